This design comes from an exercise in tuning for small area, a short achievable clock period and few clock cycles on the open sky130 flow, not from production work. Function was checked by simulation only, so behaviour that the tests miss may differ from the original. Order is by start time. A run may have started before the one above it ended, and the first run may already hold edits. Some runs may be left out. An edit can pass the tests and still lose a function that they never use. Power and IR drop assume default switching activity.

**design.v**
```verilog
typedef enum logic [1:0] {
    S_IDLE,
    S_UART_RX,
    S_MILESTONE_1,
	 S_MILESTONE_2
} top_state_type;
typedef enum logic [1:0] {
    S_RXC_IDLE,
    S_RXC_SYNC,
    S_RXC_ASSEMBLE_DATA,
    S_RXC_STOP_BIT
} RX_Controller_state_type;
typedef enum logic [2:0] {
    S_US_IDLE,
    S_US_STRIP_FILE_HEADER_1,
    S_US_STRIP_FILE_HEADER_2,
    S_US_START_FIRST_BYTE_RECEIVE,
    S_US_WRITE_FIRST_BYTE,
    S_US_START_SECOND_BYTE_RECEIVE,
    S_US_WRITE_SECOND_BYTE
} UART_SRAM_state_type;
typedef enum logic [3:0] {
    S_VS_WAIT_NEW_PIXEL_ROW,
    S_VS_NEW_PIXEL_ROW_DELAY_1,
    S_VS_NEW_PIXEL_ROW_DELAY_2,
    S_VS_NEW_PIXEL_ROW_DELAY_3,
    S_VS_NEW_PIXEL_ROW_DELAY_4,
    S_VS_NEW_PIXEL_ROW_DELAY_5,
    S_VS_FETCH_PIXEL_DATA_0,
    S_VS_FETCH_PIXEL_DATA_1,
    S_VS_FETCH_PIXEL_DATA_2,
    S_VS_FETCH_PIXEL_DATA_3
} VGA_SRAM_state_type;
parameter 
   VIEW_AREA_LEFT = 160,
   VIEW_AREA_RIGHT = 480,
   VIEW_AREA_TOP = 120,
   VIEW_AREA_BOTTOM = 360;
typedef enum logic [4:0] {
    S_MS1_IDLE,
    S_MS1_LEAD_IN_0,
    S_MS1_LEAD_IN_1,
    S_MS1_LEAD_IN_2,
    S_MS1_LEAD_IN_3,
    S_MS1_LEAD_IN_4,
    S_MS1_LEAD_IN_5,
    S_MS1_LEAD_IN_6,
    S_MS1_LEAD_IN_7,
    S_MS1_COMMON_CASE_0,
    S_MS1_COMMON_CASE_1,
    S_MS1_COMMON_CASE_2,
    S_MS1_COMMON_CASE_3,
    S_MS1_COMMON_CASE_4,
    S_MS1_COMMON_CASE_5,
    S_MS1_COMMON_CASE_6,
    S_MS1_COMMON_CASE_7,
    S_MS1_COMMON_CASE_8,
    S_MS1_COMMON_CASE_9,
    S_MS1_COMMON_CASE_10,
    S_MS1_COMMON_CASE_11,
    S_MS1_COMMON_CASE_12,
    S_MS1_COMMON_CASE_13,
    S_MS1_LEAD_OUT_0,
    S_MS1_LEAD_OUT_1,
    S_MS1_LEAD_OUT_2,
    S_MS1_LEAD_OUT_3,
    S_MS1_LEAD_OUT_4,
    S_MS1_LEAD_OUT_5,
    S_MS1_LEAD_OUT_6,
    S_MS1_LEAD_OUT_7
} MS1_state_type;
typedef enum logic [4:0] {
   S_MS2_IDLE,
	S_MS2_FSP_LEAD_IN_0,
	S_MS2_FSP_LEAD_IN_1,
	S_MS2_FSP_LEAD_IN_2,
	S_MS2_FSP_LEAD_IN_3,
	S_MS2_FSP_COMMON_CASE,
	S_MS2_FSP_COMMON_CASE_1,
	S_MS2_FSP_LEAD_OUT_0,
	S_MS2_FSP_LEAD_OUT_1,
	S_MS2_FSP_LEAD_OUT_2,
	S_MS2_FSP_LEAD_OUT_3,
	S_MS2_COMPUTE_T,
	S_MS2_FSP_LEAD_IN_4,
	S_MS2_FSP_LEAD_IN_5,
	S_MS2_FSP_LEAD_IN_6,
	S_MS2_COMPUTE_T_LI_0,
	S_MS2_COMPUTE_T_LI_1,
	S_MS2_COMPUTE_T0,
	S_MS2_COMPUTE_T1,
	S_MS2_COMPUTE_T2,
	S_MS2_COMPUTE_T3,
	S_MS2_COMPUTE_S_LI0,
	S_MS2_COMPUTE_S_LI1,
	S_MS2_COMPUTE_S0,
	S_MS2_COMPUTE_S1,
	S_MS2_COMPUTE_S2,
	S_MS2_COMPUTE_S3,
	S_MS2_COMPUTE_S4,
	S_MS2_COMPUTE_S5
} MS2_state_type;
`timescale 1ns/100ps
`default_nettype none
module milestone1(
   input logic clock,
   input logic resetn,
   input logic [15:0] SRAM_read_data,
	output logic [17:0] SRAM_address,
   output logic [15:0] SRAM_write_data,
   output logic SRAM_we_n,
	input logic M1_start,
   output logic M1_end
);
logic [17:0] even_pixel_counter;
logic [17:0] red_counter;
logic [17:0] odd_pixel_counter;
MS1_state_type MS1_state;
logic [3:0] PB_pushed;
logic [7:0] VGA_red, VGA_green, VGA_blue;
logic [9:0] pixel_X_pos;
logic [9:0] pixel_Y_pos;
logic [15:0] VGA_sram_data[5:0];
logic [2:0] rect_row_count;      
logic [2:0] rect_col_count;      
logic [5:0] rect_width_count;    
logic [4:0] rect_height_count;   
logic [2:0] color;
logic [15:0] VGA_sram_data_green [5:0];
logic [15:0] VGA_sram_data_blue [5:0];
logic [15:0] VGA_sram_data_red [5:0];
logic [15:0] u_buffer, v_buffer;
parameter signed a = 32'h129FC;  
parameter signed c = 32'h19893;  
parameter signed e = 32'hFFFF9BE8;  
parameter signed f = 32'hFFFF2FDF;  
parameter signed h = 32'h2049B;  
logic [17:0] y_counter, uv_counter, rgb_counter, row_counter;
logic signed [8:0] u_plus_5, u_minus_5, u_plus_3, u_minus_3, u_plus_1, u_minus_1;
logic signed [8:0] v_plus_5, v_minus_5, v_plus_3, v_minus_3, v_plus_1, v_minus_1;
logic signed [31:0] u_even_prime, v_even_prime, u_odd_prime, v_odd_prime;
logic [17:0] y_address;
logic [17:0] u_address;
logic [17:0] v_address;
logic [17:0] rgb_address;
logic signed [31:0] r_even, r_odd, g_even, g_odd, b_even, b_odd;
logic [7:0] clipped_r_even, clipped_r_odd, clipped_g_even, clipped_g_odd, clipped_b_even, clipped_b_odd; 
logic unsigned [7:0] y_even, y_odd;
logic signed [31:0] adder1, adder2, adder3;
logic signed [63:0] long_res1, long_res2, long_res3, long_res4, long_res5;
logic [31:0] Multi_op_1, Multi_op_2, Multi_op_3, Multi_op_4, Multi_op_5, Multi_op_6, Multi_result_1, Multi_result_2, Multi_result_3;
logic [63:0] Multi_result_long_1, Multi_result_long_2, Multi_result_long_3;
assign Multi_result_long_1 = $signed(Multi_op_1) * $signed(Multi_op_2);
assign Multi_result_long_2 = $signed(Multi_op_3) * $signed(Multi_op_4);
assign Multi_result_long_3 = $signed(Multi_op_5) * $signed(Multi_op_6);
assign Multi_result_1 = Multi_result_long_1[31:0];
assign Multi_result_2 = Multi_result_long_2[31:0];
assign Multi_result_3 = Multi_result_long_3[31:0];
always_comb begin
	if (r_even[31]) begin  
		clipped_r_even = 8'd0;  
		end else if (|r_even[30:24]) begin  
			clipped_r_even = 8'd255;	
		end else begin 
			clipped_r_even = r_even[23:16]; 
		end
	if (g_even[31]) begin 
		clipped_g_even = 8'd0;
		end else if (|g_even[30:24]) begin
			clipped_g_even = 8'd255;
		end else begin
			clipped_g_even = g_even[23:16];	
	end
	if (b_even[31]) begin
		clipped_b_even = 8'd0;
	end else if (|b_even[30:24]) begin
		clipped_b_even = 8'd255;
	end else begin
		clipped_b_even = b_even[23:16];	
	end
	if (r_odd[31]) begin
		clipped_r_odd = 8'd0;
	end else if (|r_odd[30:24]) begin
		clipped_r_odd = 8'd255;
	end else begin
		clipped_r_odd = r_odd[23:16];	
	end
	if (g_odd[31]) begin 
		clipped_g_odd = 8'd0;
	end else if (|g_odd[30:24]) begin
		clipped_g_odd = 8'd255;	
	end else begin
		clipped_g_odd = g_odd[23:16];	
	end
	if (b_odd[31]) begin
		clipped_b_odd = 8'd0;
	end else if (|b_odd[30:24]) begin
		clipped_b_odd = 8'd255;
	end else begin
		clipped_b_odd = b_odd[23:16];		
	end
end
always_ff @ (posedge clock or negedge resetn) begin
	if (resetn == 1'b0) begin
		rect_row_count <= 3'd0;
		rect_col_count <= 3'd0;
		rect_width_count <= 6'd0;
		rect_height_count <= 5'd0;			
		SRAM_we_n <= 1'b1;
		SRAM_write_data <= 16'd0;
		SRAM_address <= 18'd0;
		y_counter <= 18'd0;
		uv_counter <= 18'd0;
		rgb_counter <= 18'd0;
		y_address <= 18'd0;
		u_address <= 18'd38400;
		v_address <= 18'd57600;
		rgb_address <= 18'd146944;
		row_counter <= 18'd0;
		M1_end <= 1'b0;
		MS1_state <= S_MS1_IDLE;
	end else begin
		case (MS1_state)
				S_MS1_IDLE: begin
						y_address <= y_address + y_counter;
						u_address <= u_address + uv_counter;
						v_address <= v_address + uv_counter;
						rgb_address <= rgb_address + rgb_counter;
						adder1 <= 32'd0;
						adder2 <= 32'd0;
						adder3 <= 32'd0;
						y_counter <= 18'd0;
						uv_counter <= 18'd0;
						rgb_counter <= 18'd0;
						u_plus_5 <= 9'd0;
						u_minus_5 <= 9'd0;
						u_plus_3 <= 9'd0;
						u_minus_3 <= 9'd0;
						u_plus_1 <= 9'd0;
						u_minus_1 <= 9'd0;
						v_plus_5 <= 9'd0;
						v_minus_5 <= 9'd0;
						v_plus_3 <= 9'd0;
						v_minus_3 <= 9'd0;
						v_plus_1 <= 9'd0;
						v_minus_1 <= 9'd0;
						u_even_prime <= 32'd0;
						v_even_prime <= 32'd0;
						u_odd_prime <= 32'd0;
						v_odd_prime <= 32'd0;
						y_even <= 8'd0;
						y_odd <= 8'd0;
						if (M1_start == 1'b1) begin
							if (M1_end == 1'b1) begin
								M1_end <= 1'b1;  
							end else begin
								M1_end <= 1'b0;
							end
							MS1_state <= S_MS1_LEAD_IN_0;
						end
            end
            S_MS1_LEAD_IN_0: begin
						  row_counter <= row_counter + 18'd1;
                    SRAM_we_n <= 1'b1;
                    SRAM_address <= y_address + y_counter;  
						  y_counter <= y_counter + 2'd1;
                    MS1_state <= S_MS1_LEAD_IN_1;
            end
            S_MS1_LEAD_IN_1: begin
                    SRAM_address <= u_address + uv_counter;
                    MS1_state <= S_MS1_LEAD_IN_2;
            end
            S_MS1_LEAD_IN_2: begin
                    SRAM_address <= v_address + uv_counter;
                    uv_counter <= uv_counter + 2'd1;  
						  MS1_state <= S_MS1_LEAD_IN_3;
            end
            S_MS1_LEAD_IN_3: begin
               SRAM_address <= u_address + uv_counter;  
					y_even <= SRAM_read_data[15:8];
					y_odd <= SRAM_read_data[7:0];
               MS1_state <= S_MS1_LEAD_IN_4;
            end
            S_MS1_LEAD_IN_4: begin
               SRAM_address <= v_address + uv_counter;  
					uv_counter <= uv_counter + 2'd1;
					u_even_prime <= SRAM_read_data[15:8];
					u_minus_5 <= SRAM_read_data[15:8];
					u_minus_3 <= SRAM_read_data[15:8];
					u_plus_1 <= SRAM_read_data[7:0];
					u_minus_1 <= SRAM_read_data[15:8];
               MS1_state <= S_MS1_LEAD_IN_5;
				end	
            S_MS1_LEAD_IN_5: begin
					v_even_prime <= SRAM_read_data[15:8];
					v_minus_5 <= SRAM_read_data[15:8];
					v_minus_3 <= SRAM_read_data[15:8];
					v_plus_1 <= SRAM_read_data[7:0];
					v_minus_1 <= SRAM_read_data[15:8];
               MS1_state <= S_MS1_LEAD_IN_6;
            end
            S_MS1_LEAD_IN_6: begin
					u_plus_5 <= SRAM_read_data[7:0];
					u_plus_3 <= SRAM_read_data[15:8];
               MS1_state <= S_MS1_LEAD_IN_7;
            end
            S_MS1_LEAD_IN_7: begin
					v_plus_5 <= SRAM_read_data[7:0];
					v_plus_3 <= SRAM_read_data[15:8];
					adder1 <= u_plus_5 + u_minus_5;
					adder2 <= u_plus_3 + u_minus_3;
					adder3 <= u_plus_1 + u_minus_1;
					MS1_state <= S_MS1_COMMON_CASE_0;
            end
				S_MS1_COMMON_CASE_0: begin  
					SRAM_we_n <= 1'b1;
					SRAM_address <= y_address + y_counter;  
					if (y_counter < 18'd159) begin  
						y_counter <= y_counter + 2'd1;
					end
					Multi_op_1 <= adder1;
					Multi_op_2 <= 32'd21;
					Multi_op_3 <= adder2;
					Multi_op_4 <= 32'd52;
					Multi_op_5 <= adder3;
					Multi_op_6 <= 32'd159;
					adder1 <= v_plus_5 + v_minus_5;
					adder2 <= v_plus_3 + v_minus_3;
					adder3 <= v_plus_1 + v_minus_1;
					MS1_state <= S_MS1_COMMON_CASE_1;
            end
            S_MS1_COMMON_CASE_1: begin
					SRAM_address <= u_address + uv_counter;
					u_odd_prime <= $signed(Multi_result_1 - Multi_result_2 + Multi_result_3 + 32'd128) >>> 32'd8;  
					Multi_op_1 <= adder1;
					Multi_op_2 <= 32'd21;
					Multi_op_3 <= adder2;
					Multi_op_4 <= 32'd52;
					Multi_op_5 <= adder3;
					Multi_op_6 <= 32'd159;
					adder1 <= y_even-8'd16;  
					adder2 <= v_even_prime-32'h80;  
					adder3 <= $signed(u_even_prime)-32'h80;
					MS1_state <= S_MS1_COMMON_CASE_2;
            end
            S_MS1_COMMON_CASE_2: begin
					SRAM_address <= v_address + uv_counter;
					if (y_counter < 18'd155) begin  
						uv_counter <= uv_counter + 2'd1;
					end
					v_odd_prime <= $signed(Multi_result_1 - Multi_result_2 + Multi_result_3 + 32'd128) >>> 32'd8;
					Multi_op_1 <= a;
					Multi_op_2 <= adder1;
					Multi_op_3 <= c;
					Multi_op_4 <= adder2;
					Multi_op_5 <= e;
					Multi_op_6 <= adder3;
					MS1_state <= S_MS1_COMMON_CASE_3;
            end
            S_MS1_COMMON_CASE_3: begin
					if (y_counter > 18'd3) begin 
						SRAM_we_n <= 1'b0;
						SRAM_address <= rgb_address + rgb_counter;
						rgb_counter <= rgb_counter + 1'd1;
					   SRAM_write_data <= {clipped_g_odd[7:0], clipped_b_odd[7:0]};
					end
					y_even <= SRAM_read_data[15:8];
					y_odd <= SRAM_read_data[7:0];
					r_even <= (Multi_result_1 + Multi_result_2);  
					g_even <= Multi_result_3;  
					Multi_op_3 <= f;
					Multi_op_4 <= adder2;
					Multi_op_5 <= h;
					Multi_op_6 <= adder3;
					adder1 <= y_odd-32'd16;
					adder2 <= v_odd_prime-32'd128;
					adder3 <= u_odd_prime-32'd128;
					MS1_state <= S_MS1_COMMON_CASE_4;
            end
            S_MS1_COMMON_CASE_4: begin  
					u_buffer <= SRAM_read_data;  
					SRAM_we_n <= 1'b1;
					g_even <= (Multi_result_1 + Multi_result_2 + g_even) ;  
					b_even <= (Multi_result_1 + Multi_result_3) ;
					Multi_op_1 <= a;
					Multi_op_2 <= adder1;
					Multi_op_3 <= c;
					Multi_op_4 <= adder2;
					Multi_op_5 <= e;
					Multi_op_6 <= adder3;
               MS1_state <= S_MS1_COMMON_CASE_5;
            end
            S_MS1_COMMON_CASE_5: begin
					v_buffer <= SRAM_read_data;
					SRAM_we_n <= 1'b0;
					SRAM_address <= rgb_address + rgb_counter;
					rgb_counter <= rgb_counter + 1'd1;
					SRAM_write_data <= {clipped_r_even[7:0], clipped_g_even[7:0]};
					r_odd <= (Multi_result_1 + Multi_result_2) ;
					g_odd <= Multi_result_3;  
					Multi_op_3 <= f;
					Multi_op_4 <= adder2;
					Multi_op_5 <= h;
					Multi_op_6 <= adder3;
						u_even_prime <= u_plus_1;  
						if (y_counter > 18'd157) begin
							u_plus_5 <= u_buffer[7:0];  
						end else begin
							u_plus_5 <= u_buffer[15:8];
					MS1_state <= S_MS1_COMMON_CASE_13;
						end 
						u_minus_5 <= u_minus_3;
						u_plus_3 <= u_plus_5;
						u_minus_3 <= u_minus_1;
						u_plus_1 <= u_plus_3;
						u_minus_1 <= u_plus_1;
					MS1_state <= S_MS1_COMMON_CASE_6;
            end
            S_MS1_COMMON_CASE_6: begin
						SRAM_we_n <= 1'b0;
						SRAM_address <= rgb_address + rgb_counter;
						rgb_counter <= rgb_counter + 1'd1;
						SRAM_write_data <= {clipped_b_even[7:0], clipped_r_odd[7:0]};
						g_odd <= (Multi_result_1 + Multi_result_2 + g_odd);
						b_odd <= (Multi_result_1 + Multi_result_3);
							v_even_prime <= v_plus_1;
							if (y_counter > 18'd157) begin
								v_plus_5 <= v_buffer[7:0];  
							end else begin
								v_plus_5 <= v_buffer[15:8];
							end 
							v_minus_5 <= v_minus_3;
							v_plus_3 <= v_plus_5;
							v_minus_3 <= v_minus_1;
							v_plus_1 <= v_plus_3;
							v_minus_1 <= v_plus_1;
							adder1 <= u_plus_5 + u_minus_5;
							adder2 <= u_plus_3 + u_minus_3;
							adder3 <= u_plus_1 + u_minus_1;
						MS1_state <= S_MS1_COMMON_CASE_7;
            end
            S_MS1_COMMON_CASE_7: begin
					SRAM_we_n <= 1'b1;
					SRAM_address <= y_address + y_counter;
					y_counter <= y_counter + 2'd1;
					Multi_op_1 <= adder1;
					Multi_op_2 <= 32'd21;
					Multi_op_3 <= adder2;
					Multi_op_4 <= 32'd52;
					Multi_op_5 <= adder3;
					Multi_op_6 <= 32'd159;
					adder1 <= v_plus_5 + v_minus_5;
					adder2 <= v_plus_3 + v_minus_3;
					adder3 <= v_plus_1 + v_minus_1;
					MS1_state <= S_MS1_COMMON_CASE_8;
            end
            S_MS1_COMMON_CASE_8: begin
					u_odd_prime <= $signed(Multi_result_1 - Multi_result_2 + Multi_result_3 + 32'd128) >>> 32'd8;  
					Multi_op_1 <= adder1;
					Multi_op_2 <= 32'd21;
					Multi_op_3 <= adder2;
					Multi_op_4 <= 32'd52;
					Multi_op_5 <= adder3;
					Multi_op_6 <= 32'd159;
					adder1 <= y_even-32'd16;
					adder2 <= v_even_prime-32'd128;
					adder3 <= u_even_prime-32'd128;
					MS1_state <= S_MS1_COMMON_CASE_9;
            end
            S_MS1_COMMON_CASE_9: begin
					v_odd_prime <= $signed(Multi_result_1 - Multi_result_2 + Multi_result_3 + 32'd128) >>> 32'd8;
					Multi_op_1 <= a;
					Multi_op_2 <= adder1;
					Multi_op_3 <= c;
					Multi_op_4 <= adder2;
					Multi_op_5 <= e;
					Multi_op_6 <= adder3;
					MS1_state <= S_MS1_COMMON_CASE_10;
            end
            S_MS1_COMMON_CASE_10: begin
					SRAM_we_n <= 1'b0;
					SRAM_address <= rgb_address + rgb_counter;
					rgb_counter <= rgb_counter + 1'd1;
					SRAM_write_data <= {clipped_g_odd[7:0], clipped_b_odd[7:0]};
					y_even <= SRAM_read_data[15:8];
					y_odd <= SRAM_read_data[7:0];
					r_even <= (Multi_result_1 + Multi_result_2) ;
					g_even <= Multi_result_3;  
					Multi_op_3 <= f;
					Multi_op_4 <= adder2;
					Multi_op_5 <= h;
					Multi_op_6 <= adder3;
					adder1 <= y_odd-32'd16;
					adder2 <= v_odd_prime-32'd128;  
					adder3 <= u_odd_prime-32'd128;
					MS1_state <= S_MS1_COMMON_CASE_11;
            end
            S_MS1_COMMON_CASE_11: begin
					SRAM_we_n <= 1'b1;
					g_even <= (Multi_result_1 + Multi_result_2 + g_even);
					b_even <= (Multi_result_1 + Multi_result_3);
					Multi_op_1 <= a;
					Multi_op_2 <= adder1;
					Multi_op_3 <= c;
					Multi_op_4 <= adder2;
					Multi_op_5 <= e;
					Multi_op_6 <= adder3;
               MS1_state <= S_MS1_COMMON_CASE_12;
            end
            S_MS1_COMMON_CASE_12: begin
					SRAM_we_n <= 1'b0;
					SRAM_address <= rgb_address + rgb_counter;
					rgb_counter <= rgb_counter + 1'd1;
					SRAM_write_data <= {clipped_r_even[7:0], clipped_g_even[7:0]};
					r_odd <= (Multi_result_1 + Multi_result_2) ;
					g_odd <= Multi_result_3;  
					Multi_op_3 <= f;
					Multi_op_4 <= adder2;
					Multi_op_5 <= h;
					Multi_op_6 <= adder3;
					u_even_prime <= u_plus_1;
					u_plus_5 <= u_buffer[7:0];
					u_minus_5 <= u_minus_3;
					u_plus_3 <= u_plus_5;
					u_minus_3 <= u_minus_1;
					u_plus_1 <= u_plus_3;
					u_minus_1 <= u_plus_1;
					MS1_state <= S_MS1_COMMON_CASE_13;
            end
            S_MS1_COMMON_CASE_13: begin
					SRAM_we_n <= 1'b0;
					SRAM_address <= rgb_address + rgb_counter;
					SRAM_write_data <= {clipped_b_even[7:0], clipped_r_odd[7:0]};
					g_odd <= (Multi_result_1 + Multi_result_2 + g_odd);
					b_odd <= (Multi_result_1 + Multi_result_3) ;
					v_even_prime <= v_plus_1;
					v_plus_5 <= v_buffer[7:0];
					v_minus_5 <= v_minus_3;
					v_plus_3 <= v_plus_5;
					v_minus_3 <= v_minus_1;
					v_plus_1 <= v_plus_3;
					v_minus_1 <= v_plus_1;
					adder1 <= u_plus_5 + u_minus_5;
					adder2 <= u_plus_3 + u_minus_3;
					adder3 <= u_plus_1 + u_minus_1;
				   if (rgb_counter > 18'd477) begin  
						rgb_counter <= rgb_counter + 18'd1;
						MS1_state <= S_MS1_LEAD_OUT_0;
					end else begin
						rgb_counter <= rgb_counter + 18'd1;
						MS1_state <= S_MS1_COMMON_CASE_0;
					end
            end
				S_MS1_LEAD_OUT_0: begin
					SRAM_address <= rgb_address + rgb_counter;
					SRAM_write_data <= {clipped_g_odd[7:0], clipped_b_odd[7:0]};  
					rgb_counter <= rgb_counter + 18'd1;  
					uv_counter <= uv_counter + 18'd1;
					SRAM_we_n <= 1'b0;  
					MS1_state <= S_MS1_LEAD_OUT_1;
            end
				S_MS1_LEAD_OUT_1: begin
					SRAM_we_n <= 1'b1;
					if (row_counter > 18'd239) begin  
						M1_end <= 1'b1;
						MS1_state <= S_MS1_IDLE;
					end else begin
						MS1_state <= S_MS1_IDLE;
					end
            end
				default: MS1_state <= S_MS1_IDLE;
				endcase
		end
	end
endmodule
```
**run.sh**
```bash
#!/bin/bash
# synth_recipe.tcl (not shown) runs the flow's synth.tcl, then flattens the netlist and writes it again
# the make line also repeats each setting of config.mk as NAME=value (left out here)
make -C /OpenROAD-flow-scripts/flow DESIGN_CONFIG=/design/flow/config.mk WORK_HOME=/design/flow/orfs CLKGATE_MAP_FILE= SYNTH_SCRIPT=/design/flow/synth_recipe.tcl finish
```
**config.mk**
```make
export PLATFORM = sky130hd
export DESIGN_NAME = milestone1
export DESIGN_NICKNAME = milestone1
export VERILOG_FILES = /design/flow/design.v
export SDC_FILE = /design/flow/constraint.sdc
export NUM_CORES = 4
export LEC_CHECK = 0
export CAP_MARGIN = 20
export CORE_MARGIN = 2
export CORE_UTILIZATION = 40
export SLEW_MARGIN = 20
```
**constraint.sdc**
```tcl
create_clock -name core_clock -period 11.0 [get_ports {clock}]
set_input_delay 2.2000 -clock core_clock [delete_from_list [all_inputs] [get_ports {clock}]]
set_output_delay 2.2000 -clock core_clock [all_outputs]
set_load 0.01 [all_outputs]
```
==> impl_results.md, run 1 <==
* Skew-Pair Late Insertion Delay at 0.74 ns
* Post-DR wirelength/cell at 21.19 um
* Clk sinks at 728
* Synth Area in XOR/XNOR at 5.663%
* Post-synth top area share at 26.76%
* #FFs+latches synth at 728
* Synth Area in Adders at 37.91%
* Delay-heaviest family, CP: adder cells
* Max Transition Viols Final at 0
* Setup WS pre-CTS at 0.1494 ns
* DRC Markers at 0
* RD Place Congestion at 0.9551
* Setup violations, final at 0
* Via count at 61440
* Final wirelength at 248400 um
* Slew HR at 16.55%
* Met2 WL at 119200 um
* Critical Path Source Type: flop
* Post-synthesis sequential area ratio at 24.81%
* TNS Setup at 0 ns
* Required time of the worst setup path at 11.42 ns
* Post-synthesis mux area share at 0.1881%
* Tcrit/Tclk final at 96.05%
* Slowest cell delay on critical path at 0.56 ns
* DR top layer: met5
* Worst EP arrival at 10.99 ns
* Asr flop ratio synth at 25.41%
* Max Clock Skew at 0.06064 ns
* Top post-synthesis cells by count: inv_1, fa_1, nand2_1
* Status: timing/DRC/antenna clean
* Largest net degree at the start of global routing at 75
* Clock period minus worst slack at 10.57 ns
* Nets at 10750
* Area growth, synth to finish at 11.09%
* Post-route ant nets at 0
* Layout Utilization at 44.73%
* Overall Global Routing Usage at 23.19%
* Via/cell ratio at 5.243
* Die Width at 463.5 um
* Maximum capacitance violations at 0
* Crit end category: flop
* Met3 Wirelength at 12710 um
* Port Buffers at 54
* Synth cell types at 86
* Post-Synth Simple-Gate Area at 14.62%
* Drt first pass iters at 6
* Clk slew on worst S/H paths at 0.06 ns
* Synthesized area at 84460 um2
* Worst Path Buf+Inv at 5
* Initial core utilization at 40.26%
* Num CTS Buffers at 83
* Dominant synthesized flop cell: edfxtp_1
* Final hold violation count at 0
* Worst path most repeated cell: fa_1
* Clock buffer depth at 3
* Largest family of logic cells by synthesized area: adder cells
* Vias in the first global route at 64320
* Final WS setup at 0.4349 ns
* Worst setup path category: reg -> reg
* Share of post-route cells with drive strength above 1 at 7.573%
* Number of flops mapped to enable cells by yosys at 543
* Wl on met1 at 106900 um
* R2r worst-path depth at 42
* WP depth at 42
* Compound-Gate Fraction of Synth Area at 9.035%
* Syn Nets at 10560
* Die height at 463.5 um
* First-pass GRT wire length at 385900 um
* Number of placement rows at 168
* Largest fanout on the critical path at 10
* Synth area leader: fa_1
* Hold depth at 2
* Clk root buf: clkbuf_16
* Slowest cell on crit path: fa_1
* CTS tree: done
* DR iter-0 viols at 4372
* I/O pin cnt at 55
* Ys Warns at 1
* CORE AREA at 209800 um2
* Initial antenna violation count at 3
* Post-CTS Hold Fix Bufs at 0
* Area after DPL at 89890 um2
* Area of the die at 214900 um2
* H-tree lvl count at 3
* Global route overflow at 0
* Dpl hpwl at 200200 um
* Synth area leaders: fa_1, edfxtp_1, ha_1
* Synth Instances at 8657
* Worst-margin pin slew at 1.243 ns
* Worst Hold Class: reg -> reg
* Synthesized area per cell at 9.757 um2
* Leading cell type by number of instances after synthesis: inv_1
* Fmax at 0.09465 GHz
* Final Instance Area at 93830 um2
==> final cells by class <==
| cell class | instances | area, um2 |
|---|---|---|
| flip-flops and latches | 728 | 20950 |
| fillers | 20120 | 116000 |
| multi-input cells | 6182 | 57440 |
| clock inverters | 61 | 757.0 |
| inverters | 1407 | 5285 |
| clock buffers | 93 | 2136 |
| well taps | 2805 | 3510 |
| diodes | 2 | 5.005 |
| repair buffers | 442 | 3746 |
==> path summary, 6_finish.rpt <==
kind / from / to / slack [ns]
worst min register to register: v_address[14] / v_address[14] / 0.46
worst max-delay path: Multi_op_4[2] / g_odd[31] / 0.43
max in group asynchronous: resetn / rgb_counter[11] / 7.44
min in group asynchronous: resetn / y_counter[17] / 1.43
worst max register to register: Multi_op_4[2] / g_odd[31] / 0.43
worst min-delay path: v_address[14] / v_address[14] / 0.46
==> per-stage QoR <==
stage	instances	hold WS [ns]
2_1_floorplan	8657	0.4412
3_3_place_gp	11490	0.4491
3_5_place_dp	11490	0.4521
4_1_cts	11640	0.4619
5_1_grt	11720	0.4770
6_report	11720	0.4592
==> tightest hold or removal path, stage by stage (launching register included) <==
cell	delay (ns)
dfstp_2	0.37
nand2_1	0.05
nand2_1	0.05
==> flip-flops by register name, indices dropped and copies added, names as in the netlist, 24 cells and up <==
signal       count
adder2          32
adder3          32
g_even          32
Multi_op_5      32
v_odd_prime     24
u_odd_prime     24
Multi_op_3      32
g_odd           32
Multi_op_6      32
Multi_op_4      32
==> layer usage <==
layer,GRT usage [%],up-vias
met2,38.74,1725
met5,0,-
met1,31.32,31180
li1,-,28160
met3,2.490,382
met4,7.956,4
==> cell usage in the layout, fill, tap and decap left out, types with 30 or more instances in the layout <==
master	instances
xor2_1	171
and3_1	40
nor2b_1	58
o21a_1	46
or2_2	31
nand3_1	65
nand4_1	30
a222oi_1	32
clkbuf_16	84
buf_4	361
and2_1	685
nand2b_1	70
o21bai_1	44
ha_1	746
a21o_1	129
clkdlybuf4s50_1	53
xnor2_1	351
a21oi_1	271
nor3_1	77
o21ai_0	307
nand2_1	1079
inv_1	1403
dfrtp_1	170
a22o_1	83
nor2_1	345
fa_1	1128
edfxtp_1	543
==> cells by family after synthesis <==
family          after synthesis
flops                       728
compound gates             1170
xor+xnor                    542
buf+inv                    1747
fa+ha+maj                  1882
mux                          15
other cells                   1
simple gates               2572
==> repair_timing <==
action	CTS	global route
endpoints found under the setup margin	0	16
buffers inserted	0	73
gates resized for setup	0	67
hold endpoints to repair	0	0
Testbench counts, summed over its fixed seeds: cycles 1,628,640.
Power of run 1 is not shown: default switching activity piles up to over one toggle a cycle in this logic, so the estimate is an artifact.
==> run 2, diff against run 1 <==
==> design.v (replaced) <==
`timescale 1ns/100ps
`default_nettype none
module milestone1(
   input  logic        clock,
   input  logic        resetn,
   input  logic [15:0] SRAM_read_data,
   output logic [17:0] SRAM_address,
   output logic [15:0] SRAM_write_data,
   output logic        SRAM_we_n,
   input  logic        M1_start,
   output logic        M1_end
);
logic [4:0]  t;
logic        run;         
logic [6:0]  gr;          
logic [15:0] yaddr;       
logic [14:0] caddr;       
logic [17:0] waddr;       
logic        first;       
wire last_grp  = (gr == 7'd79);
wire img_done  = yaddr[15] & yaddr[12] & yaddr[10] & yaddr[9];  
logic [7:0]  win [1:11];    
logic [7:0]  st_u, st_v;    
logic [15:0] ybuf;
logic signed [9:0] cu, cv;  
logic [7:0]  h1, h2;        
wire [8:0] s1 = win[5] + win[7];
wire [8:0] s3 = win[3] + win[9];
wire [8:0] s5 = win[1] + win[11];
wire signed [17:0] isum = $signed({9'd0, s1}) * 18'sd159 - $signed({9'd0, s3}) * 18'sd52
                        + $signed({9'd0, s5}) * 18'sd21 + 18'sd128;
wire signed [9:0] ival = isum[17:8];
wire odd_px = (t == 5'd1) || (t == 5'd4);
wire [7:0] px_y = odd_px ? ybuf[7:0] : ybuf[15:8];
wire signed [9:0] px_u = odd_px ? cu : $signed({2'b00, win[4]});
wire signed [9:0] px_v = odd_px ? cv : $signed({2'b00, win[5]});
wire signed [27:0] yy = $signed({20'd0, px_y}) * 28'sd76284;
wire signed [27:0] r_x = yy + px_v * 28'sd104595 - 28'sd14608704;
wire signed [27:0] g_x = yy - px_u * 28'sd25624 - px_v * 28'sd53281 + 28'sd8879296;
wire signed [27:0] b_x = yy + px_u * 28'sd132251 - 28'sd18148672;
function automatic [7:0] clip(input logic signed [27:0] x);
   if (x[27])            clip = 8'd0;
   else if (|x[26:24])   clip = 8'd255;
   else                  clip = x[23:16];
endfunction
wire [7:0] r8 = clip(r_x);
wire [7:0] g8 = clip(g_x);
wire [7:0] b8 = clip(b_x);
logic       sh;            
logic [1:0] shsrc;         
always_comb begin
   sh = 1'b0; shsrc = 2'd3;
   case (t)
      5'd0:  begin sh = 1'b1; shsrc = (gr >= 7'd78) ? 2'd3 : 2'd0; end
      5'd1:  begin sh = 1'b1; shsrc = (gr >= 7'd78) ? 2'd3 : 2'd0; end
      5'd9, 5'd10, 5'd17: begin sh = 1'b1; shsrc = 2'd0; end
      5'd18: begin sh = last_grp; shsrc = 2'd0; end
      5'd11, 5'd12, 5'd13, 5'd14: begin sh = 1'b1; shsrc = 2'd3; end
      5'd15: begin sh = 1'b1; shsrc = 2'd1; end
      5'd16: begin sh = 1'b1; shsrc = 2'd2; end
      5'd19: begin sh = 1'b1; shsrc = (gr == 7'd78) ? 2'd3 : 2'd1; end
      5'd20: begin sh = 1'b1; shsrc = (gr == 7'd78) ? 2'd3 : 2'd2; end
      default: ;
   endcase
end
logic [7:0] sh_in;
always_comb begin
   case (shsrc)
      2'd0: sh_in = SRAM_read_data[15:8];
      2'd1: sh_in = st_u;
      2'd2: sh_in = st_v;
      default: sh_in = win[10];
   endcase
end
always_ff @(posedge clock) begin
   if (run && sh) begin
      for (int i = 1; i < 11; i++) win[i] <= win[i+1];
      win[11] <= sh_in;
   end
   if (run && (t == 5'd0 || t == 5'd9 || t == 5'd17)) st_u <= SRAM_read_data[7:0];
   if (run && (t == 5'd1 || t == 5'd10 || (t == 5'd18 && last_grp))) st_v <= SRAM_read_data[7:0];
   if (run && (t == 5'd2 || t == 5'd21)) ybuf <= SRAM_read_data;
   if (run && (t == 5'd1 || t == 5'd20)) cu <= ival;
   if (run && (t == 5'd2 || t == 5'd21)) cv <= ival;
   case (t)
      5'd0, 5'd3: h1 <= b8;
      5'd1, 5'd4: begin h1 <= g8; h2 <= b8; end
      default: ;
   endcase
end
wire wr_slot = (t <= 5'd5);
always_ff @(posedge clock or negedge resetn) begin
   if (!resetn) begin
      t <= 5'd6;
      run <= 1'b0;
      gr <= 7'd79;
      yaddr <= 16'd0;
      caddr <= 15'd0;
      waddr <= 18'd146944;
      SRAM_address <= 18'd0;
      SRAM_we_n <= 1'b1;
      M1_end <= 1'b0;
   end else begin
      if (!run) begin
         SRAM_we_n <= 1'b1;
         if (M1_start && !M1_end) run <= 1'b1;
      end else begin
         if (t == 5'd6 && last_grp && img_done) begin
            run <= 1'b0;
            M1_end <= 1'b1;
         end
         if (t == 5'd21) begin
            t <= 5'd0;
            gr <= last_grp ? 7'd0 : gr + 7'd1;
         end else if (t == 5'd5 && !last_grp)
            t <= 5'd18;
         else
            t <= t + 5'd1;
         SRAM_we_n <= 1'b1;
         case (t)
            5'd0, 5'd1, 5'd2, 5'd3, 5'd4, 5'd5: begin
               SRAM_we_n <= 1'b0;
               SRAM_address <= waddr;
               waddr <= waddr + 18'd1;
            end
            5'd18, 5'd21: begin
               SRAM_address <= {2'b00, yaddr};
               yaddr <= yaddr + 16'd1;
            end
            5'd6, 5'd14, 5'd19: SRAM_address <= 18'd38400 + caddr;
            5'd7, 5'd15, 5'd20: SRAM_address <= 18'd57600 + caddr;
            default: ;
         endcase
         if ((t == 5'd7 || t == 5'd15) || (t == 5'd20 && gr < 7'd77) || (t == 5'd20 && gr == 7'd79))
            caddr <= caddr + 15'd1;
      end
   end
end
always_ff @(posedge clock) begin
   case (t)
      5'd0, 5'd3: SRAM_write_data <= {r8, g8};
      5'd1, 5'd4: SRAM_write_data <= {h1, r8};
      5'd2, 5'd5: SRAM_write_data <= {h1, h2};
      default: ;
   endcase
end
endmodule
==> impl_results.md, run 2 <==
* Status: timing/DRC/antenna clean
* H-tree lvl count at 1 (-2)
* Die height at 270.8 um (-42%)
* Worst setup path category: reg -> reg
* Vias in the first global route at 20190 (-69%)
* Synth area leader: ha_1
* Maximum capacitance violations at 0 (unchanged)
* Area of the die at 73340 um2 (-66%)
* Share of post-route cells with drive strength above 1 at 6.544% (-1.0 points)
* Filler cell count at 6620 (-67%)
* Commonest non-fill, non-tap cells in the layout: ha_1, inv_1, fa_1, edfxtp_1, a21oi_1
* Synthesized area at 28480 um2 (-66%)
* Required time of the worst setup path at 11.38 ns (-0.04 ns)
* Dpl hpwl at 58780 um (-71%)
* Clock period minus worst slack at 10.47 ns (-0.09290 ns)
* Overall Global Routing Usage at 19.13% (-4.1 points)
* Largest fanout on the critical path at 25 (+15)
* Regs by FF count: win: 88 flops, SRAM_address: 18 flops, waddr: 18 flops
* Slew HR at 32.03% (+15 points)
* Clock buffer depth at 3 (unchanged)
* Asr flop ratio synth at 32.28% (+6.9 points)
* Setup violations, final at 0 (unchanged)
* Critical Path Source Type: flop
* Worst path most repeated cell: ha_1
* Number of placement rows at 97 (-42%)
* Synth area leaders: ha_1, edfxtp_1, fa_1
* Fmax at 0.09549 GHz (+0.89%)
* Drt first pass iters at 7 (+1)
* RD Place Congestion at 0.9403 (-1.5%)
* Tcrit/Tclk final at 95.20% (-0.84 points)
* Post-synthesis sequential area ratio at 25.40% (+0.60 points)
* Nets at 3645 (-66%)
* Synth cell types at 86 (unchanged)
* CORE AREA at 70270 um2 (-67%)
* Initial antenna violation count at 1 (-2)
* Max Transition Viols Final at 0 (unchanged)
* Via count at 19070 (-69%)
* Leading cell type by number of instances after synthesis: ha_1
* First-pass GRT wire length at 111400 um (-71%)
* Ys Warns at 2 (+1)
* #FFs+latches synth at 254 (-65%)
* Worst Hold Class: reg -> reg
* Worst-margin pin slew at 1.016 ns (-0.2270 ns)
* Via/cell ratio at 5.063 (-3.4%)
* I/O pin cnt at 55 (unchanged)
* Global route overflow at 0 (unchanged)
* Largest net degree at the start of global routing at 83 (+11%)
* Synthesized area per cell at 10.53 um2 (+7.9%)
* TNS Setup at 0 ns (unchanged)
* Number of flops mapped to enable cells by yosys at 172 (-68%)
* CTS tree: done
* Slowest cell delay on critical path at 0.56 ns (about the same)
* DRC Markers at 0 (unchanged)
* Max Clock Skew at 0.02757 ns (-0.03307 ns)
* Synth Instances at 2704 (-69%)
* Port Buffers at 54 (unchanged)
* Clk sinks at 254 (-65%)
* Dominant synthesized flop cell: edfxtp_1
* Final wirelength at 69000 um (-72%)
* RSZ-0062 raised after global routing: false
* DR iter-0 viols at 994 (-77%)
* Die Width at 270.8 um (-42%)
* Post-DR wirelength/cell at 18.32 um (-14%)
* Max FFs per register at 88
* Clk root buf: clkbuf_16
* Final hold violation count at 0 (unchanged)
* Area growth, synth to finish at 10.65%
* Post-synth top area share at 24.91% (-1.8 points)
* Commonest non-fill, non-tap cell in the layout: ha_1
* Initial core utilization at 40.52% (+0.26 points)
* Crit end category: flop
* Syn Nets at 3543 (-66%)
* Skew-Pair Late Insertion Delay at 0.56 ns (-0.18 ns)
* Clk slew on worst S/H paths at 0.07 ns (about the same)
* Ant diodes at 0 (-2)
* Post-route ant nets at 0 (unchanged)
* Num CTS Buffers at 27 (-67%)
* Worst EP arrival at 10.86 ns (-0.13 ns)
* Slowest cell on crit path: dfstp_2
* Top post-synthesis cells by count: ha_1, inv_1, fa_1
* Largest Register: win
## run 2: cell types whose count changed after synthesis, moves of 186 or more
| cell | before | now |
|---|---|---|
| inv_1 | 1406 | 560 |
| and2_1 | 687 | 12 |
| edfxtp_1 | 543 | 172 |
| nand2_1 | 1083 | 118 |
| clkbuf_1 | 319 | 17 |
| xnor2_1 | 363 | 115 |
| fa_1 | 1129 | 253 |
| ha_1 | 753 | 567 |
| o21ai_0 | 313 | 75 |
| nor2_1 | 355 | 104 |
## run 2: worst paths after layout
check	startpoint	end	depth (start not counted)	slack [ns]
setup / recovery	t[1]	SRAM_write_data[1]	40	0.53
hold / removal	win[8][2]	win[7][2]	0	0.41
setup reg to reg	t[1]	SRAM_write_data[1]	40	0.53
hold reg to reg	win[8][2]	win[7][2]	0	0.41
max in group asynchronous	resetn	t[3]	1	8.77
min in group asynchronous	resetn	SRAM_address[2]	1	1.68
## run 2: area by class of cell
class                   instances  area, um2  share of cell area (%)
clock buffers                  32      714.4                   2.267
clock inverters                18      205.2                  0.6512
inverters                     562       2110                   6.695
multi-input cells            1859      19130                   60.70
flip-flops and latches        254       7234                   22.96
well taps                     940       1176                   3.733
repair buffers                102      943.4                   2.994
## run 2: logic make-up (layout without fill, tap and decap cells)
family                     after synthesis  after routing  share of synthesized area [%]
muxes                                   65             65                          2.373
AOI/OAI and AO/OA                      407            407                          9.763
buffers and inverters                  591            714                          7.882
DFF                                    254            254                          25.40
xor gates and xnor gates               167            167                          5.136
adders and majority gates              820            820                          42.70
and+or+nand+nor                        400            400                          6.744
## run 2: per-stage QoR
step | hold slack [ns] | util [%] | instance area [um2] | instances | setup WS [ns]
after floorplan | 0.4003 | - | 28480 | 2704 | 1.030
after global placement | 0.4021 | 43.30 | 30430 | 3710 | 0.4812
after detailed placement | 0.4045 | 43.30 | 30430 | 3710 | 0.3308
after CTS | 0.4133 | 44.61 | 31350 | 3760 | 0.3254
after global routing | 0.4249 | 44.84 | 31510 | 3767 | 0.04299
final | 0.4131 | 44.84 | 31510 | 3767 | 0.5278
## run 2: critical path, delay by kind of cell (launching register included)
family | cells | cell delay (ns)
adder cells (fa/ha/maj) | 13 | 4.98
buffers and inverters | 6 | 0.60
XOR/XNOR | 2 | 0.30
AO/OA/AOI/OAI | 12 | 2.71
flip-flops | 1 | 0.56
multiplexers | 2 | 0.60
AND/OR/NAND/NOR | 5 | 0.53
## run 2: timing repair
| action | CTS | global route |
|---|---|---|
| setup endpoints to repair | 0 | 30 |
| setup buffers | 0 | 6 |
| resized for setup | 0 | 19 |
| hold buffers | 0 | 0 |
| hold endpoints to repair | 0 | 0 |
## run 2: layer usage
metal / track usage [%] / routed length (um)
met5: 0 / 0
met4: 4.085 / 1370
met3: 1.065 / 1987
met2: 32.19 / 32540
met1: 27.20 / 33100
Testbench counts for the RTL of run 2, summed over its fixed seeds: cycles 1,169,292.
Power of run 2 is not shown: the default activity estimate is doubtful for this run.
==> run 3, diff against run 2 <==
==> design.v (replaced) <==
`timescale 1ns/100ps
`default_nettype none
module milestone1(
   input  logic        clock,
   input  logic        resetn,
   input  logic [15:0] SRAM_read_data,
   output logic [17:0] SRAM_address,
   output logic [15:0] SRAM_write_data,
   output logic        SRAM_we_n,
   input  logic        M1_start,
   output logic        M1_end
);
logic [4:0]  t;
logic        run;
logic [6:0]  gr;          
logic [15:0] yaddr;       
logic [14:0] caddr;       
logic [17:0] waddr;       
wire last_grp = (gr == 7'd79);
wire img_done = yaddr[15] & yaddr[12] & yaddr[10] & yaddr[9];  
logic [7:0]  win [1:11];   
logic [7:0]  st_u, st_v;   
logic [7:0]  yl;           
logic [8:0]  cu;           
logic [7:0]  py;           
logic [8:0]  pu, pv;
logic [7:0]  h1, h2;       
wire [7:0] tp0 = win[1], tp1 = win[3], tp2 = win[5], tp3 = win[7], tp4 = win[9], tp5 = win[11];
wire [8:0] s1 = tp2 + tp3;
wire [8:0] s3 = tp1 + tp4;
wire [8:0] s5 = tp0 + tp5;
wire [10:0] pu3 = {2'b00, pu} + {1'b0, pu, 1'b0};
wire [10:0] pv3 = {2'b00, pv} + {1'b0, pv, 1'b0};
wire ip_w1 = s1[0] ^ s1[2];
wire ip_w2 = s1[0] & s1[2];
wire ip_w3 = s1[1] ^ s1[3];
wire ip_w4 = s1[1] & s1[3];
wire ip_w5 = ~s1[4] ^ ~s3[0];
wire ip_w6 = ~s1[4] & ~s3[0];
wire ip_w7 = s1[0] ^ ~s1[5] ^ ~s3[0];
wire ip_w8 = (s1[0] & ~s1[5]) | (s1[0] & ~s3[0]) | (~s1[5] & ~s3[0]);
wire ip_w9 = ~s3[1] ^ ~s3[3] ^ s5[1];
wire ip_w10 = (~s3[1] & ~s3[3]) | (~s3[1] & s5[1]) | (~s3[3] & s5[1]);
wire ip_w11 = s1[1] ^ ~s1[6] ^ ~s3[1];
wire ip_w12 = (s1[1] & ~s1[6]) | (s1[1] & ~s3[1]) | (~s1[6] & ~s3[1]);
wire ip_w13 = ~s3[2] ^ ~s3[4] ^ s5[2];
wire ip_w14 = (~s3[2] & ~s3[4]) | (~s3[2] & s5[2]) | (~s3[4] & s5[2]);
wire ip_w15 = ~s1[7] ^ ~s3[2] ^ ~s3[3];
wire ip_w16 = (~s1[7] & ~s3[2]) | (~s1[7] & ~s3[3]) | (~s3[2] & ~s3[3]);
wire ip_w17 = ~s3[5] ^ s5[3] ^ s5[5];
wire ip_w18 = (~s3[5] & s5[3]) | (~s3[5] & s5[5]) | (s5[3] & s5[5]);
wire ip_w19 = s5[7] ^ 1'b1;
wire ip_w20 = s5[7] & 1'b1;
wire ip_w21 = ~s1[8] ^ ~s3[3] ^ ~s3[4];
wire ip_w22 = (~s1[8] & ~s3[3]) | (~s1[8] & ~s3[4]) | (~s3[3] & ~s3[4]);
wire ip_w23 = ~s3[6] ^ s5[4] ^ s5[6];
wire ip_w24 = (~s3[6] & s5[4]) | (~s3[6] & s5[6]) | (s5[4] & s5[6]);
wire ip_w25 = s5[8] ^ ip_w3 ^ ip_w2;
wire ip_w26 = (s5[8] & ip_w3) | (s5[8] & ip_w2) | (ip_w3 & ip_w2);
wire ip_w27 = s1[2] ^ s1[4] ^ ~s3[4];
wire ip_w28 = (s1[2] & s1[4]) | (s1[2] & ~s3[4]) | (s1[4] & ~s3[4]);
wire ip_w29 = ~s3[5] ^ ~s3[7] ^ s5[5];
wire ip_w30 = (~s3[5] & ~s3[7]) | (~s3[5] & s5[5]) | (~s3[7] & s5[5]);
wire ip_w31 = s5[7] ^ 1'b1 ^ ip_w4;
wire ip_w32 = (s5[7] & 1'b1) | (s5[7] & ip_w4) | (1'b1 & ip_w4);
wire ip_w33 = s1[3] ^ s1[5] ^ ~s3[5];
wire ip_w34 = (s1[3] & s1[5]) | (s1[3] & ~s3[5]) | (s1[5] & ~s3[5]);
wire ip_w35 = ~s3[6] ^ ~s3[8] ^ s5[6];
wire ip_w36 = (~s3[6] & ~s3[8]) | (~s3[6] & s5[6]) | (~s3[8] & s5[6]);
wire ip_w37 = s5[8] ^ 1'b1;
wire ip_w38 = s5[8] & 1'b1;
wire ip_w39 = s1[4] ^ s1[6] ^ ~s3[6];
wire ip_w40 = (s1[4] & s1[6]) | (s1[4] & ~s3[6]) | (s1[6] & ~s3[6]);
wire ip_w41 = s1[5] ^ s1[7];
wire ip_w42 = s1[5] & s1[7];
wire ip_w43 = ~s1[2] ^ ~s3[0];
wire ip_w44 = ~s1[2] & ~s3[0];
wire ip_w45 = ~s1[3] ^ ~s3[1];
wire ip_w46 = ~s1[3] & ~s3[1];
wire ip_w47 = ~s3[2] ^ s5[0] ^ s5[2];
wire ip_w48 = (~s3[2] & s5[0]) | (~s3[2] & s5[2]) | (s5[0] & s5[2]);
wire ip_w49 = s5[4] ^ 1'b1;
wire ip_w50 = s5[4] & 1'b1;
wire ip_w51 = s5[3] ^ s5[5] ^ 1'b1;
wire ip_w52 = (s5[3] & s5[5]) | (s5[3] & 1'b1) | (s5[5] & 1'b1);
wire ip_w53 = ip_w7 ^ ip_w9 ^ ip_w6;
wire ip_w54 = (ip_w7 & ip_w9) | (ip_w7 & ip_w6) | (ip_w9 & ip_w6);
wire ip_w55 = s5[4] ^ s5[6] ^ ip_w11;
wire ip_w56 = (s5[4] & s5[6]) | (s5[4] & ip_w11) | (s5[6] & ip_w11);
wire ip_w57 = ip_w13 ^ ip_w8 ^ ip_w10;
wire ip_w58 = (ip_w13 & ip_w8) | (ip_w13 & ip_w10) | (ip_w8 & ip_w10);
wire ip_w59 = ip_w1 ^ ip_w15 ^ ip_w17;
wire ip_w60 = (ip_w1 & ip_w15) | (ip_w1 & ip_w17) | (ip_w15 & ip_w17);
wire ip_w61 = ip_w19 ^ ip_w12 ^ ip_w14;
wire ip_w62 = (ip_w19 & ip_w12) | (ip_w19 & ip_w14) | (ip_w12 & ip_w14);
wire ip_w63 = ip_w21 ^ ip_w23 ^ ip_w25;
wire ip_w64 = (ip_w21 & ip_w23) | (ip_w21 & ip_w25) | (ip_w23 & ip_w25);
wire ip_w65 = ip_w16 ^ ip_w18 ^ ip_w20;
wire ip_w66 = (ip_w16 & ip_w18) | (ip_w16 & ip_w20) | (ip_w18 & ip_w20);
wire ip_w67 = ip_w27 ^ ip_w29 ^ ip_w31;
wire ip_w68 = (ip_w27 & ip_w29) | (ip_w27 & ip_w31) | (ip_w29 & ip_w31);
wire ip_w69 = ip_w22 ^ ip_w24 ^ ip_w26;
wire ip_w70 = (ip_w22 & ip_w24) | (ip_w22 & ip_w26) | (ip_w24 & ip_w26);
wire ip_w71 = ip_w33 ^ ip_w35 ^ ip_w37;
wire ip_w72 = (ip_w33 & ip_w35) | (ip_w33 & ip_w37) | (ip_w35 & ip_w37);
wire ip_w73 = ip_w28 ^ ip_w30 ^ ip_w32;
wire ip_w74 = (ip_w28 & ip_w30) | (ip_w28 & ip_w32) | (ip_w30 & ip_w32);
wire ip_w75 = ~s3[7] ^ s5[7] ^ ip_w39;
wire ip_w76 = (~s3[7] & s5[7]) | (~s3[7] & ip_w39) | (s5[7] & ip_w39);
wire ip_w77 = ip_w34 ^ ip_w36 ^ ip_w38;
wire ip_w78 = (ip_w34 & ip_w36) | (ip_w34 & ip_w38) | (ip_w36 & ip_w38);
wire ip_w79 = ~s3[7] ^ ~s3[8] ^ s5[8];
wire ip_w80 = (~s3[7] & ~s3[8]) | (~s3[7] & s5[8]) | (~s3[8] & s5[8]);
wire ip_w81 = 1'b1 ^ ip_w41 ^ ip_w40;
wire ip_w82 = (1'b1 & ip_w41) | (1'b1 & ip_w40) | (ip_w41 & ip_w40);
wire ip_w83 = s1[6] ^ s1[8] ^ ~s3[8];
wire ip_w84 = (s1[6] & s1[8]) | (s1[6] & ~s3[8]) | (s1[8] & ~s3[8]);
wire ip_w85 = s5[0] ^ s5[2];
wire ip_w86 = s5[0] & s5[2];
wire ip_w87 = s5[1] ^ s5[3] ^ ip_w45;
wire ip_w88 = (s5[1] & s5[3]) | (s5[1] & ip_w45) | (s5[3] & ip_w45);
wire ip_w89 = ip_w5 ^ ip_w47 ^ ip_w49;
wire ip_w90 = (ip_w5 & ip_w47) | (ip_w5 & ip_w49) | (ip_w47 & ip_w49);
wire ip_w91 = ip_w51 ^ ip_w53 ^ ip_w48;
wire ip_w92 = (ip_w51 & ip_w53) | (ip_w51 & ip_w48) | (ip_w53 & ip_w48);
wire ip_w93 = ip_w55 ^ ip_w57 ^ ip_w52;
wire ip_w94 = (ip_w55 & ip_w57) | (ip_w55 & ip_w52) | (ip_w57 & ip_w52);
wire ip_w95 = ip_w59 ^ ip_w61 ^ ip_w56;
wire ip_w96 = (ip_w59 & ip_w61) | (ip_w59 & ip_w56) | (ip_w61 & ip_w56);
wire ip_w97 = ip_w63 ^ ip_w65 ^ ip_w60;
wire ip_w98 = (ip_w63 & ip_w65) | (ip_w63 & ip_w60) | (ip_w65 & ip_w60);
wire ip_w99 = ip_w67 ^ ip_w69 ^ ip_w64;
wire ip_w100 = (ip_w67 & ip_w69) | (ip_w67 & ip_w64) | (ip_w69 & ip_w64);
wire ip_w101 = ip_w71 ^ ip_w73 ^ ip_w68;
wire ip_w102 = (ip_w71 & ip_w73) | (ip_w71 & ip_w68) | (ip_w73 & ip_w68);
wire ip_w103 = ip_w75 ^ ip_w77 ^ ip_w72;
wire ip_w104 = (ip_w75 & ip_w77) | (ip_w75 & ip_w72) | (ip_w77 & ip_w72);
wire ip_w105 = ip_w79 ^ ip_w81 ^ ip_w76;
wire ip_w106 = (ip_w79 & ip_w81) | (ip_w79 & ip_w76) | (ip_w81 & ip_w76);
wire ip_w107 = ip_w42 ^ ip_w83 ^ ip_w80;
wire ip_w108 = (ip_w42 & ip_w83) | (ip_w42 & ip_w80) | (ip_w83 & ip_w80);
wire ip_w109 = ~s1[0] ^ s5[0];
wire ip_w110 = ~s1[0] & s5[0];
wire ip_w111 = ~s1[1] ^ s5[1];
wire ip_w112 = ~s1[1] & s5[1];
wire ip_w113 = 1'b1 ^ ip_w43 ^ ip_w85;
wire ip_w114 = (1'b1 & ip_w43) | (1'b1 & ip_w85) | (ip_w43 & ip_w85);
wire ip_w115 = ip_w44 ^ ip_w87 ^ ip_w86;
wire ip_w116 = (ip_w44 & ip_w87) | (ip_w44 & ip_w86) | (ip_w87 & ip_w86);
wire ip_w117 = ip_w46 ^ ip_w89 ^ ip_w88;
wire ip_w118 = (ip_w46 & ip_w89) | (ip_w46 & ip_w88) | (ip_w89 & ip_w88);
wire ip_w119 = ip_w50 ^ ip_w91 ^ ip_w90;
wire ip_w120 = (ip_w50 & ip_w91) | (ip_w50 & ip_w90) | (ip_w91 & ip_w90);
wire ip_w121 = ip_w54 ^ ip_w93 ^ ip_w92;
wire ip_w122 = (ip_w54 & ip_w93) | (ip_w54 & ip_w92) | (ip_w93 & ip_w92);
wire ip_w123 = ip_w58 ^ ip_w95 ^ ip_w94;
wire ip_w124 = (ip_w58 & ip_w95) | (ip_w58 & ip_w94) | (ip_w95 & ip_w94);
wire ip_w125 = ip_w62 ^ ip_w97 ^ ip_w96;
wire ip_w126 = (ip_w62 & ip_w97) | (ip_w62 & ip_w96) | (ip_w97 & ip_w96);
wire ip_w127 = ip_w66 ^ ip_w99 ^ ip_w98;
wire ip_w128 = (ip_w66 & ip_w99) | (ip_w66 & ip_w98) | (ip_w99 & ip_w98);
wire ip_w129 = ip_w70 ^ ip_w101 ^ ip_w100;
wire ip_w130 = (ip_w70 & ip_w101) | (ip_w70 & ip_w100) | (ip_w101 & ip_w100);
wire ip_w131 = ip_w74 ^ ip_w103 ^ ip_w102;
wire ip_w132 = (ip_w74 & ip_w103) | (ip_w74 & ip_w102) | (ip_w103 & ip_w102);
wire ip_w133 = ip_w78 ^ ip_w105 ^ ip_w104;
wire ip_w134 = (ip_w78 & ip_w105) | (ip_w78 & ip_w104) | (ip_w105 & ip_w104);
wire ip_w135 = ip_w82 ^ ip_w107 ^ ip_w106;
wire ip_w136 = (ip_w82 & ip_w107) | (ip_w82 & ip_w106) | (ip_w107 & ip_w106);
wire ip_w137 = s1[7] ^ ip_w84 ^ ip_w108;
wire ip_w138 = (s1[7] & ip_w84) | (s1[7] & ip_w108) | (ip_w84 & ip_w108);
wire [16:0] ip_a = {1'b0, s1[8], ip_w137, ip_w135, ip_w133, ip_w131, ip_w129, ip_w127, ip_w125, ip_w123, ip_w121, ip_w119, ip_w117, ip_w115, ip_w113, ip_w111, 1'b1};
wire [16:0] ip_b = {1'b0, ip_w138, ip_w136, ip_w134, ip_w132, ip_w130, ip_w128, ip_w126, ip_w124, ip_w122, ip_w120, ip_w118, ip_w116, ip_w114, ip_w112, ip_w110, ip_w109};
wire [6:0] ip_lo = {1'b0, ip_a[5:0]} + {1'b0, ip_b[5:0]};
logic [10:0] ip_ha, ip_hb; logic ip_c;
always_ff @(posedge clock) begin ip_ha <= ip_a[16:6]; ip_hb <= ip_b[16:6]; ip_c <= ip_lo[6]; end
wire [10:0] ip_s = ip_ha + ip_hb + {10'd0, ip_c};
wire [8:0] ival = ip_s[10:2];    
wire ur_w1 = py[2] ^ py[4];
wire ur_w2 = py[2] & py[4];
wire ur_w3 = py[0] ^ py[3];
wire ur_w4 = py[0] & py[3];
wire ur_w5 = ~py[6] ^ pv[1];
wire ur_w6 = ~py[6] & pv[1];
wire ur_w7 = py[0] ^ ~py[7] ^ pv[2];
wire ur_w8 = (py[0] & ~py[7]) | (py[0] & pv[2]) | (~py[7] & pv[2]);
wire ur_w9 = py[1] ^ pv[3];
wire ur_w10 = py[1] & pv[3];
wire ur_w11 = py[0] ^ py[2] ^ pv3[0];
wire ur_w12 = (py[0] & py[2]) | (py[0] & pv3[0]) | (py[2] & pv3[0]);
wire ur_w13 = pv[4] ^ pv[7];
wire ur_w14 = pv[4] & pv[7];
wire ur_w15 = py[1] ^ py[3] ^ pv3[1];
wire ur_w16 = (py[1] & py[3]) | (py[1] & pv3[1]) | (py[3] & pv3[1]);
wire ur_w17 = pv[5] ^ pv[8];
wire ur_w18 = pv[5] & pv[8];
wire ur_w19 = py[0] ^ py[2] ^ py[4];
wire ur_w20 = (py[0] & py[2]) | (py[0] & py[4]) | (py[2] & py[4]);
wire ur_w21 = pv3[2] ^ pv[6];
wire ur_w22 = pv3[2] & pv[6];
wire ur_w23 = py[1] ^ py[3] ^ py[5];
wire ur_w24 = (py[1] & py[3]) | (py[1] & py[5]) | (py[3] & py[5]);
wire ur_w25 = pv3[3] ^ pv[7] ^ 1'b1;
wire ur_w26 = (pv3[3] & pv[7]) | (pv3[3] & 1'b1) | (pv[7] & 1'b1);
wire ur_w27 = py[6] ^ pv3[0] ^ pv3[4];
wire ur_w28 = (py[6] & pv3[0]) | (py[6] & pv3[4]) | (pv3[0] & pv3[4]);
wire ur_w29 = pv[8] ^ 1'b1 ^ ur_w1;
wire ur_w30 = (pv[8] & 1'b1) | (pv[8] & ur_w1) | (1'b1 & ur_w1);
wire ur_w31 = py[5] ^ py[7] ^ pv3[1];
wire ur_w32 = (py[5] & py[7]) | (py[5] & pv3[1]) | (py[7] & pv3[1]);
wire ur_w33 = pv3[5] ^ ur_w3 ^ ur_w2;
wire ur_w34 = (pv3[5] & ur_w3) | (pv3[5] & ur_w2) | (ur_w3 & ur_w2);
wire ur_w35 = py[1] ^ py[4] ^ py[6];
wire ur_w36 = (py[1] & py[4]) | (py[1] & py[6]) | (py[4] & py[6]);
wire ur_w37 = pv3[2] ^ pv3[6] ^ ur_w4;
wire ur_w38 = (pv3[2] & pv3[6]) | (pv3[2] & ur_w4) | (pv3[6] & ur_w4);
wire ur_w39 = py[2] ^ py[5] ^ py[7];
wire ur_w40 = (py[2] & py[5]) | (py[2] & py[7]) | (py[5] & py[7]);
wire ur_w41 = pv3[3] ^ pv3[7] ^ 1'b1;
wire ur_w42 = (pv3[3] & pv3[7]) | (pv3[3] & 1'b1) | (pv3[7] & 1'b1);
wire ur_w43 = py[3] ^ py[6] ^ pv3[4];
wire ur_w44 = (py[3] & py[6]) | (py[3] & pv3[4]) | (py[6] & pv3[4]);
wire ur_w45 = py[4] ^ py[7] ^ pv3[5];
wire ur_w46 = (py[4] & py[7]) | (py[4] & pv3[5]) | (py[7] & pv3[5]);
wire ur_w47 = ~py[4] ^ pv[2];
wire ur_w48 = ~py[4] & pv[2];
wire ur_w49 = ~py[5] ^ pv[0] ^ pv[3];
wire ur_w50 = (~py[5] & pv[0]) | (~py[5] & pv[3]) | (pv[0] & pv[3]);
wire ur_w51 = pv[4] ^ pv3[8] ^ 1'b1;
wire ur_w52 = (pv[4] & pv3[8]) | (pv[4] & 1'b1) | (pv3[8] & 1'b1);
wire ur_w53 = pv[5] ^ pv3[9] ^ ur_w7;
wire ur_w54 = (pv[5] & pv3[9]) | (pv[5] & ur_w7) | (pv3[9] & ur_w7);
wire ur_w55 = pv[6] ^ pv3[10] ^ ur_w9;
wire ur_w56 = (pv[6] & pv3[10]) | (pv[6] & ur_w9) | (pv3[10] & ur_w9);
wire ur_w57 = 1'b1 ^ ur_w11 ^ ur_w13;
wire ur_w58 = (1'b1 & ur_w11) | (1'b1 & ur_w13) | (ur_w11 & ur_w13);
wire ur_w59 = ur_w15 ^ ur_w17 ^ ur_w12;
wire ur_w60 = (ur_w15 & ur_w17) | (ur_w15 & ur_w12) | (ur_w17 & ur_w12);
wire ur_w61 = ur_w19 ^ ur_w21 ^ ur_w16;
wire ur_w62 = (ur_w19 & ur_w21) | (ur_w19 & ur_w16) | (ur_w21 & ur_w16);
wire ur_w63 = ur_w23 ^ ur_w25 ^ ur_w20;
wire ur_w64 = (ur_w23 & ur_w25) | (ur_w23 & ur_w20) | (ur_w25 & ur_w20);
wire ur_w65 = ur_w27 ^ ur_w29 ^ ur_w24;
wire ur_w66 = (ur_w27 & ur_w29) | (ur_w27 & ur_w24) | (ur_w29 & ur_w24);
wire ur_w67 = ur_w31 ^ ur_w33 ^ ur_w28;
wire ur_w68 = (ur_w31 & ur_w33) | (ur_w31 & ur_w28) | (ur_w33 & ur_w28);
wire ur_w69 = ur_w35 ^ ur_w37 ^ ur_w32;
wire ur_w70 = (ur_w35 & ur_w37) | (ur_w35 & ur_w32) | (ur_w37 & ur_w32);
wire ur_w71 = ur_w39 ^ ur_w41 ^ ur_w36;
wire ur_w72 = (ur_w39 & ur_w41) | (ur_w39 & ur_w36) | (ur_w41 & ur_w36);
wire ur_w73 = pv3[8] ^ ur_w43 ^ ur_w40;
wire ur_w74 = (pv3[8] & ur_w43) | (pv3[8] & ur_w40) | (ur_w43 & ur_w40);
wire ur_w75 = pv3[9] ^ 1'b1 ^ ur_w45;
wire ur_w76 = (pv3[9] & 1'b1) | (pv3[9] & ur_w45) | (1'b1 & ur_w45);
wire ur_w77 = py[5] ^ pv3[6] ^ pv3[10];
wire ur_w78 = (py[5] & pv3[6]) | (py[5] & pv3[10]) | (pv3[6] & pv3[10]);
wire ur_w79 = py[6] ^ pv3[7];
wire ur_w80 = py[6] & pv3[7];
wire ur_w81 = ~py[0] ^ pv3[2];
wire ur_w82 = ~py[0] & pv3[2];
wire ur_w83 = ~py[1] ^ pv3[3];
wire ur_w84 = ~py[1] & pv3[3];
wire ur_w85 = ~py[2] ^ pv[0] ^ pv3[4];
wire ur_w86 = (~py[2] & pv[0]) | (~py[2] & pv3[4]) | (pv[0] & pv3[4]);
wire ur_w87 = ~py[3] ^ pv[1] ^ pv3[5];
wire ur_w88 = (~py[3] & pv[1]) | (~py[3] & pv3[5]) | (pv[1] & pv3[5]);
wire ur_w89 = pv3[6] ^ 1'b1 ^ ur_w47;
wire ur_w90 = (pv3[6] & 1'b1) | (pv3[6] & ur_w47) | (1'b1 & ur_w47);
wire ur_w91 = pv3[7] ^ ur_w49 ^ ur_w48;
wire ur_w92 = (pv3[7] & ur_w49) | (pv3[7] & ur_w48) | (ur_w49 & ur_w48);
wire ur_w93 = ur_w5 ^ ur_w51 ^ ur_w50;
wire ur_w94 = (ur_w5 & ur_w51) | (ur_w5 & ur_w50) | (ur_w51 & ur_w50);
wire ur_w95 = ur_w6 ^ ur_w53 ^ ur_w52;
wire ur_w96 = (ur_w6 & ur_w53) | (ur_w6 & ur_w52) | (ur_w53 & ur_w52);
wire ur_w97 = ur_w8 ^ ur_w55 ^ ur_w54;
wire ur_w98 = (ur_w8 & ur_w55) | (ur_w8 & ur_w54) | (ur_w55 & ur_w54);
wire ur_w99 = ur_w10 ^ ur_w57 ^ ur_w56;
wire ur_w100 = (ur_w10 & ur_w57) | (ur_w10 & ur_w56) | (ur_w57 & ur_w56);
wire ur_w101 = ur_w14 ^ ur_w59 ^ ur_w58;
wire ur_w102 = (ur_w14 & ur_w59) | (ur_w14 & ur_w58) | (ur_w59 & ur_w58);
wire ur_w103 = ur_w18 ^ ur_w61 ^ ur_w60;
wire ur_w104 = (ur_w18 & ur_w61) | (ur_w18 & ur_w60) | (ur_w61 & ur_w60);
wire ur_w105 = ur_w22 ^ ur_w63 ^ ur_w62;
wire ur_w106 = (ur_w22 & ur_w63) | (ur_w22 & ur_w62) | (ur_w63 & ur_w62);
wire ur_w107 = ur_w26 ^ ur_w65 ^ ur_w64;
wire ur_w108 = (ur_w26 & ur_w65) | (ur_w26 & ur_w64) | (ur_w65 & ur_w64);
wire ur_w109 = ur_w30 ^ ur_w67 ^ ur_w66;
wire ur_w110 = (ur_w30 & ur_w67) | (ur_w30 & ur_w66) | (ur_w67 & ur_w66);
wire ur_w111 = ur_w34 ^ ur_w69 ^ ur_w68;
wire ur_w112 = (ur_w34 & ur_w69) | (ur_w34 & ur_w68) | (ur_w69 & ur_w68);
wire ur_w113 = ur_w38 ^ ur_w71 ^ ur_w70;
wire ur_w114 = (ur_w38 & ur_w71) | (ur_w38 & ur_w70) | (ur_w71 & ur_w70);
wire ur_w115 = ur_w42 ^ ur_w73 ^ ur_w72;
wire ur_w116 = (ur_w42 & ur_w73) | (ur_w42 & ur_w72) | (ur_w73 & ur_w72);
wire ur_w117 = ur_w44 ^ ur_w75 ^ ur_w74;
wire ur_w118 = (ur_w44 & ur_w75) | (ur_w44 & ur_w74) | (ur_w75 & ur_w74);
wire ur_w119 = ur_w46 ^ ur_w77 ^ ur_w76;
wire ur_w120 = (ur_w46 & ur_w77) | (ur_w46 & ur_w76) | (ur_w77 & ur_w76);
wire ur_w121 = 1'b1 ^ ur_w79 ^ ur_w78;
wire ur_w122 = (1'b1 & ur_w79) | (1'b1 & ur_w78) | (ur_w79 & ur_w78);
wire ur_w123 = py[7] ^ pv3[8] ^ ur_w80;
wire ur_w124 = (py[7] & pv3[8]) | (py[7] & ur_w80) | (pv3[8] & ur_w80);
wire [26:0] ur_a = {1'b1, pv3[10], pv3[9], ur_w123, ur_w121, ur_w119, ur_w117, ur_w115, ur_w113, ur_w111, ur_w109, ur_w107, ur_w105, ur_w103, ur_w101, ur_w99, ur_w97, ur_w95, ur_w93, ur_w91, ur_w89, ur_w87, ur_w85, ur_w83, 1'b1, pv3[1], pv3[0]};
wire [26:0] ur_b = {1'b0, 1'b1, ur_w124, ur_w122, ur_w120, ur_w118, ur_w116, ur_w114, ur_w112, ur_w110, ur_w108, ur_w106, ur_w104, ur_w102, ur_w100, ur_w98, ur_w96, ur_w94, ur_w92, ur_w90, ur_w88, ur_w86, ur_w84, ur_w82, ur_w81, 1'b0, 1'b0};
wire [12:0] ur_lo = {1'b0, ur_a[11:0]} + {1'b0, ur_b[11:0]};
logic [14:0] ur_ha, ur_hb; logic ur_c;
always_ff @(posedge clock) begin ur_ha <= ur_a[26:12]; ur_hb <= ur_b[26:12]; ur_c <= ur_lo[12]; end
wire [14:0] ur_s = ur_ha + ur_hb + {14'd0, ur_c};
wire [7:0] ur8 = ur_s[14] ? 8'd0 : (|ur_s[13:12]) ? 8'd255 : ur_s[11:4];
wire ug_w1 = py[0] ^ py[2] ^ py[4];
wire ug_w2 = (py[0] & py[2]) | (py[0] & py[4]) | (py[2] & py[4]);
wire ug_w3 = py[1] ^ py[3] ^ py[5];
wire ug_w4 = (py[1] & py[3]) | (py[1] & py[5]) | (py[3] & py[5]);
wire ug_w5 = py[2] ^ py[4] ^ py[6];
wire ug_w6 = (py[2] & py[4]) | (py[2] & py[6]) | (py[4] & py[6]);
wire ug_w7 = ~pu3[2] ^ ~pu[5];
wire ug_w8 = ~pu3[2] & ~pu[5];
wire ug_w9 = py[0] ^ py[3] ^ py[5];
wire ug_w10 = (py[0] & py[3]) | (py[0] & py[5]) | (py[3] & py[5]);
wire ug_w11 = py[7] ^ ~pu3[3] ^ ~pu[6];
wire ug_w12 = (py[7] & ~pu3[3]) | (py[7] & ~pu[6]) | (~pu3[3] & ~pu[6]);
wire ug_w13 = ~pv3[2] ^ ~pv[4];
wire ug_w14 = ~pv3[2] & ~pv[4];
wire ug_w15 = py[1] ^ py[4] ^ py[6];
wire ug_w16 = (py[1] & py[4]) | (py[1] & py[6]) | (py[4] & py[6]);
wire ug_w17 = ~pu3[4] ^ ~pu[7] ^ ~pv3[3];
wire ug_w18 = (~pu3[4] & ~pu[7]) | (~pu3[4] & ~pv3[3]) | (~pu[7] & ~pv3[3]);
wire ug_w19 = py[2] ^ py[5] ^ py[7];
wire ug_w20 = (py[2] & py[5]) | (py[2] & py[7]) | (py[5] & py[7]);
wire ug_w21 = ~pu3[5] ^ ~pu[8];
wire ug_w22 = ~pu3[5] & ~pu[8];
wire ug_w23 = py[3] ^ py[6] ^ ~pu3[6];
wire ug_w24 = (py[3] & py[6]) | (py[3] & ~pu3[6]) | (py[6] & ~pu3[6]);
wire ug_w25 = py[4] ^ py[7];
wire ug_w26 = py[4] & py[7];
wire ug_w27 = ~py[3] ^ ~pu3[2];
wire ug_w28 = ~py[3] & ~pu3[2];
wire ug_w29 = ~py[4] ^ ~pu3[3] ^ ~pv[1];
wire ug_w30 = (~py[4] & ~pu3[3]) | (~py[4] & ~pv[1]) | (~pu3[3] & ~pv[1]);
wire ug_w31 = ~py[5] ^ ~pu3[4];
wire ug_w32 = ~py[5] & ~pu3[4];
wire ug_w33 = ~py[6] ^ ~pu3[5] ^ ~pv[3];
wire ug_w34 = (~py[6] & ~pu3[5]) | (~py[6] & ~pv[3]) | (~pu3[5] & ~pv[3]);
wire ug_w35 = py[0] ^ ~py[7] ^ ~pu3[6];
wire ug_w36 = (py[0] & ~py[7]) | (py[0] & ~pu3[6]) | (~py[7] & ~pu3[6]);
wire ug_w37 = py[1] ^ ~pu[0] ^ ~pu3[7];
wire ug_w38 = (py[1] & ~pu[0]) | (py[1] & ~pu3[7]) | (~pu[0] & ~pu3[7]);
wire ug_w39 = py[0] ^ py[2] ^ ~pu[1];
wire ug_w40 = (py[0] & py[2]) | (py[0] & ~pu[1]) | (py[2] & ~pu[1]);
wire ug_w41 = py[1] ^ py[3] ^ ~pu[2];
wire ug_w42 = (py[1] & py[3]) | (py[1] & ~pu[2]) | (py[3] & ~pu[2]);
wire ug_w43 = ~pu3[9] ^ ~pv[0];
wire ug_w44 = ~pu3[9] & ~pv[0];
wire ug_w45 = ~pu3[0] ^ ~pu[3] ^ ~pu3[10];
wire ug_w46 = (~pu3[0] & ~pu[3]) | (~pu3[0] & ~pu3[10]) | (~pu[3] & ~pu3[10]);
wire ug_w47 = ~pv[1] ^ ~pv[8] ^ ug_w1;
wire ug_w48 = (~pv[1] & ~pv[8]) | (~pv[1] & ug_w1) | (~pv[8] & ug_w1);
wire ug_w49 = ~pu3[1] ^ ~pu[4] ^ ~pv3[0];
wire ug_w50 = (~pu3[1] & ~pu[4]) | (~pu3[1] & ~pv3[0]) | (~pu[4] & ~pv3[0]);
wire ug_w51 = ~pv[2] ^ ug_w3 ^ ug_w2;
wire ug_w52 = (~pv[2] & ug_w3) | (~pv[2] & ug_w2) | (ug_w3 & ug_w2);
wire ug_w53 = ~pv3[1] ^ ~pv[3] ^ 1'b1;
wire ug_w54 = (~pv3[1] & ~pv[3]) | (~pv3[1] & 1'b1) | (~pv[3] & 1'b1);
wire ug_w55 = ug_w5 ^ ug_w7 ^ ug_w4;
wire ug_w56 = (ug_w5 & ug_w7) | (ug_w5 & ug_w4) | (ug_w7 & ug_w4);
wire ug_w57 = 1'b1 ^ ug_w9 ^ ug_w11;
wire ug_w58 = (1'b1 & ug_w9) | (1'b1 & ug_w11) | (ug_w9 & ug_w11);
wire ug_w59 = ug_w13 ^ ug_w6 ^ ug_w8;
wire ug_w60 = (ug_w13 & ug_w6) | (ug_w13 & ug_w8) | (ug_w6 & ug_w8);
wire ug_w61 = ~pv[5] ^ ug_w15 ^ ug_w17;
wire ug_w62 = (~pv[5] & ug_w15) | (~pv[5] & ug_w17) | (ug_w15 & ug_w17);
wire ug_w63 = ug_w10 ^ ug_w12 ^ ug_w14;
wire ug_w64 = (ug_w10 & ug_w12) | (ug_w10 & ug_w14) | (ug_w12 & ug_w14);
wire ug_w65 = ~pv3[4] ^ ~pv[6] ^ ug_w19;
wire ug_w66 = (~pv3[4] & ~pv[6]) | (~pv3[4] & ug_w19) | (~pv[6] & ug_w19);
wire ug_w67 = ug_w21 ^ ug_w16 ^ ug_w18;
wire ug_w68 = (ug_w21 & ug_w16) | (ug_w21 & ug_w18) | (ug_w16 & ug_w18);
wire ug_w69 = ~pv3[5] ^ ~pv[7] ^ 1'b1;
wire ug_w70 = (~pv3[5] & ~pv[7]) | (~pv3[5] & 1'b1) | (~pv[7] & 1'b1);
wire ug_w71 = ug_w23 ^ ug_w20 ^ ug_w22;
wire ug_w72 = (ug_w23 & ug_w20) | (ug_w23 & ug_w22) | (ug_w20 & ug_w22);
wire ug_w73 = ~pu3[7] ^ ~pv3[6] ^ ~pv[8];
wire ug_w74 = (~pu3[7] & ~pv3[6]) | (~pu3[7] & ~pv[8]) | (~pv3[6] & ~pv[8]);
wire ug_w75 = 1'b1 ^ ug_w25 ^ ug_w24;
wire ug_w76 = (1'b1 & ug_w25) | (1'b1 & ug_w24) | (ug_w25 & ug_w24);
wire ug_w77 = py[5] ^ ~pu3[8] ^ ~pv3[7];
wire ug_w78 = (py[5] & ~pu3[8]) | (py[5] & ~pv3[7]) | (~pu3[8] & ~pv3[7]);
wire ug_w79 = 1'b1 ^ ug_w26;
wire ug_w80 = 1'b1 & ug_w26;
wire ug_w81 = py[6] ^ ~pu3[9] ^ ~pv3[8];
wire ug_w82 = (py[6] & ~pu3[9]) | (py[6] & ~pv3[8]) | (~pu3[9] & ~pv3[8]);
wire ug_w83 = py[7] ^ ~pu3[10];
wire ug_w84 = py[7] & ~pu3[10];
wire ug_w85 = ~py[1] ^ ~pu3[0];
wire ug_w86 = ~py[1] & ~pu3[0];
wire ug_w87 = ~py[2] ^ ~pu3[1];
wire ug_w88 = ~py[2] & ~pu3[1];
wire ug_w89 = ~pv[0] ^ ~pv[5] ^ 1'b1;
wire ug_w90 = (~pv[0] & ~pv[5]) | (~pv[0] & 1'b1) | (~pv[5] & 1'b1);
wire ug_w91 = ~pv[6] ^ 1'b1 ^ ug_w29;
wire ug_w92 = (~pv[6] & 1'b1) | (~pv[6] & ug_w29) | (1'b1 & ug_w29);
wire ug_w93 = ~pv[2] ^ ~pv[7] ^ ug_w31;
wire ug_w94 = (~pv[2] & ~pv[7]) | (~pv[2] & ug_w31) | (~pv[7] & ug_w31);
wire ug_w95 = ~pv[8] ^ 1'b1 ^ ug_w33;
wire ug_w96 = (~pv[8] & 1'b1) | (~pv[8] & ug_w33) | (1'b1 & ug_w33);
wire ug_w97 = ~pv[4] ^ 1'b1 ^ ug_w35;
wire ug_w98 = (~pv[4] & 1'b1) | (~pv[4] & ug_w35) | (1'b1 & ug_w35);
wire ug_w99 = ~pv[5] ^ 1'b1 ^ ug_w37;
wire ug_w100 = (~pv[5] & 1'b1) | (~pv[5] & ug_w37) | (1'b1 & ug_w37);
wire ug_w101 = ~pu3[8] ^ ~pv[6] ^ ug_w39;
wire ug_w102 = (~pu3[8] & ~pv[6]) | (~pu3[8] & ug_w39) | (~pv[6] & ug_w39);
wire ug_w103 = ~pv[7] ^ ug_w41 ^ ug_w43;
wire ug_w104 = (~pv[7] & ug_w41) | (~pv[7] & ug_w43) | (ug_w41 & ug_w43);
wire ug_w105 = ug_w45 ^ ug_w47 ^ ug_w42;
wire ug_w106 = (ug_w45 & ug_w47) | (ug_w45 & ug_w42) | (ug_w47 & ug_w42);
wire ug_w107 = ug_w49 ^ ug_w51 ^ ug_w46;
wire ug_w108 = (ug_w49 & ug_w51) | (ug_w49 & ug_w46) | (ug_w51 & ug_w46);
wire ug_w109 = ug_w53 ^ ug_w55 ^ ug_w50;
wire ug_w110 = (ug_w53 & ug_w55) | (ug_w53 & ug_w50) | (ug_w55 & ug_w50);
wire ug_w111 = ug_w57 ^ ug_w59 ^ ug_w54;
wire ug_w112 = (ug_w57 & ug_w59) | (ug_w57 & ug_w54) | (ug_w59 & ug_w54);
wire ug_w113 = ug_w61 ^ ug_w63 ^ ug_w58;
wire ug_w114 = (ug_w61 & ug_w63) | (ug_w61 & ug_w58) | (ug_w63 & ug_w58);
wire ug_w115 = ug_w65 ^ ug_w67 ^ ug_w62;
wire ug_w116 = (ug_w65 & ug_w67) | (ug_w65 & ug_w62) | (ug_w67 & ug_w62);
wire ug_w117 = ug_w69 ^ ug_w71 ^ ug_w66;
wire ug_w118 = (ug_w69 & ug_w71) | (ug_w69 & ug_w66) | (ug_w71 & ug_w66);
wire ug_w119 = ug_w73 ^ ug_w75 ^ ug_w70;
wire ug_w120 = (ug_w73 & ug_w75) | (ug_w73 & ug_w70) | (ug_w75 & ug_w70);
wire ug_w121 = ug_w77 ^ ug_w79 ^ ug_w74;
wire ug_w122 = (ug_w77 & ug_w79) | (ug_w77 & ug_w74) | (ug_w79 & ug_w74);
wire ug_w123 = 1'b1 ^ ug_w81 ^ ug_w78;
wire ug_w124 = (1'b1 & ug_w81) | (1'b1 & ug_w78) | (ug_w81 & ug_w78);
wire ug_w125 = ~pv3[9] ^ 1'b1 ^ ug_w83;
wire ug_w126 = (~pv3[9] & 1'b1) | (~pv3[9] & ug_w83) | (1'b1 & ug_w83);
wire ug_w127 = ~pv3[10] ^ 1'b1;
wire ug_w128 = ~pv3[10] & 1'b1;
wire ug_w129 = ~py[0] ^ ~pv[2];
wire ug_w130 = ~py[0] & ~pv[2];
wire ug_w131 = ~pv[3] ^ 1'b1 ^ ug_w85;
wire ug_w132 = (~pv[3] & 1'b1) | (~pv[3] & ug_w85) | (1'b1 & ug_w85);
wire ug_w133 = ~pv[4] ^ ug_w87 ^ ug_w86;
wire ug_w134 = (~pv[4] & ug_w87) | (~pv[4] & ug_w86) | (ug_w87 & ug_w86);
wire ug_w135 = ug_w27 ^ ug_w89 ^ ug_w88;
wire ug_w136 = (ug_w27 & ug_w89) | (ug_w27 & ug_w88) | (ug_w89 & ug_w88);
wire ug_w137 = ug_w28 ^ ug_w91 ^ ug_w90;
wire ug_w138 = (ug_w28 & ug_w91) | (ug_w28 & ug_w90) | (ug_w91 & ug_w90);
wire ug_w139 = ug_w30 ^ ug_w93 ^ ug_w92;
wire ug_w140 = (ug_w30 & ug_w93) | (ug_w30 & ug_w92) | (ug_w93 & ug_w92);
wire ug_w141 = ug_w32 ^ ug_w95 ^ ug_w94;
wire ug_w142 = (ug_w32 & ug_w95) | (ug_w32 & ug_w94) | (ug_w95 & ug_w94);
wire ug_w143 = ug_w34 ^ ug_w97 ^ ug_w96;
wire ug_w144 = (ug_w34 & ug_w97) | (ug_w34 & ug_w96) | (ug_w97 & ug_w96);
wire ug_w145 = ug_w36 ^ ug_w99 ^ ug_w98;
wire ug_w146 = (ug_w36 & ug_w99) | (ug_w36 & ug_w98) | (ug_w99 & ug_w98);
wire ug_w147 = ug_w38 ^ ug_w101 ^ ug_w100;
wire ug_w148 = (ug_w38 & ug_w101) | (ug_w38 & ug_w100) | (ug_w101 & ug_w100);
wire ug_w149 = ug_w40 ^ ug_w103 ^ ug_w102;
wire ug_w150 = (ug_w40 & ug_w103) | (ug_w40 & ug_w102) | (ug_w103 & ug_w102);
wire ug_w151 = ug_w44 ^ ug_w105 ^ ug_w104;
wire ug_w152 = (ug_w44 & ug_w105) | (ug_w44 & ug_w104) | (ug_w105 & ug_w104);
wire ug_w153 = ug_w48 ^ ug_w107 ^ ug_w106;
wire ug_w154 = (ug_w48 & ug_w107) | (ug_w48 & ug_w106) | (ug_w107 & ug_w106);
wire ug_w155 = ug_w52 ^ ug_w109 ^ ug_w108;
wire ug_w156 = (ug_w52 & ug_w109) | (ug_w52 & ug_w108) | (ug_w109 & ug_w108);
wire ug_w157 = ug_w56 ^ ug_w111 ^ ug_w110;
wire ug_w158 = (ug_w56 & ug_w111) | (ug_w56 & ug_w110) | (ug_w111 & ug_w110);
wire ug_w159 = ug_w60 ^ ug_w113 ^ ug_w112;
wire ug_w160 = (ug_w60 & ug_w113) | (ug_w60 & ug_w112) | (ug_w113 & ug_w112);
wire ug_w161 = ug_w64 ^ ug_w115 ^ ug_w114;
wire ug_w162 = (ug_w64 & ug_w115) | (ug_w64 & ug_w114) | (ug_w115 & ug_w114);
wire ug_w163 = ug_w68 ^ ug_w117 ^ ug_w116;
wire ug_w164 = (ug_w68 & ug_w117) | (ug_w68 & ug_w116) | (ug_w117 & ug_w116);
wire ug_w165 = ug_w72 ^ ug_w119 ^ ug_w118;
wire ug_w166 = (ug_w72 & ug_w119) | (ug_w72 & ug_w118) | (ug_w119 & ug_w118);
wire ug_w167 = ug_w76 ^ ug_w121 ^ ug_w120;
wire ug_w168 = (ug_w76 & ug_w121) | (ug_w76 & ug_w120) | (ug_w121 & ug_w120);
wire ug_w169 = ug_w80 ^ ug_w123 ^ ug_w122;
wire ug_w170 = (ug_w80 & ug_w123) | (ug_w80 & ug_w122) | (ug_w123 & ug_w122);
wire ug_w171 = ug_w82 ^ ug_w125 ^ ug_w124;
wire ug_w172 = (ug_w82 & ug_w125) | (ug_w82 & ug_w124) | (ug_w125 & ug_w124);
wire ug_w173 = ug_w84 ^ ug_w127 ^ ug_w126;
wire ug_w174 = (ug_w84 & ug_w127) | (ug_w84 & ug_w126) | (ug_w127 & ug_w126);
wire [26:0] ug_a = {1'b1, ug_w128, ug_w173, ug_w171, ug_w169, ug_w167, ug_w165, ug_w163, ug_w161, ug_w159, ug_w157, ug_w155, ug_w153, ug_w151, ug_w149, ug_w147, ug_w145, ug_w143, ug_w141, ug_w139, ug_w137, ug_w135, ug_w133, ug_w131, 1'b1, ~pv[1], ~pv[0]};
wire [26:0] ug_b = {1'b0, ug_w174, ug_w172, ug_w170, ug_w168, ug_w166, ug_w164, ug_w162, ug_w160, ug_w158, ug_w156, ug_w154, ug_w152, ug_w150, ug_w148, ug_w146, ug_w144, ug_w142, ug_w140, ug_w138, ug_w136, ug_w134, ug_w132, ug_w130, ug_w129, 1'b0, 1'b1};
wire [12:0] ug_lo = {1'b0, ug_a[11:0]} + {1'b0, ug_b[11:0]};
logic [14:0] ug_ha, ug_hb; logic ug_c;
always_ff @(posedge clock) begin ug_ha <= ug_a[26:12]; ug_hb <= ug_b[26:12]; ug_c <= ug_lo[12]; end
wire [14:0] ug_s = ug_ha + ug_hb + {14'd0, ug_c};
wire [7:0] ug8 = ug_s[14] ? 8'd0 : (|ug_s[13:12]) ? 8'd255 : ug_s[11:4];
wire ub_w1 = ~py[6] ^ pu[1];
wire ub_w2 = ~py[6] & pu[1];
wire ub_w3 = py[0] ^ ~py[7] ^ pu[2];
wire ub_w4 = (py[0] & ~py[7]) | (py[0] & pu[2]) | (~py[7] & pu[2]);
wire ub_w5 = py[1] ^ pu[0] ^ pu[3];
wire ub_w6 = (py[1] & pu[0]) | (py[1] & pu[3]) | (pu[0] & pu[3]);
wire ub_w7 = py[0] ^ py[2] ^ pu[1];
wire ub_w8 = (py[0] & py[2]) | (py[0] & pu[1]) | (py[2] & pu[1]);
wire ub_w9 = py[1] ^ py[3] ^ pu[2];
wire ub_w10 = (py[1] & py[3]) | (py[1] & pu[2]) | (py[3] & pu[2]);
wire ub_w11 = py[0] ^ py[2] ^ py[4];
wire ub_w12 = (py[0] & py[2]) | (py[0] & py[4]) | (py[2] & py[4]);
wire ub_w13 = pu[3] ^ pu[6];
wire ub_w14 = pu[3] & pu[6];
wire ub_w15 = py[1] ^ py[3] ^ py[5];
wire ub_w16 = (py[1] & py[3]) | (py[1] & py[5]) | (py[3] & py[5]);
wire ub_w17 = pu[4] ^ pu[7] ^ 1'b1;
wire ub_w18 = (pu[4] & pu[7]) | (pu[4] & 1'b1) | (pu[7] & 1'b1);
wire ub_w19 = py[2] ^ py[4] ^ py[6];
wire ub_w20 = (py[2] & py[4]) | (py[2] & py[6]) | (py[4] & py[6]);
wire ub_w21 = pu[5] ^ pu[8] ^ 1'b1;
wire ub_w22 = (pu[5] & pu[8]) | (pu[5] & 1'b1) | (pu[8] & 1'b1);
wire ub_w23 = py[0] ^ py[3] ^ py[5];
wire ub_w24 = (py[0] & py[3]) | (py[0] & py[5]) | (py[3] & py[5]);
wire ub_w25 = py[7] ^ pu[6];
wire ub_w26 = py[7] & pu[6];
wire ub_w27 = py[1] ^ py[4] ^ py[6];
wire ub_w28 = (py[1] & py[4]) | (py[1] & py[6]) | (py[4] & py[6]);
wire ub_w29 = pu[0] ^ pu[7];
wire ub_w30 = pu[0] & pu[7];
wire ub_w31 = py[2] ^ py[5] ^ py[7];
wire ub_w32 = (py[2] & py[5]) | (py[2] & py[7]) | (py[5] & py[7]);
wire ub_w33 = pu[1] ^ pu[8];
wire ub_w34 = pu[1] & pu[8];
wire ub_w35 = py[3] ^ py[6] ^ pu[2];
wire ub_w36 = (py[3] & py[6]) | (py[3] & pu[2]) | (py[6] & pu[2]);
wire ub_w37 = ~py[4] ^ pu3[3];
wire ub_w38 = ~py[4] & pu3[3];
wire ub_w39 = ~py[5] ^ pu[0] ^ pu3[4];
wire ub_w40 = (~py[5] & pu[0]) | (~py[5] & pu3[4]) | (pu[0] & pu3[4]);
wire ub_w41 = pu3[5] ^ pu3[8] ^ 1'b1;
wire ub_w42 = (pu3[5] & pu3[8]) | (pu3[5] & 1'b1) | (pu3[8] & 1'b1);
wire ub_w43 = pu3[6] ^ pu3[9] ^ ub_w3;
wire ub_w44 = (pu3[6] & pu3[9]) | (pu3[6] & ub_w3) | (pu3[9] & ub_w3);
wire ub_w45 = pu3[7] ^ pu3[10] ^ ub_w5;
wire ub_w46 = (pu3[7] & pu3[10]) | (pu3[7] & ub_w5) | (pu3[10] & ub_w5);
wire ub_w47 = pu[4] ^ pu3[8] ^ ub_w7;
wire ub_w48 = (pu[4] & pu3[8]) | (pu[4] & ub_w7) | (pu3[8] & ub_w7);
wire ub_w49 = pu[5] ^ pu3[9] ^ ub_w9;
wire ub_w50 = (pu[5] & pu3[9]) | (pu[5] & ub_w9) | (pu3[9] & ub_w9);
wire ub_w51 = pu3[10] ^ ub_w11 ^ ub_w13;
wire ub_w52 = (pu3[10] & ub_w11) | (pu3[10] & ub_w13) | (ub_w11 & ub_w13);
wire ub_w53 = ub_w15 ^ ub_w17 ^ ub_w12;
wire ub_w54 = (ub_w15 & ub_w17) | (ub_w15 & ub_w12) | (ub_w17 & ub_w12);
wire ub_w55 = ub_w19 ^ ub_w21 ^ ub_w16;
wire ub_w56 = (ub_w19 & ub_w21) | (ub_w19 & ub_w16) | (ub_w21 & ub_w16);
wire ub_w57 = ub_w23 ^ ub_w25 ^ ub_w20;
wire ub_w58 = (ub_w23 & ub_w25) | (ub_w23 & ub_w20) | (ub_w25 & ub_w20);
wire ub_w59 = ub_w27 ^ ub_w29 ^ ub_w24;
wire ub_w60 = (ub_w27 & ub_w29) | (ub_w27 & ub_w24) | (ub_w29 & ub_w24);
wire ub_w61 = ub_w31 ^ ub_w33 ^ ub_w28;
wire ub_w62 = (ub_w31 & ub_w33) | (ub_w31 & ub_w28) | (ub_w33 & ub_w28);
wire ub_w63 = 1'b1 ^ ub_w35 ^ ub_w32;
wire ub_w64 = (1'b1 & ub_w35) | (1'b1 & ub_w32) | (ub_w35 & ub_w32);
wire ub_w65 = py[4] ^ py[7] ^ pu[3];
wire ub_w66 = (py[4] & py[7]) | (py[4] & pu[3]) | (py[7] & pu[3]);
wire ub_w67 = py[5] ^ pu[4];
wire ub_w68 = py[5] & pu[4];
wire ub_w69 = py[6] ^ pu[5];
wire ub_w70 = py[6] & pu[5];
wire ub_w71 = py[7] ^ pu[6];
wire ub_w72 = py[7] & pu[6];
wire ub_w73 = ~py[0] ^ pu3[2];
wire ub_w74 = ~py[0] & pu3[2];
wire ub_w75 = ~py[1] ^ pu3[0] ^ pu3[3];
wire ub_w76 = (~py[1] & pu3[0]) | (~py[1] & pu3[3]) | (pu3[0] & pu3[3]);
wire ub_w77 = ~py[2] ^ pu3[1] ^ pu3[4];
wire ub_w78 = (~py[2] & pu3[1]) | (~py[2] & pu3[4]) | (pu3[1] & pu3[4]);
wire ub_w79 = ~py[3] ^ pu3[2] ^ pu3[5];
wire ub_w80 = (~py[3] & pu3[2]) | (~py[3] & pu3[5]) | (pu3[2] & pu3[5]);
wire ub_w81 = pu3[6] ^ 1'b1 ^ ub_w37;
wire ub_w82 = (pu3[6] & 1'b1) | (pu3[6] & ub_w37) | (1'b1 & ub_w37);
wire ub_w83 = pu3[7] ^ ub_w39 ^ ub_w38;
wire ub_w84 = (pu3[7] & ub_w39) | (pu3[7] & ub_w38) | (ub_w39 & ub_w38);
wire ub_w85 = ub_w1 ^ ub_w41 ^ ub_w40;
wire ub_w86 = (ub_w1 & ub_w41) | (ub_w1 & ub_w40) | (ub_w41 & ub_w40);
wire ub_w87 = ub_w2 ^ ub_w43 ^ ub_w42;
wire ub_w88 = (ub_w2 & ub_w43) | (ub_w2 & ub_w42) | (ub_w43 & ub_w42);
wire ub_w89 = ub_w4 ^ ub_w45 ^ ub_w44;
wire ub_w90 = (ub_w4 & ub_w45) | (ub_w4 & ub_w44) | (ub_w45 & ub_w44);
wire ub_w91 = ub_w6 ^ ub_w47 ^ ub_w46;
wire ub_w92 = (ub_w6 & ub_w47) | (ub_w6 & ub_w46) | (ub_w47 & ub_w46);
wire ub_w93 = ub_w8 ^ ub_w49 ^ ub_w48;
wire ub_w94 = (ub_w8 & ub_w49) | (ub_w8 & ub_w48) | (ub_w49 & ub_w48);
wire ub_w95 = ub_w10 ^ ub_w51 ^ ub_w50;
wire ub_w96 = (ub_w10 & ub_w51) | (ub_w10 & ub_w50) | (ub_w51 & ub_w50);
wire ub_w97 = ub_w14 ^ ub_w53 ^ ub_w52;
wire ub_w98 = (ub_w14 & ub_w53) | (ub_w14 & ub_w52) | (ub_w53 & ub_w52);
wire ub_w99 = ub_w18 ^ ub_w55 ^ ub_w54;
wire ub_w100 = (ub_w18 & ub_w55) | (ub_w18 & ub_w54) | (ub_w55 & ub_w54);
wire ub_w101 = ub_w22 ^ ub_w57 ^ ub_w56;
wire ub_w102 = (ub_w22 & ub_w57) | (ub_w22 & ub_w56) | (ub_w57 & ub_w56);
wire ub_w103 = ub_w26 ^ ub_w59 ^ ub_w58;
wire ub_w104 = (ub_w26 & ub_w59) | (ub_w26 & ub_w58) | (ub_w59 & ub_w58);
wire ub_w105 = ub_w30 ^ ub_w61 ^ ub_w60;
wire ub_w106 = (ub_w30 & ub_w61) | (ub_w30 & ub_w60) | (ub_w61 & ub_w60);
wire ub_w107 = ub_w34 ^ ub_w63 ^ ub_w62;
wire ub_w108 = (ub_w34 & ub_w63) | (ub_w34 & ub_w62) | (ub_w63 & ub_w62);
wire ub_w109 = ub_w36 ^ ub_w65 ^ ub_w64;
wire ub_w110 = (ub_w36 & ub_w65) | (ub_w36 & ub_w64) | (ub_w65 & ub_w64);
wire ub_w111 = 1'b1 ^ ub_w67 ^ ub_w66;
wire ub_w112 = (1'b1 & ub_w67) | (1'b1 & ub_w66) | (ub_w67 & ub_w66);
wire ub_w113 = 1'b1 ^ ub_w69 ^ ub_w68;
wire ub_w114 = (1'b1 & ub_w69) | (1'b1 & ub_w68) | (ub_w69 & ub_w68);
wire ub_w115 = 1'b1 ^ ub_w71 ^ ub_w70;
wire ub_w116 = (1'b1 & ub_w71) | (1'b1 & ub_w70) | (ub_w71 & ub_w70);
wire ub_w117 = pu[7] ^ 1'b1 ^ ub_w72;
wire ub_w118 = (pu[7] & 1'b1) | (pu[7] & ub_w72) | (1'b1 & ub_w72);
wire [26:0] ub_a = {1'b1, pu[8], ub_w117, ub_w115, ub_w113, ub_w111, ub_w109, ub_w107, ub_w105, ub_w103, ub_w101, ub_w99, ub_w97, ub_w95, ub_w93, ub_w91, ub_w89, ub_w87, ub_w85, ub_w83, ub_w81, ub_w79, ub_w77, ub_w75, 1'b1, pu3[1], pu3[0]};
wire [26:0] ub_b = {1'b0, ub_w118, ub_w116, ub_w114, ub_w112, ub_w110, ub_w108, ub_w106, ub_w104, ub_w102, ub_w100, ub_w98, ub_w96, ub_w94, ub_w92, ub_w90, ub_w88, ub_w86, ub_w84, ub_w82, ub_w80, ub_w78, ub_w76, ub_w74, ub_w73, 1'b0, 1'b0};
wire [12:0] ub_lo = {1'b0, ub_a[11:0]} + {1'b0, ub_b[11:0]};
logic [14:0] ub_ha, ub_hb; logic ub_c;
always_ff @(posedge clock) begin ub_ha <= ub_a[26:12]; ub_hb <= ub_b[26:12]; ub_c <= ub_lo[12]; end
wire [14:0] ub_s = ub_ha + ub_hb + {14'd0, ub_c};
wire [7:0] ub8 = ub_s[14] ? 8'd0 : (|ub_s[13:12]) ? 8'd255 : ub_s[11:4];
wire t_we    = (t <= 5'd4) || (t == 5'd9) || (t == 5'd10);
wire t_yrd   = (t == 5'd5) || (t == 5'd8) || (t == 5'd23) || (t == 5'd26);
wire t_urd   = (t == 5'd6) || (t == 5'd11) || (t == 5'd19) || (t == 5'd24);
wire t_vrd   = (t == 5'd7) || (t == 5'd12) || (t == 5'd20) || (t == 5'd25);
wire t_le    = (t == 5'd1) || (t == 5'd8) || (t == 5'd26);
logic sh, sh_bus, sh_stu, sh_stv;    
always_comb begin
   sh = 1'b0; sh_bus = 1'b0; sh_stu = 1'b0; sh_stv = 1'b0;
   case (t)
      5'd0:  begin sh = 1'b1; sh_bus = (gr < 7'd78); end
      5'd4:  begin sh = 1'b1; sh_stu = (gr != 7'd78); end
      5'd7:  begin sh = 1'b1; sh_stv = (gr != 7'd78); end
      5'd9:  begin sh = 1'b1; sh_bus = (gr != 7'd77) && (gr != 7'd78); end
      5'd14, 5'd15, 5'd22, 5'd23, 5'd27: begin sh = 1'b1; sh_bus = 1'b1; end
      5'd16, 5'd17, 5'd18, 5'd19: sh = 1'b1;
      5'd20, 5'd24: begin sh = 1'b1; sh_stu = 1'b1; end
      5'd21, 5'd25: begin sh = 1'b1; sh_stv = 1'b1; end
      default: ;
   endcase
end
wire [7:0] sh_in = sh_bus ? SRAM_read_data[15:8] : sh_stu ? st_u : sh_stv ? st_v : win[10];
always_ff @(posedge clock) begin
   if (sh) begin
      for (int i = 1; i < 11; i++) win[i] <= win[i+1];
      win[11] <= sh_in;
   end
   if ((t == 5'd9) || (t == 5'd14) || (t == 5'd22) || (t == 5'd27)) st_u <= SRAM_read_data[7:0];
   if ((t == 5'd0) || (t == 5'd15) || (t == 5'd23)) st_v <= SRAM_read_data[7:0];
   cu <= ival;
   yl <= SRAM_read_data[7:0];
   if (t_le) begin
      py <= SRAM_read_data[15:8];
      pu <= {win[4][7], ~win[4][7], win[4][6:0]};
      pv <= {win[5][7], ~win[5][7], win[5][6:0]};
   end else begin
      py <= yl;
      pu <= cu;
      pv <= ival;
   end
   h1 <= ((t == 5'd0) || (t == 5'd3)) ? ub8 : ug8;
   h2 <= ub8;
   case (t)
      5'd0, 5'd3: SRAM_write_data <= {ur8, ug8};
      5'd1, 5'd4: SRAM_write_data <= {h1, ur8};
      5'd2, 5'd5, 5'd10: SRAM_write_data <= {h1, h2};
      default: ;
   endcase
end
always_ff @(posedge clock or negedge resetn) begin
   if (!resetn) begin
      t <= 5'd11;
      run <= 1'b0;
      gr <= 7'd79;
      yaddr <= 16'd0;
      caddr <= 15'd0;
      waddr <= 18'd146944;
      SRAM_address <= 18'd0;
      SRAM_we_n <= 1'b1;
      M1_end <= 1'b0;
   end else if (!run) begin
      SRAM_we_n <= 1'b1;
      if (M1_start && !M1_end) run <= 1'b1;
   end else begin
      if (t == 5'd11 && last_grp && img_done) begin
         run <= 1'b0;
         M1_end <= 1'b1;
      end
      if (t == 5'd9 || t == 5'd27) begin
         t <= 5'd0;
         gr <= last_grp ? 7'd0 : gr + 7'd1;
      end else if (t == 5'd4)
         t <= last_grp ? 5'd10 : 5'd5;
      else
         t <= t + 5'd1;
      SRAM_we_n <= ~t_we;
      if (t_we) begin
         SRAM_address <= waddr;
         waddr <= waddr + 18'd1;
      end else if (t_yrd) begin
         SRAM_address <= {2'b00, yaddr};
         yaddr <= yaddr + 16'd1;
      end else if (t_urd)
         SRAM_address <= 18'd38400 + caddr;
      else if (t_vrd)
         SRAM_address <= 18'd57600 + caddr;
      if ((t == 5'd12) || (t == 5'd20) || (t == 5'd25) || (t == 5'd7 && gr != 7'd77 && gr != 7'd78))
         caddr <= caddr + 15'd1;
   end
end
endmodule
==> impl_results.md, run 3 <==
* Dominant synthesized flop cell: dfxtp_1
* P_leak at 11.46 nW
* Pwr Density at 141.9 nW/um2
* Worst R2R Start: win[5][0]
* Skew-Pair Late Insertion Delay at 0.56 ns (about the same)
* Ys Warns at 2 (unchanged)
* Critical Path Source Type: flop
* CTS resizes at 0 (unchanged)
* Area of the multi-input gates at 12320 um2 (-36%)
* Number of flops mapped to enable cells by yosys at 120 (-30%)
* Die height at 242.4 um (-10%)
* Regs by FF count: win: 88 flops, SRAM_address: 18 flops, waddr: 18 flops
* Port Buffers at 54 (unchanged)
* CP Launch Point: win[5][0]
* Commonest non-fill, non-tap cell in the layout: inv_1
* Critical-path cell list: ha_1 -> inv_1 -> fa_1 -> nor2b_1 -> o21ai_0 -> a21boi_0 -> o21ai_0 -> a21boi_0 -> o21ai_0 -> nor2b_1 -> fa_1 -> inv_1 -> fa_1 -> fa_1 -> inv_1 -> fa_1
* H-tree lvl count at 2 (+1)
* Initial core utilization at 40.40% (-0.12 points)
* Synth Instances at 2035 (-25%)
* Setup violations, final at 0 (unchanged)
* Worst Hold Class: reg -> reg
* Status: timing/DRC/antenna clean
* Via/cell ratio at 5.005 (-1.2%)
* Syn Nets at 2460 (-31%)
* Filler cell count at 5198 (-21%)
* Die Width at 242.4 um (-10%)
* Worst path most repeated cell: fa_1
* Global route overflow at 0 (unchanged)
* Worst setup path category: reg -> reg
* DRC Markers at 0 (unchanged)
* RD Place Congestion at 0.9009 (-4.2%)
* First-pass GRT wire length at 83100 um (-25%)
* Clk root buf: clkbuf_16
* Tcrit/Tclk final at 41.32% (-54 points)
* Num CTS Buffers at 42 (+56%)
* Slowest cell delay on critical path at 0.54 ns (-0.02 ns)
* Largest net degree at the start of global routing at 89 (+7.2%)
* Dpl hpwl at 39940 um (-32%)
* Worst-margin pin slew at 1.108 ns (+0.09178 ns)
* CORE AREA at 56280 um2 (-20%)
* Worst EP arrival at 4.98 ns (-5.88 ns)
* Vias in the first global route at 15180 (-25%)
* Area growth, synth to finish at 12.11%
* Asr flop ratio synth at 22.28% (-10 points)
* Max Transition Viols Final at 0 (unchanged)
* Post-route ant nets at 0 (unchanged)
* Post-DR wirelength/cell at 17.91 um (-2.2%)
* CTS tree: done
* Synth cell types at 88 (+2.3%)
* Max Clock Skew at 0.01052 ns (-0.01705 ns)
* Commonest non-fill, non-tap cells in the layout: inv_1, ha_1, fa_1, dfxtp_1, edfxtp_1
* Slowest cell on crit path: fa_1
* TNS Setup at 0 ns (unchanged)
* Slew HR at 26.04% (-6.0 points)
* Post-CTS Setup Repair Bufs at 0 (unchanged)
* Leading cell type by number of instances after synthesis: inv_1
* Largest fanout on the critical path at 3 (-88%)
* Hold WS at 0.4151 ns (+0.001986 ns)
* Synthesized area per cell at 11.17 um2 (+6.1%)
* Peak VDD IR at 121.5 uV
* Synth area leader: fa_1
* Top post-synthesis cells by count: inv_1, ha_1, fa_1
* DR iter-0 viols at 939 (-5.5%)
* #FFs+latches synth at 368 (+45%)
* Overall Global Routing Usage at 17.99% (-1.1 points)
* Nets at 2526 (-31%)
* Initial antenna violation count at 0 (-1)
* Area of the die at 58770 um2 (-20%)
* Post-synthesis sequential area ratio at 39.57% (+14 points)
* Clk sinks at 368 (+45%)
* Post-CTS Hold Fix Bufs at 0 (unchanged)
* Clock buffer depth at 3 (unchanged)
* Maximum capacitance violations at 0 (unchanged)
* Max FFs per register at 88 (unchanged)
* Hold path startpoint: win[8][2]
* Largest Register: win
* Via count at 14460 (-24%)
* Seq. cell area at 8997 um2 (+24%)
* Post-synth top area share at 16.46% (-8.4 points)
* Inst Count DP at 2813 (-24%)
* I/O pin cnt at 55 (unchanged)
* Share of post-route cells with drive strength above 1 at 7.689% (+1.1 points)
* RSZ-0062 raised after global routing: false
* Layout Utilization at 45.29% (+0.45 points)
* Ant diodes at 0 (unchanged)
* Clock period minus worst slack at 4.546 ns (-5.927 ns)
* Fmax at 0.2200 GHz (+130%)
* Drt first pass iters at 5 (-2)
* Final wirelength at 51740 um (-25%)
* Clk slew on worst S/H paths at 0.06 ns (about the same)
* Required time of the worst setup path at 11.43 ns (+0.05 ns)
* Number of placement rows at 87 (-10%)
* Final Instance Count excl. Fillers at 2889 (-23%)
* Final hold violation count at 0 (unchanged)
* Crit end category: flop
* Synth area leaders: fa_1, edfxtp_1, dfxtp_1
* Synthesized area at 22740 um2 (-20%)
-- run 3: cell count changes in the layout (fill, tap and decap cells not counted), sizes merged, moves of 21 or more --
cell	before	now
xor2	52	31
inv	563	339
edfxtp	172	120
a21oi	117	70
fa	253	187
dfxtp	0	166
clkbuf	32	53
buf	49	9
mux2i	45	14
ha	567	219
-- run 3: cell type report --
class	count	area share (%)
tap	756	3.711
timing repair buffer	62	2.361
inverter	335	4.933
multi-input combinational	1292	48.33
sequential	368	35.30
clock inverter	23	0.8001
clock buffer	53	4.565
-- run 3: layer usage --
layer | share of wire [%] | global-route usage, % | vias up
met4 | 2.7 | 5.428 | 0
met3 | 4.6 | 3.346 | 85
met2 | 47 | 29.50 | 296
li1 | - | - | 6955
met5 | 0 | 0 | -
met1 | 46 | 24.21 | 7123
-- run 3: through the flow --
stage	power, mW	area, um2	setup slack (ns)
detailed placement	2.248	24110	6.452
CTS	3.663	25480	6.437
global route	3.808	25490	6.079
global placement	2.234	24110	6.588
finish	3.616	25490	6.454
floorplan	2.057	22740	2.565
-- run 3: final timing paths --
check,cells after the start,slack [ns],end
setup / recovery,16,6.45,ip_ha[2]
hold / removal,0,0.42,win[7][2]
setup reg to reg,16,6.45,ip_ha[2]
hold reg to reg,0,0.42,win[7][2]
max in group asynchronous,1,8.81,run
min in group asynchronous,1,1.68,SRAM_address[15]
-- run 3: critical path: cells and delay by family (launching register included) --
family	cells	cell delay [ns]
adders and majority gates	6	2.60
AOI/OAI and AO/OA	5	0.93
DFF	1	0.38
buffers and inverters	3	0.17
and+or+nand+nor	2	0.33
-- run 3: cell families (layout without fill, tap and decap cells) --
family	count (synthesis)	count (layout)	share of synthesized area, %
xor+xnor	128	128	5.024
mux	42	42	2.003
fa+ha+maj	409	409	28.65
flops	368	368	39.57
buf+inv	375	473	6.372
simple gates	371	371	8.128
compound gates	342	342	10.25
-- run 3: report_power, final --
part / internal (mW) / switching [mW] / leakage, nW / total, mW
combinational: 0.289 / 0.407 / 7.12 / 0.696
sequential: 1.49 / 0.0345 / 3.67 / 1.53
clock: 0.821 / 0.573 / 0.673 / 1.39
total: 2.60 / 1.01 / 11.5 / 3.62
Testbench counts for the RTL of run 3, summed over its fixed seeds: cycles 1,170,732.
==> run 4, diff against run 3 <==
--- a/design.v
+++ b/design.v
@@ -12,12 +12,13 @@
 );
 logic [4:0]  t;
 logic        run;
+logic        st;          
 logic [6:0]  gr;          
 logic [15:0] yaddr;       
-logic [14:0] caddr;       
 logic [17:0] waddr;       
 wire last_grp = (gr == 7'd79);
-wire img_done = yaddr[15] & yaddr[12] & yaddr[10] & yaddr[9];  
+wire g78      = (gr == 7'd78);
+wire img_done = yaddr[15] & yaddr[12] & yaddr[10] & yaddr[9] & yaddr[1];  
 logic [7:0]  win [1:11];   
 logic [7:0]  st_u, st_v;   
 logic [7:0]  yl;           
@@ -25,7 +26,9 @@
 logic [7:0]  py;           
 logic [8:0]  pu, pv;
 logic [7:0]  h1, h2;       
-wire [7:0] tp0 = win[1], tp1 = win[3], tp2 = win[5], tp3 = win[7], tp4 = win[9], tp5 = win[11];
+wire clamp5 = last_grp && (t <= 5'd1);
+wire [7:0] tp0 = win[1], tp1 = win[3], tp2 = win[5], tp3 = win[7], tp4 = win[9];
+wire [7:0] tp5 = clamp5 ? win[9] : win[11];
 wire [8:0] s1 = tp2 + tp3;
 wire [8:0] s3 = tp1 + tp4;
 wire [8:0] s5 = tp0 + tp5;
@@ -613,23 +616,22 @@
 always_ff @(posedge clock) begin ub_ha <= ub_a[26:12]; ub_hb <= ub_b[26:12]; ub_c <= ub_lo[12]; end
 wire [14:0] ub_s = ub_ha + ub_hb + {14'd0, ub_c};
 wire [7:0] ub8 = ub_s[14] ? 8'd0 : (|ub_s[13:12]) ? 8'd255 : ub_s[11:4];
-wire t_we    = (t <= 5'd4) || (t == 5'd9) || (t == 5'd10);
-wire t_yrd   = (t == 5'd5) || (t == 5'd8) || (t == 5'd23) || (t == 5'd26);
-wire t_urd   = (t == 5'd6) || (t == 5'd11) || (t == 5'd19) || (t == 5'd24);
-wire t_vrd   = (t == 5'd7) || (t == 5'd12) || (t == 5'd20) || (t == 5'd25);
-wire t_le    = (t == 5'd1) || (t == 5'd8) || (t == 5'd26);
+wire t_we    = !st && ((t <= 5'd4) || (t == 5'd9));
+wire t_yrd   = (t == 5'd5) || (t == 5'd8 && !(st && g78)) || (t == 5'd14);
+wire t_crd   = (t == 5'd6) || (t == 5'd7) || (t == 5'd10) || (t == 5'd11) || (t == 5'd15);
+wire t_le    = (t == 5'd1) || (t == 5'd8);
 logic sh, sh_bus, sh_stu, sh_stv;    
 always_comb begin
    sh = 1'b0; sh_bus = 1'b0; sh_stu = 1'b0; sh_stv = 1'b0;
    case (t)
-      5'd0:  begin sh = 1'b1; sh_bus = (gr < 7'd78); end
-      5'd4:  begin sh = 1'b1; sh_stu = (gr != 7'd78); end
-      5'd7:  begin sh = 1'b1; sh_stv = (gr != 7'd78); end
-      5'd9:  begin sh = 1'b1; sh_bus = (gr != 7'd77) && (gr != 7'd78); end
-      5'd14, 5'd15, 5'd22, 5'd23, 5'd27: begin sh = 1'b1; sh_bus = 1'b1; end
-      5'd16, 5'd17, 5'd18, 5'd19: sh = 1'b1;
-      5'd20, 5'd24: begin sh = 1'b1; sh_stu = 1'b1; end
-      5'd21, 5'd25: begin sh = 1'b1; sh_stv = 1'b1; end
+      5'd0:  begin sh = 1'b1; sh_bus = !g78; end
+      5'd1, 5'd2, 5'd3: sh = last_grp;
+      5'd4:  begin sh = 1'b1; sh_stu = !g78 && !last_grp; end
+      5'd7:  begin sh = 1'b1; sh_stv = !g78; end
+      5'd9:  begin sh = 1'b1; sh_bus = (gr != 7'd77); end
+      5'd13, 5'd14: begin sh = 1'b1; sh_bus = 1'b1; end
+      5'd10, 5'd15: begin sh = 1'b1; sh_stu = 1'b1; end
+      5'd11: begin sh = 1'b1; sh_stv = 1'b1; end
       default: ;
    endcase
 end
@@ -639,8 +641,8 @@
       for (int i = 1; i < 11; i++) win[i] <= win[i+1];
       win[11] <= sh_in;
    end
-   if ((t == 5'd9) || (t == 5'd14) || (t == 5'd22) || (t == 5'd27)) st_u <= SRAM_read_data[7:0];
-   if ((t == 5'd0) || (t == 5'd15) || (t == 5'd23)) st_v <= SRAM_read_data[7:0];
+   if ((t == 5'd9) || (t == 5'd13)) st_u <= SRAM_read_data[7:0];
+   if ((t == 5'd0) || (t == 5'd14)) st_v <= SRAM_read_data[7:0];
    cu <= ival;
    yl <= SRAM_read_data[7:0];
    if (t_le) begin
@@ -661,45 +663,54 @@
       default: ;
    endcase
 end
+logic [16:0] cbase;
+always_comb begin
+   case (t)
+      5'd6:    cbase = g78 ? (st ? 17'd38400 : 17'd38401) : 17'd38402;
+      5'd7:    cbase = g78 ? (st ? 17'd57600 : 17'd57601) : 17'd57602;
+      5'd10:   cbase = 17'd38401;
+      5'd11:   cbase = 17'd57601;
+      default: cbase = 17'd38402;
+   endcase
+end
+wire [17:0] caddr = {3'b000, yaddr[15:1]} + {1'b0, cbase};
+wire fin = (t == 5'd0) && img_done;    
 always_ff @(posedge clock or negedge resetn) begin
    if (!resetn) begin
-      t <= 5'd11;
+      t <= 5'd6;
       run <= 1'b0;
-      gr <= 7'd79;
+      st <= 1'b1;
+      gr <= 7'd78;
       yaddr <= 16'd0;
-      caddr <= 15'd0;
       waddr <= 18'd146944;
-      SRAM_address <= 18'd0;
       SRAM_we_n <= 1'b1;
       M1_end <= 1'b0;
    end else if (!run) begin
       SRAM_we_n <= 1'b1;
       if (M1_start && !M1_end) run <= 1'b1;
    end else begin
-      if (t == 5'd11 && last_grp && img_done) begin
+      if (fin) begin
          run <= 1'b0;
          M1_end <= 1'b1;
       end
-      if (t == 5'd9 || t == 5'd27) begin
+      if (t == 5'd9) begin
          t <= 5'd0;
          gr <= last_grp ? 7'd0 : gr + 7'd1;
+         if (last_grp) st <= 1'b0;
       end else if (t == 5'd4)
          t <= last_grp ? 5'd10 : 5'd5;
+      else if (t == 5'd15)
+         t <= 5'd7;
       else
          t <= t + 5'd1;
-      SRAM_we_n <= ~t_we;
-      if (t_we) begin
-         SRAM_address <= waddr;
-         waddr <= waddr + 18'd1;
-      end else if (t_yrd) begin
-         SRAM_address <= {2'b00, yaddr};
-         yaddr <= yaddr + 16'd1;
-      end else if (t_urd)
-         SRAM_address <= 18'd38400 + caddr;
-      else if (t_vrd)
-         SRAM_address <= 18'd57600 + caddr;
-      if ((t == 5'd12) || (t == 5'd20) || (t == 5'd25) || (t == 5'd7 && gr != 7'd77 && gr != 7'd78))
-         caddr <= caddr + 15'd1;
+      SRAM_we_n <= ~t_we | fin;
+      if (t_we) waddr <= waddr + 18'd1;
+      if (t_yrd) yaddr <= yaddr + 16'd1;
    end
 end
+always_ff @(posedge clock) begin
+   if (t_we)       SRAM_address <= waddr;
+   else if (t_yrd) SRAM_address <= {2'b00, yaddr};
+   else            SRAM_address <= caddr;
+end
 endmodule
==> impl_results.md, run 4 <==
* Post-CTS Hold Fix Bufs at 0 (unchanged)
* CTS resizes at 0 (unchanged)
* Post-DR wirelength/cell at 17.33 um (-3.2%)
* Number of flops mapped to enable cells by yosys at 120 (unchanged)
* Clock period minus worst slack at 6.220 ns (+1.674 ns)
* H-tree lvl count at 2 (unchanged)
* Port Buffers at 54 (unchanged)
* RD Place Congestion at 0.8918 (-1.0%)
* Largest family of logic cells by synthesized area: adder cells
* Commonest non-fill, non-tap cells in the layout: inv_1, ha_1, fa_1, dfxtp_1, edfxtp_1
* Die height at 235.9 um (-2.7%)
* P_leak at 11.06 nW (-3.4%)
* Nets at 2408 (-4.7%)
* Via/cell ratio at 4.946 (-1.2%)
* Vias in the first global route at 14040 (-7.5%)
* I/O pin cnt at 55 (unchanged)
* Top post-synthesis cells by count: inv_1, ha_1, fa_1
* Max Transition Viols Final at 0 (unchanged)
* Synth area leaders: fa_1, dfxtp_1, edfxtp_1
* Worst setup path category: reg -> reg
* Final wirelength at 46660 um (-9.8%)
* Synth Instances at 1893 (-7.0%)
* CTS tree: done
* Via count at 13320 (-7.9%)
* Number of placement rows at 84 (-3.4%)
* Regs by FF count: win: 88 flops, SRAM_address: 18 flops, waddr: 18 flops
* Reg2Reg Capture Point: ip_ha[3]
* Synth Area in XOR/XNOR at 4.520% (-0.50 points)
* Largest net degree at the start of global routing at 89 (unchanged)
* Num CTS Buffers at 40 (-4.8%)
* Tcrit/Tclk final at 56.54% (+15 points)
* Slew HR at 28.08% (+2.0 points)
* Maximum capacitance violations at 0 (unchanged)
* Filler cell count at 4825 (-7.2%)
* Post-synth top area share at 17.40% (+0.94 points)
* Worst Hold Class: reg -> reg
* Synth Area in Adders at 30.77% (+2.1 points)
* Peak VDD IR at 118.1 uV (-2.8%)
* Share of post-route cells with drive strength above 1 at 7.681% (-0.0079 points)
* Asr flop ratio synth at 14.12% (-8.2 points)
* Max Clock Skew at 0.02586 ns (+0.01534 ns)
* Overall Global Routing Usage at 17.48% (-0.51 points)
* Total power at 3.424 mW (-5.3%)
* Largest Register: win
* Crit end category: flop
* Largest fanout on the critical path at 8 (+5)
* Post-CTS Setup Repair Bufs at 0 (unchanged)
* Setup WS pre-CTS at 4.804 ns (-1.648 ns)
* Global route overflow at 0 (unchanged)
* Initial core utilization at 40.69% (+0.29 points)
* Dpl hpwl at 36830 um (-7.8%)
* #FFs+latches synth at 354 (-3.8%)
* R2r worst-path depth at 19 (+3)
* Post-route ant nets at 0 (unchanged)
* First-pass GRT wire length at 76570 um (-7.9%)
* Reg-to-reg slack, setup at 4.78 ns (-1.67 ns)
* DRC Markers at 0 (unchanged)
* Clock buffer depth at 3 (unchanged)
* Clk root buf: clkbuf_16
* Die Width at 235.9 um (-2.7%)
* CP Capture Point: ip_ha[3]
* Critical Path Source Type: flop
* Fmax at 0.1608 GHz (-27%)
* Skew-Pair Late Insertion Delay at 0.56 ns (about the same)
* Synthesized area at 21510 um2 (-5.4%)
* Drt first pass iters at 5 (unchanged)
* Required time of the worst setup path at 11.44 ns (about the same)
* Ant diodes at 0 (unchanged)
* TNS Setup at 0 ns (unchanged)
* Setup violations, final at 0 (unchanged)
* Initial antenna violation count at 2 (+2)
* Worst-margin pin slew at 1.079 ns (-0.02881 ns)
* Post-synthesis sequential area ratio at 39.77% (+0.20 points)
* Status: timing/DRC/antenna clean
* Max FFs per register at 88 (unchanged)
* Final hold violation count at 0 (unchanged)
* Commonest non-fill, non-tap cell in the layout: inv_1
* Leading cell type by number of instances after synthesis: inv_1
* Compound-Gate Fraction of Synth Area at 9.545% (-0.71 points)
* Post-Synth Simple-Gate Area at 6.061% (-2.1 points)
* Ys Warns at 2 (unchanged)
* Worst R2R Start: gr[6]
* Area of the die at 55650 um2 (-5.3%)
* Pwr Density at 141.3 nW/um2 (-0.40%)
* Area growth, synth to finish at 12.66%
* Post-synthesis mux area share at 2.996% (+0.99 points)
* Syn Nets at 2328 (-5.4%)
* Worst EP arrival at 6.66 ns (+1.68 ns)
* Clk slew on worst S/H paths at 0.06 ns (about the same)
* CP Launch Point: gr[6]
* Synth cell types at 69 (-22%)
* Final WS setup at 4.780 ns (-1.674 ns)
* CORE AREA at 52870 um2 (-6.1%)
* Synthesized area per cell at 11.36 um2 (+1.7%)
* Clk sinks at 354 (-3.8%)
* Dominant synthesized flop cell: dfxtp_1
* DR iter-0 viols at 742 (-21%)
* RSZ-0062 raised after global routing: false
* Synth area leader: fa_1
run 4: metal layers:
metal	wire (um)	track usage (%)
met5	0	0
met4	945	4.767
met3	2175	2.902
met2	21520	28.22
met1	22020	24.34
run 4: power by group:
part           internal (mW)  leakage, nW  switching [mW]
clock                  0.813        0.653           0.544
combinational          0.252         7.03           0.344
sequential              1.44         3.38          0.0335
run 4: how the worst min path moves through the flow:
| stage | from | endpoint | slack [ns] | cells after the start |
|---|---|---|---|---|
| after CTS | win[6][2] | win[5][2] | 0.42 | 0 |
| final | win[6][2] | win[5][2] | 0.42 | 0 |
| after floorplan | win[2][0] | win[1][0] | 0.40 | 0 |
| after global placement | win[8][4] | win[7][4] | 0.40 | 0 |
| after global routing | win[8][5] | win[7][5] | 0.42 | 0 |
| after detailed placement | win[6][2] | win[5][2] | 0.40 | 0 |
run 4: final cells by class:
class | count | area (um2) | area share (%)
Clock buffer | 56 | 1155 | 4.765
Clock inverter | 18 | 205.2 | 0.8467
Inverter | 335 | 1257 | 5.189
Multi-Input combinational cell | 1181 | 11610 | 47.90
Sequential cell | 354 | 8556 | 35.30
Tap cell | 688 | 860.8 | 3.552
Timing Repair Buffer | 61 | 591.8 | 2.442
run 4: cell families (layout without fill, tap and decap cells):
family                     count (synthesis)  in the layout
buffers and inverters                    358            470
AOI/OAI and AO/OA                        311            311
adders and majority gates                417            417
DFF                                      354            354
and+or+nand+nor                          283            283
muxes                                     59             59
xor gates and xnor gates                 111            111
run 4: worst max-delay path, cell delays in order, from the launching register on:
cell,delay [ns]
dfstp_2,0.53
nand2b_1,0.10
nor3_2,0.35
nand2_1,0.17
nor4_1,0.33
o21ai_1,0.40
mux2_2,0.40
ha_1,0.27
a21o_1,0.17
a21o_1,0.20
a21o_1,0.19
a21oi_1,0.24
o21bai_1,0.10
a21oi_1,0.18
xor2_1,0.60
ha_1,0.36
fa_1,0.47
fa_1,0.54
inv_1,0.05
fa_1,0.43
run 4: through the flow:
stage | util (%) | cells | hold WS [ns] | instance area (um2)
after detailed placement | 43.24 | 2618 | 0.4045 | 22860
after floorplan | - | 1893 | 0.4003 | 21510
after CTS | 45.81 | 2692 | 0.4154 | 24220
after global routing | 45.84 | 2693 | 0.4240 | 24230
after global placement | 43.24 | 2618 | 0.4008 | 22860
final | 45.84 | 2693 | 0.4162 | 24230
Testbench counts for the RTL of run 4, summed over its fixed seeds: cycles 1,157,880.
==> run 5, diff against run 4 <==
==> design.v (replaced) <==
`timescale 1ns/100ps
`default_nettype none
module milestone1(
   input  logic        clock,
   input  logic        resetn,
   input  logic [15:0] SRAM_read_data,
   output logic [17:0] SRAM_address,
   output logic [15:0] SRAM_write_data,
   output logic        SRAM_we_n,
   input  logic        M1_start,
   output logic        M1_end
);
logic [4:0]  t;
logic        run;
logic        st;          
logic [6:0]  gr;          
logic [15:0] yaddr;       
logic [17:0] waddr;       
wire last_grp = (gr == 7'd79);
wire g78      = (gr == 7'd78);
wire img_done = yaddr[15] & yaddr[12] & yaddr[10] & yaddr[9] & yaddr[1];  
logic [7:0]  win [1:11];   
logic [7:0]  st_u, st_v;   
logic [7:0]  yl;           
logic [8:0]  cu;           
logic [7:0]  py;           
logic [8:0]  pu, pv;
logic [10:0] pu3, pv3;     
logic [7:0]  h1, h2;       
logic clamp5;    
always_ff @(posedge clock) clamp5 <= (t == 5'd9 && g78) || (t == 5'd0 && last_grp);
wire [7:0] tp0 = win[1], tp1 = win[3], tp2 = win[5], tp3 = win[7], tp4 = win[9];
wire [7:0] tp5 = clamp5 ? win[9] : win[11];
wire [8:0] s1 = tp2 + tp3;
wire [8:0] s3 = tp1 + tp4;
wire [8:0] s5 = tp0 + tp5;
wire ip_w1 = ~tp2[0] ^ ~tp3[0] ^ tp0[0];
wire ip_w2 = (~tp2[0] & ~tp3[0]) | (~tp2[0] & tp0[0]) | (~tp3[0] & tp0[0]);
wire ip_w3 = 1'b1 ^ ~tp2[1] ^ ~tp3[1];
wire ip_w4 = (1'b1 & ~tp2[1]) | (1'b1 & ~tp3[1]) | (~tp2[1] & ~tp3[1]);
wire ip_w5 = tp0[1] ^ ip_w2 ^ ip_w3;
wire ip_w6 = (tp0[1] & ip_w2) | (tp0[1] & ip_w3) | (ip_w2 & ip_w3);
wire ip_w7 = ~tp2[2] ^ ~tp3[2] ^ ~tp1[0];
wire ip_w8 = (~tp2[2] & ~tp3[2]) | (~tp2[2] & ~tp1[0]) | (~tp3[2] & ~tp1[0]);
wire ip_w9 = ~tp4[0] ^ tp0[0] ^ tp0[2];
wire ip_w10 = (~tp4[0] & tp0[0]) | (~tp4[0] & tp0[2]) | (tp0[0] & tp0[2]);
wire ip_w11 = ip_w4 ^ ip_w7 ^ ip_w9;
wire ip_w12 = (ip_w4 & ip_w7) | (ip_w4 & ip_w9) | (ip_w7 & ip_w9);
wire ip_w13 = tp5[0] ^ tp5[2] ^ ip_w6;
wire ip_w14 = (tp5[0] & tp5[2]) | (tp5[0] & ip_w6) | (tp5[2] & ip_w6);
wire ip_w15 = 1'b1 ^ ~tp2[3] ^ ~tp3[3];
wire ip_w16 = (1'b1 & ~tp2[3]) | (1'b1 & ~tp3[3]) | (~tp2[3] & ~tp3[3]);
wire ip_w17 = ~tp1[1] ^ ~tp4[1] ^ tp0[1];
wire ip_w18 = (~tp1[1] & ~tp4[1]) | (~tp1[1] & tp0[1]) | (~tp4[1] & tp0[1]);
wire ip_w19 = tp0[3] ^ ip_w8 ^ ip_w10;
wire ip_w20 = (tp0[3] & ip_w8) | (tp0[3] & ip_w10) | (ip_w8 & ip_w10);
wire ip_w21 = ip_w15 ^ ip_w17 ^ tp5[1];
wire ip_w22 = (ip_w15 & ip_w17) | (ip_w15 & tp5[1]) | (ip_w17 & tp5[1]);
wire ip_w23 = tp5[3] ^ ip_w12 ^ ip_w19;
wire ip_w24 = (tp5[3] & ip_w12) | (tp5[3] & ip_w19) | (ip_w12 & ip_w19);
wire ip_w25 = ip_w21 ^ ip_w14 ^ ip_w23;
wire ip_w26 = (ip_w21 & ip_w14) | (ip_w21 & ip_w23) | (ip_w14 & ip_w23);
wire ip_w27 = ~tp2[4] ^ ~tp3[4] ^ ~tp1[0];
wire ip_w28 = (~tp2[4] & ~tp3[4]) | (~tp2[4] & ~tp1[0]) | (~tp3[4] & ~tp1[0]);
wire ip_w29 = ~tp1[2] ^ ~tp4[0] ^ ~tp4[2];
wire ip_w30 = (~tp1[2] & ~tp4[0]) | (~tp1[2] & ~tp4[2]) | (~tp4[0] & ~tp4[2]);
wire ip_w31 = tp0[0] ^ tp0[2] ^ tp0[4];
wire ip_w32 = (tp0[0] & tp0[2]) | (tp0[0] & tp0[4]) | (tp0[2] & tp0[4]);
wire ip_w33 = ip_w16 ^ ip_w18 ^ ip_w27;
wire ip_w34 = (ip_w16 & ip_w18) | (ip_w16 & ip_w27) | (ip_w18 & ip_w27);
wire ip_w35 = ip_w29 ^ ip_w31 ^ tp5[0];
wire ip_w36 = (ip_w29 & ip_w31) | (ip_w29 & tp5[0]) | (ip_w31 & tp5[0]);
wire ip_w37 = tp5[2] ^ tp5[4] ^ ip_w20;
wire ip_w38 = (tp5[2] & tp5[4]) | (tp5[2] & ip_w20) | (tp5[4] & ip_w20);
wire ip_w39 = ip_w33 ^ ip_w22 ^ ip_w35;
wire ip_w40 = (ip_w33 & ip_w22) | (ip_w33 & ip_w35) | (ip_w22 & ip_w35);
wire ip_w41 = ip_w24 ^ ip_w37 ^ ip_w39;
wire ip_w42 = (ip_w24 & ip_w37) | (ip_w24 & ip_w39) | (ip_w37 & ip_w39);
wire ip_w43 = 1'b1 ^ tp2[0] ^ ~tp2[5];
wire ip_w44 = (1'b1 & tp2[0]) | (1'b1 & ~tp2[5]) | (tp2[0] & ~tp2[5]);
wire ip_w45 = tp3[0] ^ ~tp3[5] ^ ~tp1[0];
wire ip_w46 = (tp3[0] & ~tp3[5]) | (tp3[0] & ~tp1[0]) | (~tp3[5] & ~tp1[0]);
wire ip_w47 = ~tp1[1] ^ ~tp1[3] ^ ~tp4[0];
wire ip_w48 = (~tp1[1] & ~tp1[3]) | (~tp1[1] & ~tp4[0]) | (~tp1[3] & ~tp4[0]);
wire ip_w49 = ~tp4[1] ^ ~tp4[3] ^ tp0[1];
wire ip_w50 = (~tp4[1] & ~tp4[3]) | (~tp4[1] & tp0[1]) | (~tp4[3] & tp0[1]);
wire ip_w51 = tp0[3] ^ tp0[5] ^ ip_w28;
wire ip_w52 = (tp0[3] & tp0[5]) | (tp0[3] & ip_w28) | (tp0[5] & ip_w28);
wire ip_w53 = ip_w30 ^ ip_w32 ^ ip_w43;
wire ip_w54 = (ip_w30 & ip_w32) | (ip_w30 & ip_w43) | (ip_w32 & ip_w43);
wire ip_w55 = ip_w45 ^ ip_w47 ^ ip_w49;
wire ip_w56 = (ip_w45 & ip_w47) | (ip_w45 & ip_w49) | (ip_w47 & ip_w49);
wire ip_w57 = tp5[1] ^ tp5[3] ^ tp5[5];
wire ip_w58 = (tp5[1] & tp5[3]) | (tp5[1] & tp5[5]) | (tp5[3] & tp5[5]);
wire ip_w59 = ip_w34 ^ ip_w51 ^ ip_w53;
wire ip_w60 = (ip_w34 & ip_w51) | (ip_w34 & ip_w53) | (ip_w51 & ip_w53);
wire ip_w61 = ip_w55 ^ ip_w36 ^ ip_w57;
wire ip_w62 = (ip_w55 & ip_w36) | (ip_w55 & ip_w57) | (ip_w36 & ip_w57);
wire ip_w63 = ip_w38 ^ ip_w59 ^ ip_w40;
wire ip_w64 = (ip_w38 & ip_w59) | (ip_w38 & ip_w40) | (ip_w59 & ip_w40);
wire ip_w65 = ip_w61 ^ ip_w42 ^ ip_w63;
wire ip_w66 = (ip_w61 & ip_w42) | (ip_w61 & ip_w63) | (ip_w42 & ip_w63);
wire ip_w67 = 1'b1 ^ tp2[1] ^ ~tp2[6];
wire ip_w68 = (1'b1 & tp2[1]) | (1'b1 & ~tp2[6]) | (tp2[1] & ~tp2[6]);
wire ip_w69 = tp3[1] ^ ~tp3[6] ^ ~tp1[1];
wire ip_w70 = (tp3[1] & ~tp3[6]) | (tp3[1] & ~tp1[1]) | (~tp3[6] & ~tp1[1]);
wire ip_w71 = ~tp1[2] ^ ~tp1[4] ^ ~tp4[1];
wire ip_w72 = (~tp1[2] & ~tp1[4]) | (~tp1[2] & ~tp4[1]) | (~tp1[4] & ~tp4[1]);
wire ip_w73 = ~tp4[2] ^ ~tp4[4] ^ tp0[2];
wire ip_w74 = (~tp4[2] & ~tp4[4]) | (~tp4[2] & tp0[2]) | (~tp4[4] & tp0[2]);
wire ip_w75 = tp0[4] ^ tp0[6] ^ ip_w44;
wire ip_w76 = (tp0[4] & tp0[6]) | (tp0[4] & ip_w44) | (tp0[6] & ip_w44);
wire ip_w77 = ip_w46 ^ ip_w48 ^ ip_w50;
wire ip_w78 = (ip_w46 & ip_w48) | (ip_w46 & ip_w50) | (ip_w48 & ip_w50);
wire ip_w79 = ip_w67 ^ ip_w69 ^ ip_w71;
wire ip_w80 = (ip_w67 & ip_w69) | (ip_w67 & ip_w71) | (ip_w69 & ip_w71);
wire ip_w81 = ip_w73 ^ tp5[2] ^ tp5[4];
wire ip_w82 = (ip_w73 & tp5[2]) | (ip_w73 & tp5[4]) | (tp5[2] & tp5[4]);
wire ip_w83 = tp5[6] ^ ip_w52 ^ ip_w54;
wire ip_w84 = (tp5[6] & ip_w52) | (tp5[6] & ip_w54) | (ip_w52 & ip_w54);
wire ip_w85 = ip_w56 ^ ip_w75 ^ ip_w77;
wire ip_w86 = (ip_w56 & ip_w75) | (ip_w56 & ip_w77) | (ip_w75 & ip_w77);
wire ip_w87 = ip_w79 ^ ip_w58 ^ ip_w81;
wire ip_w88 = (ip_w79 & ip_w58) | (ip_w79 & ip_w81) | (ip_w58 & ip_w81);
wire ip_w89 = ip_w60 ^ ip_w83 ^ ip_w85;
wire ip_w90 = (ip_w60 & ip_w83) | (ip_w60 & ip_w85) | (ip_w83 & ip_w85);
wire ip_w91 = ip_w62 ^ ip_w87 ^ ip_w89;
wire ip_w92 = (ip_w62 & ip_w87) | (ip_w62 & ip_w89) | (ip_w87 & ip_w89);
wire ip_w93 = ip_w64 ^ ip_w91 ^ ip_w66;
wire ip_w94 = (ip_w64 & ip_w91) | (ip_w64 & ip_w66) | (ip_w91 & ip_w66);
wire ip_w95 = 1'b1 ^ tp2[0] ^ tp2[2];
wire ip_w96 = (1'b1 & tp2[0]) | (1'b1 & tp2[2]) | (tp2[0] & tp2[2]);
wire ip_w97 = ~tp2[7] ^ tp3[0] ^ tp3[2];
wire ip_w98 = (~tp2[7] & tp3[0]) | (~tp2[7] & tp3[2]) | (tp3[0] & tp3[2]);
wire ip_w99 = ~tp3[7] ^ ~tp1[2] ^ ~tp1[3];
wire ip_w100 = (~tp3[7] & ~tp1[2]) | (~tp3[7] & ~tp1[3]) | (~tp1[2] & ~tp1[3]);
wire ip_w101 = ~tp1[5] ^ ~tp4[2] ^ ~tp4[3];
wire ip_w102 = (~tp1[5] & ~tp4[2]) | (~tp1[5] & ~tp4[3]) | (~tp4[2] & ~tp4[3]);
wire ip_w103 = ~tp4[5] ^ tp0[3] ^ tp0[5];
wire ip_w104 = (~tp4[5] & tp0[3]) | (~tp4[5] & tp0[5]) | (tp0[3] & tp0[5]);
wire ip_w105 = tp0[7] ^ ip_w68 ^ ip_w70;
wire ip_w106 = (tp0[7] & ip_w68) | (tp0[7] & ip_w70) | (ip_w68 & ip_w70);
wire ip_w107 = ip_w72 ^ ip_w74 ^ ip_w95;
wire ip_w108 = (ip_w72 & ip_w74) | (ip_w72 & ip_w95) | (ip_w74 & ip_w95);
wire ip_w109 = ip_w97 ^ ip_w99 ^ ip_w101;
wire ip_w110 = (ip_w97 & ip_w99) | (ip_w97 & ip_w101) | (ip_w99 & ip_w101);
wire ip_w111 = ip_w103 ^ tp5[3] ^ tp5[5];
wire ip_w112 = (ip_w103 & tp5[3]) | (ip_w103 & tp5[5]) | (tp5[3] & tp5[5]);
wire ip_w113 = tp5[7] ^ ip_w76 ^ ip_w78;
wire ip_w114 = (tp5[7] & ip_w76) | (tp5[7] & ip_w78) | (ip_w76 & ip_w78);
wire ip_w115 = ip_w80 ^ ip_w105 ^ ip_w107;
wire ip_w116 = (ip_w80 & ip_w105) | (ip_w80 & ip_w107) | (ip_w105 & ip_w107);
wire ip_w117 = ip_w109 ^ ip_w82 ^ ip_w111;
wire ip_w118 = (ip_w109 & ip_w82) | (ip_w109 & ip_w111) | (ip_w82 & ip_w111);
wire ip_w119 = ip_w84 ^ ip_w86 ^ ip_w113;
wire ip_w120 = (ip_w84 & ip_w86) | (ip_w84 & ip_w113) | (ip_w86 & ip_w113);
wire ip_w121 = ip_w115 ^ ip_w88 ^ ip_w117;
wire ip_w122 = (ip_w115 & ip_w88) | (ip_w115 & ip_w117) | (ip_w88 & ip_w117);
wire ip_w123 = ip_w90 ^ ip_w119 ^ ip_w121;
wire ip_w124 = (ip_w90 & ip_w119) | (ip_w90 & ip_w121) | (ip_w119 & ip_w121);
wire ip_w125 = ip_w92 ^ ip_w123 ^ ip_w94;
wire ip_w126 = (ip_w92 & ip_w123) | (ip_w92 & ip_w94) | (ip_w123 & ip_w94);
wire ip_w127 = tp2[1] ^ tp2[3] ^ tp3[1];
wire ip_w128 = (tp2[1] & tp2[3]) | (tp2[1] & tp3[1]) | (tp2[3] & tp3[1]);
wire ip_w129 = tp3[3] ^ ~tp1[3] ^ ~tp1[4];
wire ip_w130 = (tp3[3] & ~tp1[3]) | (tp3[3] & ~tp1[4]) | (~tp1[3] & ~tp1[4]);
wire ip_w131 = ~tp1[6] ^ ~tp4[3] ^ ~tp4[4];
wire ip_w132 = (~tp1[6] & ~tp4[3]) | (~tp1[6] & ~tp4[4]) | (~tp4[3] & ~tp4[4]);
wire ip_w133 = ~tp4[6] ^ tp0[4] ^ tp0[6];
wire ip_w134 = (~tp4[6] & tp0[4]) | (~tp4[6] & tp0[6]) | (tp0[4] & tp0[6]);
wire ip_w135 = ip_w96 ^ ip_w98 ^ ip_w100;
wire ip_w136 = (ip_w96 & ip_w98) | (ip_w96 & ip_w100) | (ip_w98 & ip_w100);
wire ip_w137 = ip_w102 ^ ip_w104 ^ ip_w127;
wire ip_w138 = (ip_w102 & ip_w104) | (ip_w102 & ip_w127) | (ip_w104 & ip_w127);
wire ip_w139 = ip_w129 ^ ip_w131 ^ ip_w133;
wire ip_w140 = (ip_w129 & ip_w131) | (ip_w129 & ip_w133) | (ip_w131 & ip_w133);
wire ip_w141 = tp5[4] ^ tp5[6] ^ ip_w106;
wire ip_w142 = (tp5[4] & tp5[6]) | (tp5[4] & ip_w106) | (tp5[6] & ip_w106);
wire ip_w143 = ip_w108 ^ ip_w110 ^ ip_w135;
wire ip_w144 = (ip_w108 & ip_w110) | (ip_w108 & ip_w135) | (ip_w110 & ip_w135);
wire ip_w145 = ip_w137 ^ ip_w139 ^ ip_w112;
wire ip_w146 = (ip_w137 & ip_w139) | (ip_w137 & ip_w112) | (ip_w139 & ip_w112);
wire ip_w147 = ip_w114 ^ ip_w141 ^ ip_w116;
wire ip_w148 = (ip_w114 & ip_w141) | (ip_w114 & ip_w116) | (ip_w141 & ip_w116);
wire ip_w149 = ip_w143 ^ ip_w118 ^ ip_w145;
wire ip_w150 = (ip_w143 & ip_w118) | (ip_w143 & ip_w145) | (ip_w118 & ip_w145);
wire ip_w151 = ip_w120 ^ ip_w147 ^ ip_w122;
wire ip_w152 = (ip_w120 & ip_w147) | (ip_w120 & ip_w122) | (ip_w147 & ip_w122);
wire ip_w153 = ip_w149 ^ ip_w124 ^ ip_w151;
wire ip_w154 = (ip_w149 & ip_w124) | (ip_w149 & ip_w151) | (ip_w124 & ip_w151);
wire ip_w155 = 1'b1 ^ tp2[2] ^ tp2[4];
wire ip_w156 = (1'b1 & tp2[2]) | (1'b1 & tp2[4]) | (tp2[2] & tp2[4]);
wire ip_w157 = tp3[2] ^ tp3[4] ^ ~tp1[4];
wire ip_w158 = (tp3[2] & tp3[4]) | (tp3[2] & ~tp1[4]) | (tp3[4] & ~tp1[4]);
wire ip_w159 = ~tp1[5] ^ ~tp1[7] ^ ~tp4[4];
wire ip_w160 = (~tp1[5] & ~tp1[7]) | (~tp1[5] & ~tp4[4]) | (~tp1[7] & ~tp4[4]);
wire ip_w161 = ~tp4[5] ^ ~tp4[7] ^ tp0[5];
wire ip_w162 = (~tp4[5] & ~tp4[7]) | (~tp4[5] & tp0[5]) | (~tp4[7] & tp0[5]);
wire ip_w163 = tp0[7] ^ ip_w128 ^ ip_w130;
wire ip_w164 = (tp0[7] & ip_w128) | (tp0[7] & ip_w130) | (ip_w128 & ip_w130);
wire ip_w165 = ip_w132 ^ ip_w134 ^ ip_w155;
wire ip_w166 = (ip_w132 & ip_w134) | (ip_w132 & ip_w155) | (ip_w134 & ip_w155);
wire ip_w167 = ip_w157 ^ ip_w159 ^ ip_w161;
wire ip_w168 = (ip_w157 & ip_w159) | (ip_w157 & ip_w161) | (ip_w159 & ip_w161);
wire ip_w169 = tp5[5] ^ tp5[7] ^ ip_w136;
wire ip_w170 = (tp5[5] & tp5[7]) | (tp5[5] & ip_w136) | (tp5[7] & ip_w136);
wire ip_w171 = ip_w138 ^ ip_w140 ^ ip_w163;
wire ip_w172 = (ip_w138 & ip_w140) | (ip_w138 & ip_w163) | (ip_w140 & ip_w163);
wire ip_w173 = ip_w165 ^ ip_w167 ^ ip_w142;
wire ip_w174 = (ip_w165 & ip_w167) | (ip_w165 & ip_w142) | (ip_w167 & ip_w142);
wire ip_w175 = ip_w144 ^ ip_w169 ^ ip_w171;
wire ip_w176 = (ip_w144 & ip_w169) | (ip_w144 & ip_w171) | (ip_w169 & ip_w171);
wire ip_w177 = ip_w146 ^ ip_w173 ^ ip_w148;
wire ip_w178 = (ip_w146 & ip_w173) | (ip_w146 & ip_w148) | (ip_w173 & ip_w148);
wire ip_w179 = ip_w175 ^ ip_w150 ^ ip_w177;
wire ip_w180 = (ip_w175 & ip_w150) | (ip_w175 & ip_w177) | (ip_w150 & ip_w177);
wire ip_w181 = ip_w152 ^ ip_w179 ^ ip_w154;
wire ip_w182 = (ip_w152 & ip_w179) | (ip_w152 & ip_w154) | (ip_w179 & ip_w154);
wire ip_w183 = 1'b1 ^ tp2[3] ^ tp2[5];
wire ip_w184 = (1'b1 & tp2[3]) | (1'b1 & tp2[5]) | (tp2[3] & tp2[5]);
wire ip_w185 = tp3[3] ^ tp3[5] ^ ~tp1[5];
wire ip_w186 = (tp3[3] & tp3[5]) | (tp3[3] & ~tp1[5]) | (tp3[5] & ~tp1[5]);
wire ip_w187 = ~tp1[6] ^ ~tp4[5] ^ ~tp4[6];
wire ip_w188 = (~tp1[6] & ~tp4[5]) | (~tp1[6] & ~tp4[6]) | (~tp4[5] & ~tp4[6]);
wire ip_w189 = tp0[6] ^ ip_w156 ^ ip_w158;
wire ip_w190 = (tp0[6] & ip_w156) | (tp0[6] & ip_w158) | (ip_w156 & ip_w158);
wire ip_w191 = ip_w160 ^ ip_w162 ^ ip_w183;
wire ip_w192 = (ip_w160 & ip_w162) | (ip_w160 & ip_w183) | (ip_w162 & ip_w183);
wire ip_w193 = ip_w185 ^ ip_w187 ^ tp5[6];
wire ip_w194 = (ip_w185 & ip_w187) | (ip_w185 & tp5[6]) | (ip_w187 & tp5[6]);
wire ip_w195 = ip_w164 ^ ip_w166 ^ ip_w168;
wire ip_w196 = (ip_w164 & ip_w166) | (ip_w164 & ip_w168) | (ip_w166 & ip_w168);
wire ip_w197 = ip_w189 ^ ip_w191 ^ ip_w193;
wire ip_w198 = (ip_w189 & ip_w191) | (ip_w189 & ip_w193) | (ip_w191 & ip_w193);
wire ip_w199 = ip_w170 ^ ip_w172 ^ ip_w195;
wire ip_w200 = (ip_w170 & ip_w172) | (ip_w170 & ip_w195) | (ip_w172 & ip_w195);
wire ip_w201 = ip_w174 ^ ip_w197 ^ ip_w176;
wire ip_w202 = (ip_w174 & ip_w197) | (ip_w174 & ip_w176) | (ip_w197 & ip_w176);
wire ip_w203 = ip_w199 ^ ip_w178 ^ ip_w201;
wire ip_w204 = (ip_w199 & ip_w178) | (ip_w199 & ip_w201) | (ip_w178 & ip_w201);
wire ip_w205 = ip_w180 ^ ip_w203 ^ ip_w182;
wire ip_w206 = (ip_w180 & ip_w203) | (ip_w180 & ip_w182) | (ip_w203 & ip_w182);
wire ip_w207 = tp2[4] ^ tp2[6] ^ tp3[4];
wire ip_w208 = (tp2[4] & tp2[6]) | (tp2[4] & tp3[4]) | (tp2[6] & tp3[4]);
wire ip_w209 = tp3[6] ^ ~tp1[6] ^ ~tp1[7];
wire ip_w210 = (tp3[6] & ~tp1[6]) | (tp3[6] & ~tp1[7]) | (~tp1[6] & ~tp1[7]);
wire ip_w211 = ~tp4[6] ^ ~tp4[7] ^ tp0[7];
wire ip_w212 = (~tp4[6] & ~tp4[7]) | (~tp4[6] & tp0[7]) | (~tp4[7] & tp0[7]);
wire ip_w213 = ip_w184 ^ ip_w186 ^ ip_w188;
wire ip_w214 = (ip_w184 & ip_w186) | (ip_w184 & ip_w188) | (ip_w186 & ip_w188);
wire ip_w215 = ip_w207 ^ ip_w209 ^ ip_w211;
wire ip_w216 = (ip_w207 & ip_w209) | (ip_w207 & ip_w211) | (ip_w209 & ip_w211);
wire ip_w217 = tp5[7] ^ ip_w190 ^ ip_w192;
wire ip_w218 = (tp5[7] & ip_w190) | (tp5[7] & ip_w192) | (ip_w190 & ip_w192);
wire ip_w219 = ip_w213 ^ ip_w215 ^ ip_w194;
wire ip_w220 = (ip_w213 & ip_w215) | (ip_w213 & ip_w194) | (ip_w215 & ip_w194);
wire ip_w221 = ip_w196 ^ ip_w217 ^ ip_w198;
wire ip_w222 = (ip_w196 & ip_w217) | (ip_w196 & ip_w198) | (ip_w217 & ip_w198);
wire ip_w223 = ip_w219 ^ ip_w200 ^ ip_w221;
wire ip_w224 = (ip_w219 & ip_w200) | (ip_w219 & ip_w221) | (ip_w200 & ip_w221);
wire ip_w225 = ip_w202 ^ ip_w223 ^ ip_w204;
wire ip_w226 = (ip_w202 & ip_w223) | (ip_w202 & ip_w204) | (ip_w223 & ip_w204);
wire ip_w227 = 1'b1 ^ tp2[5] ^ tp2[7];
wire ip_w228 = (1'b1 & tp2[5]) | (1'b1 & tp2[7]) | (tp2[5] & tp2[7]);
wire ip_w229 = tp3[5] ^ tp3[7] ^ ~tp1[7];
wire ip_w230 = (tp3[5] & tp3[7]) | (tp3[5] & ~tp1[7]) | (tp3[7] & ~tp1[7]);
wire ip_w231 = ~tp4[7] ^ ip_w208 ^ ip_w210;
wire ip_w232 = (~tp4[7] & ip_w208) | (~tp4[7] & ip_w210) | (ip_w208 & ip_w210);
wire ip_w233 = ip_w212 ^ ip_w227 ^ ip_w229;
wire ip_w234 = (ip_w212 & ip_w227) | (ip_w212 & ip_w229) | (ip_w227 & ip_w229);
wire ip_w235 = ip_w214 ^ ip_w216 ^ ip_w231;
wire ip_w236 = (ip_w214 & ip_w216) | (ip_w214 & ip_w231) | (ip_w216 & ip_w231);
wire ip_w237 = ip_w233 ^ ip_w218 ^ ip_w235;
wire ip_w238 = (ip_w233 & ip_w218) | (ip_w233 & ip_w235) | (ip_w218 & ip_w235);
wire ip_w239 = ip_w220 ^ ip_w237 ^ ip_w222;
wire ip_w240 = (ip_w220 & ip_w237) | (ip_w220 & ip_w222) | (ip_w237 & ip_w222);
wire ip_w241 = ip_w224 ^ ip_w239 ^ ip_w226;
wire ip_w242 = (ip_w224 & ip_w239) | (ip_w224 & ip_w226) | (ip_w239 & ip_w226);
wire ip_w243 = tp2[6] ^ tp3[6] ^ ip_w228;
wire ip_w244 = (tp2[6] & tp3[6]) | (tp2[6] & ip_w228) | (tp3[6] & ip_w228);
wire ip_w245 = ip_w230 ^ ip_w232 ^ ip_w234;
wire ip_w246 = (ip_w230 & ip_w232) | (ip_w230 & ip_w234) | (ip_w232 & ip_w234);
wire ip_w247 = ip_w243 ^ ip_w236 ^ ip_w245;
wire ip_w248 = (ip_w243 & ip_w236) | (ip_w243 & ip_w245) | (ip_w236 & ip_w245);
wire ip_w249 = ip_w238 ^ ip_w247 ^ ip_w240;
wire ip_w250 = (ip_w238 & ip_w247) | (ip_w238 & ip_w240) | (ip_w247 & ip_w240);
wire ip_w251 = tp2[7] ^ tp3[7] ^ ip_w244;
wire ip_w252 = (tp2[7] & tp3[7]) | (tp2[7] & ip_w244) | (tp3[7] & ip_w244);
wire ip_w253 = ip_w246 ^ ip_w251 ^ ip_w248;
wire ip_w254 = (ip_w246 & ip_w251) | (ip_w246 & ip_w248) | (ip_w251 & ip_w248);
wire [16:0] ip_a = {1'b0, ip_w252, ip_w250, ip_w242, ip_w241, ip_w206, ip_w205, ip_w181, ip_w126, ip_w125, ip_w93, ip_w65, ip_w26, ip_w25, ip_w11, tp5[1], tp5[0]};
wire [16:0] ip_b = {1'b0, ip_w254, ip_w253, ip_w249, 1'b0, ip_w225, 1'b0, 1'b0, ip_w153, 1'b0, 1'b0, 1'b0, ip_w41, 1'b0, ip_w13, ip_w5, ip_w1};
wire [6:0] ip_lo = {1'b0, ip_a[5:0]} + {1'b0, ip_b[5:0]};
logic [10:0] ip_ha, ip_hb; logic ip_c;
always_ff @(posedge clock) begin ip_ha <= ip_a[16:6]; ip_hb <= ip_b[16:6]; ip_c <= ip_lo[6]; end
wire [10:0] ip_s = ip_ha + ip_hb + {10'd0, ip_c};
wire [8:0] ival = ip_s[10:2];    
wire ur_w1 = 1'b1 ^ ~py[0] ^ pv3[2];
wire ur_w2 = (1'b1 & ~py[0]) | (1'b1 & pv3[2]) | (~py[0] & pv3[2]);
wire ur_w3 = ~py[1] ^ pv3[3] ^ ur_w2;
wire ur_w4 = (~py[1] & pv3[3]) | (~py[1] & ur_w2) | (pv3[3] & ur_w2);
wire ur_w5 = ~py[2] ^ pv[0] ^ pv3[4];
wire ur_w6 = (~py[2] & pv[0]) | (~py[2] & pv3[4]) | (pv[0] & pv3[4]);
wire ur_w7 = ~py[3] ^ pv[1] ^ pv3[5];
wire ur_w8 = (~py[3] & pv[1]) | (~py[3] & pv3[5]) | (pv[1] & pv3[5]);
wire ur_w9 = 1'b1 ^ ~py[4] ^ pv[2];
wire ur_w10 = (1'b1 & ~py[4]) | (1'b1 & pv[2]) | (~py[4] & pv[2]);
wire ur_w11 = pv3[6] ^ ur_w8 ^ ur_w9;
wire ur_w12 = (pv3[6] & ur_w8) | (pv3[6] & ur_w9) | (ur_w8 & ur_w9);
wire ur_w13 = ~py[5] ^ pv[0] ^ pv[3];
wire ur_w14 = (~py[5] & pv[0]) | (~py[5] & pv[3]) | (pv[0] & pv[3]);
wire ur_w15 = pv3[7] ^ ur_w10 ^ ur_w13;
wire ur_w16 = (pv3[7] & ur_w10) | (pv3[7] & ur_w13) | (ur_w10 & ur_w13);
wire ur_w17 = 1'b1 ^ ~py[6] ^ pv[1];
wire ur_w18 = (1'b1 & ~py[6]) | (1'b1 & pv[1]) | (~py[6] & pv[1]);
wire ur_w19 = pv[4] ^ pv3[8] ^ ur_w14;
wire ur_w20 = (pv[4] & pv3[8]) | (pv[4] & ur_w14) | (pv3[8] & ur_w14);
wire ur_w21 = ur_w17 ^ ur_w16 ^ ur_w19;
wire ur_w22 = (ur_w17 & ur_w16) | (ur_w17 & ur_w19) | (ur_w16 & ur_w19);
wire ur_w23 = py[0] ^ ~py[7] ^ pv[2];
wire ur_w24 = (py[0] & ~py[7]) | (py[0] & pv[2]) | (~py[7] & pv[2]);
wire ur_w25 = pv[5] ^ pv3[9] ^ ur_w18;
wire ur_w26 = (pv[5] & pv3[9]) | (pv[5] & ur_w18) | (pv3[9] & ur_w18);
wire ur_w27 = ur_w23 ^ ur_w20 ^ ur_w25;
wire ur_w28 = (ur_w23 & ur_w20) | (ur_w23 & ur_w25) | (ur_w20 & ur_w25);
wire ur_w29 = py[1] ^ pv[3] ^ pv[6];
wire ur_w30 = (py[1] & pv[3]) | (py[1] & pv[6]) | (pv[3] & pv[6]);
wire ur_w31 = pv3[10] ^ ur_w24 ^ ur_w29;
wire ur_w32 = (pv3[10] & ur_w24) | (pv3[10] & ur_w29) | (ur_w24 & ur_w29);
wire ur_w33 = ur_w26 ^ ur_w31 ^ ur_w28;
wire ur_w34 = (ur_w26 & ur_w31) | (ur_w26 & ur_w28) | (ur_w31 & ur_w28);
wire ur_w35 = 1'b1 ^ py[0] ^ py[2];
wire ur_w36 = (1'b1 & py[0]) | (1'b1 & py[2]) | (py[0] & py[2]);
wire ur_w37 = pv3[0] ^ pv[4] ^ pv[7];
wire ur_w38 = (pv3[0] & pv[4]) | (pv3[0] & pv[7]) | (pv[4] & pv[7]);
wire ur_w39 = ur_w30 ^ ur_w35 ^ ur_w37;
wire ur_w40 = (ur_w30 & ur_w35) | (ur_w30 & ur_w37) | (ur_w35 & ur_w37);
wire ur_w41 = ur_w32 ^ ur_w39 ^ ur_w34;
wire ur_w42 = (ur_w32 & ur_w39) | (ur_w32 & ur_w34) | (ur_w39 & ur_w34);
wire ur_w43 = py[1] ^ py[3] ^ pv3[1];
wire ur_w44 = (py[1] & py[3]) | (py[1] & pv3[1]) | (py[3] & pv3[1]);
wire ur_w45 = pv[5] ^ pv[8] ^ ur_w36;
wire ur_w46 = (pv[5] & pv[8]) | (pv[5] & ur_w36) | (pv[8] & ur_w36);
wire ur_w47 = ur_w38 ^ ur_w43 ^ ur_w40;
wire ur_w48 = (ur_w38 & ur_w43) | (ur_w38 & ur_w40) | (ur_w43 & ur_w40);
wire ur_w49 = ur_w45 ^ ur_w47 ^ ur_w42;
wire ur_w50 = (ur_w45 & ur_w47) | (ur_w45 & ur_w42) | (ur_w47 & ur_w42);
wire ur_w51 = py[0] ^ py[2] ^ py[4];
wire ur_w52 = (py[0] & py[2]) | (py[0] & py[4]) | (py[2] & py[4]);
wire ur_w53 = pv3[2] ^ pv[6] ^ ur_w44;
wire ur_w54 = (pv3[2] & pv[6]) | (pv3[2] & ur_w44) | (pv[6] & ur_w44);
wire ur_w55 = ur_w51 ^ ur_w46 ^ ur_w53;
wire ur_w56 = (ur_w51 & ur_w46) | (ur_w51 & ur_w53) | (ur_w46 & ur_w53);
wire ur_w57 = ur_w48 ^ ur_w55 ^ ur_w50;
wire ur_w58 = (ur_w48 & ur_w55) | (ur_w48 & ur_w50) | (ur_w55 & ur_w50);
wire ur_w59 = 1'b1 ^ py[1] ^ py[3];
wire ur_w60 = (1'b1 & py[1]) | (1'b1 & py[3]) | (py[1] & py[3]);
wire ur_w61 = py[5] ^ pv3[3] ^ pv[7];
wire ur_w62 = (py[5] & pv3[3]) | (py[5] & pv[7]) | (pv3[3] & pv[7]);
wire ur_w63 = ur_w52 ^ ur_w59 ^ ur_w61;
wire ur_w64 = (ur_w52 & ur_w59) | (ur_w52 & ur_w61) | (ur_w59 & ur_w61);
wire ur_w65 = ur_w54 ^ ur_w63 ^ ur_w56;
wire ur_w66 = (ur_w54 & ur_w63) | (ur_w54 & ur_w56) | (ur_w63 & ur_w56);
wire ur_w67 = 1'b1 ^ py[2] ^ py[4];
wire ur_w68 = (1'b1 & py[2]) | (1'b1 & py[4]) | (py[2] & py[4]);
wire ur_w69 = py[6] ^ pv3[0] ^ pv3[4];
wire ur_w70 = (py[6] & pv3[0]) | (py[6] & pv3[4]) | (pv3[0] & pv3[4]);
wire ur_w71 = pv[8] ^ ur_w60 ^ ur_w62;
wire ur_w72 = (pv[8] & ur_w60) | (pv[8] & ur_w62) | (ur_w60 & ur_w62);
wire ur_w73 = ur_w67 ^ ur_w69 ^ ur_w64;
wire ur_w74 = (ur_w67 & ur_w69) | (ur_w67 & ur_w64) | (ur_w69 & ur_w64);
wire ur_w75 = ur_w71 ^ ur_w73 ^ ur_w66;
wire ur_w76 = (ur_w71 & ur_w73) | (ur_w71 & ur_w66) | (ur_w73 & ur_w66);
wire ur_w77 = py[0] ^ py[3] ^ py[5];
wire ur_w78 = (py[0] & py[3]) | (py[0] & py[5]) | (py[3] & py[5]);
wire ur_w79 = py[7] ^ pv3[1] ^ pv3[5];
wire ur_w80 = (py[7] & pv3[1]) | (py[7] & pv3[5]) | (pv3[1] & pv3[5]);
wire ur_w81 = ur_w68 ^ ur_w70 ^ ur_w77;
wire ur_w82 = (ur_w68 & ur_w70) | (ur_w68 & ur_w77) | (ur_w70 & ur_w77);
wire ur_w83 = ur_w79 ^ ur_w72 ^ ur_w81;
wire ur_w84 = (ur_w79 & ur_w72) | (ur_w79 & ur_w81) | (ur_w72 & ur_w81);
wire ur_w85 = ur_w74 ^ ur_w83 ^ ur_w76;
wire ur_w86 = (ur_w74 & ur_w83) | (ur_w74 & ur_w76) | (ur_w83 & ur_w76);
wire ur_w87 = py[1] ^ py[4] ^ py[6];
wire ur_w88 = (py[1] & py[4]) | (py[1] & py[6]) | (py[4] & py[6]);
wire ur_w89 = pv3[2] ^ pv3[6] ^ ur_w78;
wire ur_w90 = (pv3[2] & pv3[6]) | (pv3[2] & ur_w78) | (pv3[6] & ur_w78);
wire ur_w91 = ur_w80 ^ ur_w87 ^ ur_w82;
wire ur_w92 = (ur_w80 & ur_w87) | (ur_w80 & ur_w82) | (ur_w87 & ur_w82);
wire ur_w93 = ur_w89 ^ ur_w84 ^ ur_w91;
wire ur_w94 = (ur_w89 & ur_w84) | (ur_w89 & ur_w91) | (ur_w84 & ur_w91);
wire ur_w95 = 1'b1 ^ py[2] ^ py[5];
wire ur_w96 = (1'b1 & py[2]) | (1'b1 & py[5]) | (py[2] & py[5]);
wire ur_w97 = py[7] ^ pv3[3] ^ pv3[7];
wire ur_w98 = (py[7] & pv3[3]) | (py[7] & pv3[7]) | (pv3[3] & pv3[7]);
wire ur_w99 = ur_w88 ^ ur_w95 ^ ur_w97;
wire ur_w100 = (ur_w88 & ur_w95) | (ur_w88 & ur_w97) | (ur_w95 & ur_w97);
wire ur_w101 = ur_w90 ^ ur_w99 ^ ur_w92;
wire ur_w102 = (ur_w90 & ur_w99) | (ur_w90 & ur_w92) | (ur_w99 & ur_w92);
wire ur_w103 = py[3] ^ py[6] ^ pv3[4];
wire ur_w104 = (py[3] & py[6]) | (py[3] & pv3[4]) | (py[6] & pv3[4]);
wire ur_w105 = pv3[8] ^ ur_w96 ^ ur_w98;
wire ur_w106 = (pv3[8] & ur_w96) | (pv3[8] & ur_w98) | (ur_w96 & ur_w98);
wire ur_w107 = ur_w103 ^ ur_w100 ^ ur_w105;
wire ur_w108 = (ur_w103 & ur_w100) | (ur_w103 & ur_w105) | (ur_w100 & ur_w105);
wire ur_w109 = 1'b1 ^ py[4] ^ py[7];
wire ur_w110 = (1'b1 & py[4]) | (1'b1 & py[7]) | (py[4] & py[7]);
wire ur_w111 = pv3[5] ^ pv3[9] ^ ur_w104;
wire ur_w112 = (pv3[5] & pv3[9]) | (pv3[5] & ur_w104) | (pv3[9] & ur_w104);
wire ur_w113 = ur_w109 ^ ur_w106 ^ ur_w111;
wire ur_w114 = (ur_w109 & ur_w106) | (ur_w109 & ur_w111) | (ur_w106 & ur_w111);
wire ur_w115 = py[5] ^ pv3[6] ^ pv3[10];
wire ur_w116 = (py[5] & pv3[6]) | (py[5] & pv3[10]) | (pv3[6] & pv3[10]);
wire ur_w117 = ur_w110 ^ ur_w115 ^ ur_w112;
wire ur_w118 = (ur_w110 & ur_w115) | (ur_w110 & ur_w112) | (ur_w115 & ur_w112);
wire ur_w119 = 1'b1 ^ py[6] ^ pv3[7];
wire ur_w120 = (1'b1 & py[6]) | (1'b1 & pv3[7]) | (py[6] & pv3[7]);
wire ur_w121 = ur_w116 ^ ur_w119 ^ ur_w118;
wire ur_w122 = (ur_w116 & ur_w119) | (ur_w116 & ur_w118) | (ur_w119 & ur_w118);
wire ur_w123 = py[7] ^ pv3[8] ^ ur_w120;
wire ur_w124 = (py[7] & pv3[8]) | (py[7] & ur_w120) | (pv3[8] & ur_w120);
wire [26:0] ur_a = {1'b1, pv3[10], pv3[9], ur_w122, ur_w121, ur_w114, ur_w108, ur_w102, ur_w94, ur_w86, ur_w85, ur_w75, ur_w58, ur_w57, ur_w49, ur_w41, ur_w33, ur_w22, ur_w21, ur_w12, ur_w11, ur_w6, ur_w4, ur_w3, ur_w1, pv3[1], pv3[0]};
wire [26:0] ur_b = {1'b0, 1'b1, ur_w124, ur_w123, 1'b0, ur_w117, ur_w113, ur_w107, ur_w101, ur_w93, 1'b0, 1'b0, ur_w65, 1'b0, 1'b0, 1'b0, 1'b0, ur_w27, 1'b0, ur_w15, 1'b0, ur_w7, ur_w5, 1'b0, 1'b0, 1'b0, 1'b0};
wire [8:0] ur_lo = {1'b0, ur_a[7:0]} + {1'b0, ur_b[7:0]};
logic [18:0] ur_ha, ur_hb; logic ur_c;
always_ff @(posedge clock) begin ur_ha <= ur_a[26:8]; ur_hb <= ur_b[26:8]; ur_c <= ur_lo[8]; end
wire [18:0] ur_s = ur_ha + ur_hb + {18'd0, ur_c};
wire [7:0] ur8 = ur_s[18] ? 8'd0 : (|ur_s[17:16]) ? 8'd255 : ur_s[15:8];
wire ug_w1 = 1'b1 ^ ~py[0] ^ ~pv[2];
wire ug_w2 = (1'b1 & ~py[0]) | (1'b1 & ~pv[2]) | (~py[0] & ~pv[2]);
wire ug_w3 = 1'b1 ^ ~py[1] ^ ~pu3[0];
wire ug_w4 = (1'b1 & ~py[1]) | (1'b1 & ~pu3[0]) | (~py[1] & ~pu3[0]);
wire ug_w5 = ~pv[3] ^ ug_w2 ^ ug_w3;
wire ug_w6 = (~pv[3] & ug_w2) | (~pv[3] & ug_w3) | (ug_w2 & ug_w3);
wire ug_w7 = ~py[2] ^ ~pu3[1] ^ ~pv[4];
wire ug_w8 = (~py[2] & ~pu3[1]) | (~py[2] & ~pv[4]) | (~pu3[1] & ~pv[4]);
wire ug_w9 = ug_w4 ^ ug_w7 ^ ug_w6;
wire ug_w10 = (ug_w4 & ug_w7) | (ug_w4 & ug_w6) | (ug_w7 & ug_w6);
wire ug_w11 = 1'b1 ^ ~py[3] ^ ~pu3[2];
wire ug_w12 = (1'b1 & ~py[3]) | (1'b1 & ~pu3[2]) | (~py[3] & ~pu3[2]);
wire ug_w13 = ~pv[0] ^ ~pv[5] ^ ug_w8;
wire ug_w14 = (~pv[0] & ~pv[5]) | (~pv[0] & ug_w8) | (~pv[5] & ug_w8);
wire ug_w15 = ug_w11 ^ ug_w13 ^ ug_w10;
wire ug_w16 = (ug_w11 & ug_w13) | (ug_w11 & ug_w10) | (ug_w13 & ug_w10);
wire ug_w17 = 1'b1 ^ ~py[4] ^ ~pu3[3];
wire ug_w18 = (1'b1 & ~py[4]) | (1'b1 & ~pu3[3]) | (~py[4] & ~pu3[3]);
wire ug_w19 = ~pv[1] ^ ~pv[6] ^ ug_w12;
wire ug_w20 = (~pv[1] & ~pv[6]) | (~pv[1] & ug_w12) | (~pv[6] & ug_w12);
wire ug_w21 = ug_w17 ^ ug_w14 ^ ug_w19;
wire ug_w22 = (ug_w17 & ug_w14) | (ug_w17 & ug_w19) | (ug_w14 & ug_w19);
wire ug_w23 = ~py[5] ^ ~pu3[4] ^ ~pv[2];
wire ug_w24 = (~py[5] & ~pu3[4]) | (~py[5] & ~pv[2]) | (~pu3[4] & ~pv[2]);
wire ug_w25 = ~pv[7] ^ ug_w18 ^ ug_w23;
wire ug_w26 = (~pv[7] & ug_w18) | (~pv[7] & ug_w23) | (ug_w18 & ug_w23);
wire ug_w27 = ug_w20 ^ ug_w25 ^ ug_w22;
wire ug_w28 = (ug_w20 & ug_w25) | (ug_w20 & ug_w22) | (ug_w25 & ug_w22);
wire ug_w29 = 1'b1 ^ ~py[6] ^ ~pu3[5];
wire ug_w30 = (1'b1 & ~py[6]) | (1'b1 & ~pu3[5]) | (~py[6] & ~pu3[5]);
wire ug_w31 = ~pv[3] ^ ~pv[8] ^ ug_w24;
wire ug_w32 = (~pv[3] & ~pv[8]) | (~pv[3] & ug_w24) | (~pv[8] & ug_w24);
wire ug_w33 = ug_w29 ^ ug_w26 ^ ug_w31;
wire ug_w34 = (ug_w29 & ug_w26) | (ug_w29 & ug_w31) | (ug_w26 & ug_w31);
wire ug_w35 = 1'b1 ^ py[0] ^ ~py[7];
wire ug_w36 = (1'b1 & py[0]) | (1'b1 & ~py[7]) | (py[0] & ~py[7]);
wire ug_w37 = ~pu3[6] ^ ~pv[4] ^ ug_w30;
wire ug_w38 = (~pu3[6] & ~pv[4]) | (~pu3[6] & ug_w30) | (~pv[4] & ug_w30);
wire ug_w39 = ug_w35 ^ ug_w32 ^ ug_w37;
wire ug_w40 = (ug_w35 & ug_w32) | (ug_w35 & ug_w37) | (ug_w32 & ug_w37);
wire ug_w41 = 1'b1 ^ py[1] ^ ~pu[0];
wire ug_w42 = (1'b1 & py[1]) | (1'b1 & ~pu[0]) | (py[1] & ~pu[0]);
wire ug_w43 = ~pu3[7] ^ ~pv[5] ^ ug_w36;
wire ug_w44 = (~pu3[7] & ~pv[5]) | (~pu3[7] & ug_w36) | (~pv[5] & ug_w36);
wire ug_w45 = ug_w41 ^ ug_w38 ^ ug_w43;
wire ug_w46 = (ug_w41 & ug_w38) | (ug_w41 & ug_w43) | (ug_w38 & ug_w43);
wire ug_w47 = py[0] ^ py[2] ^ ~pu[1];
wire ug_w48 = (py[0] & py[2]) | (py[0] & ~pu[1]) | (py[2] & ~pu[1]);
wire ug_w49 = ~pu3[8] ^ ~pv[6] ^ ug_w42;
wire ug_w50 = (~pu3[8] & ~pv[6]) | (~pu3[8] & ug_w42) | (~pv[6] & ug_w42);
wire ug_w51 = ug_w47 ^ ug_w44 ^ ug_w49;
wire ug_w52 = (ug_w47 & ug_w44) | (ug_w47 & ug_w49) | (ug_w44 & ug_w49);
wire ug_w53 = py[1] ^ py[3] ^ ~pu[2];
wire ug_w54 = (py[1] & py[3]) | (py[1] & ~pu[2]) | (py[3] & ~pu[2]);
wire ug_w55 = ~pu3[9] ^ ~pv[0] ^ ~pv[7];
wire ug_w56 = (~pu3[9] & ~pv[0]) | (~pu3[9] & ~pv[7]) | (~pv[0] & ~pv[7]);
wire ug_w57 = ug_w48 ^ ug_w53 ^ ug_w55;
wire ug_w58 = (ug_w48 & ug_w53) | (ug_w48 & ug_w55) | (ug_w53 & ug_w55);
wire ug_w59 = ug_w50 ^ ug_w57 ^ ug_w52;
wire ug_w60 = (ug_w50 & ug_w57) | (ug_w50 & ug_w52) | (ug_w57 & ug_w52);
wire ug_w61 = py[0] ^ py[2] ^ py[4];
wire ug_w62 = (py[0] & py[2]) | (py[0] & py[4]) | (py[2] & py[4]);
wire ug_w63 = ~pu3[0] ^ ~pu[3] ^ ~pu3[10];
wire ug_w64 = (~pu3[0] & ~pu[3]) | (~pu3[0] & ~pu3[10]) | (~pu[3] & ~pu3[10]);
wire ug_w65 = ~pv[1] ^ ~pv[8] ^ ug_w54;
wire ug_w66 = (~pv[1] & ~pv[8]) | (~pv[1] & ug_w54) | (~pv[8] & ug_w54);
wire ug_w67 = ug_w56 ^ ug_w61 ^ ug_w63;
wire ug_w68 = (ug_w56 & ug_w61) | (ug_w56 & ug_w63) | (ug_w61 & ug_w63);
wire ug_w69 = ug_w58 ^ ug_w65 ^ ug_w67;
wire ug_w70 = (ug_w58 & ug_w65) | (ug_w58 & ug_w67) | (ug_w65 & ug_w67);
wire ug_w71 = py[1] ^ py[3] ^ py[5];
wire ug_w72 = (py[1] & py[3]) | (py[1] & py[5]) | (py[3] & py[5]);
wire ug_w73 = ~pu3[1] ^ ~pu[4] ^ ~pv3[0];
wire ug_w74 = (~pu3[1] & ~pu[4]) | (~pu3[1] & ~pv3[0]) | (~pu[4] & ~pv3[0]);
wire ug_w75 = ~pv[2] ^ ug_w62 ^ ug_w64;
wire ug_w76 = (~pv[2] & ug_w62) | (~pv[2] & ug_w64) | (ug_w62 & ug_w64);
wire ug_w77 = ug_w71 ^ ug_w73 ^ ug_w66;
wire ug_w78 = (ug_w71 & ug_w73) | (ug_w71 & ug_w66) | (ug_w73 & ug_w66);
wire ug_w79 = ug_w68 ^ ug_w75 ^ ug_w77;
wire ug_w80 = (ug_w68 & ug_w75) | (ug_w68 & ug_w77) | (ug_w75 & ug_w77);
wire ug_w81 = 1'b1 ^ py[2] ^ py[4];
wire ug_w82 = (1'b1 & py[2]) | (1'b1 & py[4]) | (py[2] & py[4]);
wire ug_w83 = py[6] ^ ~pu3[2] ^ ~pu[5];
wire ug_w84 = (py[6] & ~pu3[2]) | (py[6] & ~pu[5]) | (~pu3[2] & ~pu[5]);
wire ug_w85 = ~pv3[1] ^ ~pv[3] ^ ug_w72;
wire ug_w86 = (~pv3[1] & ~pv[3]) | (~pv3[1] & ug_w72) | (~pv[3] & ug_w72);
wire ug_w87 = ug_w74 ^ ug_w81 ^ ug_w83;
wire ug_w88 = (ug_w74 & ug_w81) | (ug_w74 & ug_w83) | (ug_w81 & ug_w83);
wire ug_w89 = ug_w76 ^ ug_w85 ^ ug_w87;
wire ug_w90 = (ug_w76 & ug_w85) | (ug_w76 & ug_w87) | (ug_w85 & ug_w87);
wire ug_w91 = ug_w78 ^ ug_w89 ^ ug_w80;
wire ug_w92 = (ug_w78 & ug_w89) | (ug_w78 & ug_w80) | (ug_w89 & ug_w80);
wire ug_w93 = 1'b1 ^ py[0] ^ py[3];
wire ug_w94 = (1'b1 & py[0]) | (1'b1 & py[3]) | (py[0] & py[3]);
wire ug_w95 = py[5] ^ py[7] ^ ~pu3[3];
wire ug_w96 = (py[5] & py[7]) | (py[5] & ~pu3[3]) | (py[7] & ~pu3[3]);
wire ug_w97 = ~pu[6] ^ ~pv3[2] ^ ~pv[4];
wire ug_w98 = (~pu[6] & ~pv3[2]) | (~pu[6] & ~pv[4]) | (~pv3[2] & ~pv[4]);
wire ug_w99 = ug_w82 ^ ug_w84 ^ ug_w93;
wire ug_w100 = (ug_w82 & ug_w84) | (ug_w82 & ug_w93) | (ug_w84 & ug_w93);
wire ug_w101 = ug_w95 ^ ug_w97 ^ ug_w86;
wire ug_w102 = (ug_w95 & ug_w97) | (ug_w95 & ug_w86) | (ug_w97 & ug_w86);
wire ug_w103 = ug_w88 ^ ug_w99 ^ ug_w101;
wire ug_w104 = (ug_w88 & ug_w99) | (ug_w88 & ug_w101) | (ug_w99 & ug_w101);
wire ug_w105 = ug_w90 ^ ug_w103 ^ ug_w92;
wire ug_w106 = (ug_w90 & ug_w103) | (ug_w90 & ug_w92) | (ug_w103 & ug_w92);
wire ug_w107 = py[1] ^ py[4] ^ py[6];
wire ug_w108 = (py[1] & py[4]) | (py[1] & py[6]) | (py[4] & py[6]);
wire ug_w109 = ~pu3[4] ^ ~pu[7] ^ ~pv3[3];
wire ug_w110 = (~pu3[4] & ~pu[7]) | (~pu3[4] & ~pv3[3]) | (~pu[7] & ~pv3[3]);
wire ug_w111 = ~pv[5] ^ ug_w94 ^ ug_w96;
wire ug_w112 = (~pv[5] & ug_w94) | (~pv[5] & ug_w96) | (ug_w94 & ug_w96);
wire ug_w113 = ug_w98 ^ ug_w107 ^ ug_w109;
wire ug_w114 = (ug_w98 & ug_w107) | (ug_w98 & ug_w109) | (ug_w107 & ug_w109);
wire ug_w115 = ug_w100 ^ ug_w111 ^ ug_w113;
wire ug_w116 = (ug_w100 & ug_w111) | (ug_w100 & ug_w113) | (ug_w111 & ug_w113);
wire ug_w117 = ug_w102 ^ ug_w115 ^ ug_w104;
wire ug_w118 = (ug_w102 & ug_w115) | (ug_w102 & ug_w104) | (ug_w115 & ug_w104);
wire ug_w119 = py[2] ^ py[5] ^ py[7];
wire ug_w120 = (py[2] & py[5]) | (py[2] & py[7]) | (py[5] & py[7]);
wire ug_w121 = ~pu3[5] ^ ~pu[8] ^ ~pv3[4];
wire ug_w122 = (~pu3[5] & ~pu[8]) | (~pu3[5] & ~pv3[4]) | (~pu[8] & ~pv3[4]);
wire ug_w123 = ~pv[6] ^ ug_w108 ^ ug_w110;
wire ug_w124 = (~pv[6] & ug_w108) | (~pv[6] & ug_w110) | (ug_w108 & ug_w110);
wire ug_w125 = ug_w119 ^ ug_w121 ^ ug_w112;
wire ug_w126 = (ug_w119 & ug_w121) | (ug_w119 & ug_w112) | (ug_w121 & ug_w112);
wire ug_w127 = ug_w114 ^ ug_w123 ^ ug_w125;
wire ug_w128 = (ug_w114 & ug_w123) | (ug_w114 & ug_w125) | (ug_w123 & ug_w125);
wire ug_w129 = ug_w116 ^ ug_w127 ^ ug_w118;
wire ug_w130 = (ug_w116 & ug_w127) | (ug_w116 & ug_w118) | (ug_w127 & ug_w118);
wire ug_w131 = 1'b1 ^ py[3] ^ py[6];
wire ug_w132 = (1'b1 & py[3]) | (1'b1 & py[6]) | (py[3] & py[6]);
wire ug_w133 = ~pu3[6] ^ ~pv3[5] ^ ~pv[7];
wire ug_w134 = (~pu3[6] & ~pv3[5]) | (~pu3[6] & ~pv[7]) | (~pv3[5] & ~pv[7]);
wire ug_w135 = ug_w120 ^ ug_w122 ^ ug_w131;
wire ug_w136 = (ug_w120 & ug_w122) | (ug_w120 & ug_w131) | (ug_w122 & ug_w131);
wire ug_w137 = ug_w133 ^ ug_w124 ^ ug_w135;
wire ug_w138 = (ug_w133 & ug_w124) | (ug_w133 & ug_w135) | (ug_w124 & ug_w135);
wire ug_w139 = ug_w126 ^ ug_w137 ^ ug_w128;
wire ug_w140 = (ug_w126 & ug_w137) | (ug_w126 & ug_w128) | (ug_w137 & ug_w128);
wire ug_w141 = 1'b1 ^ py[4] ^ py[7];
wire ug_w142 = (1'b1 & py[4]) | (1'b1 & py[7]) | (py[4] & py[7]);
wire ug_w143 = ~pu3[7] ^ ~pv3[6] ^ ~pv[8];
wire ug_w144 = (~pu3[7] & ~pv3[6]) | (~pu3[7] & ~pv[8]) | (~pv3[6] & ~pv[8]);
wire ug_w145 = ug_w132 ^ ug_w134 ^ ug_w141;
wire ug_w146 = (ug_w132 & ug_w134) | (ug_w132 & ug_w141) | (ug_w134 & ug_w141);
wire ug_w147 = ug_w143 ^ ug_w136 ^ ug_w145;
wire ug_w148 = (ug_w143 & ug_w136) | (ug_w143 & ug_w145) | (ug_w136 & ug_w145);
wire ug_w149 = ug_w138 ^ ug_w147 ^ ug_w140;
wire ug_w150 = (ug_w138 & ug_w147) | (ug_w138 & ug_w140) | (ug_w147 & ug_w140);
wire ug_w151 = 1'b1 ^ py[5] ^ ~pu3[8];
wire ug_w152 = (1'b1 & py[5]) | (1'b1 & ~pu3[8]) | (py[5] & ~pu3[8]);
wire ug_w153 = ~pv3[7] ^ ug_w142 ^ ug_w144;
wire ug_w154 = (~pv3[7] & ug_w142) | (~pv3[7] & ug_w144) | (ug_w142 & ug_w144);
wire ug_w155 = ug_w151 ^ ug_w146 ^ ug_w153;
wire ug_w156 = (ug_w151 & ug_w146) | (ug_w151 & ug_w153) | (ug_w146 & ug_w153);
wire ug_w157 = ug_w148 ^ ug_w155 ^ ug_w150;
wire ug_w158 = (ug_w148 & ug_w155) | (ug_w148 & ug_w150) | (ug_w155 & ug_w150);
wire ug_w159 = 1'b1 ^ py[6] ^ ~pu3[9];
wire ug_w160 = (1'b1 & py[6]) | (1'b1 & ~pu3[9]) | (py[6] & ~pu3[9]);
wire ug_w161 = ~pv3[8] ^ ug_w152 ^ ug_w159;
wire ug_w162 = (~pv3[8] & ug_w152) | (~pv3[8] & ug_w159) | (ug_w152 & ug_w159);
wire ug_w163 = ug_w154 ^ ug_w161 ^ ug_w156;
wire ug_w164 = (ug_w154 & ug_w161) | (ug_w154 & ug_w156) | (ug_w161 & ug_w156);
wire ug_w165 = 1'b1 ^ py[7] ^ ~pu3[10];
wire ug_w166 = (1'b1 & py[7]) | (1'b1 & ~pu3[10]) | (py[7] & ~pu3[10]);
wire ug_w167 = ~pv3[9] ^ ug_w160 ^ ug_w165;
wire ug_w168 = (~pv3[9] & ug_w160) | (~pv3[9] & ug_w165) | (ug_w160 & ug_w165);
wire ug_w169 = ug_w162 ^ ug_w167 ^ ug_w164;
wire ug_w170 = (ug_w162 & ug_w167) | (ug_w162 & ug_w164) | (ug_w167 & ug_w164);
wire ug_w171 = 1'b1 ^ ~pv3[10] ^ ug_w166;
wire ug_w172 = (1'b1 & ~pv3[10]) | (1'b1 & ug_w166) | (~pv3[10] & ug_w166);
wire ug_w173 = ug_w168 ^ ug_w171 ^ ug_w170;
wire ug_w174 = (ug_w168 & ug_w171) | (ug_w168 & ug_w170) | (ug_w171 & ug_w170);
wire [26:0] ug_a = {1'b1, ug_w172, ug_w173, ug_w169, ug_w158, ug_w157, ug_w149, ug_w130, ug_w129, ug_w106, ug_w105, ug_w91, ug_w70, ug_w60, ug_w59, ug_w46, ug_w40, ug_w34, ug_w28, ug_w27, ug_w16, ug_w15, ug_w9, ug_w5, ug_w1, ~pv[1], ~pv[0]};
wire [26:0] ug_b = {1'b0, ug_w174, 1'b0, 1'b0, ug_w163, 1'b0, 1'b0, ug_w139, 1'b0, ug_w117, 1'b0, 1'b0, ug_w79, ug_w69, 1'b0, ug_w51, ug_w45, ug_w39, ug_w33, 1'b0, ug_w21, 1'b0, 1'b0, 1'b0, 1'b0, 1'b0, 1'b1};
wire [8:0] ug_lo = {1'b0, ug_a[7:0]} + {1'b0, ug_b[7:0]};
logic [18:0] ug_ha, ug_hb; logic ug_c;
always_ff @(posedge clock) begin ug_ha <= ug_a[26:8]; ug_hb <= ug_b[26:8]; ug_c <= ug_lo[8]; end
wire [18:0] ug_s = ug_ha + ug_hb + {18'd0, ug_c};
wire [7:0] ug8 = ug_s[18] ? 8'd0 : (|ug_s[17:16]) ? 8'd255 : ug_s[15:8];
wire ub_w1 = 1'b1 ^ ~py[0] ^ pu3[2];
wire ub_w2 = (1'b1 & ~py[0]) | (1'b1 & pu3[2]) | (~py[0] & pu3[2]);
wire ub_w3 = ~py[1] ^ pu3[0] ^ pu3[3];
wire ub_w4 = (~py[1] & pu3[0]) | (~py[1] & pu3[3]) | (pu3[0] & pu3[3]);
wire ub_w5 = ~py[2] ^ pu3[1] ^ pu3[4];
wire ub_w6 = (~py[2] & pu3[1]) | (~py[2] & pu3[4]) | (pu3[1] & pu3[4]);
wire ub_w7 = ~py[3] ^ pu3[2] ^ pu3[5];
wire ub_w8 = (~py[3] & pu3[2]) | (~py[3] & pu3[5]) | (pu3[2] & pu3[5]);
wire ub_w9 = 1'b1 ^ ~py[4] ^ pu3[3];
wire ub_w10 = (1'b1 & ~py[4]) | (1'b1 & pu3[3]) | (~py[4] & pu3[3]);
wire ub_w11 = pu3[6] ^ ub_w8 ^ ub_w9;
wire ub_w12 = (pu3[6] & ub_w8) | (pu3[6] & ub_w9) | (ub_w8 & ub_w9);
wire ub_w13 = ~py[5] ^ pu[0] ^ pu3[4];
wire ub_w14 = (~py[5] & pu[0]) | (~py[5] & pu3[4]) | (pu[0] & pu3[4]);
wire ub_w15 = pu3[7] ^ ub_w10 ^ ub_w13;
wire ub_w16 = (pu3[7] & ub_w10) | (pu3[7] & ub_w13) | (ub_w10 & ub_w13);
wire ub_w17 = 1'b1 ^ ~py[6] ^ pu[1];
wire ub_w18 = (1'b1 & ~py[6]) | (1'b1 & pu[1]) | (~py[6] & pu[1]);
wire ub_w19 = pu3[5] ^ pu3[8] ^ ub_w14;
wire ub_w20 = (pu3[5] & pu3[8]) | (pu3[5] & ub_w14) | (pu3[8] & ub_w14);
wire ub_w21 = ub_w17 ^ ub_w16 ^ ub_w19;
wire ub_w22 = (ub_w17 & ub_w16) | (ub_w17 & ub_w19) | (ub_w16 & ub_w19);
wire ub_w23 = py[0] ^ ~py[7] ^ pu[2];
wire ub_w24 = (py[0] & ~py[7]) | (py[0] & pu[2]) | (~py[7] & pu[2]);
wire ub_w25 = pu3[6] ^ pu3[9] ^ ub_w18;
wire ub_w26 = (pu3[6] & pu3[9]) | (pu3[6] & ub_w18) | (pu3[9] & ub_w18);
wire ub_w27 = ub_w23 ^ ub_w20 ^ ub_w25;
wire ub_w28 = (ub_w23 & ub_w20) | (ub_w23 & ub_w25) | (ub_w20 & ub_w25);
wire ub_w29 = py[1] ^ pu[0] ^ pu[3];
wire ub_w30 = (py[1] & pu[0]) | (py[1] & pu[3]) | (pu[0] & pu[3]);
wire ub_w31 = pu3[7] ^ pu3[10] ^ ub_w24;
wire ub_w32 = (pu3[7] & pu3[10]) | (pu3[7] & ub_w24) | (pu3[10] & ub_w24);
wire ub_w33 = ub_w29 ^ ub_w26 ^ ub_w31;
wire ub_w34 = (ub_w29 & ub_w26) | (ub_w29 & ub_w31) | (ub_w26 & ub_w31);
wire ub_w35 = py[0] ^ py[2] ^ pu[1];
wire ub_w36 = (py[0] & py[2]) | (py[0] & pu[1]) | (py[2] & pu[1]);
wire ub_w37 = pu[4] ^ pu3[8] ^ ub_w30;
wire ub_w38 = (pu[4] & pu3[8]) | (pu[4] & ub_w30) | (pu3[8] & ub_w30);
wire ub_w39 = ub_w35 ^ ub_w32 ^ ub_w37;
wire ub_w40 = (ub_w35 & ub_w32) | (ub_w35 & ub_w37) | (ub_w32 & ub_w37);
wire ub_w41 = py[1] ^ py[3] ^ pu[2];
wire ub_w42 = (py[1] & py[3]) | (py[1] & pu[2]) | (py[3] & pu[2]);
wire ub_w43 = pu[5] ^ pu3[9] ^ ub_w36;
wire ub_w44 = (pu[5] & pu3[9]) | (pu[5] & ub_w36) | (pu3[9] & ub_w36);
wire ub_w45 = ub_w41 ^ ub_w38 ^ ub_w43;
wire ub_w46 = (ub_w41 & ub_w38) | (ub_w41 & ub_w43) | (ub_w38 & ub_w43);
wire ub_w47 = py[0] ^ py[2] ^ py[4];
wire ub_w48 = (py[0] & py[2]) | (py[0] & py[4]) | (py[2] & py[4]);
wire ub_w49 = pu[3] ^ pu[6] ^ pu3[10];
wire ub_w50 = (pu[3] & pu[6]) | (pu[3] & pu3[10]) | (pu[6] & pu3[10]);
wire ub_w51 = ub_w42 ^ ub_w47 ^ ub_w49;
wire ub_w52 = (ub_w42 & ub_w47) | (ub_w42 & ub_w49) | (ub_w47 & ub_w49);
wire ub_w53 = ub_w44 ^ ub_w51 ^ ub_w46;
wire ub_w54 = (ub_w44 & ub_w51) | (ub_w44 & ub_w46) | (ub_w51 & ub_w46);
wire ub_w55 = 1'b1 ^ py[1] ^ py[3];
wire ub_w56 = (1'b1 & py[1]) | (1'b1 & py[3]) | (py[1] & py[3]);
wire ub_w57 = py[5] ^ pu[4] ^ pu[7];
wire ub_w58 = (py[5] & pu[4]) | (py[5] & pu[7]) | (pu[4] & pu[7]);
wire ub_w59 = ub_w48 ^ ub_w50 ^ ub_w55;
wire ub_w60 = (ub_w48 & ub_w50) | (ub_w48 & ub_w55) | (ub_w50 & ub_w55);
wire ub_w61 = ub_w57 ^ ub_w52 ^ ub_w59;
wire ub_w62 = (ub_w57 & ub_w52) | (ub_w57 & ub_w59) | (ub_w52 & ub_w59);
wire ub_w63 = 1'b1 ^ py[2] ^ py[4];
wire ub_w64 = (1'b1 & py[2]) | (1'b1 & py[4]) | (py[2] & py[4]);
wire ub_w65 = py[6] ^ pu[5] ^ pu[8];
wire ub_w66 = (py[6] & pu[5]) | (py[6] & pu[8]) | (pu[5] & pu[8]);
wire ub_w67 = ub_w56 ^ ub_w58 ^ ub_w63;
wire ub_w68 = (ub_w56 & ub_w58) | (ub_w56 & ub_w63) | (ub_w58 & ub_w63);
wire ub_w69 = ub_w65 ^ ub_w60 ^ ub_w67;
wire ub_w70 = (ub_w65 & ub_w60) | (ub_w65 & ub_w67) | (ub_w60 & ub_w67);
wire ub_w71 = py[0] ^ py[3] ^ py[5];
wire ub_w72 = (py[0] & py[3]) | (py[0] & py[5]) | (py[3] & py[5]);
wire ub_w73 = py[7] ^ pu[6] ^ ub_w64;
wire ub_w74 = (py[7] & pu[6]) | (py[7] & ub_w64) | (pu[6] & ub_w64);
wire ub_w75 = ub_w66 ^ ub_w71 ^ ub_w68;
wire ub_w76 = (ub_w66 & ub_w71) | (ub_w66 & ub_w68) | (ub_w71 & ub_w68);
wire ub_w77 = ub_w73 ^ ub_w70 ^ ub_w75;
wire ub_w78 = (ub_w73 & ub_w70) | (ub_w73 & ub_w75) | (ub_w70 & ub_w75);
wire ub_w79 = py[1] ^ py[4] ^ py[6];
wire ub_w80 = (py[1] & py[4]) | (py[1] & py[6]) | (py[4] & py[6]);
wire ub_w81 = pu[0] ^ pu[7] ^ ub_w72;
wire ub_w82 = (pu[0] & pu[7]) | (pu[0] & ub_w72) | (pu[7] & ub_w72);
wire ub_w83 = ub_w79 ^ ub_w74 ^ ub_w81;
wire ub_w84 = (ub_w79 & ub_w74) | (ub_w79 & ub_w81) | (ub_w74 & ub_w81);
wire ub_w85 = ub_w76 ^ ub_w83 ^ ub_w78;
wire ub_w86 = (ub_w76 & ub_w83) | (ub_w76 & ub_w78) | (ub_w83 & ub_w78);
wire ub_w87 = py[2] ^ py[5] ^ py[7];
wire ub_w88 = (py[2] & py[5]) | (py[2] & py[7]) | (py[5] & py[7]);
wire ub_w89 = pu[1] ^ pu[8] ^ ub_w80;
wire ub_w90 = (pu[1] & pu[8]) | (pu[1] & ub_w80) | (pu[8] & ub_w80);
wire ub_w91 = ub_w87 ^ ub_w82 ^ ub_w89;
wire ub_w92 = (ub_w87 & ub_w82) | (ub_w87 & ub_w89) | (ub_w82 & ub_w89);
wire ub_w93 = ub_w84 ^ ub_w91 ^ ub_w86;
wire ub_w94 = (ub_w84 & ub_w91) | (ub_w84 & ub_w86) | (ub_w91 & ub_w86);
wire ub_w95 = 1'b1 ^ py[3] ^ py[6];
wire ub_w96 = (1'b1 & py[3]) | (1'b1 & py[6]) | (py[3] & py[6]);
wire ub_w97 = pu[2] ^ ub_w88 ^ ub_w95;
wire ub_w98 = (pu[2] & ub_w88) | (pu[2] & ub_w95) | (ub_w88 & ub_w95);
wire ub_w99 = ub_w90 ^ ub_w97 ^ ub_w92;
wire ub_w100 = (ub_w90 & ub_w97) | (ub_w90 & ub_w92) | (ub_w97 & ub_w92);
wire ub_w101 = py[4] ^ py[7] ^ pu[3];
wire ub_w102 = (py[4] & py[7]) | (py[4] & pu[3]) | (py[7] & pu[3]);
wire ub_w103 = ub_w96 ^ ub_w101 ^ ub_w98;
wire ub_w104 = (ub_w96 & ub_w101) | (ub_w96 & ub_w98) | (ub_w101 & ub_w98);
wire ub_w105 = 1'b1 ^ py[5] ^ pu[4];
wire ub_w106 = (1'b1 & py[5]) | (1'b1 & pu[4]) | (py[5] & pu[4]);
wire ub_w107 = ub_w102 ^ ub_w105 ^ ub_w104;
wire ub_w108 = (ub_w102 & ub_w105) | (ub_w102 & ub_w104) | (ub_w105 & ub_w104);
wire ub_w109 = 1'b1 ^ py[6] ^ pu[5];
wire ub_w110 = (1'b1 & py[6]) | (1'b1 & pu[5]) | (py[6] & pu[5]);
wire ub_w111 = ub_w106 ^ ub_w109 ^ ub_w108;
wire ub_w112 = (ub_w106 & ub_w109) | (ub_w106 & ub_w108) | (ub_w109 & ub_w108);
wire ub_w113 = 1'b1 ^ py[7] ^ pu[6];
wire ub_w114 = (1'b1 & py[7]) | (1'b1 & pu[6]) | (py[7] & pu[6]);
wire ub_w115 = ub_w110 ^ ub_w113 ^ ub_w112;
wire ub_w116 = (ub_w110 & ub_w113) | (ub_w110 & ub_w112) | (ub_w113 & ub_w112);
wire ub_w117 = 1'b1 ^ pu[7] ^ ub_w114;
wire ub_w118 = (1'b1 & pu[7]) | (1'b1 & ub_w114) | (pu[7] & ub_w114);
wire [26:0] ub_a = {1'b1, pu[8], ub_w116, ub_w115, ub_w111, ub_w107, ub_w100, ub_w94, ub_w93, ub_w85, ub_w77, ub_w62, ub_w54, ub_w53, ub_w40, ub_w34, ub_w28, ub_w22, ub_w21, ub_w12, ub_w11, ub_w6, ub_w4, ub_w2, ub_w1, pu3[1], pu3[0]};
wire [26:0] ub_b = {1'b0, ub_w118, ub_w117, 1'b0, 1'b0, 1'b0, ub_w103, ub_w99, 1'b0, 1'b0, 1'b0, ub_w69, ub_w61, 1'b0, ub_w45, ub_w39, ub_w33, ub_w27, 1'b0, ub_w15, 1'b0, ub_w7, ub_w5, ub_w3, 1'b0, 1'b0, 1'b0};
wire [8:0] ub_lo = {1'b0, ub_a[7:0]} + {1'b0, ub_b[7:0]};
logic [18:0] ub_ha, ub_hb; logic ub_c;
always_ff @(posedge clock) begin ub_ha <= ub_a[26:8]; ub_hb <= ub_b[26:8]; ub_c <= ub_lo[8]; end
wire [18:0] ub_s = ub_ha + ub_hb + {18'd0, ub_c};
wire [7:0] ub8 = ub_s[18] ? 8'd0 : (|ub_s[17:16]) ? 8'd255 : ub_s[15:8];
wire t_we    = !st && ((t <= 5'd4) || (t == 5'd9));
wire t_yrd   = (t == 5'd5) || (t == 5'd8 && !(st && g78)) || (t == 5'd14);
wire t_crd   = (t == 5'd6) || (t == 5'd7) || (t == 5'd10) || (t == 5'd11) || (t == 5'd15);
wire t_le    = (t == 5'd1) || (t == 5'd8);
logic sh, sh_bus, sh_stu, sh_stv;    
always_comb begin
   sh = 1'b0; sh_bus = 1'b0; sh_stu = 1'b0; sh_stv = 1'b0;
   case (t)
      5'd0:  begin sh = 1'b1; sh_bus = !g78; end
      5'd1, 5'd2, 5'd3: sh = last_grp;
      5'd4:  begin sh = 1'b1; sh_stu = !g78 && !last_grp; end
      5'd7:  begin sh = 1'b1; sh_stv = !g78; end
      5'd9:  begin sh = 1'b1; sh_bus = (gr != 7'd77); end
      5'd13, 5'd14: begin sh = 1'b1; sh_bus = 1'b1; end
      5'd10, 5'd15: begin sh = 1'b1; sh_stu = 1'b1; end
      5'd11: begin sh = 1'b1; sh_stv = 1'b1; end
      default: ;
   endcase
end
wire [7:0] sh_in = sh_bus ? SRAM_read_data[15:8] : sh_stu ? st_u : sh_stv ? st_v : win[10];
wire [8:0] nu = t_le ? {win[4][7], ~win[4][7], win[4][6:0]} : cu;
wire [8:0] nv = t_le ? {win[5][7], ~win[5][7], win[5][6:0]} : ival;
always_ff @(posedge clock) begin
   if (sh) begin
      for (int i = 1; i < 11; i++) win[i] <= win[i+1];
      win[11] <= sh_in;
   end
   if ((t == 5'd9) || (t == 5'd13)) st_u <= SRAM_read_data[7:0];
   if ((t == 5'd0) || (t == 5'd14)) st_v <= SRAM_read_data[7:0];
   cu <= ival;
   yl <= SRAM_read_data[7:0];
   py <= t_le ? SRAM_read_data[15:8] : yl;
   pu <= nu;
   pv <= nv;
   pu3 <= {2'b00, nu} + {1'b0, nu, 1'b0};
   pv3 <= {2'b00, nv} + {1'b0, nv, 1'b0};
   h1 <= ((t == 5'd0) || (t == 5'd3)) ? ub8 : ug8;
   h2 <= ub8;
   case (t)
      5'd0, 5'd3: SRAM_write_data <= {ur8, ug8};
      5'd1, 5'd4: SRAM_write_data <= {h1, ur8};
      5'd2, 5'd5, 5'd10: SRAM_write_data <= {h1, h2};
      default: ;
   endcase
end
logic [16:0] cbase;
always_comb begin
   case (t)
      5'd6:    cbase = g78 ? (st ? 17'd38400 : 17'd38401) : 17'd38402;
      5'd7:    cbase = g78 ? (st ? 17'd57600 : 17'd57601) : 17'd57602;
      5'd10:   cbase = 17'd38401;
      5'd11:   cbase = 17'd57601;
      default: cbase = 17'd38402;
   endcase
end
wire [17:0] caddr = {3'b000, yaddr[15:1]} + {1'b0, cbase};
wire fin = (t == 5'd0) && img_done;    
always_ff @(posedge clock or negedge resetn) begin
   if (!resetn) begin
      t <= 5'd6;
      run <= 1'b0;
      st <= 1'b1;
      gr <= 7'd78;
      yaddr <= 16'd0;
      waddr <= 18'd146944;
      SRAM_we_n <= 1'b1;
      M1_end <= 1'b0;
   end else if (!run) begin
      SRAM_we_n <= 1'b1;
      if (M1_start && !M1_end) run <= 1'b1;
   end else begin
      if (fin) begin
         run <= 1'b0;
         M1_end <= 1'b1;
      end
      if (t == 5'd9) begin
         t <= 5'd0;
         gr <= last_grp ? 7'd0 : gr + 7'd1;
         if (last_grp) st <= 1'b0;
      end else if (t == 5'd4)
         t <= last_grp ? 5'd10 : 5'd5;
      else if (t == 5'd15)
         t <= 5'd7;
      else
         t <= t + 5'd1;
      SRAM_we_n <= ~t_we | fin;
      if (t_we) waddr <= waddr + 18'd1;
      if (t_yrd) yaddr <= yaddr + 16'd1;
   end
end
always_ff @(posedge clock) begin
   if (t_we)       SRAM_address <= waddr;
   else if (t_yrd) SRAM_address <= {2'b00, yaddr};
   else            SRAM_address <= caddr;
end
endmodule
==> impl_results.md, run 5 <==
* Setup violations, final at 0 (unchanged)
* Area after DPL at 23470 um2 (+2.7%)
* Clk sinks at 370 (+4.5%)
* Clk slew on worst S/H paths at 0.06 ns (about the same)
* H-tree lvl count at 2 (unchanged)
* RD Place Congestion at 0.8986 (+0.76%)
* Worst Hold Class: reg -> reg
* First-pass GRT wire length at 79750 um (+4.2%)
* TNS Setup at 0 ns (unchanged)
* Leading cell type by number of instances after synthesis: inv_1
* Pwr Density at 141.0 nW/um2 (-0.23%)
* Final hold violation count at 0 (unchanged)
* Top post-synthesis cells by count: inv_1, fa_1, dfxtp_1
* Drt first pass iters at 5 (unchanged)
* Clock buffer depth at 3 (unchanged)
* Via count at 13220 (-0.73%)
* Synthesized area per cell at 11.75 um2 (+3.4%)
* Initial core utilization at 40.30% (-0.39 points)
* Maximum capacitance violations at 0 (unchanged)
* Initial antenna violation count at 0 (-2)
* Net Sw Frac at 27.09% (+0.18 points)
* Commonest non-fill, non-tap cells in the layout: inv_1, fa_1, dfxtp_1, edfxtp_1, ha_1
* Required time of the worst setup path at 11.47 ns (+0.03 ns)
* I/O pin cnt at 55 (unchanged)
* CORE AREA at 54880 um2 (+3.8%)
* Commonest non-fill, non-tap cell in the layout: inv_1
* Dpl hpwl at 40450 um (+9.8%)
* Asr flop ratio synth at 13.51% (-0.61 points)
* Post-route ant nets at 0 (unchanged)
* Crit end category: flop
* Final Instance Area at 24900 um2 (+2.8%)
* Die height at 239.1 um (+1.4%)
* Tcrit/Tclk final at 39.84% (-17 points)
* Max FFs per register at 88 (unchanged)
* Num CTS Buffers at 43 (+7.5%)
* Syn Nets at 2307 (-0.90%)
* Worst EP arrival at 4.85 ns (-1.81 ns)
* Synth cell types at 73 (+5.8%)
* Skew-Pair Late Insertion Delay at 0.60 ns (+0.04 ns)
* Largest net degree at the start of global routing at 77 (-13%)
* Post-CTS Hold Fix Bufs at 0 (unchanged)
* Nets at 2381 (-1.1%)
* Register share of total power at 44.3% (+1.3 points)
* Max Transition Viols Final at 0 (unchanged)
* Peak VDD IR at 121.8 uV (+3.2%)
* Ant diodes at 0 (unchanged)
* Combinational Power Share at 15.2% (-2.2 points)
* Psw at 0.9511 mW (+3.2%)
* CTS resizes at 0 (unchanged)
* Post-CTS Setup Repair Bufs at 0 (unchanged)
* Final wirelength at 50190 um (+7.6%)
* Clock network power share at 40.5% (+0.9 points)
* CTS tree: done
* Area of the die at 57180 um2 (+2.8%)
* Worst-margin pin slew at 1.103 ns (+0.02439 ns)
* Largest fanout on the critical path at 4 (-4)
* DR iter-0 viols at 745 (+0.40%)
* Clock period minus worst slack at 4.383 ns (-1.837 ns)
* Post-synthesis sequential area ratio at 40.14% (+0.36 points)
* Synth Instances at 1882 (-0.58%)
* Synthesized area at 22110 um2 (+2.8%)
* Hold path startpoint: pv3[9]
* Ys Warns at 2 (unchanged)
* Worst R2R Start: win[5][7]
* DRC Markers at 0 (unchanged)
* #FFs+latches synth at 370 (+4.5%)
* CP Launch Point: win[5][7]
* Hold WS at 0.3971 ns (-0.01908 ns)
* P_leak at 11.30 nW (+2.1%)
* Slew HR at 26.46% (-1.6 points)
* Vias in the first global route at 14140 (+0.69%)
* Die Width at 239.1 um (+1.4%)
* Area growth, synth to finish at 12.60% (about the same)
* Largest Register: win
* Number of flops mapped to enable cells by yosys at 120 (unchanged)
* Overall Global Routing Usage at 18.39% (+0.91 points)
* Share of post-route cells with drive strength above 1 at 7.534% (-0.15 points)
* Clk root buf: clkbuf_16
* Dominant synthesized flop cell: dfxtp_1
* Synth area leaders: fa_1, dfxtp_1, edfxtp_1
* Global route overflow at 0 (unchanged)
* Internal at 2.559 mW (+2.3%)
* Fmax at 0.2282 GHz (+42%)
* Via/cell ratio at 4.906 (-0.80%)
* RSZ-0062 raised after global routing: false
* Number of placement rows at 86 (+2.4%)
* Post-synth top area share at 26.16% (+8.8 points)
* Port Buffers at 54 (unchanged)
* Status: timing/DRC/antenna clean
* Worst setup path category: reg -> reg
* Critical Path Source Type: flop
* Synth area leader: fa_1
* Post-DR wirelength/cell at 18.62 um (+7.5%)
* Max Clock Skew at 0.02494 ns (-0.0009131 ns)
[run 5: stage by stage]
stage | std cells | setup WS, ns | utilization, % | power, mW
finish | 2695 | 6.617 | 45.38 | 3.510
global route | 2695 | 6.439 | 45.38 | 3.689
CTS | 2695 | 6.600 | 45.36 | 3.557
detailed placement | 2615 | 6.597 | 42.77 | 2.118
global placement | 2615 | 6.631 | 42.77 | 2.108
floorplan | 1882 | 2.952 | - | 1.951
[run 5: cell type report]
cell class | count | area (um2)
fill | 5025 | 29980
multi-input combinational | 1059 | 11560
sequential | 370 | 8876
inverter | 423 | 1588
clock buffer | 62 | 1209
tap | 704 | 880.8
timing repair buffer | 59 | 573.1
clock inverter | 18 | 216.5
[run 5: worst max-delay path, stage by stage, from the launching register on]
cell      delay, ns
edfxtp_1       0.43
inv_1          0.14
fa_1           0.52
fa_1           0.55
inv_1          0.06
fa_1           0.52
inv_1          0.05
fa_1           0.46
fa_1           0.40
fa_1           0.42
inv_1          0.09
fa_1           0.17
inv_1          0.05
fa_1           0.42
[run 5: layer usage]
layer	part of all wire (%)	up-vias	GRT usage, %	wire length (um)
met5	0	-	0	0
met4	2.7	0	5.928	1367
met3	4.8	88	3.360	2430
met2	48	315	30.34	23910
met1	45	6647	24.58	22480
li1	-	6173	-	-
[run 5: logic make-up after synthesis]
logic type                 synth area share [%]
xor gates and xnor gates                  3.129
muxes                                     2.665
buffers and inverters                     7.723
adders and majority gates                 32.78
AOI/OAI and AO/OA                         7.649
and+or+nand+nor                           5.918
DFF                                       40.14
[run 5: power groups by stage]
stage | logic, mW | clock network, mW | registers (mW)
2_1_floorplan | 0.384 | 0 | 1.57
3_3_place_gp | 0.526 | 0 | 1.58
3_5_place_dp | 0.533 | 0 | 1.58
4_1_cts | 0.537 | 1.46 | 1.56
5_1_grt | 0.606 | 1.52 | 1.57
6_report | 0.532 | 1.42 | 1.56
[run 5: worst paths after layout]
path,end,slack [ns],cells after the start
min in group asynchronous,yaddr[6],1.74,2
hold / removal,ur_ha[16],0.40,0
max in group asynchronous,gr[0],8.80,2
setup / recovery,ip_ha[4],6.62,13
setup reg to reg,ip_ha[4],6.62,13
hold reg to reg,ur_ha[16],0.40,0
Testbench counts for the RTL of run 5, summed over its fixed seeds: cycles 1,157,880.
==> run 6, diff against run 5 <==
==> design.v (replaced) <==
`timescale 1ns/100ps
`default_nettype none
module milestone1(
   input  logic        clock,
   input  logic        resetn,
   input  logic [15:0] SRAM_read_data,
   output logic [17:0] SRAM_address,
   output logic [15:0] SRAM_write_data,
   output logic        SRAM_we_n,
   input  logic        M1_start,
   output logic        M1_end
);
logic [4:0]  t;
logic        run;
logic        st;          
logic [6:0]  gr;          
logic [15:0] yaddr;       
logic [17:0] waddr;       
wire last_grp = (gr == 7'd79);
wire g78      = (gr == 7'd78);
wire img_done = yaddr[15] & yaddr[12] & yaddr[10] & yaddr[9] & yaddr[1];  
logic [7:0]  win [1:11];   
logic [7:0]  st_u, st_v;   
logic [7:0]  yl;           
logic [8:0]  cu;           
logic [7:0]  py;           
logic [8:0]  pu, pv;
logic [10:0] pu3, pv3;     
logic [7:0]  h1, h2;       
logic clamp5;    
always_ff @(posedge clock) clamp5 <= (t == 5'd9 && g78) || (t == 5'd0 && last_grp);
wire [7:0] tp0 = win[1], tp1 = win[3], tp2 = win[5], tp3 = win[7], tp4 = win[9];
wire [7:0] tp5 = clamp5 ? win[9] : win[11];
wire [8:0] s1 = tp2 + tp3;
wire [8:0] s3 = tp1 + tp4;
wire [8:0] s5 = tp0 + tp5;
wire ip_w1 = tp2[0] ^ tp3[0];
wire ip_w2 = tp2[0] & tp3[0];
wire ip_w4, ip_w3;
fadd u_ip_w3 (.a(tp2[1]), .b(tp3[1]), .c(tp1[3]), .s(ip_w3), .co(ip_w4));
wire ip_w6, ip_w5;
fadd u_ip_w5 (.a(tp1[4]), .b(tp4[3]), .c(tp4[4]), .s(ip_w5), .co(ip_w6));
wire ip_w8, ip_w7;
fadd u_ip_w7 (.a(tp2[0]), .b(tp2[2]), .c(tp3[0]), .s(ip_w7), .co(ip_w8));
wire ip_w10, ip_w9;
fadd u_ip_w9 (.a(tp3[2]), .b(tp1[4]), .c(tp1[5]), .s(ip_w9), .co(ip_w10));
wire ip_w12, ip_w11;
fadd u_ip_w11 (.a(tp4[4]), .b(tp4[5]), .c(tp0[3]), .s(ip_w11), .co(ip_w12));
wire ip_w13 = tp0[5] ^ tp0[7];
wire ip_w14 = tp0[5] & tp0[7];
wire ip_w15 = tp2[1] ^ tp2[3];
wire ip_w16 = tp2[1] | tp2[3];
wire ip_w18, ip_w17;
fadd u_ip_w17 (.a(tp3[1]), .b(tp3[3]), .c(tp1[5]), .s(ip_w17), .co(ip_w18));
wire ip_w20, ip_w19;
fadd u_ip_w19 (.a(tp1[6]), .b(tp4[5]), .c(tp4[6]), .s(ip_w19), .co(ip_w20));
wire ip_w21 = tp2[2] ^ tp2[4];
wire ip_w22 = tp2[2] | tp2[4];
wire ip_w24, ip_w23;
fadd u_ip_w23 (.a(tp3[2]), .b(tp3[4]), .c(tp1[6]), .s(ip_w23), .co(ip_w24));
wire ip_w25 = tp1[7] ^ tp4[6];
wire ip_w26 = tp1[7] & tp4[6];
wire ip_w27 = ~1'b0 ^ tp2[3];
wire ip_w28 = ~1'b0 & tp2[3];
wire ip_w29 = tp1[0] ^ tp1[1];
wire ip_w30 = tp1[0] & tp1[1];
wire ip_w32, ip_w31;
fadd u_ip_w31 (.a(tp1[1]), .b(tp1[2]), .c(tp4[1]), .s(ip_w31), .co(ip_w32));
wire ip_w34, ip_w33;
fadd u_ip_w33 (.a(tp4[2]), .b(tp0[0]), .c(tp0[2]), .s(ip_w33), .co(ip_w34));
wire ip_w36, ip_w35;
fadd u_ip_w35 (.a(tp1[2]), .b(tp1[3]), .c(tp4[2]), .s(ip_w35), .co(ip_w36));
wire ip_w38, ip_w37;
fadd u_ip_w37 (.a(tp4[3]), .b(tp0[1]), .c(tp0[3]), .s(ip_w37), .co(ip_w38));
wire ip_w40, ip_w39;
fadd u_ip_w39 (.a(tp2[5]), .b(tp3[5]), .c(~tp0[5]), .s(ip_w39), .co(ip_w40));
wire ip_w42, ip_w41;
fadd u_ip_w41 (.a(tp0[2]), .b(tp0[4]), .c(tp0[6]), .s(ip_w41), .co(ip_w42));
wire ip_w44, ip_w43;
fadd u_ip_w43 (.a(tp2[6]), .b(tp3[6]), .c(tp1[0]), .s(ip_w43), .co(ip_w44));
wire ip_w46, ip_w45;
fadd u_ip_w45 (.a(~tp4[0]), .b(ip_w2), .c(ip_w3), .s(ip_w45), .co(ip_w46));
wire ip_w47 = ip_w5 ^ ip_w41;
wire ip_w48 = ip_w5 & ip_w41;
wire ip_w50, ip_w49;
fadd u_ip_w49 (.a(tp2[7]), .b(tp3[7]), .c(tp1[1]), .s(ip_w49), .co(ip_w50));
wire ip_w52, ip_w51;
fadd u_ip_w51 (.a(~tp4[1]), .b(ip_w13), .c(ip_w4), .s(ip_w51), .co(ip_w52));
wire ip_w54, ip_w53;
fadd u_ip_w53 (.a(ip_w6), .b(ip_w7), .c(ip_w9), .s(ip_w53), .co(ip_w54));
wire ip_w56, ip_w55;
fadd u_ip_w55 (.a(ip_w11), .b(tp5[3]), .c(tp5[5]), .s(ip_w55), .co(ip_w56));
wire ip_w58, ip_w57;
fadd u_ip_w57 (.a(tp1[2]), .b(tp4[2]), .c(~tp0[4]), .s(ip_w57), .co(ip_w58));
wire ip_w60, ip_w59;
fadd u_ip_w59 (.a(tp0[6]), .b(~ip_w15), .c(ip_w14), .s(ip_w59), .co(ip_w60));
wire ip_w62, ip_w61;
fadd u_ip_w61 (.a(ip_w8), .b(ip_w10), .c(ip_w12), .s(ip_w61), .co(ip_w62));
wire ip_w64, ip_w63;
fadd u_ip_w63 (.a(ip_w17), .b(ip_w19), .c(tp5[4]), .s(ip_w63), .co(ip_w64));
wire ip_w66, ip_w65;
fadd u_ip_w65 (.a(tp4[7]), .b(tp0[5]), .c(tp0[7]), .s(ip_w65), .co(ip_w66));
wire ip_w68, ip_w67;
fadd u_ip_w67 (.a(tp1[3]), .b(tp4[3]), .c(ip_w21), .s(ip_w67), .co(ip_w68));
wire ip_w70, ip_w69;
fadd u_ip_w69 (.a(ip_w25), .b(ip_w16), .c(ip_w18), .s(ip_w69), .co(ip_w70));
wire ip_w72, ip_w71;
fadd u_ip_w71 (.a(ip_w20), .b(ip_w23), .c(ip_w65), .s(ip_w71), .co(ip_w72));
wire ip_w74, ip_w73;
fadd u_ip_w73 (.a(tp2[5]), .b(tp3[3]), .c(tp3[5]), .s(ip_w73), .co(ip_w74));
wire ip_w76, ip_w75;
fadd u_ip_w75 (.a(tp1[7]), .b(tp4[7]), .c(tp0[6]), .s(ip_w75), .co(ip_w76));
wire ip_w78, ip_w77;
fadd u_ip_w77 (.a(tp1[4]), .b(tp4[4]), .c(~ip_w27), .s(ip_w77), .co(ip_w78));
wire ip_w80, ip_w79;
fadd u_ip_w79 (.a(ip_w22), .b(ip_w26), .c(ip_w24), .s(ip_w79), .co(ip_w80));
wire ip_w81 = tp2[4] ^ tp2[6];
wire ip_w82 = tp2[4] | tp2[6];
wire ip_w84, ip_w83;
fadd u_ip_w83 (.a(tp3[4]), .b(tp3[6]), .c(tp0[7]), .s(ip_w83), .co(ip_w84));
wire ip_w85 = tp1[5] ^ tp4[5];
wire ip_w86 = ~(tp1[5] | tp4[5]);
wire ip_w87 = ~1'b0 ^ tp2[5];
wire ip_w88 = ~1'b0 & tp2[5];
wire ip_w90, ip_w89;
fadd u_ip_w89 (.a(tp1[0]), .b(tp4[0]), .c(tp0[0]), .s(ip_w89), .co(ip_w90));
wire ip_w92, ip_w91;
fadd u_ip_w91 (.a(tp4[0]), .b(tp4[1]), .c(tp0[1]), .s(ip_w91), .co(ip_w92));
wire ip_w94, ip_w93;
fadd u_ip_w93 (.a(tp2[3]), .b(tp3[3]), .c(~tp0[3]), .s(ip_w93), .co(ip_w94));
wire ip_w96, ip_w95;
fadd u_ip_w95 (.a(tp2[4]), .b(tp3[4]), .c(~tp0[4]), .s(ip_w95), .co(ip_w96));
wire ip_w98, ip_w97;
fadd u_ip_w97 (.a(ip_w30), .b(ip_w31), .c(ip_w33), .s(ip_w97), .co(ip_w98));
wire ip_w99 = tp5[0] ^ tp5[2];
wire ip_w100 = tp5[0] & tp5[2];
wire ip_w102, ip_w101;
fadd u_ip_w101 (.a(ip_w1), .b(ip_w32), .c(ip_w34), .s(ip_w101), .co(ip_w102));
wire ip_w104, ip_w103;
fadd u_ip_w103 (.a(ip_w35), .b(ip_w37), .c(tp5[1]), .s(ip_w103), .co(ip_w104));
wire ip_w106, ip_w105;
fadd u_ip_w105 (.a(~ip_w39), .b(tp5[3]), .c(tp5[5]), .s(ip_w105), .co(ip_w106));
wire ip_w108, ip_w107;
fadd u_ip_w107 (.a(ip_w36), .b(ip_w38), .c(~ip_w40), .s(ip_w107), .co(ip_w108));
wire ip_w110, ip_w109;
fadd u_ip_w109 (.a(tp5[2]), .b(tp5[4]), .c(tp5[6]), .s(ip_w109), .co(ip_w110));
wire ip_w112, ip_w111;
fadd u_ip_w111 (.a(~ip_w43), .b(ip_w47), .c(ip_w107), .s(ip_w111), .co(ip_w112));
wire ip_w114, ip_w113;
fadd u_ip_w113 (.a(~ip_w42), .b(ip_w44), .c(ip_w49), .s(ip_w113), .co(ip_w114));
wire ip_w116, ip_w115;
fadd u_ip_w115 (.a(tp5[7]), .b(ip_w48), .c(ip_w51), .s(ip_w115), .co(ip_w116));
wire ip_w118, ip_w117;
fadd u_ip_w117 (.a(ip_w46), .b(ip_w53), .c(~ip_w113), .s(ip_w117), .co(ip_w118));
wire ip_w120, ip_w119;
fadd u_ip_w119 (.a(ip_w50), .b(ip_w57), .c(~tp5[6]), .s(ip_w119), .co(ip_w120));
wire ip_w122, ip_w121;
fadd u_ip_w121 (.a(ip_w59), .b(ip_w52), .c(ip_w61), .s(ip_w121), .co(ip_w122));
wire ip_w124, ip_w123;
fadd u_ip_w123 (.a(ip_w54), .b(ip_w56), .c(ip_w63), .s(ip_w123), .co(ip_w124));
wire ip_w126, ip_w125;
fadd u_ip_w125 (.a(~ip_w58), .b(tp5[5]), .c(tp5[7]), .s(ip_w125), .co(ip_w126));
wire ip_w128, ip_w127;
fadd u_ip_w127 (.a(ip_w60), .b(ip_w62), .c(ip_w69), .s(ip_w127), .co(ip_w128));
wire ip_w130, ip_w129;
fadd u_ip_w129 (.a(~ip_w67), .b(ip_w71), .c(ip_w64), .s(ip_w129), .co(ip_w130));
wire ip_w132, ip_w131;
fadd u_ip_w131 (.a(ip_w66), .b(ip_w73), .c(ip_w75), .s(ip_w131), .co(ip_w132));
wire ip_w134, ip_w133;
fadd u_ip_w133 (.a(tp5[6]), .b(ip_w70), .c(ip_w79), .s(ip_w133), .co(ip_w134));
wire ip_w136, ip_w135;
fadd u_ip_w135 (.a(ip_w68), .b(ip_w77), .c(~ip_w72), .s(ip_w135), .co(ip_w136));
wire ip_w138, ip_w137;
fadd u_ip_w137 (.a(ip_w28), .b(ip_w85), .c(ip_w74), .s(ip_w137), .co(ip_w138));
wire ip_w140, ip_w139;
fadd u_ip_w139 (.a(~ip_w81), .b(ip_w76), .c(ip_w83), .s(ip_w139), .co(ip_w140));
wire ip_w142, ip_w141;
fadd u_ip_w141 (.a(tp5[7]), .b(ip_w80), .c(ip_w137), .s(ip_w141), .co(ip_w142));
wire ip_w144, ip_w143;
fadd u_ip_w143 (.a(tp2[7]), .b(tp3[5]), .c(tp3[7]), .s(ip_w143), .co(ip_w144));
wire ip_w146, ip_w145;
fadd u_ip_w145 (.a(tp1[6]), .b(tp4[6]), .c(~ip_w87), .s(ip_w145), .co(ip_w146));
wire ip_w148, ip_w147;
fadd u_ip_w147 (.a(ip_w82), .b(ip_w86), .c(ip_w84), .s(ip_w147), .co(ip_w148));
wire ip_w149 = tp2[6] ^ tp3[6];
wire ip_w150 = tp2[6] | tp3[6];
wire ip_w151 = tp1[7] ^ tp4[7];
wire ip_w152 = ~(tp1[7] | tp4[7]);
wire ip_w153 = 1'b0 ^ tp2[1];
wire ip_w154 = ~(1'b0 | tp2[1]);
wire ip_w156, ip_w155;
fadd u_ip_w155 (.a(tp2[2]), .b(tp3[2]), .c(~tp0[2]), .s(ip_w155), .co(ip_w156));
wire ip_w157 = ip_w89 ^ tp5[0];
wire ip_w158 = ip_w89 & tp5[0];
wire ip_w160, ip_w159;
fadd u_ip_w159 (.a(ip_w29), .b(ip_w90), .c(ip_w91), .s(ip_w159), .co(ip_w160));
wire ip_w162, ip_w161;
fadd u_ip_w161 (.a(~ip_w93), .b(tp5[1]), .c(tp5[3]), .s(ip_w161), .co(ip_w162));
wire ip_w164, ip_w163;
fadd u_ip_w163 (.a(~ip_w92), .b(ip_w94), .c(ip_w95), .s(ip_w163), .co(ip_w164));
wire ip_w166, ip_w165;
fadd u_ip_w165 (.a(tp5[4]), .b(ip_w97), .c(ip_w99), .s(ip_w165), .co(ip_w166));
wire ip_w168, ip_w167;
fadd u_ip_w167 (.a(~ip_w96), .b(ip_w101), .c(ip_w98), .s(ip_w167), .co(ip_w168));
wire ip_w170, ip_w169;
fadd u_ip_w169 (.a(ip_w100), .b(ip_w103), .c(ip_w105), .s(ip_w169), .co(ip_w170));
wire ip_w172, ip_w171;
fadd u_ip_w171 (.a(ip_w102), .b(ip_w45), .c(ip_w104), .s(ip_w171), .co(ip_w172));
wire ip_w174, ip_w173;
fadd u_ip_w173 (.a(ip_w106), .b(ip_w109), .c(ip_w111), .s(ip_w173), .co(ip_w174));
wire ip_w176, ip_w175;
fadd u_ip_w175 (.a(ip_w108), .b(ip_w110), .c(ip_w55), .s(ip_w175), .co(ip_w176));
wire ip_w178, ip_w177;
fadd u_ip_w177 (.a(ip_w112), .b(ip_w115), .c(ip_w117), .s(ip_w177), .co(ip_w178));
wire ip_w180, ip_w179;
fadd u_ip_w179 (.a(ip_w114), .b(ip_w119), .c(~ip_w116), .s(ip_w179), .co(ip_w180));
wire ip_w182, ip_w181;
fadd u_ip_w181 (.a(ip_w121), .b(ip_w118), .c(ip_w123), .s(ip_w181), .co(ip_w182));
wire ip_w184, ip_w183;
fadd u_ip_w183 (.a(~ip_w120), .b(ip_w125), .c(ip_w122), .s(ip_w183), .co(ip_w184));
wire ip_w186, ip_w185;
fadd u_ip_w185 (.a(ip_w127), .b(ip_w129), .c(ip_w124), .s(ip_w185), .co(ip_w186));
wire ip_w188, ip_w187;
fadd u_ip_w187 (.a(ip_w131), .b(ip_w126), .c(ip_w128), .s(ip_w187), .co(ip_w188));
wire ip_w190, ip_w189;
fadd u_ip_w189 (.a(ip_w133), .b(~ip_w135), .c(ip_w130), .s(ip_w189), .co(ip_w190));
wire ip_w192, ip_w191;
fadd u_ip_w191 (.a(~ip_w78), .b(ip_w132), .c(ip_w139), .s(ip_w191), .co(ip_w192));
wire ip_w194, ip_w193;
fadd u_ip_w193 (.a(ip_w134), .b(ip_w141), .c(ip_w191), .s(ip_w193), .co(ip_w194));
wire ip_w196, ip_w195;
fadd u_ip_w195 (.a(ip_w143), .b(~ip_w145), .c(ip_w138), .s(ip_w195), .co(ip_w196));
wire ip_w198, ip_w197;
fadd u_ip_w197 (.a(ip_w147), .b(ip_w140), .c(ip_w142), .s(ip_w197), .co(ip_w198));
wire ip_w200, ip_w199;
fadd u_ip_w199 (.a(ip_w88), .b(ip_w151), .c(ip_w144), .s(ip_w199), .co(ip_w200));
wire ip_w202, ip_w201;
fadd u_ip_w201 (.a(ip_w149), .b(ip_w146), .c(~ip_w148), .s(ip_w201), .co(ip_w202));
wire ip_w203 = tp2[7] ^ tp3[7];
wire ip_w204 = tp2[7] | tp3[7];
wire ip_w205 = ip_w150 ^ ip_w152;
wire ip_w206 = ip_w150 & ip_w152;
wire ip_w207 = tp2[0] ^ tp3[0];
wire ip_w208 = ~(tp2[0] | tp3[0]);
wire ip_w210, ip_w209;
fadd u_ip_w209 (.a(~tp3[1]), .b(tp0[1]), .c(ip_w153), .s(ip_w209), .co(ip_w210));
wire ip_w212, ip_w211;
fadd u_ip_w211 (.a(ip_w154), .b(~ip_w155), .c(tp5[2]), .s(ip_w211), .co(ip_w212));
wire ip_w214, ip_w213;
fadd u_ip_w213 (.a(~ip_w156), .b(ip_w159), .c(ip_w158), .s(ip_w213), .co(ip_w214));
wire ip_w216, ip_w215;
fadd u_ip_w215 (.a(ip_w160), .b(~ip_w163), .c(ip_w162), .s(ip_w215), .co(ip_w216));
wire ip_w218, ip_w217;
fadd u_ip_w217 (.a(~ip_w164), .b(ip_w167), .c(ip_w166), .s(ip_w217), .co(ip_w218));
wire ip_w220, ip_w219;
fadd u_ip_w219 (.a(ip_w168), .b(ip_w171), .c(ip_w170), .s(ip_w219), .co(ip_w220));
wire ip_w222, ip_w221;
fadd u_ip_w221 (.a(ip_w172), .b(ip_w175), .c(ip_w174), .s(ip_w221), .co(ip_w222));
wire ip_w224, ip_w223;
fadd u_ip_w223 (.a(ip_w176), .b(~ip_w179), .c(ip_w178), .s(ip_w223), .co(ip_w224));
wire ip_w226, ip_w225;
fadd u_ip_w225 (.a(~ip_w180), .b(ip_w183), .c(ip_w185), .s(ip_w225), .co(ip_w226));
wire ip_w228, ip_w227;
fadd u_ip_w227 (.a(ip_w184), .b(ip_w187), .c(ip_w189), .s(ip_w227), .co(ip_w228));
wire ip_w230, ip_w229;
fadd u_ip_w229 (.a(~ip_w136), .b(ip_w188), .c(ip_w190), .s(ip_w229), .co(ip_w230));
wire ip_w232, ip_w231;
fadd u_ip_w231 (.a(ip_w195), .b(ip_w192), .c(ip_w197), .s(ip_w231), .co(ip_w232));
wire ip_w234, ip_w233;
fadd u_ip_w233 (.a(ip_w199), .b(ip_w196), .c(~ip_w201), .s(ip_w233), .co(ip_w234));
wire ip_w236, ip_w235;
fadd u_ip_w235 (.a(~ip_w203), .b(ip_w205), .c(ip_w200), .s(ip_w235), .co(ip_w236));
wire ip_w237 = ~1'b0 ^ ip_w204;
wire ip_w238 = ~1'b0 & ip_w204;
wire ip_w239 = tp0[0] ^ ip_w207;
wire ip_w240 = tp0[0] & ip_w207;
wire ip_w242, ip_w241;
fadd u_ip_w241 (.a(ip_w208), .b(tp5[1]), .c(ip_w209), .s(ip_w241), .co(ip_w242));
wire ip_w244, ip_w243;
fadd u_ip_w243 (.a(ip_w210), .b(ip_w157), .c(ip_w211), .s(ip_w243), .co(ip_w244));
wire ip_w246, ip_w245;
fadd u_ip_w245 (.a(ip_w212), .b(ip_w161), .c(ip_w213), .s(ip_w245), .co(ip_w246));
wire ip_w248, ip_w247;
fadd u_ip_w247 (.a(ip_w214), .b(ip_w165), .c(ip_w215), .s(ip_w247), .co(ip_w248));
wire ip_w250, ip_w249;
fadd u_ip_w249 (.a(ip_w216), .b(ip_w169), .c(ip_w217), .s(ip_w249), .co(ip_w250));
wire ip_w252, ip_w251;
fadd u_ip_w251 (.a(ip_w218), .b(ip_w173), .c(ip_w219), .s(ip_w251), .co(ip_w252));
wire ip_w254, ip_w253;
fadd u_ip_w253 (.a(ip_w177), .b(ip_w220), .c(ip_w221), .s(ip_w253), .co(ip_w254));
wire ip_w256, ip_w255;
fadd u_ip_w255 (.a(ip_w181), .b(ip_w222), .c(ip_w223), .s(ip_w255), .co(ip_w256));
wire ip_w258, ip_w257;
fadd u_ip_w257 (.a(ip_w182), .b(ip_w224), .c(ip_w225), .s(ip_w257), .co(ip_w258));
wire ip_w260, ip_w259;
fadd u_ip_w259 (.a(ip_w186), .b(ip_w227), .c(ip_w226), .s(ip_w259), .co(ip_w260));
wire ip_w262, ip_w261;
fadd u_ip_w261 (.a(ip_w193), .b(ip_w229), .c(ip_w228), .s(ip_w261), .co(ip_w262));
wire ip_w264, ip_w263;
fadd u_ip_w263 (.a(ip_w194), .b(ip_w231), .c(ip_w230), .s(ip_w263), .co(ip_w264));
wire ip_w266, ip_w265;
fadd u_ip_w265 (.a(ip_w198), .b(ip_w233), .c(ip_w232), .s(ip_w265), .co(ip_w266));
wire ip_w268, ip_w267;
fadd u_ip_w267 (.a(~ip_w202), .b(ip_w235), .c(ip_w234), .s(ip_w267), .co(ip_w268));
wire ip_w270, ip_w269;
fadd u_ip_w269 (.a(ip_w206), .b(ip_w237), .c(ip_w236), .s(ip_w269), .co(ip_w270));
wire ip_w271 = ~1'b0 ^ ip_w238;
wire ip_w272 = ~1'b0 & ip_w238;
wire [16:0] ip_a = {ip_w271, ip_w269, ip_w267, ip_w265, ip_w263, ip_w261, ip_w259, ip_w257, ip_w255, ip_w253, ip_w251, ip_w249, ip_w247, ip_w245, ip_w243, ip_w241, tp5[0]};
wire [16:0] ip_b = {ip_w270, ip_w268, ip_w266, ip_w264, ip_w262, ip_w260, ip_w258, ip_w256, ip_w254, ip_w252, ip_w250, ip_w248, ip_w246, ip_w244, ip_w242, ip_w240, ip_w239};
wire [6:0] ip_lo = {1'b0, ip_a[5:0]} + {1'b0, ip_b[5:0]};
logic [10:0] ip_ha, ip_hb; logic ip_c;
always_ff @(posedge clock) begin ip_ha <= ip_a[16:6]; ip_hb <= ip_b[16:6]; ip_c <= ip_lo[6]; end
wire [10:0] ip_s = ip_ha + ip_hb + {10'd0, ip_c};
wire [8:0] ival = ip_s[10:2];    
wire ur_w1 = ~1'b0 ^ py[2];
wire ur_w2 = ~1'b0 & py[2];
wire ur_w3 = py[0] ^ py[3];
wire ur_w4 = py[0] & py[3];
wire ur_w5 = 1'b0 ^ py[6];
wire ur_w6 = ~(1'b0 | py[6]);
wire ur_w8, ur_w7;
fadd u_ur_w7 (.a(py[0]), .b(pv[2]), .c(pv[5]), .s(ur_w7), .co(ur_w8));
wire ur_w9 = py[1] ^ pv[3];
wire ur_w10 = py[1] & pv[3];
wire ur_w11 = py[0] ^ py[2];
wire ur_w12 = py[0] | py[2];
wire ur_w13 = pv3[0] ^ pv[4];
wire ur_w14 = pv3[0] & pv[4];
wire ur_w16, ur_w15;
fadd u_ur_w15 (.a(py[1]), .b(py[3]), .c(pv3[1]), .s(ur_w15), .co(ur_w16));
wire ur_w17 = pv[5] ^ pv[8];
wire ur_w18 = pv[5] & pv[8];
wire ur_w20, ur_w19;
fadd u_ur_w19 (.a(py[0]), .b(py[2]), .c(py[4]), .s(ur_w19), .co(ur_w20));
wire ur_w21 = pv3[2] ^ pv[6];
wire ur_w22 = pv3[2] & pv[6];
wire ur_w23 = py[1] ^ py[3];
wire ur_w24 = py[1] | py[3];
wire ur_w26, ur_w25;
fadd u_ur_w25 (.a(py[5]), .b(pv3[3]), .c(pv[7]), .s(ur_w25), .co(ur_w26));
wire ur_w28, ur_w27;
fadd u_ur_w27 (.a(py[4]), .b(py[6]), .c(pv3[0]), .s(ur_w27), .co(ur_w28));
wire ur_w30, ur_w29;
fadd u_ur_w29 (.a(pv3[4]), .b(pv[8]), .c(ur_w1), .s(ur_w29), .co(ur_w30));
wire ur_w32, ur_w31;
fadd u_ur_w31 (.a(py[5]), .b(py[7]), .c(pv3[1]), .s(ur_w31), .co(ur_w32));
wire ur_w34, ur_w33;
fadd u_ur_w33 (.a(pv3[5]), .b(ur_w3), .c(ur_w2), .s(ur_w33), .co(ur_w34));
wire ur_w36, ur_w35;
fadd u_ur_w35 (.a(py[1]), .b(py[4]), .c(py[6]), .s(ur_w35), .co(ur_w36));
wire ur_w38, ur_w37;
fadd u_ur_w37 (.a(pv3[2]), .b(pv3[6]), .c(ur_w4), .s(ur_w37), .co(ur_w38));
wire ur_w39 = py[2] ^ py[5];
wire ur_w40 = py[2] | py[5];
wire ur_w42, ur_w41;
fadd u_ur_w41 (.a(py[7]), .b(pv3[3]), .c(pv3[7]), .s(ur_w41), .co(ur_w42));
wire ur_w44, ur_w43;
fadd u_ur_w43 (.a(py[3]), .b(py[6]), .c(pv3[4]), .s(ur_w43), .co(ur_w44));
wire ur_w45 = py[4] ^ py[7];
wire ur_w46 = py[4] | py[7];
wire ur_w47 = 1'b0 ^ py[4];
wire ur_w48 = ~(1'b0 | py[4]);
wire ur_w50, ur_w49;
fadd u_ur_w49 (.a(pv[0]), .b(pv[3]), .c(pv3[7]), .s(ur_w49), .co(ur_w50));
wire ur_w52, ur_w51;
fadd u_ur_w51 (.a(pv[1]), .b(pv[4]), .c(pv3[8]), .s(ur_w51), .co(ur_w52));
wire ur_w54, ur_w53;
fadd u_ur_w53 (.a(~py[7]), .b(pv3[9]), .c(ur_w6), .s(ur_w53), .co(ur_w54));
wire ur_w56, ur_w55;
fadd u_ur_w55 (.a(pv[6]), .b(pv3[10]), .c(ur_w9), .s(ur_w55), .co(ur_w56));
wire ur_w58, ur_w57;
fadd u_ur_w57 (.a(pv[7]), .b(~ur_w11), .c(ur_w13), .s(ur_w57), .co(ur_w58));
wire ur_w60, ur_w59;
fadd u_ur_w59 (.a(ur_w17), .b(ur_w12), .c(ur_w14), .s(ur_w59), .co(ur_w60));
wire ur_w62, ur_w61;
fadd u_ur_w61 (.a(ur_w21), .b(ur_w18), .c(ur_w16), .s(ur_w61), .co(ur_w62));
wire ur_w64, ur_w63;
fadd u_ur_w63 (.a(ur_w22), .b(ur_w20), .c(ur_w25), .s(ur_w63), .co(ur_w64));
wire ur_w66, ur_w65;
fadd u_ur_w65 (.a(ur_w24), .b(ur_w26), .c(ur_w27), .s(ur_w65), .co(ur_w66));
wire ur_w68, ur_w67;
fadd u_ur_w67 (.a(ur_w28), .b(ur_w31), .c(ur_w30), .s(ur_w67), .co(ur_w68));
wire ur_w70, ur_w69;
fadd u_ur_w69 (.a(ur_w32), .b(ur_w35), .c(ur_w34), .s(ur_w69), .co(ur_w70));
wire ur_w72, ur_w71;
fadd u_ur_w71 (.a(~ur_w39), .b(ur_w36), .c(ur_w41), .s(ur_w71), .co(ur_w72));
wire ur_w74, ur_w73;
fadd u_ur_w73 (.a(pv3[8]), .b(ur_w40), .c(ur_w42), .s(ur_w73), .co(ur_w74));
wire ur_w76, ur_w75;
fadd u_ur_w75 (.a(pv3[5]), .b(pv3[9]), .c(~ur_w45), .s(ur_w75), .co(ur_w76));
wire ur_w78, ur_w77;
fadd u_ur_w77 (.a(py[5]), .b(pv3[6]), .c(pv3[10]), .s(ur_w77), .co(ur_w78));
wire ur_w79 = ~1'b0 ^ py[6];
wire ur_w80 = ~1'b0 & py[6];
wire ur_w81 = 1'b0 ^ py[0];
wire ur_w82 = ~(1'b0 | py[0]);
wire ur_w83 = ~py[1] ^ pv3[3];
wire ur_w84 = ~py[1] & pv3[3];
wire ur_w86, ur_w85;
fadd u_ur_w85 (.a(~py[2]), .b(pv[0]), .c(pv3[4]), .s(ur_w85), .co(ur_w86));
wire ur_w88, ur_w87;
fadd u_ur_w87 (.a(~py[3]), .b(pv[1]), .c(pv3[5]), .s(ur_w87), .co(ur_w88));
wire ur_w90, ur_w89;
fadd u_ur_w89 (.a(pv[2]), .b(pv3[6]), .c(ur_w47), .s(ur_w89), .co(ur_w90));
wire ur_w92, ur_w91;
fadd u_ur_w91 (.a(~py[5]), .b(ur_w48), .c(ur_w49), .s(ur_w91), .co(ur_w92));
wire ur_w94, ur_w93;
fadd u_ur_w93 (.a(ur_w5), .b(ur_w50), .c(ur_w51), .s(ur_w93), .co(ur_w94));
wire ur_w96, ur_w95;
fadd u_ur_w95 (.a(ur_w52), .b(ur_w7), .c(ur_w53), .s(ur_w95), .co(ur_w96));
wire ur_w98, ur_w97;
fadd u_ur_w97 (.a(ur_w8), .b(ur_w54), .c(ur_w55), .s(ur_w97), .co(ur_w98));
wire ur_w100, ur_w99;
fadd u_ur_w99 (.a(ur_w10), .b(ur_w56), .c(ur_w57), .s(ur_w99), .co(ur_w100));
wire ur_w102, ur_w101;
fadd u_ur_w101 (.a(ur_w15), .b(ur_w58), .c(ur_w59), .s(ur_w101), .co(ur_w102));
wire ur_w104, ur_w103;
fadd u_ur_w103 (.a(ur_w19), .b(ur_w60), .c(ur_w61), .s(ur_w103), .co(ur_w104));
wire ur_w106, ur_w105;
fadd u_ur_w105 (.a(~ur_w23), .b(ur_w62), .c(ur_w63), .s(ur_w105), .co(ur_w106));
wire ur_w108, ur_w107;
fadd u_ur_w107 (.a(ur_w29), .b(ur_w64), .c(ur_w65), .s(ur_w107), .co(ur_w108));
wire ur_w110, ur_w109;
fadd u_ur_w109 (.a(ur_w33), .b(ur_w66), .c(ur_w67), .s(ur_w109), .co(ur_w110));
wire ur_w112, ur_w111;
fadd u_ur_w111 (.a(ur_w37), .b(ur_w68), .c(ur_w69), .s(ur_w111), .co(ur_w112));
wire ur_w114, ur_w113;
fadd u_ur_w113 (.a(ur_w38), .b(ur_w71), .c(ur_w70), .s(ur_w113), .co(ur_w114));
wire ur_w116, ur_w115;
fadd u_ur_w115 (.a(ur_w43), .b(ur_w73), .c(ur_w72), .s(ur_w115), .co(ur_w116));
wire ur_w118, ur_w117;
fadd u_ur_w117 (.a(ur_w44), .b(ur_w75), .c(ur_w74), .s(ur_w117), .co(ur_w118));
wire ur_w120, ur_w119;
fadd u_ur_w119 (.a(ur_w46), .b(ur_w77), .c(ur_w76), .s(ur_w119), .co(ur_w120));
wire ur_w122, ur_w121;
fadd u_ur_w121 (.a(pv3[7]), .b(ur_w79), .c(ur_w78), .s(ur_w121), .co(ur_w122));
wire ur_w124, ur_w123;
fadd u_ur_w123 (.a(py[7]), .b(pv3[8]), .c(ur_w80), .s(ur_w123), .co(ur_w124));
wire [26:0] ur_a = {~1'b0, pv3[10], pv3[9], ur_w123, ur_w121, ur_w119, ur_w117, ur_w115, ur_w113, ur_w111, ur_w109, ur_w107, ur_w105, ur_w103, ur_w101, ur_w99, ur_w97, ur_w95, ur_w93, ur_w91, ur_w89, ur_w87, ur_w85, ur_w83, pv3[2], pv3[1], pv3[0]};
wire [26:0] ur_b = {1'b0, ~1'b0, ur_w124, ur_w122, ur_w120, ur_w118, ur_w116, ur_w114, ur_w112, ur_w110, ur_w108, ur_w106, ur_w104, ur_w102, ur_w100, ur_w98, ur_w96, ur_w94, ur_w92, ur_w90, ur_w88, ur_w86, ur_w84, ur_w82, ur_w81, 1'b0, 1'b0};
wire [14:0] ur_lo = {1'b0, ur_a[13:0]} + {1'b0, ur_b[13:0]};
logic [12:0] ur_ha, ur_hb; logic ur_c;
always_ff @(posedge clock) begin ur_ha <= ur_a[26:14]; ur_hb <= ur_b[26:14]; ur_c <= ur_lo[14]; end
wire [12:0] ur_s = (ur_ha + ur_hb + {12'd0, ur_c});
wire [7:0] ur8 = ur_s[12] ? 8'd0 : (|ur_s[11:10]) ? 8'd255 : ur_s[9:2];
wire ug_w1 = 1'b0 ^ py[1];
wire ug_w2 = ~(1'b0 | py[1]);
wire ug_w4, ug_w3;
fadd u_ug_w3 (.a(pu3[0]), .b(pu[3]), .c(pu3[10]), .s(ug_w3), .co(ug_w4));
wire ug_w5 = pv[1] ^ pv[8];
wire ug_w6 = pv[1] & pv[8];
wire ug_w8, ug_w7;
fadd u_ug_w7 (.a(pu3[1]), .b(pu[4]), .c(pv3[0]), .s(ug_w7), .co(ug_w8));
wire ug_w9 = py[1] ^ py[3];
wire ug_w10 = ~(py[1] | py[3]);
wire ug_w11 = ~py[2] ^ ~py[4];
wire ug_w12 = ~py[2] | ~py[4];
wire ug_w14, ug_w13;
fadd u_ug_w13 (.a(pu3[2]), .b(pu[5]), .c(pv3[1]), .s(ug_w13), .co(ug_w14));
wire ug_w15 = ~py[0] ^ ~py[3];
wire ug_w16 = ~py[0] | ~py[3];
wire ug_w18, ug_w17;
fadd u_ug_w17 (.a(pu3[3]), .b(pu[6]), .c(pv3[2]), .s(ug_w17), .co(ug_w18));
wire ug_w19 = py[5] ^ py[7];
wire ug_w20 = ~(py[5] | py[7]);
wire ug_w22, ug_w21;
fadd u_ug_w21 (.a(pu3[4]), .b(pu[7]), .c(pv3[3]), .s(ug_w21), .co(ug_w22));
wire ug_w24, ug_w23;
fadd u_ug_w23 (.a(py[1]), .b(py[4]), .c(py[6]), .s(ug_w23), .co(ug_w24));
wire ug_w25 = ~py[2] ^ ~py[5];
wire ug_w26 = ~py[2] | ~py[5];
wire ug_w28, ug_w27;
fadd u_ug_w27 (.a(pu3[5]), .b(pu[8]), .c(pv3[4]), .s(ug_w27), .co(ug_w28));
wire ug_w29 = pu3[6] ^ pv3[5];
wire ug_w30 = pu3[6] & pv3[5];
wire ug_w31 = 1'b0 ^ py[4];
wire ug_w32 = ~(1'b0 | py[4]);
wire ug_w33 = ~1'b0 ^ py[3];
wire ug_w34 = ~1'b0 & py[3];
wire ug_w35 = py[4] ^ pu3[3];
wire ug_w36 = py[4] & pu3[3];
wire ug_w37 = py[5] ^ pu3[4];
wire ug_w38 = py[5] | pu3[4];
wire ug_w39 = py[6] ^ pu3[5];
wire ug_w40 = py[6] & pu3[5];
wire ug_w41 = py[7] ^ pu3[6];
wire ug_w42 = py[7] & pu3[6];
wire ug_w43 = pu[0] ^ pu3[7];
wire ug_w44 = pu[0] & pu3[7];
wire ug_w46, ug_w45;
fadd u_ug_w45 (.a(pu[1]), .b(pu3[8]), .c(pv[6]), .s(ug_w45), .co(ug_w46));
wire ug_w48, ug_w47;
fadd u_ug_w47 (.a(pu[2]), .b(pu3[9]), .c(pv[0]), .s(ug_w47), .co(ug_w48));
wire ug_w49 = ~py[3] ^ pv[7];
wire ug_w50 = ~py[3] & pv[7];
wire ug_w52, ug_w51;
fadd u_ug_w51 (.a(py[0]), .b(py[2]), .c(py[4]), .s(ug_w51), .co(ug_w52));
wire ug_w54, ug_w53;
fadd u_ug_w53 (.a(ug_w5), .b(ug_w2), .c(ug_w3), .s(ug_w53), .co(ug_w54));
wire ug_w56, ug_w55;
fadd u_ug_w55 (.a(~py[5]), .b(pv[2]), .c(ug_w9), .s(ug_w55), .co(ug_w56));
wire ug_w58, ug_w57;
fadd u_ug_w57 (.a(ug_w6), .b(ug_w4), .c(ug_w7), .s(ug_w57), .co(ug_w58));
wire ug_w60, ug_w59;
fadd u_ug_w59 (.a(py[6]), .b(~pv[3]), .c(ug_w11), .s(ug_w59), .co(ug_w60));
wire ug_w62, ug_w61;
fadd u_ug_w61 (.a(ug_w10), .b(ug_w8), .c(ug_w13), .s(ug_w61), .co(ug_w62));
wire ug_w64, ug_w63;
fadd u_ug_w63 (.a(pv[4]), .b(~ug_w15), .c(ug_w19), .s(ug_w63), .co(ug_w64));
wire ug_w66, ug_w65;
fadd u_ug_w65 (.a(ug_w12), .b(ug_w14), .c(ug_w17), .s(ug_w65), .co(ug_w66));
wire ug_w68, ug_w67;
fadd u_ug_w67 (.a(pv[5]), .b(ug_w16), .c(ug_w20), .s(ug_w67), .co(ug_w68));
wire ug_w70, ug_w69;
fadd u_ug_w69 (.a(ug_w18), .b(ug_w21), .c(~ug_w23), .s(ug_w69), .co(ug_w70));
wire ug_w72, ug_w71;
fadd u_ug_w71 (.a(py[7]), .b(~pv[6]), .c(ug_w25), .s(ug_w71), .co(ug_w72));
wire ug_w74, ug_w73;
fadd u_ug_w73 (.a(ug_w22), .b(~ug_w24), .c(ug_w27), .s(ug_w73), .co(ug_w74));
wire ug_w76, ug_w75;
fadd u_ug_w75 (.a(py[3]), .b(py[6]), .c(~pv[7]), .s(ug_w75), .co(ug_w76));
wire ug_w78, ug_w77;
fadd u_ug_w77 (.a(ug_w29), .b(ug_w26), .c(ug_w28), .s(ug_w77), .co(ug_w78));
wire ug_w80, ug_w79;
fadd u_ug_w79 (.a(pu3[7]), .b(pv3[6]), .c(pv[8]), .s(ug_w79), .co(ug_w80));
wire ug_w82, ug_w81;
fadd u_ug_w81 (.a(~py[7]), .b(ug_w31), .c(ug_w30), .s(ug_w81), .co(ug_w82));
wire ug_w83 = ~py[5] ^ pu3[8];
wire ug_w84 = ~py[5] | pu3[8];
wire ug_w85 = pv3[7] ^ ug_w32;
wire ug_w86 = pv3[7] & ug_w32;
wire ug_w87 = pu3[9] ^ pv3[8];
wire ug_w88 = pu3[9] & pv3[8];
wire ug_w89 = 1'b0 ^ py[7];
wire ug_w90 = ~(1'b0 | py[7]);
wire ug_w91 = ~1'b0 ^ py[1];
wire ug_w92 = ~1'b0 & py[1];
wire ug_w93 = py[2] ^ pu3[1];
wire ug_w94 = py[2] | pu3[1];
wire ug_w96, ug_w95;
fadd u_ug_w95 (.a(pu3[2]), .b(pv[0]), .c(pv[5]), .s(ug_w95), .co(ug_w96));
wire ug_w98, ug_w97;
fadd u_ug_w97 (.a(pv[1]), .b(pv[6]), .c(ug_w35), .s(ug_w97), .co(ug_w98));
wire ug_w100, ug_w99;
fadd u_ug_w99 (.a(pv[2]), .b(pv[7]), .c(~ug_w37), .s(ug_w99), .co(ug_w100));
wire ug_w102, ug_w101;
fadd u_ug_w101 (.a(pv[3]), .b(pv[8]), .c(ug_w39), .s(ug_w101), .co(ug_w102));
wire ug_w104, ug_w103;
fadd u_ug_w103 (.a(~py[0]), .b(pv[4]), .c(ug_w41), .s(ug_w103), .co(ug_w104));
wire ug_w106, ug_w105;
fadd u_ug_w105 (.a(~py[1]), .b(pv[5]), .c(ug_w43), .s(ug_w105), .co(ug_w106));
wire ug_w108, ug_w107;
fadd u_ug_w107 (.a(py[0]), .b(py[2]), .c(~ug_w44), .s(ug_w107), .co(ug_w108));
wire ug_w110, ug_w109;
fadd u_ug_w109 (.a(ug_w1), .b(ug_w49), .c(ug_w46), .s(ug_w109), .co(ug_w110));
wire ug_w112, ug_w111;
fadd u_ug_w111 (.a(ug_w50), .b(ug_w48), .c(~ug_w51), .s(ug_w111), .co(ug_w112));
wire ug_w114, ug_w113;
fadd u_ug_w113 (.a(~ug_w52), .b(ug_w55), .c(ug_w54), .s(ug_w113), .co(ug_w114));
wire ug_w116, ug_w115;
fadd u_ug_w115 (.a(ug_w56), .b(~ug_w59), .c(ug_w58), .s(ug_w115), .co(ug_w116));
wire ug_w118, ug_w117;
fadd u_ug_w117 (.a(~ug_w60), .b(ug_w63), .c(ug_w62), .s(ug_w117), .co(ug_w118));
wire ug_w120, ug_w119;
fadd u_ug_w119 (.a(ug_w64), .b(ug_w67), .c(ug_w66), .s(ug_w119), .co(ug_w120));
wire ug_w122, ug_w121;
fadd u_ug_w121 (.a(ug_w68), .b(~ug_w71), .c(ug_w70), .s(ug_w121), .co(ug_w122));
wire ug_w124, ug_w123;
fadd u_ug_w123 (.a(ug_w75), .b(ug_w72), .c(~ug_w77), .s(ug_w123), .co(ug_w124));
wire ug_w126, ug_w125;
fadd u_ug_w125 (.a(~ug_w76), .b(ug_w79), .c(ug_w81), .s(ug_w125), .co(ug_w126));
wire ug_w128, ug_w127;
fadd u_ug_w127 (.a(~ug_w83), .b(ug_w80), .c(ug_w85), .s(ug_w127), .co(ug_w128));
wire ug_w130, ug_w129;
fadd u_ug_w129 (.a(~py[6]), .b(ug_w87), .c(ug_w84), .s(ug_w129), .co(ug_w130));
wire ug_w132, ug_w131;
fadd u_ug_w131 (.a(pu3[10]), .b(pv3[9]), .c(ug_w89), .s(ug_w131), .co(ug_w132));
wire ug_w133 = ~1'b0 ^ pv3[10];
wire ug_w134 = ~1'b0 & pv3[10];
wire ug_w135 = ~1'b0 ^ py[0];
wire ug_w136 = ~1'b0 & py[0];
wire ug_w138, ug_w137;
fadd u_ug_w137 (.a(pu3[0]), .b(pv[3]), .c(ug_w91), .s(ug_w137), .co(ug_w138));
wire ug_w140, ug_w139;
fadd u_ug_w139 (.a(pv[4]), .b(~ug_w93), .c(ug_w92), .s(ug_w139), .co(ug_w140));
wire ug_w142, ug_w141;
fadd u_ug_w141 (.a(ug_w33), .b(ug_w94), .c(ug_w95), .s(ug_w141), .co(ug_w142));
wire ug_w144, ug_w143;
fadd u_ug_w143 (.a(ug_w34), .b(ug_w96), .c(ug_w97), .s(ug_w143), .co(ug_w144));
wire ug_w146, ug_w145;
fadd u_ug_w145 (.a(ug_w36), .b(ug_w98), .c(ug_w99), .s(ug_w145), .co(ug_w146));
wire ug_w148, ug_w147;
fadd u_ug_w147 (.a(ug_w38), .b(ug_w100), .c(ug_w101), .s(ug_w147), .co(ug_w148));
wire ug_w150, ug_w149;
fadd u_ug_w149 (.a(ug_w40), .b(ug_w102), .c(ug_w103), .s(ug_w149), .co(ug_w150));
wire ug_w152, ug_w151;
fadd u_ug_w151 (.a(ug_w42), .b(ug_w104), .c(ug_w105), .s(ug_w151), .co(ug_w152));
wire ug_w154, ug_w153;
fadd u_ug_w153 (.a(ug_w45), .b(ug_w106), .c(~ug_w107), .s(ug_w153), .co(ug_w154));
wire ug_w156, ug_w155;
fadd u_ug_w155 (.a(ug_w47), .b(~ug_w108), .c(ug_w109), .s(ug_w155), .co(ug_w156));
wire ug_w158, ug_w157;
fadd u_ug_w157 (.a(ug_w110), .b(ug_w53), .c(ug_w111), .s(ug_w157), .co(ug_w158));
wire ug_w160, ug_w159;
fadd u_ug_w159 (.a(ug_w112), .b(ug_w57), .c(ug_w113), .s(ug_w159), .co(ug_w160));
wire ug_w162, ug_w161;
fadd u_ug_w161 (.a(ug_w61), .b(ug_w114), .c(ug_w115), .s(ug_w161), .co(ug_w162));
wire ug_w164, ug_w163;
fadd u_ug_w163 (.a(ug_w65), .b(ug_w116), .c(ug_w117), .s(ug_w163), .co(ug_w164));
wire ug_w166, ug_w165;
fadd u_ug_w165 (.a(ug_w69), .b(ug_w118), .c(ug_w119), .s(ug_w165), .co(ug_w166));
wire ug_w168, ug_w167;
fadd u_ug_w167 (.a(ug_w73), .b(ug_w120), .c(ug_w121), .s(ug_w167), .co(ug_w168));
wire ug_w170, ug_w169;
fadd u_ug_w169 (.a(ug_w74), .b(ug_w122), .c(~ug_w123), .s(ug_w169), .co(ug_w170));
wire ug_w172, ug_w171;
fadd u_ug_w171 (.a(ug_w78), .b(ug_w125), .c(~ug_w124), .s(ug_w171), .co(ug_w172));
wire ug_w174, ug_w173;
fadd u_ug_w173 (.a(ug_w82), .b(ug_w127), .c(ug_w126), .s(ug_w173), .co(ug_w174));
wire ug_w176, ug_w175;
fadd u_ug_w175 (.a(ug_w86), .b(ug_w129), .c(ug_w128), .s(ug_w175), .co(ug_w176));
wire ug_w178, ug_w177;
fadd u_ug_w177 (.a(ug_w88), .b(ug_w130), .c(ug_w131), .s(ug_w177), .co(ug_w178));
wire ug_w180, ug_w179;
fadd u_ug_w179 (.a(ug_w90), .b(ug_w133), .c(ug_w132), .s(ug_w179), .co(ug_w180));
wire [26:0] ug_a = {~1'b0, ug_w134, ug_w179, ug_w177, ug_w175, ug_w173, ug_w171, ug_w169, ug_w167, ug_w165, ug_w163, ug_w161, ug_w159, ug_w157, ug_w155, ug_w153, ug_w151, ug_w149, ug_w147, ug_w145, ug_w143, ug_w141, ug_w139, ug_w137, pv[2], pv[1], pv[0]};
wire [26:0] ug_b = {1'b0, ug_w180, ug_w178, ug_w176, ug_w174, ug_w172, ug_w170, ug_w168, ug_w166, ug_w164, ug_w162, ug_w160, ug_w158, ug_w156, ug_w154, ug_w152, ug_w150, ug_w148, ug_w146, ug_w144, ug_w142, ug_w140, ug_w138, ug_w136, ug_w135, ~1'b0, ~1'b0};
wire [14:0] ug_lo = {1'b0, ug_a[13:0]} + {1'b0, ug_b[13:0]};
logic [12:0] ug_ha, ug_hb; logic ug_c;
always_ff @(posedge clock) begin ug_ha <= ug_a[26:14]; ug_hb <= ug_b[26:14]; ug_c <= ug_lo[14]; end
wire [12:0] ug_s = ~(ug_ha + ug_hb + {12'd0, ug_c});
wire [7:0] ug8 = ug_s[12] ? 8'd0 : (|ug_s[11:10]) ? 8'd255 : ug_s[9:2];
wire ub_w1 = 1'b0 ^ py[6];
wire ub_w2 = ~(1'b0 | py[6]);
wire ub_w4, ub_w3;
fadd u_ub_w3 (.a(py[0]), .b(pu[2]), .c(pu3[6]), .s(ub_w3), .co(ub_w4));
wire ub_w6, ub_w5;
fadd u_ub_w5 (.a(py[1]), .b(pu[0]), .c(pu[3]), .s(ub_w5), .co(ub_w6));
wire ub_w8, ub_w7;
fadd u_ub_w7 (.a(py[0]), .b(py[2]), .c(pu[1]), .s(ub_w7), .co(ub_w8));
wire ub_w10, ub_w9;
fadd u_ub_w9 (.a(py[1]), .b(py[3]), .c(pu[2]), .s(ub_w9), .co(ub_w10));
wire ub_w12, ub_w11;
fadd u_ub_w11 (.a(py[0]), .b(py[2]), .c(py[4]), .s(ub_w11), .co(ub_w12));
wire ub_w13 = pu[3] ^ pu[6];
wire ub_w14 = pu[3] & pu[6];
wire ub_w15 = py[1] ^ py[3];
wire ub_w16 = py[1] | py[3];
wire ub_w18, ub_w17;
fadd u_ub_w17 (.a(py[5]), .b(pu[4]), .c(pu[7]), .s(ub_w17), .co(ub_w18));
wire ub_w19 = py[2] ^ py[4];
wire ub_w20 = py[2] | py[4];
wire ub_w22, ub_w21;
fadd u_ub_w21 (.a(py[6]), .b(pu[5]), .c(pu[8]), .s(ub_w21), .co(ub_w22));
wire ub_w24, ub_w23;
fadd u_ub_w23 (.a(py[0]), .b(py[3]), .c(py[5]), .s(ub_w23), .co(ub_w24));
wire ub_w25 = py[7] ^ pu[6];
wire ub_w26 = py[7] & pu[6];
wire ub_w28, ub_w27;
fadd u_ub_w27 (.a(py[1]), .b(py[4]), .c(py[6]), .s(ub_w27), .co(ub_w28));
wire ub_w29 = pu[0] ^ pu[7];
wire ub_w30 = pu[0] & pu[7];
wire ub_w32, ub_w31;
fadd u_ub_w31 (.a(py[2]), .b(py[5]), .c(py[7]), .s(ub_w31), .co(ub_w32));
wire ub_w33 = pu[1] ^ pu[8];
wire ub_w34 = pu[1] & pu[8];
wire ub_w35 = py[3] ^ py[6];
wire ub_w36 = py[3] | py[6];
wire ub_w37 = 1'b0 ^ py[4];
wire ub_w38 = ~(1'b0 | py[4]);
wire ub_w40, ub_w39;
fadd u_ub_w39 (.a(pu[0]), .b(pu3[4]), .c(pu3[7]), .s(ub_w39), .co(ub_w40));
wire ub_w42, ub_w41;
fadd u_ub_w41 (.a(pu[1]), .b(pu3[5]), .c(pu3[8]), .s(ub_w41), .co(ub_w42));
wire ub_w44, ub_w43;
fadd u_ub_w43 (.a(~py[7]), .b(pu3[9]), .c(ub_w2), .s(ub_w43), .co(ub_w44));
wire ub_w46, ub_w45;
fadd u_ub_w45 (.a(pu3[7]), .b(pu3[10]), .c(ub_w4), .s(ub_w45), .co(ub_w46));
wire ub_w48, ub_w47;
fadd u_ub_w47 (.a(pu[4]), .b(pu3[8]), .c(ub_w6), .s(ub_w47), .co(ub_w48));
wire ub_w50, ub_w49;
fadd u_ub_w49 (.a(pu[5]), .b(pu3[9]), .c(ub_w8), .s(ub_w49), .co(ub_w50));
wire ub_w52, ub_w51;
fadd u_ub_w51 (.a(pu3[10]), .b(ub_w13), .c(ub_w10), .s(ub_w51), .co(ub_w52));
wire ub_w54, ub_w53;
fadd u_ub_w53 (.a(ub_w14), .b(ub_w12), .c(ub_w17), .s(ub_w53), .co(ub_w54));
wire ub_w56, ub_w55;
fadd u_ub_w55 (.a(ub_w16), .b(ub_w18), .c(ub_w21), .s(ub_w55), .co(ub_w56));
wire ub_w58, ub_w57;
fadd u_ub_w57 (.a(ub_w25), .b(ub_w20), .c(ub_w22), .s(ub_w57), .co(ub_w58));
wire ub_w60, ub_w59;
fadd u_ub_w59 (.a(ub_w29), .b(ub_w26), .c(ub_w24), .s(ub_w59), .co(ub_w60));
wire ub_w62, ub_w61;
fadd u_ub_w61 (.a(ub_w33), .b(ub_w30), .c(ub_w28), .s(ub_w61), .co(ub_w62));
wire ub_w64, ub_w63;
fadd u_ub_w63 (.a(pu[2]), .b(~ub_w35), .c(ub_w34), .s(ub_w63), .co(ub_w64));
wire ub_w66, ub_w65;
fadd u_ub_w65 (.a(py[4]), .b(py[7]), .c(pu[3]), .s(ub_w65), .co(ub_w66));
wire ub_w67 = ~1'b0 ^ py[5];
wire ub_w68 = ~1'b0 & py[5];
wire ub_w69 = ~1'b0 ^ py[6];
wire ub_w70 = ~1'b0 & py[6];
wire ub_w71 = ~1'b0 ^ py[7];
wire ub_w72 = ~1'b0 & py[7];
wire ub_w73 = 1'b0 ^ py[0];
wire ub_w74 = ~(1'b0 | py[0]);
wire ub_w76, ub_w75;
fadd u_ub_w75 (.a(~py[1]), .b(pu3[0]), .c(pu3[3]), .s(ub_w75), .co(ub_w76));
wire ub_w78, ub_w77;
fadd u_ub_w77 (.a(~py[2]), .b(pu3[1]), .c(pu3[4]), .s(ub_w77), .co(ub_w78));
wire ub_w80, ub_w79;
fadd u_ub_w79 (.a(~py[3]), .b(pu3[2]), .c(pu3[5]), .s(ub_w79), .co(ub_w80));
wire ub_w82, ub_w81;
fadd u_ub_w81 (.a(pu3[3]), .b(pu3[6]), .c(ub_w37), .s(ub_w81), .co(ub_w82));
wire ub_w84, ub_w83;
fadd u_ub_w83 (.a(~py[5]), .b(ub_w38), .c(ub_w39), .s(ub_w83), .co(ub_w84));
wire ub_w86, ub_w85;
fadd u_ub_w85 (.a(ub_w1), .b(ub_w40), .c(ub_w41), .s(ub_w85), .co(ub_w86));
wire ub_w88, ub_w87;
fadd u_ub_w87 (.a(ub_w42), .b(ub_w3), .c(ub_w43), .s(ub_w87), .co(ub_w88));
wire ub_w90, ub_w89;
fadd u_ub_w89 (.a(ub_w5), .b(ub_w44), .c(ub_w45), .s(ub_w89), .co(ub_w90));
wire ub_w92, ub_w91;
fadd u_ub_w91 (.a(ub_w7), .b(ub_w46), .c(ub_w47), .s(ub_w91), .co(ub_w92));
wire ub_w94, ub_w93;
fadd u_ub_w93 (.a(ub_w9), .b(ub_w48), .c(ub_w49), .s(ub_w93), .co(ub_w94));
wire ub_w96, ub_w95;
fadd u_ub_w95 (.a(ub_w11), .b(ub_w50), .c(ub_w51), .s(ub_w95), .co(ub_w96));
wire ub_w98, ub_w97;
fadd u_ub_w97 (.a(~ub_w15), .b(ub_w52), .c(ub_w53), .s(ub_w97), .co(ub_w98));
wire ub_w100, ub_w99;
fadd u_ub_w99 (.a(~ub_w19), .b(ub_w54), .c(ub_w55), .s(ub_w99), .co(ub_w100));
wire ub_w102, ub_w101;
fadd u_ub_w101 (.a(ub_w23), .b(ub_w57), .c(ub_w56), .s(ub_w101), .co(ub_w102));
wire ub_w104, ub_w103;
fadd u_ub_w103 (.a(ub_w27), .b(ub_w58), .c(ub_w59), .s(ub_w103), .co(ub_w104));
wire ub_w106, ub_w105;
fadd u_ub_w105 (.a(ub_w31), .b(ub_w60), .c(ub_w61), .s(ub_w105), .co(ub_w106));
wire ub_w108, ub_w107;
fadd u_ub_w107 (.a(ub_w32), .b(ub_w63), .c(ub_w62), .s(ub_w107), .co(ub_w108));
wire ub_w110, ub_w109;
fadd u_ub_w109 (.a(ub_w36), .b(ub_w65), .c(ub_w64), .s(ub_w109), .co(ub_w110));
wire ub_w112, ub_w111;
fadd u_ub_w111 (.a(pu[4]), .b(ub_w67), .c(ub_w66), .s(ub_w111), .co(ub_w112));
wire ub_w114, ub_w113;
fadd u_ub_w113 (.a(pu[5]), .b(ub_w69), .c(ub_w68), .s(ub_w113), .co(ub_w114));
wire ub_w116, ub_w115;
fadd u_ub_w115 (.a(pu[6]), .b(ub_w71), .c(ub_w70), .s(ub_w115), .co(ub_w116));
wire ub_w117 = pu[7] ^ ub_w72;
wire ub_w118 = pu[7] | ub_w72;
wire [26:0] ub_a = {~1'b0, pu[8], ~ub_w117, ub_w115, ub_w113, ub_w111, ub_w109, ub_w107, ub_w105, ub_w103, ub_w101, ub_w99, ub_w97, ub_w95, ub_w93, ub_w91, ub_w89, ub_w87, ub_w85, ub_w83, ub_w81, ub_w79, ub_w77, ub_w75, pu3[2], pu3[1], pu3[0]};
wire [26:0] ub_b = {1'b0, ub_w118, ub_w116, ub_w114, ub_w112, ub_w110, ub_w108, ub_w106, ub_w104, ub_w102, ub_w100, ub_w98, ub_w96, ub_w94, ub_w92, ub_w90, ub_w88, ub_w86, ub_w84, ub_w82, ub_w80, ub_w78, ub_w76, ub_w74, ub_w73, 1'b0, 1'b0};
wire [14:0] ub_lo = {1'b0, ub_a[13:0]} + {1'b0, ub_b[13:0]};
logic [12:0] ub_ha, ub_hb; logic ub_c;
always_ff @(posedge clock) begin ub_ha <= ub_a[26:14]; ub_hb <= ub_b[26:14]; ub_c <= ub_lo[14]; end
wire [12:0] ub_s = (ub_ha + ub_hb + {12'd0, ub_c});
wire [7:0] ub8 = ub_s[12] ? 8'd0 : (|ub_s[11:10]) ? 8'd255 : ub_s[9:2];
wire t_we    = !st && ((t <= 5'd4) || (t == 5'd9));
wire t_yrd   = (t == 5'd5) || (t == 5'd8 && !(st && g78)) || (t == 5'd14);
wire t_crd   = (t == 5'd6) || (t == 5'd7) || (t == 5'd10) || (t == 5'd11) || (t == 5'd15);
wire t_le    = (t == 5'd1) || (t == 5'd8);
logic sh, sh_bus, sh_stu, sh_stv;    
always_comb begin
   sh = 1'b0; sh_bus = 1'b0; sh_stu = 1'b0; sh_stv = 1'b0;
   case (t)
      5'd0:  begin sh = 1'b1; sh_bus = !g78; end
      5'd1, 5'd2, 5'd3: sh = last_grp;
      5'd4:  begin sh = 1'b1; sh_stu = !g78 && !last_grp; end
      5'd7:  begin sh = 1'b1; sh_stv = !g78; end
      5'd9:  begin sh = 1'b1; sh_bus = (gr != 7'd77); end
      5'd13, 5'd14: begin sh = 1'b1; sh_bus = 1'b1; end
      5'd10, 5'd15: begin sh = 1'b1; sh_stu = 1'b1; end
      5'd11: begin sh = 1'b1; sh_stv = 1'b1; end
      default: ;
   endcase
end
wire [7:0] sh_in = sh_bus ? SRAM_read_data[15:8] : sh_stu ? st_u : sh_stv ? st_v : win[10];
wire [8:0] nu = t_le ? {win[4][7], ~win[4][7], win[4][6:0]} : cu;
wire [8:0] nv = t_le ? {win[5][7], ~win[5][7], win[5][6:0]} : ival;
always_ff @(posedge clock) begin
   if (sh) begin
      for (int i = 1; i < 11; i++) win[i] <= win[i+1];
      win[11] <= sh_in;
   end
   if ((t == 5'd9) || (t == 5'd13)) st_u <= SRAM_read_data[7:0];
   if ((t == 5'd0) || (t == 5'd14)) st_v <= SRAM_read_data[7:0];
   cu <= ival;
   yl <= SRAM_read_data[7:0];
   py <= t_le ? SRAM_read_data[15:8] : yl;
   pu <= nu;
   pv <= nv;
   pu3 <= {2'b00, nu} + {1'b0, nu, 1'b0};
   pv3 <= {2'b00, nv} + {1'b0, nv, 1'b0};
   h1 <= ((t == 5'd0) || (t == 5'd3)) ? ub8 : ug8;
   h2 <= ub8;
   case (t)
      5'd0, 5'd3: SRAM_write_data <= {ur8, ug8};
      5'd1, 5'd4: SRAM_write_data <= {h1, ur8};
      5'd2, 5'd5, 5'd10: SRAM_write_data <= {h1, h2};
      default: ;
   endcase
end
logic [16:0] cbase;
always_comb begin
   case (t)
      5'd6:    cbase = g78 ? (st ? 17'd38400 : 17'd38401) : 17'd38402;
      5'd7:    cbase = g78 ? (st ? 17'd57600 : 17'd57601) : 17'd57602;
      5'd10:   cbase = 17'd38401;
      5'd11:   cbase = 17'd57601;
      default: cbase = 17'd38402;
   endcase
end
wire [17:0] caddr = {3'b000, yaddr[15:1]} + {1'b0, cbase};
wire fin = (t == 5'd0) && img_done;    
always_ff @(posedge clock or negedge resetn) begin
   if (!resetn) begin
      t <= 5'd6;
      run <= 1'b0;
      st <= 1'b1;
      gr <= 7'd78;
      yaddr <= 16'd0;
      waddr <= 18'd146944;
      SRAM_we_n <= 1'b1;
      M1_end <= 1'b0;
   end else if (!run) begin
      SRAM_we_n <= 1'b1;
      if (M1_start && !M1_end) run <= 1'b1;
   end else begin
      if (fin) begin
         run <= 1'b0;
         M1_end <= 1'b1;
      end
      if (t == 5'd9) begin
         t <= 5'd0;
         gr <= last_grp ? 7'd0 : gr + 7'd1;
         if (last_grp) st <= 1'b0;
      end else if (t == 5'd4)
         t <= last_grp ? 5'd10 : 5'd5;
      else if (t == 5'd15)
         t <= 5'd7;
      else
         t <= t + 5'd1;
      SRAM_we_n <= ~t_we | fin;
      if (t_we) waddr <= waddr + 18'd1;
      if (t_yrd) yaddr <= yaddr + 16'd1;
   end
end
always_ff @(posedge clock) begin
   if (t_we)       SRAM_address <= waddr;
   else if (t_yrd) SRAM_address <= {2'b00, yaddr};
   else            SRAM_address <= caddr;
end
endmodule
module fadd(input logic a, input logic b, input logic c, output logic s, output logic co);
assign s = a ^ b ^ c;
assign co = (a & b) | (a & c) | (b & c);
endmodule
--- a/config.mk
+++ b/config.mk
@@ -9,3 +9,5 @@
 export CORE_MARGIN = 2
 export CORE_UTILIZATION = 40
 export SLEW_MARGIN = 20
+export SYNTH_HIERARCHICAL = 1
+export SYNTH_MINIMUM_KEEP_SIZE = 0
==> impl_results.md, run 6 <==
* Ys Warns at 8 (+6)
* Asr flop ratio synth at 13.74% (+0.22 points)
* Via count at 12510 (-5.4%)
* Port Buffers at 54 (unchanged)
* Setup violations, final at 0 (unchanged)
* Hold depth at 0 (unchanged)
* Clk root buf: clkbuf_16
* Clock period minus worst slack at 3.923 ns (-0.4600 ns)
* Global route overflow at 0 (unchanged)
* Pwr Density at 140.5 nW/um2 (-0.34%)
* Clk sinks at 364 (-1.6%)
* Via/cell ratio at 5.069 (+3.3%)
* Critical Path Source Type: flop
* Area growth, synth to finish at 12.87%
* Fmax at 0.2549 GHz (+12%)
* Area after DPL at 22930 um2 (-2.3%)
* Status: timing/DRC/antenna clean
* Regs by FF count: win: 88 flops, SRAM_address: 18 flops, waddr: 18 flops
* Synthesized area per cell at 12.95 um2 (+10%)
* I/O pin cnt at 55 (unchanged)
* Final hold violation count at 0 (unchanged)
* Post-CTS Setup Repair Bufs at 0 (unchanged)
* Register share of total power at 43.7% (-0.6 points)
* Crit end category: flop
* Area of the die at 55690 um2 (-2.6%)
* Post-CTS Hold Fix Bufs at 0 (unchanged)
* Slew HR at 38.80% (+12 points)
* Commonest non-fill, non-tap cell in the layout: fa_1
* Synth area leader: fa_1
* TNS Setup at 0 ns (unchanged)
* Ant diodes at 0 (unchanged)
* RSZ-0062 raised after global routing: false
* Reg2Reg Capture Point: pv3[9]
* Leading cell type by number of instances after synthesis: fa_1
* Top post-synthesis cells by count: fa_1, dfxtp_1, ha_1
* H-tree lvl count at 2 (unchanged)
* Worst EP arrival at 4.35 ns (-0.50 ns)
* Number of placement rows at 85 (-1.2%)
* Total power at 3.414 mW (-2.7%)
* Syn Nets at 2127 (-7.8%)
* Max FFs per register at 88 (unchanged)
* Net Sw Frac at 25.42% (-1.7 points)
* Worst Hold Class: reg -> reg
* Post-synthesis sequential area ratio at 40.67% (+0.54 points)
* Final Instance Count excl. Fillers at 2467 (-8.5%)
* Inst Count DP at 2399 (-8.3%)
* RD Place Congestion at 0.8779 (-2.3%)
* Skew-Pair Late Insertion Delay at 0.55 ns (-0.05 ns)
* Largest net degree at the start of global routing at 89 (+16%)
* Share of post-route cells with drive strength above 1 at 9.034% (+1.5 points)
* Max Clock Skew at 0.02186 ns (-0.003085 ns)
* Layout Utilization at 45.42% (+0.048 points)
* Worst setup path category: reg -> reg
* Clock network power share at 40.7% (+0.2 points)
* Final wirelength at 47980 um (-4.4%)
* Initial antenna violation count at 2 (+2)
* Peak VDD IR at 132.8 uV (+9.0%)
* Number of flops mapped to enable cells by yosys at 120 (unchanged)
* Max Transition Viols Final at 0 (unchanged)
* Commonest non-fill, non-tap cells in the layout: fa_1, dfxtp_1, ha_1, inv_1, edfxtp_1
* Maximum capacitance violations at 0 (unchanged)
* Hold path startpoint: win[6][3]
* Hold WS at 0.4174 ns (+0.02031 ns)
* R2r worst-path depth at 17 (+4)
* Hold Crit Endpoint: win[5][3]
* Required time of the worst setup path at 11.43 ns (-0.04 ns)
* Final Instance Area at 24300 um2 (-2.4%)
* Synth Instances at 1663 (-12%)
* Tcrit/Tclk final at 35.66% (-4.2 points)
* P_leak at 10.20 nW (-9.7%)
* CORE AREA at 53500 um2 (-2.5%)
* Clock buffer depth at 3 (unchanged)
* CTS resizes at 0 (unchanged)
* Worst R2R Start: t[1]
* Post-synth top area share at 25.57% (-0.59 points)
* Internal at 2.546 mW (-0.52%)
* Clk slew on worst S/H paths at 0.07 ns (about the same)
* Synth cell types at 79 (+8.2%)
* Setup WS pre-CTS at 7.067 ns (+0.4697 ns)
* Psw at 0.8680 mW (-8.7%)
* Die height at 236.0 um (-1.3%)
* Post-route ant nets at 0 (unchanged)
* Overall Global Routing Usage at 17.73% (-0.66 points)
* Num CTS Buffers at 38 (-12%)
* Dpl hpwl at 37070 um (-8.4%)
* Dominant synthesized flop cell: dfxtp_1
* Synth area leaders: fa_1, dfxtp_1, edfxtp_1
* DR iter-0 viols at 746 (+0.13%)
* Worst-margin pin slew at 0.9181 ns (-0.1851 ns)
* Final WS setup at 7.077 ns (+0.4600 ns)
* Reg-to-reg slack, setup at 7.08 ns (+0.46 ns)
* Largest Register: win
* CTS tree: done
* Synthesized area at 21530 um2 (-2.7%)
* DRC Markers at 0 (unchanged)
* Nets at 2207 (-7.3%)
* #FFs+latches synth at 364 (-1.6%)
* Post-DR wirelength/cell at 19.45 um (+4.4%)
* Drt first pass iters at 5 (unchanged)
* CP Launch Point: t[1]
* Vias in the first global route at 13320 (-5.8%)
* Largest fanout on the critical path at 35 (+31)
* Die Width at 236.0 um (-1.3%)
* Combinational Power Share at 15.6% (+0.4 points)
* Initial core utilization at 40.24% (-0.055 points)
* First-pass GRT wire length at 76270 um (-4.4%)
## run 6: cell count changes after synthesis, sizes merged, moves of 10 or more
cell   delta
o22ai    +10
fa       -14
nor2b    +10
nand4    -10
o21a     +12
inv     -281
a21oi    -11
nor2     +19
nand3    -14
o31ai    -10
ha       +53
nor3     +11
o21ai    +16
## run 6: area by class of cell
| cell class | count | area, um2 |
|---|---|---|
| inverters | 141 | 529.3 |
| multi-input cells | 1131 | 12140 |
| clock buffers | 53 | 1151 |
| fillers | 4812 | 29200 |
| clock inverters | 15 | 216.5 |
| repair buffers | 67 | 636.9 |
| well taps | 696 | 870.8 |
| flip-flops and latches | 364 | 8756 |
## run 6: critical path, cell delays in order, from the launching register on
cell and delay [ns]:
dfstp_2 0.56, inv_1 0.07, ha_1 0.22, nor2b_1 0.16, a21oi_1 0.14, or3_1 0.12
buf_4 0.40, o21ai_0 0.31, ha_1 0.32, fa_1 0.41, a21o_1 0.17, a21oi_1 0.21
o21bai_1 0.08, a21oi_1 0.23, nor2b_1 0.08, nor2_1 0.09, o21bai_1 0.08, xor2_1 0.14
## run 6: cells by family after synthesis
kind of cell	count (synthesis)	synth area share [%]
simple gates	294	6.765
xor+xnor	82	3.336
compound gates	255	7.922
buf+inv	168	3.040
mux	55	2.813
fa+ha+maj	445	35.45
flops	364	40.67
## run 6: how the worst max path moves through the flow
stage | end
after detailed placement | pv3[9]
final | pv3[9]
after floorplan | win[10][0]
after global routing | pu3[9]
after global placement | pv3[9]
after CTS | pv3[9]
## run 6: modules after synthesis (local to each module, per instance)
module | copies in the design | cell area [um2]
milestone1 | 1 | 16080
fadd | 272 | 20.02
## run 6: power groups by stage
stage | Combinational [mW] | Clock [mW] | Sequential [mW]
2_1_floorplan | 0.381 | 0 | 1.52
3_3_place_gp | 0.520 | 0 | 1.52
3_5_place_dp | 0.530 | 0 | 1.52
4_1_cts | 0.534 | 1.42 | 1.49
5_1_grt | 0.600 | 1.47 | 1.50
6_report | 0.533 | 1.39 | 1.49
## run 6: routing by layer
metal / track usage [%] / wire length [um] / part of all wire, %
met3: 3.078 / 2123 / 4.4
met5: 0 / 0 / 0
met2: 28.69 / 22460 / 47
met4: 5.462 / 1235 / 2.6
met1: 24.39 / 22170 / 46
Testbench counts for the RTL of run 6, summed over its fixed seeds: cycles 1,157,880.
==> run 7, diff against run 6 <==
--- a/design.v
+++ b/design.v
@@ -756,25 +756,58 @@
 always_ff @(posedge clock) begin ub_ha <= ub_a[26:14]; ub_hb <= ub_b[26:14]; ub_c <= ub_lo[14]; end
 wire [12:0] ub_s = (ub_ha + ub_hb + {12'd0, ub_c});
 wire [7:0] ub8 = ub_s[12] ? 8'd0 : (|ub_s[11:10]) ? 8'd255 : ub_s[9:2];
-wire t_we    = !st && ((t <= 5'd4) || (t == 5'd9));
-wire t_yrd   = (t == 5'd5) || (t == 5'd8 && !(st && g78)) || (t == 5'd14);
-wire t_crd   = (t == 5'd6) || (t == 5'd7) || (t == 5'd10) || (t == 5'd11) || (t == 5'd15);
-wire t_le    = (t == 5'd1) || (t == 5'd8);
+logic [4:0] tn;
+logic [6:0] grn;
+logic       stn;
+always_comb begin
+   tn = t; grn = gr; stn = st;
+   if (run) begin
+      if (t == 5'd9) begin
+         tn = 5'd0;
+         grn = last_grp ? 7'd0 : gr + 7'd1;
+         if (last_grp) stn = 1'b0;
+      end else if (t == 5'd4)
+         tn = last_grp ? 5'd10 : 5'd5;
+      else if (t == 5'd15)
+         tn = 5'd7;
+      else
+         tn = t + 5'd1;
+   end
+end
+wire n_g78  = (grn == 7'd78);
+wire n_last = (grn == 7'd79);
+logic t_we, t_yrd, t_le, isv;
+logic [1:0] coff;
 logic sh, sh_bus, sh_stu, sh_stv;    
+logic d_sh, d_bus, d_stu, d_stv;
 always_comb begin
-   sh = 1'b0; sh_bus = 1'b0; sh_stu = 1'b0; sh_stv = 1'b0;
-   case (t)
-      5'd0:  begin sh = 1'b1; sh_bus = !g78; end
-      5'd1, 5'd2, 5'd3: sh = last_grp;
-      5'd4:  begin sh = 1'b1; sh_stu = !g78 && !last_grp; end
-      5'd7:  begin sh = 1'b1; sh_stv = !g78; end
-      5'd9:  begin sh = 1'b1; sh_bus = (gr != 7'd77); end
-      5'd13, 5'd14: begin sh = 1'b1; sh_bus = 1'b1; end
-      5'd10, 5'd15: begin sh = 1'b1; sh_stu = 1'b1; end
-      5'd11: begin sh = 1'b1; sh_stv = 1'b1; end
+   d_sh = 1'b0; d_bus = 1'b0; d_stu = 1'b0; d_stv = 1'b0;
+   case (tn)
+      5'd0:  begin d_sh = 1'b1; d_bus = !n_g78; end
+      5'd1, 5'd2, 5'd3: d_sh = n_last;
+      5'd4:  begin d_sh = 1'b1; d_stu = !n_g78 && !n_last; end
+      5'd7:  begin d_sh = 1'b1; d_stv = !n_g78; end
+      5'd9:  begin d_sh = 1'b1; d_bus = (grn != 7'd77); end
+      5'd13, 5'd14: begin d_sh = 1'b1; d_bus = 1'b1; end
+      5'd10, 5'd15: begin d_sh = 1'b1; d_stu = 1'b1; end
+      5'd11: begin d_sh = 1'b1; d_stv = 1'b1; end
       default: ;
    endcase
 end
+always_ff @(posedge clock or negedge resetn) begin
+   if (!resetn) begin
+      t_we <= 1'b0; t_yrd <= 1'b0; t_le <= 1'b0; isv <= 1'b0; coff <= 2'd0;
+      sh <= 1'b0; sh_bus <= 1'b0; sh_stu <= 1'b0; sh_stv <= 1'b0;
+   end else begin
+      t_we  <= !stn && ((tn <= 5'd4) || (tn == 5'd9));
+      t_yrd <= (tn == 5'd5) || (tn == 5'd8 && !(stn && n_g78)) || (tn == 5'd14);
+      t_le  <= (tn == 5'd1) || (tn == 5'd8);
+      isv   <= (tn == 5'd7) || (tn == 5'd11);
+      coff  <= ((tn == 5'd6) || (tn == 5'd7)) ? (n_g78 ? (stn ? 2'd0 : 2'd1) : 2'd2)
+             : ((tn == 5'd10) || (tn == 5'd11)) ? 2'd1 : 2'd2;
+      sh <= d_sh; sh_bus <= d_bus; sh_stu <= d_stu; sh_stv <= d_stv;
+   end
+end
 wire [7:0] sh_in = sh_bus ? SRAM_read_data[15:8] : sh_stu ? st_u : sh_stv ? st_v : win[10];
 wire [8:0] nu = t_le ? {win[4][7], ~win[4][7], win[4][6:0]} : cu;
 wire [8:0] nv = t_le ? {win[5][7], ~win[5][7], win[5][6:0]} : ival;
@@ -801,16 +834,7 @@
       default: ;
    endcase
 end
-logic [16:0] cbase;
-always_comb begin
-   case (t)
-      5'd6:    cbase = g78 ? (st ? 17'd38400 : 17'd38401) : 17'd38402;
-      5'd7:    cbase = g78 ? (st ? 17'd57600 : 17'd57601) : 17'd57602;
-      5'd10:   cbase = 17'd38401;
-      5'd11:   cbase = 17'd57601;
-      default: cbase = 17'd38402;
-   endcase
-end
+wire [16:0] cbase = (isv ? 17'd57600 : 17'd38400) + {15'd0, coff};
 wire [17:0] caddr = {3'b000, yaddr[15:1]} + {1'b0, cbase};
 wire fin = (t == 5'd0) && img_done;    
 always_ff @(posedge clock or negedge resetn) begin
@@ -831,16 +855,9 @@
          run <= 1'b0;
          M1_end <= 1'b1;
       end
-      if (t == 5'd9) begin
-         t <= 5'd0;
-         gr <= last_grp ? 7'd0 : gr + 7'd1;
-         if (last_grp) st <= 1'b0;
-      end else if (t == 5'd4)
-         t <= last_grp ? 5'd10 : 5'd5;
-      else if (t == 5'd15)
-         t <= 5'd7;
-      else
-         t <= t + 5'd1;
+      t <= tn;
+      gr <= grn;
+      st <= stn;
       SRAM_we_n <= ~t_we | fin;
       if (t_we) waddr <= waddr + 18'd1;
       if (t_yrd) yaddr <= yaddr + 16'd1;
==> impl_results.md, run 7 <==
* Net Sw Frac at 26.52% (+1.1 points)
* TNS Setup at 0 ns (unchanged)
* Regs by FF count: win: 88 flops, SRAM_address: 18 flops, waddr: 18 flops
* Leading cell type by number of instances after synthesis: fa_1
* P_leak at 10.26 nW (+0.61%)
* Global route overflow at 0 (unchanged)
* Delay-heaviest family, CP: buffers and inverters
* Max FFs per register at 88 (unchanged)
* Dominant synthesized flop cell: dfxtp_1
* GRT busiest layer: met2
* Commonest non-fill, non-tap cells in the layout: fa_1, dfxtp_1, ha_1, inv_1, edfxtp_1
* Nets at 2258 (+2.3%)
* Worst-margin pin slew at 1.072 ns (+0.1543 ns)
* Tcrit/Tclk final at 34.82% (-0.84 points)
* Final Instance Count excl. Fillers at 2525 (+2.4%)
* Slowest cell on crit path: clkdlybuf4s50_1
* Status: timing/DRC/antenna clean
* Max Clock Skew at 0.05090 ns (+0.02904 ns)
* Max Transition Viols Final at 0 (unchanged)
* Fmax at 0.2610 GHz (+2.4%)
* Syn Nets at 2180 (+2.5%)
* Post-synth top area share at 25.10% (-0.48 points)
* Clock period minus worst slack at 3.831 ns (-0.09217 ns)
* Combinational Power Share at 15.9% (+0.3 points)
* Worst EP arrival at 1.63 ns (-2.72 ns)
* Largest Register: win
* Ant diodes at 0 (unchanged)
* Die height at 238.2 um (+0.93%)
* Area of the die at 56730 um2 (+1.9%)
* Largest fanout on the critical path at 1 (-97%)
* Slowest cell delay on critical path at 0.54 ns (-0.02 ns)
* Via/cell ratio at 5.136 (+1.3%)
* Via count at 12970 (+3.7%)
* Inst Count DP at 2447 (+2.0%)
* Dpl hpwl at 37900 um (+2.2%)
* H-tree lvl count at 2 (unchanged)
* Post-CTS Hold Fix Bufs at 0 (unchanged)
* Final wirelength at 48970 um (+2.1%)
* Critical-path cell list: clkdlybuf4s50_1
* Ys Warns at 8 (unchanged)
* Required time of the worst setup path at 8.80 ns (-2.63 ns)
* Asr flop ratio synth at 16.04% (+2.3 points)
* Initial antenna violation count at 3 (+1)
* Clock buffer depth at 3 (unchanged)
* Pwr Density at 140.6 nW/um2 (+0.10%)
* Clk root buf: clkbuf_16
* Post-CTS Setup Repair Bufs at 0 (unchanged)
* Commonest non-fill, non-tap cell in the layout: fa_1
* Worst setup path category: reg -> out
* Worst Path Buf+Inv at 1 (-1)
* Critical Path Source Type: flop
* Hold WS at 0.4159 ns (-0.001495 ns)
* DR iter-0 viols at 905 (+21%)
* Filler cell count at 4834 (+0.46%)
* RD Place Congestion at 0.9112 (+3.8%)
* #FFs+latches synth at 374 (+2.7%)
* Synth area leader: fa_1
* Worst Hold Class: reg -> reg
* CTS tree: done
* Vias in the first global route at 14310 (+7.4%)
* Met2 Use GR at 30.65% (+2.0 points)
* Internal at 2.553 mW (+0.29%)
* Skew-Pair Late Insertion Delay at 0.59 ns (+0.04 ns)
* Setup violations, final at 0 (unchanged)
* Clock network power share at 40.1% (-0.6 points)
* Die Width at 238.2 um (+0.93%)
* Initial core utilization at 40.60% (+0.36 points)
* First-pass GRT wire length at 78990 um (+3.6%)
* Final Instance Area at 24710 um2 (+1.7%)
* I/O pin cnt at 55 (unchanged)
* CTS resizes at 0 (unchanged)
* Crit end category: primary output
* DRC Markers at 0 (unchanged)
* Port Buffers at 54 (unchanged)
* CORE AREA at 54030 um2 (+0.99%)
* Peak VDD IR at 113.6 uV (-14%)
* Slew HR at 28.24% (-11 points)
* Clk sinks at 374 (+2.7%)
* Post-synthesis sequential area ratio at 41.05% (+0.38 points)
* Number of flops mapped to enable cells by yosys at 120 (unchanged)
* Clk slew on worst S/H paths at 0.06 ns (about the same)
* Post-route ant nets at 0 (unchanged)
* Final hold violation count at 0 (unchanged)
* Overall Global Routing Usage at 18.17% (+0.43 points)
* Largest net degree at the start of global routing at 70 (-21%)
* Post-DR wirelength/cell at 19.39 um (-0.29%)
* Met3 Resource Use GR at 2.788% (-0.29 points)
* Area growth, synth to finish at 12.63%
* Register share of total power at 44.0% (+0.3 points)
* RSZ-0062 raised after global routing: false
* Synthesized area per cell at 12.78 um2 (-1.3%)
* Synthesized area at 21940 um2 (+1.9%)
* Synth Instances at 1717 (+3.2%)
* Maximum capacitance violations at 0 (unchanged)
* Area after DPL at 23310 um2 (+1.7%)
* Synth cell types at 74 (-6.3%)
* Synth area leaders: fa_1, dfxtp_1, edfxtp_1
* Setup WS pre-CTS at 7.306 ns (+0.2388 ns)
* Number of placement rows at 85 (unchanged)
* Share of post-route cells with drive strength above 1 at 8.584% (-0.45 points)
* Top post-synthesis cells by count: fa_1, dfxtp_1, ha_1
* Num CTS Buffers at 42 (+11%)
* Final WS setup at 7.169 ns (+0.09217 ns)
* Psw at 0.9217 mW (+6.2%)
* Drt first pass iters at 7 (+2)
* M1 GR Usage at 24.00% (-0.39 points)
run 7: power groups by stage:
stage          clock, mW  sequential [mW]  combinational [mW]
3_3_place_gp           0             1.56               0.546
5_1_grt             1.49             1.54               0.632
3_5_place_dp           0             1.56               0.553
6_report            1.39             1.53               0.551
4_1_cts             1.43             1.53               0.557
2_1_floorplan          0             1.56               0.401
run 7: Yosys stat by module (local to each module, per instance):
module | cells inside | area [um2] | times used
milestone1 | 1445 | 16490 | 1
fadd | 1 | 20.02 | 272
run 7: metrics by stage:
stage          util (%)  total power, mW
2_1_floorplan         -            1.957
3_3_place_gp      43.14            2.103
3_5_place_dp      43.14            2.112
4_1_cts           45.71            3.522
5_1_grt           45.73            3.660
6_report          45.73            3.475
run 7: path summary, 6_finish.rpt:
kind / from / endpoint / slack (ns) / cells after the start
setup / recovery: SRAM_we_n / SRAM_we_n / 7.17 / 1
hold / removal: win[8][4] / win[7][4] / 0.42 / 0
setup reg to reg: ip_ha[0] / pv3[9] / 7.27 / 17
hold reg to reg: win[8][4] / win[7][4] / 0.42 / 0
max in group asynchronous: resetn / sh / 8.64 / 2
min in group asynchronous: resetn / waddr[16] / 1.79 / 2
run 7: cells by family (layout without fill, tap and decap cells):
family / after synthesis / in the layout / synth area share, %
fa+ha+maj: 444 / 444 / 34.73
flops: 374 / 374 / 41.05
simple gates: 297 / 297 / 6.616
compound gates: 279 / 279 / 8.333
buf+inv: 185 / 297 / 3.217
xor+xnor: 85 / 85 / 3.394
mux: 53 / 53 / 2.652
run 7: cell type report:
type | count | area (um2) | share of cell area (%)
clock buffers | 59 | 1186 | 4.800
well taps | 696 | 870.8 | 3.524
inverters | 153 | 574.3 | 2.324
flip-flops and latches | 374 | 9010 | 36.46
multi-input cells | 1158 | 12240 | 49.55
repair buffers | 66 | 625.6 | 2.532
clock inverters | 19 | 198.9 | 0.8051
run 7: metal layers:
| metal | vias to the layer above | wire length, um |
|---|---|---|
| li1 | 6037 | - |
| met1 | 6555 | 21840 |
| met2 | 290 | 23630 |
| met3 | 82 | 2143 |
| met4 | 4 | 1318 |
| met5 | - | 42 |
Testbench counts for the RTL of run 7, summed over its fixed seeds: cycles 1,157,880.
==> run 8, diff against run 7 <==
--- a/config.mk
+++ b/config.mk
@@ -8,6 +8,7 @@
 export CAP_MARGIN = 20
 export CORE_MARGIN = 2
 export CORE_UTILIZATION = 40
+export CTS_BUF_LIST = sky130_fd_sc_hd__clkbuf_4
 export SLEW_MARGIN = 20
 export SYNTH_HIERARCHICAL = 1
 export SYNTH_MINIMUM_KEEP_SIZE = 0
==> impl_results.md, run 8 <==
* CTS resizes at 0 (unchanged)
* Crit end category: primary output
* Largest Register: win
* Number of placement rows at 85 (unchanged)
* Largest net degree at the start of global routing at 70 (unchanged)
* DRC Markers at 0 (unchanged)
* Post-synthesis sequential area ratio at 41.05% (unchanged)
* Port Buffers at 54 (unchanged)
* RD Place Congestion at 0.9112 (unchanged)
* Slew HR at 28.87% (+0.63 points)
* Commonest non-fill, non-tap cells in the layout: fa_1, dfxtp_1, ha_1, inv_1, clkbuf_4
* Critical Path Source Type: flop
* Final hold violation count at 0 (unchanged)
* Number of flops mapped to enable cells by yosys at 120 (unchanged)
* Die Width at 238.2 um (unchanged)
* Post-CTS Setup Repair Bufs at 0 (unchanged)
* Delay-heaviest family, CP: buffers and inverters
* Final wirelength at 49880 um (+1.9%)
* Final Instance Count excl. Fillers at 2635 (+4.4%)
* Synthesized area at 21940 um2 (unchanged)
* Post-DR wirelength/cell at 18.93 um (-2.4%)
* Via count at 13370 (+3.1%)
* Syn Nets at 2180 (unchanged)
* Ys Warns at 8 (unchanged)
* Initial antenna violation count at 4 (+1)
* Max FFs per register at 88 (unchanged)
* Top post-synthesis cells by count: fa_1, dfxtp_1, ha_1
* Slowest cell on crit path: clkdlybuf4s50_1
* Global route overflow at 0 (unchanged)
* Synth cell types at 74 (unchanged)
* Regs by FF count: win: 88 flops, SRAM_address: 18 flops, waddr: 18 flops
* Critical-path cell list: clkdlybuf4s50_1
* Area growth, synth to finish at 12.32%
* Clk sinks at 374 (unchanged)
* RSZ-0062 raised after global routing: false
* Largest fanout on the critical path at 1 (unchanged)
* Vias in the first global route at 14860 (+3.9%)
* Worst-margin pin slew at 1.063 ns (-0.009415 ns)
* Post-CTS Hold Fix Bufs at 0 (unchanged)
* Initial core utilization at 40.60% (unchanged)
* Die height at 238.2 um (unchanged)
* Worst setup path category: reg -> out
* Leading cell type by number of instances after synthesis: fa_1
* Setup violations, final at 0 (unchanged)
* Internal at 2.392 mW (-6.3%)
* Num CTS Buffers at 100 (+140%)
* Pwr Density at 135.3 nW/um2 (-3.8%)
* Area of the die at 56730 um2 (unchanged)
* I/O pin cnt at 55 (unchanged)
* Synth Instances at 1717 (unchanged)
* Peak VDD IR at 91.61 uV (-19%)
* Synth area leader: fa_1
* Worst Path Buf+Inv at 1 (unchanged)
* Synth area leaders: fa_1, dfxtp_1, edfxtp_1
* Fmax at 0.2449 GHz (-6.2%)
* Nets at 2316 (+2.6%)
* Max Clock Skew at 0.06901 ns (+0.01811 ns)
* Area after DPL at 23310 um2 (unchanged)
* Status: timing/DRC/antenna clean
* Dominant synthesized flop cell: dfxtp_1
* CTS tree: done
* #FFs+latches synth at 374 (unchanged)
* Register share of total power at 45.9% (+1.9 points)
* Final Instance Area at 24640 um2 (-0.28%)
* Clock period minus worst slack at 4.083 ns (+0.2526 ns)
* Clock network power share at 37.5% (-2.6 points)
* Net Sw Frac at 28.26% (+1.7 points)
* Post-synth top area share at 25.10% (unchanged)
* Clk slew on worst S/H paths at 0.07 ns (about the same)
* Commonest non-fill, non-tap cell in the layout: fa_1
* First-pass GRT wire length at 80550 um (+2.0%)
* Clk root buf: clkbuf_4
* Combinational Power Share at 16.6% (+0.7 points)
* Overall Global Routing Usage at 18.53% (+0.36 points)
* Final WS setup at 6.917 ns (-0.2526 ns)
* Post-route ant nets at 0 (unchanged)
* CORE AREA at 54030 um2 (unchanged)
* Max Transition Viols Final at 0 (unchanged)
* Asr flop ratio synth at 16.04% (unchanged)
* Worst Hold Class: reg -> reg
* H-tree lvl count at 3 (+1)
* DR iter-0 viols at 736 (-19%)
* Worst EP arrival at 1.88 ns (+0.25 ns)
* P_leak at 10.37 nW (+1.0%)
* Psw at 0.9420 mW (+2.2%)
* Slowest cell delay on critical path at 0.54 ns (about the same)
* Required time of the worst setup path at 8.80 ns (about the same)
* Synthesized area per cell at 12.78 um2 (unchanged)
* Share of post-route cells with drive strength above 1 at 12.75% (+4.2 points)
* TNS Setup at 0 ns (unchanged)
* Tcrit/Tclk final at 37.12% (+2.3 points)
* Inst Count DP at 2447 (unchanged)
* Setup WS pre-CTS at 7.306 ns (unchanged)
* Skew-Pair Late Insertion Delay at 0.85 ns (+0.26 ns)
* Clock buffer depth at 3 (unchanged)
* Maximum capacitance violations at 0 (unchanged)
* Via/cell ratio at 5.074 (-1.2%)
* Drt first pass iters at 5 (-2)
* Dpl hpwl at 37900 um (unchanged)
run 8: cell counts after synthesis:
No cell type changed its count.
run 8: worst paths after layout:
path | start | end | slack (ns) | cells after the start
hold / removal | win[6][4] | win[5][4] | 0.41 | 0
setup / recovery | SRAM_we_n | SRAM_we_n | 6.92 | 1
max in group asynchronous | resetn | sh | 8.88 | 2
min in group asynchronous | resetn | waddr[7] | 1.54 | 2
hold reg to reg | win[6][4] | win[5][4] | 0.41 | 0
setup reg to reg | ip_ha[0] | pv3[9] | 7.25 | 17
run 8: cells by family after synthesis:
family,after synthesis,share of synthesized area (%)
simple gates,297,6.616
fa+ha+maj,444,34.73
flops,374,41.05
mux,53,2.652
xor+xnor,85,3.394
buf+inv,185,3.217
compound gates,279,8.333
run 8: worst register-to-register path: stages, from the launching register on:
cell	delay [ns]
dfxtp_1	0.30
ha_1	0.30
a211oi_1	0.27
nor2_1	0.10
or2_2	0.30
xor2_1	0.15
nand2_1	0.06
o21ai_0	0.22
ha_1	0.33
fa_1	0.41
a21o_1	0.17
a21oi_1	0.24
o21bai_1	0.10
a21oi_1	0.25
nor2b_1	0.07
nor2_1	0.10
o21bai_1	0.08
xnor2_1	0.13
run 8: final cells by class:
type,count,area (um2)
fill,4906,29390
multi-input combinational,1158,12240
sequential,374,9010
clock buffer,141,1059
tap,696,870.8
timing repair buffer,66,625.6
inverter,153,574.3
clock inverter,46,255.2
antenna,1,2.502
run 8: power by group through the flow:
stage | registers (mW) | clock network, mW | logic [mW]
finish | 1.53 | 1.25 | 0.553
global route | 1.53 | 1.38 | 0.633
floorplan | 1.56 | 0 | 0.401
CTS | 1.53 | 1.30 | 0.558
global placement | 1.56 | 0 | 0.546
detailed placement | 1.56 | 0 | 0.553
run 8: stage by stage:
stage / total power [mW] / hold WS, ns / utilization, %
6_report: 3.334 / 0.4128 / 45.61
3_5_place_dp: 2.112 / 0.4045 / 43.14
2_1_floorplan: 1.957 / 0.3950 / -
3_3_place_gp: 2.103 / 0.4016 / 43.14
4_1_cts: 3.387 / 0.4173 / 45.57
5_1_grt: 3.550 / 0.4165 / 45.61
run 8: modules after synthesis (local to each module, per instance):
module / times used / flip-flops and latches
milestone1: 1 / 374
fadd: 272 / 0
run 8: metal layers:
| layer | global-route usage (%) | vias to the layer above | wire length, um |
|---|---|---|---|
| met4 | 6.818 | 4 | 1443 |
| met2 | 30.71 | 343 | 24030 |
| met1 | 23.79 | 6707 | 21920 |
| met3 | 4.223 | 102 | 2472 |
| li1 | - | 6214 | - |
| met5 | 0 | - | 21 |
==> run 9, diff against run 8 <==
==> flow/run.sh (new file) <==
#!/bin/bash
# The standard layout; the timing repair aims at a tighter setup target
# (repair_timing setup margin). Clock and constraints are unchanged.
set -euo pipefail
bash standard.sh SETUP_SLACK_MARGIN=7.8 finish > standard.log 2>&1
==> standard.sh (new file) <==
#!/bin/bash
# synth_recipe.tcl (not shown) runs the flow's synth.tcl, then flattens the netlist and writes it again
# the make line also repeats each setting of config.mk as NAME=value (left out here)
make -C /OpenROAD-flow-scripts/flow DESIGN_CONFIG=/design/flow/config.mk WORK_HOME=/design/flow/orfs CLKGATE_MAP_FILE= SYNTH_SCRIPT=/design/flow/synth_recipe.tcl "${@:-finish}"
--- a/config.mk
+++ b/config.mk
@@ -8,7 +8,6 @@
 export CAP_MARGIN = 20
 export CORE_MARGIN = 2
 export CORE_UTILIZATION = 40
-export CTS_BUF_LIST = sky130_fd_sc_hd__clkbuf_4
 export SLEW_MARGIN = 20
 export SYNTH_HIERARCHICAL = 1
 export SYNTH_MINIMUM_KEEP_SIZE = 0
removed: run.sh
==> impl_results.md, run 9 <==
* Status: timing/DRC/antenna clean
* Synthesized area per cell at 12.78 um2 (unchanged)
* Peak VDD IR at 123.8 uV (+35%)
* Pwr Density at 138.9 nW/um2 (+2.7%)
* Asr flop ratio synth at 16.04% (unchanged)
* Ys Warns at 8 (unchanged)
* Final Instance Area at 25370 um2 (+3.0%)
* Worst Hold Class: reg -> reg
* Area of the die at 56730 um2 (unchanged)
* Critical-path cell list: fa_2 -> fa_1 -> fa_1 -> fa_1 -> fa_1 -> fa_1
* Largest Register: win
* Clk root buf: clkbuf_16
* Post-DR wirelength/cell at 19.34 um (+2.2%)
* Synthesized area at 21940 um2 (unchanged)
* Combinational Power Share at 16.2% (-0.4 points)
* Max Clock Skew at 0.01205 ns (-0.05696 ns)
* Slowest cell on crit path: fa_2
* Final wirelength at 49950 um (+0.14%)
* Synth cell types at 74 (unchanged)
* Tcrit/Tclk final at 32.06% (-5.1 points)
* Required time of the worst setup path at 11.45 ns (+2.65 ns)
* Drt first pass iters at 5 (unchanged)
* Port Buffers at 54 (unchanged)
* Max FFs per register at 88 (unchanged)
* Clk slew on worst S/H paths at 0.06 ns (about the same)
* Fmax at 0.2836 GHz (+16%)
* Global route overflow at 0 (unchanged)
* Max Transition Viols Final at 0 (unchanged)
* Slowest cell delay on critical path at 0.58 ns (+0.04 ns)
* Setup violations, final at 0 (unchanged)
* Post-synth top area share at 25.10% (unchanged)
* H-tree lvl count at 2 (-1)
* I/O pin cnt at 55 (unchanged)
* Syn Nets at 2180 (unchanged)
* Number of placement rows at 85 (unchanged)
* Post-synthesis sequential area ratio at 41.05% (unchanged)
* Synth area leaders: fa_1, dfxtp_1, edfxtp_1
* Clock buffer depth at 3 (unchanged)
* TNS Setup at 0 ns (unchanged)
* Final WS setup at 7.474 ns (+0.5570 ns)
* Commonest non-fill, non-tap cells in the layout: fa_1, dfxtp_1, ha_1, inv_1, edfxtp_1
* Final hold violation count at 0 (unchanged)
* Worst-margin pin slew at 0.9578 ns (-0.1052 ns)
* Via/cell ratio at 5.125 (+1.0%)
* Regs by FF count: win: 88 flops, SRAM_address: 18 flops, waddr: 18 flops
* CORE AREA at 54030 um2 (unchanged)
* #FFs+latches synth at 374 (unchanged)
* DR iter-0 viols at 871 (+18%)
* Synth area leader: fa_1
* Clk sinks at 374 (unchanged)
* Setup WS pre-CTS at 7.340 ns (+0.03427 ns)
* Via count at 13240 (-0.99%)
* Vias in the first global route at 14130 (-5.0%)
* Slew HR at 36.15% (+7.3 points)
* Commonest non-fill, non-tap cell in the layout: fa_1
* Nets at 2316 (unchanged)
* CTS tree: done
* Worst path most repeated cell: fa_1
* Overall Global Routing Usage at 18.09% (-0.44 points)
* RSZ-0062 raised after global routing: true
* Area growth, synth to finish at 15.64%
* Post-CTS Hold Fix Bufs at 0 (unchanged)
* Net Sw Frac at 26.43% (-1.8 points)
* Leading cell type by number of instances after synthesis: fa_1
* Dominant synthesized flop cell: dfxtp_1
* Initial core utilization at 40.60% (unchanged)
* P_leak at 10.60 nW (+2.2%)
* First-pass GRT wire length at 78440 um (-2.6%)
* Post-route ant nets at 0 (unchanged)
* Critical Path Source Type: flop
* Synth Instances at 1717 (unchanged)
* Number of flops mapped to enable cells by yosys at 120 (unchanged)
* Clock period minus worst slack at 3.526 ns (-0.5570 ns)
* Ant diodes at 0 (-1)
* Top post-synthesis cells by count: fa_1, dfxtp_1, ha_1
* Worst setup path category: reg -> reg
* Dpl hpwl at 37910 um (about the same)
* Clock network power share at 40.3% (+2.8 points)
* Register share of total power at 43.5% (-2.4 points)
* Worst Path Buf+Inv at 0 (-1)
* Num CTS Buffers at 42 (-58%)
* Initial antenna violation count at 0 (-4)
* Share of post-route cells with drive strength above 1 at 17.06% (+4.3 points)
* Largest net degree at the start of global routing at 88 (+26%)
* Psw at 0.9316 mW (-1.1%)
* Skew-Pair Late Insertion Delay at 0.58 ns (-0.27 ns)
* Crit end category: flop
* Area after DPL at 23320 um2 (about the same)
* Worst EP arrival at 3.98 ns (+2.10 ns)
* DRC Markers at 0 (unchanged)
* Die Width at 238.2 um (unchanged)
* Maximum capacitance violations at 0 (unchanged)
* Internal at 2.593 mW (+8.4%)
* Filler cell count at 4784 (-2.5%)
* Hold WS at 0.4159 ns (+0.003102 ns)
* Largest fanout on the critical path at 3 (+2)
* RD Place Congestion at 0.8849 (-2.9%)
* Die height at 238.2 um (unchanged)
* Delay-heaviest family, CP: adder cells
run 9: cell counts after synthesis:
No cell type changed its count.
run 9: final timing paths:
path,start,to,slack [ns],depth (start not counted)
max,win[3][6],ip_ha[3],7.47,6
min,win[8][3],win[7][3],0.42,0
max in group asynchronous,resetn,sh,8.61,2
max reg2reg,win[3][6],ip_ha[3],7.47,6
min reg2reg,win[8][3],win[7][3],0.42,0
min in group asynchronous,resetn,waddr[14],1.80,2
run 9: Yosys stat by module (local to each module, per instance):
module | area, um2 | flip-flops and latches | cells inside | copies in the design
milestone1 | 16490 | 374 | 1445 | 1
fadd | 20.02 | 0 | 1 | 272
run 9: layer usage:
layer / share of wire (%) / vias up / track usage, %
li1: - / 6158 / -
met3: 4.8 / 80 / 3.239
met2: 48 / 304 / 30.47
met1: 44 / 6695 / 23.69
met5: 0 / - / 0
met4: 2.7 / 0 / 5.871
run 9: timing repair:
item                                   4_1_cts  5_1_grt
resized for setup                          193       49
buffers inserted                            33       27
pin swaps                                   12       25
setup endpoints to repair                   72       79
endpoints found under the hold margin        0        0
run 9: area by class of cell:
class                   count  area [um2]  area share [%]
well taps                 696       870.8           3.433
clock buffers              55        1182           4.661
inverters                 153       591.8           2.333
repair buffers            124       985.9           3.886
clock inverters            23       224.0          0.8828
flip-flops and latches    374        9037           35.62
multi-input cells        1158       12480           49.18
run 9: logic make-up (layout without fill, tap and decap cells):
| group | Yosys count | count (layout) | synth area share (%) |
|---|---|---|---|
| buf+inv | 185 | 355 | 3.217 |
| flops | 374 | 374 | 41.05 |
| mux | 53 | 53 | 2.652 |
| simple gates | 297 | 297 | 6.616 |
| fa+ha+maj | 444 | 444 | 34.73 |
| xor+xnor | 85 | 85 | 3.394 |
| compound gates | 279 | 279 | 8.333 |
run 9: power groups by stage:
stage / registers, mW / clock network, mW / logic [mW]
2_1_floorplan: 1.56 / 0 / 0.401
3_3_place_gp: 1.56 / 0 / 0.541
3_5_place_dp: 1.56 / 0 / 0.551
4_1_cts: 1.54 / 1.46 / 0.558
5_1_grt: 1.54 / 1.51 / 0.643
6_report: 1.53 / 1.42 / 0.570
run 9: worst register-to-register path: cells and delay by family, from the launching register on:
family / cells / cell delay, ns
flops: 1 / 0.49
fa+ha+maj: 6 / 2.93
run 9: metrics by stage:
| step | utilization [%] | cells | total power [mW] |
|---|---|---|---|
| global route | 46.96 | 2583 | 3.694 |
| finish | 46.96 | 2583 | 3.525 |
| floorplan | - | 1717 | 1.957 |
| detailed placement | 43.17 | 2445 | 2.115 |
| CTS | 46.19 | 2556 | 3.555 |
| global placement | 43.15 | 2444 | 2.104 |
==> run 10, diff against run 9 <==
==> run.sh (new file) <==
#!/bin/bash
# synth_recipe.tcl (not shown) runs the flow's synth.tcl, then flattens the netlist and writes it again
# the make line also repeats each setting of config.mk as NAME=value (left out here)
make -C /OpenROAD-flow-scripts/flow DESIGN_CONFIG=/design/flow/config.mk WORK_HOME=/design/flow/orfs CLKGATE_MAP_FILE= SYNTH_SCRIPT=/design/flow/synth_recipe.tcl finish
--- a/config.mk
+++ b/config.mk
@@ -8,6 +8,8 @@
 export CAP_MARGIN = 20
 export CORE_MARGIN = 2
 export CORE_UTILIZATION = 40
+export CTS_CLUSTER_DIAMETER = 100
+export CTS_CLUSTER_SIZE = 30
 export SLEW_MARGIN = 20
 export SYNTH_HIERARCHICAL = 1
 export SYNTH_MINIMUM_KEEP_SIZE = 0
removed: flow/run.sh
removed: standard.sh
==> impl_results.md, run 10 <==
* Register share of total power at 51.4% (+7.9 points)
* Status: timing/DRC/antenna clean
* Dpl hpwl at 37900 um (about the same)
* Worst EP arrival at 1.65 ns (-2.33 ns)
* Synth Instances at 1717 (unchanged)
* Worst Path Buf+Inv at 1 (+1)
* Number of flops mapped to enable cells by yosys at 120 (unchanged)
* Dominant synthesized flop cell: dfxtp_1
* Reg-to-reg slack, setup at 7.26 ns (-0.21 ns)
* Combinational Power Share at 18.5% (+2.3 points)
* Ys Warns at 8 (unchanged)
* Top post-synthesis cells by count: fa_1, dfxtp_1, ha_1
* Hold Crit Endpoint: win[1][0]
* Net Sw Frac at 28.48% (+2.0 points)
* Post-CTS Hold Fix Bufs at 0 (unchanged)
* Largest fanout on the critical path at 1 (-2)
* Num CTS Buffers at 20 (-52%)
* Synth area leader: fa_1
* DRC Markers at 0 (unchanged)
* Fmax at 0.2599 GHz (-8.4%)
* #FFs+latches synth at 374 (unchanged)
* Largest family of logic cells by synthesized area: adder cells
* Post-synth top area share at 25.10% (unchanged)
* Clock buffer depth at 3 (unchanged)
* Area after DPL at 23310 um2 (about the same)
* Initial core utilization at 40.60% (unchanged)
* Max FFs per register at 88 (unchanged)
* RD Place Congestion at 0.9112 (+3.0%)
* DR iter-0 viols at 847 (-2.8%)
* Setup violations, final at 0 (unchanged)
* Area growth, synth to finish at 9.571%
* Synth Area in XOR/XNOR at 3.394% (unchanged)
* Slew HR at 28.85% (-7.3 points)
* Nets at 2236 (-3.5%)
* Inst Count DP at 2447 (+0.082%)
* Final WS setup at 7.152 ns (-0.3216 ns)
* Commonest non-fill, non-tap cells in the layout: fa_1, dfxtp_1, ha_1, inv_1, edfxtp_1
* Skew-Pair Late Insertion Delay at 0.57 ns (about the same)
* Worst Hold Class: reg -> reg
* Max Clock Skew at 0.05516 ns (+0.04311 ns)
* Post-Synth Simple-Gate Area at 6.616% (unchanged)
* Commonest non-fill, non-tap cell in the layout: fa_1
* R2r worst-path depth at 17 (+11)
* Leading cell type by number of instances after synthesis: fa_1
* Ant diodes at 0 (unchanged)
* Compound-Gate Fraction of Synth Area at 8.333% (unchanged)
* Filler cell count at 4887 (+2.2%)
* P_leak at 9.935 nW (-6.3%)
* Required time of the worst setup path at 8.80 ns (-2.65 ns)
* Final Instance Area at 24040 um2 (-5.3%)
* Max Transition Viols Final at 0 (unchanged)
* Clock network power share at 30.1% (-10 points)
* Critical Path Source Type: flop
* Synthesized area per cell at 12.78 um2 (unchanged)
* H-tree lvl count at 1 (-1)
* Synth cell types at 74 (unchanged)
* Crit end category: primary output
* Synth Area in Adders at 34.73% (unchanged)
* Setup WS pre-CTS at 7.306 ns (-0.03427 ns)
* Via/cell ratio at 5.172 (+0.92%)
* Number of placement rows at 85 (unchanged)
* Initial antenna violation count at 3 (+3)
* Delay-heaviest family, CP: buffers and inverters
* Overall Global Routing Usage at 17.76% (-0.33 points)
* Internal at 2.128 mW (-18%)
* Hold depth at 0 (unchanged)
* Clk sinks at 374 (unchanged)
* Syn Nets at 2180 (unchanged)
* I/O pin cnt at 55 (unchanged)
* Post-DR wirelength/cell at 19.46 um (+0.61%)
* Regs by FF count: win: 88 flops, SRAM_address: 18 flops, waddr: 18 flops
* Hold path startpoint: win[2][0]
* Die Width at 238.2 um (unchanged)
* Synth area leaders: fa_1, dfxtp_1, edfxtp_1
* Post-synthesis sequential area ratio at 41.05% (unchanged)
* Final Instance Count excl. Fillers at 2483 (-3.9%)
* Final wirelength at 48310 um (-3.3%)
* Asr flop ratio synth at 16.04% (unchanged)
* Psw at 0.8473 mW (-9.1%)
* Worst R2R Start: ip_ha[0]
* Global route overflow at 0 (unchanged)
* Maximum capacitance violations at 0 (unchanged)
* Clock period minus worst slack at 3.848 ns (+0.3216 ns)
* Port Buffers at 54 (unchanged)
* Largest Register: win
* CORE AREA at 54030 um2 (unchanged)
* Synthesized area at 21940 um2 (unchanged)
* CTS tree: done
* Drt first pass iters at 5 (unchanged)
* Slowest cell delay on critical path at 0.54 ns (-0.04 ns)
* Post-synthesis mux area share at 2.652% (unchanged)
* Area of the die at 56730 um2 (unchanged)
* Die height at 238.2 um (unchanged)
* Worst-margin pin slew at 1.063 ns (+0.1056 ns)
* Worst setup path category: reg -> out
* Reg2Reg Capture Point: pv3[9]
* Final hold violation count at 0 (unchanged)
* TNS Setup at 0 ns (unchanged)
* Largest net degree at the start of global routing at 70 (-20%)
* Pwr Density at 123.8 nW/um2 (-11%)
* Clk root buf: clkbuf_16
* Via count at 12840 (-3.0%)
* Slowest cell on crit path: clkdlybuf4s50_1
* Share of post-route cells with drive strength above 1 at 6.771% (-10 points)
* First-pass GRT wire length at 77950 um (-0.62%)
* Post-route ant nets at 0 (unchanged)
* Critical-path cell list: clkdlybuf4s50_1
* Vias in the first global route at 14020 (-0.74%)
* Tcrit/Tclk final at 34.98% (+2.9 points)
* CTS resizes at 0 (-100%)
* Post-CTS Setup Repair Bufs at 0 (-100%)
* Peak VDD IR at 100.5 uV (-19%)
* Clk slew on worst S/H paths at 0.11 ns (+0.05 ns)
* RSZ-0062 raised after global routing: false
-- run 10: how the worst max path moves through the flow --
stage / to / cells past startpoint / from
2_1_floorplan: ip_ha[3] / 6 / win[7][2]
3_3_place_gp: pv3[9] / 17 / ip_ha[0]
3_5_place_dp: pv3[9] / 17 / ip_ha[0]
4_1_cts: SRAM_we_n / 1 / SRAM_we_n
5_1_grt: pv3[9] / 17 / ip_ha[0]
6_report: SRAM_we_n / 1 / SRAM_we_n
-- run 10: cell families (layout without fill, tap and decap cells) --
kind of cell,Yosys count,after routing
simple gates,297,297
flops,374,374
fa+ha+maj,444,444
mux,53,53
buf+inv,185,255
compound gates,279,279
xor+xnor,85,85
-- run 10: final cells by class --
| type | count | area, um2 | share of cell area, % |
|---|---|---|---|
| Sequential cell | 374 | 9010 | 37.48 |
| Multi-Input combinational cell | 1158 | 12240 | 50.93 |
| Clock buffer | 26 | 523.0 | 2.176 |
| Inverter | 153 | 574.3 | 2.389 |
| Timing Repair Buffer | 66 | 625.6 | 2.603 |
| Tap cell | 696 | 870.8 | 3.623 |
| Clock inverter | 10 | 190.2 | 0.7912 |
-- run 10: routing by layer --
metal	global-route usage, %	wire length (um)	part of all wire, %
met2	30.38	23500	49
met4	4.640	1279	2.6
met5	0	21	0.043
met3	2.291	1956	4.0
met1	23.90	21550	45
-- run 10: power by group through the flow --
stage / clock, mW / sequential [mW] / combinational (mW)
after floorplan: 0 / 1.56 / 0.401
after global placement: 0 / 1.56 / 0.546
after detailed placement: 0 / 1.56 / 0.553
after CTS: 0.929 / 1.53 / 0.558
after global routing: 0.982 / 1.53 / 0.633
final: 0.896 / 1.53 / 0.551
-- run 10: modules after synthesis, one instance, submodules excluded --
| module | flip-flops and latches | copies in the design | cell area [um2] |
|---|---|---|---|
| fadd | 0 | 272 | 20.02 |
| milestone1 | 374 | 1 | 16490 |
-- run 10: per-stage QoR --
| step | util (%) | hold WS [ns] | power, mW |
|---|---|---|---|
| after floorplan | - | 0.3950 | 1.957 |
| after global placement | 43.14 | 0.4016 | 2.103 |
| after detailed placement | 43.14 | 0.4045 | 2.112 |
| after CTS | 44.46 | 0.4190 | 3.015 |
| after global routing | 44.49 | 0.4164 | 3.149 |
| final | 44.49 | 0.4259 | 2.975 |
==> run 11, diff against run 10 <==
--- a/config.mk
+++ b/config.mk
@@ -8,8 +8,8 @@
 export CAP_MARGIN = 20
 export CORE_MARGIN = 2
 export CORE_UTILIZATION = 40
-export CTS_CLUSTER_DIAMETER = 100
-export CTS_CLUSTER_SIZE = 30
+export CTS_CLUSTER_DIAMETER = 80
+export CTS_CLUSTER_SIZE = 40
 export SLEW_MARGIN = 20
 export SYNTH_HIERARCHICAL = 1
 export SYNTH_MINIMUM_KEEP_SIZE = 0
==> impl_results.md, run 11 <==
* Internal at 2.268 mW (+6.6%)
* Largest fanout on the critical path at 1 (unchanged)
* H-tree lvl count at 1 (unchanged)
* Via count at 12910 (+0.54%)
* Clk root buf: clkbuf_16
* DR iter-0 viols at 775 (-8.5%)
* Commonest non-fill, non-tap cell in the layout: fa_1
* Syn Nets at 2180 (unchanged)
* Clock period minus worst slack at 3.847 ns (-0.001050 ns)
* Clk slew on worst S/H paths at 0.10 ns (about the same)
* Ant diodes at 0 (unchanged)
* Top post-synthesis cells by count: fa_1, dfxtp_1, ha_1
* Critical-path cell list: clkdlybuf4s50_1
* Fmax at 0.2599 GHz (about the same)
* Skew-Pair Late Insertion Delay at 0.58 ns (about the same)
* Number of placement rows at 85 (unchanged)
* Tcrit/Tclk final at 34.97% (about the same)
* #FFs+latches synth at 374 (unchanged)
* Max Clock Skew at 0.02550 ns (-0.02966 ns)
* Post-route ant nets at 0 (unchanged)
* Regs by FF count: win: 88 flops, SRAM_address: 18 flops, waddr: 18 flops
* Max FFs per register at 88 (unchanged)
* Largest net degree at the start of global routing at 70 (unchanged)
* Net Sw Frac at 28.90% (+0.43 points)
* Global route overflow at 0 (unchanged)
* Worst Hold Class: reg -> reg
* Synth cell types at 74 (unchanged)
* Final hold violation count at 0 (unchanged)
* Peak VDD IR at 158.3 uV (+57%)
* P_leak at 10.07 nW (+1.4%)
* Final Instance Count excl. Fillers at 2496 (+0.52%)
* Initial antenna violation count at 3 (unchanged)
* Pwr Density at 131.3 nW/um2 (+6.1%)
* Vias in the first global route at 14120 (+0.69%)
* Synth area leaders: fa_1, dfxtp_1, edfxtp_1
* Inst Count DP at 2447 (unchanged)
* Post-CTS Setup Repair Bufs at 0 (unchanged)
* Initial core utilization at 40.60% (unchanged)
* Worst EP arrival at 1.65 ns (about the same)
* Share of post-route cells with drive strength above 1 at 7.667% (+0.90 points)
* Post-DR wirelength/cell at 19.40 um (-0.31%)
* RSZ-0062 raised after global routing: false
* Hold depth at 0 (unchanged)
* Clock network power share at 34.8% (+4.7 points)
* Slowest cell delay on critical path at 0.54 ns (about the same)
* First-pass GRT wire length at 78020 um (about the same)
* Worst Path Buf+Inv at 1 (unchanged)
* Nets at 2243 (+0.31%)
* Area of the multi-input gates at 12240 um2 (unchanged)
* Die Width at 238.2 um (unchanged)
* TNS Setup at 0 ns (unchanged)
* RD Place Congestion at 0.9112 (unchanged)
* Maximum capacitance violations at 0 (unchanged)
* Clock buffer depth at 3 (unchanged)
* Synthesized area per cell at 12.78 um2 (unchanged)
* CTS tree: done
* Die height at 238.2 um (unchanged)
* Psw at 0.9222 mW (+8.8%)
* DRC Markers at 0 (unchanged)
* Seq. cell area at 9010 um2 (unchanged)
* Ys Warns at 8 (unchanged)
* Largest Register: win
* CORE AREA at 54030 um2 (unchanged)
* Slew HR at 27.94% (-0.91 points)
* Total power at 3.190 mW (+7.2%)
* Leading cell type by number of instances after synthesis: fa_1
* Area of the die at 56730 um2 (unchanged)
* Post-CTS Hold Fix Bufs at 0 (unchanged)
* Overall Global Routing Usage at 17.78% (+0.022 points)
* Crit end category: primary output
* Asr flop ratio synth at 16.04% (unchanged)
* Synth area leader: fa_1
* Max Transition Viols Final at 0 (unchanged)
* Port Buffers at 54 (unchanged)
* Worst-margin pin slew at 1.077 ns (+0.01361 ns)
* Post-synthesis sequential area ratio at 41.05% (unchanged)
* Register share of total power at 47.9% (-3.5 points)
* WP depth at 1 (unchanged)
* Worst setup path category: reg -> out
* Post-synth top area share at 25.10% (unchanged)
* Clk sinks at 374 (unchanged)
* I/O pin cnt at 55 (unchanged)
* Synthesized area at 21940 um2 (unchanged)
* Combinational Power Share at 17.3% (-1.2 points)
* Required time of the worst setup path at 8.80 ns (about the same)
* Synth Instances at 1717 (unchanged)
* Dpl hpwl at 37900 um (unchanged)
* Setup violations, final at 0 (unchanged)
* Delay-heaviest family, CP: buffers and inverters
* CTS resizes at 0 (unchanged)
* Num CTS Buffers at 27 (+35%)
* Area growth, synth to finish at 10.79%
* Final wirelength at 48410 um (+0.21%)
* Status: timing/DRC/antenna clean
* Critical Path Source Type: flop
* Number of flops mapped to enable cells by yosys at 120 (unchanged)
* Slowest cell on crit path: clkdlybuf4s50_1
* Dominant synthesized flop cell: dfxtp_1
* Commonest non-fill, non-tap cells in the layout: fa_1, dfxtp_1, ha_1, inv_1, edfxtp_1
* Filler cell count at 4844 (-0.88%)
* Via/cell ratio at 5.172 (about the same)
* Drt first pass iters at 7 (+2)
* R2r worst-path depth at 17 (unchanged)
==> run 11: cell types whose count changed in the layout (fill, tap and decap cells not counted), sizes merged <==
| cell | delta |
|---|---|
| inv | +12 |
| clkbuf | +2 |
| clkinv | -1 |
==> run 11: cell families (layout without fill, tap and decap cells) <==
family	after synthesis	count (layout)	synth area share, %
compound gates	279	279	8.333
xor+xnor	85	85	3.394
fa+ha+maj	444	444	34.73
buf+inv	185	268	3.217
flops	374	374	41.05
mux	53	53	2.652
simple gates	297	297	6.616
==> run 11: per-layer routing <==
metal | up-vias | global-route usage (%) | share of wire [%]
met4 | 4 | 5.341 | 3.2
met1 | 6542 | 23.75 | 44
li1 | 6000 | - | -
met2 | 262 | 29.99 | 48
met5 | - | 0 | 0.043
met3 | 102 | 2.696 | 4.2
==> run 11: area by class of cell <==
type	count	share of cell area [%]
Clock buffer	28	2.796
Clock inverter	21	1.236
Inverter	153	2.363
Multi-Input combinational cell	1158	50.38
Sequential cell	374	37.07
Tap cell	696	3.583
Timing Repair Buffer	66	2.574
==> run 11: stage by stage <==
stage               worst slack [ns]  cell area (um2)  hold WS [ns]  utilization, %
floorplan                      7.528            21940        0.3950               -
global placement               7.432            23310        0.4016           43.14
detailed placement             7.306            23310        0.4045           43.14
CTS                            7.099            24290        0.4240           44.96
global route                   6.973            24300        0.4208           44.98
finish                         7.153            24300        0.4203           44.98
==> run 11: power groups by stage <==
stage	Combinational, mW	Sequential, mW	Clock (mW)
floorplan	0.401	1.56	0
global placement	0.546	1.56	0
detailed placement	0.553	1.56	0
CTS	0.558	1.53	1.15
global route	0.633	1.53	1.20
finish	0.552	1.53	1.11
==> run 11: Yosys stat by module (local to each module, per instance) <==
module	cells	flops+latches	cell area (um2)
fadd	1	0	20.02
milestone1	1445	374	16490
==> run 11: worst paths after layout <==
check | from | end | slack [ns]
setup / recovery | SRAM_we_n | SRAM_we_n | 7.15
hold / removal | win[6][4] | win[5][4] | 0.42
setup reg to reg | ip_ha[0] | pv3[9] | 7.30
hold reg to reg | win[6][4] | win[5][4] | 0.42
max in group asynchronous | resetn | sh | 8.66
min in group asynchronous | resetn | waddr[7] | 1.75
==> run 12, diff against run 11 <==
--- a/design.v
+++ b/design.v
@@ -836,6 +836,8 @@
 end
 wire [16:0] cbase = (isv ? 17'd57600 : 17'd38400) + {15'd0, coff};
 wire [17:0] caddr = {3'b000, yaddr[15:1]} + {1'b0, cbase};
+logic we;                     
+assign SRAM_we_n = ~we;
 wire fin = (t == 5'd0) && img_done;    
 always_ff @(posedge clock or negedge resetn) begin
    if (!resetn) begin
@@ -845,10 +847,10 @@
       gr <= 7'd78;
       yaddr <= 16'd0;
       waddr <= 18'd146944;
-      SRAM_we_n <= 1'b1;
+      we <= 1'b0;
       M1_end <= 1'b0;
    end else if (!run) begin
-      SRAM_we_n <= 1'b1;
+      we <= 1'b0;
       if (M1_start && !M1_end) run <= 1'b1;
    end else begin
       if (fin) begin
@@ -858,7 +860,7 @@
       t <= tn;
       gr <= grn;
       st <= stn;
-      SRAM_we_n <= ~t_we | fin;
+      we <= t_we & ~fin;
       if (t_we) waddr <= waddr + 18'd1;
       if (t_yrd) yaddr <= yaddr + 16'd1;
    end
==> flow/run.sh (new file) <==
#!/bin/bash
# The standard layout; the timing repair aims at a tighter setup target
# (repair_timing setup margin), and the clock tree is built without dummy loads.
# Clock and constraints are unchanged.
set -euo pipefail
bash standard.sh SETUP_SLACK_MARGIN=7.8 "CTS_ARGS=-sink_clustering_enable -repair_clock_nets -sink_clustering_size 30 -sink_clustering_max_diameter 100 -dont_use_dummy_load" finish > standard.log 2>&1
==> standard.sh (new file) <==
#!/bin/bash
# synth_recipe.tcl (not shown) runs the flow's synth.tcl, then flattens the netlist and writes it again
# the make line also repeats each setting of config.mk as NAME=value (left out here)
make -C /OpenROAD-flow-scripts/flow DESIGN_CONFIG=/design/flow/config.mk WORK_HOME=/design/flow/orfs CLKGATE_MAP_FILE= SYNTH_SCRIPT=/design/flow/synth_recipe.tcl "${@:-finish}"
--- a/config.mk
+++ b/config.mk
@@ -8,8 +8,8 @@
 export CAP_MARGIN = 20
 export CORE_MARGIN = 2
 export CORE_UTILIZATION = 40
-export CTS_CLUSTER_DIAMETER = 80
-export CTS_CLUSTER_SIZE = 40
+export CTS_CLUSTER_DIAMETER = 100
+export CTS_CLUSTER_SIZE = 30
 export SLEW_MARGIN = 20
 export SYNTH_HIERARCHICAL = 1
 export SYNTH_MINIMUM_KEEP_SIZE = 0
removed: run.sh
==> impl_results.md, run 12 <==
* Post-synthesis mux area share at 2.754% (+0.10 points)
* Global route overflow at 0 (unchanged)
* Compound-Gate Fraction of Synth Area at 8.325% (about the same)
* Final Instance Area at 24420 um2 (+0.48%)
* Reg2Reg Capture Point: ip_ha[3]
* Post-synthesis sequential area ratio at 40.95% (-0.10 points)
* Number of flops mapped to enable cells by yosys at 120 (unchanged)
* Nets at 2306 (+2.8%)
* Slew HR at 30.09% (+2.2 points)
* Synth Instances at 1735 (+1.0%)
* Post-CTS Hold Fix Bufs at 0 (unchanged)
* Initial antenna violation count at 0 (-3)
* Ys Warns at 8 (unchanged)
* Largest Register: win
* Max FFs per register at 88 (unchanged)
* Hold WS at 0.4030 ns (-0.01720 ns)
* Via/cell ratio at 5.174 (about the same)
* Synth area leaders: fa_1, dfxtp_1, edfxtp_1
* Worst setup path category: reg -> reg
* Port Buffers at 54 (unchanged)
* Number of placement rows at 85 (unchanged)
* First-pass GRT wire length at 78240 um (+0.28%)
* Clk sinks at 374 (unchanged)
* TNS Setup at 0 ns (unchanged)
* Worst EP arrival at 3.96 ns (+2.31 ns)
* Via count at 13130 (+1.7%)
* Area of the multi-input gates at 12470 um2 (+1.9%)
* Required time of the worst setup path at 11.44 ns (+2.64 ns)
* RSZ-0062 raised after global routing: true
* Area of the die at 56860 um2 (+0.23%)
* Max Transition Viols Final at 0 (unchanged)
* Largest family of logic cells by synthesized area: adder cells
* Synth Area in Adders at 34.65% (-0.081 points)
* Vias in the first global route at 14050 (-0.48%)
* Worst R2R Start: win[9][5]
* H-tree lvl count at 1 (unchanged)
* Largest fanout on the critical path at 4 (+3)
* Leading cell type by number of instances after synthesis: fa_1
* Initial core utilization at 40.62% (about the same)
* CP Launch Point: win[9][5]
* DR iter-0 viols at 746 (-3.7%)
* Drt first pass iters at 5 (-2)
* Dpl hpwl at 37750 um (-0.40%)
* Post-synth top area share at 25.04% (-0.059 points)
* Worst Hold Class: reg -> reg
* Commonest non-fill, non-tap cells in the layout: fa_1, dfxtp_1, ha_1, inv_1, edfxtp_1
* Synth cell types at 73 (-1.4%)
* Area after DPL at 23380 um2 (+0.33%)
* Num CTS Buffers at 19 (-30%)
* Seq. cell area at 9026 um2 (+0.18%)
* CP Capture Point: ip_ha[3]
* Skew-Pair Late Insertion Delay at 0.55 ns (-0.03 ns)
* Synthesized area at 21990 um2 (+0.23%)
* Post-route ant nets at 0 (unchanged)
* R2r worst-path depth at 6 (-11)
* Top post-synthesis cells by count: fa_1, dfxtp_1, ha_1
* Asr flop ratio synth at 16.04% (unchanged)
* Post-Synth Simple-Gate Area at 6.623% (+0.0073 points)
* #FFs+latches synth at 374 (unchanged)
* Setup violations, final at 0 (unchanged)
* Clk slew on worst S/H paths at 0.11 ns (about the same)
* Status: timing/DRC/antenna clean
* Post-DR wirelength/cell at 19.46 um (+0.32%)
* Reg-to-reg slack, setup at 7.47 ns (+0.17 ns)
* Clock period minus worst slack at 3.526 ns (-0.3213 ns)
* Share of post-route cells with drive strength above 1 at 14.07% (+6.4 points)
* Max Clock Skew at 0.07205 ns (+0.04655 ns)
* Clock buffer depth at 3 (unchanged)
* Synth Area in XOR/XNOR at 3.426% (+0.032 points)
* Largest net degree at the start of global routing at 84 (+20%)
* Fmax at 0.2836 GHz (+9.1%)
* CTS tree: done
* Regs by FF count: win: 88 flops, SRAM_address: 18 flops, waddr: 18 flops
* Final hold violation count at 0 (unchanged)
* Dominant synthesized flop cell: dfxtp_1
* Commonest non-fill, non-tap cell in the layout: fa_1
* I/O pin cnt at 55 (unchanged)
* Maximum capacitance violations at 0 (unchanged)
* Filler cell count at 4847 (+0.062%)
* Area growth, synth to finish at 11.06%
* Synth area leader: fa_1
* Die Width at 238.5 um (+0.12%)
* Die height at 238.5 um (+0.12%)
* Syn Nets at 2198 (+0.83%)
* Final wirelength at 49380 um (+2.0%)
* Crit end category: flop
* Overall Global Routing Usage at 17.77% (about the same)
* Critical Path Source Type: flop
* DRC Markers at 0 (unchanged)
* Tcrit/Tclk final at 32.05% (-2.9 points)
* Clk root buf: clkbuf_16
* Worst-margin pin slew at 1.049 ns (-0.02833 ns)
* RD Place Congestion at 0.9156 (+0.48%)
* CORE AREA at 54130 um2 (+0.20%)
* Synthesized area per cell at 12.67 um2 (-0.81%)
==> run 12: changes by cell type in the layout (fill, tap and decap cells not counted), sizes merged, moves of 9 or more <==
cell	before	now
nor3	29	17
o221ai	1	10
nor2	65	76
clkdlybuf4s50	53	17
o2bb2ai	9	0
inv	169	147
buf	13	104
clkbuf	28	19
==> run 12: metal layers <==
metal	vias to the layer above	GRT usage (%)	share of wire, %
met3	78	2.487	4.5
met4	0	4.773	2.8
met5	-	0	0
met1	6622	24.03	45
met2	284	30.06	48
li1	6147	-	-
==> run 12: how the worst min path moves through the flow <==
| stage | from | endpoint | slack (ns) | cells past startpoint |
|---|---|---|---|---|
| final | win[8][2] | win[7][2] | 0.40 | 0 |
| after global routing | win[8][2] | win[7][2] | 0.40 | 0 |
| after CTS | win[8][2] | win[7][2] | 0.40 | 0 |
| after detailed placement | win[2][2] | win[1][2] | 0.41 | 0 |
| after floorplan | pv3[10] | ur_ha[11] | 0.39 | 0 |
| after global placement | win[6][6] | win[5][6] | 0.40 | 0 |
==> run 12: kinds of logic after synthesis <==
| kind of cell | Yosys count |
|---|---|
| fa+ha+maj | 444 |
| flops | 374 |
| simple gates | 304 |
| compound gates | 284 |
| buf+inv | 188 |
| xor+xnor | 86 |
| mux | 55 |
==> run 12: per-stage QoR <==
| stage | util (%) | instances | setup WS, ns |
|---|---|---|---|
| after CTS | 44.68 | 2525 | 7.485 |
| after global routing | 45.11 | 2537 | 7.386 |
| final | 45.11 | 2538 | 7.474 |
| after floorplan | - | 1735 | 7.591 |
| after global placement | 43.20 | 2462 | 7.446 |
| after detailed placement | 43.20 | 2462 | 7.255 |
==> run 12: timing repair <==
item                                    in CTS  in global routing
gates resized for setup                    186                 47
endpoints found under the setup margin      60                 59
pin swaps                                   19                  4
buffers inserted                            44                 12
==> run 12: final cells by class <==
cell class                      count  share of cell area [%]
Sequential cell                   374                   36.96
Antenna cell                        1                 0.01025
Tap cell                          696                   3.566
Clock buffer                       19                   1.947
Multi-Input combinational cell   1173                   51.08
Inverter                          154                   2.470
Timing Repair Buffer              121                   3.961
==> run 12: critical path, cell delays in order, from the launching register on <==
cell and delay (ns):
edfxtp_1 0.52, fa_1 0.46, fa_1 0.58, fa_1 0.44, fa_1 0.49, fa_1 0.52
fa_1 0.41
==> run 12: modules after synthesis, one instance, submodules excluded <==
module | times used | cells inside | flops+latches
fadd | 272 | 1 | 0
milestone1 | 1 | 1463 | 374
Testbench counts for the RTL of run 12, summed over its fixed seeds: cycles 1,157,880.
Power of run 12 is left out: the tool's default activity adds up to more than one toggle a clock period on the data nets, which glitch-free logic cannot reach.
==> run 13, diff against run 12 <==
==> flow/run.sh (replaced) <==
#!/bin/bash
# The standard layout; the timing repair aims at a tighter setup target
# (repair_timing setup margin), and the clock tree is built without dummy loads.
# Clock and constraints are unchanged.
set -euo pipefail
bash standard.sh SETUP_SLACK_MARGIN=7.5 "CTS_ARGS=-sink_clustering_enable -repair_clock_nets -sink_clustering_size 30 -sink_clustering_max_diameter 100 -dont_use_dummy_load" finish > standard.log 2>&1
==> impl_results.md, run 13 <==
* Initial antenna violation count at 0 (unchanged)
* Filler cell count at 4893 (+0.95%)
* Largest Register: win
* Final wirelength at 49400 um (about the same)
* TNS Setup at 0 ns (unchanged)
* Max FFs per register at 88 (unchanged)
* Initial core utilization at 40.62% (unchanged)
* RD Place Congestion at 0.8784 (-4.1%)
* Worst setup path category: reg -> reg
* Drt first pass iters at 5 (unchanged)
* Num CTS Buffers at 18 (-1)
* Post-synth top area share at 25.04% (unchanged)
* Fmax at 0.2821 GHz (-0.54%)
* Via count at 13070 (-0.44%)
* Largest fanout on the critical path at 3 (-1)
* CP Launch Point: win[3][6]
* DR iter-0 viols at 764 (+2.4%)
* Clock period minus worst slack at 3.545 ns (+0.01924 ns)
* Worst Hold Class: reg -> reg
* Max Transition Viols Final at 0 (unchanged)
* RSZ-0062 raised after global routing: true
* Final hold violation count at 0 (unchanged)
* Worst-margin pin slew at 1.090 ns (+0.04122 ns)
* Port Buffers at 54 (unchanged)
* Maximum capacitance violations at 0 (unchanged)
* Tcrit/Tclk final at 32.23% (+0.17 points)
* Crit end category: flop
* Worst EP arrival at 3.99 ns (+0.03 ns)
* Hold path startpoint: win[2][2]
* Area of the multi-input gates at 12470 um2 (about the same)
* Ys Warns at 8 (unchanged)
* Skew-Pair Late Insertion Delay at 0.55 ns (about the same)
* Synth cell types at 73 (unchanged)
* Required time of the worst setup path at 11.45 ns (about the same)
* Area of the die at 56860 um2 (unchanged)
* Asr flop ratio synth at 16.04% (unchanged)
* Post-CTS Hold Fix Bufs at 0 (unchanged)
* Commonest non-fill, non-tap cells in the layout: fa_1, dfxtp_1, ha_1, inv_1, edfxtp_1
* Number of placement rows at 85 (unchanged)
* Syn Nets at 2198 (unchanged)
* Nets at 2298 (-0.35%)
* Synth area leaders: fa_1, dfxtp_1, edfxtp_1
* Ant diodes at 0 (-1)
* Overall Global Routing Usage at 17.73% (-0.039 points)
* H-tree lvl count at 1 (unchanged)
* Vias in the first global route at 13850 (-1.4%)
* Dpl hpwl at 37690 um (-0.14%)
* Synth Instances at 1735 (unchanged)
* Via/cell ratio at 5.169 (about the same)
* Worst R2R Start: win[3][6]
* Clk slew on worst S/H paths at 0.12 ns (about the same)
* Final WS setup at 7.455 ns (-0.01924 ns)
* Post-DR wirelength/cell at 19.53 um (+0.38%)
* Top post-synthesis cells by count: fa_1, dfxtp_1, ha_1
* Critical Path Source Type: flop
* Regs by FF count: win: 88 flops, SRAM_address: 18 flops, waddr: 18 flops
* Max Clock Skew at 0.08402 ns (+0.01197 ns)
* Share of post-route cells with drive strength above 1 at 10.37% (-3.7 points)
* Clock buffer depth at 3 (unchanged)
* Post-synthesis sequential area ratio at 40.95% (unchanged)
* DRC Markers at 0 (unchanged)
* Global route overflow at 0 (unchanged)
* Clk sinks at 374 (unchanged)
* CORE AREA at 54130 um2 (unchanged)
* Leading cell type by number of instances after synthesis: fa_1
* Status: timing/DRC/antenna clean
* First-pass GRT wire length at 77780 um (-0.58%)
* Synth area leader: fa_1
* Die height at 238.5 um (unchanged)
* Area growth, synth to finish at 10.67%
* Post-route ant nets at 0 (unchanged)
* Number of flops mapped to enable cells by yosys at 120 (unchanged)
* Synthesized area per cell at 12.67 um2 (unchanged)
* Dominant synthesized flop cell: dfxtp_1
* Setup violations, final at 0 (unchanged)
* Seq. cell area at 9014 um2 (-0.14%)
* #FFs+latches synth at 374 (unchanged)
* Clk root buf: clkbuf_16
* Synthesized area at 21990 um2 (unchanged)
* Commonest non-fill, non-tap cell in the layout: fa_1
* Die Width at 238.5 um (unchanged)
* Setup WS pre-CTS at 7.280 ns (+0.02482 ns)
* Slew HR at 27.34% (-2.7 points)
* I/O pin cnt at 55 (unchanged)
* Largest net degree at the start of global routing at 68 (-19%)
* CTS tree: done
[run 13: logic make-up (layout without fill, tap and decap cells)]
family / after synthesis / count (layout) / synth area share (%)
flip-flops: 374 / 374 / 40.95
buffers and inverters: 188 / 286 / 3.266
AND/OR/NAND/NOR: 304 / 304 / 6.623
AO/OA/AOI/OAI: 284 / 284 / 8.325
XOR/XNOR: 86 / 86 / 3.426
multiplexers: 55 / 55 / 2.754
adder cells (fa/ha/maj): 444 / 444 / 34.65
[run 13: cell type report]
type | count | area share [%]
clock buffer | 18 | 1.851
inverter | 154 | 2.406
multi-input combinational | 1173 | 51.24
sequential | 374 | 37.04
tap | 696 | 3.579
timing repair buffer | 114 | 3.887
[run 13: layer usage]
metal,track usage [%],share of wire (%),vias to the layer above
met5,0,0,-
met4,3.580,2.1,0
met3,2.846,4.7,53
met2,30.09,48,266
met1,24.11,45,6630
li1,-,-,6124
[run 13: final timing paths]
path	end	depth (start not counted)	slack (ns)
setup reg to reg	ip_ha[3]	6	7.46
setup / recovery	ip_ha[3]	6	7.46
hold / removal	win[1][2]	0	0.38
min in group asynchronous	we	2	1.78
hold reg to reg	win[1][2]	0	0.38
max in group asynchronous	sh	2	8.61
[run 13: per-module statistics from Yosys (local to each module, per instance)]
module | copies in the design | area [um2] | cells
milestone1 | 1 | 16540 | 1463
fadd | 272 | 20.02 | 1
[run 13: repair_timing]
item                       CTS  global route
resized for setup           47            47
setup endpoints to repair   47            15
setup buffers               26            23
pin swaps                    7            21
[run 13: critical path, cell delays in order (launching register included)]
cell and delay (ns):
edfxtp_1 0.49, fa_2 0.58, fa_1 0.43, fa_1 0.54
fa_1 0.46, fa_1 0.52, fa_2 0.43
[run 13: through the flow]
stage | area [um2] | hold slack, ns | util (%) | std cells
floorplan | 21990 | 0.3950 | - | 1735
global placement | 23340 | 0.4012 | 43.12 | 2462
detailed placement | 23340 | 0.4045 | 43.12 | 2462
CTS | 23970 | 0.3852 | 44.28 | 2506
global route | 24330 | 0.4062 | 44.95 | 2529
finish | 24330 | 0.3820 | 44.95 | 2529
Power of run 13 is left out for the same reason.
==> run 14, diff against run 13 <==
==> flow/run.sh (replaced) <==
#!/bin/bash
# The standard layout; the timing repair aims at a tighter setup target
# (repair_timing setup margin), the clock tree is built without dummy loads, and
# the port buffers are plain buffers. Clock and constraints are unchanged.
set -euo pipefail
bash standard.sh SETUP_SLACK_MARGIN=7.8 \
  "CTS_ARGS=-sink_clustering_enable -repair_clock_nets -sink_clustering_size 30 -sink_clustering_max_diameter 100 -dont_use_dummy_load" \
  "BUFFER_PORTS_ARGS=-buffer_cell sky130_fd_sc_hd__buf_2" \
  finish > standard.log 2>&1
==> impl_results.md, run 14 <==
* Clock period minus worst slack at 3.563 ns (+0.01826 ns)
* Maximum capacitance violations at 0 (unchanged)
* Synth area leader: fa_1
* Share of post-route cells with drive strength above 1 at 16.30% (+5.9 points)
* Nets at 2318 (+0.87%)
* Reg2Reg Capture Point: ip_ha[3]
* Critical-path cell list: fa_2 -> fa_2 -> fa_2 -> fa_1 -> fa_1 -> fa_1
* Clk slew on worst S/H paths at 0.11 ns (about the same)
* Final wirelength at 49450 um (+0.11%)
* Area of the die at 56860 um2 (unchanged)
* Final Instance Area at 24430 um2 (+0.38%)
* Number of flops mapped to enable cells by yosys at 120 (unchanged)
* Die Width at 238.5 um (unchanged)
* Post-DR wirelength/cell at 19.40 um (-0.68%)
* Largest Register: win
* CP Capture Point: ip_ha[3]
* Largest net degree at the start of global routing at 69 (+1.5%)
* Filler cell count at 4893 (unchanged)
* Leading cell type by number of instances after synthesis: fa_1
* Drt first pass iters at 5 (unchanged)
* Fmax at 0.2807 GHz (-0.51%)
* CP Launch Point: win[3][6]
* Post-synthesis sequential area ratio at 40.95% (unchanged)
* Max Clock Skew at 0.06273 ns (-0.02130 ns)
* Dominant synthesized flop cell: dfxtp_1
* Area growth, synth to finish at 11.09%
* First-pass GRT wire length at 78270 um (+0.62%)
* Ant diodes at 0 (unchanged)
* Synth cell types at 73 (unchanged)
* Number of placement rows at 85 (unchanged)
* Post-synth top area share at 25.04% (unchanged)
* Vias in the first global route at 14020 (+1.2%)
* Top post-synthesis cells by count: fa_1, dfxtp_1, ha_1
* Worst setup path category: reg -> reg
* Clk root buf: clkbuf_16
* Die height at 238.5 um (unchanged)
* Max FFs per register at 88 (unchanged)
* Reg-to-reg slack, setup at 7.44 ns (-0.02 ns)
* Post-route ant nets at 0 (unchanged)
* CTS tree: done
* Area after DPL at 23120 um2 (-0.95%)
* Syn Nets at 2198 (unchanged)
* Synth area leaders: fa_1, dfxtp_1, edfxtp_1
* Final hold violation count at 0 (unchanged)
* R2r worst-path depth at 6 (unchanged)
* CORE AREA at 54130 um2 (unchanged)
* Global route overflow at 0 (unchanged)
* Via count at 13110 (+0.31%)
* Port Buffers at 54 (unchanged)
* Asr flop ratio synth at 16.04% (unchanged)
* Slowest cell delay on critical path at 0.59 ns (about the same)
* Required time of the worst setup path at 11.44 ns (about the same)
* Critical Path Source Type: flop
* Skew-Pair Late Insertion Delay at 0.55 ns (about the same)
* Via/cell ratio at 5.144 (-0.48%)
* Overall Global Routing Usage at 17.86% (+0.13 points)
* Num CTS Buffers at 17 (-1)
* Initial core utilization at 40.62% (unchanged)
* Worst Hold Class: reg -> reg
* Slew HR at 31.89% (+4.5 points)
* Post-CTS Hold Fix Bufs at 0 (unchanged)
* Setup violations, final at 0 (unchanged)
* TNS Setup at 0 ns (unchanged)
* H-tree lvl count at 1 (unchanged)
* Max Transition Viols Final at 0 (unchanged)
* RSZ-0062 raised after global routing: true
* Final WS setup at 7.437 ns (-0.01826 ns)
* Initial antenna violation count at 0 (unchanged)
* Clk sinks at 374 (unchanged)
* Synthesized area per cell at 12.67 um2 (unchanged)
* Commonest non-fill, non-tap cell in the layout: fa_1
* #FFs+latches synth at 374 (unchanged)
* Crit end category: flop
* Largest fanout on the critical path at 3 (unchanged)
* Setup WS pre-CTS at 7.327 ns (+0.04747 ns)
* Ys Warns at 8 (unchanged)
* RD Place Congestion at 0.8986 (+2.3%)
* Status: timing/DRC/antenna clean
* Hold WS at 0.3801 ns (-0.001960 ns)
* Synthesized area at 21990 um2 (unchanged)
* I/O pin cnt at 55 (unchanged)
* Dpl hpwl at 37900 um (+0.54%)
* Regs by FF count: win: 88 flops, SRAM_address: 18 flops, waddr: 18 flops
* Worst R2R Start: win[3][6]
* DRC Markers at 0 (unchanged)
* Tcrit/Tclk final at 32.39% (+0.17 points)
* Slowest cell on crit path: fa_2
* Synth Instances at 1735 (unchanged)
* DR iter-0 viols at 639 (-16%)
* Worst-margin pin slew at 1.022 ns (-0.06820 ns)
* Clock buffer depth at 3 (unchanged)
* Worst EP arrival at 4.00 ns (about the same)
* Commonest non-fill, non-tap cells in the layout: fa_1, dfxtp_1, ha_1, inv_1, edfxtp_1
-- run 14: changes by cell type in the layout (fill, tap and decap cells not counted), moves of 15 or more --
cell and delta:
buf_2 +45, dlygate4sd2_1 -35, fa_1 -23, fa_2 +23
clkdlybuf4s50_1 -17, buf_6 +15
-- run 14: how the worst min path moves through the flow --
stage          slack (ns)  cells past startpoint   endpoint      start
2_1_floorplan        0.39                      0  ur_ha[11]    pv3[10]
6_report             0.38                      0  win[7][0]  win[8][0]
3_5_place_dp         0.40                      0  win[1][7]  win[2][7]
4_1_cts              0.38                      0  win[7][0]  win[8][0]
5_1_grt              0.38                      0  win[7][0]  win[8][0]
3_3_place_gp         0.40                      0  win[7][2]  win[8][2]
-- run 14: through the flow --
step / instances / util (%)
floorplan: 1735 / -
global placement: 2462 / 42.71
detailed placement: 2462 / 42.71
CTS: 2516 / 44.21
global route: 2549 / 45.12
finish: 2549 / 45.12
-- run 14: logic make-up (layout without fill, tap and decap cells) --
logic type | Yosys count | after routing | share of synthesized area [%]
flip-flops | 374 | 374 | 40.95
AO/OA/AOI/OAI | 284 | 284 | 8.325
buffers and inverters | 188 | 306 | 3.266
AND/OR/NAND/NOR | 304 | 304 | 6.623
multiplexers | 55 | 55 | 2.754
XOR/XNOR | 86 | 86 | 3.426
adder cells (fa/ha/maj) | 444 | 444 | 34.65
-- run 14: modules after synthesis, one instance, submodules excluded --
module,cells,flip-flops and latches,area [um2],times used
fadd,1,0,20.02,272
milestone1,1463,374,16540,1
-- run 14: what timing repair did --
item,CTS,global route
setup buffers,37,33
gates resized for setup,37,65
setup endpoints to repair,55,59
pin swaps,14,35
-- run 14: metal layers --
| metal | GRT usage, % | vias to the layer above | wire length, um | share of wire (%) |
|---|---|---|---|---|
| li1 | - | 6165 | - | - |
| met1 | 24.02 | 6604 | 22080 | 45 |
| met2 | 30.29 | 285 | 23780 | 48 |
| met3 | 3.112 | 59 | 2462 | 5.0 |
| met4 | 3.939 | 0 | 1124 | 2.3 |
| met5 | 0 | - | 0 | 0 |
-- run 14: area by class of cell --
class | count | area, um2 | share of cell area [%]
flip-flops and latches | 374 | 9022 | 36.94
repair buffers | 135 | 978.4 | 4.006
inverters | 154 | 600.6 | 2.459
well taps | 696 | 870.8 | 3.565
multi-input cells | 1173 | 12530 | 51.29
clock buffers | 17 | 425.4 | 1.742
-- run 14: worst max-delay path: cells and delay by family, from the launching register on --
kind,cells,cell delay [ns]
DFF,1,0.51
adders and majority gates,6,2.94
Power of run 14 is left out for the same reason.
==> run 15, diff against run 14 <==
--- a/design.v
+++ b/design.v
@@ -29,290 +29,294 @@
 logic [7:0]  h1, h2;       
 logic clamp5;    
 always_ff @(posedge clock) clamp5 <= (t == 5'd9 && g78) || (t == 5'd0 && last_grp);
-wire [7:0] tp0 = win[1], tp1 = win[3], tp2 = win[5], tp3 = win[7], tp4 = win[9];
 wire [7:0] tp5 = clamp5 ? win[9] : win[11];
-wire [8:0] s1 = tp2 + tp3;
-wire [8:0] s3 = tp1 + tp4;
-wire [8:0] s5 = tp0 + tp5;
-wire ip_w1 = tp2[0] ^ tp3[0];
-wire ip_w2 = tp2[0] & tp3[0];
-wire ip_w4, ip_w3;
-fadd u_ip_w3 (.a(tp2[1]), .b(tp3[1]), .c(tp1[3]), .s(ip_w3), .co(ip_w4));
-wire ip_w6, ip_w5;
-fadd u_ip_w5 (.a(tp1[4]), .b(tp4[3]), .c(tp4[4]), .s(ip_w5), .co(ip_w6));
+wire [7:0] w2 = win[2], w4 = win[4], w6 = win[6], w8 = win[8], w10 = win[10];
+wire ip_w2, ip_w1;
+fadd u_ip_w1 (.a(w2[3]), .b(w2[5]), .c(w2[7]), .s(ip_w1), .co(ip_w2));
+wire ip_w3 = ~1'b0 ^ w2[4];
+wire ip_w4 = ~1'b0 & w2[4];
+wire ip_w5 = ~1'b0 ^ w2[5];
+wire ip_w6 = ~1'b0 & w2[5];
 wire ip_w8, ip_w7;
-fadd u_ip_w7 (.a(tp2[0]), .b(tp2[2]), .c(tp3[0]), .s(ip_w7), .co(ip_w8));
+fadd u_ip_w7 (.a(w2[1]), .b(w2[3]), .c(w2[5]), .s(ip_w7), .co(ip_w8));
 wire ip_w10, ip_w9;
-fadd u_ip_w9 (.a(tp3[2]), .b(tp1[4]), .c(tp1[5]), .s(ip_w9), .co(ip_w10));
+fadd u_ip_w9 (.a(w2[2]), .b(w2[4]), .c(w2[6]), .s(ip_w9), .co(ip_w10));
 wire ip_w12, ip_w11;
-fadd u_ip_w11 (.a(tp4[4]), .b(tp4[5]), .c(tp0[3]), .s(ip_w11), .co(ip_w12));
-wire ip_w13 = tp0[5] ^ tp0[7];
-wire ip_w14 = tp0[5] & tp0[7];
-wire ip_w15 = tp2[1] ^ tp2[3];
-wire ip_w16 = tp2[1] | tp2[3];
+fadd u_ip_w11 (.a(w4[3]), .b(w4[4]), .c(w10[3]), .s(ip_w11), .co(ip_w12));
+wire ip_w13 = w10[4] ^ w6[1];
+wire ip_w14 = w10[4] & w6[1];
+wire ip_w16, ip_w15;
+fadd u_ip_w15 (.a(w4[4]), .b(w4[5]), .c(w10[4]), .s(ip_w15), .co(ip_w16));
 wire ip_w18, ip_w17;
-fadd u_ip_w17 (.a(tp3[1]), .b(tp3[3]), .c(tp1[5]), .s(ip_w17), .co(ip_w18));
+fadd u_ip_w17 (.a(w10[5]), .b(w6[0]), .c(w6[2]), .s(ip_w17), .co(ip_w18));
 wire ip_w20, ip_w19;
-fadd u_ip_w19 (.a(tp1[6]), .b(tp4[5]), .c(tp4[6]), .s(ip_w19), .co(ip_w20));
-wire ip_w21 = tp2[2] ^ tp2[4];
-wire ip_w22 = tp2[2] | tp2[4];
+fadd u_ip_w19 (.a(w4[1]), .b(w10[1]), .c(w6[7]), .s(ip_w19), .co(ip_w20));
+wire ip_w21 = w8[0] ^ w8[2];
+wire ip_w22 = w8[0] & w8[2];
 wire ip_w24, ip_w23;
-fadd u_ip_w23 (.a(tp3[2]), .b(tp3[4]), .c(tp1[6]), .s(ip_w23), .co(ip_w24));
-wire ip_w25 = tp1[7] ^ tp4[6];
-wire ip_w26 = tp1[7] & tp4[6];
-wire ip_w27 = ~1'b0 ^ tp2[3];
-wire ip_w28 = ~1'b0 & tp2[3];
-wire ip_w29 = tp1[0] ^ tp1[1];
-wire ip_w30 = tp1[0] & tp1[1];
+fadd u_ip_w23 (.a(w2[6]), .b(w4[5]), .c(w4[6]), .s(ip_w23), .co(ip_w24));
+wire ip_w26, ip_w25;
+fadd u_ip_w25 (.a(w10[5]), .b(w10[6]), .c(w6[1]), .s(ip_w25), .co(ip_w26));
+wire ip_w28, ip_w27;
+fadd u_ip_w27 (.a(w6[3]), .b(w8[1]), .c(w8[3]), .s(ip_w27), .co(ip_w28));
+wire ip_w30, ip_w29;
+fadd u_ip_w29 (.a(w4[2]), .b(w10[2]), .c(~ip_w3), .s(ip_w29), .co(ip_w30));
 wire ip_w32, ip_w31;
-fadd u_ip_w31 (.a(tp1[1]), .b(tp1[2]), .c(tp4[1]), .s(ip_w31), .co(ip_w32));
+fadd u_ip_w31 (.a(w2[7]), .b(w4[6]), .c(w4[7]), .s(ip_w31), .co(ip_w32));
 wire ip_w34, ip_w33;
-fadd u_ip_w33 (.a(tp4[2]), .b(tp0[0]), .c(tp0[2]), .s(ip_w33), .co(ip_w34));
+fadd u_ip_w33 (.a(w10[6]), .b(w10[7]), .c(w6[2]), .s(ip_w33), .co(ip_w34));
 wire ip_w36, ip_w35;
-fadd u_ip_w35 (.a(tp1[2]), .b(tp1[3]), .c(tp4[2]), .s(ip_w35), .co(ip_w36));
+fadd u_ip_w35 (.a(w6[4]), .b(w8[2]), .c(w8[4]), .s(ip_w35), .co(ip_w36));
 wire ip_w38, ip_w37;
-fadd u_ip_w37 (.a(tp4[3]), .b(tp0[1]), .c(tp0[3]), .s(ip_w37), .co(ip_w38));
-wire ip_w40, ip_w39;
-fadd u_ip_w39 (.a(tp2[5]), .b(tp3[5]), .c(~tp0[5]), .s(ip_w39), .co(ip_w40));
+fadd u_ip_w37 (.a(w4[3]), .b(w10[3]), .c(~ip_w5), .s(ip_w37), .co(ip_w38));
+wire ip_w39 = w2[6] ^ ~w4[4];
+wire ip_w40 = w2[6] | ~w4[4];
 wire ip_w42, ip_w41;
-fadd u_ip_w41 (.a(tp0[2]), .b(tp0[4]), .c(tp0[6]), .s(ip_w41), .co(ip_w42));
+fadd u_ip_w41 (.a(w4[7]), .b(w10[7]), .c(w6[3]), .s(ip_w41), .co(ip_w42));
 wire ip_w44, ip_w43;
-fadd u_ip_w43 (.a(tp2[6]), .b(tp3[6]), .c(tp1[0]), .s(ip_w43), .co(ip_w44));
-wire ip_w46, ip_w45;
-fadd u_ip_w45 (.a(~tp4[0]), .b(ip_w2), .c(ip_w3), .s(ip_w45), .co(ip_w46));
-wire ip_w47 = ip_w5 ^ ip_w41;
-wire ip_w48 = ip_w5 & ip_w41;
+fadd u_ip_w43 (.a(w6[5]), .b(w8[3]), .c(w8[5]), .s(ip_w43), .co(ip_w44));
+wire ip_w45 = w2[7] ^ ~w4[5];
+wire ip_w46 = w2[7] | ~w4[5];
+wire ip_w48, ip_w47;
+fadd u_ip_w47 (.a(w2[1]), .b(w2[3]), .c(w4[0]), .s(ip_w47), .co(ip_w48));
 wire ip_w50, ip_w49;
-fadd u_ip_w49 (.a(tp2[7]), .b(tp3[7]), .c(tp1[1]), .s(ip_w49), .co(ip_w50));
+fadd u_ip_w49 (.a(w2[0]), .b(w2[2]), .c(w2[4]), .s(ip_w49), .co(ip_w50));
 wire ip_w52, ip_w51;
-fadd u_ip_w51 (.a(~tp4[1]), .b(ip_w13), .c(ip_w4), .s(ip_w51), .co(ip_w52));
+fadd u_ip_w51 (.a(w4[1]), .b(w4[2]), .c(w10[1]), .s(ip_w51), .co(ip_w52));
 wire ip_w54, ip_w53;
-fadd u_ip_w53 (.a(ip_w6), .b(ip_w7), .c(ip_w9), .s(ip_w53), .co(ip_w54));
+fadd u_ip_w53 (.a(w4[2]), .b(w4[3]), .c(w10[2]), .s(ip_w53), .co(ip_w54));
 wire ip_w56, ip_w55;
-fadd u_ip_w55 (.a(ip_w11), .b(tp5[3]), .c(tp5[5]), .s(ip_w55), .co(ip_w56));
-wire ip_w58, ip_w57;
-fadd u_ip_w57 (.a(tp1[2]), .b(tp4[2]), .c(~tp0[4]), .s(ip_w57), .co(ip_w58));
+fadd u_ip_w55 (.a(w10[3]), .b(w6[0]), .c(w8[0]), .s(ip_w55), .co(ip_w56));
+wire ip_w57 = w6[5] ^ w8[5];
+wire ip_w58 = ~(w6[5] | w8[5]);
 wire ip_w60, ip_w59;
-fadd u_ip_w59 (.a(tp0[6]), .b(~ip_w15), .c(ip_w14), .s(ip_w59), .co(ip_w60));
+fadd u_ip_w59 (.a(w4[0]), .b(w10[0]), .c(w6[6]), .s(ip_w59), .co(ip_w60));
 wire ip_w62, ip_w61;
-fadd u_ip_w61 (.a(ip_w8), .b(ip_w10), .c(ip_w12), .s(ip_w61), .co(ip_w62));
+fadd u_ip_w61 (.a(w8[1]), .b(~w8[6]), .c(ip_w13), .s(ip_w61), .co(ip_w62));
 wire ip_w64, ip_w63;
-fadd u_ip_w63 (.a(ip_w17), .b(ip_w19), .c(tp5[4]), .s(ip_w63), .co(ip_w64));
+fadd u_ip_w63 (.a(ip_w8), .b(ip_w9), .c(ip_w11), .s(ip_w63), .co(ip_w64));
 wire ip_w66, ip_w65;
-fadd u_ip_w65 (.a(tp4[7]), .b(tp0[5]), .c(tp0[7]), .s(ip_w65), .co(ip_w66));
+fadd u_ip_w65 (.a(~w8[7]), .b(ip_w21), .c(ip_w14), .s(ip_w65), .co(ip_w66));
 wire ip_w68, ip_w67;
-fadd u_ip_w67 (.a(tp1[3]), .b(tp4[3]), .c(ip_w21), .s(ip_w67), .co(ip_w68));
+fadd u_ip_w67 (.a(ip_w10), .b(ip_w12), .c(ip_w1), .s(ip_w67), .co(ip_w68));
 wire ip_w70, ip_w69;
-fadd u_ip_w69 (.a(ip_w25), .b(ip_w16), .c(ip_w18), .s(ip_w69), .co(ip_w70));
+fadd u_ip_w69 (.a(ip_w15), .b(ip_w17), .c(~ip_w19), .s(ip_w69), .co(ip_w70));
 wire ip_w72, ip_w71;
-fadd u_ip_w71 (.a(ip_w20), .b(ip_w23), .c(ip_w65), .s(ip_w71), .co(ip_w72));
+fadd u_ip_w71 (.a(ip_w22), .b(ip_w2), .c(ip_w16), .s(ip_w71), .co(ip_w72));
 wire ip_w74, ip_w73;
-fadd u_ip_w73 (.a(tp2[5]), .b(tp3[3]), .c(tp3[5]), .s(ip_w73), .co(ip_w74));
+fadd u_ip_w73 (.a(ip_w18), .b(ip_w23), .c(ip_w25), .s(ip_w73), .co(ip_w74));
 wire ip_w76, ip_w75;
-fadd u_ip_w75 (.a(tp1[7]), .b(tp4[7]), .c(tp0[6]), .s(ip_w75), .co(ip_w76));
+fadd u_ip_w75 (.a(ip_w20), .b(~ip_w27), .c(ip_w29), .s(ip_w75), .co(ip_w76));
 wire ip_w78, ip_w77;
-fadd u_ip_w77 (.a(tp1[4]), .b(tp4[4]), .c(~ip_w27), .s(ip_w77), .co(ip_w78));
+fadd u_ip_w77 (.a(ip_w4), .b(ip_w24), .c(ip_w26), .s(ip_w77), .co(ip_w78));
 wire ip_w80, ip_w79;
-fadd u_ip_w79 (.a(ip_w22), .b(ip_w26), .c(ip_w24), .s(ip_w79), .co(ip_w80));
-wire ip_w81 = tp2[4] ^ tp2[6];
-wire ip_w82 = tp2[4] | tp2[6];
+fadd u_ip_w79 (.a(ip_w28), .b(ip_w31), .c(ip_w33), .s(ip_w79), .co(ip_w80));
+wire ip_w82, ip_w81;
+fadd u_ip_w81 (.a(~ip_w35), .b(ip_w30), .c(ip_w37), .s(ip_w81), .co(ip_w82));
 wire ip_w84, ip_w83;
-fadd u_ip_w83 (.a(tp3[4]), .b(tp3[6]), .c(tp0[7]), .s(ip_w83), .co(ip_w84));
-wire ip_w85 = tp1[5] ^ tp4[5];
-wire ip_w86 = ~(tp1[5] | tp4[5]);
-wire ip_w87 = ~1'b0 ^ tp2[5];
-wire ip_w88 = ~1'b0 & tp2[5];
+fadd u_ip_w83 (.a(w10[4]), .b(~ip_w6), .c(ip_w39), .s(ip_w83), .co(ip_w84));
+wire ip_w86, ip_w85;
+fadd u_ip_w85 (.a(ip_w32), .b(ip_w34), .c(ip_w36), .s(ip_w85), .co(ip_w86));
+wire ip_w88, ip_w87;
+fadd u_ip_w87 (.a(ip_w41), .b(ip_w43), .c(~ip_w38), .s(ip_w87), .co(ip_w88));
 wire ip_w90, ip_w89;
-fadd u_ip_w89 (.a(tp1[0]), .b(tp4[0]), .c(tp0[0]), .s(ip_w89), .co(ip_w90));
+fadd u_ip_w89 (.a(w6[4]), .b(w6[6]), .c(w8[4]), .s(ip_w89), .co(ip_w90));
 wire ip_w92, ip_w91;
-fadd u_ip_w91 (.a(tp4[0]), .b(tp4[1]), .c(tp0[1]), .s(ip_w91), .co(ip_w92));
+fadd u_ip_w91 (.a(w10[5]), .b(~w8[6]), .c(ip_w45), .s(ip_w91), .co(ip_w92));
 wire ip_w94, ip_w93;
-fadd u_ip_w93 (.a(tp2[3]), .b(tp3[3]), .c(~tp0[3]), .s(ip_w93), .co(ip_w94));
-wire ip_w96, ip_w95;
-fadd u_ip_w95 (.a(tp2[4]), .b(tp3[4]), .c(~tp0[4]), .s(ip_w95), .co(ip_w96));
+fadd u_ip_w93 (.a(ip_w40), .b(ip_w42), .c(ip_w44), .s(ip_w93), .co(ip_w94));
+wire ip_w95 = ~w4[6] ^ ~w10[6];
+wire ip_w96 = ~w4[6] | ~w10[6];
 wire ip_w98, ip_w97;
-fadd u_ip_w97 (.a(ip_w30), .b(ip_w31), .c(ip_w33), .s(ip_w97), .co(ip_w98));
-wire ip_w99 = tp5[0] ^ tp5[2];
-wire ip_w100 = tp5[0] & tp5[2];
-wire ip_w102, ip_w101;
-fadd u_ip_w101 (.a(ip_w1), .b(ip_w32), .c(ip_w34), .s(ip_w101), .co(ip_w102));
+fadd u_ip_w97 (.a(w6[5]), .b(w6[7]), .c(w8[5]), .s(ip_w97), .co(ip_w98));
+wire ip_w99 = w8[7] ^ ip_w46;
+wire ip_w100 = w8[7] & ip_w46;
+wire ip_w101 = ~w4[7] ^ ~w10[7];
+wire ip_w102 = ~w4[7] | ~w10[7];
 wire ip_w104, ip_w103;
-fadd u_ip_w103 (.a(ip_w35), .b(ip_w37), .c(tp5[1]), .s(ip_w103), .co(ip_w104));
+fadd u_ip_w103 (.a(w2[0]), .b(w2[2]), .c(w4[0]), .s(ip_w103), .co(ip_w104));
 wire ip_w106, ip_w105;
-fadd u_ip_w105 (.a(~ip_w39), .b(tp5[3]), .c(tp5[5]), .s(ip_w105), .co(ip_w106));
-wire ip_w108, ip_w107;
-fadd u_ip_w107 (.a(ip_w36), .b(ip_w38), .c(~ip_w40), .s(ip_w107), .co(ip_w108));
+fadd u_ip_w105 (.a(w4[1]), .b(w10[0]), .c(w10[1]), .s(ip_w105), .co(ip_w106));
+wire ip_w107 = w6[3] ^ w8[3];
+wire ip_w108 = ~(w6[3] | w8[3]);
 wire ip_w110, ip_w109;
-fadd u_ip_w109 (.a(tp5[2]), .b(tp5[4]), .c(tp5[6]), .s(ip_w109), .co(ip_w110));
+fadd u_ip_w109 (.a(~w10[2]), .b(w6[4]), .c(w8[4]), .s(ip_w109), .co(ip_w110));
 wire ip_w112, ip_w111;
-fadd u_ip_w111 (.a(~ip_w43), .b(ip_w47), .c(ip_w107), .s(ip_w111), .co(ip_w112));
+fadd u_ip_w111 (.a(ip_w48), .b(ip_w49), .c(ip_w51), .s(ip_w111), .co(ip_w112));
 wire ip_w114, ip_w113;
-fadd u_ip_w113 (.a(~ip_w42), .b(ip_w44), .c(ip_w49), .s(ip_w113), .co(ip_w114));
+fadd u_ip_w113 (.a(ip_w57), .b(ip_w50), .c(ip_w52), .s(ip_w113), .co(ip_w114));
 wire ip_w116, ip_w115;
-fadd u_ip_w115 (.a(tp5[7]), .b(ip_w48), .c(ip_w51), .s(ip_w115), .co(ip_w116));
+fadd u_ip_w115 (.a(ip_w7), .b(ip_w53), .c(ip_w55), .s(ip_w115), .co(ip_w116));
 wire ip_w118, ip_w117;
-fadd u_ip_w117 (.a(ip_w46), .b(ip_w53), .c(~ip_w113), .s(ip_w117), .co(ip_w118));
+fadd u_ip_w117 (.a(ip_w58), .b(ip_w54), .c(ip_w56), .s(ip_w117), .co(ip_w118));
 wire ip_w120, ip_w119;
-fadd u_ip_w119 (.a(ip_w50), .b(ip_w57), .c(~tp5[6]), .s(ip_w119), .co(ip_w120));
+fadd u_ip_w119 (.a(~ip_w59), .b(ip_w61), .c(ip_w117), .s(ip_w119), .co(ip_w120));
 wire ip_w122, ip_w121;
-fadd u_ip_w121 (.a(ip_w59), .b(ip_w52), .c(ip_w61), .s(ip_w121), .co(ip_w122));
+fadd u_ip_w121 (.a(~ip_w60), .b(ip_w62), .c(ip_w65), .s(ip_w121), .co(ip_w122));
 wire ip_w124, ip_w123;
-fadd u_ip_w123 (.a(ip_w54), .b(ip_w56), .c(ip_w63), .s(ip_w123), .co(ip_w124));
+fadd u_ip_w123 (.a(ip_w64), .b(ip_w67), .c(ip_w69), .s(ip_w123), .co(ip_w124));
 wire ip_w126, ip_w125;
-fadd u_ip_w125 (.a(~ip_w58), .b(tp5[5]), .c(tp5[7]), .s(ip_w125), .co(ip_w126));
+fadd u_ip_w125 (.a(ip_w66), .b(ip_w71), .c(ip_w68), .s(ip_w125), .co(ip_w126));
 wire ip_w128, ip_w127;
-fadd u_ip_w127 (.a(ip_w60), .b(ip_w62), .c(ip_w69), .s(ip_w127), .co(ip_w128));
+fadd u_ip_w127 (.a(ip_w70), .b(ip_w73), .c(~ip_w75), .s(ip_w127), .co(ip_w128));
 wire ip_w130, ip_w129;
-fadd u_ip_w129 (.a(~ip_w67), .b(ip_w71), .c(ip_w64), .s(ip_w129), .co(ip_w130));
+fadd u_ip_w129 (.a(ip_w72), .b(ip_w77), .c(ip_w74), .s(ip_w129), .co(ip_w130));
 wire ip_w132, ip_w131;
-fadd u_ip_w131 (.a(ip_w66), .b(ip_w73), .c(ip_w75), .s(ip_w131), .co(ip_w132));
+fadd u_ip_w131 (.a(~ip_w79), .b(ip_w76), .c(ip_w81), .s(ip_w131), .co(ip_w132));
 wire ip_w134, ip_w133;
-fadd u_ip_w133 (.a(tp5[6]), .b(ip_w70), .c(ip_w79), .s(ip_w133), .co(ip_w134));
+fadd u_ip_w133 (.a(ip_w78), .b(ip_w85), .c(ip_w80), .s(ip_w133), .co(ip_w134));
 wire ip_w136, ip_w135;
-fadd u_ip_w135 (.a(ip_w68), .b(ip_w77), .c(~ip_w72), .s(ip_w135), .co(ip_w136));
+fadd u_ip_w135 (.a(ip_w83), .b(~ip_w87), .c(ip_w82), .s(ip_w135), .co(ip_w136));
 wire ip_w138, ip_w137;
-fadd u_ip_w137 (.a(ip_w28), .b(ip_w85), .c(ip_w74), .s(ip_w137), .co(ip_w138));
+fadd u_ip_w137 (.a(~ip_w89), .b(ip_w84), .c(ip_w91), .s(ip_w137), .co(ip_w138));
 wire ip_w140, ip_w139;
-fadd u_ip_w139 (.a(~ip_w81), .b(ip_w76), .c(ip_w83), .s(ip_w139), .co(ip_w140));
+fadd u_ip_w139 (.a(ip_w86), .b(ip_w93), .c(ip_w88), .s(ip_w139), .co(ip_w140));
 wire ip_w142, ip_w141;
-fadd u_ip_w141 (.a(tp5[7]), .b(ip_w80), .c(ip_w137), .s(ip_w141), .co(ip_w142));
+fadd u_ip_w141 (.a(~ip_w95), .b(ip_w90), .c(ip_w97), .s(ip_w141), .co(ip_w142));
 wire ip_w144, ip_w143;
-fadd u_ip_w143 (.a(tp2[7]), .b(tp3[5]), .c(tp3[7]), .s(ip_w143), .co(ip_w144));
+fadd u_ip_w143 (.a(ip_w99), .b(~ip_w92), .c(ip_w94), .s(ip_w143), .co(ip_w144));
 wire ip_w146, ip_w145;
-fadd u_ip_w145 (.a(tp1[6]), .b(tp4[6]), .c(~ip_w87), .s(ip_w145), .co(ip_w146));
+fadd u_ip_w145 (.a(w6[6]), .b(w8[6]), .c(~ip_w101), .s(ip_w145), .co(ip_w146));
 wire ip_w148, ip_w147;
-fadd u_ip_w147 (.a(ip_w82), .b(ip_w86), .c(ip_w84), .s(ip_w147), .co(ip_w148));
-wire ip_w149 = tp2[6] ^ tp3[6];
-wire ip_w150 = tp2[6] | tp3[6];
-wire ip_w151 = tp1[7] ^ tp4[7];
-wire ip_w152 = ~(tp1[7] | tp4[7]);
-wire ip_w153 = 1'b0 ^ tp2[1];
-wire ip_w154 = ~(1'b0 | tp2[1]);
+fadd u_ip_w147 (.a(ip_w96), .b(ip_w98), .c(ip_w100), .s(ip_w147), .co(ip_w148));
+wire ip_w149 = w6[7] ^ w8[7];
+wire ip_w150 = w6[7] | w8[7];
+wire ip_w151 = ~1'b0 ^ w2[1];
+wire ip_w152 = ~1'b0 & w2[1];
+wire ip_w154, ip_w153;
+fadd u_ip_w153 (.a(~w10[0]), .b(w6[2]), .c(w8[2]), .s(ip_w153), .co(ip_w154));
 wire ip_w156, ip_w155;
-fadd u_ip_w155 (.a(tp2[2]), .b(tp3[2]), .c(~tp0[2]), .s(ip_w155), .co(ip_w156));
-wire ip_w157 = ip_w89 ^ tp5[0];
-wire ip_w158 = ip_w89 & tp5[0];
+fadd u_ip_w155 (.a(ip_w107), .b(ip_w104), .c(ip_w47), .s(ip_w155), .co(ip_w156));
+wire ip_w158, ip_w157;
+fadd u_ip_w157 (.a(ip_w108), .b(ip_w106), .c(~ip_w109), .s(ip_w157), .co(ip_w158));
 wire ip_w160, ip_w159;
-fadd u_ip_w159 (.a(ip_w29), .b(ip_w90), .c(ip_w91), .s(ip_w159), .co(ip_w160));
+fadd u_ip_w159 (.a(~ip_w110), .b(ip_w113), .c(ip_w112), .s(ip_w159), .co(ip_w160));
 wire ip_w162, ip_w161;
-fadd u_ip_w161 (.a(~ip_w93), .b(tp5[1]), .c(tp5[3]), .s(ip_w161), .co(ip_w162));
+fadd u_ip_w161 (.a(ip_w114), .b(ip_w116), .c(ip_w63), .s(ip_w161), .co(ip_w162));
 wire ip_w164, ip_w163;
-fadd u_ip_w163 (.a(~ip_w92), .b(ip_w94), .c(ip_w95), .s(ip_w163), .co(ip_w164));
+fadd u_ip_w163 (.a(ip_w118), .b(ip_w121), .c(ip_w120), .s(ip_w163), .co(ip_w164));
 wire ip_w166, ip_w165;
-fadd u_ip_w165 (.a(tp5[4]), .b(ip_w97), .c(ip_w99), .s(ip_w165), .co(ip_w166));
+fadd u_ip_w165 (.a(ip_w122), .b(ip_w125), .c(ip_w124), .s(ip_w165), .co(ip_w166));
 wire ip_w168, ip_w167;
-fadd u_ip_w167 (.a(~ip_w96), .b(ip_w101), .c(ip_w98), .s(ip_w167), .co(ip_w168));
+fadd u_ip_w167 (.a(ip_w126), .b(ip_w129), .c(ip_w128), .s(ip_w167), .co(ip_w168));
 wire ip_w170, ip_w169;
-fadd u_ip_w169 (.a(ip_w100), .b(ip_w103), .c(ip_w105), .s(ip_w169), .co(ip_w170));
+fadd u_ip_w169 (.a(ip_w130), .b(ip_w133), .c(~ip_w135), .s(ip_w169), .co(ip_w170));
 wire ip_w172, ip_w171;
-fadd u_ip_w171 (.a(ip_w102), .b(ip_w45), .c(ip_w104), .s(ip_w171), .co(ip_w172));
+fadd u_ip_w171 (.a(~ip_w137), .b(ip_w134), .c(ip_w139), .s(ip_w171), .co(ip_w172));
 wire ip_w174, ip_w173;
-fadd u_ip_w173 (.a(ip_w106), .b(ip_w109), .c(ip_w111), .s(ip_w173), .co(ip_w174));
+fadd u_ip_w173 (.a(ip_w141), .b(~ip_w138), .c(ip_w143), .s(ip_w173), .co(ip_w174));
 wire ip_w176, ip_w175;
-fadd u_ip_w175 (.a(ip_w108), .b(ip_w110), .c(ip_w55), .s(ip_w175), .co(ip_w176));
+fadd u_ip_w175 (.a(ip_w145), .b(ip_w142), .c(ip_w147), .s(ip_w175), .co(ip_w176));
 wire ip_w178, ip_w177;
-fadd u_ip_w177 (.a(ip_w112), .b(ip_w115), .c(ip_w117), .s(ip_w177), .co(ip_w178));
-wire ip_w180, ip_w179;
-fadd u_ip_w179 (.a(ip_w114), .b(ip_w119), .c(~ip_w116), .s(ip_w179), .co(ip_w180));
+fadd u_ip_w177 (.a(ip_w102), .b(~ip_w149), .c(ip_w146), .s(ip_w177), .co(ip_w178));
+wire ip_w179 = w6[0] ^ w8[0];
+wire ip_w180 = ~(w6[0] | w8[0]);
 wire ip_w182, ip_w181;
-fadd u_ip_w181 (.a(ip_w121), .b(ip_w118), .c(ip_w123), .s(ip_w181), .co(ip_w182));
+fadd u_ip_w181 (.a(w6[1]), .b(w8[1]), .c(~ip_w151), .s(ip_w181), .co(ip_w182));
 wire ip_w184, ip_w183;
-fadd u_ip_w183 (.a(~ip_w120), .b(ip_w125), .c(ip_w122), .s(ip_w183), .co(ip_w184));
+fadd u_ip_w183 (.a(ip_w152), .b(ip_w103), .c(~ip_w153), .s(ip_w183), .co(ip_w184));
 wire ip_w186, ip_w185;
-fadd u_ip_w185 (.a(ip_w127), .b(ip_w129), .c(ip_w124), .s(ip_w185), .co(ip_w186));
+fadd u_ip_w185 (.a(~ip_w154), .b(ip_w105), .c(ip_w155), .s(ip_w185), .co(ip_w186));
 wire ip_w188, ip_w187;
-fadd u_ip_w187 (.a(ip_w131), .b(ip_w126), .c(ip_w128), .s(ip_w187), .co(ip_w188));
+fadd u_ip_w187 (.a(ip_w156), .b(ip_w111), .c(ip_w157), .s(ip_w187), .co(ip_w188));
 wire ip_w190, ip_w189;
-fadd u_ip_w189 (.a(ip_w133), .b(~ip_w135), .c(ip_w130), .s(ip_w189), .co(ip_w190));
+fadd u_ip_w189 (.a(ip_w158), .b(ip_w115), .c(ip_w159), .s(ip_w189), .co(ip_w190));
 wire ip_w192, ip_w191;
-fadd u_ip_w191 (.a(~ip_w78), .b(ip_w132), .c(ip_w139), .s(ip_w191), .co(ip_w192));
+fadd u_ip_w191 (.a(ip_w160), .b(ip_w119), .c(ip_w161), .s(ip_w191), .co(ip_w192));
 wire ip_w194, ip_w193;
-fadd u_ip_w193 (.a(ip_w134), .b(ip_w141), .c(ip_w191), .s(ip_w193), .co(ip_w194));
+fadd u_ip_w193 (.a(ip_w162), .b(ip_w123), .c(ip_w163), .s(ip_w193), .co(ip_w194));
 wire ip_w196, ip_w195;
-fadd u_ip_w195 (.a(ip_w143), .b(~ip_w145), .c(ip_w138), .s(ip_w195), .co(ip_w196));
+fadd u_ip_w195 (.a(ip_w164), .b(ip_w127), .c(ip_w165), .s(ip_w195), .co(ip_w196));
 wire ip_w198, ip_w197;
-fadd u_ip_w197 (.a(ip_w147), .b(ip_w140), .c(ip_w142), .s(ip_w197), .co(ip_w198));
+fadd u_ip_w197 (.a(~ip_w131), .b(ip_w166), .c(ip_w167), .s(ip_w197), .co(ip_w198));
 wire ip_w200, ip_w199;
-fadd u_ip_w199 (.a(ip_w88), .b(ip_w151), .c(ip_w144), .s(ip_w199), .co(ip_w200));
+fadd u_ip_w199 (.a(~ip_w132), .b(ip_w168), .c(ip_w169), .s(ip_w199), .co(ip_w200));
 wire ip_w202, ip_w201;
-fadd u_ip_w201 (.a(ip_w149), .b(ip_w146), .c(~ip_w148), .s(ip_w201), .co(ip_w202));
-wire ip_w203 = tp2[7] ^ tp3[7];
-wire ip_w204 = tp2[7] | tp3[7];
-wire ip_w205 = ip_w150 ^ ip_w152;
-wire ip_w206 = ip_w150 & ip_w152;
-wire ip_w207 = tp2[0] ^ tp3[0];
-wire ip_w208 = ~(tp2[0] | tp3[0]);
-wire ip_w210, ip_w209;
-fadd u_ip_w209 (.a(~tp3[1]), .b(tp0[1]), .c(ip_w153), .s(ip_w209), .co(ip_w210));
-wire ip_w212, ip_w211;
-fadd u_ip_w211 (.a(ip_w154), .b(~ip_w155), .c(tp5[2]), .s(ip_w211), .co(ip_w212));
-wire ip_w214, ip_w213;
-fadd u_ip_w213 (.a(~ip_w156), .b(ip_w159), .c(ip_w158), .s(ip_w213), .co(ip_w214));
-wire ip_w216, ip_w215;
-fadd u_ip_w215 (.a(ip_w160), .b(~ip_w163), .c(ip_w162), .s(ip_w215), .co(ip_w216));
-wire ip_w218, ip_w217;
-fadd u_ip_w217 (.a(~ip_w164), .b(ip_w167), .c(ip_w166), .s(ip_w217), .co(ip_w218));
-wire ip_w220, ip_w219;
-fadd u_ip_w219 (.a(ip_w168), .b(ip_w171), .c(ip_w170), .s(ip_w219), .co(ip_w220));
-wire ip_w222, ip_w221;
-fadd u_ip_w221 (.a(ip_w172), .b(ip_w175), .c(ip_w174), .s(ip_w221), .co(ip_w222));
-wire ip_w224, ip_w223;
-fadd u_ip_w223 (.a(ip_w176), .b(~ip_w179), .c(ip_w178), .s(ip_w223), .co(ip_w224));
-wire ip_w226, ip_w225;
-fadd u_ip_w225 (.a(~ip_w180), .b(ip_w183), .c(ip_w185), .s(ip_w225), .co(ip_w226));
-wire ip_w228, ip_w227;
-fadd u_ip_w227 (.a(ip_w184), .b(ip_w187), .c(ip_w189), .s(ip_w227), .co(ip_w228));
-wire ip_w230, ip_w229;
-fadd u_ip_w229 (.a(~ip_w136), .b(ip_w188), .c(ip_w190), .s(ip_w229), .co(ip_w230));
-wire ip_w232, ip_w231;
-fadd u_ip_w231 (.a(ip_w195), .b(ip_w192), .c(ip_w197), .s(ip_w231), .co(ip_w232));
-wire ip_w234, ip_w233;
-fadd u_ip_w233 (.a(ip_w199), .b(ip_w196), .c(~ip_w201), .s(ip_w233), .co(ip_w234));
-wire ip_w236, ip_w235;
-fadd u_ip_w235 (.a(~ip_w203), .b(ip_w205), .c(ip_w200), .s(ip_w235), .co(ip_w236));
-wire ip_w237 = ~1'b0 ^ ip_w204;
-wire ip_w238 = ~1'b0 & ip_w204;
-wire ip_w239 = tp0[0] ^ ip_w207;
-wire ip_w240 = tp0[0] & ip_w207;
-wire ip_w242, ip_w241;
-fadd u_ip_w241 (.a(ip_w208), .b(tp5[1]), .c(ip_w209), .s(ip_w241), .co(ip_w242));
-wire ip_w244, ip_w243;
-fadd u_ip_w243 (.a(ip_w210), .b(ip_w157), .c(ip_w211), .s(ip_w243), .co(ip_w244));
-wire ip_w246, ip_w245;
-fadd u_ip_w245 (.a(ip_w212), .b(ip_w161), .c(ip_w213), .s(ip_w245), .co(ip_w246));
-wire ip_w248, ip_w247;
-fadd u_ip_w247 (.a(ip_w214), .b(ip_w165), .c(ip_w215), .s(ip_w247), .co(ip_w248));
-wire ip_w250, ip_w249;
-fadd u_ip_w249 (.a(ip_w216), .b(ip_w169), .c(ip_w217), .s(ip_w249), .co(ip_w250));
-wire ip_w252, ip_w251;
-fadd u_ip_w251 (.a(ip_w218), .b(ip_w173), .c(ip_w219), .s(ip_w251), .co(ip_w252));
-wire ip_w254, ip_w253;
-fadd u_ip_w253 (.a(ip_w177), .b(ip_w220), .c(ip_w221), .s(ip_w253), .co(ip_w254));
-wire ip_w256, ip_w255;
-fadd u_ip_w255 (.a(ip_w181), .b(ip_w222), .c(ip_w223), .s(ip_w255), .co(ip_w256));
-wire ip_w258, ip_w257;
-fadd u_ip_w257 (.a(ip_w182), .b(ip_w224), .c(ip_w225), .s(ip_w257), .co(ip_w258));
-wire ip_w260, ip_w259;
-fadd u_ip_w259 (.a(ip_w186), .b(ip_w227), .c(ip_w226), .s(ip_w259), .co(ip_w260));
-wire ip_w262, ip_w261;
-fadd u_ip_w261 (.a(ip_w193), .b(ip_w229), .c(ip_w228), .s(ip_w261), .co(ip_w262));
-wire ip_w264, ip_w263;
-fadd u_ip_w263 (.a(ip_w194), .b(ip_w231), .c(ip_w230), .s(ip_w263), .co(ip_w264));
-wire ip_w266, ip_w265;
-fadd u_ip_w265 (.a(ip_w198), .b(ip_w233), .c(ip_w232), .s(ip_w265), .co(ip_w266));
-wire ip_w268, ip_w267;
-fadd u_ip_w267 (.a(~ip_w202), .b(ip_w235), .c(ip_w234), .s(ip_w267), .co(ip_w268));
-wire ip_w270, ip_w269;
-fadd u_ip_w269 (.a(ip_w206), .b(ip_w237), .c(ip_w236), .s(ip_w269), .co(ip_w270));
-wire ip_w271 = ~1'b0 ^ ip_w238;
-wire ip_w272 = ~1'b0 & ip_w238;
-wire [16:0] ip_a = {ip_w271, ip_w269, ip_w267, ip_w265, ip_w263, ip_w261, ip_w259, ip_w257, ip_w255, ip_w253, ip_w251, ip_w249, ip_w247, ip_w245, ip_w243, ip_w241, tp5[0]};
-wire [16:0] ip_b = {ip_w270, ip_w268, ip_w266, ip_w264, ip_w262, ip_w260, ip_w258, ip_w256, ip_w254, ip_w252, ip_w250, ip_w248, ip_w246, ip_w244, ip_w242, ip_w240, ip_w239};
-wire [6:0] ip_lo = {1'b0, ip_a[5:0]} + {1'b0, ip_b[5:0]};
-logic [10:0] ip_ha, ip_hb; logic ip_c;
-always_ff @(posedge clock) begin ip_ha <= ip_a[16:6]; ip_hb <= ip_b[16:6]; ip_c <= ip_lo[6]; end
-wire [10:0] ip_s = ip_ha + ip_hb + {10'd0, ip_c};
-wire [8:0] ival = ip_s[10:2];    
+fadd u_ip_w201 (.a(~ip_w136), .b(ip_w171), .c(ip_w170), .s(ip_w201), .co(ip_w202));
+wire ip_w204, ip_w203;
+fadd u_ip_w203 (.a(ip_w140), .b(ip_w173), .c(ip_w172), .s(ip_w203), .co(ip_w204));
+wire ip_w206, ip_w205;
+fadd u_ip_w205 (.a(ip_w144), .b(ip_w175), .c(ip_w174), .s(ip_w205), .co(ip_w206));
+wire ip_w208, ip_w207;
+fadd u_ip_w207 (.a(ip_w148), .b(ip_w177), .c(ip_w176), .s(ip_w207), .co(ip_w208));
+wire ip_w209 = ip_w150 ^ ip_w178;
+wire ip_w210 = ip_w150 | ip_w178;
+wire [16:0] ip_a = {~1'b0, ~ip_w209, ip_w207, ip_w205, ip_w203, ip_w201, ip_w199, ip_w197, ip_w195, ip_w193, ip_w191, ip_w189, ip_w187, ip_w185, ip_w183, ~ip_w181, w2[0]};
+wire [16:0] ip_b = {ip_w210, ip_w208, ip_w206, ip_w204, ip_w202, ip_w200, ip_w198, ip_w196, ip_w194, ip_w192, ip_w190, ip_w188, ip_w186, ip_w184, ~ip_w182, ip_w180, ip_w179};
+logic [16:0] pa, pb;
+always_ff @(posedge clock) begin pa <= ip_a; pb <= ip_b; end
+wire iq_w1 = pa[4] ^ pb[4];
+wire iq_w2 = pa[4] & pb[4];
+wire iq_w4, iq_w3;
+fadd u_iq_w3 (.a(pa[5]), .b(pb[5]), .c(tp5[1]), .s(iq_w3), .co(iq_w4));
+wire iq_w6, iq_w5;
+fadd u_iq_w5 (.a(pa[6]), .b(pb[6]), .c(tp5[2]), .s(iq_w5), .co(iq_w6));
+wire iq_w8, iq_w7;
+fadd u_iq_w7 (.a(pa[7]), .b(pb[7]), .c(tp5[3]), .s(iq_w7), .co(iq_w8));
+wire iq_w9 = pa[8] ^ pb[8];
+wire iq_w10 = pa[8] & pb[8];
+wire iq_w11 = pa[9] ^ pb[9];
+wire iq_w12 = pa[9] & pb[9];
+wire iq_w13 = pa[2] ^ pb[2];
+wire iq_w14 = pa[2] & pb[2];
+wire iq_w16, iq_w15;
+fadd u_iq_w15 (.a(pa[3]), .b(pb[3]), .c(tp5[1]), .s(iq_w15), .co(iq_w16));
+wire iq_w18, iq_w17;
+fadd u_iq_w17 (.a(iq_w1), .b(tp5[0]), .c(tp5[2]), .s(iq_w17), .co(iq_w18));
+wire iq_w20, iq_w19;
+fadd u_iq_w19 (.a(iq_w2), .b(tp5[3]), .c(tp5[5]), .s(iq_w19), .co(iq_w20));
+wire iq_w22, iq_w21;
+fadd u_iq_w21 (.a(tp5[4]), .b(tp5[6]), .c(iq_w4), .s(iq_w21), .co(iq_w22));
+wire iq_w24, iq_w23;
+fadd u_iq_w23 (.a(tp5[5]), .b(tp5[7]), .c(iq_w6), .s(iq_w23), .co(iq_w24));
+wire iq_w26, iq_w25;
+fadd u_iq_w25 (.a(iq_w9), .b(tp5[4]), .c(tp5[6]), .s(iq_w25), .co(iq_w26));
+wire iq_w28, iq_w27;
+fadd u_iq_w27 (.a(iq_w11), .b(iq_w10), .c(tp5[5]), .s(iq_w27), .co(iq_w28));
+wire iq_w30, iq_w29;
+fadd u_iq_w29 (.a(pa[10]), .b(pb[10]), .c(iq_w12), .s(iq_w29), .co(iq_w30));
+wire iq_w31 = pa[11] ^ pb[11];
+wire iq_w32 = pa[11] & pb[11];
+wire iq_w33 = pa[0] ^ pb[0];
+wire iq_w34 = pa[0] & pb[0];
+wire iq_w36, iq_w35;
+fadd u_iq_w35 (.a(pa[1]), .b(pb[1]), .c(tp5[1]), .s(iq_w35), .co(iq_w36));
+wire iq_w38, iq_w37;
+fadd u_iq_w37 (.a(iq_w13), .b(tp5[0]), .c(tp5[2]), .s(iq_w37), .co(iq_w38));
+wire iq_w40, iq_w39;
+fadd u_iq_w39 (.a(iq_w14), .b(tp5[3]), .c(iq_w15), .s(iq_w39), .co(iq_w40));
+wire iq_w42, iq_w41;
+fadd u_iq_w41 (.a(tp5[4]), .b(iq_w16), .c(iq_w17), .s(iq_w41), .co(iq_w42));
+wire iq_w44, iq_w43;
+fadd u_iq_w43 (.a(iq_w18), .b(iq_w3), .c(iq_w19), .s(iq_w43), .co(iq_w44));
+wire iq_w46, iq_w45;
+fadd u_iq_w45 (.a(iq_w20), .b(iq_w5), .c(iq_w21), .s(iq_w45), .co(iq_w46));
+wire iq_w48, iq_w47;
+fadd u_iq_w47 (.a(iq_w7), .b(iq_w22), .c(iq_w23), .s(iq_w47), .co(iq_w48));
+wire iq_w50, iq_w49;
+fadd u_iq_w49 (.a(iq_w8), .b(iq_w25), .c(iq_w24), .s(iq_w49), .co(iq_w50));
+wire iq_w52, iq_w51;
+fadd u_iq_w51 (.a(tp5[7]), .b(iq_w26), .c(iq_w27), .s(iq_w51), .co(iq_w52));
+wire iq_w54, iq_w53;
+fadd u_iq_w53 (.a(tp5[6]), .b(iq_w29), .c(iq_w28), .s(iq_w53), .co(iq_w54));
+wire iq_w56, iq_w55;
+fadd u_iq_w55 (.a(iq_w31), .b(tp5[7]), .c(iq_w30), .s(iq_w55), .co(iq_w56));
+wire iq_w58, iq_w57;
+fadd u_iq_w57 (.a(pa[12]), .b(pb[12]), .c(iq_w32), .s(iq_w57), .co(iq_w58));
+wire iq_w59 = pa[13] ^ pb[13];
+wire iq_w60 = pa[13] & pb[13];
+wire iq_w61 = pa[14] ^ pb[14];
+wire iq_w62 = pa[14] & pb[14];
+wire iq_w63 = pa[15] ^ pb[15];
+wire iq_w64 = pa[15] & pb[15];
+wire iq_w65 = pa[16] ^ pb[16];
+wire iq_w66 = pa[16] & pb[16];
+wire [16:0] iq_a = {iq_w65, iq_w63, iq_w61, iq_w59, iq_w57, iq_w55, iq_w53, iq_w51, iq_w49, iq_w47, iq_w45, iq_w43, iq_w41, iq_w39, iq_w37, iq_w35, tp5[0]};
+wire [16:0] iq_b = {iq_w64, iq_w62, iq_w60, iq_w58, iq_w56, iq_w54, iq_w52, iq_w50, iq_w48, iq_w46, iq_w44, iq_w42, iq_w40, iq_w38, iq_w36, iq_w34, iq_w33};
+wire [8:0] iq_lo = {1'b0, iq_a[7:0]} + {1'b0, iq_b[7:0]};
+logic [8:0] iq_ha, iq_hb; logic iq_c;
+always_ff @(posedge clock) begin iq_ha <= iq_a[16:8]; iq_hb <= iq_b[16:8]; iq_c <= iq_lo[8]; end
+wire [8:0] ival = iq_ha + iq_hb + {8'd0, iq_c};    
 wire ur_w1 = ~1'b0 ^ py[2];
 wire ur_w2 = ~1'b0 & py[2];
 wire ur_w3 = py[0] ^ py[3];
@@ -785,7 +789,8 @@
    case (tn)
       5'd0:  begin d_sh = 1'b1; d_bus = !n_g78; end
       5'd1, 5'd2, 5'd3: d_sh = n_last;
-      5'd4:  begin d_sh = 1'b1; d_stu = !n_g78 && !n_last; end
+      5'd4:  d_sh = n_last;
+      5'd6:  begin d_sh = 1'b1; d_stu = !n_g78; end
       5'd7:  begin d_sh = 1'b1; d_stv = !n_g78; end
       5'd9:  begin d_sh = 1'b1; d_bus = (grn != 7'd77); end
       5'd13, 5'd14: begin d_sh = 1'b1; d_bus = 1'b1; end
==> flow/run.sh (replaced) <==
#!/bin/bash
# The standard layout; the timing repair aims at a tighter setup target
# (repair_timing setup margin), and the clock tree is built without dummy loads.
# Clock and constraints are unchanged.
set -euo pipefail
bash standard.sh SETUP_SLACK_MARGIN=7.8 "CTS_ARGS=-sink_clustering_enable -repair_clock_nets -sink_clustering_size 30 -sink_clustering_max_diameter 100 -dont_use_dummy_load" finish > standard.log 2>&1
==> impl_results.md, run 15 <==
* Status: timing/DRC/antenna clean
* Num CTS Buffers at 19 (+2)
* CTS tree: done
* Post-synthesis sequential area ratio at 41.53% (+0.58 points)
* Tcrit/Tclk final at 30.11% (-2.3 points)
* Post-Synth Simple-Gate Area at 6.756% (+0.13 points)
* WP depth at 2 (-4)
* Synth area leaders: fa_1, dfxtp_1, edfxtp_1
* Regs by FF count: win: 80 flops, SRAM_address: 18 flops, waddr: 18 flops
* Clock period minus worst slack at 3.312 ns (-0.2507 ns)
* Nets at 2313 (-0.22%)
* H-tree lvl count at 1 (unchanged)
* Critical-path cell list: inv_1 -> buf_2
* Slew HR at 30.52% (-1.4 points)
* Overall Global Routing Usage at 18.01% (+0.15 points)
* I/O pin cnt at 55 (unchanged)
* Worst EP arrival at 1.11 ns (-2.89 ns)
* Global route overflow at 0 (unchanged)
* Initial antenna violation count at 1 (+1)
* Clk root buf: clkbuf_16
* Commonest non-fill, non-tap cells in the layout: fa_1, dfxtp_1, ha_1, inv_1, edfxtp_1
* Worst-margin pin slew at 1.042 ns (+0.02049 ns)
* Commonest non-fill, non-tap cell in the layout: fa_1
* Die Width at 241.2 um (+1.1%)
* Synthesized area per cell at 12.76 um2 (+0.66%)
* TNS Setup at 0 ns (unchanged)
* Largest Register: win
* Reg2Reg Capture Point: pa[10]
* Maximum capacitance violations at 0 (unchanged)
* Slowest cell on crit path: dfrtp_1
* Post-route ant nets at 0 (unchanged)
* Post-DR wirelength/cell at 19.50 um (+0.53%)
* Top post-synthesis cells by count: fa_1, dfxtp_1, ha_1
* Slowest cell delay on critical path at 0.38 ns (-0.21 ns)
* RD Place Congestion at 0.9013 (+0.30%)
* Required time of the worst setup path at 8.80 ns (-2.64 ns)
* Synth Instances at 1764 (+1.7%)
* Dpl hpwl at 39330 um (+3.8%)
* Skew-Pair Late Insertion Delay at 0.56 ns (about the same)
* Synth area leader: fa_1
* Critical Path Source Type: flop
* Worst setup path category: reg -> out
* Synth cell types at 75 (+2.7%)
* Fmax at 0.3019 GHz (+7.6%)
* Share of post-route cells with drive strength above 1 at 11.55% (-4.7 points)
* Asr flop ratio synth at 15.19% (-0.85 points)
* Area of the die at 58170 um2 (+2.3%)
* Largest fanout on the critical path at 1 (-2)
* Clk sinks at 395 (+5.6%)
* Worst R2R Start: win[4][7]
* Post-synth top area share at 24.55% (-0.48 points)
* #FFs+latches synth at 395 (+5.6%)
* Area growth, synth to finish at 9.469%
* Number of placement rows at 86 (+1.2%)
* Largest net degree at the start of global routing at 81 (+17%)
* Drt first pass iters at 5 (unchanged)
* Max FFs per register at 80 (-9.1%)
* Largest family of logic cells by synthesized area: adder cells
* DRC Markers at 0 (unchanged)
* Setup violations, final at 0 (unchanged)
* P_leak at 10.38 nW
* Number of flops mapped to enable cells by yosys at 112 (-6.7%)
* Filler cell count at 5084 (+3.9%)
* RSZ-0062 raised after global routing: true
* CP Capture Point: SRAM_we_n
* Peak VDD IR at 98.74 uV
* DR iter-0 viols at 805 (+26%)
* Max Transition Viols Final at 0 (unchanged)
* Post-synthesis mux area share at 2.641% (-0.11 points)
* R2r worst-path depth at 6 (unchanged)
* Worst Hold Class: reg -> reg
* Compound-Gate Fraction of Synth Area at 8.696% (+0.37 points)
* Syn Nets at 2231 (+1.5%)
* CORE AREA at 55310 um2 (+2.2%)
* Initial core utilization at 40.69% (+0.067 points)
* Final wirelength at 50570 um (+2.3%)
* First-pass GRT wire length at 80420 um (+2.8%)
* Max Clock Skew at 0.08299 ns (+0.02026 ns)
* Worst Path Buf+Inv at 2 (+2)
* Die height at 241.2 um (+1.1%)
* Synthesized area at 22500 um2 (+2.3%)
* Leading cell type by number of instances after synthesis: fa_1
* Dominant synthesized flop cell: dfxtp_1
* Via count at 13290 (+1.3%)
* Clock buffer depth at 3 (unchanged)
* Reg-to-reg slack, setup at 7.78 ns (+0.34 ns)
* Post-CTS Hold Fix Bufs at 0 (unchanged)
* CP Launch Point: we
* Final hold violation count at 0 (unchanged)
* Delay-heaviest family, CP: flip-flops
* Synth Area in Adders at 34.12% (-0.54 points)
* Synth Area in XOR/XNOR at 3.269% (-0.16 points)
* Port Buffers at 54 (unchanged)
* Ys Warns at 8 (unchanged)
* Final Instance Count excl. Fillers at 2593 (+1.7%)
* Vias in the first global route at 14250 (+1.6%)
* Inst Count DP at 2541 (+3.2%)
* Via/cell ratio at 5.125 (-0.38%)
* Clk slew on worst S/H paths at 0.11 ns (about the same)
* Crit end category: primary output
* Pwr Density at 120.9 nW/um2
## run 15: changes by cell type after synthesis, moves of 8 or more
| cell | before | now |
|---|---|---|
| inv_1 | 152 | 140 |
| a211oi_1 | 19 | 11 |
| o221ai_1 | 10 | 0 |
| a21o_1 | 25 | 46 |
| nand2_1 | 99 | 86 |
| dfxtp_1 | 194 | 223 |
| buf_2 | 2 | 10 |
| a31oi_1 | 15 | 5 |
| edfxtp_1 | 120 | 112 |
| a21oi_1 | 70 | 86 |
| nand3_1 | 25 | 34 |
| o21ai_1 | 2 | 11 |
| o21ai_0 | 63 | 51 |
## run 15: worst reg2reg max path: stages (launching register included)
cell,delay [ns]
edfxtp_1,0.50
buf_4,0.19
fa_1,0.39
fa_2,0.59
fa_1,0.46
fa_1,0.55
fa_2,0.43
## run 15: logic make-up (layout without fill, tap and decap cells)
| logic type | Yosys count | count (layout) |
|---|---|---|
| simple gates | 305 | 305 |
| compound gates | 302 | 302 |
| xor+xnor | 84 | 84 |
| flops | 395 | 395 |
| other cells | 0 | 1 |
| buf+inv | 176 | 256 |
| mux | 54 | 54 |
| fa+ha+maj | 448 | 448 |
## run 15: area by class of cell
cell class | count | area (um2) | area share (%)
timing repair buffer | 94 | 718.2 | 2.915
inverter | 143 | 548.0 | 2.225
multi-input combinational | 1193 | 12580 | 51.06
sequential | 395 | 9375 | 38.06
antenna | 1 | 2.502 | 0.01016
clock buffer | 19 | 475.5 | 1.930
tap | 748 | 935.9 | 3.799
## run 15: worst min-delay path by stage
stage	from	end	slack, ns	cells past startpoint
after floorplan	pb[16]	iq_ha[8]	0.34	1
after global placement	pb[16]	iq_ha[8]	0.34	1
after detailed placement	pb[16]	iq_ha[8]	0.35	1
after CTS	pb[16]	iq_ha[8]	0.36	1
after global routing	pb[16]	iq_ha[8]	0.39	1
final	pb[16]	iq_ha[8]	0.36	1
## run 15: power breakdown
group	leakage (nW)	switching (mW)	internal, mW
logic	6.39	0.360	0.254
clock network	0.234	0.449	0.311
registers	3.76	0.0304	1.57
total	10.4	0.839	2.14
## run 15: metal layers
metal	vias to the layer above	track usage (%)	part of all wire, %
met5	-	0	0
met4	0	3.498	1.9
met3	50	1.922	3.6
met2	245	30.76	49
met1	6807	25.00	46
li1	6186	-	-
## run 15: metrics by stage
stage	hold slack (ns)	util (%)	total power [mW]	area (um2)	setup slack, ns
3_3_place_gp	0.3411	43.20	2.239	23890	7.497
4_1_cts	0.3625	44.07	3.018	24370	7.658
3_5_place_dp	0.3487	43.22	2.249	23900	7.308
5_1_grt	0.3909	44.53	3.142	24630	7.630
2_1_floorplan	0.3379	-	2.052	22500	7.835
6_report	0.3646	44.54	2.979	24630	7.688
## run 15: modules after synthesis (local to each module, per instance)
| module | area [um2] | cells | flops+latches |
|---|---|---|---|
| milestone1 | 17080 | 1493 | 395 |
| fadd | 20.02 | 1 | 0 |
## run 15: timing repair
action	CTS	global route
setup endpoints to repair	56	50
setup buffers	11	21
resized for setup	176	26
pin swaps	3	5
Testbench counts for the RTL of run 15, summed over its fixed seeds: cycles 1,157,880.
==> run 16, diff against run 15 <==
==> flow/run.sh (replaced) <==
#!/bin/bash
# The standard layout; the timing repair aims at a tighter setup target
# (repair_timing setup margin), and the clock tree is built without dummy loads.
# Clock and constraints are unchanged.
set -euo pipefail
bash standard.sh SETUP_SLACK_MARGIN=8.0 "CTS_ARGS=-sink_clustering_enable -repair_clock_nets -sink_clustering_size 30 -sink_clustering_max_diameter 100 -dont_use_dummy_load" finish > standard.log 2>&1
==> impl_results.md, run 16 <==
* Status: timing/DRC/antenna clean
* Clock buffer depth at 3 (unchanged)
* Overall Global Routing Usage at 18.42% (+0.41 points)
* Synth Instances at 1764 (unchanged)
* Layout Utilization at 45.50% (+0.96 points)
* Area of the die at 58170 um2 (unchanged)
* Syn Nets at 2231 (unchanged)
* Vias in the first global route at 14530 (+2.0%)
* Via count at 13490 (+1.5%)
* Dpl hpwl at 39880 um (+1.4%)
* P_leak at 10.57 nW (+1.8%)
* Die Width at 241.2 um (unchanged)
* Total power at 2.993 mW (+0.45%)
* Number of flops mapped to enable cells by yosys at 112 (unchanged)
* Leading cell type by number of instances after synthesis: fa_1
* Ys Warns at 8 (unchanged)
* H-tree lvl count at 1 (unchanged)
* Worst Hold Class: reg -> reg
* Post-route ant nets at 0 (unchanged)
* Hold WS at 0.3724 ns (+0.007782 ns)
* Inst Count DP at 2540 (-0.039%)
* Clk root buf: clkbuf_16
* Global route overflow at 0 (unchanged)
* Pwr Density at 118.9 nW/um2 (-1.7%)
* #FFs+latches synth at 395 (unchanged)
* Synthesized area per cell at 12.76 um2 (unchanged)
* Final WS setup at 7.688 ns (unchanged)
* First-pass GRT wire length at 82140 um (+2.1%)
* Fmax at 0.3019 GHz (unchanged)
* Largest Register: win
* Clock period minus worst slack at 3.312 ns (unchanged)
* Final Instance Area at 25170 um2 (+2.2%)
* CP Launch Point: we
* Skew-Pair Late Insertion Delay at 0.56 ns (about the same)
* Synth cell types at 75 (unchanged)
* Regs by FF count: win: 80 flops, SRAM_address: 18 flops, waddr: 18 flops
* Clk sinks at 395 (unchanged)
* Final wirelength at 51790 um (+2.4%)
* Drt first pass iters at 8 (+3)
* Share of post-route cells with drive strength above 1 at 15.68% (+4.1 points)
* CTS tree: done
* Die height at 241.2 um (unchanged)
* Clk slew on worst S/H paths at 0.11 ns (about the same)
* TNS Setup at 0 ns (unchanged)
* Final Instance Count excl. Fillers at 2630 (+1.4%)
* Peak VDD IR at 124.4 uV (+26%)
* DRC Markers at 0 (unchanged)
* CORE AREA at 55310 um2 (unchanged)
* Setup WS pre-CTS at 7.371 ns (+0.06305 ns)
* RD Place Congestion at 0.9102 (+0.99%)
* Commonest non-fill, non-tap cell in the layout: fa_1
* Slew HR at 29.71% (-0.81 points)
* Critical Path Source Type: flop
* DR iter-0 viols at 731 (-9.2%)
* Worst setup path category: reg -> out
* Via/cell ratio at 5.128 (about the same)
* RSZ-0062 raised after global routing: true
* Max Clock Skew at 0.08332 ns (+0.0003314 ns)
* Worst R2R Start: win[8][4]
* Port Buffers at 54 (unchanged)
* Nets at 2350 (+1.6%)
* Max Transition Viols Final at 0 (unchanged)
* Required time of the worst setup path at 8.80 ns (about the same)
* I/O pin cnt at 55 (unchanged)
* Crit end category: primary output
* Largest net degree at the start of global routing at 81 (unchanged)
* Largest fanout on the critical path at 1 (unchanged)
* Area after DPL at 23900 um2 (unchanged)
* Worst EP arrival at 1.11 ns (about the same)
* Filler cell count at 5062 (-0.43%)
* Initial antenna violation count at 0 (-1)
* Dominant synthesized flop cell: dfxtp_1
* Final hold violation count at 0 (unchanged)
* Max FFs per register at 80 (unchanged)
* Post-synth top area share at 24.55% (unchanged)
* Initial core utilization at 40.69% (unchanged)
* Post-DR wirelength/cell at 19.69 um (+0.98%)
* Post-synthesis sequential area ratio at 41.53% (unchanged)
* Asr flop ratio synth at 15.19% (unchanged)
* Tcrit/Tclk final at 30.11% (unchanged)
* Top post-synthesis cells by count: fa_1, dfxtp_1, ha_1
* Synth area leader: fa_1
* Area growth, synth to finish at 11.83%
* Maximum capacitance violations at 0 (unchanged)
* Worst-margin pin slew at 1.054 ns (+0.01211 ns)
* Synthesized area at 22500 um2 (unchanged)
* Setup violations, final at 0 (unchanged)
* Num CTS Buffers at 19 (unchanged)
* Hold path startpoint: pb[16]
* Synth area leaders: fa_1, dfxtp_1, edfxtp_1
* Commonest non-fill, non-tap cells in the layout: fa_1, dfxtp_1, ha_1, inv_1, edfxtp_1
* Number of placement rows at 86 (unchanged)
==> run 16: cell types whose count changed in the layout (fill, tap and decap cells not counted), sizes merged <==
cell | previous run | this run
buf | 77 | 114
clkinvlp | 3 | 7
inv | 138 | 134
==> run 16: area by class of cell <==
cell class                 instances  area (um2)  area share [%]
antenna                            1       2.502        0.009944
clock buffer                      19       475.5           1.889
inverter                         143       563.0           2.237
multi-input combinational       1193       12750           50.65
sequential                       395        9394           37.33
tap                              748       935.9           3.719
timing repair buffer             131        1049           4.166
==> run 16: where the power goes <==
group	switching [mW]	total (mW)	internal, mW
sequential	0.0297	1.60	1.57
combinational	0.368	0.629	0.261
clock	0.448	0.760	0.311
==> run 16: per-layer routing <==
layer | share of wire (%) | wire (um) | vias up | global-route usage (%)
met5 | 0 | 0 | - | 0
met4 | 2.0 | 1032 | 0 | 3.928
met3 | 3.4 | 1769 | 62 | 1.807
met2 | 49 | 25260 | 236 | 31.54
met1 | 46 | 23730 | 6917 | 25.46
li1 | - | - | 6272 | -
==> run 16: worst paths after layout <==
kind	slack, ns	to	depth (start not counted)
max reg2reg	7.84	pa[10]	7
min	0.37	iq_ha[8]	1
min reg2reg	0.37	iq_ha[8]	1
max	7.69	SRAM_we_n	2
min in group asynchronous	1.77	yaddr[11]	2
max in group asynchronous	8.60	sh	2
==> run 16: logic make-up (layout without fill, tap and decap cells) <==
| logic type | after synthesis | count (layout) | share of synthesized area, % |
|---|---|---|---|
| buf+inv | 176 | 293 | 2.991 |
| mux | 54 | 54 | 2.641 |
| compound gates | 302 | 302 | 8.696 |
| fa+ha+maj | 448 | 448 | 34.12 |
| simple gates | 305 | 305 | 6.756 |
| flops | 395 | 395 | 41.53 |
| other cells | 0 | 1 | 0 |
| xor+xnor | 84 | 84 | 3.269 |
==> run 16: modules after synthesis (local to each module, per instance) <==
module / cells / copies in the design / cell area (um2) / flops+latches
milestone1: 1493 / 1 / 17080 / 395
fadd: 1 / 271 / 20.02 / 0
==> run 16: what timing repair did <==
item,4_1_cts,5_1_grt
hold buffers,0,0
setup buffers,40,30
resized for setup,211,56
endpoints found under the setup margin,69,67
cloned,0,0
pin swaps,12,20
endpoints found under the hold margin,0,0
==> run 16: worst max-delay path, stage by stage, from the launching register on <==
cell,delay [ns]
dfrtp_1,0.38
inv_1,0.05
buf_2,0.12
==> run 17, diff against run 16 <==
==> flow/run.sh (replaced) <==
#!/bin/bash
# The standard layout; the timing repair aims at a tighter setup target
# (repair_timing setup margin), and the clock tree is built without dummy loads.
# Clock and constraints are unchanged.
set -euo pipefail
bash standard.sh SETUP_SLACK_MARGIN=7.7 "CTS_ARGS=-sink_clustering_enable -repair_clock_nets -sink_clustering_size 30 -sink_clustering_max_diameter 100 -dont_use_dummy_load" finish > standard.log 2>&1
==> impl_results.md, run 17 <==
* Post-synthesis sequential area ratio at 41.53% (unchanged)
* Dominant synthesized flop cell: dfxtp_1
* Fmax at 0.3025 GHz (+0.20%)
* Post-CTS Hold Fix Bufs at 0 (unchanged)
* Clk sinks at 395 (unchanged)
* Final hold violation count at 0 (unchanged)
* M1 GR Usage at 24.89% (-0.56 points)
* Area after DPL at 23900 um2 (unchanged)
* Initial core utilization at 40.69% (unchanged)
* Post-route ant nets at 0 (unchanged)
* Post-synth top area share at 24.55% (unchanged)
* Crit end category: primary output
* Final Instance Area at 24370 um2 (-3.1%)
* Maximum capacitance violations at 0 (unchanged)
* Nets at 2295 (-2.3%)
* Commonest non-fill, non-tap cell in the layout: fa_1
* Reg2Reg Capture Point: pa[10]
* Synth area leaders: fa_1, dfxtp_1, edfxtp_1
* Clk root buf: clkbuf_16
* Peak VDD IR at 98.61 uV (-21%)
* RD Place Congestion at 0.9013 (-0.98%)
* Skew-Pair Late Insertion Delay at 0.56 ns (about the same)
* Die height at 241.2 um (unchanged)
* Filler cell count at 5104 (+0.83%)
* Number of placement rows at 86 (unchanged)
* Ant diodes at 0 (-1)
* Final wirelength at 50250 um (-3.0%)
* Leading cell type by number of instances after synthesis: fa_1
* Regs by FF count: win: 80 flops, SRAM_address: 18 flops, waddr: 18 flops
* Synth cell types at 75 (unchanged)
* Asr flop ratio synth at 15.19% (unchanged)
* Vias in the first global route at 14210 (-2.2%)
* Reg-to-reg slack, setup at 7.79 ns (-0.05 ns)
* Overall Global Routing Usage at 17.95% (-0.46 points)
* Hold path startpoint: pb[16]
* Commonest non-fill, non-tap cells in the layout: fa_1, dfxtp_1, ha_1, inv_1, edfxtp_1
* Pwr Density at 121.8 nW/um2 (+2.4%)
* Worst EP arrival at 1.11 ns (about the same)
* Synth area leader: fa_1
* Total power at 2.969 mW (-0.78%)
* Global route overflow at 0 (unchanged)
* DR iter-0 viols at 717 (-1.9%)
* Ys Warns at 8 (unchanged)
* Required time of the worst setup path at 8.80 ns (about the same)
* Clk slew on worst S/H paths at 0.11 ns (about the same)
* Clock period minus worst slack at 3.306 ns (-0.006490 ns)
* I/O pin cnt at 55 (unchanged)
* Met3 Resource Use GR at 1.887% (+0.080 points)
* Syn Nets at 2231 (unchanged)
* Hold Crit Endpoint: iq_ha[8]
* Worst setup path category: reg -> out
* Critical Path Source Type: flop
* Final WS setup at 7.694 ns (+0.006490 ns)
* Slew HR at 29.75% (+0.035 points)
* Hold depth at 1 (unchanged)
* Area of the multi-input gates at 12530 um2 (-1.7%)
* Clock buffer depth at 3 (unchanged)
* CTS tree: done
* Num CTS Buffers at 19 (unchanged)
* Met2 Use GR at 30.60% (-0.94 points)
* Seq. cell area at 9371 um2 (-0.24%)
* Max FFs per register at 80 (unchanged)
* Port Buffers at 54 (unchanged)
* Worst-margin pin slew at 1.054 ns (-0.0005185 ns)
* R2r worst-path depth at 7 (unchanged)
* Die Width at 241.2 um (unchanged)
* Synth Instances at 1764 (unchanged)
* Post-DR wirelength/cell at 19.52 um (-0.87%)
* RSZ-0062 raised after global routing: true
* First-pass GRT wire length at 80190 um (-2.4%)
* Final Instance Count excl. Fillers at 2574 (-2.1%)
* Dpl hpwl at 39330 um (-1.4%)
* Setup WS pre-CTS at 7.308 ns (-0.06305 ns)
* CORE AREA at 55310 um2 (unchanged)
* Max Transition Viols Final at 0 (unchanged)
* H-tree lvl count at 1 (unchanged)
* Via/cell ratio at 5.128 (about the same)
* DRC Markers at 0 (unchanged)
* Number of flops mapped to enable cells by yosys at 112 (unchanged)
* Largest fanout on the critical path at 1 (unchanged)
* GRT busiest layer: met2
* Via count at 13200 (-2.1%)
* Largest net degree at the start of global routing at 81 (unchanged)
* Tcrit/Tclk final at 30.05% (-0.059 points)
* Initial antenna violation count at 1 (+1)
* Inst Count DP at 2541 (+0.039%)
* Worst R2R Start: win[6][3]
* Layout Utilization at 44.07% (-1.4 points)
* Status: timing/DRC/antenna clean
* Worst Hold Class: reg -> reg
* Area growth, synth to finish at 8.318%
* Share of post-route cells with drive strength above 1 at 9.858% (-5.8 points)
* Synthesized area at 22500 um2 (unchanged)
* Largest Register: win
* Area of the die at 58170 um2 (unchanged)
* Drt first pass iters at 5 (-3)
* Setup violations, final at 0 (unchanged)
* Max Clock Skew at 0.08092 ns (-0.002401 ns)
* P_leak at 10.28 nW (-2.7%)
* Synthesized area per cell at 12.76 um2 (unchanged)
* Top post-synthesis cells by count: fa_1, dfxtp_1, ha_1
* TNS Setup at 0 ns (unchanged)
* #FFs+latches synth at 395 (unchanged)
* Hold WS at 0.3637 ns (-0.008696 ns)
[run 17: changes by cell type in the layout (fill, tap and decap cells not counted), sizes merged]
cell	previous run	this run
buf	114	59
diode	1	0
inv	134	139
clkinvlp	7	2
[run 17: kinds of logic after synthesis]
| family | Yosys count | share of synthesized area [%] |
|---|---|---|
| muxes | 54 | 2.641 |
| DFF | 395 | 41.53 |
| adders and majority gates | 448 | 34.12 |
| and+or+nand+nor | 305 | 6.756 |
| buffers and inverters | 176 | 2.991 |
| AOI/OAI and AO/OA | 302 | 8.696 |
| xor gates and xnor gates | 84 | 3.269 |
[run 17: repair_timing]
action	CTS	global route
setup buffers	3	11
pin swaps	2	3
gates resized for setup	159	17
setup endpoints to repair	47	21
hold endpoints to repair	0	0
[run 17: how the worst max path moves through the flow]
stage | cells past startpoint | startpoint | to
after floorplan | 10 | py[1] | ub_c
final | 2 | we | SRAM_we_n
after detailed placement | 10 | py[1] | ub_c
after global routing | 2 | we | SRAM_we_n
after CTS | 2 | we | SRAM_we_n
after global placement | 10 | py[1] | ub_c
[run 17: modules after synthesis, one instance, submodules excluded]
| module | area (um2) | copies in the design |
|---|---|---|
| fadd | 20.02 | 271 |
| milestone1 | 17080 | 1 |
[run 17: worst max-delay path, cell delays in order (launching register included)]
cell and delay [ns]:
dfrtp_1 0.38, inv_1 0.05, buf_2 0.12
[run 17: where the power goes]
part | internal, mW | switching, mW | leakage (nW) | total, mW
combinational | 0.251 | 0.357 | 6.29 | 0.608
sequential | 1.57 | 0.0310 | 3.76 | 1.61
clock | 0.311 | 0.445 | 0.234 | 0.756
[run 17: per-layer routing]
layer,part of all wire [%],routed length [um],up-vias
met5,0,0,-
met4,2.2,1087,0
met3,3.4,1727,60
met2,49,24400,243
met1,46,23030,6747
li1,-,-,6149
[run 17: area by class of cell]
cell class | count | share of cell area [%]
tap | 748 | 3.840
inverter | 143 | 2.233
multi-input combinational | 1193 | 51.39
clock buffer | 19 | 1.951
timing repair buffer | 76 | 2.135
sequential | 395 | 38.45
==> run 18, diff against run 17 <==
--- a/design.v
+++ b/design.v
@@ -799,11 +799,8 @@
       default: ;
    endcase
 end
-always_ff @(posedge clock or negedge resetn) begin
-   if (!resetn) begin
-      t_we <= 1'b0; t_yrd <= 1'b0; t_le <= 1'b0; isv <= 1'b0; coff <= 2'd0;
-      sh <= 1'b0; sh_bus <= 1'b0; sh_stu <= 1'b0; sh_stv <= 1'b0;
-   end else begin
+always_ff @(posedge clock) begin
+   begin
       t_we  <= !stn && ((tn <= 5'd4) || (tn == 5'd9));
       t_yrd <= (tn == 5'd5) || (tn == 5'd8 && !(stn && n_g78)) || (tn == 5'd14);
       t_le  <= (tn == 5'd1) || (tn == 5'd8);
==> impl_results.md, run 18 <==
* Status: timing/DRC/antenna clean
* Clk sinks at 395 (unchanged)
* Synth area leader: fa_1
* TNS Setup at 0 ns (unchanged)
* Ys Warns at 8 (unchanged)
* Pwr Density at 121.8 nW/um2 (about the same)
* Global route overflow at 0 (unchanged)
* Initial antenna violation count at 2 (+1)
* Critical-path cell list: buf_2
* Area of the die at 57900 um2 (-0.47%)
* Post-route ant nets at 0 (unchanged)
* Area after DPL at 23800 um2 (-0.44%)
* Required time of the worst setup path at 8.80 ns (about the same)
* Met3 Wirelength at 2105 um (+22%)
* CORE AREA at 55200 um2 (-0.19%)
* Synthesized area per cell at 12.70 um2 (-0.48%)
* Port Buffers at 54 (unchanged)
* Clock period minus worst slack at 3.337 ns (+0.03114 ns)
* Via/cell ratio at 5.089 (-0.76%)
* Slowest cell delay on critical path at 0.43 ns (+0.05 ns)
* DRC Markers at 0 (unchanged)
* Met2 WL at 23780 um (-2.5%)
* Maximum capacitance violations at 0 (unchanged)
* Max Transition Viols Final at 0 (unchanged)
* Area growth, synth to finish at 8.375% (about the same)
* Final WS setup at 7.663 ns (-0.03114 ns)
* Post-synth top area share at 24.67% (+0.12 points)
* RD Place Congestion at 0.8723 (-3.2%)
* P_leak at 10.03 nW (-2.4%)
* Clock buffer depth at 3 (unchanged)
* Commonest non-fill, non-tap cells in the layout: fa_1, dfxtp_1, ha_1, inv_1, edfxtp_1
* Largest Register: win
* Worst-margin pin slew at 1.048 ns (-0.005407 ns)
* Hold WS at 0.3690 ns (+0.005281 ns)
* Skew-Pair Late Insertion Delay at 0.55 ns (about the same)
* Slew HR at 29.85% (+0.10 points)
* First-pass GRT wire length at 77210 um (-3.7%)
* Via count at 13070 (-0.95%)
* Delay-heaviest family, CP: flip-flops
* Top post-synthesis cells by count: fa_1, dfxtp_1, ha_1
* Wl on met1 at 22340 um (-3.0%)
* Asr flop ratio synth at 12.66% (-2.5 points)
* Setup violations, final at 0 (unchanged)
* Synthesized area at 22400 um2 (-0.48%)
* Dominant synthesized flop cell: dfxtp_1
* Largest fanout on the critical path at 1 (unchanged)
* RSZ-0062 raised after global routing: true
* Synth Instances at 1764 (unchanged)
* Clk slew on worst S/H paths at 0.10 ns (about the same)
* Worst EP arrival at 1.14 ns (+0.03 ns)
* Peak VDD IR at 115.5 uV (+17%)
* Post-CTS Hold Fix Bufs at 0 (unchanged)
* Post-DR wirelength/cell at 19.15 um (-1.9%)
* Overall Global Routing Usage at 17.50% (-0.46 points)
* Critical Path Source Type: flop
* Largest net degree at the start of global routing at 81 (unchanged)
* Num CTS Buffers at 19 (unchanged)
* Layout Utilization at 43.97% (-0.10 points)
* Drt first pass iters at 5 (unchanged)
* Setup WS pre-CTS at 7.530 ns (+0.2218 ns)
* Initial core utilization at 40.57% (-0.12 points)
* Final wirelength at 49190 um (-2.1%)
* Max Clock Skew at 0.04928 ns (-0.03164 ns)
* Final Instance Area at 24270 um2 (-0.43%)
* H-tree lvl count at 1 (unchanged)
* Worst Hold Class: reg -> reg
* Max FFs per register at 80 (unchanged)
* Dpl hpwl at 38340 um (-2.5%)
* Die height at 240.6 um (-0.24%)
* DR top layer: met5
* Syn Nets at 2231 (unchanged)
* Clk root buf: clkbuf_16
* Die Width at 240.6 um (-0.24%)
* Post-synthesis sequential area ratio at 41.51% (about the same)
* CTS tree: done
* Slowest cell on crit path: edfxtp_1
* Fmax at 0.2997 GHz (-0.93%)
* #FFs+latches synth at 395 (unchanged)
* Vias in the first global route at 13650 (-3.9%)
* Filler cell count at 5006 (-1.9%)
* I/O pin cnt at 55 (unchanged)
* Nets at 2290 (-0.22%)
* Commonest non-fill, non-tap cell in the layout: fa_1
* Crit end category: primary output
* Share of post-route cells with drive strength above 1 at 8.951% (-0.91 points)
* DR iter-0 viols at 879 (+23%)
* Worst Path Buf+Inv at 1 (-1)
* Synth area leaders: fa_1, dfxtp_1, edfxtp_1
* Synth cell types at 79 (+5.3%)
* Tcrit/Tclk final at 30.34% (+0.28 points)
* Final hold violation count at 0 (unchanged)
* Leading cell type by number of instances after synthesis: fa_1
* Number of flops mapped to enable cells by yosys at 112 (unchanged)
* Ant diodes at 0 (unchanged)
* Number of placement rows at 86 (unchanged)
* Worst setup path category: reg -> out
* Regs by FF count: win: 80 flops, SRAM_address: 18 flops, waddr: 18 flops
==> run 18: power by group <==
part	internal [mW]	total (mW)	switching, mW
combinational	0.251	0.597	0.346
sequential	1.57	1.60	0.0297
clock	0.311	0.755	0.444
total	2.14	2.96	0.820
==> run 18: stage by stage <==
stage          cells  total power, mW
2_1_floorplan   1764            2.048
3_3_place_gp    2543            2.221
3_5_place_dp    2543            2.227
4_1_cts         2563            2.989
5_1_grt         2569            3.118
6_report        2569            2.957
==> run 18: logic make-up (layout without fill, tap and decap cells) <==
logic type | Yosys count | after routing | synth area share (%)
AO/OA/AOI/OAI | 281 | 281 | 8.185
XOR/XNOR | 80 | 80 | 3.129
multiplexers | 51 | 51 | 2.486
AND/OR/NAND/NOR | 335 | 335 | 7.419
adder cells (fa/ha/maj) | 448 | 448 | 34.28
flip-flops | 395 | 395 | 41.51
buffers and inverters | 174 | 231 | 2.995
==> run 18: per-module statistics from Yosys (local to each module, per instance) <==
| module | cell area, um2 | flip-flops and latches |
|---|---|---|
| milestone1 | 16970 | 395 |
| fadd | 20.02 | 0 |
==> run 18: final timing paths <==
| path | cells past startpoint | startpoint | endpoint | slack (ns) |
|---|---|---|---|---|
| min in group asynchronous | 2 | resetn | waddr[8] | 1.75 |
| setup reg to reg | 7 | ub_ha[0] | h1[6] | 7.79 |
| hold / removal | 1 | pb[16] | iq_ha[8] | 0.37 |
| setup / recovery | 1 | SRAM_write_data[0] | SRAM_write_data[0] | 7.66 |
| hold reg to reg | 1 | pb[16] | iq_ha[8] | 0.37 |
| max in group asynchronous | 2 | resetn | t[4] | 8.80 |
==> run 18: final cells by class <==
class	instances	area, um2	area share (%)
inverter	143	536.8	2.212
tap	748	935.9	3.856
clock buffer	19	475.5	1.959
sequential	395	9313	38.37
timing repair buffer	69	506.7	2.088
multi-input combinational	1195	12500	51.52
==> run 18: metal layers <==
layer	up-vias	track usage, %
li1	6151	-
met1	6627	23.91
met2	236	29.78
met3	57	2.310
met4	2	3.896
met5	-	0
==> run 18: what timing repair did <==
item,CTS,global route
gates resized for setup,158,19
hold endpoints to repair,0,0
setup endpoints to repair,40,32
setup buffers,1,5
pin swaps,0,3
Testbench counts for the RTL of run 18, summed over its fixed seeds: cycles 1,157,880.
==> run 19, diff against run 18 <==
--- a/config.mk
+++ b/config.mk
@@ -7,7 +7,7 @@
 export LEC_CHECK = 0
 export CAP_MARGIN = 20
 export CORE_MARGIN = 2
-export CORE_UTILIZATION = 40
+export CORE_UTILIZATION = 60
 export CTS_CLUSTER_DIAMETER = 100
 export CTS_CLUSTER_SIZE = 30
 export SLEW_MARGIN = 20
==> impl_results.md, run 19 <==
* Seq. cell area at 9319 um2 (about the same)
* Asr flop ratio synth at 12.66% (unchanged)
* Nets at 2300 (+0.44%)
* R2r worst-path depth at 7 (unchanged)
* Total power at 2.915 mW (-1.4%)
* Drt first pass iters at 7 (+2)
* Initial antenna violation count at 2 (unchanged)
* Reg2Reg Capture Point: pa[9]
* Vias in the first global route at 14020 (+2.7%)
* Initial core utilization at 61.03% (+20 points)
* Post-synthesis sequential area ratio at 41.51% (unchanged)
* Port Buffers at 54 (unchanged)
* Clk slew on worst S/H paths at 0.11 ns (about the same)
* Worst EP arrival at 1.10 ns (-0.04 ns)
* Post-route ant nets at 0 (unchanged)
* Worst R2R Start: win[8][1]
* Synth area leader: fa_1
* Clock period minus worst slack at 3.300 ns (-0.03690 ns)
* Worst Hold Class: reg -> reg
* Via/cell ratio at 5.708 (+12%)
* Fmax at 0.3030 GHz (+1.1%)
* Post-synth top area share at 24.67% (unchanged)
* Final hold violation count at 0 (unchanged)
* Leading cell type by number of instances after synthesis: fa_1
* Clock buffer depth at 3 (unchanged)
* Synthesized area at 22400 um2 (unchanged)
* Number of placement rows at 70 (-19%)
* Die height at 197.2 um (-18%)
* Crit end category: primary output
* Setup violations, final at 0 (unchanged)
* Tcrit/Tclk final at 30.00% (-0.34 points)
* TNS Setup at 0 ns (unchanged)
* Required time of the worst setup path at 8.80 ns (about the same)
* Commonest non-fill, non-tap cells in the layout: fa_1, dfxtp_1, ha_1, inv_1, edfxtp_1
* Via count at 13120 (+0.38%)
* Dpl hpwl at 38090 um (-0.65%)
* Share of post-route cells with drive strength above 1 at 9.558% (+0.61 points)
* Peak VDD IR at 109.1 uV (-5.6%)
* First-pass GRT wire length at 77520 um (+0.40%)
* Overall Global Routing Usage at 26.49% (+9.0 points)
* Largest fanout on the critical path at 1 (unchanged)
* Clk root buf: clkbuf_16
* H-tree lvl count at 1 (unchanged)
* Commonest non-fill, non-tap cell in the layout: fa_1
* I/O pin cnt at 55 (unchanged)
* CORE AREA at 36700 um2 (-34%)
* Synth cell types at 79 (unchanged)
* DR iter-0 viols at 737 (-16%)
* Synth Instances at 1764 (unchanged)
* RSZ-0062 raised after global routing: true
* Critical Path Source Type: flop
* Syn Nets at 2231 (unchanged)
* CP Launch Point: we
* Maximum capacitance violations at 0 (unchanged)
* Worst setup path category: reg -> out
* Max Transition Viols Final at 0 (unchanged)
* Area growth, synth to finish at 6.799%
* Die Width at 197.2 um (-18%)
* Status: timing/DRC/antenna clean
* Ant diodes at 0 (unchanged)
* Dominant synthesized flop cell: dfxtp_1
* CP Capture Point: SRAM_we_n
* Number of flops mapped to enable cells by yosys at 112 (unchanged)
* Filler cell count at 2783 (-44%)
* Reg-to-reg slack, setup at 7.79 ns (about the same)
* Slew HR at 32.16% (+2.3 points)
* Clk sinks at 395 (unchanged)
* Max Clock Skew at 0.05582 ns (+0.006536 ns)
* Max FFs per register at 80 (unchanged)
* Largest net degree at the start of global routing at 81 (unchanged)
* #FFs+latches synth at 395 (unchanged)
* Global route overflow at 0 (unchanged)
* Post-DR wirelength/cell at 21.16 um (+11%)
* P_leak at 10.04 nW (about the same)
* CTS tree: done
* Worst-margin pin slew at 1.018 ns (-0.03081 ns)
* Layout Utilization at 65.18% (+21 points)
* Regs by FF count: win: 80 flops, SRAM_address: 18 flops, waddr: 18 flops
* Pwr Density at 121.9 nW/um2 (about the same)
* Final wirelength at 48650 um (-1.1%)
* Num CTS Buffers at 17 (-2)
* DRC Markers at 0 (unchanged)
* Ys Warns at 8 (unchanged)
* Hold WS at 0.3788 ns (+0.009784 ns)
* Skew-Pair Late Insertion Delay at 0.54 ns (about the same)
* Largest Register: win
* Area of the die at 38890 um2 (-33%)
* Synthesized area per cell at 12.70 um2 (unchanged)
* Area of the multi-input gates at 12490 um2 (-0.11%)
* Post-CTS Hold Fix Bufs at 0 (unchanged)
* Synth area leaders: fa_1, dfxtp_1, edfxtp_1
* Top post-synthesis cells by count: fa_1, dfxtp_1, ha_1
* RD Place Congestion at 0.8963 (+2.8%)
==> run 19: cell count changes in the layout (fill, tap and decap cells not counted), moves of 2 or more <==
| cell | previous run | this run |
|---|---|---|
| buf_6 | 3 | 0 |
| buf_4 | 14 | 27 |
| buf_2 | 34 | 37 |
| dfxtp_2 | 11 | 13 |
| clkbuf_16 | 19 | 17 |
| dfxtp_1 | 221 | 218 |
==> run 19: worst min path at each step <==
stage,from,endpoint,slack [ns],depth (start not counted)
2_1_floorplan,pb[16],iq_ha[8],0.34,1
3_3_place_gp,pb[16],iq_ha[8],0.34,1
3_5_place_dp,pb[16],iq_ha[8],0.35,1
4_1_cts,pb[16],iq_ha[8],0.38,1
5_1_grt,pb[16],iq_ha[8],0.38,1
6_report,pb[16],iq_ha[8],0.38,1
==> run 19: timing repair <==
action,CTS,global route
pin swaps,0,7
endpoints found under the setup margin,44,21
resized for setup,158,18
setup buffers,1,18
==> run 19: worst max-delay path, cell delays in order, from the launching register on <==
cell and delay (ns):
dfrtp_1 0.39, inv_1 0.06, buf_2 0.12
==> run 19: layout make-up <==
type | count | share of cell area [%]
tap | 468 | 2.448
timing repair buffer | 81 | 2.333
clock buffer | 17 | 1.779
sequential | 395 | 38.96
inverter | 143 | 2.260
multi-input combinational | 1195 | 52.22
==> run 19: per-module statistics from Yosys, one instance, submodules excluded <==
module | cell area [um2] | cells inside | flops+latches | times used
milestone1 | 16970 | 1493 | 395 | 1
fadd | 20.02 | 1 | 0 | 271
==> run 19: power by group <==
part           leakage (nW)  internal (mW)  switching [mW]  total (mW)
logic                  6.11          0.252           0.344       0.596
registers              3.72           1.57          0.0332        1.61
clock network         0.209          0.280           0.431       0.711
==> run 19: metrics by stage <==
step / worst slack, ns / cells / area, um2
2_1_floorplan: 7.898 / 1764 / 22400
4_1_cts: 7.665 / 2281 / 23720
5_1_grt: 7.627 / 2299 / 23920
3_3_place_gp: 7.572 / 2263 / 23450
6_report: 7.700 / 2299 / 23920
3_5_place_dp: 7.557 / 2263 / 23450
==> run 19: cells by family after synthesis <==
group	Yosys count	synth area share, %
AOI/OAI and AO/OA	281	8.185
xor gates and xnor gates	80	3.129
buffers and inverters	174	2.995
muxes	51	2.486
DFF	395	41.51
adders and majority gates	448	34.28
and+or+nand+nor	335	7.419
==> run 19: layer usage <==
metal / vias up / global-route usage (%) / routed length, um
met4: 2 / 11.22 / 2299
met2: 279 / 44.26 / 23540
met5: - / 0 / 8
met3: 110 / 3.620 / 1968
li1: 6172 / - / -
met1: 6560 / 35.08 / 20830
==> run 20, diff against run 19 <==
--- a/config.mk
+++ b/config.mk
@@ -10,6 +10,7 @@
 export CORE_UTILIZATION = 60
 export CTS_CLUSTER_DIAMETER = 100
 export CTS_CLUSTER_SIZE = 30
+export PLACE_DENSITY = 0.75
 export SLEW_MARGIN = 20
 export SYNTH_HIERARCHICAL = 1
 export SYNTH_MINIMUM_KEEP_SIZE = 0
==> impl_results.md, run 20 <==
* Status: timing/DRC/antenna clean
* Post-synth top area share at 24.67% (unchanged)
* Worst Path Buf+Inv at 2 (unchanged)
* Max Clock Skew at 0.07000 ns (+0.01418 ns)
* P_leak at 9.985 nW (-0.57%)
* Synth cell types at 79 (unchanged)
* Synth area leaders: fa_1, dfxtp_1, edfxtp_1
* Number of flops mapped to enable cells by yosys at 112 (unchanged)
* Num CTS Buffers at 17 (unchanged)
* RD Place Congestion at 0.9192 (+2.6%)
* Top post-synthesis cells by count: fa_1, dfxtp_1, ha_1
* #FFs+latches synth at 395 (unchanged)
* Post-DR wirelength/cell at 20.67 um (-2.3%)
* Delay-heaviest family, CP: flip-flops
* Leading cell type by number of instances after synthesis: fa_1
* Clk root buf: clkbuf_16
* Overall Global Routing Usage at 25.46% (-1.0 points)
* DR iter-0 viols at 916 (+24%)
* Synth Instances at 1764 (unchanged)
* Drt first pass iters at 5 (-2)
* Synth area leader: fa_1
* Fmax at 0.3034 GHz (+0.11%)
* CTS tree: done
* H-tree lvl count at 1 (unchanged)
* Share of post-route cells with drive strength above 1 at 8.636% (-0.92 points)
* Slowest cell on crit path: dfrtp_1
* Post-route ant nets at 0 (unchanged)
* Die height at 197.2 um (unchanged)
* Via/cell ratio at 5.798 (+1.6%)
* Post-CTS Hold Fix Bufs at 0 (unchanged)
* Filler cell count at 2731 (-1.9%)
* Pwr Density at 121.9 nW/um2 (about the same)
* Final wirelength at 47260 um (-2.8%)
* Port Buffers at 54 (unchanged)
* Synthesized area at 22400 um2 (unchanged)
* Via count at 13260 (+1.0%)
* Peak VDD IR at 186.1 uV (+71%)
* Dominant synthesized flop cell: dfxtp_1
* Tcrit/Tclk final at 29.97% (-0.033 points)
* Commonest non-fill, non-tap cell in the layout: fa_1
* Clk slew on worst S/H paths at 0.11 ns (about the same)
* Skew-Pair Late Insertion Delay at 0.54 ns (about the same)
* Ys Warns at 8 (unchanged)
* Layout Utilization at 64.89% (-0.29 points)
* Synthesized area per cell at 12.70 um2 (unchanged)
* Initial core utilization at 61.03% (unchanged)
* I/O pin cnt at 55 (unchanged)
* Global route overflow at 0 (unchanged)
* Critical Path Source Type: flop
* Nets at 2287 (-0.57%)
* Post-synthesis sequential area ratio at 41.51% (unchanged)
* Ant diodes at 0 (unchanged)
* Worst setup path category: reg -> out
* Number of placement rows at 70 (unchanged)
* Worst EP arrival at 1.10 ns (about the same)
* Max Transition Viols Final at 0 (unchanged)
* RSZ-0062 raised after global routing: true
* Commonest non-fill, non-tap cells in the layout: fa_1, dfxtp_1, ha_1, inv_1, edfxtp_1
* Clock period minus worst slack at 3.296 ns (-0.003660 ns)
* Vias in the first global route at 14040 (+0.12%)
* Asr flop ratio synth at 12.66% (unchanged)
* TNS Setup at 0 ns (unchanged)
* Critical-path cell list: inv_1 -> buf_2
* Slowest cell delay on critical path at 0.39 ns (about the same)
* Final hold violation count at 0 (unchanged)
* First-pass GRT wire length at 76020 um (-1.9%)
* Largest Register: win
* Regs by FF count: win: 80 flops, SRAM_address: 18 flops, waddr: 18 flops
* Area growth, synth to finish at 6.330%
* Clock buffer depth at 3 (unchanged)
* Crit end category: primary output
* Dpl hpwl at 37010 um (-2.8%)
* Setup violations, final at 0 (unchanged)
* Worst Hold Class: reg -> reg
* Area of the multi-input gates at 12490 um2 (about the same)
* DRC Markers at 0 (unchanged)
* Initial antenna violation count at 1 (-1)
* CORE AREA at 36700 um2 (unchanged)
* Maximum capacitance violations at 0 (unchanged)
* Worst-margin pin slew at 1.060 ns (+0.04236 ns)
* Required time of the worst setup path at 8.80 ns (about the same)
* Largest fanout on the critical path at 1 (unchanged)
* Area of the die at 38890 um2 (unchanged)
* Clk sinks at 395 (unchanged)
* Die Width at 197.2 um (unchanged)
* Largest net degree at the start of global routing at 81 (unchanged)
* Slew HR at 29.34% (-2.8 points)
* Seq. cell area at 9319 um2 (unchanged)
* Max FFs per register at 80 (unchanged)
* Syn Nets at 2231 (unchanged)
run 20: cell counts after synthesis:
No cell type changed its count.
run 20: cells by family (layout without fill, tap and decap cells):
group,Yosys count,count (layout),share of synthesized area [%]
multiplexers,51,51,2.486
AO/OA/AOI/OAI,281,281,8.185
adder cells (fa/ha/maj),448,448,34.28
AND/OR/NAND/NOR,335,335,7.419
buffers and inverters,174,228,2.995
XOR/XNOR,80,80,3.129
flip-flops,395,395,41.51
run 20: stage by stage:
step	hold slack, ns	total power, mW	instances	instance area [um2]	setup WS, ns
2_1_floorplan	0.3379	2.048	1764	22400	7.898
3_3_place_gp	0.3396	2.202	2263	23450	7.636
3_5_place_dp	0.3435	2.218	2263	23450	7.628
4_1_cts	0.3693	2.916	2281	23740	7.675
5_1_grt	0.3729	3.051	2286	23810	7.666
6_report	0.3673	2.903	2286	23810	7.704
run 20: timing repair:
item / in CTS / in global routing
pin swaps: 1 / 3
resized for setup: 159 / 13
setup endpoints to repair: 41 / 21
buffers inserted: 1 / 5
run 20: area by class of cell:
cell class / instances / share of cell area, %
Inverter: 143 / 2.254
Clock buffer: 17 / 1.786
Sequential cell: 395 / 39.13
Tap cell: 468 / 2.459
Multi-Input combinational cell: 1195 / 52.43
Timing Repair Buffer: 68 / 1.934
run 20: worst paths after layout:
kind / cells past startpoint / slack [ns] / startpoint / end
setup / recovery: 2 / 7.70 / we / SRAM_we_n
hold reg to reg: 1 / 0.37 / pb[16] / iq_ha[8]
min in group asynchronous: 2 / 1.75 / resetn / run
max in group asynchronous: 2 / 8.82 / resetn / waddr[4]
hold / removal: 1 / 0.37 / pb[16] / iq_ha[8]
setup reg to reg: 7 / 7.76 / win[6][5] / pa[10]
run 20: routing by layer:
layer  wire length, um  part of all wire [%]  track usage, %
met2             22990                    49           43.27
met1             20250                    43           34.12
met4              1622                   3.4           8.131
met5                 0                     0               0
met3              2396                   5.1           3.585
run 20: Yosys stat by module (local to each module, per instance):
| module | cells | flops+latches |
|---|---|---|
| milestone1 | 1493 | 395 |
| fadd | 1 | 0 |
run 20: power by group:
part           internal (mW)  switching (mW)  leakage (nW)  total [mW]
clock network          0.280           0.428         0.209       0.708
registers               1.57          0.0306          3.72        1.61
logic                  0.249           0.341          6.06       0.590
==> run 21, diff against run 20 <==
--- a/config.mk
+++ b/config.mk
@@ -7,10 +7,10 @@
 export LEC_CHECK = 0
 export CAP_MARGIN = 20
 export CORE_MARGIN = 2
-export CORE_UTILIZATION = 60
+export CORE_UTILIZATION = 70
 export CTS_CLUSTER_DIAMETER = 100
 export CTS_CLUSTER_SIZE = 30
-export PLACE_DENSITY = 0.75
+export PLACE_DENSITY = 0.85
 export SLEW_MARGIN = 20
 export SYNTH_HIERARCHICAL = 1
 export SYNTH_MINIMUM_KEEP_SIZE = 0
==> impl_results.md, run 21 <==
* Dpl hpwl at 38330 um (+3.6%)
* Via count at 13730 (+3.6%)
* Syn Nets at 2231 (unchanged)
* Largest fanout on the critical path at 1 (unchanged)
* Synth area leader: fa_1
* Status: timing/DRC/antenna clean
* DR iter-0 viols at 1018 (+11%)
* Share of post-route cells with drive strength above 1 at 9.443% (+0.81 points)
* Max Transition Viols Final at 0 (unchanged)
* Worst EP arrival at 1.10 ns (about the same)
* Largest Register: win
* Initial core utilization at 70.97% (+9.9 points)
* I/O pin cnt at 55 (unchanged)
* Met2 WL at 24810 um (+7.9%)
* Drt first pass iters at 5 (unchanged)
* Pwr Density at 122.4 nW/um2 (+0.42%)
* Asr flop ratio synth at 12.66% (unchanged)
* Synthesized area at 22400 um2 (unchanged)
* Slowest cell delay on critical path at 0.42 ns (+0.03 ns)
* Clock buffer depth at 3 (unchanged)
* Slowest cell on crit path: edfxtp_1
* Peak VDD IR at 120.1 uV (-35%)
* Overall Global Routing Usage at 31.17% (+5.7 points)
* Inst Count DP at 2197 (-2.9%)
* Setup violations, final at 0 (unchanged)
* First-pass GRT wire length at 79240 um (+4.2%)
* Commonest non-fill, non-tap cell in the layout: fa_1
* RD Place Congestion at 0.9107 (-0.92%)
* Area of the die at 33440 um2 (-14%)
* Final hold violation count at 0 (unchanged)
* Synthesized area per cell at 12.70 um2 (unchanged)
* CTS tree: done
* RSZ-0062 raised after global routing: true
* Max FFs per register at 80 (unchanged)
* Slew HR at 30.07% (+0.73 points)
* Number of placement rows at 65 (-7.1%)
* Largest net degree at the start of global routing at 81 (unchanged)
* Area growth, synth to finish at 6.481%
* Crit end category: primary output
* Synth Instances at 1764 (unchanged)
* Final WS setup at 7.702 ns (-0.001520 ns)
* Dominant synthesized flop cell: dfxtp_1
* P_leak at 10.05 nW (+0.64%)
* TNS Setup at 0 ns (unchanged)
* Worst Path Buf+Inv at 1 (-1)
* Nets at 2301 (+0.61%)
* Hold WS at 0.3698 ns (+0.002536 ns)
* Area after DPL at 23360 um2 (-0.35%)
* Layout Utilization at 75.57% (+11 points)
* Vias in the first global route at 14660 (+4.4%)
* Critical-path cell list: buf_2
* CORE AREA at 31560 um2 (-14%)
* Critical Path Source Type: flop
* Met3 Wirelength at 2813 um (+17%)
* Number of flops mapped to enable cells by yosys at 112 (unchanged)
* Post-DR wirelength/cell at 22.32 um (+8.0%)
* #FFs+latches synth at 395 (unchanged)
* Post-synth top area share at 24.67% (unchanged)
* Worst setup path category: reg -> out
* Num CTS Buffers at 17 (unchanged)
* Clk sinks at 395 (unchanged)
* Tcrit/Tclk final at 29.98% (about the same)
* DRC Markers at 0 (unchanged)
* Post-route ant nets at 0 (unchanged)
* Final Instance Count excl. Fillers at 2235 (-2.2%)
* Required time of the worst setup path at 8.80 ns (about the same)
* Final wirelength at 49890 um (+5.6%)
* Port Buffers at 54 (unchanged)
* Maximum capacitance violations at 0 (unchanged)
* Regs by FF count: win: 80 flops, SRAM_address: 18 flops, waddr: 18 flops
* Leading cell type by number of instances after synthesis: fa_1
* Die Width at 182.9 um (-7.3%)
* Clk root buf: clkbuf_16
* Die height at 182.9 um (-7.3%)
* DR top layer: met4
* Skew-Pair Late Insertion Delay at 0.54 ns (about the same)
* Worst-margin pin slew at 1.048 ns (-0.01237 ns)
* Fmax at 0.3032 GHz (about the same)
* Max Clock Skew at 0.07411 ns (+0.004111 ns)
* Top post-synthesis cells by count: fa_1, dfxtp_1, ha_1
* Clk slew on worst S/H paths at 0.11 ns (about the same)
* Synth area leaders: fa_1, dfxtp_1, edfxtp_1
* Final Instance Area at 23850 um2 (+0.14%)
* Wl on met1 at 19760 um (-2.4%)
* Global route overflow at 0 (unchanged)
* Synth cell types at 79 (unchanged)
* Initial antenna violation count at 1 (unchanged)
* Via/cell ratio at 6.141 (+5.9%)
* Total power at 2.920 mW (+0.56%)
* Ys Warns at 8 (unchanged)
* Delay-heaviest family, CP: flip-flops
* Post-synthesis sequential area ratio at 41.51% (unchanged)
* Commonest non-fill, non-tap cells in the layout: fa_1, dfxtp_1, ha_1, inv_1, edfxtp_1
* H-tree lvl count at 1 (unchanged)
* Clock period minus worst slack at 3.298 ns (+0.001520 ns)
* Setup WS pre-CTS at 7.617 ns (-0.01102 ns)
* Worst Hold Class: reg -> reg
## run 21: per-module statistics from Yosys, one instance, submodules excluded
module	cells	area [um2]	copies in the design
milestone1	1493	16970	1
fadd	1	20.02	271
## run 21: layout make-up
type	count	area (um2)
repair buffers	82	565.5
fillers	1999	7709
multi-input cells	1195	12500
clock buffers	17	425.4
inverters	143	540.5
diodes	1	2.502
flip-flops and latches	395	9314
well taps	402	503.0
## run 21: per-layer routing
metal	vias up	track usage, %
met5	-	0
met3	133	4.805
met2	472	52.78
met1	6941	40.25
met4	0	14.21
li1	6180	-
## run 21: final timing paths
path,from,end,slack (ns),cells past startpoint
max,SRAM_write_data[6],SRAM_write_data[6],7.70,1
min,pb[16],iq_ha[8],0.37,1
max reg2reg,win[6][3],pa[9],7.77,7
min reg2reg,pb[16],iq_ha[8],0.37,1
max in group asynchronous,resetn,yaddr[2],8.79,2
min in group asynchronous,resetn,M1_end,1.75,2
## run 21: kinds of logic (layout without fill, tap and decap cells)
| kind of cell | count (synthesis) | after routing | synth area share (%) |
|---|---|---|---|
| buf+inv | 174 | 242 | 2.995 |
| fa+ha+maj | 448 | 448 | 34.28 |
| simple gates | 335 | 335 | 7.419 |
| xor+xnor | 80 | 80 | 3.129 |
| flops | 395 | 395 | 41.51 |
| other cells | 0 | 1 | 0 |
| mux | 51 | 51 | 2.486 |
| compound gates | 281 | 281 | 8.185 |
## run 21: repair_timing
action,in CTS,in global routing
cloned,0,0
hold buffers,0,0
gates resized for setup,141,27
setup endpoints to repair,39,33
pin swaps,1,7
hold endpoints to repair,0,0
setup buffers,1,19
## run 21: power by group
group	internal, mW	switching [mW]
combinational	0.254	0.356
clock	0.280	0.425
sequential	1.57	0.0302
==> run 22, diff against run 21 <==
==> flow/run.sh (replaced) <==
#!/bin/bash
# The standard layout; the timing repair aims at a tighter setup target
# (repair_timing setup margin), and the clock tree is built without dummy loads.
# Clock and constraints are unchanged.
set -euo pipefail
bash standard.sh SETUP_SLACK_MARGIN=7.75 "CTS_ARGS=-sink_clustering_enable -repair_clock_nets -sink_clustering_size 30 -sink_clustering_max_diameter 100 -dont_use_dummy_load" finish > standard.log 2>&1
--- a/config.mk
+++ b/config.mk
@@ -7,10 +7,10 @@
 export LEC_CHECK = 0
 export CAP_MARGIN = 20
 export CORE_MARGIN = 2
-export CORE_UTILIZATION = 70
+export CORE_UTILIZATION = 60
 export CTS_CLUSTER_DIAMETER = 100
 export CTS_CLUSTER_SIZE = 30
-export PLACE_DENSITY = 0.85
+export PLACE_DENSITY = 0.75
 export SLEW_MARGIN = 20
 export SYNTH_HIERARCHICAL = 1
 export SYNTH_MINIMUM_KEEP_SIZE = 0
==> impl_results.md, run 22 <==
* Layout Utilization at 65.29% (-10 points)
* Post-route ant nets at 0 (unchanged)
* Delay-heaviest family, CP: flip-flops
* Synth Area in Adders at 34.28% (unchanged)
* RSZ-0062 raised after global routing: true
* Clk sinks at 395 (unchanged)
* Clock period minus worst slack at 3.299 ns (+0.001390 ns)
* Slowest cell delay on critical path at 0.39 ns (-0.03 ns)
* Synthesized area per cell at 12.70 um2 (unchanged)
* Hold WS at 0.3683 ns (-0.001569 ns)
* Vias in the first global route at 14050 (-4.2%)
* Worst Path Buf+Inv at 2 (+1)
* Drt first pass iters at 5 (unchanged)
* Initial core utilization at 61.03% (-9.9 points)
* Largest fanout on the critical path at 1 (unchanged)
* Regs by FF count: win: 80 flops, SRAM_address: 18 flops, waddr: 18 flops
* Pwr Density at 121.4 nW/um2 (-0.83%)
* Clk slew on worst S/H paths at 0.11 ns (about the same)
* Post-CTS Hold Fix Bufs at 0 (unchanged)
* Fmax at 0.3031 GHz (about the same)
* Post-synth top area share at 24.67% (unchanged)
* H-tree lvl count at 1 (unchanged)
* Clock buffer depth at 3 (unchanged)
* Nets at 2304 (+0.13%)
* Max Clock Skew at 0.06875 ns (-0.005363 ns)
* Clk root buf: clkbuf_16
* Commonest non-fill, non-tap cell in the layout: fa_1
* Largest family of logic cells by synthesized area: adder cells
* RD Place Congestion at 0.9192 (+0.93%)
* Leading cell type by number of instances after synthesis: fa_1
* Top post-synthesis cells by count: fa_1, dfxtp_1, ha_1
* P_leak at 10.06 nW (about the same)
* Final hold violation count at 0 (unchanged)
* CTS tree: done
* Asr flop ratio synth at 12.66% (unchanged)
* Setup violations, final at 0 (unchanged)
* Area of the die at 38890 um2 (+16%)
* Synth cell types at 79 (unchanged)
* I/O pin cnt at 55 (unchanged)
* Via/cell ratio at 5.767 (-6.1%)
* Compound-Gate Fraction of Synth Area at 8.185% (unchanged)
* Inst Count DP at 2263 (+3.0%)
* Critical Path Source Type: flop
* Total power at 2.910 mW (-0.35%)
* Dominant synthesized flop cell: dfxtp_1
* Skew-Pair Late Insertion Delay at 0.54 ns (about the same)
* Setup WS pre-CTS at 7.628 ns (+0.01102 ns)
* Final wirelength at 47600 um (-4.6%)
* Synth area leaders: fa_1, dfxtp_1, edfxtp_1
* Max Transition Viols Final at 0 (unchanged)
* Area of the multi-input gates at 12500 um2 (unchanged)
* #FFs+latches synth at 395 (unchanged)
* Seq. cell area at 9320 um2 (about the same)
* Die height at 197.2 um (+7.8%)
* First-pass GRT wire length at 76100 um (-4.0%)
* Overall Global Routing Usage at 25.49% (-5.7 points)
* Tcrit/Tclk final at 29.99% (about the same)
* Synth Area in XOR/XNOR at 3.129% (unchanged)
* Number of placement rows at 70 (+7.7%)
* Number of flops mapped to enable cells by yosys at 112 (unchanged)
* Worst Hold Class: reg -> reg
* Final Instance Count excl. Fillers at 2303 (+3.0%)
* Num CTS Buffers at 17 (unchanged)
* Ant diodes at 0 (-1)
* Post-Synth Simple-Gate Area at 7.419% (unchanged)
* Share of post-route cells with drive strength above 1 at 9.864% (+0.42 points)
* Port Buffers at 54 (unchanged)
* Critical-path cell list: inv_1 -> buf_2
* CORE AREA at 36700 um2 (+16%)
* Synth Instances at 1764 (unchanged)
* Worst-margin pin slew at 1.044 ns (-0.003360 ns)
* Largest net degree at the start of global routing at 81 (unchanged)
* Synth area leader: fa_1
* Die Width at 197.2 um (+7.8%)
* Largest Register: win
* Maximum capacitance violations at 0 (unchanged)
* Crit end category: primary output
* Commonest non-fill, non-tap cells in the layout: fa_1, dfxtp_1, ha_1, inv_1, edfxtp_1
* TNS Setup at 0 ns (unchanged)
* Area after DPL at 23450 um2 (+0.35%)
* Initial antenna violation count at 1 (unchanged)
* Required time of the worst setup path at 8.80 ns (about the same)
* Worst setup path category: reg -> out
* DR iter-0 viols at 874 (-14%)
* Via count at 13280 (-3.2%)
* Final WS setup at 7.701 ns (-0.001390 ns)
* Peak VDD IR at 187.7 uV (+56%)
* Post-synthesis sequential area ratio at 41.51% (unchanged)
* Dpl hpwl at 37010 um (-3.4%)
* DRC Markers at 0 (unchanged)
* Syn Nets at 2231 (unchanged)
* Post-DR wirelength/cell at 20.67 um (-7.4%)
* Slowest cell on crit path: dfrtp_1
* Area growth, synth to finish at 6.995%
* Final Instance Area at 23960 um2 (+0.48%)
* Synthesized area at 22400 um2 (unchanged)
* Global route overflow at 0 (unchanged)
* Slew HR at 30.39% (+0.32 points)
* Worst EP arrival at 1.10 ns (about the same)
* Ys Warns at 8 (unchanged)
* Max FFs per register at 80 (unchanged)
* Filler cell count at 2719 (+36%)
* Post-synthesis mux area share at 2.486% (unchanged)
* Status: timing/DRC/antenna clean
[run 22: cell types whose count changed in the layout (fill, tap and decap cells not counted), moves of 2 or more]
cell / delta
buf_4: +4
dfxtp_2: +2
nor2_1: -2
dfxtp_1: -3
o21ai_1: +3
o21ai_0: -3
clkbuf_2: -2
nor2_2: +2
[run 22: kinds of logic after synthesis]
group | after synthesis
simple gates | 335
buf+inv | 174
compound gates | 281
xor+xnor | 80
mux | 51
fa+ha+maj | 448
flops | 395
[run 22: final cells by class]
type	count	area share, %
Clock buffer	17	1.775
Multi-Input combinational cell	1195	52.15
Sequential cell	395	38.90
Inverter	143	2.271
Timing Repair Buffer	85	2.465
Tap cell	468	2.444
[run 22: modules after synthesis (local to each module, per instance)]
| module | times used | cell area, um2 | flops+latches |
|---|---|---|---|
| fadd | 271 | 20.02 | 0 |
| milestone1 | 1 | 16970 | 395 |
[run 22: report_power, final]
part	switching, mW	internal (mW)
combinational	0.341	0.251
clock	0.432	0.280
sequential	0.0308	1.57
[run 22: what timing repair did]
action / CTS / global route
endpoints found under the hold margin: 0 / 0
resized for setup: 164 / 16
setup buffers: 1 / 22
endpoints found under the setup margin: 46 / 38
pin swaps: 1 / 5
[run 22: worst paths after layout]
kind | from | end | slack, ns | cells past startpoint
worst max register to register | win[8][3] | pa[10] | 7.80 | 7
min in group asynchronous | resetn | run | 1.75 | 2
max in group asynchronous | resetn | waddr[4] | 8.82 | 2
worst min-delay path | pb[16] | iq_ha[8] | 0.37 | 1
worst max-delay path | we | SRAM_we_n | 7.70 | 2
worst min register to register | pb[16] | iq_ha[8] | 0.37 | 1
[run 22: per-layer routing]
metal,part of all wire (%),track usage [%]
met4,3.5,8.131
met5,0,0
met2,49,43.36
met1,43,34.13
met3,4.6,3.585
==> run 23, diff against run 22 <==
==> flow/run.sh (replaced) <==
#!/bin/bash
# The standard layout; the timing repair aims at a tighter setup target
# (repair_timing setup margin), and the clock tree is built without dummy loads.
# Clock and constraints are unchanged.
set -euo pipefail
bash standard.sh SETUP_SLACK_MARGIN=7.7 "CTS_ARGS=-sink_clustering_enable -repair_clock_nets -sink_clustering_size 20 -sink_clustering_max_diameter 80 -buf_list sky130_fd_sc_hd__clkbuf_8 -dont_use_dummy_load" finish > standard.log 2>&1
--- a/config.mk
+++ b/config.mk
@@ -8,8 +8,9 @@
 export CAP_MARGIN = 20
 export CORE_MARGIN = 2
 export CORE_UTILIZATION = 60
-export CTS_CLUSTER_DIAMETER = 100
-export CTS_CLUSTER_SIZE = 30
+export CTS_BUF_LIST = sky130_fd_sc_hd__clkbuf_8
+export CTS_CLUSTER_DIAMETER = 80
+export CTS_CLUSTER_SIZE = 20
 export PLACE_DENSITY = 0.75
 export SLEW_MARGIN = 20
 export SYNTH_HIERARCHICAL = 1
==> impl_results.md, run 23 <==
* Layout Utilization at 65.06% (-0.23 points)
* Pwr Density at 118.3 nW/um2 (-2.6%)
* H-tree lvl count at 1 (unchanged)
* Leading cell type by number of instances after synthesis: fa_1
* Tcrit/Tclk final at 31.23% (+1.2 points)
* Slowest cell delay on critical path at 0.41 ns (+0.02 ns)
* Skew-Pair Late Insertion Delay at 0.66 ns (+0.12 ns)
* CORE AREA at 36700 um2 (unchanged)
* Ant diodes at 0 (unchanged)
* R2r worst-path depth at 7 (unchanged)
* First-pass GRT wire length at 75650 um (-0.59%)
* Peak VDD IR at 115.4 uV (-38%)
* Vias in the first global route at 14040 (-0.043%)
* Num CTS Buffers at 25 (+8)
* Clock period minus worst slack at 3.435 ns (+0.1356 ns)
* Final hold violation count at 0 (unchanged)
* Maximum capacitance violations at 0 (unchanged)
* Synthesized area per cell at 12.70 um2 (unchanged)
* Dpl hpwl at 37010 um (unchanged)
* Status: timing/DRC/antenna clean
* DR iter-0 viols at 798 (-8.7%)
* Largest fanout on the critical path at 1 (unchanged)
* Die Width at 197.2 um (unchanged)
* Number of placement rows at 70 (unchanged)
* Ys Warns at 8 (unchanged)
* Reg2Reg Capture Point: pa[10]
* Clk root buf: clkbuf_8
* Critical Path Source Type: flop
* Post-route ant nets at 0 (unchanged)
* Slowest cell on crit path: edfxtp_1
* Nets at 2304 (unchanged)
* Synth area leaders: fa_1, dfxtp_1, edfxtp_1
* Worst R2R Start: win[8][5]
* Post-CTS Hold Fix Bufs at 0 (unchanged)
* Area of the die at 38890 um2 (unchanged)
* P_leak at 10.01 nW (-0.50%)
* CP Launch Point: SRAM_write_data[2]
* Hold Crit Endpoint: iq_ha[8]
* Clk slew on worst S/H paths at 0.12 ns (about the same)
* Final wirelength at 47240 um (-0.76%)
* Global route overflow at 0 (unchanged)
* Crit end category: primary output
* Clock network power share at 22.4% (-2.1 points)
* RSZ-0062 raised after global routing: true
* Post-synthesis sequential area ratio at 41.51% (unchanged)
* Commonest non-fill, non-tap cell in the layout: fa_1
* Reg-to-reg slack, setup at 7.77 ns (-0.03 ns)
* Max Clock Skew at 0.1182 ns (+0.04948 ns)
* Final WS setup at 7.565 ns (-0.1356 ns)
* Internal at 2.027 mW (-3.8%)
* Synth area leader: fa_1
* WP depth at 1 (-1)
* Synthesized area at 22400 um2 (unchanged)
* Port Buffers at 54 (unchanged)
* Via count at 13300 (+0.11%)
* #FFs+latches synth at 395 (unchanged)
* Worst-margin pin slew at 1.047 ns (+0.003089 ns)
* Register share of total power at 56.8% (+1.6 points)
* Synth cell types at 79 (unchanged)
* CTS tree: done
* I/O pin cnt at 55 (unchanged)
* Area growth, synth to finish at 6.615%
* Worst Hold Class: reg -> reg
* Psw at 0.7969 mW (-0.82%)
* Combinational Power Share at 20.7% (+0.4 points)
* Setup WS pre-CTS at 7.628 ns (unchanged)
* Slew HR at 30.18% (-0.21 points)
* Critical-path cell list: buf_2
* Worst EP arrival at 1.23 ns (+0.13 ns)
* RD Place Congestion at 0.9192 (unchanged)
* Post-synth top area share at 24.67% (unchanged)
* Max Transition Viols Final at 0 (unchanged)
* Worst Path Buf+Inv at 1 (-1)
* Asr flop ratio synth at 12.66% (unchanged)
* Setup violations, final at 0 (unchanged)
* Share of post-route cells with drive strength above 1 at 9.755% (-0.11 points)
* TNS Setup at 0 ns (unchanged)
* Initial antenna violation count at 1 (unchanged)
* Via/cell ratio at 5.774 (+0.11%)
* Commonest non-fill, non-tap cells in the layout: fa_1, dfxtp_1, ha_1, inv_1, edfxtp_1
* Delay-heaviest family, CP: flip-flops
* Worst setup path category: reg -> out
* Hold path startpoint: pb[16]
* Max FFs per register at 80 (unchanged)
* Post-DR wirelength/cell at 20.51 um (-0.76%)
* Net Sw Frac at 28.22% (+0.60 points)
* Filler cell count at 2711 (-0.29%)
* Largest net degree at the start of global routing at 81 (unchanged)
* Total power at 2.824 mW (-2.9%)
* Overall Global Routing Usage at 25.43% (-0.060 points)
* Clock buffer depth at 3 (unchanged)
* Fmax at 0.2911 GHz (-3.9%)
* Dominant synthesized flop cell: dfxtp_1
* Synth Instances at 1764 (unchanged)
* Number of flops mapped to enable cells by yosys at 112 (unchanged)
* Initial core utilization at 61.03% (unchanged)
* DRC Markers at 0 (unchanged)
* Required time of the worst setup path at 8.80 ns (about the same)
* Top post-synthesis cells by count: fa_1, dfxtp_1, ha_1
* Drt first pass iters at 6 (+1)
* Regs by FF count: win: 80 flops, SRAM_address: 18 flops, waddr: 18 flops
* Die height at 197.2 um (unchanged)
* Syn Nets at 2231 (unchanged)
* Hold depth at 1 (unchanged)
* Largest Register: win
* Clk sinks at 395 (unchanged)
## run 23: cell count changes in the layout (fill, tap and decap cells not counted), moves of 2 or more
| cell | before | now |
|---|---|---|
| clkbuf_8 | 0 | 25 |
| clkbuf_16 | 17 | 0 |
| buf_6 | 0 | 14 |
| buf_2 | 36 | 23 |
| buf_4 | 32 | 23 |
| dfxtp_1 | 217 | 211 |
| dfxtp_2 | 14 | 19 |
| fa_1 | 273 | 275 |
| fa_2 | 3 | 1 |
## run 23: repair_timing
item | 4_1_cts | 5_1_grt
pin swaps | 0 | 2
setup buffers | 1 | 14
resized for setup | 163 | 27
setup endpoints to repair | 42 | 56
cloned | 0 | 0
## run 23: layer usage
layer,routed length [um],global-route usage [%]
met1,20060,34.10
met2,22760,42.51
met3,2798,4.081
met4,1619,8.772
met5,0,0
## run 23: worst max path at each step
| stage | to | slack (ns) |
|---|---|---|
| final | SRAM_write_data[2] | 7.57 |
| after global routing | SRAM_write_data[1] | 7.51 |
| after CTS | SRAM_write_data[2] | 7.54 |
| after detailed placement | ur_c | 7.63 |
| after global placement | ur_c | 7.64 |
| after floorplan | pa[10] | 7.90 |
## run 23: area by class of cell
class	count	area [um2]	area share [%]
clock buffer	25	344.1	1.441
inverter	143	540.5	2.264
multi-input combinational	1195	12460	52.19
sequential	395	9330	39.08
tap	468	585.6	2.452
timing repair buffer	77	615.6	2.578
## run 23: power groups by stage
stage	sequential, mW	combinational, mW	clock, mW
6_report	1.60	0.585	0.634
5_1_grt	1.61	0.661	0.706
4_1_cts	1.61	0.585	0.658
3_5_place_dp	1.64	0.580	0
3_3_place_gp	1.64	0.567	0
2_1_floorplan	1.63	0.417	0
## run 23: cells by family after synthesis
family	Yosys count	share of synthesized area [%]
AO/OA/AOI/OAI	281	8.185
XOR/XNOR	80	3.129
adder cells (fa/ha/maj)	448	34.28
buffers and inverters	174	2.995
flip-flops	395	41.51
multiplexers	51	2.486
AND/OR/NAND/NOR	335	7.419
## run 23: stage by stage
step / hold slack, ns / cells / area (um2)
after global routing: 0.3745 / 2303 / 23880
after floorplan: 0.3379 / 1764 / 22400
after global placement: 0.3396 / 2263 / 23450
after detailed placement: 0.3435 / 2263 / 23450
final: 0.3690 / 2303 / 23880
after CTS: 0.3707 / 2289 / 23680
## run 23: Yosys stat by module (local to each module, per instance)
module	flops+latches	area, um2	copies in the design	cells
fadd	0	20.02	271	1
milestone1	395	16970	1	1493
==> run 24, diff against run 23 <==
==> flow/run.sh (replaced) <==
#!/bin/bash
# The standard layout; the timing repair aims at a tighter setup target
# (repair_timing setup margin), and the clock tree is built without dummy loads.
# Clock and constraints are unchanged.
set -euo pipefail
bash standard.sh SETUP_SLACK_MARGIN=7.7 "CTS_ARGS=-sink_clustering_enable -repair_clock_nets -sink_clustering_size 30 -sink_clustering_max_diameter 100 -dont_use_dummy_load" finish > standard.log 2>&1
--- a/config.mk
+++ b/config.mk
@@ -8,10 +8,10 @@
 export CAP_MARGIN = 20
 export CORE_MARGIN = 2
 export CORE_UTILIZATION = 60
-export CTS_BUF_LIST = sky130_fd_sc_hd__clkbuf_8
-export CTS_CLUSTER_DIAMETER = 80
-export CTS_CLUSTER_SIZE = 20
+export CTS_CLUSTER_DIAMETER = 100
+export CTS_CLUSTER_SIZE = 30
 export PLACE_DENSITY = 0.75
 export SLEW_MARGIN = 20
 export SYNTH_HIERARCHICAL = 1
 export SYNTH_MINIMUM_KEEP_SIZE = 0
+export TNS_END_PERCENT = 20
==> impl_results.md, run 24 <==
* Status: timing/DRC/antenna clean
* Critical-path cell list: dlygate4sd2_1
* Drt first pass iters at 5 (-1)
* #FFs+latches synth at 395 (unchanged)
* Layout Utilization at 65.07% (about the same)
* Area growth, synth to finish at 6.632% (about the same)
* Max FFs per register at 80 (unchanged)
* Nets at 2283 (-0.91%)
* Num CTS Buffers at 17 (-32%)
* Commonest non-fill, non-tap cells in the layout: fa_1, dfxtp_1, ha_1, inv_1, edfxtp_1
* Reg2Reg Capture Point: pa[10]
* Setup violations, final at 0 (unchanged)
* Critical Path Source Type: flop
* First-pass GRT wire length at 76090 um (+0.58%)
* Final hold violation count at 0 (unchanged)
* Worst setup path category: reg -> out
* Worst Hold Class: reg -> reg
* Crit end category: primary output
* Synth cell types at 79 (unchanged)
* Initial antenna violation count at 1 (unchanged)
* Hold path startpoint: pb[16]
* I/O pin cnt at 55 (unchanged)
* CORE AREA at 36700 um2 (unchanged)
* DRC Markers at 0 (unchanged)
* Ys Warns at 8 (unchanged)
* Reg-to-reg slack, setup at 7.76 ns (about the same)
* Delay-heaviest family, CP: flip-flops
* CP Launch Point: SRAM_write_data[4]
* Synth Instances at 1764 (unchanged)
* Slowest cell delay on critical path at 0.36 ns (-0.05 ns)
* R2r worst-path depth at 7 (unchanged)
* Worst EP arrival at 1.17 ns (-0.06 ns)
* H-tree lvl count at 1 (unchanged)
* Initial core utilization at 61.03% (unchanged)
* Number of placement rows at 70 (unchanged)
* Fmax at 0.2972 GHz (+2.1%)
* Largest net degree at the start of global routing at 81 (unchanged)
* Post-CTS Hold Fix Bufs at 0 (unchanged)
* Worst R2R Start: win[10][7]
* Hold WS at 0.3671 ns (-0.001958 ns)
* Final Instance Count excl. Fillers at 2282 (-0.91%)
* Synth area leaders: fa_1, dfxtp_1, edfxtp_1
* Clk sinks at 395 (unchanged)
* Share of post-route cells with drive strength above 1 at 6.670% (-3.1 points)
* Tcrit/Tclk final at 30.59% (-0.64 points)
* Clk root buf: clkbuf_16
* Worst Path Buf+Inv at 1 (unchanged)
* Worst-margin pin slew at 1.052 ns (+0.005230 ns)
* Via/cell ratio at 5.784 (+0.18%)
* Final wirelength at 47190 um (-0.12%)
* Number of flops mapped to enable cells by yosys at 112 (unchanged)
* Area of the die at 38890 um2 (unchanged)
* Total power at 2.900 mW (+2.7%)
* Synthesized area at 22400 um2 (unchanged)
* Dominant synthesized flop cell: dfxtp_1
* Required time of the worst setup path at 8.80 ns (about the same)
* Synth area leader: fa_1
* Die Width at 197.2 um (unchanged)
* Via count at 13200 (-0.74%)
* RD Place Congestion at 0.9192 (unchanged)
* Post-route ant nets at 0 (unchanged)
* TNS Setup at 0 ns (unchanged)
* Slowest cell on crit path: edfxtp_1
* Regs by FF count: win: 80 flops, SRAM_address: 18 flops, waddr: 18 flops
* RSZ-0062 raised after global routing: true
* Skew-Pair Late Insertion Delay at 0.54 ns (-0.12 ns)
* Clock period minus worst slack at 3.365 ns (-0.06995 ns)
* Post-DR wirelength/cell at 20.68 um (+0.80%)
* CTS tree: done
* P_leak at 10.00 nW (about the same)
* Synthesized area per cell at 12.70 um2 (unchanged)
* Global route overflow at 0 (unchanged)
* WP depth at 1 (unchanged)
* Filler cell count at 2736 (+0.92%)
* Max Transition Viols Final at 0 (unchanged)
* Largest Register: win
* Top post-synthesis cells by count: fa_1, dfxtp_1, ha_1
* Syn Nets at 2231 (unchanged)
* Post-synth top area share at 24.67% (unchanged)
* Pwr Density at 121.4 nW/um2 (+2.7%)
* Clock buffer depth at 3 (unchanged)
* Hold depth at 1 (unchanged)
* DR iter-0 viols at 871 (+9.1%)
* Port Buffers at 54 (unchanged)
* Slew HR at 29.83% (-0.35 points)
* Max Clock Skew at 0.07000 ns (-0.04823 ns)
* Vias in the first global route at 14060 (+0.11%)
* Peak VDD IR at 186.3 uV (+61%)
* Die height at 197.2 um (unchanged)
* Hold Crit Endpoint: iq_ha[8]
* Ant diodes at 0 (unchanged)
* Commonest non-fill, non-tap cell in the layout: fa_1
* Dpl hpwl at 37010 um (unchanged)
* Largest fanout on the critical path at 1 (unchanged)
* Inst Count DP at 2263 (unchanged)
* Leading cell type by number of instances after synthesis: fa_1
* Clk slew on worst S/H paths at 0.11 ns (about the same)
* Overall Global Routing Usage at 25.49% (+0.051 points)
* Maximum capacitance violations at 0 (unchanged)
* Asr flop ratio synth at 12.66% (unchanged)
* Post-synthesis sequential area ratio at 41.51% (unchanged)
==> run 24: cell counts after synthesis <==
No cell type changed its count.
==> run 24: timing repair <==
action,in CTS,in global routing
gates resized for setup,81,14
pin swaps,0,2
cloned,0,0
buffers inserted,1,1
setup endpoints to repair,41,52
==> run 24: worst max-delay path by stage <==
stage,to,slack (ns)
6_report,SRAM_write_data[4],7.64
2_1_floorplan,pa[10],7.90
5_1_grt,SRAM_write_data[1],7.59
3_3_place_gp,ur_c,7.64
3_5_place_dp,ur_c,7.63
4_1_cts,SRAM_write_data[0],7.62
==> run 24: per-stage QoR <==
step | cell area (um2) | worst slack (ns)
3_3_place_gp | 23450 | 7.636
3_5_place_dp | 23450 | 7.628
2_1_floorplan | 22400 | 7.898
4_1_cts | 23830 | 7.623
6_report | 23880 | 7.635
5_1_grt | 23880 | 7.591
==> run 24: per-module statistics from Yosys, one instance, submodules excluded <==
module | flip-flops and latches | copies in the design | cells | area, um2
milestone1 | 395 | 1 | 1493 | 16970
fadd | 0 | 271 | 1 | 20.02
==> run 24: logic make-up (layout without fill, tap and decap cells) <==
logic type,count (synthesis),after routing,synth area share [%]
compound gates,281,281,8.185
mux,51,51,2.486
xor+xnor,80,80,3.129
fa+ha+maj,448,448,34.28
flops,395,395,41.51
simple gates,335,335,7.419
buf+inv,174,224,2.995
==> run 24: cell type report <==
class / instances / area [um2] / area share [%]
Sequential cell: 395 / 9314 / 39.00
Multi-Input combinational cell: 1195 / 12470 / 52.20
Clock buffer: 17 / 425.4 / 1.781
Timing Repair Buffer: 64 / 553.0 / 2.316
Inverter: 143 / 536.8 / 2.248
Tap cell: 468 / 585.6 / 2.452
==> run 24: per-layer routing <==
metal	track usage [%]	vias to the layer above	share of wire (%)
met5	0	-	0
met4	8.131	0	3.5
met3	3.637	98	4.7
met2	43.24	332	48
met1	34.17	6632	43
li1	-	6137	-
==> run 24: power breakdown <==
part           switching, mW  internal (mW)  total (mW)  leakage [nW]
logic                  0.338          0.247       0.585          6.07
clock network          0.429          0.280       0.709         0.209
registers             0.0308           1.57        1.61          3.72
total                  0.798           2.10        2.90          10.0
==> run 25, diff against run 24 <==
--- a/config.mk
+++ b/config.mk
@@ -10,8 +10,8 @@
 export CORE_UTILIZATION = 60
 export CTS_CLUSTER_DIAMETER = 100
 export CTS_CLUSTER_SIZE = 30
+export GPL_ROUTABILITY_DRIVEN = 0
 export PLACE_DENSITY = 0.75
 export SLEW_MARGIN = 20
 export SYNTH_HIERARCHICAL = 1
 export SYNTH_MINIMUM_KEEP_SIZE = 0
-export TNS_END_PERCENT = 20
==> impl_results.md, run 25 <==
* Status: timing/DRC/antenna clean
* TNS Setup at 0 ns (unchanged)
* Setup WS pre-CTS at 7.595 ns (-0.03380 ns)
* Peak VDD IR at 156.9 uV (-16%)
* Post-synth top area share at 24.67% (unchanged)
* Maximum capacitance violations at 0 (unchanged)
* Synthesized area per cell at 12.70 um2 (unchanged)
* WP depth at 1 (unchanged)
* H-tree lvl count at 1 (unchanged)
* Syn Nets at 2231 (unchanged)
* Critical Path Source Type: flop
* Slew HR at 29.80% (-0.034 points)
* Synthesized area at 22400 um2 (unchanged)
* Pwr Density at 122.8 nW/um2 (+1.1%)
* Synth cell types at 79 (unchanged)
* Vias in the first global route at 14540 (+3.5%)
* Max Transition Viols Final at 0 (unchanged)
* Asr flop ratio synth at 12.66% (unchanged)
* Top post-synthesis cells by count: fa_1, dfxtp_1, ha_1
* Clock buffer depth at 3 (unchanged)
* Dpl hpwl at 37490 um (+1.3%)
* Post-synthesis sequential area ratio at 41.51% (unchanged)
* Via count at 13460 (+2.0%)
* Via/cell ratio at 5.887 (+1.8%)
* Worst Hold Class: reg -> reg
* Fmax at 0.3025 GHz (+1.8%)
* Nets at 2286 (+0.13%)
* Area of the die at 38890 um2 (unchanged)
* Initial antenna violation count at 1 (unchanged)
* Clk sinks at 395 (unchanged)
* Clock period minus worst slack at 3.306 ns (-0.05937 ns)
* Skew-Pair Late Insertion Delay at 0.54 ns (about the same)
* Largest fanout on the critical path at 1 (unchanged)
* Synth area leaders: fa_1, dfxtp_1, edfxtp_1
* Combinational Power Share at 20.9% (+0.7 points)
* CTS tree: done
* Post-DR wirelength/cell at 20.92 um (+1.2%)
* Worst EP arrival at 1.11 ns (-0.06 ns)
* RSZ-0062 raised after global routing: true
* Port Buffers at 54 (unchanged)
* Area after DPL at 23430 um2 (about the same)
* Net Sw Frac at 27.87% (+0.36 points)
* Global route overflow at 0 (unchanged)
* Crit end category: primary output
* Worst setup path category: reg -> out
* Die Width at 197.2 um (unchanged)
* Delay-heaviest family, CP: flip-flops
* Ys Warns at 8 (unchanged)
* R2r worst-path depth at 7 (unchanged)
* Largest Register: win
* Drt first pass iters at 5 (unchanged)
* Psw at 0.8155 mW (+2.2%)
* Commonest non-fill, non-tap cells in the layout: fa_1, dfxtp_1, ha_1, inv_1, edfxtp_1
* Share of post-route cells with drive strength above 1 at 9.026% (+2.4 points)
* Final wirelength at 47820 um (+1.3%)
* Clk slew on worst S/H paths at 0.11 ns (about the same)
* Synth area leader: fa_1
* DR iter-0 viols at 959 (+10%)
* Max FFs per register at 80 (unchanged)
* Worst-margin pin slew at 1.053 ns (+0.0005181 ns)
* Internal at 2.110 mW (+0.39%)
* I/O pin cnt at 55 (unchanged)
* Final Instance Area at 23830 um2 (-0.21%)
* Worst Path Buf+Inv at 1 (unchanged)
* Synth Instances at 1764 (unchanged)
* Number of placement rows at 70 (unchanged)
* Die height at 197.2 um (unchanged)
* Slowest cell delay on critical path at 0.41 ns (+0.05 ns)
* Post-CTS Hold Fix Bufs at 0 (unchanged)
* Hold WS at 0.4040 ns (+0.03689 ns)
* Commonest non-fill, non-tap cell in the layout: fa_1
* Hold depth at 1 (unchanged)
* Max Clock Skew at 0.06860 ns (-0.001399 ns)
* Initial core utilization at 61.03% (unchanged)
* Clock network power share at 24.2% (-0.3 points)
* DRC Markers at 0 (unchanged)
* Area growth, synth to finish at 6.403%
* Slowest cell on crit path: edfxtp_1
* Dominant synthesized flop cell: dfxtp_1
* Final hold violation count at 0 (unchanged)
* Required time of the worst setup path at 8.80 ns (about the same)
* P_leak at 9.987 nW (-0.13%)
* Largest net degree at the start of global routing at 81 (unchanged)
* Overall Global Routing Usage at 25.72% (+0.24 points)
* Num CTS Buffers at 17 (unchanged)
* Clk root buf: clkbuf_16
* Number of flops mapped to enable cells by yosys at 112 (unchanged)
* Regs by FF count: win: 80 flops, SRAM_address: 18 flops, waddr: 18 flops
* Critical-path cell list: buf_2
* Final WS setup at 7.694 ns (+0.05937 ns)
* Tcrit/Tclk final at 30.05% (-0.54 points)
* Setup violations, final at 0 (unchanged)
* Leading cell type by number of instances after synthesis: fa_1
* CORE AREA at 36700 um2 (unchanged)
* Register share of total power at 54.9% (-0.5 points)
* Post-route ant nets at 0 (unchanged)
* First-pass GRT wire length at 76760 um (+0.88%)
* #FFs+latches synth at 395 (unchanged)
## run 25: cell counts after synthesis
No cell type changed its count.
## run 25: cell families (layout without fill, tap and decap cells)
group	Yosys count	after routing	synth area share, %
compound gates	281	281	8.185
other cells	0	1	0
fa+ha+maj	448	448	34.28
buf+inv	174	227	2.995
xor+xnor	80	80	3.129
simple gates	335	335	7.419
mux	51	51	2.486
flops	395	395	41.51
## run 25: layout make-up
| type | count | area (um2) |
|---|---|---|
| diodes | 1 | 2.502 |
| clock buffers | 17 | 425.4 |
| fillers | 2705 | 12870 |
| inverters | 143 | 536.8 |
| multi-input cells | 1195 | 12510 |
| flip-flops and latches | 395 | 9319 |
| well taps | 468 | 585.6 |
| repair buffers | 67 | 452.9 |
## run 25: stage by stage
stage	power [mW]	std cells	util, %
CTS	2.932	2279	64.60
detailed placement	2.228	2261	63.85
global route	3.073	2286	64.93
global placement	2.204	2261	63.85
floorplan	2.048	1764	-
finish	2.926	2286	64.93
## run 25: path summary, 6_finish.rpt
path                                           from             endpoint  slack [ns]
worst max-delay path            SRAM_write_data[10]  SRAM_write_data[10]        7.69
worst min-delay path                         pb[16]             iq_ha[8]        0.40
worst max register to register           win[10][7]               pa[10]        7.79
worst min register to register               pb[16]             iq_ha[8]        0.40
max in group asynchronous                    resetn             waddr[3]        8.80
min in group asynchronous                    resetn                gr[4]        1.74
## run 25: power groups by stage
stage / clock network [mW] / registers [mW] / logic, mW
after floorplan: 0 / 1.63 / 0.417
after global placement: 0 / 1.64 / 0.568
after detailed placement: 0 / 1.64 / 0.590
after CTS: 0.730 / 1.61 / 0.596
after global routing: 0.776 / 1.61 / 0.683
final: 0.709 / 1.61 / 0.611
## run 25: per-module statistics from Yosys (local to each module, per instance)
| module | flip-flops and latches | cells |
|---|---|---|
| milestone1 | 395 | 1493 |
| fadd | 0 | 1 |
## run 25: what timing repair did
item                                    in CTS  in global routing
buffers inserted                             1                  6
pin swaps                                    0                  1
endpoints found under the setup margin      40                 37
gates resized for setup                    159                 20
## run 25: metal layers
layer | track usage (%) | vias to the layer above | part of all wire, %
met5 | 0 | - | 0
met1 | 33.39 | 6822 | 41
met3 | 4.781 | 90 | 6.3
li1 | - | 6148 | -
met4 | 9.190 | 0 | 3.4
met2 | 43.56 | 398 | 49

port drivers added, routing unchanged:
In the flow no input, the clock included, has a driving cell. The finished layouts below were timed again as built, in two steps. Step 1 sets driving cells, clkbuf_16 on the clock port and buf_2 on the other inputs (assumed; they add their load-dependent delay and slew). Step 2, shift: input delay + t, output delay - t, t = (earliest + latest rising clock arrival at the registers) / 2. This alone moves slack from input paths to output paths. Three values: ideal, step 1, step 2; two values: the first two.
run	t, ns	setup WS [ns]	latest minus earliest clock arrival (ns)	slew at the worst register clock pin (ns)	pins driven straight from the clock port
run 1	0.781	0.435 / 0.435 / 0.435	0.061 / 0.062	0.08 / 0.08	1
run 2	0.588	0.528 / 0.528 / 0.528	0.027 / 0.028	0.08 / 0.08	1
run 3	0.611	6.454 / 6.454 / 6.454	0.013 / 0.013	0.07 / 0.07	1
run 4	0.607	4.780 / 4.780 / 4.780	0.027 / 0.026	0.07 / 0.07	1
run 5	0.645	6.617 / 6.617 / 6.617	0.027 / 0.027	0.06 / 0.06	1
run 6	0.593	7.077 / 7.077 / 7.077	0.022 / 0.022	0.07 / 0.07	1
run 7	0.629	7.169 / 7.110 / 7.270	0.052 / 0.053	0.07 / 0.07	1
run 8	0.865	6.917 / 6.867 / 7.249	0.070 / 0.069	0.07 / 0.07	1
run 9	0.629	7.474 / 7.474 / 7.474	0.018 / 0.018	0.06 / 0.06	1
run 10	0.605	7.152 / 7.094 / 7.262	0.057 / 0.057	0.11 / 0.11	1
run 11	0.633	7.153 / 7.095 / 7.297	0.029 / 0.029	0.10 / 0.10	1
run 12	0.573	7.474 / 7.474 / 7.474	0.077 / 0.076	0.11 / 0.11	1
run 13	0.570	7.455 / 7.455 / 7.455	0.088 / 0.088	0.12 / 0.12	1
run 14	0.578	7.437 / 7.437 / 7.437	0.063 / 0.063	0.11 / 0.11	1
run 15	0.580	7.688 / 7.630 / 7.778	0.086 / 0.086	0.11 / 0.11	1
run 16	0.577	7.688 / 7.633 / 7.822	0.088 / 0.088	0.11 / 0.11	1
run 17	0.579	7.694 / 7.636 / 7.789	0.083 / 0.083	0.11 / 0.11	1
run 18	0.588	7.663 / 7.604 / 7.792	0.054 / 0.054	0.11 / 0.11	1
run 19	0.566	7.700 / 7.644 / 7.787	0.058 / 0.059	0.12 / 0.12	1
run 20	0.559	7.704 / 7.652 / 7.764	0.073 / 0.073	0.11 / 0.11	1
run 21	0.558	7.702 / 7.648 / 7.734	0.081 / 0.081	0.12 / 0.12	1
run 22	0.561	7.701 / 7.649 / 7.796	0.074 / 0.074	0.11 / 0.11	1
run 23	0.657	7.565 / 7.512 / 7.768	0.119 / 0.118	0.12 / 0.12	1
run 24	0.559	7.635 / 7.583 / 7.763	0.073 / 0.073	0.11 / 0.11	1
run 25	0.560	7.694 / 7.640 / 7.792	0.068 / 0.069	0.11 / 0.11	1
After both steps every run listed still meets setup and hold.
